Source: an optimization exercise on an open RTL-to-GDS flow (aim: small area, a short achievable clock period and few clock cycles per item). Production flows keep margins and buffers that such runs may drop. Where RTL was checked, it was by simulation tests only, not by an equivalence proof against the original. The runs stand in the order in which they began. Some may have run side by side, so a run need not build on the results above it, and the first need not be the original design. Some runs may be left out. An edit can pass the tests and still lose a function that they never use. For runs 3, 4, 6 and 7, only the layout was checked, not whether the RTL still works.

==> flow/design.v <==
`timescale 1ns/10ps
parameter   IN          = 2;   
parameter   ICH         = 3;   
parameter   OCH         = 2;   
parameter   IX          = 8;   
parameter   IY          = 4;   
parameter	KX			= 4;   
parameter	KY			= 3;   
parameter   OX          = 5;   
parameter   OY          = 2;   
parameter	DATA_LEN	= 32;  
 `timescale 1ns/10ps
module cnn_kernel (
    clk             ,
    reset_n         ,
    i_soft_reset    ,
    i_cnn_weight    ,
    i_in_valid      ,
    i_in_fmap       ,
    o_ot_valid      ,
    o_ot_kernel_acc              
    );
 parameter   IN          = 2;   
parameter   ICH         = 3;   
parameter   OCH         = 2;   
parameter   IX          = 8;   
parameter   IY          = 4;   
parameter	KX			= 4;   
parameter	KY			= 3;   
parameter   OX          = 5;   
parameter   OY          = 2;   
parameter	DATA_LEN	= 32;  
localparam LATENCY = 2;
localparam ELEM_LEN = 8;             
localparam MUL_LEN  = 2*ELEM_LEN;    
input                               		clk         	;
input                               		reset_n     	;
input                               		i_soft_reset	;
input     [KX*KY*ELEM_LEN-1 : 0]  			i_cnn_weight 	;
input                               		i_in_valid  	;
input     [KX*KY*ELEM_LEN-1 : 0]  			i_in_fmap    	;
output                              		o_ot_valid  	;
output    [DATA_LEN-1 : 0]  				o_ot_kernel_acc ;
wire    [LATENCY-1 : 0] 	ce;
reg     [LATENCY-1 : 0] 	r_valid;
always @(posedge clk or negedge reset_n) begin
    if(!reset_n) begin
        r_valid   <= {LATENCY{1'b0}};
    end else if(i_soft_reset) begin
        r_valid   <= {LATENCY{1'b0}};
    end else begin
        r_valid[LATENCY-2]  <= i_in_valid;
        r_valid[LATENCY-1]  <= r_valid[LATENCY-2];
    end
end
assign	ce = r_valid;
wire      [KY*KX*MUL_LEN-1 : 0]    mul  ;
reg       [KY*KX*MUL_LEN-1 : 0]    r_mul;
genvar mul_idx;
generate
	for(mul_idx = 0; mul_idx < KY*KX; mul_idx = mul_idx + 1) begin : gen_mul
		assign  mul[mul_idx * MUL_LEN +: MUL_LEN]	= $signed(i_in_fmap[mul_idx * ELEM_LEN +: ELEM_LEN]) * $signed(i_cnn_weight[mul_idx * ELEM_LEN +: ELEM_LEN]);
		always @(posedge clk or negedge reset_n) begin
		    if(!reset_n) begin
		        r_mul[mul_idx * MUL_LEN +: MUL_LEN] <= {MUL_LEN{1'b0}};
		    end else if(i_soft_reset) begin
		        r_mul[mul_idx * MUL_LEN +: MUL_LEN] <= {MUL_LEN{1'b0}};
		    end else if(i_in_valid)begin
		        r_mul[mul_idx * MUL_LEN +: MUL_LEN] <= mul[mul_idx * MUL_LEN +: MUL_LEN];
		    end
		end
	end
endgenerate
reg       [DATA_LEN-1 : 0]    acc_kernel 	;
reg       [DATA_LEN-1 : 0]    r_acc_kernel  ;
integer acc_idx;
always @ (*) begin
	acc_kernel[0 +: DATA_LEN]= {DATA_LEN{1'b0}};
	for(acc_idx =0; acc_idx < KY*KX; acc_idx = acc_idx +1) begin
		acc_kernel[0 +: DATA_LEN] = acc_kernel[0 +: DATA_LEN] + {{(DATA_LEN-MUL_LEN){r_mul[acc_idx*MUL_LEN+MUL_LEN-1]}}, r_mul[acc_idx*MUL_LEN +: MUL_LEN]}; 
	end
end
always @(posedge clk or negedge reset_n) begin
	if(!reset_n) begin
		r_acc_kernel[0 +: DATA_LEN] <= {DATA_LEN{1'b0}};
	end else if(i_soft_reset) begin
		r_acc_kernel[0 +: DATA_LEN] <= {DATA_LEN{1'b0}};
	end else if(ce[LATENCY-2])begin
		r_acc_kernel[0 +: DATA_LEN] <= acc_kernel[0 +: DATA_LEN];
	end
end
assign o_ot_valid = r_valid[LATENCY-1];
assign o_ot_kernel_acc = r_acc_kernel;
endmodule
 `timescale 1ns/10ps
module cnn_topCore (
    clk             ,
    reset_n         ,
    i_soft_reset    ,
    i_in_valid      ,
    i_in_kind       ,
    i_in_data       ,
    o_in_ready      ,
    o_ot_valid      ,
    o_ot_data       ,
    i_ot_ready
    );
 parameter   IN          = 2;   
parameter   ICH         = 3;   
parameter   OCH         = 2;   
parameter   IX          = 8;   
parameter   IY          = 4;   
parameter	KX			= 4;   
parameter	KY			= 3;   
parameter   OX          = 5;   
parameter   OY          = 2;   
parameter	DATA_LEN	= 32;  
localparam ELEM_LEN  = 8;
localparam PACK      = DATA_LEN/ELEM_LEN;           
localparam W_ELEMS   = OCH*ICH*KY*KX;               
localparam F_ELEMS   = ICH*IY*IX;                   
localparam O_ELEMS   = OCH*OY*OX;                   
localparam W_WORDS   = W_ELEMS/PACK;                
localparam F_WORDS   = F_ELEMS/PACK;                
input                       clk         	;
input                       reset_n     	;
input                       i_soft_reset	;
input                       i_in_valid  	;
input                       i_in_kind   	;    
input     [DATA_LEN-1 : 0]  i_in_data   	;
output                      o_in_ready  	;
output                      o_ot_valid  	;
output    [DATA_LEN-1 : 0]  o_ot_data   	;
input                       i_ot_ready  	;
localparam ST_LOAD  = 2'd0;
localparam ST_ISSUE = 2'd1;
localparam ST_WAIT  = 2'd2;
localparam ST_OUT   = 2'd3;
reg [1:0] present_state;
reg [4:0] w_ptr;             
reg [4:0] f_ptr;             
reg [4:0] o_ptr;             
reg       och;
reg [1:0] ich;
reg       oy;
reg [2:0] ox;
reg [ELEM_LEN-1 : 0] wbuf [0 : W_ELEMS-1];
reg [ELEM_LEN-1 : 0] fbuf [0 : F_ELEMS-1];
reg [DATA_LEN-1 : 0] obuf [0 : O_ELEMS-1];
wire in_fire  = i_in_valid & o_in_ready & !i_soft_reset;
wire ot_fire  = o_ot_valid & i_ot_ready & !i_soft_reset;
wire w_fire   = in_fire &  i_in_kind;
wire f_fire   = in_fire & !i_in_kind;
wire                  w_ot_valid_temp;
wire [DATA_LEN-1 : 0] w_ot_kernel_acc_temp;
wire                  load = (present_state == ST_ISSUE);
wire last_ox  = (ox  == OX-1);
wire last_oy  = (oy  == OY-1);
wire last_ich = (ich == ICH-1);
wire last_och = (och == OCH-1);
always @(posedge clk or negedge reset_n) begin
    if(!reset_n) begin
        present_state <= ST_LOAD;
        w_ptr <= 0;
        f_ptr <= 0;
        o_ptr <= 0;
        och <= 0; ich <= 0; oy <= 0; ox <= 0;
    end else if(i_soft_reset) begin
        present_state <= ST_LOAD;
        w_ptr <= 0;
        f_ptr <= 0;
        o_ptr <= 0;
        och <= 0; ich <= 0; oy <= 0; ox <= 0;
    end else begin
        case (present_state)
            ST_LOAD: begin
                if(w_fire) w_ptr <= (w_ptr == W_WORDS-1) ? 5'd0 : w_ptr + 5'd1;
                if(f_fire) begin
                    if(f_ptr == F_WORDS-1) begin
                        f_ptr <= 0;
                        present_state <= ST_ISSUE;
                        och <= 0; ich <= 0; oy <= 0; ox <= 0;
                    end else begin
                        f_ptr <= f_ptr + 5'd1;
                    end
                end
            end
            ST_ISSUE: present_state <= ST_WAIT;
            ST_WAIT: begin
                if(w_ot_valid_temp) begin
                    present_state <= ST_ISSUE;
                    ox <= last_ox ? 3'd0 : ox + 3'd1;
                    if(last_ox) begin
                        oy <= last_oy ? 1'b0 : oy + 1'b1;
                        if(last_oy) begin
                            ich <= last_ich ? 2'd0 : ich + 2'd1;
                            if(last_ich) begin
                                och <= last_och ? 1'b0 : och + 1'b1;
                                if(last_och) begin
                                    present_state <= ST_OUT;
                                    o_ptr <= 0;
                                end
                            end
                        end
                    end
                end
            end
            ST_OUT: begin
                if(ot_fire) begin
                    if(o_ptr == O_ELEMS-1) begin
                        o_ptr <= 0;
                        present_state <= ST_LOAD;
                    end else begin
                        o_ptr <= o_ptr + 5'd1;
                    end
                end
            end
        endcase
    end
end
integer p;
always @(posedge clk) begin
    if(present_state == ST_LOAD && w_fire) begin
        for(p = 0; p < PACK; p = p+1)
            wbuf[w_ptr*PACK + p] <= i_in_data[p*ELEM_LEN +: ELEM_LEN];
    end
    if(present_state == ST_LOAD && f_fire) begin
        for(p = 0; p < PACK; p = p+1)
            fbuf[f_ptr*PACK + p] <= i_in_data[p*ELEM_LEN +: ELEM_LEN];
    end
end
always @(posedge clk) begin
    if(!i_soft_reset && present_state == ST_WAIT && w_ot_valid_temp) begin
        obuf[och*OY*OX + oy*OX + ox] <= (ich == 0) ? w_ot_kernel_acc_temp
                                      : obuf[och*OY*OX + oy*OX + ox] + w_ot_kernel_acc_temp;
    end
end
reg [KX*KY*ELEM_LEN-1 : 0] w_cnn_weight;
reg [KX*KY*ELEM_LEN-1 : 0] w_in_fmap_kernel;
integer kx, ky;
always @(*) begin
    for(ky = 0; ky < KY; ky = ky+1) begin
        for(kx = 0; kx < KX; kx = kx+1) begin
            w_cnn_weight[(ky*KX+kx)*ELEM_LEN +: ELEM_LEN]     = wbuf[((och*ICH + ich)*KY + ky)*KX + kx];
            w_in_fmap_kernel[(ky*KX+kx)*ELEM_LEN +: ELEM_LEN] = fbuf[(ich*IY + oy + ky)*IX + ox + kx];
        end
    end
end
cnn_kernel u_cnn_kernel(
.clk             (clk            ),
.reset_n         (reset_n        ),
.i_soft_reset    (i_soft_reset   ),
.i_cnn_weight    (w_cnn_weight   ),
.i_in_valid      (load           ),
.i_in_fmap       (w_in_fmap_kernel),
.o_ot_valid      (w_ot_valid_temp),
.o_ot_kernel_acc (w_ot_kernel_acc_temp)
);
assign o_in_ready = (present_state == ST_LOAD);
assign o_ot_valid = (present_state == ST_OUT);
assign o_ot_data  = obuf[o_ptr];
endmodule
==> flow/run.sh <==
#!/bin/bash
# synth_recipe.tcl (not shown) runs the flow's synth.tcl, then flattens the netlist and writes it again
# the make line also repeats each setting of config.mk as NAME=value (left out here)
make -C /OpenROAD-flow-scripts/flow DESIGN_CONFIG=/design/flow/config.mk WORK_HOME=/design/flow/orfs CLKGATE_MAP_FILE= SYNTH_SCRIPT=/design/flow/synth_recipe.tcl finish
==> flow/config.mk <==
export PLATFORM = sky130hd
export DESIGN_NAME = cnn_topCore
export DESIGN_NICKNAME = cnn_topCore
export VERILOG_FILES = /design/flow/design.v
export SDC_FILE = /design/flow/constraint.sdc
export NUM_CORES = 4
export LEC_CHECK = 0
export CAP_MARGIN = 20
export CORE_MARGIN = 2
export CORE_UTILIZATION = 40
export SLEW_MARGIN = 20
==> flow/constraint.sdc <==
create_clock -name core_clock -period 10.0 [get_ports {clk}]
set_input_delay 2.0000 -clock core_clock [delete_from_list [all_inputs] [get_ports {clk}]]
set_output_delay 2.0000 -clock core_clock [all_outputs]
set_load 0.01 [all_outputs]
==> results.json, run 1 <==
{
  "drive_gt1_frac": 0.243,
  "start_kind": "flip-flop",
  "critical-path-top-delay-family": "adder cells",
  "avgSynthCellArea_um2": 14.0,
  "clock_tree.root_cell": "clkbuf_16",
  "gp_congestion": 0.945,
  "reg2reg_slack_ns": 0.34,
  "crit_fanout": 31,
  "cts_tree": "yes",
  "async_flop_share": 0.112,
  "cp_common_cell": "inv_1",
  "regToRegEndpoint": "u_cnn_kernel.r_mul[63]$_DFFE_PN0P_",
  "die_area_mm2": 0.392,
  "ios": 72,
  "drtPass1Iterations": 6,
  "hold_viol": 0,
  "synth.top_cell.area_share": 0.385,
  "initial_core_util": 0.402,
  "grt_most_used_layer": "met2",
  "postLayoutSetupSlackWorst_ns": 0.340,
  "wl_per_cell_um": 30.9,
  "cp_data_required_time_ns": 10.75,
  "die_x_um": 626,
  "wirelength_mm": 510,
  "place_ws_ns": 0.191,
  "ys_ff_latch": 2234,
  "syn_area_mm2": 0.155,
  "ys_top_cells_by_area": "edfxtp_1 38%, mux4_2 21%, fa_1 11%",
  "crit_type": "flip-flop to flip-flop",
  "layout_commonest_cell": "edfxtp_1",
  "routed-via-count": 101000,
  "worst_ep_arrival_time_ns": 10.40,
  "fin_crit_sh": 0.966,
  "synthToLayoutAreaGrowth_pct": 10.9,
  "design_area_mm2": 0.172,
  "finalClockSkew_ns": 0.0975,
  "clk_path_buf_depth": 4,
  "holdCritPathClass": "flip-flop to flip-flop",
  "grt_setup_unrepaired": "false",
  "maxCapViolations": 0,
  "yosysSeqAreaShare": 0.425,
  "slew_headroom": 0.180,
  "drc_errors": 0,
  "fin_hold_ws_ns": 0.480,
  "status": "complete, no violations",
  "finalSetupViolations": 0,
  "clk_latency_ns": 1.00,
  "holdPathEnd": "u_cnn_kernel.r_mul[48]$_DFFE_PN0P_",
  "antenna_found_initial": 28,
  "finalMaxSlewViolations": 0,
  "fin_setup_tns_ns": 0,
  "cp-end-kind": "flip-flop",
  "routed_via_density": 6.10,
  "globalRouteTotalUtil": 0.257,
  "yosysTopAreaCell": "edfxtp_1",
  "path_clk_slew_ns": 0.06,
  "placed_area_mm2": 0.163,
  "layout_common_cells": "1984 x edfxtp_1, 1413 x mux4_2, 1097 x inv_1",
  "grtUsageMet2": 0.404,
  "numCtsBuffers": 244,
  "ys.flop_type": "edfxtp_1",
  "grt-ovfl-total": 0,
  "fmax_mhz": 104,
  "yosysUniqueCellTypes": 83,
  "critical_path_buf_inv_count": 11,
  "ff2ff_path_depth": 32,
  "synth-edff-count": 1984,
  "min_from": "u_cnn_kernel.r_mul[48]$_DFFE_PN0P_",
  "clock-sinks": 2234,
  "htreeDepth": 4,
  "holdPathStages": 2,
  "grt_pass1_wl_mm": 730,
  "grt_max_degree": 193,
  "grt_pass1_vias": 102000,
  "core_mm2": 0.385,
  "final.min_clock_period_ns": 9.66,
  "tightest_slew_ns": 1.22,
  "use_met1": 0.342,
  "fin_nets": 12400,
  "synth_cells": 11000,
  "fp-row-count": 228,
  "r2r_start": "och$_DFFE_PN0P_",
  "die_h_um": 626,
  "detail_route.iter0.violations": 12300,
  "io_buffer_count": 71,
  "dp_hpwl_mm": 356,
  "critPathMaxStageDelay_ns": 1.19,
  "grtUsageMet3": 0.0577,
  "cp_slowest_cell": "fa_4",
  "ys_warn_count": 2,
  "postRouteAntennaNets": 0,
  "postCtsHoldBufs": 0
}
[cell families (layout without fill, tap and decap cells)]
kind of cell    after synthesis  in the layout  share of synthesized area
compound gates             1253           1253                     0.0498
fa+ha+maj                  1264           1264                      0.143
mux                        2218           2218                      0.261
simple gates               2048           2048                     0.0584
xor+xnor                    286            286                     0.0164
flops                      2234           2234                      0.425
other cells                   0             18                          0
buf+inv                    1718           2025                     0.0471
[flip-flops by register name (all words and copies together), names as in the netlist]
name,flops
fbuf,768
obuf,640
wbuf,576
u_cnn_kernel.r_mul,192
u_cnn_kernel.r_acc_kernel,32
f_ptr,5
o_ptr,5
w_ptr,5
ox,3
ich,2
present_state,2
u_cnn_kernel.r_valid,2
och,1
oy,1
[through the flow]
step | instances | util
3_5_place_dp | 16100 | 0.424
4_1_cts | 16500 | 0.445
6_report | 16500 | 0.446
2_1_floorplan | 11000 | -
5_1_grt | 16500 | 0.446
3_3_place_gp | 16000 | 0.423
[what timing repair did]
| action | 4_1_cts | 5_1_grt |
|---|---|---|
| setup buffers | 0 | 0 |
| endpoints found under the setup margin | 0 | 6 |
| resized for setup | 0 | 8 |
[how the worst max path moves through the flow]
stage          slack (ns)                            endpoint                from  cells past startpoint
2_1_floorplan        1.20  u_cnn_kernel.r_mul[62]$_DFFE_PN0P_  ich[1]$_DFFE_PN0P_                     32
3_3_place_gp         0.30  u_cnn_kernel.r_mul[63]$_DFFE_PN0P_     och$_DFFE_PN0P_                     32
3_5_place_dp         0.19  u_cnn_kernel.r_mul[63]$_DFFE_PN0P_     och$_DFFE_PN0P_                     32
4_1_cts              0.06  u_cnn_kernel.r_mul[63]$_DFFE_PN0P_     och$_DFFE_PN0P_                     32
5_1_grt              0.02  u_cnn_kernel.r_mul[30]$_DFFE_PN0P_     och$_DFFE_PN0P_                     28
6_report             0.34  u_cnn_kernel.r_mul[63]$_DFFE_PN0P_     och$_DFFE_PN0P_                     32
[cell usage after synthesis (all sizes together) (27+ instances only)]
library cell,count
or2,135
o211ai,54
fa,833
xnor2,189
o21bai,36
xor2,97
ha,431
edfxtp,1984
a211oi,50
a21o,72
o22ai,55
a22o,51
a31oi,41
nor2b,109
mux2i,564
nor2,701
dfrtp,250
o21ai,427
a21oi,341
mux4,1413
buf,337
clkbuf,275
and2,27
inv,1104
nand2b,133
mux2,241
nand3,91
nand2,747
nor3,40
[area by class of cell]
class / count / area, µm²
inverters: 1106 / 4160
clock inverters: 159 / 1770
diodes: 18 / 45.0
clock buffers: 289 / 6420
repair buffers: 471 / 4350
flip-flops and latches: 2234 / 65900
well taps: 5175 / 6470
fillers: 33800 / 214000
multi-input cells: 7069 / 82700
[worst min-delay path: stages, from the launching register on]
cell	delay, ns
dfrtp_1	0.34
nand2_1	0.05
o31ai_1	0.05
[layer usage]
| layer | routed length (µm) | vias to the layer above |
|---|---|---|
| li1 | - | 41400 |
| met1 | 198000 | 52900 |
| met3 | 50400 | 1056 |
| met4 | 27800 | 12 |
| met2 | 233000 | 5360 |
| met5 | 87 | - |
Testbench counts, summed over its fixed seeds: cycles 28,816, images 128.
Power of run 1 is not shown: the default activity estimate is doubtful for this run.
==> run 2: too many edits to list; what changed since run 1 <==
flow/design.v: 262 -> 1397 lines; modules unchanged: 0
  cnn_kernel: edited, 82 -> 1236 lines, shown in part
  cnn_fa: new, 4 lines
  cnn_topCore: edited, 167 -> 144 lines
==> module cnn_kernel as of run 2, first 32 of 1236 lines <==
module cnn_kernel (
    input  wire        clk,
    input  wire [47:0] i_dig,      
    input  wire [31:0] i_w,        
    input  wire        i_act,      
    input  wire        i_clr,      
    output reg  [20:0] o_a0,
    output reg  [20:0] o_a1,
    output reg  [20:0] o_a2,
    output reg  [20:0] o_a3,
    output reg  [20:0] o_a4
);
wire pp_0_0_0_0 = (i_dig[0] & i_w[0]) ^ i_dig[2];
wire pp_0_0_0_1 = ((i_dig[0] & i_w[1]) | (i_dig[1] & i_w[0])) ^ i_dig[2];
wire pp_0_0_0_2 = ((i_dig[0] & i_w[2]) | (i_dig[1] & i_w[1])) ^ i_dig[2];
wire pp_0_0_0_3 = ((i_dig[0] & i_w[3]) | (i_dig[1] & i_w[2])) ^ i_dig[2];
wire pp_0_0_0_4 = ((i_dig[0] & i_w[4]) | (i_dig[1] & i_w[3])) ^ i_dig[2];
wire pp_0_0_0_5 = ((i_dig[0] & i_w[5]) | (i_dig[1] & i_w[4])) ^ i_dig[2];
wire pp_0_0_0_6 = ((i_dig[0] & i_w[6]) | (i_dig[1] & i_w[5])) ^ i_dig[2];
wire pp_0_0_0_7 = ((i_dig[0] & i_w[7]) | (i_dig[1] & i_w[6])) ^ i_dig[2];
wire pp_0_0_0_8 = ~(((i_dig[0] & i_w[7]) | (i_dig[1] & i_w[7])) ^ i_dig[2]);
wire pp_0_0_1_0 = (i_dig[3] & i_w[0]) ^ i_dig[5];
wire pp_0_0_1_1 = ((i_dig[3] & i_w[1]) | (i_dig[4] & i_w[0])) ^ i_dig[5];
wire pp_0_0_1_2 = ((i_dig[3] & i_w[2]) | (i_dig[4] & i_w[1])) ^ i_dig[5];
wire pp_0_0_1_3 = ((i_dig[3] & i_w[3]) | (i_dig[4] & i_w[2])) ^ i_dig[5];
wire pp_0_0_1_4 = ((i_dig[3] & i_w[4]) | (i_dig[4] & i_w[3])) ^ i_dig[5];
wire pp_0_0_1_5 = ((i_dig[3] & i_w[5]) | (i_dig[4] & i_w[4])) ^ i_dig[5];
wire pp_0_0_1_6 = ((i_dig[3] & i_w[6]) | (i_dig[4] & i_w[5])) ^ i_dig[5];
wire pp_0_0_1_7 = ((i_dig[3] & i_w[7]) | (i_dig[4] & i_w[6])) ^ i_dig[5];
wire pp_0_0_1_8 = ~(((i_dig[3] & i_w[7]) | (i_dig[4] & i_w[7])) ^ i_dig[5]);
wire pp_0_0_2_0 = (i_dig[6] & i_w[0]) ^ i_dig[8];
wire pp_0_0_2_1 = ((i_dig[6] & i_w[1]) | (i_dig[7] & i_w[0])) ^ i_dig[8];
==> module cnn_fa as of run 2 <==
module cnn_fa (input wire a, input wire b, input wire c, output wire s, output wire co);
assign s = a ^ b ^ c;
assign co = (a & b) | (c & (a ^ b));
endmodule
==> module cnn_topCore as of run 2 <==
module cnn_topCore (
    clk             ,
    reset_n         ,
    i_soft_reset    ,
    i_in_valid      ,
    i_in_kind       ,
    i_in_data       ,
    o_in_ready      ,
    o_ot_valid      ,
    o_ot_data       ,
    i_ot_ready
    );
input               clk         ;
input               reset_n     ;
input               i_soft_reset;
input               i_in_valid  ;
input               i_in_kind   ;    
input     [31 : 0]  i_in_data   ;
output              o_in_ready  ;
output              o_ot_valid  ;
output    [31 : 0]  o_ot_data   ;
input               i_ot_ready  ;
localparam ACC = 21;
reg        rdy;
reg  [4:0] fcnt;             
wire in_fire = i_in_valid & rdy & ~i_soft_reset;
wire w_fire  = in_fire &  i_in_kind;
wire f_fire  = in_fire & ~i_in_kind;
wire [4:0] fcnt_next = f_fire ? ((fcnt == 5'd23) ? 5'd0 : fcnt + 5'd1) : fcnt;
integer li, di;
reg  [47:0] dig_d;
reg  [7:0]  px;
reg  [2:0]  tri3;
always @(*) begin
    dig_d = 48'd0;
    for (li = 0; li < 4; li = li + 1) begin
        px = fcnt[0] ? i_in_data[(3-li)*8 +: 8] : i_in_data[li*8 +: 8];
        for (di = 0; di < 4; di = di + 1) begin
            tri3 = {px[2*di+1], px[2*di], (di == 0) ? 1'b0 : px[2*di-1]};
            dig_d[(li*4+di)*3 + 0] = f_fire & (tri3[1] ^ tri3[0]);
            dig_d[(li*4+di)*3 + 1] = f_fire & ((tri3 == 3'b100) | (tri3 == 3'b011));
            dig_d[(li*4+di)*3 + 2] = f_fire & tri3[2] & ~(tri3[1] & tri3[0]);
        end
    end
end
reg  [47:0] dig;             
reg         l_v;
reg  [4:0]  l_cnt;
always @(posedge clk) dig <= dig_d;
wire [1:0] l_ich = l_cnt[4:3];
wire [1:0] l_iy  = l_cnt[2:1];
wire       l_h   = l_cnt[0];
wire act0 = l_v & (l_iy != 2'd3);    
wire act1 = l_v & (l_iy != 2'd0);    
wire rotate = l_v & l_h & (l_iy != 2'd3);
reg [31:0] wr0 [0:8];
reg [31:0] wr1 [0:8];
integer q;
always @(posedge clk) begin
    if (w_fire | rotate) begin
        for (q = 0; q < 8; q = q + 1) begin
            wr0[q] <= wr0[q+1];
            wr1[q] <= wr1[q+1];
        end
        wr0[8] <= w_fire ? wr1[0] : wr0[0];
        wr1[8] <= w_fire ? i_in_data : wr1[0];
    end
end
function [31:0] wop;
    input [31:0] k;
    input        fwd;
    input        rev;
    begin
        wop = ({32{fwd}} & k) | ({32{rev}} & {k[7:0], k[15:8], k[23:16], k[31:24]});
    end
endfunction
wire [31:0] w00 = wop(wr0[0], act0 & ~l_h, act0 & l_h);
wire [31:0] w01 = wop(wr0[8], act1 & ~l_h, act1 & l_h);
wire [31:0] w10 = wop(wr1[0], act0 & ~l_h, act0 & l_h);
wire [31:0] w11 = wop(wr1[8], act1 & ~l_h, act1 & l_h);
reg act2_0, act2_1, clr2_0, clr2_1, last2;
wire [ACC-1:0] a00_0, a00_1, a00_2, a00_3, a00_4;
wire [ACC-1:0] a01_0, a01_1, a01_2, a01_3, a01_4;
wire [ACC-1:0] a10_0, a10_1, a10_2, a10_3, a10_4;
wire [ACC-1:0] a11_0, a11_1, a11_2, a11_3, a11_4;
cnn_kernel u00 (.clk(clk), .i_dig(dig), .i_w(w00), .i_act(act2_0), .i_clr(clr2_0),
    .o_a0(a00_0), .o_a1(a00_1), .o_a2(a00_2), .o_a3(a00_3), .o_a4(a00_4));
cnn_kernel u01 (.clk(clk), .i_dig(dig), .i_w(w01), .i_act(act2_1), .i_clr(clr2_1),
    .o_a0(a01_0), .o_a1(a01_1), .o_a2(a01_2), .o_a3(a01_3), .o_a4(a01_4));
cnn_kernel u10 (.clk(clk), .i_dig(dig), .i_w(w10), .i_act(act2_0), .i_clr(clr2_0),
    .o_a0(a10_0), .o_a1(a10_1), .o_a2(a10_2), .o_a3(a10_3), .o_a4(a10_4));
cnn_kernel u11 (.clk(clk), .i_dig(dig), .i_w(w11), .i_act(act2_1), .i_clr(clr2_1),
    .o_a0(a11_0), .o_a1(a11_1), .o_a2(a11_2), .o_a3(a11_3), .o_a4(a11_4));
reg [ACC-1:0] ring [0:19];
reg [ACC-1:0] obuf;
reg           ov;
reg           pending;       
reg  [4:0]    kcnt;          
reg  [4:0]    pos;           
wire ot_fire   = ov & i_ot_ready & ~i_soft_reset;
wire ring_free = (kcnt == 5'd20);
wire load      = pending & ring_free;
wire or_take   = (~ov | ot_fire) & ~ring_free & (pos == kcnt);
wire [4:0] kcnt_next = load ? 5'd0 : (or_take ? kcnt + 5'd1 : kcnt);
wire [ACC*20-1:0] res = {
    a11_0, a11_1, a11_2, a11_3, a11_4,
    a10_0, a10_1, a10_2, a10_3, a10_4,
    a01_0, a01_1, a01_2, a01_3, a01_4,
    a00_0, a00_1, a00_2, a00_3, a00_4 };
integer e;
always @(posedge clk) begin
    for (e = 0; e < 20; e = e + 1)
        ring[e] <= load ? res[e*ACC +: ACC] : ring[(e+1) % 20];
    if (or_take) obuf <= ring[0];
end
always @(posedge clk or negedge reset_n) begin
    if (!reset_n) begin
        rdy <= 1'b0; fcnt <= 5'd0; l_v <= 1'b0; l_cnt <= 5'd0;
        act2_0 <= 1'b0; act2_1 <= 1'b0; clr2_0 <= 1'b0; clr2_1 <= 1'b0; last2 <= 1'b0;
        pending <= 1'b0; kcnt <= 5'd20; pos <= 5'd0; ov <= 1'b0;
    end else if (i_soft_reset) begin
        rdy <= 1'b0; fcnt <= 5'd0; l_v <= 1'b0; l_cnt <= 5'd0;
        act2_0 <= 1'b0; act2_1 <= 1'b0; clr2_0 <= 1'b0; clr2_1 <= 1'b0; last2 <= 1'b0;
        pending <= 1'b0; kcnt <= 5'd20; pos <= 5'd0; ov <= 1'b0;
    end else begin
        fcnt   <= fcnt_next;
        rdy    <= (fcnt_next != 5'd0) | (kcnt_next == 5'd20);
        l_v    <= f_fire;
        l_cnt  <= fcnt;
        act2_0 <= act0;
        act2_1 <= act1;
        clr2_0 <= l_v & (l_ich == 2'd0) & (l_iy == 2'd0) & ~l_h;
        clr2_1 <= l_v & (l_ich == 2'd0) & (l_iy == 2'd1) & ~l_h;
        last2  <= l_v & (l_cnt == 5'd23);
        pending <= last2 | (pending & ~load);
        kcnt   <= kcnt_next;
        pos    <= load ? 5'd0 : ((pos == 5'd19) ? 5'd0 : pos + 5'd1);
        ov     <= or_take | (ov & ~ot_fire);
    end
end
assign o_in_ready = rdy;
assign o_ot_valid = ov;
assign o_ot_data  = {{(32-ACC){obuf[ACC-1]}}, obuf};
endmodule
--- a/flow/config.mk
+++ b/flow/config.mk
@@ -10,2 +10,4 @@
 export CORE_UTILIZATION = 40
 export SLEW_MARGIN = 20
+export SYNTH_HIERARCHICAL = 1
+export SYNTH_MINIMUM_KEEP_SIZE = 0
==> run 2 against run 1 <==
Design area down 16%. Worst hold slack worse by 0.091 ns. Clock skew down 0.038 ns. Flip-flop and latch count down 212. First-iteration DRC count down 14%. Synthesized cell count up 13%. Register-to-register slack better by 3.7 ns. Sequential share of layout area down 5.5 points. Worst setup slack better by 3.7 ns. Wire length down 15%. Highest routed layer unchanged. Still clean on timing, DRC and antenna. Die area down 14%. Largest cell class unchanged. Critical path depth down 21.
==> results.json, run 2 <==
{
  "crit_fanout": 108,
  "post-cts-setup-buffers": 0,
  "drtPass1Iterations": 7,
  "numCtsBuffers": 226,
  "cp-end-kind": "flip-flop",
  "yosysSeqAreaShare": 0.358,
  "holdPathStages": 2,
  "maxCapViolations": 0,
  "cts_tree": "yes",
  "worst_ep_arrival_time_ns": 6.71,
  "layout_commonest_cell": "nand2_1",
  "finalClockSkew_ns": 0.0595,
  "die_x_um": 580,
  "yosysMostFrequentCell": "nand2_1",
  "postRouteAntennaNets": 0,
  "ys.flop_type": "dfxtp_1",
  "ff2ff_path_depth": 11,
  "postCtsHoldBufs": 0,
  "gp_congestion": 0.902,
  "synth.top_cell.area_share": 0.207,
  "path_clk_slew_ns": 0.06,
  "clk_path_buf_depth": 4,
  "nFillCells": 31100,
  "fin_crit_sh": 0.592,
  "synthToLayoutAreaGrowth_pct": 9.28,
  "routed-via-count": 94500,
  "fin_setup_tns_ns": 0,
  "synth_top_family_by_area": "adder cells",
  "grt_pass1_vias": 96500,
  "avgSynthCellArea_um2": 10.6,
  "slew_headroom": 0.216,
  "ys_warn_count": 11,
  "globalRouteTotalUtil": 0.255,
  "layout_common_cells": "1827 x nand2_1, 1459 x xnor2_1, 1368 x fa_1",
  "largest_reg_flops": 420,
  "cp_data_required_time_ns": 10.79,
  "async_flop_share": 0.0143,
  "fmax_mhz": 169,
  "die_h_um": 580,
  "ys_ff_latch": 2022,
  "crit_type": "flip-flop to flip-flop",
  "yosys.area_share.adder": 0.260,
  "fin_nets": 14000,
  "wl_per_cell_um": 26.0,
  "synth_xor_area_frac": 0.113,
  "initial_core_util": 0.402,
  "synthMuxAreaShare": 0.0191,
  "synth_cells": 12500,
  "status": "complete, no violations",
  "final.min_clock_period_ns": 5.92,
  "detail_route.iter0.violations": 10500,
  "finalMaxSlewViolations": 0,
  "fp-row-count": 211,
  "synth_common_cells": "1830 x nand2_1, 1459 x xnor2_1, 1368 x fa_1, 1312 x dfxtp_1, 1120 x a22oi_1",
  "syn_area_mm2": 0.133,
  "antenna_found_initial": 26,
  "tightest_slew_ns": 1.18,
  "grt_pass1_wl_mm": 636,
  "ios": 72,
  "wirelength_mm": 432,
  "hold_viol": 0,
  "clock_tree.root_cell": "clkbuf_16",
  "holdCritPathClass": "flip-flop to flip-flop",
  "synth-compound-area-share": 0.122,
  "grt-ovfl-total": 0,
  "clock-sinks": 2022,
  "io_buffer_count": 71,
  "reg_top3": "ring: 420 flops, wr0: 288 flops, wr1: 288 flops",
  "core_mm2": 0.330,
  "die_area_mm2": 0.336,
  "drc_errors": 0,
  "clk_latency_ns": 0.94,
  "finalSetupViolations": 0,
  "synth-edff-count": 681,
  "yosys.area_share.simple": 0.0848,
  "start_kind": "flip-flop",
  "routed_via_density": 5.68,
  "cts_resized": 0,
  "yosysUniqueCellTypes": 78,
  "drive_gt1_frac": 0.0660,
  "ys_top_cells_by_area": "fa_1 21%, dfxtp_1 20%, edfxtp_1 15%",
  "yosysTopAreaCell": "fa_1",
  "dp_hpwl_mm": 291,
  "htreeDepth": 4,
  "top_register": "ring",
  "grt_setup_unrepaired": "false",
  "grt_max_degree": 194
}
## run 2: cells by family (layout without fill, tap and decap cells)
kind of cell	Yosys count	count (layout)
DFF	2022	2022
buffers and inverters	1470	1253
and+or+nand+nor	2707	2707
AOI/OAI and AO/OA	2388	2388
muxes	244	244
adders and majority gates	1932	1932
xor gates and xnor gates	1712	1712
other	4	13
## run 2: stage by stage
step | hold WS [ns] | setup slack (ns) | instances | utilization | instance area (µm²)
floorplan | 0.399 | 2.85 | 12500 | - | 133000
global placement | 0.400 | 4.14 | 16200 | 0.416 | 137000
detailed placement | 0.404 | 4.17 | 16200 | 0.416 | 137000
CTS | 0.393 | 4.11 | 16600 | 0.439 | 145000
global route | 0.401 | 3.78 | 16600 | 0.439 | 145000
finish | 0.389 | 4.08 | 16600 | 0.439 | 145000
## run 2: area by class of cell
type                    instances  area, µm²  share of cell area
diodes                          9       22.5            0.000156
clock buffers                 299       6220              0.0429
clock inverters               119       1290             0.00890
inverters                     534       2000              0.0138
repair buffers                301       2590              0.0179
multi-input cells            8987      79600               0.550
flip-flops and latches       2022      47600               0.329
well taps                    4366       5460              0.0377
## run 2: worst paths after layout
path                            slack, ns           startpoint                   to
worst min register to register       0.39  ring[5][14]$_DFF_P_  ring[4][14]$_DFF_P_
worst max register to register       4.08   l_cnt[0]$_DFF_PN0_  u10.r0_c[9]$_DFF_P_
worst max-delay path                 4.08   l_cnt[0]$_DFF_PN0_  u10.r0_c[9]$_DFF_P_
worst min-delay path                 0.39  ring[5][14]$_DFF_P_  ring[4][14]$_DFF_P_
max in group asynchronous            8.17              reset_n     act2_0$_DFF_PN0_
min in group asynchronous            1.18              reset_n    fcnt[3]$_DFF_PN0_
## run 2: layer usage
metal | part of all wire | track usage | wire length [µm] | up-vias
li1 | - | - | - | 41200
met1 | 0.42 | 0.347 | 182000 | 47300
met2 | 0.44 | 0.388 | 189000 | 4881
met3 | 0.10 | 0.0677 | 44700 | 1087
met4 | 0.039 | 0.0939 | 16700 | 14
met5 | 0.00026 | 0 | 112 | -
## run 2: worst max-delay path, cell delays in order, from the launching register on
cell and delay [ns]:
dfrtp_4 0.68, buf_12 0.51, mux2i_1 0.18, nor2_2 0.90, o21ai_0 0.28, xor2_1 0.26
fa_1 0.47, fa_1 0.55, fa_1 0.44, fa_1 0.40, fa_1 0.53, fa_1 0.40
## run 2: per-module statistics from Yosys (local to each module, per instance)
| module | copies in the design | cells | flops+latches |
|---|---|---|---|
| cnn_kernel | 4 | 2008 | 232 |
| cnn_fa | 1352 | 1 | 0 |
| cnn_topCore | 1 | 3095 | 1094 |
Testbench counts for the RTL of run 2, summed over its fixed seeds: cycles 3,408, images 128.
Power of run 2 is not shown: the default activity estimate is doubtful for this run.
==> run 3: changes to the inputs <==
--- a/flow/design.v
+++ b/flow/design.v
@@ -431,38 +431,10 @@
 wire t262 = 1'b1 ^ t229;
 wire t263 = 1'b1 & t229;
-wire t264 = pp_3_3_0_0 ^ t232;
-wire t265 = pp_3_3_0_0 & t232;
-wire t266, t267;
-cnn_fa ft266 (.a(t233), .b(t178), .c(t234), .s(t266), .co(t267));
-wire t268, t269;
-cnn_fa ft268 (.a(t235), .b(t236), .c(t182), .s(t268), .co(t269));
-wire t270, t271;
-cnn_fa ft270 (.a(t237), .b(t238), .c(t186), .s(t270), .co(t271));
-wire t272, t273;
-cnn_fa ft272 (.a(t239), .b(t190), .c(t240), .s(t272), .co(t273));
-wire t274, t275;
-cnn_fa ft274 (.a(t194), .b(t241), .c(t242), .s(t274), .co(t275));
-wire t276, t277;
-cnn_fa ft276 (.a(t243), .b(t244), .c(t198), .s(t276), .co(t277));
-wire t278, t279;
-cnn_fa ft278 (.a(t245), .b(t202), .c(t246), .s(t278), .co(t279));
-wire t280, t281;
-cnn_fa ft280 (.a(t206), .b(t247), .c(t248), .s(t280), .co(t281));
-wire t282, t283;
-cnn_fa ft282 (.a(t210), .b(t249), .c(t250), .s(t282), .co(t283));
-wire t284, t285;
-cnn_fa ft284 (.a(t214), .b(t251), .c(t252), .s(t284), .co(t285));
-wire t286, t287;
-cnn_fa ft286 (.a(t218), .b(t253), .c(t254), .s(t286), .co(t287));
-wire t288, t289;
-cnn_fa ft288 (.a(t222), .b(t255), .c(t256), .s(t288), .co(t289));
-wire t290, t291;
-cnn_fa ft290 (.a(t258), .b(t223), .c(t257), .s(t290), .co(t291));
-wire t292, t293;
-cnn_fa ft292 (.a(t260), .b(t227), .c(t259), .s(t292), .co(t293));
-wire t294, t295;
-cnn_fa ft294 (.a(t262), .b(t231), .c(t261), .s(t294), .co(t295));
-reg [17:0] r0_s, r0_c;
-always @(posedge clk) begin r0_s <= {1'b0, t295, t293, t291, t289, t287, t285, t283, t281, t279, t277, t275, t273, t271, t269, t267, t265, t264}; r0_c <= {1'b0, t263, t294, t292, t290, t288, t286, t284, t282, t280, t278, t276, t274, t272, t270, t268, t266, t176}; end
+reg [17:0] r0_0;
+always @(posedge clk) r0_0 <= {1'b0, t263, t261, t259, t257, t255, t253, t251, t249, t247, t245, t243, t241, t239, t237, t235, t233, t232};
+reg [17:0] r0_1;
+always @(posedge clk) r0_1 <= {1'b0, 1'b0, t262, t260, t258, t256, t254, t252, t250, t248, t246, t244, t242, t240, t238, t236, t234, pp_3_3_0_0};
+reg [17:0] r0_2;
+always @(posedge clk) r0_2 <= {1'b0, 1'b0, t231, t227, t223, t222, t218, t214, t210, t206, t202, t198, t194, t190, t186, t182, t178, t176};
 wire pp_1_0_0_0 = (i_dig[12] & i_w[0]) ^ i_dig[14];
 wire pp_1_0_0_1 = ((i_dig[12] & i_w[1]) | (i_dig[13] & i_w[0])) ^ i_dig[14];
@@ -573,200 +545,174 @@
 wire pp_3_2_3_7 = ((i_dig[45] & i_w[23]) | (i_dig[46] & i_w[22])) ^ i_dig[47];
 wire pp_3_2_3_8 = ~(((i_dig[45] & i_w[23]) | (i_dig[46] & i_w[23])) ^ i_dig[47]);
+wire t264, t265;
+cnn_fa ft264 (.a(i_dig[23]), .b(i_dig[35]), .c(i_dig[47]), .s(t264), .co(t265));
+wire t266, t267;
+cnn_fa ft266 (.a(i_dig[20]), .b(i_dig[32]), .c(i_dig[44]), .s(t266), .co(t267));
+wire t268 = pp_1_0_0_4 ^ pp_1_0_1_2;
+wire t269 = pp_1_0_0_4 & pp_1_0_1_2;
+wire t270, t271;
+cnn_fa ft270 (.a(pp_1_0_0_5), .b(pp_1_0_1_3), .c(pp_1_0_2_1), .s(t270), .co(t271));
+wire t272, t273;
+cnn_fa ft272 (.a(t264), .b(pp_1_0_0_6), .c(pp_1_0_1_4), .s(t272), .co(t273));
+wire t274, t275;
+cnn_fa ft274 (.a(pp_1_0_2_2), .b(pp_1_0_3_0), .c(pp_2_1_0_6), .s(t274), .co(t275));
+wire t276 = pp_2_1_1_4 ^ pp_2_1_2_2;
+wire t277 = pp_2_1_1_4 & pp_2_1_2_2;
+wire t278, t279;
+cnn_fa ft278 (.a(t265), .b(pp_1_0_0_7), .c(pp_1_0_1_5), .s(t278), .co(t279));
+wire t280, t281;
+cnn_fa ft280 (.a(pp_1_0_2_3), .b(pp_1_0_3_1), .c(pp_2_1_0_7), .s(t280), .co(t281));
+wire t282, t283;
+cnn_fa ft282 (.a(pp_2_1_1_5), .b(pp_2_1_2_3), .c(pp_2_1_3_1), .s(t282), .co(t283));
+wire t284 = pp_3_2_0_7 ^ pp_3_2_1_5;
+wire t285 = pp_3_2_0_7 & pp_3_2_1_5;
+wire t286 = 1'b1 ^ pp_1_0_0_8 ^ pp_1_0_1_6;
+wire t287 = (1'b1 & pp_1_0_0_8) | (pp_1_0_1_6 & (1'b1 ^ pp_1_0_0_8));
+wire t288, t289;
+cnn_fa ft288 (.a(pp_1_0_2_4), .b(pp_1_0_3_2), .c(pp_2_1_0_8), .s(t288), .co(t289));
+wire t290, t291;
+cnn_fa ft290 (.a(pp_2_1_1_6), .b(pp_2_1_2_4), .c(pp_2_1_3_2), .s(t290), .co(t291));
+wire t292, t293;
+cnn_fa ft292 (.a(pp_3_2_0_8), .b(pp_3_2_1_6), .c(pp_3_2_2_4), .s(t292), .co(t293));
+wire t294, t295;
+cnn_fa ft294 (.a(pp_1_0_1_7), .b(pp_1_0_2_5), .c(pp_1_0_3_3), .s(t294), .co(t295));
 wire t296, t297;
-cnn_fa ft296 (.a(i_dig[23]), .b(i_dig[35]), .c(i_dig[47]), .s(t296), .co(t297));
+cnn_fa ft296 (.a(pp_2_1_1_7), .b(pp_2_1_2_5), .c(pp_2_1_3_3), .s(t296), .co(t297));
 wire t298, t299;
-cnn_fa ft298 (.a(i_dig[20]), .b(i_dig[32]), .c(i_dig[44]), .s(t298), .co(t299));
-wire t300 = pp_1_0_0_4 ^ pp_1_0_1_2;
-wire t301 = pp_1_0_0_4 & pp_1_0_1_2;
-wire t302, t303;
-cnn_fa ft302 (.a(pp_1_0_0_5), .b(pp_1_0_1_3), .c(pp_1_0_2_1), .s(t302), .co(t303));
+cnn_fa ft298 (.a(pp_1_0_1_8), .b(pp_1_0_2_6), .c(pp_1_0_3_4), .s(t298), .co(t299));
+wire t300, t301;
+cnn_fa ft300 (.a(i_dig[17]), .b(i_dig[29]), .c(i_dig[41]), .s(t300), .co(t301));
+wire t302 = pp_1_0_0_2 ^ pp_1_0_1_0;
+wire t303 = pp_1_0_0_2 & pp_1_0_1_0;
 wire t304, t305;
-cnn_fa ft304 (.a(t296), .b(pp_1_0_0_6), .c(pp_1_0_1_4), .s(t304), .co(t305));
+cnn_fa ft304 (.a(pp_1_0_0_3), .b(pp_1_0_1_1), .c(pp_2_1_0_3), .s(t304), .co(t305));
 wire t306, t307;
-cnn_fa ft306 (.a(pp_1_0_2_2), .b(pp_1_0_3_0), .c(pp_2_1_0_6), .s(t306), .co(t307));
-wire t308 = pp_2_1_1_4 ^ pp_2_1_2_2;
-wire t309 = pp_2_1_1_4 & pp_2_1_2_2;
+cnn_fa ft306 (.a(t266), .b(pp_1_0_2_0), .c(pp_2_1_0_4), .s(t306), .co(t307));
+wire t308, t309;
+cnn_fa ft308 (.a(pp_2_1_1_2), .b(pp_2_1_2_0), .c(pp_3_2_0_4), .s(t308), .co(t309));
 wire t310, t311;
-cnn_fa ft310 (.a(t297), .b(pp_1_0_0_7), .c(pp_1_0_1_5), .s(t310), .co(t311));
+cnn_fa ft310 (.a(t267), .b(pp_2_1_0_5), .c(pp_2_1_1_3), .s(t310), .co(t311));
 wire t312, t313;
-cnn_fa ft312 (.a(pp_1_0_2_3), .b(pp_1_0_3_1), .c(pp_2_1_0_7), .s(t312), .co(t313));
-wire t314, t315;
-cnn_fa ft314 (.a(pp_2_1_1_5), .b(pp_2_1_2_3), .c(pp_2_1_3_1), .s(t314), .co(t315));
-wire t316 = pp_3_2_0_7 ^ pp_3_2_1_5;
-wire t317 = pp_3_2_0_7 & pp_3_2_1_5;
-wire t318 = 1'b1 ^ pp_1_0_0_8 ^ pp_1_0_1_6;
-wire t319 = (1'b1 & pp_1_0_0_8) | (pp_1_0_1_6 & (1'b1 ^ pp_1_0_0_8));
+cnn_fa ft312 (.a(pp_2_1_2_1), .b(pp_3_2_0_5), .c(pp_3_2_1_3), .s(t312), .co(t313));
+wire t314 = pp_3_2_2_1 ^ t269;
+wire t315 = pp_3_2_2_1 & t269;
+wire t316, t317;
+cnn_fa ft316 (.a(pp_2_1_3_0), .b(pp_3_2_0_6), .c(pp_3_2_1_4), .s(t316), .co(t317));
+wire t318, t319;
+cnn_fa ft318 (.a(pp_3_2_2_2), .b(pp_3_2_3_0), .c(t271), .s(t318), .co(t319));
 wire t320, t321;
-cnn_fa ft320 (.a(pp_1_0_2_4), .b(pp_1_0_3_2), .c(pp_2_1_0_8), .s(t320), .co(t321));
+cnn_fa ft320 (.a(t272), .b(t274), .c(t276), .s(t320), .co(t321));
 wire t322, t323;
-cnn_fa ft322 (.a(pp_2_1_1_6), .b(pp_2_1_2_4), .c(pp_2_1_3_2), .s(t322), .co(t323));
+cnn_fa ft322 (.a(pp_3_2_2_3), .b(pp_3_2_3_1), .c(t273), .s(t322), .co(t323));
 wire t324, t325;
-cnn_fa ft324 (.a(pp_3_2_0_8), .b(pp_3_2_1_6), .c(pp_3_2_2_4), .s(t324), .co(t325));
+cnn_fa ft324 (.a(t275), .b(t277), .c(t278), .s(t324), .co(t325));
 wire t326, t327;
-cnn_fa ft326 (.a(pp_1_0_1_7), .b(pp_1_0_2_5), .c(pp_1_0_3_3), .s(t326), .co(t327));
+cnn_fa ft326 (.a(t280), .b(t282), .c(t284), .s(t326), .co(t327));
 wire t328, t329;
-cnn_fa ft328 (.a(pp_2_1_1_7), .b(pp_2_1_2_5), .c(pp_2_1_3_3), .s(t328), .co(t329));
+cnn_fa ft328 (.a(pp_3_2_3_2), .b(t279), .c(t281), .s(t328), .co(t329));
 wire t330, t331;
-cnn_fa ft330 (.a(pp_1_0_1_8), .b(pp_1_0_2_6), .c(pp_1_0_3_4), .s(t330), .co(t331));
+cnn_fa ft330 (.a(t283), .b(t285), .c(t286), .s(t330), .co(t331));
 wire t332, t333;
-cnn_fa ft332 (.a(i_dig[17]), .b(i_dig[29]), .c(i_dig[41]), .s(t332), .co(t333));
-wire t334 = pp_1_0_0_2 ^ pp_1_0_1_0;
-wire t335 = pp_1_0_0_2 & pp_1_0_1_0;
+cnn_fa ft332 (.a(t288), .b(t290), .c(t292), .s(t332), .co(t333));
+wire t334, t335;
+cnn_fa ft334 (.a(pp_3_2_1_7), .b(pp_3_2_2_5), .c(pp_3_2_3_3), .s(t334), .co(t335));
 wire t336, t337;
-cnn_fa ft336 (.a(pp_1_0_0_3), .b(pp_1_0_1_1), .c(pp_2_1_0_3), .s(t336), .co(t337));
+cnn_fa ft336 (.a(t287), .b(t289), .c(t291), .s(t336), .co(t337));
 wire t338, t339;
-cnn_fa ft338 (.a(t298), .b(pp_1_0_2_0), .c(pp_2_1_0_4), .s(t338), .co(t339));
+cnn_fa ft338 (.a(t293), .b(t294), .c(t296), .s(t338), .co(t339));
 wire t340, t341;
-cnn_fa ft340 (.a(pp_2_1_1_2), .b(pp_2_1_2_0), .c(pp_3_2_0_4), .s(t340), .co(t341));
+cnn_fa ft340 (.a(pp_2_1_1_8), .b(pp_2_1_2_6), .c(pp_2_1_3_4), .s(t340), .co(t341));
 wire t342, t343;
-cnn_fa ft342 (.a(t299), .b(pp_2_1_0_5), .c(pp_2_1_1_3), .s(t342), .co(t343));
+cnn_fa ft342 (.a(pp_3_2_1_8), .b(pp_3_2_2_6), .c(pp_3_2_3_4), .s(t342), .co(t343));
 wire t344, t345;
-cnn_fa ft344 (.a(pp_2_1_2_1), .b(pp_3_2_0_5), .c(pp_3_2_1_3), .s(t344), .co(t345));
-wire t346 = pp_3_2_2_1 ^ t301;
-wire t347 = pp_3_2_2_1 & t301;
+cnn_fa ft344 (.a(t295), .b(t297), .c(t298), .s(t344), .co(t345));
+wire t346, t347;
+cnn_fa ft346 (.a(pp_1_0_2_7), .b(pp_1_0_3_5), .c(pp_2_1_2_7), .s(t346), .co(t347));
 wire t348, t349;
-cnn_fa ft348 (.a(pp_2_1_3_0), .b(pp_3_2_0_6), .c(pp_3_2_1_4), .s(t348), .co(t349));
+cnn_fa ft348 (.a(pp_2_1_3_5), .b(pp_3_2_2_7), .c(pp_3_2_3_5), .s(t348), .co(t349));
 wire t350, t351;
-cnn_fa ft350 (.a(pp_3_2_2_2), .b(pp_3_2_3_0), .c(t303), .s(t350), .co(t351));
+cnn_fa ft350 (.a(pp_1_0_2_8), .b(pp_1_0_3_6), .c(pp_2_1_2_8), .s(t350), .co(t351));
 wire t352, t353;
-cnn_fa ft352 (.a(t304), .b(t306), .c(t308), .s(t352), .co(t353));
+cnn_fa ft352 (.a(i_dig[14]), .b(i_dig[26]), .c(i_dig[38]), .s(t352), .co(t353));
 wire t354, t355;
-cnn_fa ft354 (.a(pp_3_2_2_3), .b(pp_3_2_3_1), .c(t305), .s(t354), .co(t355));
+cnn_fa ft354 (.a(t300), .b(pp_2_1_0_2), .c(pp_2_1_1_0), .s(t354), .co(t355));
 wire t356, t357;
-cnn_fa ft356 (.a(t307), .b(t309), .c(t310), .s(t356), .co(t357));
-wire t358, t359;
-cnn_fa ft358 (.a(t312), .b(t314), .c(t316), .s(t358), .co(t359));
+cnn_fa ft356 (.a(t301), .b(pp_2_1_1_1), .c(pp_3_2_0_3), .s(t356), .co(t357));
+wire t358 = pp_3_2_1_1 ^ t303;
+wire t359 = pp_3_2_1_1 & t303;
 wire t360, t361;
-cnn_fa ft360 (.a(pp_3_2_3_2), .b(t311), .c(t313), .s(t360), .co(t361));
+cnn_fa ft360 (.a(pp_3_2_1_2), .b(pp_3_2_2_0), .c(t305), .s(t360), .co(t361));
 wire t362, t363;
-cnn_fa ft362 (.a(t315), .b(t317), .c(t318), .s(t362), .co(t363));
+cnn_fa ft362 (.a(t306), .b(t308), .c(t268), .s(t362), .co(t363));
 wire t364, t365;
-cnn_fa ft364 (.a(t320), .b(t322), .c(t324), .s(t364), .co(t365));
+cnn_fa ft364 (.a(t307), .b(t309), .c(t310), .s(t364), .co(t365));
 wire t366, t367;
-cnn_fa ft366 (.a(pp_3_2_1_7), .b(pp_3_2_2_5), .c(pp_3_2_3_3), .s(t366), .co(t367));
+cnn_fa ft366 (.a(t312), .b(t270), .c(t314), .s(t366), .co(t367));
 wire t368, t369;
-cnn_fa ft368 (.a(t319), .b(t321), .c(t323), .s(t368), .co(t369));
+cnn_fa ft368 (.a(t311), .b(t313), .c(t316), .s(t368), .co(t369));
 wire t370, t371;
-cnn_fa ft370 (.a(t325), .b(t326), .c(t328), .s(t370), .co(t371));
+cnn_fa ft370 (.a(t315), .b(t318), .c(t320), .s(t370), .co(t371));
 wire t372, t373;
-cnn_fa ft372 (.a(pp_2_1_1_8), .b(pp_2_1_2_6), .c(pp_2_1_3_4), .s(t372), .co(t373));
+cnn_fa ft372 (.a(t317), .b(t319), .c(t321), .s(t372), .co(t373));
 wire t374, t375;
-cnn_fa ft374 (.a(pp_3_2_1_8), .b(pp_3_2_2_6), .c(pp_3_2_3_4), .s(t374), .co(t375));
+cnn_fa ft374 (.a(t322), .b(t324), .c(t326), .s(t374), .co(t375));
 wire t376, t377;
-cnn_fa ft376 (.a(t327), .b(t329), .c(t330), .s(t376), .co(t377));
+cnn_fa ft376 (.a(t323), .b(t325), .c(t327), .s(t376), .co(t377));
 wire t378, t379;
-cnn_fa ft378 (.a(pp_1_0_2_7), .b(pp_1_0_3_5), .c(pp_2_1_2_7), .s(t378), .co(t379));
+cnn_fa ft378 (.a(t328), .b(t330), .c(t332), .s(t378), .co(t379));
 wire t380, t381;
-cnn_fa ft380 (.a(pp_2_1_3_5), .b(pp_3_2_2_7), .c(pp_3_2_3_5), .s(t380), .co(t381));
+cnn_fa ft380 (.a(t334), .b(t329), .c(t331), .s(t380), .co(t381));
 wire t382, t383;
-cnn_fa ft382 (.a(pp_1_0_2_8), .b(pp_1_0_3_6), .c(pp_2_1_2_8), .s(t382), .co(t383));
+cnn_fa ft382 (.a(t333), .b(t336), .c(t338), .s(t382), .co(t383));
 wire t384, t385;
-cnn_fa ft384 (.a(i_dig[14]), .b(i_dig[26]), .c(i_dig[38]), .s(t384), .co(t385));
+cnn_fa ft384 (.a(t335), .b(t340), .c(t342), .s(t384), .co(t385));
 wire t386, t387;
-cnn_fa ft386 (.a(t332), .b(pp_2_1_0_2), .c(pp_2_1_1_0), .s(t386), .co(t387));
+cnn_fa ft386 (.a(t337), .b(t339), .c(t344), .s(t386), .co(t387));
 wire t388, t389;
-cnn_fa ft388 (.a(t333), .b(pp_2_1_1_1), .c(pp_3_2_0_3), .s(t388), .co(t389));
-wire t390 = pp_3_2_1_1 ^ t335;
-wire t391 = pp_3_2_1_1 & t335;
+cnn_fa ft388 (.a(t341), .b(t343), .c(t346), .s(t388), .co(t389));
+wire t390, t391;
+cnn_fa ft390 (.a(t348), .b(t299), .c(t345), .s(t390), .co(t391));
 wire t392, t393;
-cnn_fa ft392 (.a(pp_3_2_1_2), .b(pp_3_2_2_0), .c(t337), .s(t392), .co(t393));
+cnn_fa ft392 (.a(pp_2_1_3_6), .b(pp_3_2_2_8), .c(pp_3_2_3_6), .s(t392), .co(t393));
 wire t394, t395;
-cnn_fa ft394 (.a(t338), .b(t340), .c(t300), .s(t394), .co(t395));
+cnn_fa ft394 (.a(t347), .b(t349), .c(t350), .s(t394), .co(t395));
 wire t396, t397;
-cnn_fa ft396 (.a(t339), .b(t341), .c(t342), .s(t396), .co(t397));
-wire t398, t399;
-cnn_fa ft398 (.a(t344), .b(t302), .c(t346), .s(t398), .co(t399));
+cnn_fa ft396 (.a(pp_1_0_3_7), .b(pp_2_1_3_7), .c(pp_3_2_3_7), .s(t396), .co(t397));
+wire t398 = t352 ^ pp_1_0_0_0;
+wire t399 = t352 & pp_1_0_0_0;
 wire t400, t401;
-cnn_fa ft400 (.a(t343), .b(t345), .c(t348), .s(t400), .co(t401));
+cnn_fa ft400 (.a(t353), .b(pp_1_0_0_1), .c(pp_2_1_0_1), .s(t400), .co(t401));
 wire t402, t403;
-cnn_fa ft402 (.a(t347), .b(t350), .c(t352), .s(t402), .co(t403));
+cnn_fa ft402 (.a(pp_3_2_0_2), .b(pp_3_2_1_0), .c(t354), .s(t402), .co(t403));
 wire t404, t405;
-cnn_fa ft404 (.a(t349), .b(t351), .c(t353), .s(t404), .co(t405));
+cnn_fa ft404 (.a(t355), .b(t356), .c(t304), .s(t404), .co(t405));
 wire t406, t407;
-cnn_fa ft406 (.a(t354), .b(t356), .c(t358), .s(t406), .co(t407));
+cnn_fa ft406 (.a(t357), .b(t359), .c(t360), .s(t406), .co(t407));
 wire t408, t409;
-cnn_fa ft408 (.a(t355), .b(t357), .c(t359), .s(t408), .co(t409));
+cnn_fa ft408 (.a(t361), .b(t363), .c(t364), .s(t408), .co(t409));
 wire t410, t411;
-cnn_fa ft410 (.a(t360), .b(t362), .c(t364), .s(t410), .co(t411));
+cnn_fa ft410 (.a(t365), .b(t368), .c(t367), .s(t410), .co(t411));
 wire t412, t413;
-cnn_fa ft412 (.a(t366), .b(t361), .c(t363), .s(t412), .co(t413));
+cnn_fa ft412 (.a(t369), .b(t371), .c(t372), .s(t412), .co(t413));
 wire t414, t415;
-cnn_fa ft414 (.a(t365), .b(t368), .c(t370), .s(t414), .co(t415));
+cnn_fa ft414 (.a(t373), .b(t375), .c(t376), .s(t414), .co(t415));
 wire t416, t417;
-cnn_fa ft416 (.a(t367), .b(t372), .c(t374), .s(t416), .co(t417));
+cnn_fa ft416 (.a(t377), .b(t379), .c(t380), .s(t416), .co(t417));
 wire t418, t419;
-cnn_fa ft418 (.a(t369), .b(t371), .c(t376), .s(t418), .co(t419));
+cnn_fa ft418 (.a(t384), .b(t381), .c(t383), .s(t418), .co(t419));
 wire t420, t421;
-cnn_fa ft420 (.a(t373), .b(t375), .c(t378), .s(t420), .co(t421));
+cnn_fa ft420 (.a(t385), .b(t388), .c(t387), .s(t420), .co(t421));
 wire t422, t423;
-cnn_fa ft422 (.a(t380), .b(t331), .c(t377), .s(t422), .co(t423));
+cnn_fa ft422 (.a(t392), .b(t389), .c(t394), .s(t422), .co(t423));
 wire t424, t425;
-cnn_fa ft424 (.a(pp_2_1_3_6), .b(pp_3_2_2_8), .c(pp_3_2_3_6), .s(t424), .co(t425));
+cnn_fa ft424 (.a(t393), .b(t396), .c(t351), .s(t424), .co(t425));
 wire t426, t427;
-cnn_fa ft426 (.a(t379), .b(t381), .c(t382), .s(t426), .co(t427));
-wire t428, t429;
-cnn_fa ft428 (.a(pp_1_0_3_7), .b(pp_2_1_3_7), .c(pp_3_2_3_7), .s(t428), .co(t429));
-wire t430 = t384 ^ pp_1_0_0_0;
-wire t431 = t384 & pp_1_0_0_0;
-wire t432, t433;
-cnn_fa ft432 (.a(t385), .b(pp_1_0_0_1), .c(pp_2_1_0_1), .s(t432), .co(t433));
-wire t434, t435;
-cnn_fa ft434 (.a(pp_3_2_0_2), .b(pp_3_2_1_0), .c(t386), .s(t434), .co(t435));
-wire t436, t437;
-cnn_fa ft436 (.a(t387), .b(t388), .c(t336), .s(t436), .co(t437));
-wire t438, t439;
-cnn_fa ft438 (.a(t389), .b(t391), .c(t392), .s(t438), .co(t439));
-wire t440, t441;
-cnn_fa ft440 (.a(t393), .b(t395), .c(t396), .s(t440), .co(t441));
-wire t442, t443;
-cnn_fa ft442 (.a(t397), .b(t400), .c(t399), .s(t442), .co(t443));
-wire t444, t445;
-cnn_fa ft444 (.a(t401), .b(t403), .c(t404), .s(t444), .co(t445));
-wire t446, t447;
-cnn_fa ft446 (.a(t405), .b(t407), .c(t408), .s(t446), .co(t447));
-wire t448, t449;
-cnn_fa ft448 (.a(t409), .b(t411), .c(t412), .s(t448), .co(t449));
-wire t450, t451;
-cnn_fa ft450 (.a(t416), .b(t413), .c(t415), .s(t450), .co(t451));
-wire t452, t453;
-cnn_fa ft452 (.a(t417), .b(t420), .c(t419), .s(t452), .co(t453));
-wire t454, t455;
-cnn_fa ft454 (.a(t424), .b(t421), .c(t426), .s(t454), .co(t455));
-wire t456, t457;
-cnn_fa ft456 (.a(t425), .b(t428), .c(t383), .s(t456), .co(t457));
-wire t458, t459;
-cnn_fa ft458 (.a(pp_1_0_3_8), .b(pp_2_1_3_8), .c(pp_3_2_3_8), .s(t458), .co(t459));
-wire t460 = pp_2_1_0_0 ^ pp_3_2_0_0;
-wire t461 = pp_2_1_0_0 & pp_3_2_0_0;
-wire t462, t463;
-cnn_fa ft462 (.a(pp_3_2_0_1), .b(t431), .c(t432), .s(t462), .co(t463));
-wire t464, t465;
-cnn_fa ft464 (.a(t433), .b(t334), .c(t434), .s(t464), .co(t465));
-wire t466, t467;
-cnn_fa ft466 (.a(t435), .b(t436), .c(t390), .s(t466), .co(t467));
-wire t468, t469;
-cnn_fa ft468 (.a(t437), .b(t394), .c(t438), .s(t468), .co(t469));
-wire t470, t471;
-cnn_fa ft470 (.a(t439), .b(t440), .c(t398), .s(t470), .co(t471));
-wire t472, t473;
-cnn_fa ft472 (.a(t441), .b(t402), .c(t442), .s(t472), .co(t473));
-wire t474, t475;
-cnn_fa ft474 (.a(t406), .b(t443), .c(t444), .s(t474), .co(t475));
-wire t476, t477;
-cnn_fa ft476 (.a(t410), .b(t445), .c(t446), .s(t476), .co(t477));
-wire t478, t479;
-cnn_fa ft478 (.a(t414), .b(t447), .c(t448), .s(t478), .co(t479));
-wire t480, t481;
-cnn_fa ft480 (.a(t418), .b(t449), .c(t450), .s(t480), .co(t481));
-wire t482, t483;
-cnn_fa ft482 (.a(t422), .b(t451), .c(t452), .s(t482), .co(t483));
-wire t484, t485;
-cnn_fa ft484 (.a(t454), .b(t423), .c(t453), .s(t484), .co(t485));
-wire t486, t487;
-cnn_fa ft486 (.a(t456), .b(t427), .c(t455), .s(t486), .co(t487));
-wire t488, t489;
-cnn_fa ft488 (.a(t458), .b(t429), .c(t457), .s(t488), .co(t489));
-reg [16:0] r1_s, r1_c;
-always @(posedge clk) begin r1_s <= {1'b0, t489, t487, t485, t483, t481, t479, t477, t475, t473, t471, t469, t467, t465, t463, t461, t460}; r1_c <= {1'b0, t459, t488, t486, t484, t482, t480, t478, t476, t474, t472, t470, t468, t466, t464, t462, t430}; end
+cnn_fa ft426 (.a(pp_1_0_3_8), .b(pp_2_1_3_8), .c(pp_3_2_3_8), .s(t426), .co(t427));
+reg [16:0] r1_0;
+always @(posedge clk) r1_0 <= {1'b0, t427, t425, t423, t421, t419, t417, t415, t413, t411, t409, t407, t405, t403, t401, t399, t398};
+reg [16:0] r1_1;
+always @(posedge clk) r1_1 <= {1'b0, 1'b0, t426, t424, t422, t420, t418, t416, t414, t412, t410, t408, t406, t404, t402, t400, pp_2_1_0_0};
+reg [16:0] r1_2;
+always @(posedge clk) r1_2 <= {1'b0, 1'b0, t397, t395, t391, t390, t386, t382, t378, t374, t370, t366, t362, t358, t302, pp_3_2_0_1, pp_3_2_0_0};
 wire pp_2_0_0_0 = (i_dig[24] & i_w[0]) ^ i_dig[26];
 wire pp_2_0_0_1 = ((i_dig[24] & i_w[1]) | (i_dig[25] & i_w[0])) ^ i_dig[26];
@@ -841,134 +787,108 @@
 wire pp_3_1_3_7 = ((i_dig[45] & i_w[15]) | (i_dig[46] & i_w[14])) ^ i_dig[47];
 wire pp_3_1_3_8 = ~(((i_dig[45] & i_w[15]) | (i_dig[46] & i_w[15])) ^ i_dig[47]);
-wire t490 = i_dig[35] ^ i_dig[47];
-wire t491 = i_dig[35] & i_dig[47];
+wire t428 = i_dig[35] ^ i_dig[47];
+wire t429 = i_dig[35] & i_dig[47];
+wire t430, t431;
+cnn_fa ft430 (.a(i_dig[32]), .b(i_dig[44]), .c(pp_2_0_0_4), .s(t430), .co(t431));
+wire t432 = pp_2_0_0_5 ^ pp_2_0_1_3;
+wire t433 = pp_2_0_0_5 & pp_2_0_1_3;
+wire t434, t435;
+cnn_fa ft434 (.a(t428), .b(pp_2_0_0_6), .c(pp_2_0_1_4), .s(t434), .co(t435));
+wire t436, t437;
+cnn_fa ft436 (.a(pp_2_0_2_2), .b(pp_2_0_3_0), .c(pp_3_1_0_6), .s(t436), .co(t437));
+wire t438, t439;
+cnn_fa ft438 (.a(t429), .b(pp_2_0_0_7), .c(pp_2_0_1_5), .s(t438), .co(t439));
+wire t440, t441;
+cnn_fa ft440 (.a(pp_2_0_2_3), .b(pp_2_0_3_1), .c(pp_3_1_0_7), .s(t440), .co(t441));
+wire t442 = pp_3_1_1_5 ^ pp_3_1_2_3;
+wire t443 = pp_3_1_1_5 & pp_3_1_2_3;
+wire t444, t445;
+cnn_fa ft444 (.a(pp_2_0_0_8), .b(pp_2_0_1_6), .c(pp_2_0_2_4), .s(t444), .co(t445));
+wire t446, t447;
+cnn_fa ft446 (.a(pp_2_0_3_2), .b(pp_3_1_0_8), .c(pp_3_1_1_6), .s(t446), .co(t447));
+wire t448 = pp_3_1_2_4 ^ pp_3_1_3_2;
+wire t449 = pp_3_1_2_4 & pp_3_1_3_2;
+wire t450 = 1'b1 ^ pp_2_0_1_7 ^ pp_2_0_2_5;
+wire t451 = (1'b1 & pp_2_0_1_7) | (pp_2_0_2_5 & (1'b1 ^ pp_2_0_1_7));
+wire t452, t453;
+cnn_fa ft452 (.a(pp_2_0_3_3), .b(pp_3_1_1_7), .c(pp_3_1_2_5), .s(t452), .co(t453));
+wire t454 = 1'b1 ^ pp_2_0_1_8 ^ pp_2_0_2_6;
+wire t455 = (1'b1 & pp_2_0_1_8) | (pp_2_0_2_6 & (1'b1 ^ pp_2_0_1_8));
+wire t456 = pp_2_0_3_4 ^ pp_3_1_1_8;
+wire t457 = pp_2_0_3_4 & pp_3_1_1_8;
+wire t458, t459;
+cnn_fa ft458 (.a(i_dig[29]), .b(i_dig[41]), .c(pp_2_0_0_2), .s(t458), .co(t459));
+wire t460 = pp_2_0_0_3 ^ pp_2_0_1_1;
+wire t461 = pp_2_0_0_3 & pp_2_0_1_1;
+wire t462, t463;
+cnn_fa ft462 (.a(pp_2_0_1_2), .b(pp_2_0_2_0), .c(pp_3_1_0_4), .s(t462), .co(t463));
+wire t464 = pp_3_1_1_2 ^ pp_3_1_2_0;
+wire t465 = pp_3_1_1_2 & pp_3_1_2_0;
+wire t466, t467;
+cnn_fa ft466 (.a(pp_2_0_2_1), .b(pp_3_1_0_5), .c(pp_3_1_1_3), .s(t466), .co(t467));
+wire t468, t469;
+cnn_fa ft468 (.a(pp_3_1_2_1), .b(t431), .c(t432), .s(t468), .co(t469));
+wire t470, t471;
+cnn_fa ft470 (.a(pp_3_1_1_4), .b(pp_3_1_2_2), .c(pp_3_1_3_0), .s(t470), .co(t471));
+wire t472, t473;
+cnn_fa ft472 (.a(t433), .b(t434), .c(t436), .s(t472), .co(t473));
+wire t474, t475;
+cnn_fa ft474 (.a(pp_3_1_3_1), .b(t435), .c(t437), .s(t474), .co(t475));
+wire t476, t477;
+cnn_fa ft476 (.a(t438), .b(t440), .c(t442), .s(t476), .co(t477));
+wire t478, t479;
+cnn_fa ft478 (.a(t439), .b(t441), .c(t443), .s(t478), .co(t479));
+wire t480, t481;
+cnn_fa ft480 (.a(t444), .b(t446), .c(t448), .s(t480), .co(t481));
+wire t482, t483;
+cnn_fa ft482 (.a(pp_3_1_3_3), .b(t445), .c(t447), .s(t482), .co(t483));
+wire t484, t485;
+cnn_fa ft484 (.a(t449), .b(t450), .c(t452), .s(t484), .co(t485));
+wire t486, t487;
+cnn_fa ft486 (.a(pp_3_1_2_6), .b(pp_3_1_3_4), .c(t451), .s(t486), .co(t487));
+wire t488, t489;
+cnn_fa ft488 (.a(t453), .b(t454), .c(t456), .s(t488), .co(t489));
+wire t490, t491;
+cnn_fa ft490 (.a(pp_2_0_2_7), .b(pp_2_0_3_5), .c(pp_3_1_2_7), .s(t490), .co(t491));
 wire t492, t493;
-cnn_fa ft492 (.a(i_dig[32]), .b(i_dig[44]), .c(pp_2_0_0_4), .s(t492), .co(t493));
-wire t494 = pp_2_0_0_5 ^ pp_2_0_1_3;
-wire t495 = pp_2_0_0_5 & pp_2_0_1_3;
-wire t496, t497;
-cnn_fa ft496 (.a(t490), .b(pp_2_0_0_6), .c(pp_2_0_1_4), .s(t496), .co(t497));
-wire t498, t499;
-cnn_fa ft498 (.a(pp_2_0_2_2), .b(pp_2_0_3_0), .c(pp_3_1_0_6), .s(t498), .co(t499));
-wire t500, t501;
-cnn_fa ft500 (.a(t491), .b(pp_2_0_0_7), .c(pp_2_0_1_5), .s(t500), .co(t501));
+cnn_fa ft492 (.a(pp_3_1_3_5), .b(t455), .c(t457), .s(t492), .co(t493));
+wire t494 = 1'b1 ^ pp_2_0_2_8 ^ pp_2_0_3_6;
+wire t495 = (1'b1 & pp_2_0_2_8) | (pp_2_0_3_6 & (1'b1 ^ pp_2_0_2_8));
+wire t496 = pp_3_1_2_8 ^ pp_3_1_3_6;
+wire t497 = pp_3_1_2_8 & pp_3_1_3_6;
+wire t498 = i_dig[26] ^ i_dig[38];
+wire t499 = i_dig[26] & i_dig[38];
+wire t500 = pp_2_0_1_0 ^ pp_3_1_0_2;
+wire t501 = pp_2_0_1_0 & pp_3_1_0_2;
 wire t502, t503;
-cnn_fa ft502 (.a(pp_2_0_2_3), .b(pp_2_0_3_1), .c(pp_3_1_0_7), .s(t502), .co(t503));
-wire t504 = pp_3_1_1_5 ^ pp_3_1_2_3;
-wire t505 = pp_3_1_1_5 & pp_3_1_2_3;
+cnn_fa ft502 (.a(pp_3_1_0_3), .b(pp_3_1_1_1), .c(t459), .s(t502), .co(t503));
+wire t504, t505;
+cnn_fa ft504 (.a(t461), .b(t462), .c(t464), .s(t504), .co(t505));
 wire t506, t507;
-cnn_fa ft506 (.a(pp_2_0_0_8), .b(pp_2_0_1_6), .c(pp_2_0_2_4), .s(t506), .co(t507));
+cnn_fa ft506 (.a(t463), .b(t465), .c(t466), .s(t506), .co(t507));
 wire t508, t509;
-cnn_fa ft508 (.a(pp_2_0_3_2), .b(pp_3_1_0_8), .c(pp_3_1_1_6), .s(t508), .co(t509));
-wire t510 = pp_3_1_2_4 ^ pp_3_1_3_2;
-wire t511 = pp_3_1_2_4 & pp_3_1_3_2;
-wire t512 = 1'b1 ^ pp_2_0_1_7 ^ pp_2_0_2_5;
-wire t513 = (1'b1 & pp_2_0_1_7) | (pp_2_0_2_5 & (1'b1 ^ pp_2_0_1_7));
+cnn_fa ft508 (.a(t467), .b(t470), .c(t469), .s(t508), .co(t509));
+wire t510, t511;
+cnn_fa ft510 (.a(t471), .b(t473), .c(t474), .s(t510), .co(t511));
+wire t512, t513;
+cnn_fa ft512 (.a(t475), .b(t477), .c(t478), .s(t512), .co(t513));
 wire t514, t515;
-cnn_fa ft514 (.a(pp_2_0_3_3), .b(pp_3_1_1_7), .c(pp_3_1_2_5), .s(t514), .co(t515));
-wire t516 = 1'b1 ^ pp_2_0_1_8 ^ pp_2_0_2_6;
-wire t517 = (1'b1 & pp_2_0_1_8) | (pp_2_0_2_6 & (1'b1 ^ pp_2_0_1_8));
-wire t518 = pp_2_0_3_4 ^ pp_3_1_1_8;
-wire t519 = pp_2_0_3_4 & pp_3_1_1_8;
+cnn_fa ft514 (.a(t479), .b(t481), .c(t482), .s(t514), .co(t515));
+wire t516, t517;
+cnn_fa ft516 (.a(t483), .b(t485), .c(t486), .s(t516), .co(t517));
+wire t518, t519;
+cnn_fa ft518 (.a(t490), .b(t487), .c(t489), .s(t518), .co(t519));
 wire t520, t521;
-cnn_fa ft520 (.a(i_dig[29]), .b(i_dig[41]), .c(pp_2_0_0_2), .s(t520), .co(t521));
-wire t522 = pp_2_0_0_3 ^ pp_2_0_1_1;
-wire t523 = pp_2_0_0_3 & pp_2_0_1_1;
-wire t524, t525;
-cnn_fa ft524 (.a(pp_2_0_1_2), .b(pp_2_0_2_0), .c(pp_3_1_0_4), .s(t524), .co(t525));
-wire t526 = pp_3_1_1_2 ^ pp_3_1_2_0;
-wire t527 = pp_3_1_1_2 & pp_3_1_2_0;
-wire t528, t529;
-cnn_fa ft528 (.a(pp_2_0_2_1), .b(pp_3_1_0_5), .c(pp_3_1_1_3), .s(t528), .co(t529));
-wire t530, t531;
-cnn_fa ft530 (.a(pp_3_1_2_1), .b(t493), .c(t494), .s(t530), .co(t531));
-wire t532, t533;
-cnn_fa ft532 (.a(pp_3_1_1_4), .b(pp_3_1_2_2), .c(pp_3_1_3_0), .s(t532), .co(t533));
-wire t534, t535;
-cnn_fa ft534 (.a(t495), .b(t496), .c(t498), .s(t534), .co(t535));
-wire t536, t537;
-cnn_fa ft536 (.a(pp_3_1_3_1), .b(t497), .c(t499), .s(t536), .co(t537));
-wire t538, t539;
-cnn_fa ft538 (.a(t500), .b(t502), .c(t504), .s(t538), .co(t539));
-wire t540, t541;
-cnn_fa ft540 (.a(t501), .b(t503), .c(t505), .s(t540), .co(t541));
-wire t542, t543;
-cnn_fa ft542 (.a(t506), .b(t508), .c(t510), .s(t542), .co(t543));
-wire t544, t545;
-cnn_fa ft544 (.a(pp_3_1_3_3), .b(t507), .c(t509), .s(t544), .co(t545));
-wire t546, t547;
-cnn_fa ft546 (.a(t511), .b(t512), .c(t514), .s(t546), .co(t547));
-wire t548, t549;
-cnn_fa ft548 (.a(pp_3_1_2_6), .b(pp_3_1_3_4), .c(t513), .s(t548), .co(t549));
-wire t550, t551;
-cnn_fa ft550 (.a(t515), .b(t516), .c(t518), .s(t550), .co(t551));
-wire t552, t553;
-cnn_fa ft552 (.a(pp_2_0_2_7), .b(pp_2_0_3_5), .c(pp_3_1_2_7), .s(t552), .co(t553));
-wire t554, t555;
-cnn_fa ft554 (.a(pp_3_1_3_5), .b(t517), .c(t519), .s(t554), .co(t555));
-wire t556 = 1'b1 ^ pp_2_0_2_8 ^ pp_2_0_3_6;
-wire t557 = (1'b1 & pp_2_0_2_8) | (pp_2_0_3_6 & (1'b1 ^ pp_2_0_2_8));
-wire t558 = pp_3_1_2_8 ^ pp_3_1_3_6;
-wire t559 = pp_3_1_2_8 & pp_3_1_3_6;
-wire t560 = i_dig[26] ^ i_dig[38];
-wire t561 = i_dig[26] & i_dig[38];
-wire t562 = pp_2_0_1_0 ^ pp_3_1_0_2;
-wire t563 = pp_2_0_1_0 & pp_3_1_0_2;
-wire t564, t565;
-cnn_fa ft564 (.a(pp_3_1_0_3), .b(pp_3_1_1_1), .c(t521), .s(t564), .co(t565));
-wire t566, t567;
-cnn_fa ft566 (.a(t523), .b(t524), .c(t526), .s(t566), .co(t567));
-wire t568, t569;
-cnn_fa ft568 (.a(t525), .b(t527), .c(t528), .s(t568), .co(t569));
-wire t570, t571;
-cnn_fa ft570 (.a(t529), .b(t532), .c(t531), .s(t570), .co(t571));
-wire t572, t573;
-cnn_fa ft572 (.a(t533), .b(t535), .c(t536), .s(t572), .co(t573));
-wire t574, t575;
-cnn_fa ft574 (.a(t537), .b(t539), .c(t540), .s(t574), .co(t575));
-wire t576, t577;
-cnn_fa ft576 (.a(t541), .b(t543), .c(t544), .s(t576), .co(t577));
-wire t578, t579;
-cnn_fa ft578 (.a(t545), .b(t547), .c(t548), .s(t578), .co(t579));
-wire t580, t581;
-cnn_fa ft580 (.a(t552), .b(t549), .c(t551), .s(t580), .co(t581));
-wire t582, t583;
-cnn_fa ft582 (.a(t553), .b(t556), .c(t558), .s(t582), .co(t583));
-wire t584, t585;
-cnn_fa ft584 (.a(pp_2_0_3_7), .b(pp_3_1_3_7), .c(t557), .s(t584), .co(t585));
-wire t586 = 1'b1 ^ pp_2_0_3_8;
-wire t587 = 1'b1 & pp_2_0_3_8;
-wire t588 = t560 ^ pp_2_0_0_0;
-wire t589 = t560 & pp_2_0_0_0;
-wire t590, t591;
-cnn_fa ft590 (.a(t561), .b(pp_2_0_0_1), .c(pp_3_1_0_1), .s(t590), .co(t591));
-wire t592, t593;
-cnn_fa ft592 (.a(pp_3_1_1_0), .b(t562), .c(t520), .s(t592), .co(t593));
-wire t594, t595;
-cnn_fa ft594 (.a(t563), .b(t522), .c(t564), .s(t594), .co(t595));
-wire t596, t597;
-cnn_fa ft596 (.a(t492), .b(t565), .c(t566), .s(t596), .co(t597));
-wire t598, t599;
-cnn_fa ft598 (.a(t567), .b(t568), .c(t530), .s(t598), .co(t599));
-wire t600, t601;
-cnn_fa ft600 (.a(t569), .b(t534), .c(t570), .s(t600), .co(t601));
-wire t602, t603;
-cnn_fa ft602 (.a(t538), .b(t571), .c(t572), .s(t602), .co(t603));
-wire t604, t605;
-cnn_fa ft604 (.a(t542), .b(t573), .c(t574), .s(t604), .co(t605));
-wire t606, t607;
-cnn_fa ft606 (.a(t546), .b(t575), .c(t576), .s(t606), .co(t607));
-wire t608, t609;
-cnn_fa ft608 (.a(t550), .b(t577), .c(t578), .s(t608), .co(t609));
-wire t610, t611;
-cnn_fa ft610 (.a(t554), .b(t579), .c(t580), .s(t610), .co(t611));
-wire t612, t613;
-cnn_fa ft612 (.a(t582), .b(t555), .c(t581), .s(t612), .co(t613));
-wire t614, t615;
-cnn_fa ft614 (.a(t559), .b(t583), .c(t584), .s(t614), .co(t615));
-wire t616, t617;
-cnn_fa ft616 (.a(pp_3_1_3_8), .b(t586), .c(t585), .s(t616), .co(t617));
-reg [16:0] r2_s, r2_c;
-always @(posedge clk) begin r2_s <= {1'b0, t617, t615, t613, t611, t609, t607, t605, t603, t601, t599, t597, t595, t593, t591, t589, t588}; r2_c <= {1'b0, t587, t616, t614, t612, t610, t608, t606, t604, t602, t600, t598, t596, t594, t592, t590, pp_3_1_0_0}; end
+cnn_fa ft520 (.a(t491), .b(t494), .c(t496), .s(t520), .co(t521));
+wire t522, t523;
+cnn_fa ft522 (.a(pp_2_0_3_7), .b(pp_3_1_3_7), .c(t495), .s(t522), .co(t523));
+wire t524 = 1'b1 ^ pp_2_0_3_8;
+wire t525 = 1'b1 & pp_2_0_3_8;
+reg [16:0] r2_0;
+always @(posedge clk) r2_0 <= {1'b0, t525, t523, t521, t519, t517, t515, t513, t511, t509, t507, t505, t503, t501, t500, t499, t498};
+reg [16:0] r2_1;
+always @(posedge clk) r2_1 <= {1'b0, 1'b0, t524, t522, t520, t518, t516, t514, t512, t510, t508, t506, t504, t502, pp_3_1_1_0, pp_2_0_0_1, pp_2_0_0_0};
+reg [16:0] r2_2;
+always @(posedge clk) r2_2 <= {1'b0, 1'b0, pp_3_1_3_8, t497, t493, t492, t488, t484, t480, t476, t472, t468, t430, t460, t458, pp_3_1_0_1, pp_3_1_0_0};
 wire pp_3_0_0_0 = (i_dig[36] & i_w[0]) ^ i_dig[38];
 wire pp_3_0_0_1 = ((i_dig[36] & i_w[1]) | (i_dig[37] & i_w[0])) ^ i_dig[38];
@@ -1007,241 +927,365 @@
 wire pp_3_0_3_7 = ((i_dig[45] & i_w[7]) | (i_dig[46] & i_w[6])) ^ i_dig[47];
 wire pp_3_0_3_8 = ~(((i_dig[45] & i_w[7]) | (i_dig[46] & i_w[7])) ^ i_dig[47]);
-wire t618 = i_dig[47] ^ pp_3_0_0_6;
-wire t619 = i_dig[47] & pp_3_0_0_6;
-wire t620 = pp_3_0_0_7 ^ pp_3_0_1_5;
-wire t621 = pp_3_0_0_7 & pp_3_0_1_5;
-wire t622 = 1'b1 ^ pp_3_0_0_8 ^ pp_3_0_1_6;
-wire t623 = (1'b1 & pp_3_0_0_8) | (pp_3_0_1_6 & (1'b1 ^ pp_3_0_0_8));
-wire t624 = 1'b1 ^ pp_3_0_1_7;
-wire t625 = 1'b1 & pp_3_0_1_7;
-wire t626 = i_dig[44] ^ pp_3_0_0_4;
-wire t627 = i_dig[44] & pp_3_0_0_4;
-wire t628 = pp_3_0_0_5 ^ pp_3_0_1_3;
-wire t629 = pp_3_0_0_5 & pp_3_0_1_3;
-wire t630, t631;
-cnn_fa ft630 (.a(pp_3_0_1_4), .b(pp_3_0_2_2), .c(pp_3_0_3_0), .s(t630), .co(t631));
-wire t632, t633;
-cnn_fa ft632 (.a(pp_3_0_2_3), .b(pp_3_0_3_1), .c(t619), .s(t632), .co(t633));
-wire t634, t635;
-cnn_fa ft634 (.a(pp_3_0_2_4), .b(pp_3_0_3_2), .c(t621), .s(t634), .co(t635));
+wire t526 = i_dig[47] ^ pp_3_0_0_6;
+wire t527 = i_dig[47] & pp_3_0_0_6;
+wire t528 = pp_3_0_0_7 ^ pp_3_0_1_5;
+wire t529 = pp_3_0_0_7 & pp_3_0_1_5;
+wire t530 = 1'b1 ^ pp_3_0_0_8 ^ pp_3_0_1_6;
+wire t531 = (1'b1 & pp_3_0_0_8) | (pp_3_0_1_6 & (1'b1 ^ pp_3_0_0_8));
+wire t532 = 1'b1 ^ pp_3_0_1_7;
+wire t533 = 1'b1 & pp_3_0_1_7;
+wire t534 = i_dig[44] ^ pp_3_0_0_4;
+wire t535 = i_dig[44] & pp_3_0_0_4;
+wire t536 = pp_3_0_0_5 ^ pp_3_0_1_3;
+wire t537 = pp_3_0_0_5 & pp_3_0_1_3;
+wire t538, t539;
+cnn_fa ft538 (.a(pp_3_0_1_4), .b(pp_3_0_2_2), .c(pp_3_0_3_0), .s(t538), .co(t539));
+wire t540, t541;
+cnn_fa ft540 (.a(pp_3_0_2_3), .b(pp_3_0_3_1), .c(t527), .s(t540), .co(t541));
+wire t542, t543;
+cnn_fa ft542 (.a(pp_3_0_2_4), .b(pp_3_0_3_2), .c(t529), .s(t542), .co(t543));
+wire t544, t545;
+cnn_fa ft544 (.a(pp_3_0_2_5), .b(pp_3_0_3_3), .c(t531), .s(t544), .co(t545));
+wire t546, t547;
+cnn_fa ft546 (.a(pp_3_0_1_8), .b(pp_3_0_2_6), .c(pp_3_0_3_4), .s(t546), .co(t547));
+wire t548 = 1'b1 ^ pp_3_0_2_7;
+wire t549 = 1'b1 & pp_3_0_2_7;
+reg [15:0] r3_0;
+always @(posedge clk) r3_0 <= {1'b0, pp_3_0_3_8, 1'b1, t549, t547, t545, t543, t541, t539, t537, t535, t534, pp_3_0_0_3, i_dig[41], pp_3_0_0_1, i_dig[38]};
+reg [15:0] r3_1;
+always @(posedge clk) r3_1 <= {1'b0, 1'b0, pp_3_0_3_7, pp_3_0_2_8, t548, t546, t544, t542, t540, t538, t536, pp_3_0_1_2, pp_3_0_1_1, pp_3_0_0_2, 1'b0, pp_3_0_0_0};
+reg [15:0] r3_2;
+always @(posedge clk) r3_2 <= {1'b0, 1'b0, 1'b0, pp_3_0_3_6, pp_3_0_3_5, t533, t532, t530, t528, t526, pp_3_0_2_1, pp_3_0_2_0, 1'b0, pp_3_0_1_0, 1'b0, 1'b0};
+wire [20:0] accin0 = i_act ? (i_clr ? 21'd0 : o_a4) : o_a0;
+wire t550 = accin0[17] ^ r0_0[17];
+wire t551 = accin0[17] & r0_0[17];
+wire t552 = accin0[0] ^ r0_0[0];
+wire t553 = accin0[0] & r0_0[0];
+wire t554, t555;
+cnn_fa ft554 (.a(accin0[1]), .b(r0_0[1]), .c(r0_1[1]), .s(t554), .co(t555));
+wire t556, t557;
+cnn_fa ft556 (.a(accin0[2]), .b(r0_0[2]), .c(r0_1[2]), .s(t556), .co(t557));
+wire t558, t559;
+cnn_fa ft558 (.a(accin0[3]), .b(r0_0[3]), .c(r0_1[3]), .s(t558), .co(t559));
+wire t560, t561;
+cnn_fa ft560 (.a(accin0[4]), .b(r0_0[4]), .c(r0_1[4]), .s(t560), .co(t561));
+wire t562, t563;
+cnn_fa ft562 (.a(accin0[5]), .b(r0_0[5]), .c(r0_1[5]), .s(t562), .co(t563));
+wire t564, t565;
+cnn_fa ft564 (.a(accin0[6]), .b(r0_0[6]), .c(r0_1[6]), .s(t564), .co(t565));
+wire t566, t567;
+cnn_fa ft566 (.a(accin0[7]), .b(r0_0[7]), .c(r0_1[7]), .s(t566), .co(t567));
+wire t568, t569;
+cnn_fa ft568 (.a(accin0[8]), .b(r0_0[8]), .c(r0_1[8]), .s(t568), .co(t569));
+wire t570, t571;
+cnn_fa ft570 (.a(accin0[9]), .b(r0_0[9]), .c(r0_1[9]), .s(t570), .co(t571));
+wire t572, t573;
+cnn_fa ft572 (.a(accin0[10]), .b(r0_0[10]), .c(r0_1[10]), .s(t572), .co(t573));
+wire t574, t575;
+cnn_fa ft574 (.a(accin0[11]), .b(r0_0[11]), .c(r0_1[11]), .s(t574), .co(t575));
+wire t576, t577;
+cnn_fa ft576 (.a(accin0[12]), .b(r0_0[12]), .c(r0_1[12]), .s(t576), .co(t577));
+wire t578, t579;
+cnn_fa ft578 (.a(accin0[13]), .b(r0_0[13]), .c(r0_1[13]), .s(t578), .co(t579));
+wire t580, t581;
+cnn_fa ft580 (.a(accin0[14]), .b(r0_0[14]), .c(r0_1[14]), .s(t580), .co(t581));
+wire t582, t583;
+cnn_fa ft582 (.a(accin0[15]), .b(r0_0[15]), .c(r0_1[15]), .s(t582), .co(t583));
+wire t584, t585;
+cnn_fa ft584 (.a(accin0[16]), .b(r0_0[16]), .c(r0_1[16]), .s(t584), .co(t585));
+wire t586 = r0_1[17] ^ r0_2[17] ^ 1'b1;
+wire t587 = (r0_1[17] & r0_2[17]) | (1'b1 & (r0_1[17] ^ r0_2[17]));
+wire t588 = accin0[18] ^ 1'b1;
+wire t589 = accin0[18] & 1'b1;
+wire t590 = r0_1[0] ^ r0_2[0];
+wire t591 = r0_1[0] & r0_2[0];
+wire t592, t593;
+cnn_fa ft592 (.a(r0_2[1]), .b(t553), .c(t554), .s(t592), .co(t593));
+wire t594, t595;
+cnn_fa ft594 (.a(r0_2[2]), .b(t555), .c(t556), .s(t594), .co(t595));
+wire t596, t597;
+cnn_fa ft596 (.a(r0_2[3]), .b(t557), .c(t558), .s(t596), .co(t597));
+wire t598, t599;
+cnn_fa ft598 (.a(r0_2[4]), .b(t559), .c(t560), .s(t598), .co(t599));
+wire t600, t601;
+cnn_fa ft600 (.a(r0_2[5]), .b(t561), .c(t562), .s(t600), .co(t601));
+wire t602, t603;
+cnn_fa ft602 (.a(r0_2[6]), .b(t563), .c(t564), .s(t602), .co(t603));
+wire t604, t605;
+cnn_fa ft604 (.a(r0_2[7]), .b(t565), .c(t566), .s(t604), .co(t605));
+wire t606, t607;
+cnn_fa ft606 (.a(r0_2[8]), .b(t567), .c(t568), .s(t606), .co(t607));
+wire t608, t609;
+cnn_fa ft608 (.a(r0_2[9]), .b(t569), .c(t570), .s(t608), .co(t609));
+wire t610, t611;
+cnn_fa ft610 (.a(r0_2[10]), .b(t571), .c(t572), .s(t610), .co(t611));
+wire t612, t613;
+cnn_fa ft612 (.a(r0_2[11]), .b(t573), .c(t574), .s(t612), .co(t613));
+wire t614, t615;
+cnn_fa ft614 (.a(r0_2[12]), .b(t575), .c(t576), .s(t614), .co(t615));
+wire t616, t617;
+cnn_fa ft616 (.a(r0_2[13]), .b(t577), .c(t578), .s(t616), .co(t617));
+wire t618, t619;
+cnn_fa ft618 (.a(r0_2[14]), .b(t579), .c(t580), .s(t618), .co(t619));
+wire t620, t621;
+cnn_fa ft620 (.a(r0_2[15]), .b(t581), .c(t582), .s(t620), .co(t621));
+wire t622, t623;
+cnn_fa ft622 (.a(r0_2[16]), .b(t583), .c(t584), .s(t622), .co(t623));
+wire t624, t625;
+cnn_fa ft624 (.a(t585), .b(t586), .c(t550), .s(t624), .co(t625));
+wire t626, t627;
+cnn_fa ft626 (.a(t587), .b(t588), .c(t551), .s(t626), .co(t627));
+wire t628 = accin0[19] ^ 1'b1 ^ t589;
+wire t629 = (accin0[19] & 1'b1) | (t589 & (accin0[19] ^ 1'b1));
+wire t630 = accin0[20] ^ 1'b1;
+wire t631 = accin0[20] & 1'b1;
+wire [20:0] sum0 = {t629, t627, t625, t623, t621, t619, t617, t615, t613, t611, t609, t607, t605, t603, t601, t599, t597, t595, t593, t591, t590} + {t630, t628, t626, t624, t622, t620, t618, t616, t614, t612, t610, t608, t606, t604, t602, t600, t598, t596, t594, t592, t552};
+always @(posedge clk) o_a0 <= sum0;
+wire [20:0] accin1 = i_act ? (i_clr ? 21'd0 : o_a3) : o_a1;
+wire t632 = accin1[16] ^ r1_0[16];
+wire t633 = accin1[16] & r1_0[16];
+wire t634 = accin1[0] ^ r1_0[0];
+wire t635 = accin1[0] & r1_0[0];
 wire t636, t637;
-cnn_fa ft636 (.a(pp_3_0_2_5), .b(pp_3_0_3_3), .c(t623), .s(t636), .co(t637));
+cnn_fa ft636 (.a(accin1[1]), .b(r1_0[1]), .c(r1_1[1]), .s(t636), .co(t637));
 wire t638, t639;
-cnn_fa ft638 (.a(pp_3_0_1_8), .b(pp_3_0_2_6), .c(pp_3_0_3_4), .s(t638), .co(t639));
-wire t640 = 1'b1 ^ pp_3_0_2_7;
-wire t641 = 1'b1 & pp_3_0_2_7;
-wire t642 = i_dig[41] ^ pp_3_0_0_2;
-wire t643 = i_dig[41] & pp_3_0_0_2;
-wire t644 = pp_3_0_0_3 ^ pp_3_0_1_1;
-wire t645 = pp_3_0_0_3 & pp_3_0_1_1;
+cnn_fa ft638 (.a(accin1[2]), .b(r1_0[2]), .c(r1_1[2]), .s(t638), .co(t639));
+wire t640, t641;
+cnn_fa ft640 (.a(accin1[3]), .b(r1_0[3]), .c(r1_1[3]), .s(t640), .co(t641));
+wire t642, t643;
+cnn_fa ft642 (.a(accin1[4]), .b(r1_0[4]), .c(r1_1[4]), .s(t642), .co(t643));
+wire t644, t645;
+cnn_fa ft644 (.a(accin1[5]), .b(r1_0[5]), .c(r1_1[5]), .s(t644), .co(t645));
 wire t646, t647;
-cnn_fa ft646 (.a(pp_3_0_1_2), .b(pp_3_0_2_0), .c(t626), .s(t646), .co(t647));
+cnn_fa ft646 (.a(accin1[6]), .b(r1_0[6]), .c(r1_1[6]), .s(t646), .co(t647));
 wire t648, t649;
-cnn_fa ft648 (.a(pp_3_0_2_1), .b(t627), .c(t628), .s(t648), .co(t649));
+cnn_fa ft648 (.a(accin1[7]), .b(r1_0[7]), .c(r1_1[7]), .s(t648), .co(t649));
 wire t650, t651;
-cnn_fa ft650 (.a(t629), .b(t630), .c(t618), .s(t650), .co(t651));
+cnn_fa ft650 (.a(accin1[8]), .b(r1_0[8]), .c(r1_1[8]), .s(t650), .co(t651));
 wire t652, t653;
-cnn_fa ft652 (.a(t631), .b(t620), .c(t632), .s(t652), .co(t653));
+cnn_fa ft652 (.a(accin1[9]), .b(r1_0[9]), .c(r1_1[9]), .s(t652), .co(t653));
 wire t654, t655;
-cnn_fa ft654 (.a(t622), .b(t633), .c(t634), .s(t654), .co(t655));
+cnn_fa ft654 (.a(accin1[10]), .b(r1_0[10]), .c(r1_1[10]), .s(t654), .co(t655));
 wire t656, t657;
-cnn_fa ft656 (.a(t624), .b(t635), .c(t636), .s(t656), .co(t657));
+cnn_fa ft656 (.a(accin1[11]), .b(r1_0[11]), .c(r1_1[11]), .s(t656), .co(t657));
 wire t658, t659;
-cnn_fa ft658 (.a(t638), .b(t625), .c(t637), .s(t658), .co(t659));
+cnn_fa ft658 (.a(accin1[12]), .b(r1_0[12]), .c(r1_1[12]), .s(t658), .co(t659));
 wire t660, t661;
-cnn_fa ft660 (.a(pp_3_0_3_5), .b(t639), .c(t640), .s(t660), .co(t661));
+cnn_fa ft660 (.a(accin1[13]), .b(r1_0[13]), .c(r1_1[13]), .s(t660), .co(t661));
 wire t662, t663;
-cnn_fa ft662 (.a(pp_3_0_2_8), .b(pp_3_0_3_6), .c(t641), .s(t662), .co(t663));
-wire t664 = 1'b1 ^ pp_3_0_3_7;
-wire t665 = 1'b1 & pp_3_0_3_7;
-reg [15:0] r3_s, r3_c;
-always @(posedge clk) begin r3_s <= {1'b0, t665, t663, t661, t659, t657, t655, t653, t651, t649, t647, t645, t643, t642, pp_3_0_0_1, i_dig[38]}; r3_c <= {1'b0, pp_3_0_3_8, t664, t662, t660, t658, t656, t654, t652, t650, t648, t646, t644, pp_3_0_1_0, 1'b0, pp_3_0_0_0}; end
-wire [20:0] accin0 = i_act ? (i_clr ? 21'd0 : o_a4) : o_a0;
-wire t666 = accin0[17] ^ r0_s[17];
-wire t667 = accin0[17] & r0_s[17];
-wire t668 = accin0[0] ^ r0_s[0];
-wire t669 = accin0[0] & r0_s[0];
-wire t670, t671;
-cnn_fa ft670 (.a(accin0[1]), .b(r0_s[1]), .c(r0_c[1]), .s(t670), .co(t671));
+cnn_fa ft662 (.a(accin1[14]), .b(r1_0[14]), .c(r1_1[14]), .s(t662), .co(t663));
+wire t664, t665;
+cnn_fa ft664 (.a(accin1[15]), .b(r1_0[15]), .c(r1_1[15]), .s(t664), .co(t665));
+wire t666 = r1_1[16] ^ r1_2[16] ^ 1'b1;
+wire t667 = (r1_1[16] & r1_2[16]) | (1'b1 & (r1_1[16] ^ r1_2[16]));
+wire t668 = accin1[17] ^ 1'b1;
+wire t669 = accin1[17] & 1'b1;
+wire t670 = r1_1[0] ^ r1_2[0];
+wire t671 = r1_1[0] & r1_2[0];
 wire t672, t673;
-cnn_fa ft672 (.a(accin0[2]), .b(r0_s[2]), .c(r0_c[2]), .s(t672), .co(t673));
+cnn_fa ft672 (.a(r1_2[1]), .b(t635), .c(t636), .s(t672), .co(t673));
 wire t674, t675;
-cnn_fa ft674 (.a(accin0[3]), .b(r0_s[3]), .c(r0_c[3]), .s(t674), .co(t675));
+cnn_fa ft674 (.a(r1_2[2]), .b(t637), .c(t638), .s(t674), .co(t675));
 wire t676, t677;
-cnn_fa ft676 (.a(accin0[4]), .b(r0_s[4]), .c(r0_c[4]), .s(t676), .co(t677));
+cnn_fa ft676 (.a(r1_2[3]), .b(t639), .c(t640), .s(t676), .co(t677));
 wire t678, t679;
-cnn_fa ft678 (.a(accin0[5]), .b(r0_s[5]), .c(r0_c[5]), .s(t678), .co(t679));
+cnn_fa ft678 (.a(r1_2[4]), .b(t641), .c(t642), .s(t678), .co(t679));
 wire t680, t681;
-cnn_fa ft680 (.a(accin0[6]), .b(r0_s[6]), .c(r0_c[6]), .s(t680), .co(t681));
+cnn_fa ft680 (.a(r1_2[5]), .b(t643), .c(t644), .s(t680), .co(t681));
 wire t682, t683;
-cnn_fa ft682 (.a(accin0[7]), .b(r0_s[7]), .c(r0_c[7]), .s(t682), .co(t683));
+cnn_fa ft682 (.a(r1_2[6]), .b(t645), .c(t646), .s(t682), .co(t683));
 wire t684, t685;
-cnn_fa ft684 (.a(accin0[8]), .b(r0_s[8]), .c(r0_c[8]), .s(t684), .co(t685));
+cnn_fa ft684 (.a(r1_2[7]), .b(t647), .c(t648), .s(t684), .co(t685));
 wire t686, t687;
-cnn_fa ft686 (.a(accin0[9]), .b(r0_s[9]), .c(r0_c[9]), .s(t686), .co(t687));
+cnn_fa ft686 (.a(r1_2[8]), .b(t649), .c(t650), .s(t686), .co(t687));
 wire t688, t689;
-cnn_fa ft688 (.a(accin0[10]), .b(r0_s[10]), .c(r0_c[10]), .s(t688), .co(t689));
+cnn_fa ft688 (.a(r1_2[9]), .b(t651), .c(t652), .s(t688), .co(t689));
 wire t690, t691;
-cnn_fa ft690 (.a(accin0[11]), .b(r0_s[11]), .c(r0_c[11]), .s(t690), .co(t691));
+cnn_fa ft690 (.a(r1_2[10]), .b(t653), .c(t654), .s(t690), .co(t691));
 wire t692, t693;
-cnn_fa ft692 (.a(accin0[12]), .b(r0_s[12]), .c(r0_c[12]), .s(t692), .co(t693));
+cnn_fa ft692 (.a(r1_2[11]), .b(t655), .c(t656), .s(t692), .co(t693));
 wire t694, t695;
-cnn_fa ft694 (.a(accin0[13]), .b(r0_s[13]), .c(r0_c[13]), .s(t694), .co(t695));
+cnn_fa ft694 (.a(r1_2[12]), .b(t657), .c(t658), .s(t694), .co(t695));
 wire t696, t697;
-cnn_fa ft696 (.a(accin0[14]), .b(r0_s[14]), .c(r0_c[14]), .s(t696), .co(t697));
+cnn_fa ft696 (.a(r1_2[13]), .b(t659), .c(t660), .s(t696), .co(t697));
 wire t698, t699;
-cnn_fa ft698 (.a(accin0[15]), .b(r0_s[15]), .c(r0_c[15]), .s(t698), .co(t699));
+cnn_fa ft698 (.a(r1_2[14]), .b(t661), .c(t662), .s(t698), .co(t699));
 wire t700, t701;
-cnn_fa ft700 (.a(accin0[16]), .b(r0_s[16]), .c(r0_c[16]), .s(t700), .co(t701));
-wire t702 = r0_c[17] ^ 1'b1 ^ t666;
-wire t703 = (r0_c[17] & 1'b1) | (t666 & (r0_c[17] ^ 1'b1));
-wire t704 = accin0[18] ^ 1'b1 ^ t667;
-wire t705 = (accin0[18] & 1'b1) | (t667 & (accin0[18] ^ 1'b1));
-wire t706 = accin0[19] ^ 1'b1;
-wire t707 = accin0[19] & 1'b1;
-wire t708 = accin0[20] ^ 1'b1;
-wire t709 = accin0[20] & 1'b1;
-wire [20:0] sum0 = {t707, t705, t703, t701, t699, t697, t695, t693, t691, t689, t687, t685, t683, t681, t679, t677, t675, t673, t671, t669, t668} + {t708, t706, t704, t702, t700, t698, t696, t694, t692, t690, t688, t686, t684, t682, t680, t678, t676, t674, t672, t670, r0_c[0]};
-always @(posedge clk) o_a0 <= sum0;
-wire [20:0] accin1 = i_act ? (i_clr ? 21'd0 : o_a3) : o_a1;
-wire t710 = accin1[16] ^ r1_s[16];
-wire t711 = accin1[16] & r1_s[16];
-wire t712 = accin1[0] ^ r1_s[0];
-wire t713 = accin1[0] & r1_s[0];
-wire t714, t715;
-cnn_fa ft714 (.a(accin1[1]), .b(r1_s[1]), .c(r1_c[1]), .s(t714), .co(t715));
+cnn_fa ft700 (.a(r1_2[15]), .b(t663), .c(t664), .s(t700), .co(t701));
+wire t702, t703;
+cnn_fa ft702 (.a(t665), .b(t666), .c(t632), .s(t702), .co(t703));
+wire t704, t705;
+cnn_fa ft704 (.a(t667), .b(t668), .c(t633), .s(t704), .co(t705));
+wire t706 = accin1[18] ^ 1'b1 ^ t669;
+wire t707 = (accin1[18] & 1'b1) | (t669 & (accin1[18] ^ 1'b1));
+wire t708 = accin1[19] ^ 1'b1;
+wire t709 = accin1[19] & 1'b1;
+wire t710 = accin1[20] ^ 1'b1;
+wire t711 = accin1[20] & 1'b1;
+wire [20:0] sum1 = {t709, t707, t705, t703, t701, t699, t697, t695, t693, t691, t689, t687, t685, t683, t681, t679, t677, t675, t673, t671, t670} + {t710, t708, t706, t704, t702, t700, t698, t696, t694, t692, t690, t688, t686, t684, t682, t680, t678, t676, t674, t672, t634};
+always @(posedge clk) o_a1 <= sum1;
+wire [20:0] accin2 = i_act ? (i_clr ? 21'd0 : o_a2) : o_a2;
+wire t712 = accin2[16] ^ r2_0[16];
+wire t713 = accin2[16] & r2_0[16];
+wire t714 = accin2[0] ^ r2_0[0];
+wire t715 = accin2[0] & r2_0[0];
 wire t716, t717;
-cnn_fa ft716 (.a(accin1[2]), .b(r1_s[2]), .c(r1_c[2]), .s(t716), .co(t717));
+cnn_fa ft716 (.a(accin2[1]), .b(r2_0[1]), .c(r2_1[1]), .s(t716), .co(t717));
 wire t718, t719;
-cnn_fa ft718 (.a(accin1[3]), .b(r1_s[3]), .c(r1_c[3]), .s(t718), .co(t719));
+cnn_fa ft718 (.a(accin2[2]), .b(r2_0[2]), .c(r2_1[2]), .s(t718), .co(t719));
 wire t720, t721;
-cnn_fa ft720 (.a(accin1[4]), .b(r1_s[4]), .c(r1_c[4]), .s(t720), .co(t721));
+cnn_fa ft720 (.a(accin2[3]), .b(r2_0[3]), .c(r2_1[3]), .s(t720), .co(t721));
 wire t722, t723;
-cnn_fa ft722 (.a(accin1[5]), .b(r1_s[5]), .c(r1_c[5]), .s(t722), .co(t723));
+cnn_fa ft722 (.a(accin2[4]), .b(r2_0[4]), .c(r2_1[4]), .s(t722), .co(t723));
 wire t724, t725;
-cnn_fa ft724 (.a(accin1[6]), .b(r1_s[6]), .c(r1_c[6]), .s(t724), .co(t725));
+cnn_fa ft724 (.a(accin2[5]), .b(r2_0[5]), .c(r2_1[5]), .s(t724), .co(t725));
 wire t726, t727;
-cnn_fa ft726 (.a(accin1[7]), .b(r1_s[7]), .c(r1_c[7]), .s(t726), .co(t727));
+cnn_fa ft726 (.a(accin2[6]), .b(r2_0[6]), .c(r2_1[6]), .s(t726), .co(t727));
 wire t728, t729;
-cnn_fa ft728 (.a(accin1[8]), .b(r1_s[8]), .c(r1_c[8]), .s(t728), .co(t729));
+cnn_fa ft728 (.a(accin2[7]), .b(r2_0[7]), .c(r2_1[7]), .s(t728), .co(t729));
 wire t730, t731;
-cnn_fa ft730 (.a(accin1[9]), .b(r1_s[9]), .c(r1_c[9]), .s(t730), .co(t731));
+cnn_fa ft730 (.a(accin2[8]), .b(r2_0[8]), .c(r2_1[8]), .s(t730), .co(t731));
 wire t732, t733;
-cnn_fa ft732 (.a(accin1[10]), .b(r1_s[10]), .c(r1_c[10]), .s(t732), .co(t733));
+cnn_fa ft732 (.a(accin2[9]), .b(r2_0[9]), .c(r2_1[9]), .s(t732), .co(t733));
 wire t734, t735;
-cnn_fa ft734 (.a(accin1[11]), .b(r1_s[11]), .c(r1_c[11]), .s(t734), .co(t735));
+cnn_fa ft734 (.a(accin2[10]), .b(r2_0[10]), .c(r2_1[10]), .s(t734), .co(t735));
 wire t736, t737;
-cnn_fa ft736 (.a(accin1[12]), .b(r1_s[12]), .c(r1_c[12]), .s(t736), .co(t737));
+cnn_fa ft736 (.a(accin2[11]), .b(r2_0[11]), .c(r2_1[11]), .s(t736), .co(t737));
 wire t738, t739;
-cnn_fa ft738 (.a(accin1[13]), .b(r1_s[13]), .c(r1_c[13]), .s(t738), .co(t739));
+cnn_fa ft738 (.a(accin2[12]), .b(r2_0[12]), .c(r2_1[12]), .s(t738), .co(t739));
 wire t740, t741;
-cnn_fa ft740 (.a(accin1[14]), .b(r1_s[14]), .c(r1_c[14]), .s(t740), .co(t741));
+cnn_fa ft740 (.a(accin2[13]), .b(r2_0[13]), .c(r2_1[13]), .s(t740), .co(t741));
 wire t742, t743;
-cnn_fa ft742 (.a(accin1[15]), .b(r1_s[15]), .c(r1_c[15]), .s(t742), .co(t743));
-wire t744 = r1_c[16] ^ 1'b1 ^ t710;
-wire t745 = (r1_c[16] & 1'b1) | (t710 & (r1_c[16] ^ 1'b1));
-wire t746 = accin1[17] ^ 1'b1 ^ t711;
-wire t747 = (accin1[17] & 1'b1) | (t711 & (accin1[17] ^ 1'b1));
-wire t748 = accin1[18] ^ 1'b1;
-wire t749 = accin1[18] & 1'b1;
-wire t750 = accin1[19] ^ 1'b1;
-wire t751 = accin1[19] & 1'b1;
-wire t752 = accin1[20] ^ 1'b1;
-wire t753 = accin1[20] & 1'b1;
-wire [20:0] sum1 = {t751, t749, t747, t745, t743, t741, t739, t737, t735, t733, t731, t729, t727, t725, t723, t721, t719, t717, t715, t713, t712} + {t752, t750, t748, t746, t744, t742, t740, t738, t736, t734, t732, t730, t728, t726, t724, t722, t720, t718, t716, t714, r1_c[0]};
-always @(posedge clk) o_a1 <= sum1;
-wire [20:0] accin2 = i_act ? (i_clr ? 21'd0 : o_a2) : o_a2;
-wire t754 = accin2[16] ^ r2_s[16];
-wire t755 = accin2[16] & r2_s[16];
-wire t756 = accin2[0] ^ r2_s[0];
-wire t757 = accin2[0] & r2_s[0];
+cnn_fa ft742 (.a(accin2[14]), .b(r2_0[14]), .c(r2_1[14]), .s(t742), .co(t743));
+wire t744, t745;
+cnn_fa ft744 (.a(accin2[15]), .b(r2_0[15]), .c(r2_1[15]), .s(t744), .co(t745));
+wire t746 = r2_1[16] ^ r2_2[16] ^ 1'b1;
+wire t747 = (r2_1[16] & r2_2[16]) | (1'b1 & (r2_1[16] ^ r2_2[16]));
+wire t748 = accin2[17] ^ 1'b1;
+wire t749 = accin2[17] & 1'b1;
+wire t750 = r2_1[0] ^ r2_2[0];
+wire t751 = r2_1[0] & r2_2[0];
+wire t752, t753;
+cnn_fa ft752 (.a(r2_2[1]), .b(t715), .c(t716), .s(t752), .co(t753));
+wire t754, t755;
+cnn_fa ft754 (.a(r2_2[2]), .b(t717), .c(t718), .s(t754), .co(t755));
+wire t756, t757;
+cnn_fa ft756 (.a(r2_2[3]), .b(t719), .c(t720), .s(t756), .co(t757));
 wire t758, t759;
-cnn_fa ft758 (.a(accin2[1]), .b(r2_s[1]), .c(r2_c[1]), .s(t758), .co(t759));
+cnn_fa ft758 (.a(r2_2[4]), .b(t721), .c(t722), .s(t758), .co(t759));
 wire t760, t761;
-cnn_fa ft760 (.a(accin2[2]), .b(r2_s[2]), .c(r2_c[2]), .s(t760), .co(t761));
+cnn_fa ft760 (.a(r2_2[5]), .b(t723), .c(t724), .s(t760), .co(t761));
 wire t762, t763;
-cnn_fa ft762 (.a(accin2[3]), .b(r2_s[3]), .c(r2_c[3]), .s(t762), .co(t763));
+cnn_fa ft762 (.a(r2_2[6]), .b(t725), .c(t726), .s(t762), .co(t763));
 wire t764, t765;
-cnn_fa ft764 (.a(accin2[4]), .b(r2_s[4]), .c(r2_c[4]), .s(t764), .co(t765));
+cnn_fa ft764 (.a(r2_2[7]), .b(t727), .c(t728), .s(t764), .co(t765));
 wire t766, t767;
-cnn_fa ft766 (.a(accin2[5]), .b(r2_s[5]), .c(r2_c[5]), .s(t766), .co(t767));
+cnn_fa ft766 (.a(r2_2[8]), .b(t729), .c(t730), .s(t766), .co(t767));
 wire t768, t769;
-cnn_fa ft768 (.a(accin2[6]), .b(r2_s[6]), .c(r2_c[6]), .s(t768), .co(t769));
+cnn_fa ft768 (.a(r2_2[9]), .b(t731), .c(t732), .s(t768), .co(t769));
 wire t770, t771;
-cnn_fa ft770 (.a(accin2[7]), .b(r2_s[7]), .c(r2_c[7]), .s(t770), .co(t771));
+cnn_fa ft770 (.a(r2_2[10]), .b(t733), .c(t734), .s(t770), .co(t771));
 wire t772, t773;
-cnn_fa ft772 (.a(accin2[8]), .b(r2_s[8]), .c(r2_c[8]), .s(t772), .co(t773));
+cnn_fa ft772 (.a(r2_2[11]), .b(t735), .c(t736), .s(t772), .co(t773));
 wire t774, t775;
-cnn_fa ft774 (.a(accin2[9]), .b(r2_s[9]), .c(r2_c[9]), .s(t774), .co(t775));
+cnn_fa ft774 (.a(r2_2[12]), .b(t737), .c(t738), .s(t774), .co(t775));
 wire t776, t777;
-cnn_fa ft776 (.a(accin2[10]), .b(r2_s[10]), .c(r2_c[10]), .s(t776), .co(t777));
+cnn_fa ft776 (.a(r2_2[13]), .b(t739), .c(t740), .s(t776), .co(t777));
 wire t778, t779;
-cnn_fa ft778 (.a(accin2[11]), .b(r2_s[11]), .c(r2_c[11]), .s(t778), .co(t779));
+cnn_fa ft778 (.a(r2_2[14]), .b(t741), .c(t742), .s(t778), .co(t779));
 wire t780, t781;
-cnn_fa ft780 (.a(accin2[12]), .b(r2_s[12]), .c(r2_c[12]), .s(t780), .co(t781));
+cnn_fa ft780 (.a(r2_2[15]), .b(t743), .c(t744), .s(t780), .co(t781));
 wire t782, t783;
-cnn_fa ft782 (.a(accin2[13]), .b(r2_s[13]), .c(r2_c[13]), .s(t782), .co(t783));
+cnn_fa ft782 (.a(t745), .b(t746), .c(t712), .s(t782), .co(t783));
 wire t784, t785;
-cnn_fa ft784 (.a(accin2[14]), .b(r2_s[14]), .c(r2_c[14]), .s(t784), .co(t785));
-wire t786, t787;
-cnn_fa ft786 (.a(accin2[15]), .b(r2_s[15]), .c(r2_c[15]), .s(t786), .co(t787));
-wire t788 = r2_c[16] ^ 1'b1 ^ t754;
-wire t789 = (r2_c[16] & 1'b1) | (t754 & (r2_c[16] ^ 1'b1));
-wire t790 = accin2[17] ^ 1'b1 ^ t755;
-wire t791 = (accin2[17] & 1'b1) | (t755 & (accin2[17] ^ 1'b1));
-wire t792 = accin2[18] ^ 1'b1;
-wire t793 = accin2[18] & 1'b1;
-wire t794 = accin2[19] ^ 1'b1;
-wire t795 = accin2[19] & 1'b1;
-wire t796 = accin2[20] ^ 1'b1;
-wire t797 = accin2[20] & 1'b1;
-wire [20:0] sum2 = {t795, t793, t791, t789, t787, t785, t783, t781, t779, t777, t775, t773, t771, t769, t767, t765, t763, t761, t759, t757, t756} + {t796, t794, t792, t790, t788, t786, t784, t782, t780, t778, t776, t774, t772, t770, t768, t766, t764, t762, t760, t758, r2_c[0]};
+cnn_fa ft784 (.a(t747), .b(t748), .c(t713), .s(t784), .co(t785));
+wire t786 = accin2[18] ^ 1'b1 ^ t749;
+wire t787 = (accin2[18] & 1'b1) | (t749 & (accin2[18] ^ 1'b1));
+wire t788 = accin2[19] ^ 1'b1;
+wire t789 = accin2[19] & 1'b1;
+wire t790 = accin2[20] ^ 1'b1;
+wire t791 = accin2[20] & 1'b1;
+wire [20:0] sum2 = {t789, t787, t785, t783, t781, t779, t777, t775, t773, t771, t769, t767, t765, t763, t761, t759, t757, t755, t753, t751, t750} + {t790, t788, t786, t784, t782, t780, t778, t776, t774, t772, t770, t768, t766, t764, t762, t760, t758, t756, t754, t752, t714};
 always @(posedge clk) o_a2 <= sum2;
 wire [20:0] accin3 = i_act ? (i_clr ? 21'd0 : o_a1) : o_a3;
-wire t798 = accin3[15] ^ r3_s[15];
-wire t799 = accin3[15] & r3_s[15];
-wire t800 = accin3[0] ^ r3_s[0];
-wire t801 = accin3[0] & r3_s[0];
+wire t792 = accin3[15] ^ r3_0[15];
+wire t793 = accin3[15] & r3_0[15];
+wire t794 = accin3[0] ^ r3_0[0];
+wire t795 = accin3[0] & r3_0[0];
+wire t796, t797;
+cnn_fa ft796 (.a(accin3[1]), .b(r3_0[1]), .c(r3_1[1]), .s(t796), .co(t797));
+wire t798, t799;
+cnn_fa ft798 (.a(accin3[2]), .b(r3_0[2]), .c(r3_1[2]), .s(t798), .co(t799));
+wire t800, t801;
+cnn_fa ft800 (.a(accin3[3]), .b(r3_0[3]), .c(r3_1[3]), .s(t800), .co(t801));
 wire t802, t803;
-cnn_fa ft802 (.a(accin3[1]), .b(r3_s[1]), .c(r3_c[1]), .s(t802), .co(t803));
+cnn_fa ft802 (.a(accin3[4]), .b(r3_0[4]), .c(r3_1[4]), .s(t802), .co(t803));
 wire t804, t805;
-cnn_fa ft804 (.a(accin3[2]), .b(r3_s[2]), .c(r3_c[2]), .s(t804), .co(t805));
+cnn_fa ft804 (.a(accin3[5]), .b(r3_0[5]), .c(r3_1[5]), .s(t804), .co(t805));
 wire t806, t807;
-cnn_fa ft806 (.a(accin3[3]), .b(r3_s[3]), .c(r3_c[3]), .s(t806), .co(t807));
+cnn_fa ft806 (.a(accin3[6]), .b(r3_0[6]), .c(r3_1[6]), .s(t806), .co(t807));
 wire t808, t809;
-cnn_fa ft808 (.a(accin3[4]), .b(r3_s[4]), .c(r3_c[4]), .s(t808), .co(t809));
+cnn_fa ft808 (.a(accin3[7]), .b(r3_0[7]), .c(r3_1[7]), .s(t808), .co(t809));
 wire t810, t811;
-cnn_fa ft810 (.a(accin3[5]), .b(r3_s[5]), .c(r3_c[5]), .s(t810), .co(t811));
+cnn_fa ft810 (.a(accin3[8]), .b(r3_0[8]), .c(r3_1[8]), .s(t810), .co(t811));
 wire t812, t813;
-cnn_fa ft812 (.a(accin3[6]), .b(r3_s[6]), .c(r3_c[6]), .s(t812), .co(t813));
+cnn_fa ft812 (.a(accin3[9]), .b(r3_0[9]), .c(r3_1[9]), .s(t812), .co(t813));
 wire t814, t815;
-cnn_fa ft814 (.a(accin3[7]), .b(r3_s[7]), .c(r3_c[7]), .s(t814), .co(t815));
+cnn_fa ft814 (.a(accin3[10]), .b(r3_0[10]), .c(r3_1[10]), .s(t814), .co(t815));
 wire t816, t817;
-cnn_fa ft816 (.a(accin3[8]), .b(r3_s[8]), .c(r3_c[8]), .s(t816), .co(t817));
+cnn_fa ft816 (.a(accin3[11]), .b(r3_0[11]), .c(r3_1[11]), .s(t816), .co(t817));
 wire t818, t819;
-cnn_fa ft818 (.a(accin3[9]), .b(r3_s[9]), .c(r3_c[9]), .s(t818), .co(t819));
+cnn_fa ft818 (.a(accin3[12]), .b(r3_0[12]), .c(r3_1[12]), .s(t818), .co(t819));
 wire t820, t821;
-cnn_fa ft820 (.a(accin3[10]), .b(r3_s[10]), .c(r3_c[10]), .s(t820), .co(t821));
+cnn_fa ft820 (.a(accin3[13]), .b(r3_0[13]), .c(r3_1[13]), .s(t820), .co(t821));
 wire t822, t823;
-cnn_fa ft822 (.a(accin3[11]), .b(r3_s[11]), .c(r3_c[11]), .s(t822), .co(t823));
-wire t824, t825;
-cnn_fa ft824 (.a(accin3[12]), .b(r3_s[12]), .c(r3_c[12]), .s(t824), .co(t825));
-wire t826, t827;
-cnn_fa ft826 (.a(accin3[13]), .b(r3_s[13]), .c(r3_c[13]), .s(t826), .co(t827));
-wire t828, t829;
-cnn_fa ft828 (.a(accin3[14]), .b(r3_s[14]), .c(r3_c[14]), .s(t828), .co(t829));
-wire t830 = r3_c[15] ^ 1'b1 ^ t798;
-wire t831 = (r3_c[15] & 1'b1) | (t798 & (r3_c[15] ^ 1'b1));
-wire t832 = accin3[16] ^ 1'b1 ^ t799;
-wire t833 = (accin3[16] & 1'b1) | (t799 & (accin3[16] ^ 1'b1));
-wire t834 = accin3[17] ^ 1'b1;
-wire t835 = accin3[17] & 1'b1;
-wire t836 = accin3[18] ^ 1'b1;
-wire t837 = accin3[18] & 1'b1;
-wire t838 = accin3[19] ^ 1'b1;
-wire t839 = accin3[19] & 1'b1;
-wire t840 = accin3[20] ^ 1'b1;
-wire t841 = accin3[20] & 1'b1;
-wire [20:0] sum3 = {t839, t837, t835, t833, t831, t829, t827, t825, t823, t821, t819, t817, t815, t813, t811, t809, t807, t805, t803, t801, t800} + {t840, t838, t836, t834, t832, t830, t828, t826, t824, t822, t820, t818, t816, t814, t812, t810, t808, t806, t804, t802, r3_c[0]};
+cnn_fa ft822 (.a(accin3[14]), .b(r3_0[14]), .c(r3_1[14]), .s(t822), .co(t823));
+wire t824 = r3_1[15] ^ r3_2[15] ^ 1'b1;
+wire t825 = (r3_1[15] & r3_2[15]) | (1'b1 & (r3_1[15] ^ r3_2[15]));
+wire t826 = accin3[16] ^ 1'b1;
+wire t827 = accin3[16] & 1'b1;
+wire t828 = r3_1[0] ^ r3_2[0];
+wire t829 = r3_1[0] & r3_2[0];
+wire t830, t831;
+cnn_fa ft830 (.a(r3_2[1]), .b(t795), .c(t796), .s(t830), .co(t831));
+wire t832, t833;
+cnn_fa ft832 (.a(r3_2[2]), .b(t797), .c(t798), .s(t832), .co(t833));
+wire t834, t835;
+cnn_fa ft834 (.a(r3_2[3]), .b(t799), .c(t800), .s(t834), .co(t835));
+wire t836, t837;
+cnn_fa ft836 (.a(r3_2[4]), .b(t801), .c(t802), .s(t836), .co(t837));
+wire t838, t839;
+cnn_fa ft838 (.a(r3_2[5]), .b(t803), .c(t804), .s(t838), .co(t839));
+wire t840, t841;
+cnn_fa ft840 (.a(r3_2[6]), .b(t805), .c(t806), .s(t840), .co(t841));
+wire t842, t843;
+cnn_fa ft842 (.a(r3_2[7]), .b(t807), .c(t808), .s(t842), .co(t843));
+wire t844, t845;
+cnn_fa ft844 (.a(r3_2[8]), .b(t809), .c(t810), .s(t844), .co(t845));
+wire t846, t847;
+cnn_fa ft846 (.a(r3_2[9]), .b(t811), .c(t812), .s(t846), .co(t847));
+wire t848, t849;
+cnn_fa ft848 (.a(r3_2[10]), .b(t813), .c(t814), .s(t848), .co(t849));
+wire t850, t851;
+cnn_fa ft850 (.a(r3_2[11]), .b(t815), .c(t816), .s(t850), .co(t851));
+wire t852, t853;
+cnn_fa ft852 (.a(r3_2[12]), .b(t817), .c(t818), .s(t852), .co(t853));
+wire t854, t855;
+cnn_fa ft854 (.a(r3_2[13]), .b(t819), .c(t820), .s(t854), .co(t855));
+wire t856, t857;
+cnn_fa ft856 (.a(r3_2[14]), .b(t821), .c(t822), .s(t856), .co(t857));
+wire t858, t859;
+cnn_fa ft858 (.a(t823), .b(t824), .c(t792), .s(t858), .co(t859));
+wire t860, t861;
+cnn_fa ft860 (.a(t825), .b(t826), .c(t793), .s(t860), .co(t861));
+wire t862 = accin3[17] ^ 1'b1 ^ t827;
+wire t863 = (accin3[17] & 1'b1) | (t827 & (accin3[17] ^ 1'b1));
+wire t864 = accin3[18] ^ 1'b1;
+wire t865 = accin3[18] & 1'b1;
+wire t866 = accin3[19] ^ 1'b1;
+wire t867 = accin3[19] & 1'b1;
+wire t868 = accin3[20] ^ 1'b1;
+wire t869 = accin3[20] & 1'b1;
+wire [20:0] sum3 = {t867, t865, t863, t861, t859, t857, t855, t853, t851, t849, t847, t845, t843, t841, t839, t837, t835, t833, t831, t829, t828} + {t868, t866, t864, t862, t860, t858, t856, t854, t852, t850, t848, t846, t844, t842, t840, t838, t836, t834, t832, t830, t794};
 always @(posedge clk) o_a3 <= sum3;
 always @(posedge clk) o_a4 <= i_act ? (i_clr ? 21'd0 : o_a0) : o_a4;
@@ -1309,13 +1353,16 @@
 reg [31:0] wr0 [0:8];
 reg [31:0] wr1 [0:8];
+reg [31:0] win;              
+reg        win_v;
+always @(posedge clk) win <= i_in_data;
 integer q;
 always @(posedge clk) begin
-    if (w_fire | rotate) begin
+    if (win_v | rotate) begin
         for (q = 0; q < 8; q = q + 1) begin
             wr0[q] <= wr0[q+1];
             wr1[q] <= wr1[q+1];
         end
-        wr0[8] <= w_fire ? wr1[0] : wr0[0];
-        wr1[8] <= w_fire ? i_in_data : wr1[0];
+        wr0[8] <= win_v ? wr1[0] : wr0[0];
+        wr1[8] <= win_v ? win : wr1[0];
     end
 end
@@ -1328,8 +1375,16 @@
     end
 endfunction
-wire [31:0] w00 = wop(wr0[0], act0 & ~l_h, act0 & l_h);
-wire [31:0] w01 = wop(wr0[8], act1 & ~l_h, act1 & l_h);
-wire [31:0] w10 = wop(wr1[0], act0 & ~l_h, act0 & l_h);
-wire [31:0] w11 = wop(wr1[8], act1 & ~l_h, act1 & l_h);
+reg en_f0, en_r0, en_f1, en_r1;
+wire [1:0] a_iy = fcnt[2:1];
+always @(posedge clk) begin
+    en_f0 <= f_fire & (a_iy != 2'd3) & ~fcnt[0];
+    en_r0 <= f_fire & (a_iy != 2'd3) &  fcnt[0];
+    en_f1 <= f_fire & (a_iy != 2'd0) & ~fcnt[0];
+    en_r1 <= f_fire & (a_iy != 2'd0) &  fcnt[0];
+end
+wire [31:0] w00 = wop(wr0[0], en_f0, en_r0);
+wire [31:0] w01 = wop(wr0[8], en_f1, en_r1);
+wire [31:0] w10 = wop(wr1[0], en_f0, en_r0);
+wire [31:0] w11 = wop(wr1[8], en_f1, en_r1);
 reg act2_0, act2_1, clr2_0, clr2_1, last2;
 wire [ACC-1:0] a00_0, a00_1, a00_2, a00_3, a00_4;
@@ -1369,9 +1424,9 @@
 always @(posedge clk or negedge reset_n) begin
     if (!reset_n) begin
-        rdy <= 1'b0; fcnt <= 5'd0; l_v <= 1'b0; l_cnt <= 5'd0;
+        rdy <= 1'b0; fcnt <= 5'd0; l_v <= 1'b0; win_v <= 1'b0; l_cnt <= 5'd0;
         act2_0 <= 1'b0; act2_1 <= 1'b0; clr2_0 <= 1'b0; clr2_1 <= 1'b0; last2 <= 1'b0;
         pending <= 1'b0; kcnt <= 5'd20; pos <= 5'd0; ov <= 1'b0;
     end else if (i_soft_reset) begin
-        rdy <= 1'b0; fcnt <= 5'd0; l_v <= 1'b0; l_cnt <= 5'd0;
+        rdy <= 1'b0; fcnt <= 5'd0; l_v <= 1'b0; win_v <= 1'b0; l_cnt <= 5'd0;
         act2_0 <= 1'b0; act2_1 <= 1'b0; clr2_0 <= 1'b0; clr2_1 <= 1'b0; last2 <= 1'b0;
         pending <= 1'b0; kcnt <= 5'd20; pos <= 5'd0; ov <= 1'b0;
@@ -1380,4 +1435,5 @@
         rdy    <= (fcnt_next != 5'd0) | (kcnt_next == 5'd20);
         l_v    <= f_fire;
+        win_v  <= w_fire;
         l_cnt  <= fcnt;
         act2_0 <= act0;
==> run 3 against run 2 <==
Still clean. Area after synthesis rose by 4.1%. Via count increased by 3.0%. Non-clock buffer count shrank 24. First-iteration DRC count rose by 6.9%. Final cell count increased by 2.4%. Register-to-register slack improved by 0.27 ns. Count of clock-buffer cells in the layout increased by 51. Worst setup slack gained 0.27 ns. Critical path depth grew 5. Design area up 4.9%. Synthesized cell count rose by 0.70%. Critical path type unchanged.
==> results.json, run 3 <==
{
  "status": "complete, no violations",
  "cp-end-kind": "flip-flop",
  "reg_top3": "ring: 420 flops, wr0: 288 flops, wr1: 288 flops",
  "detail_route.iter0.violations": 11200,
  "maxCapViolations": 0,
  "initial_core_util": 0.402,
  "path_clk_slew_ns": 0.06,
  "antenna_found_initial": 20,
  "cp_cell_sequence": "buf_4 -> nor2b_4 -> buf_4 -> nand2_1 -> o21ai_0 -> fa_1 -> fa_1 -> inv_1 -> fa_1 -> nor2b_1 -> o21ai_0 -> a2111oi_2 -> o311ai_0 -> a21oi_1 -> o21ai_0 -> xnor2_1",
  "drive_gt1_frac": 0.0671,
  "postCtsHoldBufs": 0,
  "synth_common_cells": "1783 x nand2_1, 1552 x dfxtp_1, 1499 x xnor2_1, 1428 x fa_1, 1120 x a22oi_1",
  "crit_type": "flip-flop to flip-flop",
  "final_cells": 17000,
  "critical-path-top-delay-family": "compound AO/OA/AOI/OAI gates",
  "post-cts-setup-buffers": 0,
  "dp_hpwl_mm": 303,
  "yosysMostFrequentCell": "nand2_1",
  "htreeDepth": 5,
  "finalSetupViolations": 0,
  "syn_area_mm2": 0.138,
  "synth-edff-count": 681,
  "largest_reg_flops": 420,
  "nFillCells": 32200,
  "start_kind": "flip-flop",
  "clock_tree.root_cell": "clkbuf_16",
  "wirelength_mm": 459,
  "die_area_mm2": 0.350,
  "grt_pass1_wl_mm": 667,
  "grt_pass1_vias": 97800,
  "cts_resized": 0,
  "cp_slowest_cell": "dfrtp_4",
  "yosysTopAreaCell": "dfxtp_1",
  "ys_top_cells_by_area": "dfxtp_1 23%, fa_1 21%, edfxtp_1 15%",
  "worst_ep_arrival_time_ns": 6.39,
  "crit_fanout": 62,
  "slew_headroom": 0.148,
  "yosysUniqueCellTypes": 82,
  "grt_max_degree": 185,
  "die_x_um": 591,
  "grt_setup_unrepaired": "false",
  "final.min_clock_period_ns": 5.65,
  "hold_viol": 0,
  "dp_cells": 16500,
  "routed-via-count": 97300,
  "postRouteAntennaNets": 0,
  "async_flop_share": 0.0133,
  "wl_per_cell_um": 27.0,
  "fin_setup_tns_ns": 0,
  "holdCritPathClass": "flip-flop to flip-flop",
  "clk_path_buf_depth": 4,
  "routed_via_density": 5.71,
  "drc_errors": 0,
  "globalRouteTotalUtil": 0.258,
  "clk_latency_ns": 0.94,
  "top_register": "ring",
  "yosysSeqAreaShare": 0.379,
  "grt-ovfl-total": 0,
  "synth_cells": 12600,
  "ios": 72,
  "avgSynthCellArea_um2": 11.0,
  "drtPass1Iterations": 6,
  "critPathMaxStageDelay_ns": 0.67,
  "layout_common_cells": "1783 x nand2_1, 1503 x dfxtp_1, 1499 x xnor2_1",
  "core_mm2": 0.343,
  "tightest_slew_ns": 1.28,
  "fin_nets": 14300,
  "clock-sinks": 2263,
  "numCtsBuffers": 267,
  "cp_data_required_time_ns": 10.75,
  "die_h_um": 591,
  "gp_congestion": 0.904,
  "cts_tree": "yes",
  "fmax_mhz": 177,
  "fp-row-count": 215,
  "synthToLayoutAreaGrowth_pct": 10.1,
  "ys.flop_type": "dfxtp_1",
  "fin_crit_sh": 0.565,
  "layout_commonest_cell": "nand2_1",
  "io_buffer_count": 71,
  "critical_path_buf_inv_count": 3,
  "ys_ff_latch": 2263,
  "finalClockSkew_ns": 0.0949,
  "finalMaxSlewViolations": 0,
  "synth.top_cell.area_share": 0.225,
  "ys_warn_count": 11
}
==> run 3: cell count changes in the layout (fill, tap and decap cells not counted), sizes merged, moves of 47 or more <==
cell and delta:
nor2 -165, nand2 -47, fa +60, dfxtp +240, clkbuf +51, mux2i -116
conb +96, a22o +124
==> run 3: worst paths after layout <==
kind / startpoint / end / slack (ns) / cells after the start
worst max-delay path: act2_0$_DFF_PN0_ / u00.o_a1[20]$_DFF_P_ / 4.35 / 16
worst min-delay path: wr0[1][23]$_DFFE_PP_ / wr0[0][23]$_DFFE_PP_ / 0.41 / 0
worst max register to register: act2_0$_DFF_PN0_ / u00.o_a1[20]$_DFF_P_ / 4.35 / 16
worst min register to register: wr0[1][23]$_DFFE_PP_ / wr0[0][23]$_DFFE_PP_ / 0.41 / 0
max in group asynchronous: reset_n / act2_0$_DFF_PN0_ / 8.06 / 1
min in group asynchronous: reset_n / win_v$_DFF_PN0_ / 1.20 / 1
==> run 3: per-module statistics from Yosys (local to each module, per instance) <==
| module | area (µm²) | flip-flops and latches | copies in the design | cells inside |
|---|---|---|---|---|
| cnn_topCore | 37900 | 1131 | 1 | 3010 |
| cnn_kernel | 17900 | 283 | 4 | 2035 |
| cnn_fa | 20.0 | 0 | 1416 | 1 |
==> run 3: cells by family (layout without fill, tap and decap cells) <==
| group | Yosys count | count (layout) | synth area share |
|---|---|---|---|
| AOI/OAI and AO/OA | 2501 | 2501 | 0.126 |
| xor gates and xnor gates | 1737 | 1737 | 0.110 |
| adders and majority gates | 2000 | 2000 | 0.259 |
| buffers and inverters | 1441 | 1250 | 0.0405 |
| DFF | 2263 | 2263 | 0.379 |
| muxes | 123 | 123 | 0.00950 |
| other | 8 | 109 | 0.000218 |
| and+or+nand+nor | 2493 | 2493 | 0.0757 |
==> run 3: area by class of cell <==
cell class	instances	area, µm²	share of cell area
multi-input combinational	8954	80500	0.530
sequential	2263	52400	0.345
clock buffer	350	7480	0.0492
tap	4557	5700	0.0375
timing repair buffer	277	2450	0.0161
inverter	491	1840	0.0121
clock inverter	132	1490	0.00977
antenna	9	22.5	0.000148
==> run 3: routing by layer <==
metal	wire, µm	global-route usage	vias to the layer above
met5	42	0	-
met2	196000	0.384	5737
li1	-	-	41800
met3	50400	0.0660	1296
met1	192000	0.356	48500
met4	21300	0.110	6
==> run 3: through the flow <==
step,hold WS [ns],utilization,cell area [µm²],setup slack [ns]
2_1_floorplan,0.399,-,138000,0.845
3_3_place_gp,0.400,0.416,143000,4.34
3_5_place_dp,0.405,0.416,143000,4.41
4_1_cts,0.409,0.443,152000,4.35
5_1_grt,0.404,0.443,152000,3.96
6_report,0.408,0.443,152000,4.35
Power of run 3 is not shown: the default activity estimate is doubtful for this run.
==> run 4: changes to the inputs <==
--- a/flow/design.v
+++ b/flow/design.v
@@ -957,5 +957,7 @@
 reg [15:0] r3_2;
 always @(posedge clk) r3_2 <= {1'b0, 1'b0, 1'b0, pp_3_0_3_6, pp_3_0_3_5, t533, t532, t530, t528, t526, pp_3_0_2_1, pp_3_0_2_0, 1'b0, pp_3_0_1_0, 1'b0, 1'b0};
-wire [20:0] accin0 = i_act ? (i_clr ? 21'd0 : o_a4) : o_a0;
+reg hold, flip;    
+always @(posedge clk) begin hold <= ~i_act; flip <= i_act & ~i_clr; end
+wire [20:0] accin0 = ({21{hold}} & o_a0) | ({21{flip}} & o_a4);
 wire t550 = accin0[17] ^ r0_0[17];
 wire t551 = accin0[17] & r0_0[17];
@@ -1042,5 +1044,5 @@
 wire [20:0] sum0 = {t629, t627, t625, t623, t621, t619, t617, t615, t613, t611, t609, t607, t605, t603, t601, t599, t597, t595, t593, t591, t590} + {t630, t628, t626, t624, t622, t620, t618, t616, t614, t612, t610, t608, t606, t604, t602, t600, t598, t596, t594, t592, t552};
 always @(posedge clk) o_a0 <= sum0;
-wire [20:0] accin1 = i_act ? (i_clr ? 21'd0 : o_a3) : o_a1;
+wire [20:0] accin1 = ({21{hold}} & o_a1) | ({21{flip}} & o_a3);
 wire t632 = accin1[16] ^ r1_0[16];
 wire t633 = accin1[16] & r1_0[16];
@@ -1125,5 +1127,5 @@
 wire [20:0] sum1 = {t709, t707, t705, t703, t701, t699, t697, t695, t693, t691, t689, t687, t685, t683, t681, t679, t677, t675, t673, t671, t670} + {t710, t708, t706, t704, t702, t700, t698, t696, t694, t692, t690, t688, t686, t684, t682, t680, t678, t676, t674, t672, t634};
 always @(posedge clk) o_a1 <= sum1;
-wire [20:0] accin2 = i_act ? (i_clr ? 21'd0 : o_a2) : o_a2;
+wire [20:0] accin2 = ({21{hold}} & o_a2) | ({21{flip}} & o_a2);
 wire t712 = accin2[16] ^ r2_0[16];
 wire t713 = accin2[16] & r2_0[16];
@@ -1208,5 +1210,5 @@
 wire [20:0] sum2 = {t789, t787, t785, t783, t781, t779, t777, t775, t773, t771, t769, t767, t765, t763, t761, t759, t757, t755, t753, t751, t750} + {t790, t788, t786, t784, t782, t780, t778, t776, t774, t772, t770, t768, t766, t764, t762, t760, t758, t756, t754, t752, t714};
 always @(posedge clk) o_a2 <= sum2;
-wire [20:0] accin3 = i_act ? (i_clr ? 21'd0 : o_a1) : o_a3;
+wire [20:0] accin3 = ({21{hold}} & o_a3) | ({21{flip}} & o_a1);
 wire t792 = accin3[15] ^ r3_0[15];
 wire t793 = accin3[15] & r3_0[15];
@@ -1289,5 +1291,5 @@
 wire [20:0] sum3 = {t867, t865, t863, t861, t859, t857, t855, t853, t851, t849, t847, t845, t843, t841, t839, t837, t835, t833, t831, t829, t828} + {t868, t866, t864, t862, t860, t858, t856, t854, t852, t850, t848, t846, t844, t842, t840, t838, t836, t834, t832, t830, t794};
 always @(posedge clk) o_a3 <= sum3;
-always @(posedge clk) o_a4 <= i_act ? (i_clr ? 21'd0 : o_a0) : o_a4;
+always @(posedge clk) o_a4 <= ({21{hold}} & o_a4) | ({21{flip}} & o_a0);
 endmodule
 module cnn_fa (input wire a, input wire b, input wire c, output wire s, output wire co);
@@ -1325,4 +1327,12 @@
 wire f_fire  = in_fire & ~i_in_kind;
 wire [4:0] fcnt_next = f_fire ? ((fcnt == 5'd23) ? 5'd0 : fcnt + 5'd1) : fcnt;
+reg  [31:0] din;             
+reg         l_v;             
+reg  [4:0]  l_cnt;           
+always @(posedge clk) din <= i_in_data;
+wire [1:0] l_ich = l_cnt[4:3];
+wire [1:0] l_iy  = l_cnt[2:1];
+wire       l_h   = l_cnt[0];
+wire rotate = l_v & l_h & (l_iy != 2'd3);
 integer li, di;
 reg  [47:0] dig_d;
@@ -1332,23 +1342,22 @@
     dig_d = 48'd0;
     for (li = 0; li < 4; li = li + 1) begin
-        px = fcnt[0] ? i_in_data[(3-li)*8 +: 8] : i_in_data[li*8 +: 8];
+        px = l_h ? din[(3-li)*8 +: 8] : din[li*8 +: 8];
         for (di = 0; di < 4; di = di + 1) begin
             tri3 = {px[2*di+1], px[2*di], (di == 0) ? 1'b0 : px[2*di-1]};
-            dig_d[(li*4+di)*3 + 0] = f_fire & (tri3[1] ^ tri3[0]);
-            dig_d[(li*4+di)*3 + 1] = f_fire & ((tri3 == 3'b100) | (tri3 == 3'b011));
-            dig_d[(li*4+di)*3 + 2] = f_fire & tri3[2] & ~(tri3[1] & tri3[0]);
+            dig_d[(li*4+di)*3 + 0] = l_v & (tri3[1] ^ tri3[0]);
+            dig_d[(li*4+di)*3 + 1] = l_v & ((tri3 == 3'b100) | (tri3 == 3'b011));
+            dig_d[(li*4+di)*3 + 2] = l_v & tri3[2] & ~(tri3[1] & tri3[0]);
         end
     end
 end
 reg  [47:0] dig;             
-reg         l_v;
-reg  [4:0]  l_cnt;
+reg         m_v;
+reg  [4:0]  m_cnt;
 always @(posedge clk) dig <= dig_d;
-wire [1:0] l_ich = l_cnt[4:3];
-wire [1:0] l_iy  = l_cnt[2:1];
-wire       l_h   = l_cnt[0];
-wire act0 = l_v & (l_iy != 2'd3);    
-wire act1 = l_v & (l_iy != 2'd0);    
-wire rotate = l_v & l_h & (l_iy != 2'd3);
+wire [1:0] m_ich = m_cnt[4:3];
+wire [1:0] m_iy  = m_cnt[2:1];
+wire       m_h   = m_cnt[0];
+wire act0 = m_v & (m_iy != 2'd3);    
+wire act1 = m_v & (m_iy != 2'd0);    
 reg [31:0] wr0 [0:8];
 reg [31:0] wr1 [0:8];
@@ -1375,28 +1384,29 @@
     end
 endfunction
-reg en_f0, en_r0, en_f1, en_r1;
-wire [1:0] a_iy = fcnt[2:1];
+wire en_f0 = l_v & (l_iy != 2'd3) & ~l_h;
+wire en_r0 = l_v & (l_iy != 2'd3) &  l_h;
+wire en_f1 = l_v & (l_iy != 2'd0) & ~l_h;
+wire en_r1 = l_v & (l_iy != 2'd0) &  l_h;
+reg [31:0] w00, w01, w10, w11;
 always @(posedge clk) begin
-    en_f0 <= f_fire & (a_iy != 2'd3) & ~fcnt[0];
-    en_r0 <= f_fire & (a_iy != 2'd3) &  fcnt[0];
-    en_f1 <= f_fire & (a_iy != 2'd0) & ~fcnt[0];
-    en_r1 <= f_fire & (a_iy != 2'd0) &  fcnt[0];
+    w00 <= wop(wr0[0], en_f0, en_r0);
+    w01 <= wop(wr0[8], en_f1, en_r1);
+    w10 <= wop(wr1[0], en_f0, en_r0);
+    w11 <= wop(wr1[8], en_f1, en_r1);
 end
-wire [31:0] w00 = wop(wr0[0], en_f0, en_r0);
-wire [31:0] w01 = wop(wr0[8], en_f1, en_r1);
-wire [31:0] w10 = wop(wr1[0], en_f0, en_r0);
-wire [31:0] w11 = wop(wr1[8], en_f1, en_r1);
-reg act2_0, act2_1, clr2_0, clr2_1, last2;
+wire clr0 = (m_ich == 2'd0) & (m_iy == 2'd0) & ~m_h;
+wire clr1 = (m_ich == 2'd0) & (m_iy == 2'd1) & ~m_h;
+reg last2;
 wire [ACC-1:0] a00_0, a00_1, a00_2, a00_3, a00_4;
 wire [ACC-1:0] a01_0, a01_1, a01_2, a01_3, a01_4;
 wire [ACC-1:0] a10_0, a10_1, a10_2, a10_3, a10_4;
 wire [ACC-1:0] a11_0, a11_1, a11_2, a11_3, a11_4;
-cnn_kernel u00 (.clk(clk), .i_dig(dig), .i_w(w00), .i_act(act2_0), .i_clr(clr2_0),
+cnn_kernel u00 (.clk(clk), .i_dig(dig), .i_w(w00), .i_act(act0), .i_clr(clr0),
     .o_a0(a00_0), .o_a1(a00_1), .o_a2(a00_2), .o_a3(a00_3), .o_a4(a00_4));
-cnn_kernel u01 (.clk(clk), .i_dig(dig), .i_w(w01), .i_act(act2_1), .i_clr(clr2_1),
+cnn_kernel u01 (.clk(clk), .i_dig(dig), .i_w(w01), .i_act(act1), .i_clr(clr1),
     .o_a0(a01_0), .o_a1(a01_1), .o_a2(a01_2), .o_a3(a01_3), .o_a4(a01_4));
-cnn_kernel u10 (.clk(clk), .i_dig(dig), .i_w(w10), .i_act(act2_0), .i_clr(clr2_0),
+cnn_kernel u10 (.clk(clk), .i_dig(dig), .i_w(w10), .i_act(act0), .i_clr(clr0),
     .o_a0(a10_0), .o_a1(a10_1), .o_a2(a10_2), .o_a3(a10_3), .o_a4(a10_4));
-cnn_kernel u11 (.clk(clk), .i_dig(dig), .i_w(w11), .i_act(act2_1), .i_clr(clr2_1),
+cnn_kernel u11 (.clk(clk), .i_dig(dig), .i_w(w11), .i_act(act1), .i_clr(clr1),
     .o_a0(a11_0), .o_a1(a11_1), .o_a2(a11_2), .o_a3(a11_3), .o_a4(a11_4));
 reg [ACC-1:0] ring [0:19];
@@ -1424,10 +1434,10 @@
 always @(posedge clk or negedge reset_n) begin
     if (!reset_n) begin
-        rdy <= 1'b0; fcnt <= 5'd0; l_v <= 1'b0; win_v <= 1'b0; l_cnt <= 5'd0;
-        act2_0 <= 1'b0; act2_1 <= 1'b0; clr2_0 <= 1'b0; clr2_1 <= 1'b0; last2 <= 1'b0;
+        rdy <= 1'b0; fcnt <= 5'd0; l_v <= 1'b0; win_v <= 1'b0; l_cnt <= 5'd0; m_v <= 1'b0; m_cnt <= 5'd0;
+        last2 <= 1'b0;
         pending <= 1'b0; kcnt <= 5'd20; pos <= 5'd0; ov <= 1'b0;
     end else if (i_soft_reset) begin
-        rdy <= 1'b0; fcnt <= 5'd0; l_v <= 1'b0; win_v <= 1'b0; l_cnt <= 5'd0;
-        act2_0 <= 1'b0; act2_1 <= 1'b0; clr2_0 <= 1'b0; clr2_1 <= 1'b0; last2 <= 1'b0;
+        rdy <= 1'b0; fcnt <= 5'd0; l_v <= 1'b0; win_v <= 1'b0; l_cnt <= 5'd0; m_v <= 1'b0; m_cnt <= 5'd0;
+        last2 <= 1'b0;
         pending <= 1'b0; kcnt <= 5'd20; pos <= 5'd0; ov <= 1'b0;
     end else begin
@@ -1437,9 +1447,7 @@
         win_v  <= w_fire;
         l_cnt  <= fcnt;
-        act2_0 <= act0;
-        act2_1 <= act1;
-        clr2_0 <= l_v & (l_ich == 2'd0) & (l_iy == 2'd0) & ~l_h;
-        clr2_1 <= l_v & (l_ich == 2'd0) & (l_iy == 2'd1) & ~l_h;
-        last2  <= l_v & (l_cnt == 5'd23);
+        m_v    <= l_v;
+        m_cnt  <= l_cnt;
+        last2  <= m_v & (m_cnt == 5'd23);
         pending <= last2 | (pending & ~load);
         kcnt   <= kcnt_next;
--- a/flow/config.mk
+++ b/flow/config.mk
@@ -9,4 +9,5 @@
 export CORE_MARGIN = 2
 export CORE_UTILIZATION = 40
+export SETUP_SLACK_MARGIN = 5
 export SLEW_MARGIN = 20
 export SYNTH_HIERARCHICAL = 1
==> run 4 against run 3 <==
Still clean. Area after synthesis rose by 1.1%. Via count fell by 0.33%. Non-clock buffer count fell by 10.
==> results.json, run 4 <==
{
  "cp_common_cell": "fa_1",
  "dp_cells": 16200,
  "synth.top_cell.area_share": 0.254,
  "fin_crit_sh": 0.480,
  "crit_fanout": 25,
  "postLayoutSetupSlackWorst_ns": 5.20,
  "layout_common_cells": "1698 x dfxtp_1, 1566 x nand2_1, 1478 x xnor2_1",
  "crit_type": "flip-flop to flip-flop",
  "syn_area_mm2": 0.140,
  "top_register": "ring",
  "status": "complete, no violations",
  "ys_warn_count": 11,
  "grt_pass1_vias": 97800,
  "detail_route.iter0.violations": 11200,
  "yosysTopAreaCell": "dfxtp_1",
  "fin_setup_tns_ns": 0,
  "start_kind": "flip-flop",
  "avgSynthCellArea_um2": 11.4,
  "routed-via-count": 96900,
  "maxCapViolations": 0,
  "ios": 72,
  "fp-row-count": 216,
  "routed_via_density": 5.80,
  "drc_errors": 0,
  "slew_headroom": 0.133,
  "place_ws_ns": 5.14,
  "finalMaxSlewViolations": 0,
  "die_h_um": 595,
  "cp_data_required_time_ns": 10.76,
  "holdCritPathClass": "flip-flop to flip-flop",
  "io_buffer_count": 71,
  "drive_gt1_frac": 0.0658,
  "htreeDepth": 5,
  "die_area_mm2": 0.354,
  "ys.flop_type": "dfxtp_1",
  "cp_cell_sequence": "buf_4 -> buf_4 -> xnor2_1 -> fa_1 -> fa_1 -> fa_1 -> fa_1 -> fa_1",
  "postCtsHoldBufs": 0,
  "postRouteAntennaNets": 0,
  "holdPathStages": 0,
  "yosysSeqAreaShare": 0.388,
  "final_cells": 16700,
  "cts_tree": "yes",
  "wl_per_cell_um": 27.3,
  "ff2ff_path_depth": 8,
  "antenna_found_initial": 17,
  "dp_hpwl_mm": 299,
  "gp_congestion": 0.909,
  "hold_viol": 0,
  "fin_hold_ws_ns": 0.383,
  "cp-end-kind": "flip-flop",
  "clk_latency_ns": 0.90,
  "clock_tree.root_cell": "clkbuf_16",
  "fmax_mhz": 208,
  "critical-path-top-delay-family": "adder cells",
  "layout_commonest_cell": "dfxtp_1",
  "fin_nets": 14000,
  "final.min_clock_period_ns": 4.80,
  "cp.depth": 8,
  "path_clk_slew_ns": 0.06,
  "reg_top3": "ring: 420 flops, wr0: 288 flops, wr1: 288 flops",
  "synthToLayoutAreaGrowth_pct": 9.95,
  "initial_core_util": 0.403,
  "numCtsBuffers": 268,
  "ys_top_cells_by_area": "dfxtp_1 25%, fa_1 20%, edfxtp_1 13%",
  "core_mm2": 0.347,
  "die_x_um": 595,
  "cp_slowest_cell": "dfxtp_4",
  "synth-edff-count": 597,
  "worst_ep_arrival_time_ns": 5.55,
  "finalSetupViolations": 0,
  "synth_common_cells": "1768 x dfxtp_1, 1567 x nand2_1, 1478 x xnor2_1, 1428 x fa_1, 1164 x a22oi_1",
  "wirelength_mm": 457,
  "synth_cells": 12300,
  "critical_path_buf_inv_count": 2,
  "tightest_slew_ns": 1.30,
  "grt_pass1_wl_mm": 664,
  "largest_reg_flops": 420,
  "yosysUniqueCellTypes": 74,
  "clk_path_buf_depth": 4,
  "ys_ff_latch": 2397,
  "yosysMostFrequentCell": "dfxtp_1",
  "finalClockSkew_ns": 0.0768,
  "drtPass1Iterations": 6,
  "grt-ovfl-total": 0,
  "grt_max_degree": 160,
  "async_flop_share": 0.0134,
  "critPathMaxStageDelay_ns": 0.77,
  "grt_setup_unrepaired": "false",
  "clock-sinks": 2397,
  "globalRouteTotalUtil": 0.252
}
[run 4: changes by cell type after synthesis, sizes merged, moves of 60 or more]
cell,before,now
a22o,128,420
inv,491,241
dfxtp,1552,1768
nand2,1783,1567
o21ai,504,323
nor2,251,151
edfxtp,681,597
and2,92,25
a21o,104,164
[run 4: path summary, 6_finish.rpt]
kind	startpoint	to	slack, ns
max	dig[17]$_DFF_P_	u10.r0_1[8]$_DFF_P_	5.20
min	wr0[7][19]$_DFFE_PP_	wr0[6][19]$_DFFE_PP_	0.38
max reg2reg	dig[17]$_DFF_P_	u10.r0_1[8]$_DFF_P_	5.20
min reg2reg	wr0[7][19]$_DFFE_PP_	wr0[6][19]$_DFFE_PP_	0.38
max in group asynchronous	reset_n	l_cnt[0]$_DFF_PN0_	8.29
min in group asynchronous	reset_n	fcnt[0]$_DFF_PN0_	1.19
[run 4: Yosys stat by module, one instance, submodules excluded]
module	copies in the design	cell area [µm²]
cnn_fa	1416	20.0
cnn_kernel	4	17700
cnn_topCore	1	40600
[run 4: cell families after synthesis]
group	Yosys count	share of synthesized area
fa+ha+maj	2000	0.256
simple gates	2132	0.0643
xor+xnor	1737	0.109
other cells	8	0.000215
mux	113	0.00868
buf+inv	1222	0.0345
flops	2397	0.388
compound gates	2671	0.139
[run 4: metrics by stage]
step / util / cell area, µm²
4_1_cts: 0.442 / 153000
5_1_grt: 0.443 / 153000
3_5_place_dp: 0.416 / 144000
6_report: 0.443 / 153000
2_1_floorplan: - / 140000
3_3_place_gp: 0.416 / 144000
[run 4: worst reg2reg max path, delay by kind of cell, from the launching register on]
| family | cells | cell delay (ns) |
|---|---|---|
| adder cells (fa/ha/maj) | 5 | 2.38 |
| buffers and inverters | 2 | 1.31 |
| flip-flops | 1 | 0.77 |
| XOR/XNOR | 1 | 0.23 |
[run 4: cell type report]
cell class / count / area, µm²
inverter: 241 / 905
multi-input combinational: 8753 / 81000
antenna: 9 / 22.5
tap: 4578 / 5730
fill: 32100 / 193000
sequential: 2397 / 54300
clock inverter: 102 / 1350
timing repair buffer: 267 / 2410
clock buffer: 376 / 7690
[run 4: repair_timing]
item / 4_1_cts / 5_1_grt
endpoints found under the setup margin: 0 / 11
setup buffers: 0 / 1
gates resized for setup: 0 / 10
endpoints found under the hold margin: 0 / 0
[run 4: per-layer routing]
layer | vias to the layer above | wire [µm] | global-route usage | share of wire
met5 | - | 26 | 0 | 0.000057
li1 | 41400 | - | - | -
met3 | 1225 | 48500 | 0.0660 | 0.11
met1 | 48900 | 190000 | 0.344 | 0.42
met4 | 4 | 23100 | 0.113 | 0.050
met2 | 5401 | 195000 | 0.376 | 0.43
Power of run 4 is not shown: the default activity estimate is doubtful for this run.
==> run 5: changes to the inputs <==
--- a/flow/design.v
+++ b/flow/design.v
@@ -1327,12 +1327,4 @@
 wire f_fire  = in_fire & ~i_in_kind;
 wire [4:0] fcnt_next = f_fire ? ((fcnt == 5'd23) ? 5'd0 : fcnt + 5'd1) : fcnt;
-reg  [31:0] din;             
-reg         l_v;             
-reg  [4:0]  l_cnt;           
-always @(posedge clk) din <= i_in_data;
-wire [1:0] l_ich = l_cnt[4:3];
-wire [1:0] l_iy  = l_cnt[2:1];
-wire       l_h   = l_cnt[0];
-wire rotate = l_v & l_h & (l_iy != 2'd3);
 integer li, di;
 reg  [47:0] dig_d;
@@ -1342,22 +1334,23 @@
     dig_d = 48'd0;
     for (li = 0; li < 4; li = li + 1) begin
-        px = l_h ? din[(3-li)*8 +: 8] : din[li*8 +: 8];
+        px = fcnt[0] ? i_in_data[(3-li)*8 +: 8] : i_in_data[li*8 +: 8];
         for (di = 0; di < 4; di = di + 1) begin
             tri3 = {px[2*di+1], px[2*di], (di == 0) ? 1'b0 : px[2*di-1]};
-            dig_d[(li*4+di)*3 + 0] = l_v & (tri3[1] ^ tri3[0]);
-            dig_d[(li*4+di)*3 + 1] = l_v & ((tri3 == 3'b100) | (tri3 == 3'b011));
-            dig_d[(li*4+di)*3 + 2] = l_v & tri3[2] & ~(tri3[1] & tri3[0]);
+            dig_d[(li*4+di)*3 + 0] = f_fire & (tri3[1] ^ tri3[0]);
+            dig_d[(li*4+di)*3 + 1] = f_fire & ((tri3 == 3'b100) | (tri3 == 3'b011));
+            dig_d[(li*4+di)*3 + 2] = f_fire & tri3[2] & ~(tri3[1] & tri3[0]);
         end
     end
 end
 reg  [47:0] dig;             
-reg         m_v;
-reg  [4:0]  m_cnt;
+reg         l_v;
+reg  [4:0]  l_cnt;
 always @(posedge clk) dig <= dig_d;
-wire [1:0] m_ich = m_cnt[4:3];
-wire [1:0] m_iy  = m_cnt[2:1];
-wire       m_h   = m_cnt[0];
-wire act0 = m_v & (m_iy != 2'd3);    
-wire act1 = m_v & (m_iy != 2'd0);    
+wire [1:0] l_ich = l_cnt[4:3];
+wire [1:0] l_iy  = l_cnt[2:1];
+wire       l_h   = l_cnt[0];
+wire act0 = l_v & (l_iy != 2'd3);    
+wire act1 = l_v & (l_iy != 2'd0);    
+wire rotate = l_v & l_h & (l_iy != 2'd3);
 reg [31:0] wr0 [0:8];
 reg [31:0] wr1 [0:8];
@@ -1384,17 +1377,18 @@
     end
 endfunction
-wire en_f0 = l_v & (l_iy != 2'd3) & ~l_h;
-wire en_r0 = l_v & (l_iy != 2'd3) &  l_h;
-wire en_f1 = l_v & (l_iy != 2'd0) & ~l_h;
-wire en_r1 = l_v & (l_iy != 2'd0) &  l_h;
-reg [31:0] w00, w01, w10, w11;
+reg en_f0, en_r0, en_f1, en_r1;
+wire [1:0] a_iy = fcnt[2:1];
 always @(posedge clk) begin
-    w00 <= wop(wr0[0], en_f0, en_r0);
-    w01 <= wop(wr0[8], en_f1, en_r1);
-    w10 <= wop(wr1[0], en_f0, en_r0);
-    w11 <= wop(wr1[8], en_f1, en_r1);
+    en_f0 <= f_fire & (a_iy != 2'd3) & ~fcnt[0];
+    en_r0 <= f_fire & (a_iy != 2'd3) &  fcnt[0];
+    en_f1 <= f_fire & (a_iy != 2'd0) & ~fcnt[0];
+    en_r1 <= f_fire & (a_iy != 2'd0) &  fcnt[0];
 end
-wire clr0 = (m_ich == 2'd0) & (m_iy == 2'd0) & ~m_h;
-wire clr1 = (m_ich == 2'd0) & (m_iy == 2'd1) & ~m_h;
+wire [31:0] w00 = wop(wr0[0], en_f0, en_r0);
+wire [31:0] w01 = wop(wr0[8], en_f1, en_r1);
+wire [31:0] w10 = wop(wr1[0], en_f0, en_r0);
+wire [31:0] w11 = wop(wr1[8], en_f1, en_r1);
+wire clr0 = (l_ich == 2'd0) & (l_iy == 2'd0) & ~l_h;
+wire clr1 = (l_ich == 2'd0) & (l_iy == 2'd1) & ~l_h;
 reg last2;
 wire [ACC-1:0] a00_0, a00_1, a00_2, a00_3, a00_4;
@@ -1434,9 +1428,9 @@
 always @(posedge clk or negedge reset_n) begin
     if (!reset_n) begin
-        rdy <= 1'b0; fcnt <= 5'd0; l_v <= 1'b0; win_v <= 1'b0; l_cnt <= 5'd0; m_v <= 1'b0; m_cnt <= 5'd0;
+        rdy <= 1'b0; fcnt <= 5'd0; l_v <= 1'b0; win_v <= 1'b0; l_cnt <= 5'd0;
         last2 <= 1'b0;
         pending <= 1'b0; kcnt <= 5'd20; pos <= 5'd0; ov <= 1'b0;
     end else if (i_soft_reset) begin
-        rdy <= 1'b0; fcnt <= 5'd0; l_v <= 1'b0; win_v <= 1'b0; l_cnt <= 5'd0; m_v <= 1'b0; m_cnt <= 5'd0;
+        rdy <= 1'b0; fcnt <= 5'd0; l_v <= 1'b0; win_v <= 1'b0; l_cnt <= 5'd0;
         last2 <= 1'b0;
         pending <= 1'b0; kcnt <= 5'd20; pos <= 5'd0; ov <= 1'b0;
@@ -1447,7 +1441,5 @@
         win_v  <= w_fire;
         l_cnt  <= fcnt;
-        m_v    <= l_v;
-        m_cnt  <= l_cnt;
-        last2  <= m_v & (m_cnt == 5'd23);
+        last2  <= l_v & (l_cnt == 5'd23);
         pending <= last2 | (pending & ~load);
         kcnt   <= kcnt_next;
==> run 5 against run 4 <==
Still clean. Utilization down 0.14 points. Die area decreased by 2.1%. Register-to-register slack worse by 0.15 ns. Flip-flop and latch count shrank 130. Sequential share of layout area decreased by 0.95 points. Worst hold slack gained 0.010 ns. Critical path depth unchanged. Area after synthesis decreased by 2.1%. Global-route usage up 0.31 points. Synthesized cell count is 1.3% lower. Critical path type unchanged. Critical endpoint is now u00.r0_1[8]$_DFF_P_.
==> results.json, run 5 <==
{
  "status": "complete, no violations",
  "yosysMostFrequentCell": "dfxtp_1",
  "ys.flop_type": "dfxtp_1",
  "crit_type": "flip-flop to flip-flop",
  "maxCapViolations": 0,
  "fin_nets": 13800,
  "fp-row-count": 214,
  "cp_data_required_time_ns": 10.78,
  "cp-end-kind": "flip-flop",
  "drtPass1Iterations": 9,
  "io_buffer_count": 71,
  "drc_errors": 0,
  "htreeDepth": 4,
  "grt-ovfl-total": 0,
  "hold_viol": 0,
  "initial_core_util": 0.402,
  "grt_max_degree": 206,
  "ys_ff_latch": 2267,
  "critical_path_buf_inv_count": 1,
  "die_area_mm2": 0.346,
  "nFillCells": 31700,
  "crit_fanout": 36,
  "avgSynthCellArea_um2": 11.3,
  "ys_top_cells_by_area": "dfxtp_1 24%, fa_1 21%, edfxtp_1 13%",
  "holdCritPathClass": "flip-flop to flip-flop",
  "synth_cells": 12100,
  "synth_common_cells": "1644 x dfxtp_1, 1552 x nand2_1, 1431 x xnor2_1, 1428 x fa_1, 1164 x a22oi_1",
  "cp_cell_sequence": "buf_4 -> a22oi_1 -> xnor2_1 -> fa_1 -> fa_1 -> fa_1 -> fa_1 -> fa_1",
  "syn_area_mm2": 0.137,
  "detail_route.iter0.violations": 11400,
  "critPathMaxStageDelay_ns": 1.01,
  "die_x_um": 589,
  "tightest_slew_ns": 1.26,
  "cp_common_cell": "fa_1",
  "synthToLayoutAreaGrowth_pct": 9.77,
  "finalClockSkew_ns": 0.0688,
  "die_h_um": 589,
  "ys_warn_count": 11,
  "antenna_found_initial": 28,
  "clk_latency_ns": 0.95,
  "fmax_mhz": 202,
  "reg_top3": "ring: 420 flops, wr0: 288 flops, wr1: 288 flops",
  "wirelength_mm": 452,
  "top_register": "ring",
  "routed_via_density": 5.78,
  "yosysSeqAreaShare": 0.377,
  "grt_setup_unrepaired": "true",
  "dp_hpwl_mm": 301,
  "start_kind": "flip-flop",
  "cts_tree": "yes",
  "layout_commonest_cell": "dfxtp_1",
  "core_mm2": 0.340,
  "postCtsHoldBufs": 0,
  "clk_path_buf_depth": 4,
  "fin_crit_sh": 0.495,
  "finalMaxSlewViolations": 0,
  "async_flop_share": 0.0115,
  "wl_met3_mm": 49.0,
  "ios": 72,
  "grt_pass1_wl_mm": 657,
  "path_clk_slew_ns": 0.07,
  "worst_ep_arrival_time_ns": 5.73,
  "fin_setup_tns_ns": 0,
  "critical-path-top-delay-family": "adder cells",
  "clock_tree.root_cell": "clkbuf_16",
  "largest_reg_flops": 420,
  "synth.top_cell.area_share": 0.241,
  "clock-sinks": 2267,
  "wl_per_cell_um": 27.3,
  "highest_layer": "met5",
  "drive_gt1_frac": 0.0651,
  "grt_pass1_vias": 96100,
  "final.min_clock_period_ns": 4.95,
  "yosysTopAreaCell": "dfxtp_1",
  "layout_common_cells": "1586 x dfxtp_1, 1551 x nand2_1, 1431 x xnor2_1",
  "numCtsBuffers": 242,
  "postRouteAntennaNets": 0,
  "slew_headroom": 0.158,
  "wl_met1_mm": 190,
  "wl_met2_mm": 193,
  "gp_congestion": 0.889,
  "finalSetupViolations": 0,
  "globalRouteTotalUtil": 0.256,
  "yosysUniqueCellTypes": 75,
  "routed-via-count": 95500,
  "cp_slowest_cell": "dfxtp_2",
  "synth-edff-count": 597
}
## run 5: worst paths after layout
| kind | end | slack (ns) | cells after the start | start |
|---|---|---|---|---|
| max in group asynchronous | fcnt[0]$_DFF_PN0_ | 8.27 | 1 | reset_n |
| worst max-delay path | u00.r0_1[8]$_DFF_P_ | 5.05 | 8 | dig[19]$_DFF_P_ |
| worst min register to register | wr1[5][5]$_DFFE_PP_ | 0.39 | 0 | wr1[6][5]$_DFFE_PP_ |
| worst max register to register | u00.r0_1[8]$_DFF_P_ | 5.05 | 8 | dig[19]$_DFF_P_ |
| worst min-delay path | wr1[5][5]$_DFFE_PP_ | 0.39 | 0 | wr1[6][5]$_DFFE_PP_ |
| min in group asynchronous | win_v$_DFF_PN0_ | 1.14 | 1 | reset_n |
## run 5: stage by stage
step / instances / setup WS, ns / cell area (µm²) / hold WS (ns) / util
after floorplan: 12200 / 4.65 / 137000 / 0.399 / -
after global placement: 16100 / 4.98 / 142000 / 0.400 / 0.416
after detailed placement: 16100 / 4.94 / 142000 / 0.405 / 0.416
after CTS: 16500 / 5.09 / 150000 / 0.385 / 0.441
after global routing: 16500 / 4.96 / 150000 / 0.399 / 0.441
final: 16500 / 5.05 / 150000 / 0.393 / 0.441
## run 5: area by class of cell
class	instances	area [µm²]	area share
well taps	4536	5680	0.0378
repair buffers	269	2440	0.0163
flip-flops and latches	2267	51700	0.344
multi-input cells	8724	80900	0.539
diodes	13	32.5	0.000217
clock inverters	134	1610	0.0107
inverters	270	1010	0.00676
clock buffers	319	6710	0.0447
## run 5: kinds of logic (layout without fill, tap and decap cells)
kind of cell,count (synthesis),in the layout,share of synthesized area
and+or+nand+nor,2151,2151,0.0662
xor gates and xnor gates,1713,1713,0.110
adders and majority gates,2001,2001,0.262
AOI/OAI and AO/OA,2641,2641,0.142
buffers and inverters,1219,992,0.0345
muxes,118,118,0.00923
DFF,2267,2267,0.377
other,8,113,0.000220
## run 5: per-layer routing
| layer | GRT usage | vias up |
|---|---|---|
| met2 | 0.380 | 5310 |
| met5 | 0.000547 | - |
| met4 | 0.104 | 12 |
| met3 | 0.0700 | 1132 |
| met1 | 0.351 | 48000 |
| li1 | - | 41000 |
## run 5: repair_timing
item,CTS,global route
gates resized for setup,4,17
buffers inserted,0,1
endpoints found under the setup margin,10,40
endpoints found under the hold margin,0,0
## run 5: worst register-to-register path, stage by stage (launching register included)
cell     delay, ns
dfxtp_2       1.01
buf_4         0.92
a22oi_1       0.32
xnor2_1       0.25
fa_1          0.49
fa_1          0.52
fa_1          0.46
fa_1          0.41
fa_1          0.46
## run 5: per-module statistics from Yosys, one instance, submodules excluded
| module | cells | times used |
|---|---|---|
| cnn_fa | 1 | 1416 |
| cnn_topCore | 2998 | 1 |
| cnn_kernel | 1926 | 4 |
Testbench counts for the RTL of run 5, summed over its fixed seeds: cycles 3,408, images 128.
Power of run 5 is not shown: the default activity estimate is doubtful for this run.
==> run 6: changes to the inputs <==
==> flow/design.v: back to that of run 4 <==
==> flow/flow/run.sh (new file) <==
#!/bin/bash
set -o pipefail
cp standard.sh standard_sh.txt
export SETUP_SLACK_MARGIN=${MARGIN:-6.5}
bash standard.sh > standard.log 2>&1
==> flow/standard.sh (new file) <==
#!/bin/bash
# synth_recipe.tcl (not shown) runs the flow's synth.tcl, then flattens the netlist and writes it again
# the make line also repeats each setting of config.mk as NAME=value (left out here)
make -C /OpenROAD-flow-scripts/flow DESIGN_CONFIG=/design/flow/config.mk WORK_HOME=/design/flow/orfs CLKGATE_MAP_FILE= SYNTH_SCRIPT=/design/flow/synth_recipe.tcl "${@:-finish}"
--- a/flow/config.mk
+++ b/flow/config.mk
@@ -9,5 +9,4 @@
 export CORE_MARGIN = 2
 export CORE_UTILIZATION = 40
-export SETUP_SLACK_MARGIN = 5
 export SLEW_MARGIN = 20
 export SYNTH_HIERARCHICAL = 1
removed: flow/run.sh
==> run 6 against run 5 <==
Still clean on timing, DRC and antenna. Worst hold slack got worse by 0.052 ns. First-iteration DRC count up 18%. Final cell count grew 5.9%. Maximum frequency up 26%. Critical path depth is 4 lower. Wire length increased by 20%. Design area grew 14%. Sequential share of layout area down 2.7 points. Critical path type is now flip-flop to primary output. Critical endpoint is now o_ot_data[29]. Largest cell class unchanged.
==> results.json, run 6 <==
{
  "grt_pass1_wl_mm": 748,
  "top_register": "ring",
  "routed-via-count": 105000,
  "globalRouteTotalUtil": 0.292,
  "min_from": "wr0[1][11]$_DFFE_PP_",
  "die_x_um": 595,
  "reg_top3": "ring: 420 flops, wr0: 288 flops, wr1: 288 flops",
  "ys_warn_count": 11,
  "nFillCells": 30000,
  "clock-sinks": 2397,
  "crit_fanout": 5,
  "multi_input_area_mm2": 0.0868,
  "critical-path-top-delay-family": "buffers and inverters",
  "clk_latency_ns": 0.96,
  "grt_max_degree": 144,
  "crit_start": "obuf[20]$_DFFE_PN_",
  "maxCapViolations": 0,
  "cts_tree": "yes",
  "synth-compound-area-share": 0.139,
  "synthToLayoutAreaGrowth_pct": 22.7,
  "wl_per_cell_um": 31.0,
  "drive_gt1_frac": 0.190,
  "die_h_um": 595,
  "final.min_clock_period_ns": 3.91,
  "cp-end-kind": "primary output",
  "numCtsBuffers": 277,
  "grt_pass1_vias": 104000,
  "r2r_start": "u00.flip$_DFF_P_",
  "start_kind": "flip-flop",
  "synth_top_family_by_area": "adder cells",
  "ys.flop_type": "dfxtp_1",
  "cp_common_cell": "buf_6",
  "cp_data_required_time_ns": 8.00,
  "clk_path_buf_depth": 4,
  "io_buffer_count": 71,
  "fin_nets": 14700,
  "fin_setup_tns_ns": 0,
  "finalClockSkew_ns": 0.107,
  "layout_common_cells": "1679 x dfxtp_1, 1545 x nand2_1, 1448 x xnor2_1",
  "async_flop_share": 0.0134,
  "slew_headroom": 0.134,
  "cp_slowest_cell": "edfxtp_1",
  "routed_via_density": 6.02,
  "crit_type": "flip-flop to primary output",
  "antenna_found_initial": 49,
  "final-seq-area_mm2": 0.0544,
  "tightest_slew_ns": 1.29,
  "synth-edff-count": 597,
  "initial_core_util": 0.403,
  "ios": 72,
  "avgSynthCellArea_um2": 11.4,
  "yosysUniqueCellTypes": 74,
  "core_mm2": 0.347,
  "synthMuxAreaShare": 0.00868,
  "synth_cells": 12300,
  "synth_common_cells": "1768 x dfxtp_1, 1567 x nand2_1, 1478 x xnor2_1, 1428 x fa_1, 1164 x a22oi_1",
  "drtPass1Iterations": 13,
  "gp_congestion": 0.918,
  "path_clk_slew_ns": 0.06,
  "finalSetupViolations": 0,
  "ys_ff_latch": 2397,
  "clock_tree.root_cell": "clkbuf_16",
  "wirelength_mm": 543,
  "critPathMaxStageDelay_ns": 0.42,
  "yosysMostFrequentCell": "dfxtp_1",
  "postCtsHoldBufs": 0,
  "layout_commonest_cell": "dfxtp_1",
  "drc_errors": 0,
  "holdCritPathClass": "flip-flop to flip-flop",
  "htreeDepth": 5,
  "finalMaxSlewViolations": 0,
  "syn_area_mm2": 0.140,
  "yosys.area_share.adder": 0.256,
  "status": "complete, no violations",
  "largest_reg_flops": 420,
  "fin_crit_sh": 0.391,
  "die_area_mm2": 0.354,
  "ys_top_cells_by_area": "dfxtp_1 25%, fa_1 20%, edfxtp_1 13%",
  "critical_path_buf_inv_count": 4,
  "synth.top_cell.area_share": 0.254,
  "synth_xor_area_frac": 0.109,
  "yosysSeqAreaShare": 0.388,
  "yosys.area_share.simple": 0.0643,
  "grt_setup_unrepaired": "true",
  "fmax_mhz": 256,
  "fp-row-count": 216,
  "worst_ep_arrival_time_ns": 1.91,
  "grt-ovfl-total": 0,
  "hold_viol": 0,
  "yosysTopAreaCell": "dfxtp_1",
  "dp_hpwl_mm": 300,
  "detail_route.iter0.violations": 13500,
  "postRouteAntennaNets": 0,
  "cp_cell_sequence": "buf_6 -> buf_16 -> buf_8 -> buf_6"
}
[run 6: path summary, 6_finish.rpt]
kind                       cells after the start                   end  slack (ns)
setup / recovery                               4         o_ot_data[29]        6.09
hold / removal                                 0  wr0[0][11]$_DFFE_PP_        0.34
setup reg to reg                              14  u00.o_a1[18]$_DFF_P_        6.09
hold reg to reg                                0  wr0[0][11]$_DFFE_PP_        0.34
max in group asynchronous                      1    l_cnt[0]$_DFF_PN0_        8.32
min in group asynchronous                      1     fcnt[1]$_DFF_PN0_        1.16
[run 6: cell families after synthesis]
family                   count (synthesis)
AO/OA/AOI/OAI                         2671
flip-flops                            2397
AND/OR/NAND/NOR                       2132
adder cells (fa/ha/maj)               2000
XOR/XNOR                              1737
buffers and inverters                 1222
multiplexers                           113
other                                    8
[run 6: area by class of cell]
| class | count | area share |
|---|---|---|
| Clock inverter | 124 | 0.00912 |
| Sequential cell | 2397 | 0.318 |
| Timing Repair inverter | 1 | 0.0000438 |
| Antenna cell | 27 | 0.000394 |
| Inverter | 241 | 0.00530 |
| Multi-Input combinational cell | 8754 | 0.507 |
| Timing Repair Buffer | 1016 | 0.0808 |
| Tap cell | 4578 | 0.0334 |
| Clock buffer | 374 | 0.0460 |
[run 6: timing repair]
item / in CTS / in global routing
resized for setup: 1316 / 484
hold endpoints to repair: 0 / 0
pin swaps: 524 / 423
buffers inserted: 485 / 168
gates cloned: 70 / 23
endpoints found under the setup margin: 970 / 627
[run 6: per-module statistics from Yosys, one instance, submodules excluded]
| module | area (µm²) | flip-flops and latches | cells inside |
|---|---|---|---|
| cnn_fa | 20.0 | 0 | 1 |
| cnn_kernel | 17700 | 285 | 1934 |
| cnn_topCore | 40600 | 1257 | 3128 |
[run 6: metal layers]
layer,global-route usage,up-vias,share of wire
li1,-,43100,-
met1,0.377,52800,0.38
met2,0.421,7457,0.41
met3,0.0988,1994,0.13
met4,0.173,58,0.074
met5,0.0131,-,0.0020
[run 6: stage by stage]
stage / setup slack (ns) / instance area (µm²) / cells / hold WS (ns) / util
global placement: 5.17 / 145000 / 16200 / 0.400 / 0.418
floorplan: 4.47 / 141000 / 12400 / 0.399 / -
global route: 6.03 / 171000 / 17500 / 0.381 / 0.494
detailed placement: 5.17 / 145000 / 16200 / 0.405 / 0.418
CTS: 6.07 / 167000 / 17300 / 0.365 / 0.481
finish: 6.09 / 171000 / 17500 / 0.341 / 0.494
Power of run 6 is not shown: the default activity estimate is doubtful for this run.
==> run 7: too many edits to list; what changed since run 6 <==
flow/design.v: 1461 -> 1427 lines; modules unchanged: 1
  cnn_kernel: edited, 1282 -> 1235 lines, shown in part
  cnn_topCore: edited, 162 -> 175 lines
==> module cnn_kernel, changes in run 7, first 40 of 1522 lines <==
@@ -3,4 +3,5 @@
     input  wire [47:0] i_dig,      
     input  wire [31:0] i_w,        
+    input  wire [31:0] i_negc,     
     input  wire        i_act,      
     input  wire        i_clr,      
@@ -155,274 +156,264 @@
 wire pp_3_3_3_7 = ((i_dig[45] & i_w[31]) | (i_dig[46] & i_w[30])) ^ i_dig[47];
 wire pp_3_3_3_8 = ~(((i_dig[45] & i_w[31]) | (i_dig[46] & i_w[31])) ^ i_dig[47]);
-wire t0 = i_dig[11] ^ i_dig[23];
-wire t1 = i_dig[11] & i_dig[23];
-wire t2, t3;
-cnn_fa ft2 (.a(i_dig[8]), .b(i_dig[20]), .c(i_dig[32]), .s(t2), .co(t3));
-wire t4 = i_dig[44] ^ pp_0_0_0_4;
-wire t5 = i_dig[44] & pp_0_0_0_4;
-wire t6 = pp_0_0_0_5 ^ pp_0_0_1_3;
-wire t7 = pp_0_0_0_5 & pp_0_0_1_3;
+wire t0 = i_negc[5] ^ i_negc[6];
+wire t1 = i_negc[5] & i_negc[6];
+wire t2 = i_negc[7] ^ pp_0_0_0_5;
+wire t3 = i_negc[7] & pp_0_0_0_5;
+wire t4, t5;
+cnn_fa ft4 (.a(i_negc[8]), .b(i_negc[9]), .c(pp_0_0_0_6), .s(t4), .co(t5));
+wire t6, t7;
+cnn_fa ft6 (.a(pp_0_0_1_4), .b(pp_0_0_2_2), .c(pp_0_0_3_0), .s(t6), .co(t7));
 wire t8, t9;
-cnn_fa ft8 (.a(i_dig[35]), .b(i_dig[47]), .c(t0), .s(t8), .co(t9));
+cnn_fa ft8 (.a(pp_1_1_0_6), .b(pp_1_1_1_4), .c(pp_1_1_2_2), .s(t8), .co(t9));
 wire t10, t11;
-cnn_fa ft10 (.a(pp_0_0_0_6), .b(pp_0_0_1_4), .c(pp_0_0_2_2), .s(t10), .co(t11));
+cnn_fa ft10 (.a(i_negc[10]), .b(pp_0_0_0_7), .c(pp_0_0_1_5), .s(t10), .co(t11));
 wire t12, t13;
-cnn_fa ft12 (.a(pp_0_0_3_0), .b(pp_1_1_0_6), .c(pp_1_1_1_4), .s(t12), .co(t13));
-wire t14 = pp_1_1_2_2 ^ pp_1_1_3_0;
-wire t15 = pp_1_1_2_2 & pp_1_1_3_0;
-wire t16, t17;
-cnn_fa ft16 (.a(t1), .b(pp_0_0_0_7), .c(pp_0_0_1_5), .s(t16), .co(t17));
+cnn_fa ft12 (.a(pp_0_0_2_3), .b(pp_0_0_3_1), .c(pp_1_1_0_7), .s(t12), .co(t13));
+wire t14, t15;
+cnn_fa ft14 (.a(pp_1_1_1_5), .b(pp_1_1_2_3), .c(pp_1_1_3_1), .s(t14), .co(t15));
==> module cnn_topCore, changes in run 7 <==
@@ -52,4 +52,17 @@
     end
 end
+reg  [31:0] negc_d;
+integer nd;
+always @(*) begin
+    negc_d = 32'd0;
+    for (nd = 0; nd < 4; nd = nd + 1) begin
+        negc_d[nd*3 +: 3]      = dig_d[(0*4+nd)*3+2] + dig_d[(1*4+nd)*3+2] + dig_d[(2*4+nd)*3+2] + dig_d[(3*4+nd)*3+2];
+        negc_d[12 + nd*2 +: 2] = dig_d[(1*4+nd)*3+2] + dig_d[(2*4+nd)*3+2] + dig_d[(3*4+nd)*3+2];
+        negc_d[20 + nd*2 +: 2] = dig_d[(2*4+nd)*3+2] + dig_d[(3*4+nd)*3+2];
+        negc_d[28 + nd]        = dig_d[(3*4+nd)*3+2];
+    end
+end
+reg  [31:0] negc;
+always @(posedge clk) negc <= negc_d;
 reg  [47:0] dig;             
 reg         m_v;
@@ -103,11 +116,11 @@
 wire [ACC-1:0] a10_0, a10_1, a10_2, a10_3, a10_4;
 wire [ACC-1:0] a11_0, a11_1, a11_2, a11_3, a11_4;
-cnn_kernel u00 (.clk(clk), .i_dig(dig), .i_w(w00), .i_act(act0), .i_clr(clr0),
+cnn_kernel u00 (.clk(clk), .i_dig(dig), .i_w(w00), .i_negc(negc), .i_act(act0), .i_clr(clr0),
     .o_a0(a00_0), .o_a1(a00_1), .o_a2(a00_2), .o_a3(a00_3), .o_a4(a00_4));
-cnn_kernel u01 (.clk(clk), .i_dig(dig), .i_w(w01), .i_act(act1), .i_clr(clr1),
+cnn_kernel u01 (.clk(clk), .i_dig(dig), .i_w(w01), .i_negc(negc), .i_act(act1), .i_clr(clr1),
     .o_a0(a01_0), .o_a1(a01_1), .o_a2(a01_2), .o_a3(a01_3), .o_a4(a01_4));
-cnn_kernel u10 (.clk(clk), .i_dig(dig), .i_w(w10), .i_act(act0), .i_clr(clr0),
+cnn_kernel u10 (.clk(clk), .i_dig(dig), .i_w(w10), .i_negc(negc), .i_act(act0), .i_clr(clr0),
     .o_a0(a10_0), .o_a1(a10_1), .o_a2(a10_2), .o_a3(a10_3), .o_a4(a10_4));
-cnn_kernel u11 (.clk(clk), .i_dig(dig), .i_w(w11), .i_act(act1), .i_clr(clr1),
+cnn_kernel u11 (.clk(clk), .i_dig(dig), .i_w(w11), .i_negc(negc), .i_act(act1), .i_clr(clr1),
     .o_a0(a11_0), .o_a1(a11_1), .o_a2(a11_2), .o_a3(a11_3), .o_a4(a11_4));
 reg [ACC-1:0] ring [0:19];
==> run 7 against run 6 <==
Die area fell by 2.5%. Count of clock-buffer cells in the layout decreased by 52. Critical path type unchanged. Non-clock buffer count shrank 101. Final cell count shrank 5.9%. Highest routed layer unchanged. Worst setup slack gained 0.18 ns. Clock skew down 0.019 ns. Sequential share of layout area down 0.43 points. Utilization decreased by 0.37 points. Critical endpoint is now o_ot_data[24].
==> results.json, run 7 <==
{
  "synth.top_cell.area_share": 0.243,
  "die_area_mm2": 0.345,
  "ys_ff_latch": 2281,
  "start_kind": "flip-flop",
  "maxCapViolations": 0,
  "fmax_mhz": 268,
  "htreeDepth": 4,
  "fin_crit_sh": 0.373,
  "yosys.area_share.adder": 0.255,
  "detail_route.iter0.violations": 14900,
  "core_mm2": 0.339,
  "top_register": "ring",
  "finalClockSkew_ns": 0.0883,
  "ys_top_cells_by_area": "dfxtp_1 24%, fa_1 20%, edfxtp_1 13%",
  "final-seq-area_mm2": 0.0521,
  "nFillCells": 29100,
  "die_h_um": 587,
  "slew_headroom": 0.137,
  "min_from": "wr0[2][11]$_DFFE_PP_",
  "r2r_start": "dig[26]$_DFF_P_",
  "ys_warn_count": 11,
  "cp-end-kind": "primary output",
  "die_x_um": 587,
  "yosysTopAreaCell": "dfxtp_1",
  "clock-sinks": 2281,
  "async_flop_share": 0.0140,
  "numCtsBuffers": 245,
  "fp-row-count": 214,
  "final.min_clock_period_ns": 3.73,
  "ys.flop_type": "dfxtp_1",
  "drtPass1Iterations": 13,
  "layout_common_cells": "1551 x dfxtp_1, 1385 x xnor2_1, 1189 x fa_1",
  "final_cells": 16500,
  "routed-via-count": 104000,
  "synth_common_cells": "1652 x dfxtp_1, 1450 x xnor2_1, 1380 x fa_1, 1137 x a22oi_1, 731 x clkbuf_1",
  "wl_per_cell_um": 34.6,
  "antenna_found_initial": 96,
  "largest_reg_flops": 420,
  "gp_congestion": 0.952,
  "crit_type": "flip-flop to primary output",
  "yosysUniqueCellTypes": 78,
  "synthToLayoutAreaGrowth_pct": 22.3,
  "clk_latency_ns": 1.00,
  "synth_top_family_by_area": "adder cells",
  "finalMaxSlewViolations": 0,
  "status": "complete, no violations",
  "yosys.area_share.simple": 0.0373,
  "synth_cells": 11300,
  "grt_pass1_wl_mm": 751,
  "syn_area_mm2": 0.136,
  "fin_setup_tns_ns": 0,
  "clk_path_buf_depth": 4,
  "crit_fanout": 6,
  "synthMuxAreaShare": 0.0445,
  "grt_max_degree": 113,
  "synth-compound-area-share": 0.138,
  "io_buffer_count": 71,
  "fin_nets": 13600,
  "dp_cells": 15300,
  "synth-edff-count": 597,
  "cp_slowest_cell": "edfxtp_1",
  "drc_errors": 0,
  "dp_hpwl_mm": 321,
  "drive_gt1_frac": 0.231,
  "routed_via_density": 6.30,
  "multi_input_area_mm2": 0.0846,
  "cp_cell_sequence": "clkbuf_16 -> buf_6",
  "yosysMostFrequentCell": "dfxtp_1",
  "cp_data_required_time_ns": 8.00,
  "critPathMaxStageDelay_ns": 0.46,
  "crit_start": "obuf[20]$_DFFE_PN_",
  "synth_xor_area_frac": 0.111,
  "grt-ovfl-total": 0,
  "cts_tree": "yes",
  "finalSetupViolations": 0,
  "layout_commonest_cell": "dfxtp_1",
  "wirelength_mm": 570,
  "globalRouteTotalUtil": 0.303,
  "hold_viol": 0,
  "avgSynthCellArea_um2": 12.1,
  "clock_tree.root_cell": "clkbuf_16",
  "postRouteAntennaNets": 0,
  "postCtsHoldBufs": 0,
  "grt_pass1_vias": 100000,
  "initial_core_util": 0.401,
  "ios": 72,
  "path_clk_slew_ns": 0.07,
  "reg_top3": "ring: 420 flops, wr0: 288 flops, wr1: 288 flops",
  "tightest_slew_ns": 1.29,
  "yosysSeqAreaShare": 0.381,
  "holdCritPathClass": "flip-flop to flip-flop",
  "grt_setup_unrepaired": "true",
  "worst_ep_arrival_time_ns": 1.73
}
## run 7: per-module statistics from Yosys, one instance, submodules excluded
module | copies in the design | area (µm²) | flip-flops and latches | cells
cnn_kernel | 4 | 16900 | 249 | 1902
cnn_fa | 1356 | 20.0 | 0 | 1
cnn_topCore | 1 | 41200 | 1285 | 2300
## run 7: layout make-up
cell class | instances | share of cell area
multi-input cells | 7859 | 0.509
inverters | 291 | 0.00666
repair buffers | 915 | 0.0832
clock inverters | 131 | 0.00959
clock buffers | 322 | 0.0420
diodes | 137 | 0.00206
well taps | 4536 | 0.0341
flip-flops and latches | 2281 | 0.314
## run 7: cell families (layout without fill, tap and decap cells)
kind of cell / count (synthesis) / in the layout
adders and majority gates: 1944 / 1944
DFF: 2281 / 2281
and+or+nand+nor: 1012 / 1013
AOI/OAI and AO/OA: 2581 / 2581
xor gates and xnor gates: 1717 / 1717
muxes: 544 / 544
other: 8 / 197
buffers and inverters: 1177 / 1659
## run 7: per-layer routing
metal | up-vias | routed length, µm | global-route usage
met1 | 52200 | 205000 | 0.381
li1 | 40500 | - | -
met2 | 8364 | 226000 | 0.426
met5 | - | 1270 | 0
met4 | 58 | 55000 | 0.219
met3 | 2638 | 83100 | 0.113
## run 7: through the flow
| step | cell area [µm²] | hold WS [ns] | worst slack [ns] | utilization |
|---|---|---|---|---|
| finish | 166000 | 0.369 | 6.27 | 0.490 |
| global route | 166000 | 0.378 | 6.21 | 0.490 |
| CTS | 160000 | 0.390 | 6.19 | 0.470 |
| detailed placement | 141000 | 0.405 | 5.07 | 0.416 |
| global placement | 141000 | 0.400 | 5.20 | 0.416 |
| floorplan | 137000 | 0.398 | 4.45 | - |
## run 7: critical path, delay by kind of cell (launching register included)
family / cells / cell delay [ns]
buffers and inverters: 2 / 0.32
DFF: 1 / 0.46
## run 7: worst paths after layout
check                                             to  slack, ns  cells after the start
worst max-delay path                   o_ot_data[24]       6.27                      2
worst min-delay path            wr0[1][11]$_DFFE_PP_       0.37                      0
worst max register to register   u10.r1_1[9]$_DFF_P_       6.29                      7
worst min register to register  wr0[1][11]$_DFFE_PP_       0.37                      0
max in group asynchronous            win_v$_DFF_PN0_       8.36                      1
min in group asynchronous           pos[0]$_DFF_PN0_       1.11                      1
## run 7: timing repair
item / 4_1_cts / 5_1_grt
cloned: 88 / 59
buffers inserted: 304 / 179
gates resized for setup: 1071 / 783
setup endpoints to repair: 1163 / 461
pin swaps: 283 / 507
Power of run 7 is not shown: the default activity estimate is doubtful for this run.
==> run 8: changes to the inputs <==
--- a/flow/design.v
+++ b/flow/design.v
@@ -13,5 +13,5 @@
 module cnn_kernel (
     input  wire        clk,
-    input  wire [47:0] i_dig,      
+    input  wire [47:0] i_dig_d,    
     input  wire [31:0] i_w,        
     input  wire [31:0] i_negc,     
@@ -24,148 +24,150 @@
     output reg  [20:0] o_a4
 );
-wire pp_0_0_0_0 = (i_dig[0] & i_w[0]) ^ i_dig[2];
-wire pp_0_0_0_1 = ((i_dig[0] & i_w[1]) | (i_dig[1] & i_w[0])) ^ i_dig[2];
-wire pp_0_0_0_2 = ((i_dig[0] & i_w[2]) | (i_dig[1] & i_w[1])) ^ i_dig[2];
-wire pp_0_0_0_3 = ((i_dig[0] & i_w[3]) | (i_dig[1] & i_w[2])) ^ i_dig[2];
-wire pp_0_0_0_4 = ((i_dig[0] & i_w[4]) | (i_dig[1] & i_w[3])) ^ i_dig[2];
-wire pp_0_0_0_5 = ((i_dig[0] & i_w[5]) | (i_dig[1] & i_w[4])) ^ i_dig[2];
-wire pp_0_0_0_6 = ((i_dig[0] & i_w[6]) | (i_dig[1] & i_w[5])) ^ i_dig[2];
-wire pp_0_0_0_7 = ((i_dig[0] & i_w[7]) | (i_dig[1] & i_w[6])) ^ i_dig[2];
-wire pp_0_0_0_8 = ~(((i_dig[0] & i_w[7]) | (i_dig[1] & i_w[7])) ^ i_dig[2]);
-wire pp_0_0_1_0 = (i_dig[3] & i_w[0]) ^ i_dig[5];
-wire pp_0_0_1_1 = ((i_dig[3] & i_w[1]) | (i_dig[4] & i_w[0])) ^ i_dig[5];
-wire pp_0_0_1_2 = ((i_dig[3] & i_w[2]) | (i_dig[4] & i_w[1])) ^ i_dig[5];
-wire pp_0_0_1_3 = ((i_dig[3] & i_w[3]) | (i_dig[4] & i_w[2])) ^ i_dig[5];
-wire pp_0_0_1_4 = ((i_dig[3] & i_w[4]) | (i_dig[4] & i_w[3])) ^ i_dig[5];
-wire pp_0_0_1_5 = ((i_dig[3] & i_w[5]) | (i_dig[4] & i_w[4])) ^ i_dig[5];
-wire pp_0_0_1_6 = ((i_dig[3] & i_w[6]) | (i_dig[4] & i_w[5])) ^ i_dig[5];
-wire pp_0_0_1_7 = ((i_dig[3] & i_w[7]) | (i_dig[4] & i_w[6])) ^ i_dig[5];
-wire pp_0_0_1_8 = ~(((i_dig[3] & i_w[7]) | (i_dig[4] & i_w[7])) ^ i_dig[5]);
-wire pp_0_0_2_0 = (i_dig[6] & i_w[0]) ^ i_dig[8];
-wire pp_0_0_2_1 = ((i_dig[6] & i_w[1]) | (i_dig[7] & i_w[0])) ^ i_dig[8];
-wire pp_0_0_2_2 = ((i_dig[6] & i_w[2]) | (i_dig[7] & i_w[1])) ^ i_dig[8];
-wire pp_0_0_2_3 = ((i_dig[6] & i_w[3]) | (i_dig[7] & i_w[2])) ^ i_dig[8];
-wire pp_0_0_2_4 = ((i_dig[6] & i_w[4]) | (i_dig[7] & i_w[3])) ^ i_dig[8];
-wire pp_0_0_2_5 = ((i_dig[6] & i_w[5]) | (i_dig[7] & i_w[4])) ^ i_dig[8];
-wire pp_0_0_2_6 = ((i_dig[6] & i_w[6]) | (i_dig[7] & i_w[5])) ^ i_dig[8];
-wire pp_0_0_2_7 = ((i_dig[6] & i_w[7]) | (i_dig[7] & i_w[6])) ^ i_dig[8];
-wire pp_0_0_2_8 = ~(((i_dig[6] & i_w[7]) | (i_dig[7] & i_w[7])) ^ i_dig[8]);
-wire pp_0_0_3_0 = (i_dig[9] & i_w[0]) ^ i_dig[11];
-wire pp_0_0_3_1 = ((i_dig[9] & i_w[1]) | (i_dig[10] & i_w[0])) ^ i_dig[11];
-wire pp_0_0_3_2 = ((i_dig[9] & i_w[2]) | (i_dig[10] & i_w[1])) ^ i_dig[11];
-wire pp_0_0_3_3 = ((i_dig[9] & i_w[3]) | (i_dig[10] & i_w[2])) ^ i_dig[11];
-wire pp_0_0_3_4 = ((i_dig[9] & i_w[4]) | (i_dig[10] & i_w[3])) ^ i_dig[11];
-wire pp_0_0_3_5 = ((i_dig[9] & i_w[5]) | (i_dig[10] & i_w[4])) ^ i_dig[11];
-wire pp_0_0_3_6 = ((i_dig[9] & i_w[6]) | (i_dig[10] & i_w[5])) ^ i_dig[11];
-wire pp_0_0_3_7 = ((i_dig[9] & i_w[7]) | (i_dig[10] & i_w[6])) ^ i_dig[11];
-wire pp_0_0_3_8 = ~(((i_dig[9] & i_w[7]) | (i_dig[10] & i_w[7])) ^ i_dig[11]);
-wire pp_1_1_0_0 = (i_dig[12] & i_w[8]) ^ i_dig[14];
-wire pp_1_1_0_1 = ((i_dig[12] & i_w[9]) | (i_dig[13] & i_w[8])) ^ i_dig[14];
-wire pp_1_1_0_2 = ((i_dig[12] & i_w[10]) | (i_dig[13] & i_w[9])) ^ i_dig[14];
-wire pp_1_1_0_3 = ((i_dig[12] & i_w[11]) | (i_dig[13] & i_w[10])) ^ i_dig[14];
-wire pp_1_1_0_4 = ((i_dig[12] & i_w[12]) | (i_dig[13] & i_w[11])) ^ i_dig[14];
-wire pp_1_1_0_5 = ((i_dig[12] & i_w[13]) | (i_dig[13] & i_w[12])) ^ i_dig[14];
-wire pp_1_1_0_6 = ((i_dig[12] & i_w[14]) | (i_dig[13] & i_w[13])) ^ i_dig[14];
-wire pp_1_1_0_7 = ((i_dig[12] & i_w[15]) | (i_dig[13] & i_w[14])) ^ i_dig[14];
-wire pp_1_1_0_8 = ~(((i_dig[12] & i_w[15]) | (i_dig[13] & i_w[15])) ^ i_dig[14]);
-wire pp_1_1_1_0 = (i_dig[15] & i_w[8]) ^ i_dig[17];
-wire pp_1_1_1_1 = ((i_dig[15] & i_w[9]) | (i_dig[16] & i_w[8])) ^ i_dig[17];
-wire pp_1_1_1_2 = ((i_dig[15] & i_w[10]) | (i_dig[16] & i_w[9])) ^ i_dig[17];
-wire pp_1_1_1_3 = ((i_dig[15] & i_w[11]) | (i_dig[16] & i_w[10])) ^ i_dig[17];
-wire pp_1_1_1_4 = ((i_dig[15] & i_w[12]) | (i_dig[16] & i_w[11])) ^ i_dig[17];
-wire pp_1_1_1_5 = ((i_dig[15] & i_w[13]) | (i_dig[16] & i_w[12])) ^ i_dig[17];
-wire pp_1_1_1_6 = ((i_dig[15] & i_w[14]) | (i_dig[16] & i_w[13])) ^ i_dig[17];
-wire pp_1_1_1_7 = ((i_dig[15] & i_w[15]) | (i_dig[16] & i_w[14])) ^ i_dig[17];
-wire pp_1_1_1_8 = ~(((i_dig[15] & i_w[15]) | (i_dig[16] & i_w[15])) ^ i_dig[17]);
-wire pp_1_1_2_0 = (i_dig[18] & i_w[8]) ^ i_dig[20];
-wire pp_1_1_2_1 = ((i_dig[18] & i_w[9]) | (i_dig[19] & i_w[8])) ^ i_dig[20];
-wire pp_1_1_2_2 = ((i_dig[18] & i_w[10]) | (i_dig[19] & i_w[9])) ^ i_dig[20];
-wire pp_1_1_2_3 = ((i_dig[18] & i_w[11]) | (i_dig[19] & i_w[10])) ^ i_dig[20];
-wire pp_1_1_2_4 = ((i_dig[18] & i_w[12]) | (i_dig[19] & i_w[11])) ^ i_dig[20];
-wire pp_1_1_2_5 = ((i_dig[18] & i_w[13]) | (i_dig[19] & i_w[12])) ^ i_dig[20];
-wire pp_1_1_2_6 = ((i_dig[18] & i_w[14]) | (i_dig[19] & i_w[13])) ^ i_dig[20];
-wire pp_1_1_2_7 = ((i_dig[18] & i_w[15]) | (i_dig[19] & i_w[14])) ^ i_dig[20];
-wire pp_1_1_2_8 = ~(((i_dig[18] & i_w[15]) | (i_dig[19] & i_w[15])) ^ i_dig[20]);
-wire pp_1_1_3_0 = (i_dig[21] & i_w[8]) ^ i_dig[23];
-wire pp_1_1_3_1 = ((i_dig[21] & i_w[9]) | (i_dig[22] & i_w[8])) ^ i_dig[23];
-wire pp_1_1_3_2 = ((i_dig[21] & i_w[10]) | (i_dig[22] & i_w[9])) ^ i_dig[23];
-wire pp_1_1_3_3 = ((i_dig[21] & i_w[11]) | (i_dig[22] & i_w[10])) ^ i_dig[23];
-wire pp_1_1_3_4 = ((i_dig[21] & i_w[12]) | (i_dig[22] & i_w[11])) ^ i_dig[23];
-wire pp_1_1_3_5 = ((i_dig[21] & i_w[13]) | (i_dig[22] & i_w[12])) ^ i_dig[23];
-wire pp_1_1_3_6 = ((i_dig[21] & i_w[14]) | (i_dig[22] & i_w[13])) ^ i_dig[23];
-wire pp_1_1_3_7 = ((i_dig[21] & i_w[15]) | (i_dig[22] & i_w[14])) ^ i_dig[23];
-wire pp_1_1_3_8 = ~(((i_dig[21] & i_w[15]) | (i_dig[22] & i_w[15])) ^ i_dig[23]);
-wire pp_2_2_0_0 = (i_dig[24] & i_w[16]) ^ i_dig[26];
-wire pp_2_2_0_1 = ((i_dig[24] & i_w[17]) | (i_dig[25] & i_w[16])) ^ i_dig[26];
-wire pp_2_2_0_2 = ((i_dig[24] & i_w[18]) | (i_dig[25] & i_w[17])) ^ i_dig[26];
-wire pp_2_2_0_3 = ((i_dig[24] & i_w[19]) | (i_dig[25] & i_w[18])) ^ i_dig[26];
-wire pp_2_2_0_4 = ((i_dig[24] & i_w[20]) | (i_dig[25] & i_w[19])) ^ i_dig[26];
-wire pp_2_2_0_5 = ((i_dig[24] & i_w[21]) | (i_dig[25] & i_w[20])) ^ i_dig[26];
-wire pp_2_2_0_6 = ((i_dig[24] & i_w[22]) | (i_dig[25] & i_w[21])) ^ i_dig[26];
-wire pp_2_2_0_7 = ((i_dig[24] & i_w[23]) | (i_dig[25] & i_w[22])) ^ i_dig[26];
-wire pp_2_2_0_8 = ~(((i_dig[24] & i_w[23]) | (i_dig[25] & i_w[23])) ^ i_dig[26]);
-wire pp_2_2_1_0 = (i_dig[27] & i_w[16]) ^ i_dig[29];
-wire pp_2_2_1_1 = ((i_dig[27] & i_w[17]) | (i_dig[28] & i_w[16])) ^ i_dig[29];
-wire pp_2_2_1_2 = ((i_dig[27] & i_w[18]) | (i_dig[28] & i_w[17])) ^ i_dig[29];
-wire pp_2_2_1_3 = ((i_dig[27] & i_w[19]) | (i_dig[28] & i_w[18])) ^ i_dig[29];
-wire pp_2_2_1_4 = ((i_dig[27] & i_w[20]) | (i_dig[28] & i_w[19])) ^ i_dig[29];
-wire pp_2_2_1_5 = ((i_dig[27] & i_w[21]) | (i_dig[28] & i_w[20])) ^ i_dig[29];
-wire pp_2_2_1_6 = ((i_dig[27] & i_w[22]) | (i_dig[28] & i_w[21])) ^ i_dig[29];
-wire pp_2_2_1_7 = ((i_dig[27] & i_w[23]) | (i_dig[28] & i_w[22])) ^ i_dig[29];
-wire pp_2_2_1_8 = ~(((i_dig[27] & i_w[23]) | (i_dig[28] & i_w[23])) ^ i_dig[29]);
-wire pp_2_2_2_0 = (i_dig[30] & i_w[16]) ^ i_dig[32];
-wire pp_2_2_2_1 = ((i_dig[30] & i_w[17]) | (i_dig[31] & i_w[16])) ^ i_dig[32];
-wire pp_2_2_2_2 = ((i_dig[30] & i_w[18]) | (i_dig[31] & i_w[17])) ^ i_dig[32];
-wire pp_2_2_2_3 = ((i_dig[30] & i_w[19]) | (i_dig[31] & i_w[18])) ^ i_dig[32];
-wire pp_2_2_2_4 = ((i_dig[30] & i_w[20]) | (i_dig[31] & i_w[19])) ^ i_dig[32];
-wire pp_2_2_2_5 = ((i_dig[30] & i_w[21]) | (i_dig[31] & i_w[20])) ^ i_dig[32];
-wire pp_2_2_2_6 = ((i_dig[30] & i_w[22]) | (i_dig[31] & i_w[21])) ^ i_dig[32];
-wire pp_2_2_2_7 = ((i_dig[30] & i_w[23]) | (i_dig[31] & i_w[22])) ^ i_dig[32];
-wire pp_2_2_2_8 = ~(((i_dig[30] & i_w[23]) | (i_dig[31] & i_w[23])) ^ i_dig[32]);
-wire pp_2_2_3_0 = (i_dig[33] & i_w[16]) ^ i_dig[35];
-wire pp_2_2_3_1 = ((i_dig[33] & i_w[17]) | (i_dig[34] & i_w[16])) ^ i_dig[35];
-wire pp_2_2_3_2 = ((i_dig[33] & i_w[18]) | (i_dig[34] & i_w[17])) ^ i_dig[35];
-wire pp_2_2_3_3 = ((i_dig[33] & i_w[19]) | (i_dig[34] & i_w[18])) ^ i_dig[35];
-wire pp_2_2_3_4 = ((i_dig[33] & i_w[20]) | (i_dig[34] & i_w[19])) ^ i_dig[35];
-wire pp_2_2_3_5 = ((i_dig[33] & i_w[21]) | (i_dig[34] & i_w[20])) ^ i_dig[35];
-wire pp_2_2_3_6 = ((i_dig[33] & i_w[22]) | (i_dig[34] & i_w[21])) ^ i_dig[35];
-wire pp_2_2_3_7 = ((i_dig[33] & i_w[23]) | (i_dig[34] & i_w[22])) ^ i_dig[35];
-wire pp_2_2_3_8 = ~(((i_dig[33] & i_w[23]) | (i_dig[34] & i_w[23])) ^ i_dig[35]);
-wire pp_3_3_0_0 = (i_dig[36] & i_w[24]) ^ i_dig[38];
-wire pp_3_3_0_1 = ((i_dig[36] & i_w[25]) | (i_dig[37] & i_w[24])) ^ i_dig[38];
-wire pp_3_3_0_2 = ((i_dig[36] & i_w[26]) | (i_dig[37] & i_w[25])) ^ i_dig[38];
-wire pp_3_3_0_3 = ((i_dig[36] & i_w[27]) | (i_dig[37] & i_w[26])) ^ i_dig[38];
-wire pp_3_3_0_4 = ((i_dig[36] & i_w[28]) | (i_dig[37] & i_w[27])) ^ i_dig[38];
-wire pp_3_3_0_5 = ((i_dig[36] & i_w[29]) | (i_dig[37] & i_w[28])) ^ i_dig[38];
-wire pp_3_3_0_6 = ((i_dig[36] & i_w[30]) | (i_dig[37] & i_w[29])) ^ i_dig[38];
-wire pp_3_3_0_7 = ((i_dig[36] & i_w[31]) | (i_dig[37] & i_w[30])) ^ i_dig[38];
-wire pp_3_3_0_8 = ~(((i_dig[36] & i_w[31]) | (i_dig[37] & i_w[31])) ^ i_dig[38]);
-wire pp_3_3_1_0 = (i_dig[39] & i_w[24]) ^ i_dig[41];
-wire pp_3_3_1_1 = ((i_dig[39] & i_w[25]) | (i_dig[40] & i_w[24])) ^ i_dig[41];
-wire pp_3_3_1_2 = ((i_dig[39] & i_w[26]) | (i_dig[40] & i_w[25])) ^ i_dig[41];
-wire pp_3_3_1_3 = ((i_dig[39] & i_w[27]) | (i_dig[40] & i_w[26])) ^ i_dig[41];
-wire pp_3_3_1_4 = ((i_dig[39] & i_w[28]) | (i_dig[40] & i_w[27])) ^ i_dig[41];
-wire pp_3_3_1_5 = ((i_dig[39] & i_w[29]) | (i_dig[40] & i_w[28])) ^ i_dig[41];
-wire pp_3_3_1_6 = ((i_dig[39] & i_w[30]) | (i_dig[40] & i_w[29])) ^ i_dig[41];
-wire pp_3_3_1_7 = ((i_dig[39] & i_w[31]) | (i_dig[40] & i_w[30])) ^ i_dig[41];
-wire pp_3_3_1_8 = ~(((i_dig[39] & i_w[31]) | (i_dig[40] & i_w[31])) ^ i_dig[41]);
-wire pp_3_3_2_0 = (i_dig[42] & i_w[24]) ^ i_dig[44];
-wire pp_3_3_2_1 = ((i_dig[42] & i_w[25]) | (i_dig[43] & i_w[24])) ^ i_dig[44];
-wire pp_3_3_2_2 = ((i_dig[42] & i_w[26]) | (i_dig[43] & i_w[25])) ^ i_dig[44];
-wire pp_3_3_2_3 = ((i_dig[42] & i_w[27]) | (i_dig[43] & i_w[26])) ^ i_dig[44];
-wire pp_3_3_2_4 = ((i_dig[42] & i_w[28]) | (i_dig[43] & i_w[27])) ^ i_dig[44];
-wire pp_3_3_2_5 = ((i_dig[42] & i_w[29]) | (i_dig[43] & i_w[28])) ^ i_dig[44];
-wire pp_3_3_2_6 = ((i_dig[42] & i_w[30]) | (i_dig[43] & i_w[29])) ^ i_dig[44];
-wire pp_3_3_2_7 = ((i_dig[42] & i_w[31]) | (i_dig[43] & i_w[30])) ^ i_dig[44];
-wire pp_3_3_2_8 = ~(((i_dig[42] & i_w[31]) | (i_dig[43] & i_w[31])) ^ i_dig[44]);
-wire pp_3_3_3_0 = (i_dig[45] & i_w[24]) ^ i_dig[47];
-wire pp_3_3_3_1 = ((i_dig[45] & i_w[25]) | (i_dig[46] & i_w[24])) ^ i_dig[47];
-wire pp_3_3_3_2 = ((i_dig[45] & i_w[26]) | (i_dig[46] & i_w[25])) ^ i_dig[47];
-wire pp_3_3_3_3 = ((i_dig[45] & i_w[27]) | (i_dig[46] & i_w[26])) ^ i_dig[47];
-wire pp_3_3_3_4 = ((i_dig[45] & i_w[28]) | (i_dig[46] & i_w[27])) ^ i_dig[47];
-wire pp_3_3_3_5 = ((i_dig[45] & i_w[29]) | (i_dig[46] & i_w[28])) ^ i_dig[47];
-wire pp_3_3_3_6 = ((i_dig[45] & i_w[30]) | (i_dig[46] & i_w[29])) ^ i_dig[47];
-wire pp_3_3_3_7 = ((i_dig[45] & i_w[31]) | (i_dig[46] & i_w[30])) ^ i_dig[47];
-wire pp_3_3_3_8 = ~(((i_dig[45] & i_w[31]) | (i_dig[46] & i_w[31])) ^ i_dig[47]);
+reg [47:0] dig;    
+always @(posedge clk) dig <= i_dig_d;
+wire pp_0_0_0_0 = (dig[0] & i_w[0]) ^ dig[2];
+wire pp_0_0_0_1 = ((dig[0] & i_w[1]) | (dig[1] & i_w[0])) ^ dig[2];
+wire pp_0_0_0_2 = ((dig[0] & i_w[2]) | (dig[1] & i_w[1])) ^ dig[2];
+wire pp_0_0_0_3 = ((dig[0] & i_w[3]) | (dig[1] & i_w[2])) ^ dig[2];
+wire pp_0_0_0_4 = ((dig[0] & i_w[4]) | (dig[1] & i_w[3])) ^ dig[2];
+wire pp_0_0_0_5 = ((dig[0] & i_w[5]) | (dig[1] & i_w[4])) ^ dig[2];
+wire pp_0_0_0_6 = ((dig[0] & i_w[6]) | (dig[1] & i_w[5])) ^ dig[2];
+wire pp_0_0_0_7 = ((dig[0] & i_w[7]) | (dig[1] & i_w[6])) ^ dig[2];
+wire pp_0_0_0_8 = ~(((dig[0] & i_w[7]) | (dig[1] & i_w[7])) ^ dig[2]);
+wire pp_0_0_1_0 = (dig[3] & i_w[0]) ^ dig[5];
+wire pp_0_0_1_1 = ((dig[3] & i_w[1]) | (dig[4] & i_w[0])) ^ dig[5];
+wire pp_0_0_1_2 = ((dig[3] & i_w[2]) | (dig[4] & i_w[1])) ^ dig[5];
+wire pp_0_0_1_3 = ((dig[3] & i_w[3]) | (dig[4] & i_w[2])) ^ dig[5];
+wire pp_0_0_1_4 = ((dig[3] & i_w[4]) | (dig[4] & i_w[3])) ^ dig[5];
+wire pp_0_0_1_5 = ((dig[3] & i_w[5]) | (dig[4] & i_w[4])) ^ dig[5];
+wire pp_0_0_1_6 = ((dig[3] & i_w[6]) | (dig[4] & i_w[5])) ^ dig[5];
+wire pp_0_0_1_7 = ((dig[3] & i_w[7]) | (dig[4] & i_w[6])) ^ dig[5];
+wire pp_0_0_1_8 = ~(((dig[3] & i_w[7]) | (dig[4] & i_w[7])) ^ dig[5]);
+wire pp_0_0_2_0 = (dig[6] & i_w[0]) ^ dig[8];
+wire pp_0_0_2_1 = ((dig[6] & i_w[1]) | (dig[7] & i_w[0])) ^ dig[8];
+wire pp_0_0_2_2 = ((dig[6] & i_w[2]) | (dig[7] & i_w[1])) ^ dig[8];
+wire pp_0_0_2_3 = ((dig[6] & i_w[3]) | (dig[7] & i_w[2])) ^ dig[8];
+wire pp_0_0_2_4 = ((dig[6] & i_w[4]) | (dig[7] & i_w[3])) ^ dig[8];
+wire pp_0_0_2_5 = ((dig[6] & i_w[5]) | (dig[7] & i_w[4])) ^ dig[8];
+wire pp_0_0_2_6 = ((dig[6] & i_w[6]) | (dig[7] & i_w[5])) ^ dig[8];
+wire pp_0_0_2_7 = ((dig[6] & i_w[7]) | (dig[7] & i_w[6])) ^ dig[8];
+wire pp_0_0_2_8 = ~(((dig[6] & i_w[7]) | (dig[7] & i_w[7])) ^ dig[8]);
+wire pp_0_0_3_0 = (dig[9] & i_w[0]) ^ dig[11];
+wire pp_0_0_3_1 = ((dig[9] & i_w[1]) | (dig[10] & i_w[0])) ^ dig[11];
+wire pp_0_0_3_2 = ((dig[9] & i_w[2]) | (dig[10] & i_w[1])) ^ dig[11];
+wire pp_0_0_3_3 = ((dig[9] & i_w[3]) | (dig[10] & i_w[2])) ^ dig[11];
+wire pp_0_0_3_4 = ((dig[9] & i_w[4]) | (dig[10] & i_w[3])) ^ dig[11];
+wire pp_0_0_3_5 = ((dig[9] & i_w[5]) | (dig[10] & i_w[4])) ^ dig[11];
+wire pp_0_0_3_6 = ((dig[9] & i_w[6]) | (dig[10] & i_w[5])) ^ dig[11];
+wire pp_0_0_3_7 = ((dig[9] & i_w[7]) | (dig[10] & i_w[6])) ^ dig[11];
+wire pp_0_0_3_8 = ~(((dig[9] & i_w[7]) | (dig[10] & i_w[7])) ^ dig[11]);
+wire pp_1_1_0_0 = (dig[12] & i_w[8]) ^ dig[14];
+wire pp_1_1_0_1 = ((dig[12] & i_w[9]) | (dig[13] & i_w[8])) ^ dig[14];
+wire pp_1_1_0_2 = ((dig[12] & i_w[10]) | (dig[13] & i_w[9])) ^ dig[14];
+wire pp_1_1_0_3 = ((dig[12] & i_w[11]) | (dig[13] & i_w[10])) ^ dig[14];
+wire pp_1_1_0_4 = ((dig[12] & i_w[12]) | (dig[13] & i_w[11])) ^ dig[14];
+wire pp_1_1_0_5 = ((dig[12] & i_w[13]) | (dig[13] & i_w[12])) ^ dig[14];
+wire pp_1_1_0_6 = ((dig[12] & i_w[14]) | (dig[13] & i_w[13])) ^ dig[14];
+wire pp_1_1_0_7 = ((dig[12] & i_w[15]) | (dig[13] & i_w[14])) ^ dig[14];
+wire pp_1_1_0_8 = ~(((dig[12] & i_w[15]) | (dig[13] & i_w[15])) ^ dig[14]);
+wire pp_1_1_1_0 = (dig[15] & i_w[8]) ^ dig[17];
+wire pp_1_1_1_1 = ((dig[15] & i_w[9]) | (dig[16] & i_w[8])) ^ dig[17];
+wire pp_1_1_1_2 = ((dig[15] & i_w[10]) | (dig[16] & i_w[9])) ^ dig[17];
+wire pp_1_1_1_3 = ((dig[15] & i_w[11]) | (dig[16] & i_w[10])) ^ dig[17];
+wire pp_1_1_1_4 = ((dig[15] & i_w[12]) | (dig[16] & i_w[11])) ^ dig[17];
+wire pp_1_1_1_5 = ((dig[15] & i_w[13]) | (dig[16] & i_w[12])) ^ dig[17];
+wire pp_1_1_1_6 = ((dig[15] & i_w[14]) | (dig[16] & i_w[13])) ^ dig[17];
+wire pp_1_1_1_7 = ((dig[15] & i_w[15]) | (dig[16] & i_w[14])) ^ dig[17];
+wire pp_1_1_1_8 = ~(((dig[15] & i_w[15]) | (dig[16] & i_w[15])) ^ dig[17]);
+wire pp_1_1_2_0 = (dig[18] & i_w[8]) ^ dig[20];
+wire pp_1_1_2_1 = ((dig[18] & i_w[9]) | (dig[19] & i_w[8])) ^ dig[20];
+wire pp_1_1_2_2 = ((dig[18] & i_w[10]) | (dig[19] & i_w[9])) ^ dig[20];
+wire pp_1_1_2_3 = ((dig[18] & i_w[11]) | (dig[19] & i_w[10])) ^ dig[20];
+wire pp_1_1_2_4 = ((dig[18] & i_w[12]) | (dig[19] & i_w[11])) ^ dig[20];
+wire pp_1_1_2_5 = ((dig[18] & i_w[13]) | (dig[19] & i_w[12])) ^ dig[20];
+wire pp_1_1_2_6 = ((dig[18] & i_w[14]) | (dig[19] & i_w[13])) ^ dig[20];
+wire pp_1_1_2_7 = ((dig[18] & i_w[15]) | (dig[19] & i_w[14])) ^ dig[20];
+wire pp_1_1_2_8 = ~(((dig[18] & i_w[15]) | (dig[19] & i_w[15])) ^ dig[20]);
+wire pp_1_1_3_0 = (dig[21] & i_w[8]) ^ dig[23];
+wire pp_1_1_3_1 = ((dig[21] & i_w[9]) | (dig[22] & i_w[8])) ^ dig[23];
+wire pp_1_1_3_2 = ((dig[21] & i_w[10]) | (dig[22] & i_w[9])) ^ dig[23];
+wire pp_1_1_3_3 = ((dig[21] & i_w[11]) | (dig[22] & i_w[10])) ^ dig[23];
+wire pp_1_1_3_4 = ((dig[21] & i_w[12]) | (dig[22] & i_w[11])) ^ dig[23];
+wire pp_1_1_3_5 = ((dig[21] & i_w[13]) | (dig[22] & i_w[12])) ^ dig[23];
+wire pp_1_1_3_6 = ((dig[21] & i_w[14]) | (dig[22] & i_w[13])) ^ dig[23];
+wire pp_1_1_3_7 = ((dig[21] & i_w[15]) | (dig[22] & i_w[14])) ^ dig[23];
+wire pp_1_1_3_8 = ~(((dig[21] & i_w[15]) | (dig[22] & i_w[15])) ^ dig[23]);
+wire pp_2_2_0_0 = (dig[24] & i_w[16]) ^ dig[26];
+wire pp_2_2_0_1 = ((dig[24] & i_w[17]) | (dig[25] & i_w[16])) ^ dig[26];
+wire pp_2_2_0_2 = ((dig[24] & i_w[18]) | (dig[25] & i_w[17])) ^ dig[26];
+wire pp_2_2_0_3 = ((dig[24] & i_w[19]) | (dig[25] & i_w[18])) ^ dig[26];
+wire pp_2_2_0_4 = ((dig[24] & i_w[20]) | (dig[25] & i_w[19])) ^ dig[26];
+wire pp_2_2_0_5 = ((dig[24] & i_w[21]) | (dig[25] & i_w[20])) ^ dig[26];
+wire pp_2_2_0_6 = ((dig[24] & i_w[22]) | (dig[25] & i_w[21])) ^ dig[26];
+wire pp_2_2_0_7 = ((dig[24] & i_w[23]) | (dig[25] & i_w[22])) ^ dig[26];
+wire pp_2_2_0_8 = ~(((dig[24] & i_w[23]) | (dig[25] & i_w[23])) ^ dig[26]);
+wire pp_2_2_1_0 = (dig[27] & i_w[16]) ^ dig[29];
+wire pp_2_2_1_1 = ((dig[27] & i_w[17]) | (dig[28] & i_w[16])) ^ dig[29];
+wire pp_2_2_1_2 = ((dig[27] & i_w[18]) | (dig[28] & i_w[17])) ^ dig[29];
+wire pp_2_2_1_3 = ((dig[27] & i_w[19]) | (dig[28] & i_w[18])) ^ dig[29];
+wire pp_2_2_1_4 = ((dig[27] & i_w[20]) | (dig[28] & i_w[19])) ^ dig[29];
+wire pp_2_2_1_5 = ((dig[27] & i_w[21]) | (dig[28] & i_w[20])) ^ dig[29];
+wire pp_2_2_1_6 = ((dig[27] & i_w[22]) | (dig[28] & i_w[21])) ^ dig[29];
+wire pp_2_2_1_7 = ((dig[27] & i_w[23]) | (dig[28] & i_w[22])) ^ dig[29];
+wire pp_2_2_1_8 = ~(((dig[27] & i_w[23]) | (dig[28] & i_w[23])) ^ dig[29]);
+wire pp_2_2_2_0 = (dig[30] & i_w[16]) ^ dig[32];
+wire pp_2_2_2_1 = ((dig[30] & i_w[17]) | (dig[31] & i_w[16])) ^ dig[32];
+wire pp_2_2_2_2 = ((dig[30] & i_w[18]) | (dig[31] & i_w[17])) ^ dig[32];
+wire pp_2_2_2_3 = ((dig[30] & i_w[19]) | (dig[31] & i_w[18])) ^ dig[32];
+wire pp_2_2_2_4 = ((dig[30] & i_w[20]) | (dig[31] & i_w[19])) ^ dig[32];
+wire pp_2_2_2_5 = ((dig[30] & i_w[21]) | (dig[31] & i_w[20])) ^ dig[32];
+wire pp_2_2_2_6 = ((dig[30] & i_w[22]) | (dig[31] & i_w[21])) ^ dig[32];
+wire pp_2_2_2_7 = ((dig[30] & i_w[23]) | (dig[31] & i_w[22])) ^ dig[32];
+wire pp_2_2_2_8 = ~(((dig[30] & i_w[23]) | (dig[31] & i_w[23])) ^ dig[32]);
+wire pp_2_2_3_0 = (dig[33] & i_w[16]) ^ dig[35];
+wire pp_2_2_3_1 = ((dig[33] & i_w[17]) | (dig[34] & i_w[16])) ^ dig[35];
+wire pp_2_2_3_2 = ((dig[33] & i_w[18]) | (dig[34] & i_w[17])) ^ dig[35];
+wire pp_2_2_3_3 = ((dig[33] & i_w[19]) | (dig[34] & i_w[18])) ^ dig[35];
+wire pp_2_2_3_4 = ((dig[33] & i_w[20]) | (dig[34] & i_w[19])) ^ dig[35];
+wire pp_2_2_3_5 = ((dig[33] & i_w[21]) | (dig[34] & i_w[20])) ^ dig[35];
+wire pp_2_2_3_6 = ((dig[33] & i_w[22]) | (dig[34] & i_w[21])) ^ dig[35];
+wire pp_2_2_3_7 = ((dig[33] & i_w[23]) | (dig[34] & i_w[22])) ^ dig[35];
+wire pp_2_2_3_8 = ~(((dig[33] & i_w[23]) | (dig[34] & i_w[23])) ^ dig[35]);
+wire pp_3_3_0_0 = (dig[36] & i_w[24]) ^ dig[38];
+wire pp_3_3_0_1 = ((dig[36] & i_w[25]) | (dig[37] & i_w[24])) ^ dig[38];
+wire pp_3_3_0_2 = ((dig[36] & i_w[26]) | (dig[37] & i_w[25])) ^ dig[38];
+wire pp_3_3_0_3 = ((dig[36] & i_w[27]) | (dig[37] & i_w[26])) ^ dig[38];
+wire pp_3_3_0_4 = ((dig[36] & i_w[28]) | (dig[37] & i_w[27])) ^ dig[38];
+wire pp_3_3_0_5 = ((dig[36] & i_w[29]) | (dig[37] & i_w[28])) ^ dig[38];
+wire pp_3_3_0_6 = ((dig[36] & i_w[30]) | (dig[37] & i_w[29])) ^ dig[38];
+wire pp_3_3_0_7 = ((dig[36] & i_w[31]) | (dig[37] & i_w[30])) ^ dig[38];
+wire pp_3_3_0_8 = ~(((dig[36] & i_w[31]) | (dig[37] & i_w[31])) ^ dig[38]);
+wire pp_3_3_1_0 = (dig[39] & i_w[24]) ^ dig[41];
+wire pp_3_3_1_1 = ((dig[39] & i_w[25]) | (dig[40] & i_w[24])) ^ dig[41];
+wire pp_3_3_1_2 = ((dig[39] & i_w[26]) | (dig[40] & i_w[25])) ^ dig[41];
+wire pp_3_3_1_3 = ((dig[39] & i_w[27]) | (dig[40] & i_w[26])) ^ dig[41];
+wire pp_3_3_1_4 = ((dig[39] & i_w[28]) | (dig[40] & i_w[27])) ^ dig[41];
+wire pp_3_3_1_5 = ((dig[39] & i_w[29]) | (dig[40] & i_w[28])) ^ dig[41];
+wire pp_3_3_1_6 = ((dig[39] & i_w[30]) | (dig[40] & i_w[29])) ^ dig[41];
+wire pp_3_3_1_7 = ((dig[39] & i_w[31]) | (dig[40] & i_w[30])) ^ dig[41];
+wire pp_3_3_1_8 = ~(((dig[39] & i_w[31]) | (dig[40] & i_w[31])) ^ dig[41]);
+wire pp_3_3_2_0 = (dig[42] & i_w[24]) ^ dig[44];
+wire pp_3_3_2_1 = ((dig[42] & i_w[25]) | (dig[43] & i_w[24])) ^ dig[44];
+wire pp_3_3_2_2 = ((dig[42] & i_w[26]) | (dig[43] & i_w[25])) ^ dig[44];
+wire pp_3_3_2_3 = ((dig[42] & i_w[27]) | (dig[43] & i_w[26])) ^ dig[44];
+wire pp_3_3_2_4 = ((dig[42] & i_w[28]) | (dig[43] & i_w[27])) ^ dig[44];
+wire pp_3_3_2_5 = ((dig[42] & i_w[29]) | (dig[43] & i_w[28])) ^ dig[44];
+wire pp_3_3_2_6 = ((dig[42] & i_w[30]) | (dig[43] & i_w[29])) ^ dig[44];
+wire pp_3_3_2_7 = ((dig[42] & i_w[31]) | (dig[43] & i_w[30])) ^ dig[44];
+wire pp_3_3_2_8 = ~(((dig[42] & i_w[31]) | (dig[43] & i_w[31])) ^ dig[44]);
+wire pp_3_3_3_0 = (dig[45] & i_w[24]) ^ dig[47];
+wire pp_3_3_3_1 = ((dig[45] & i_w[25]) | (dig[46] & i_w[24])) ^ dig[47];
+wire pp_3_3_3_2 = ((dig[45] & i_w[26]) | (dig[46] & i_w[25])) ^ dig[47];
+wire pp_3_3_3_3 = ((dig[45] & i_w[27]) | (dig[46] & i_w[26])) ^ dig[47];
+wire pp_3_3_3_4 = ((dig[45] & i_w[28]) | (dig[46] & i_w[27])) ^ dig[47];
+wire pp_3_3_3_5 = ((dig[45] & i_w[29]) | (dig[46] & i_w[28])) ^ dig[47];
+wire pp_3_3_3_6 = ((dig[45] & i_w[30]) | (dig[46] & i_w[29])) ^ dig[47];
+wire pp_3_3_3_7 = ((dig[45] & i_w[31]) | (dig[46] & i_w[30])) ^ dig[47];
+wire pp_3_3_3_8 = ~(((dig[45] & i_w[31]) | (dig[46] & i_w[31])) ^ dig[47]);
 wire t0 = i_negc[5] ^ i_negc[6];
 wire t1 = i_negc[5] & i_negc[6];
@@ -428,112 +430,112 @@
 reg [20:0] r0_2;
 always @(posedge clk) r0_2 <= {1'b0, 1'b0, 1'b0, 1'b0, 1'b0, t221, t217, t213, t212, t208, t204, t200, t196, t192, t188, t184, t180, t176, t172, t168, t166};
-wire pp_1_0_0_0 = (i_dig[12] & i_w[0]) ^ i_dig[14];
-wire pp_1_0_0_1 = ((i_dig[12] & i_w[1]) | (i_dig[13] & i_w[0])) ^ i_dig[14];
-wire pp_1_0_0_2 = ((i_dig[12] & i_w[2]) | (i_dig[13] & i_w[1])) ^ i_dig[14];
-wire pp_1_0_0_3 = ((i_dig[12] & i_w[3]) | (i_dig[13] & i_w[2])) ^ i_dig[14];
-wire pp_1_0_0_4 = ((i_dig[12] & i_w[4]) | (i_dig[13] & i_w[3])) ^ i_dig[14];
-wire pp_1_0_0_5 = ((i_dig[12] & i_w[5]) | (i_dig[13] & i_w[4])) ^ i_dig[14];
-wire pp_1_0_0_6 = ((i_dig[12] & i_w[6]) | (i_dig[13] & i_w[5])) ^ i_dig[14];
-wire pp_1_0_0_7 = ((i_dig[12] & i_w[7]) | (i_dig[13] & i_w[6])) ^ i_dig[14];
-wire pp_1_0_0_8 = ~(((i_dig[12] & i_w[7]) | (i_dig[13] & i_w[7])) ^ i_dig[14]);
-wire pp_1_0_1_0 = (i_dig[15] & i_w[0]) ^ i_dig[17];
-wire pp_1_0_1_1 = ((i_dig[15] & i_w[1]) | (i_dig[16] & i_w[0])) ^ i_dig[17];
-wire pp_1_0_1_2 = ((i_dig[15] & i_w[2]) | (i_dig[16] & i_w[1])) ^ i_dig[17];
-wire pp_1_0_1_3 = ((i_dig[15] & i_w[3]) | (i_dig[16] & i_w[2])) ^ i_dig[17];
-wire pp_1_0_1_4 = ((i_dig[15] & i_w[4]) | (i_dig[16] & i_w[3])) ^ i_dig[17];
-wire pp_1_0_1_5 = ((i_dig[15] & i_w[5]) | (i_dig[16] & i_w[4])) ^ i_dig[17];
-wire pp_1_0_1_6 = ((i_dig[15] & i_w[6]) | (i_dig[16] & i_w[5])) ^ i_dig[17];
-wire pp_1_0_1_7 = ((i_dig[15] & i_w[7]) | (i_dig[16] & i_w[6])) ^ i_dig[17];
-wire pp_1_0_1_8 = ~(((i_dig[15] & i_w[7]) | (i_dig[16] & i_w[7])) ^ i_dig[17]);
-wire pp_1_0_2_0 = (i_dig[18] & i_w[0]) ^ i_dig[20];
-wire pp_1_0_2_1 = ((i_dig[18] & i_w[1]) | (i_dig[19] & i_w[0])) ^ i_dig[20];
-wire pp_1_0_2_2 = ((i_dig[18] & i_w[2]) | (i_dig[19] & i_w[1])) ^ i_dig[20];
-wire pp_1_0_2_3 = ((i_dig[18] & i_w[3]) | (i_dig[19] & i_w[2])) ^ i_dig[20];
-wire pp_1_0_2_4 = ((i_dig[18] & i_w[4]) | (i_dig[19] & i_w[3])) ^ i_dig[20];
-wire pp_1_0_2_5 = ((i_dig[18] & i_w[5]) | (i_dig[19] & i_w[4])) ^ i_dig[20];
-wire pp_1_0_2_6 = ((i_dig[18] & i_w[6]) | (i_dig[19] & i_w[5])) ^ i_dig[20];
-wire pp_1_0_2_7 = ((i_dig[18] & i_w[7]) | (i_dig[19] & i_w[6])) ^ i_dig[20];
-wire pp_1_0_2_8 = ~(((i_dig[18] & i_w[7]) | (i_dig[19] & i_w[7])) ^ i_dig[20]);
-wire pp_1_0_3_0 = (i_dig[21] & i_w[0]) ^ i_dig[23];
-wire pp_1_0_3_1 = ((i_dig[21] & i_w[1]) | (i_dig[22] & i_w[0])) ^ i_dig[23];
-wire pp_1_0_3_2 = ((i_dig[21] & i_w[2]) | (i_dig[22] & i_w[1])) ^ i_dig[23];
-wire pp_1_0_3_3 = ((i_dig[21] & i_w[3]) | (i_dig[22] & i_w[2])) ^ i_dig[23];
-wire pp_1_0_3_4 = ((i_dig[21] & i_w[4]) | (i_dig[22] & i_w[3])) ^ i_dig[23];
-wire pp_1_0_3_5 = ((i_dig[21] & i_w[5]) | (i_dig[22] & i_w[4])) ^ i_dig[23];
-wire pp_1_0_3_6 = ((i_dig[21] & i_w[6]) | (i_dig[22] & i_w[5])) ^ i_dig[23];
-wire pp_1_0_3_7 = ((i_dig[21] & i_w[7]) | (i_dig[22] & i_w[6])) ^ i_dig[23];
-wire pp_1_0_3_8 = ~(((i_dig[21] & i_w[7]) | (i_dig[22] & i_w[7])) ^ i_dig[23]);
-wire pp_2_1_0_0 = (i_dig[24] & i_w[8]) ^ i_dig[26];
-wire pp_2_1_0_1 = ((i_dig[24] & i_w[9]) | (i_dig[25] & i_w[8])) ^ i_dig[26];
-wire pp_2_1_0_2 = ((i_dig[24] & i_w[10]) | (i_dig[25] & i_w[9])) ^ i_dig[26];
-wire pp_2_1_0_3 = ((i_dig[24] & i_w[11]) | (i_dig[25] & i_w[10])) ^ i_dig[26];
-wire pp_2_1_0_4 = ((i_dig[24] & i_w[12]) | (i_dig[25] & i_w[11])) ^ i_dig[26];
-wire pp_2_1_0_5 = ((i_dig[24] & i_w[13]) | (i_dig[25] & i_w[12])) ^ i_dig[26];
-wire pp_2_1_0_6 = ((i_dig[24] & i_w[14]) | (i_dig[25] & i_w[13])) ^ i_dig[26];
-wire pp_2_1_0_7 = ((i_dig[24] & i_w[15]) | (i_dig[25] & i_w[14])) ^ i_dig[26];
-wire pp_2_1_0_8 = ~(((i_dig[24] & i_w[15]) | (i_dig[25] & i_w[15])) ^ i_dig[26]);
-wire pp_2_1_1_0 = (i_dig[27] & i_w[8]) ^ i_dig[29];
-wire pp_2_1_1_1 = ((i_dig[27] & i_w[9]) | (i_dig[28] & i_w[8])) ^ i_dig[29];
-wire pp_2_1_1_2 = ((i_dig[27] & i_w[10]) | (i_dig[28] & i_w[9])) ^ i_dig[29];
-wire pp_2_1_1_3 = ((i_dig[27] & i_w[11]) | (i_dig[28] & i_w[10])) ^ i_dig[29];
-wire pp_2_1_1_4 = ((i_dig[27] & i_w[12]) | (i_dig[28] & i_w[11])) ^ i_dig[29];
-wire pp_2_1_1_5 = ((i_dig[27] & i_w[13]) | (i_dig[28] & i_w[12])) ^ i_dig[29];
-wire pp_2_1_1_6 = ((i_dig[27] & i_w[14]) | (i_dig[28] & i_w[13])) ^ i_dig[29];
-wire pp_2_1_1_7 = ((i_dig[27] & i_w[15]) | (i_dig[28] & i_w[14])) ^ i_dig[29];
-wire pp_2_1_1_8 = ~(((i_dig[27] & i_w[15]) | (i_dig[28] & i_w[15])) ^ i_dig[29]);
-wire pp_2_1_2_0 = (i_dig[30] & i_w[8]) ^ i_dig[32];
-wire pp_2_1_2_1 = ((i_dig[30] & i_w[9]) | (i_dig[31] & i_w[8])) ^ i_dig[32];
-wire pp_2_1_2_2 = ((i_dig[30] & i_w[10]) | (i_dig[31] & i_w[9])) ^ i_dig[32];
-wire pp_2_1_2_3 = ((i_dig[30] & i_w[11]) | (i_dig[31] & i_w[10])) ^ i_dig[32];
-wire pp_2_1_2_4 = ((i_dig[30] & i_w[12]) | (i_dig[31] & i_w[11])) ^ i_dig[32];
-wire pp_2_1_2_5 = ((i_dig[30] & i_w[13]) | (i_dig[31] & i_w[12])) ^ i_dig[32];
-wire pp_2_1_2_6 = ((i_dig[30] & i_w[14]) | (i_dig[31] & i_w[13])) ^ i_dig[32];
-wire pp_2_1_2_7 = ((i_dig[30] & i_w[15]) | (i_dig[31] & i_w[14])) ^ i_dig[32];
-wire pp_2_1_2_8 = ~(((i_dig[30] & i_w[15]) | (i_dig[31] & i_w[15])) ^ i_dig[32]);
-wire pp_2_1_3_0 = (i_dig[33] & i_w[8]) ^ i_dig[35];
-wire pp_2_1_3_1 = ((i_dig[33] & i_w[9]) | (i_dig[34] & i_w[8])) ^ i_dig[35];
-wire pp_2_1_3_2 = ((i_dig[33] & i_w[10]) | (i_dig[34] & i_w[9])) ^ i_dig[35];
-wire pp_2_1_3_3 = ((i_dig[33] & i_w[11]) | (i_dig[34] & i_w[10])) ^ i_dig[35];
-wire pp_2_1_3_4 = ((i_dig[33] & i_w[12]) | (i_dig[34] & i_w[11])) ^ i_dig[35];
-wire pp_2_1_3_5 = ((i_dig[33] & i_w[13]) | (i_dig[34] & i_w[12])) ^ i_dig[35];
-wire pp_2_1_3_6 = ((i_dig[33] & i_w[14]) | (i_dig[34] & i_w[13])) ^ i_dig[35];
-wire pp_2_1_3_7 = ((i_dig[33] & i_w[15]) | (i_dig[34] & i_w[14])) ^ i_dig[35];
-wire pp_2_1_3_8 = ~(((i_dig[33] & i_w[15]) | (i_dig[34] & i_w[15])) ^ i_dig[35]);
-wire pp_3_2_0_0 = (i_dig[36] & i_w[16]) ^ i_dig[38];
-wire pp_3_2_0_1 = ((i_dig[36] & i_w[17]) | (i_dig[37] & i_w[16])) ^ i_dig[38];
-wire pp_3_2_0_2 = ((i_dig[36] & i_w[18]) | (i_dig[37] & i_w[17])) ^ i_dig[38];
-wire pp_3_2_0_3 = ((i_dig[36] & i_w[19]) | (i_dig[37] & i_w[18])) ^ i_dig[38];
-wire pp_3_2_0_4 = ((i_dig[36] & i_w[20]) | (i_dig[37] & i_w[19])) ^ i_dig[38];
-wire pp_3_2_0_5 = ((i_dig[36] & i_w[21]) | (i_dig[37] & i_w[20])) ^ i_dig[38];
-wire pp_3_2_0_6 = ((i_dig[36] & i_w[22]) | (i_dig[37] & i_w[21])) ^ i_dig[38];
-wire pp_3_2_0_7 = ((i_dig[36] & i_w[23]) | (i_dig[37] & i_w[22])) ^ i_dig[38];
-wire pp_3_2_0_8 = ~(((i_dig[36] & i_w[23]) | (i_dig[37] & i_w[23])) ^ i_dig[38]);
-wire pp_3_2_1_0 = (i_dig[39] & i_w[16]) ^ i_dig[41];
-wire pp_3_2_1_1 = ((i_dig[39] & i_w[17]) | (i_dig[40] & i_w[16])) ^ i_dig[41];
-wire pp_3_2_1_2 = ((i_dig[39] & i_w[18]) | (i_dig[40] & i_w[17])) ^ i_dig[41];
-wire pp_3_2_1_3 = ((i_dig[39] & i_w[19]) | (i_dig[40] & i_w[18])) ^ i_dig[41];
-wire pp_3_2_1_4 = ((i_dig[39] & i_w[20]) | (i_dig[40] & i_w[19])) ^ i_dig[41];
-wire pp_3_2_1_5 = ((i_dig[39] & i_w[21]) | (i_dig[40] & i_w[20])) ^ i_dig[41];
-wire pp_3_2_1_6 = ((i_dig[39] & i_w[22]) | (i_dig[40] & i_w[21])) ^ i_dig[41];
-wire pp_3_2_1_7 = ((i_dig[39] & i_w[23]) | (i_dig[40] & i_w[22])) ^ i_dig[41];
-wire pp_3_2_1_8 = ~(((i_dig[39] & i_w[23]) | (i_dig[40] & i_w[23])) ^ i_dig[41]);
-wire pp_3_2_2_0 = (i_dig[42] & i_w[16]) ^ i_dig[44];
-wire pp_3_2_2_1 = ((i_dig[42] & i_w[17]) | (i_dig[43] & i_w[16])) ^ i_dig[44];
-wire pp_3_2_2_2 = ((i_dig[42] & i_w[18]) | (i_dig[43] & i_w[17])) ^ i_dig[44];
-wire pp_3_2_2_3 = ((i_dig[42] & i_w[19]) | (i_dig[43] & i_w[18])) ^ i_dig[44];
-wire pp_3_2_2_4 = ((i_dig[42] & i_w[20]) | (i_dig[43] & i_w[19])) ^ i_dig[44];
-wire pp_3_2_2_5 = ((i_dig[42] & i_w[21]) | (i_dig[43] & i_w[20])) ^ i_dig[44];
-wire pp_3_2_2_6 = ((i_dig[42] & i_w[22]) | (i_dig[43] & i_w[21])) ^ i_dig[44];
-wire pp_3_2_2_7 = ((i_dig[42] & i_w[23]) | (i_dig[43] & i_w[22])) ^ i_dig[44];
-wire pp_3_2_2_8 = ~(((i_dig[42] & i_w[23]) | (i_dig[43] & i_w[23])) ^ i_dig[44]);
-wire pp_3_2_3_0 = (i_dig[45] & i_w[16]) ^ i_dig[47];
-wire pp_3_2_3_1 = ((i_dig[45] & i_w[17]) | (i_dig[46] & i_w[16])) ^ i_dig[47];
-wire pp_3_2_3_2 = ((i_dig[45] & i_w[18]) | (i_dig[46] & i_w[17])) ^ i_dig[47];
-wire pp_3_2_3_3 = ((i_dig[45] & i_w[19]) | (i_dig[46] & i_w[18])) ^ i_dig[47];
-wire pp_3_2_3_4 = ((i_dig[45] & i_w[20]) | (i_dig[46] & i_w[19])) ^ i_dig[47];
-wire pp_3_2_3_5 = ((i_dig[45] & i_w[21]) | (i_dig[46] & i_w[20])) ^ i_dig[47];
-wire pp_3_2_3_6 = ((i_dig[45] & i_w[22]) | (i_dig[46] & i_w[21])) ^ i_dig[47];
-wire pp_3_2_3_7 = ((i_dig[45] & i_w[23]) | (i_dig[46] & i_w[22])) ^ i_dig[47];
-wire pp_3_2_3_8 = ~(((i_dig[45] & i_w[23]) | (i_dig[46] & i_w[23])) ^ i_dig[47]);
+wire pp_1_0_0_0 = (dig[12] & i_w[0]) ^ dig[14];
+wire pp_1_0_0_1 = ((dig[12] & i_w[1]) | (dig[13] & i_w[0])) ^ dig[14];
+wire pp_1_0_0_2 = ((dig[12] & i_w[2]) | (dig[13] & i_w[1])) ^ dig[14];
+wire pp_1_0_0_3 = ((dig[12] & i_w[3]) | (dig[13] & i_w[2])) ^ dig[14];
+wire pp_1_0_0_4 = ((dig[12] & i_w[4]) | (dig[13] & i_w[3])) ^ dig[14];
+wire pp_1_0_0_5 = ((dig[12] & i_w[5]) | (dig[13] & i_w[4])) ^ dig[14];
+wire pp_1_0_0_6 = ((dig[12] & i_w[6]) | (dig[13] & i_w[5])) ^ dig[14];
+wire pp_1_0_0_7 = ((dig[12] & i_w[7]) | (dig[13] & i_w[6])) ^ dig[14];
+wire pp_1_0_0_8 = ~(((dig[12] & i_w[7]) | (dig[13] & i_w[7])) ^ dig[14]);
+wire pp_1_0_1_0 = (dig[15] & i_w[0]) ^ dig[17];
+wire pp_1_0_1_1 = ((dig[15] & i_w[1]) | (dig[16] & i_w[0])) ^ dig[17];
+wire pp_1_0_1_2 = ((dig[15] & i_w[2]) | (dig[16] & i_w[1])) ^ dig[17];
+wire pp_1_0_1_3 = ((dig[15] & i_w[3]) | (dig[16] & i_w[2])) ^ dig[17];
+wire pp_1_0_1_4 = ((dig[15] & i_w[4]) | (dig[16] & i_w[3])) ^ dig[17];
+wire pp_1_0_1_5 = ((dig[15] & i_w[5]) | (dig[16] & i_w[4])) ^ dig[17];
+wire pp_1_0_1_6 = ((dig[15] & i_w[6]) | (dig[16] & i_w[5])) ^ dig[17];
+wire pp_1_0_1_7 = ((dig[15] & i_w[7]) | (dig[16] & i_w[6])) ^ dig[17];
+wire pp_1_0_1_8 = ~(((dig[15] & i_w[7]) | (dig[16] & i_w[7])) ^ dig[17]);
+wire pp_1_0_2_0 = (dig[18] & i_w[0]) ^ dig[20];
+wire pp_1_0_2_1 = ((dig[18] & i_w[1]) | (dig[19] & i_w[0])) ^ dig[20];
+wire pp_1_0_2_2 = ((dig[18] & i_w[2]) | (dig[19] & i_w[1])) ^ dig[20];
+wire pp_1_0_2_3 = ((dig[18] & i_w[3]) | (dig[19] & i_w[2])) ^ dig[20];
+wire pp_1_0_2_4 = ((dig[18] & i_w[4]) | (dig[19] & i_w[3])) ^ dig[20];
+wire pp_1_0_2_5 = ((dig[18] & i_w[5]) | (dig[19] & i_w[4])) ^ dig[20];
+wire pp_1_0_2_6 = ((dig[18] & i_w[6]) | (dig[19] & i_w[5])) ^ dig[20];
+wire pp_1_0_2_7 = ((dig[18] & i_w[7]) | (dig[19] & i_w[6])) ^ dig[20];
+wire pp_1_0_2_8 = ~(((dig[18] & i_w[7]) | (dig[19] & i_w[7])) ^ dig[20]);
+wire pp_1_0_3_0 = (dig[21] & i_w[0]) ^ dig[23];
+wire pp_1_0_3_1 = ((dig[21] & i_w[1]) | (dig[22] & i_w[0])) ^ dig[23];
+wire pp_1_0_3_2 = ((dig[21] & i_w[2]) | (dig[22] & i_w[1])) ^ dig[23];
+wire pp_1_0_3_3 = ((dig[21] & i_w[3]) | (dig[22] & i_w[2])) ^ dig[23];
+wire pp_1_0_3_4 = ((dig[21] & i_w[4]) | (dig[22] & i_w[3])) ^ dig[23];
+wire pp_1_0_3_5 = ((dig[21] & i_w[5]) | (dig[22] & i_w[4])) ^ dig[23];
+wire pp_1_0_3_6 = ((dig[21] & i_w[6]) | (dig[22] & i_w[5])) ^ dig[23];
+wire pp_1_0_3_7 = ((dig[21] & i_w[7]) | (dig[22] & i_w[6])) ^ dig[23];
+wire pp_1_0_3_8 = ~(((dig[21] & i_w[7]) | (dig[22] & i_w[7])) ^ dig[23]);
+wire pp_2_1_0_0 = (dig[24] & i_w[8]) ^ dig[26];
+wire pp_2_1_0_1 = ((dig[24] & i_w[9]) | (dig[25] & i_w[8])) ^ dig[26];
+wire pp_2_1_0_2 = ((dig[24] & i_w[10]) | (dig[25] & i_w[9])) ^ dig[26];
+wire pp_2_1_0_3 = ((dig[24] & i_w[11]) | (dig[25] & i_w[10])) ^ dig[26];
+wire pp_2_1_0_4 = ((dig[24] & i_w[12]) | (dig[25] & i_w[11])) ^ dig[26];
+wire pp_2_1_0_5 = ((dig[24] & i_w[13]) | (dig[25] & i_w[12])) ^ dig[26];
+wire pp_2_1_0_6 = ((dig[24] & i_w[14]) | (dig[25] & i_w[13])) ^ dig[26];
+wire pp_2_1_0_7 = ((dig[24] & i_w[15]) | (dig[25] & i_w[14])) ^ dig[26];
+wire pp_2_1_0_8 = ~(((dig[24] & i_w[15]) | (dig[25] & i_w[15])) ^ dig[26]);
+wire pp_2_1_1_0 = (dig[27] & i_w[8]) ^ dig[29];
+wire pp_2_1_1_1 = ((dig[27] & i_w[9]) | (dig[28] & i_w[8])) ^ dig[29];
+wire pp_2_1_1_2 = ((dig[27] & i_w[10]) | (dig[28] & i_w[9])) ^ dig[29];
+wire pp_2_1_1_3 = ((dig[27] & i_w[11]) | (dig[28] & i_w[10])) ^ dig[29];
+wire pp_2_1_1_4 = ((dig[27] & i_w[12]) | (dig[28] & i_w[11])) ^ dig[29];
+wire pp_2_1_1_5 = ((dig[27] & i_w[13]) | (dig[28] & i_w[12])) ^ dig[29];
+wire pp_2_1_1_6 = ((dig[27] & i_w[14]) | (dig[28] & i_w[13])) ^ dig[29];
+wire pp_2_1_1_7 = ((dig[27] & i_w[15]) | (dig[28] & i_w[14])) ^ dig[29];
+wire pp_2_1_1_8 = ~(((dig[27] & i_w[15]) | (dig[28] & i_w[15])) ^ dig[29]);
+wire pp_2_1_2_0 = (dig[30] & i_w[8]) ^ dig[32];
+wire pp_2_1_2_1 = ((dig[30] & i_w[9]) | (dig[31] & i_w[8])) ^ dig[32];
+wire pp_2_1_2_2 = ((dig[30] & i_w[10]) | (dig[31] & i_w[9])) ^ dig[32];
+wire pp_2_1_2_3 = ((dig[30] & i_w[11]) | (dig[31] & i_w[10])) ^ dig[32];
+wire pp_2_1_2_4 = ((dig[30] & i_w[12]) | (dig[31] & i_w[11])) ^ dig[32];
+wire pp_2_1_2_5 = ((dig[30] & i_w[13]) | (dig[31] & i_w[12])) ^ dig[32];
+wire pp_2_1_2_6 = ((dig[30] & i_w[14]) | (dig[31] & i_w[13])) ^ dig[32];
+wire pp_2_1_2_7 = ((dig[30] & i_w[15]) | (dig[31] & i_w[14])) ^ dig[32];
+wire pp_2_1_2_8 = ~(((dig[30] & i_w[15]) | (dig[31] & i_w[15])) ^ dig[32]);
+wire pp_2_1_3_0 = (dig[33] & i_w[8]) ^ dig[35];
+wire pp_2_1_3_1 = ((dig[33] & i_w[9]) | (dig[34] & i_w[8])) ^ dig[35];
+wire pp_2_1_3_2 = ((dig[33] & i_w[10]) | (dig[34] & i_w[9])) ^ dig[35];
+wire pp_2_1_3_3 = ((dig[33] & i_w[11]) | (dig[34] & i_w[10])) ^ dig[35];
+wire pp_2_1_3_4 = ((dig[33] & i_w[12]) | (dig[34] & i_w[11])) ^ dig[35];
+wire pp_2_1_3_5 = ((dig[33] & i_w[13]) | (dig[34] & i_w[12])) ^ dig[35];
+wire pp_2_1_3_6 = ((dig[33] & i_w[14]) | (dig[34] & i_w[13])) ^ dig[35];
+wire pp_2_1_3_7 = ((dig[33] & i_w[15]) | (dig[34] & i_w[14])) ^ dig[35];
+wire pp_2_1_3_8 = ~(((dig[33] & i_w[15]) | (dig[34] & i_w[15])) ^ dig[35]);
+wire pp_3_2_0_0 = (dig[36] & i_w[16]) ^ dig[38];
+wire pp_3_2_0_1 = ((dig[36] & i_w[17]) | (dig[37] & i_w[16])) ^ dig[38];
+wire pp_3_2_0_2 = ((dig[36] & i_w[18]) | (dig[37] & i_w[17])) ^ dig[38];
+wire pp_3_2_0_3 = ((dig[36] & i_w[19]) | (dig[37] & i_w[18])) ^ dig[38];
+wire pp_3_2_0_4 = ((dig[36] & i_w[20]) | (dig[37] & i_w[19])) ^ dig[38];
+wire pp_3_2_0_5 = ((dig[36] & i_w[21]) | (dig[37] & i_w[20])) ^ dig[38];
+wire pp_3_2_0_6 = ((dig[36] & i_w[22]) | (dig[37] & i_w[21])) ^ dig[38];
+wire pp_3_2_0_7 = ((dig[36] & i_w[23]) | (dig[37] & i_w[22])) ^ dig[38];
+wire pp_3_2_0_8 = ~(((dig[36] & i_w[23]) | (dig[37] & i_w[23])) ^ dig[38]);
+wire pp_3_2_1_0 = (dig[39] & i_w[16]) ^ dig[41];
+wire pp_3_2_1_1 = ((dig[39] & i_w[17]) | (dig[40] & i_w[16])) ^ dig[41];
+wire pp_3_2_1_2 = ((dig[39] & i_w[18]) | (dig[40] & i_w[17])) ^ dig[41];
+wire pp_3_2_1_3 = ((dig[39] & i_w[19]) | (dig[40] & i_w[18])) ^ dig[41];
+wire pp_3_2_1_4 = ((dig[39] & i_w[20]) | (dig[40] & i_w[19])) ^ dig[41];
+wire pp_3_2_1_5 = ((dig[39] & i_w[21]) | (dig[40] & i_w[20])) ^ dig[41];
+wire pp_3_2_1_6 = ((dig[39] & i_w[22]) | (dig[40] & i_w[21])) ^ dig[41];
+wire pp_3_2_1_7 = ((dig[39] & i_w[23]) | (dig[40] & i_w[22])) ^ dig[41];
+wire pp_3_2_1_8 = ~(((dig[39] & i_w[23]) | (dig[40] & i_w[23])) ^ dig[41]);
+wire pp_3_2_2_0 = (dig[42] & i_w[16]) ^ dig[44];
+wire pp_3_2_2_1 = ((dig[42] & i_w[17]) | (dig[43] & i_w[16])) ^ dig[44];
+wire pp_3_2_2_2 = ((dig[42] & i_w[18]) | (dig[43] & i_w[17])) ^ dig[44];
+wire pp_3_2_2_3 = ((dig[42] & i_w[19]) | (dig[43] & i_w[18])) ^ dig[44];
+wire pp_3_2_2_4 = ((dig[42] & i_w[20]) | (dig[43] & i_w[19])) ^ dig[44];
+wire pp_3_2_2_5 = ((dig[42] & i_w[21]) | (dig[43] & i_w[20])) ^ dig[44];
+wire pp_3_2_2_6 = ((dig[42] & i_w[22]) | (dig[43] & i_w[21])) ^ dig[44];
+wire pp_3_2_2_7 = ((dig[42] & i_w[23]) | (dig[43] & i_w[22])) ^ dig[44];
+wire pp_3_2_2_8 = ~(((dig[42] & i_w[23]) | (dig[43] & i_w[23])) ^ dig[44]);
+wire pp_3_2_3_0 = (dig[45] & i_w[16]) ^ dig[47];
+wire pp_3_2_3_1 = ((dig[45] & i_w[17]) | (dig[46] & i_w[16])) ^ dig[47];
+wire pp_3_2_3_2 = ((dig[45] & i_w[18]) | (dig[46] & i_w[17])) ^ dig[47];
+wire pp_3_2_3_3 = ((dig[45] & i_w[19]) | (dig[46] & i_w[18])) ^ dig[47];
+wire pp_3_2_3_4 = ((dig[45] & i_w[20]) | (dig[46] & i_w[19])) ^ dig[47];
+wire pp_3_2_3_5 = ((dig[45] & i_w[21]) | (dig[46] & i_w[20])) ^ dig[47];
+wire pp_3_2_3_6 = ((dig[45] & i_w[22]) | (dig[46] & i_w[21])) ^ dig[47];
+wire pp_3_2_3_7 = ((dig[45] & i_w[23]) | (dig[46] & i_w[22])) ^ dig[47];
+wire pp_3_2_3_8 = ~(((dig[45] & i_w[23]) | (dig[46] & i_w[23])) ^ dig[47]);
 wire t254 = i_negc[16] ^ pp_1_0_0_4;
 wire t255 = i_negc[16] & pp_1_0_0_4;
@@ -726,76 +728,76 @@
 reg [16:0] r1_1;
 always @(posedge clk) r1_1 <= {1'b0, t409, t438, t436, t434, t432, t430, t428, t426, t424, t422, t420, t418, t416, t414, t412, t380};
-wire pp_2_0_0_0 = (i_dig[24] & i_w[0]) ^ i_dig[26];
-wire pp_2_0_0_1 = ((i_dig[24] & i_w[1]) | (i_dig[25] & i_w[0])) ^ i_dig[26];
-wire pp_2_0_0_2 = ((i_dig[24] & i_w[2]) | (i_dig[25] & i_w[1])) ^ i_dig[26];
-wire pp_2_0_0_3 = ((i_dig[24] & i_w[3]) | (i_dig[25] & i_w[2])) ^ i_dig[26];
-wire pp_2_0_0_4 = ((i_dig[24] & i_w[4]) | (i_dig[25] & i_w[3])) ^ i_dig[26];
-wire pp_2_0_0_5 = ((i_dig[24] & i_w[5]) | (i_dig[25] & i_w[4])) ^ i_dig[26];
-wire pp_2_0_0_6 = ((i_dig[24] & i_w[6]) | (i_dig[25] & i_w[5])) ^ i_dig[26];
-wire pp_2_0_0_7 = ((i_dig[24] & i_w[7]) | (i_dig[25] & i_w[6])) ^ i_dig[26];
-wire pp_2_0_0_8 = ~(((i_dig[24] & i_w[7]) | (i_dig[25] & i_w[7])) ^ i_dig[26]);
-wire pp_2_0_1_0 = (i_dig[27] & i_w[0]) ^ i_dig[29];
-wire pp_2_0_1_1 = ((i_dig[27] & i_w[1]) | (i_dig[28] & i_w[0])) ^ i_dig[29];
-wire pp_2_0_1_2 = ((i_dig[27] & i_w[2]) | (i_dig[28] & i_w[1])) ^ i_dig[29];
-wire pp_2_0_1_3 = ((i_dig[27] & i_w[3]) | (i_dig[28] & i_w[2])) ^ i_dig[29];
-wire pp_2_0_1_4 = ((i_dig[27] & i_w[4]) | (i_dig[28] & i_w[3])) ^ i_dig[29];
-wire pp_2_0_1_5 = ((i_dig[27] & i_w[5]) | (i_dig[28] & i_w[4])) ^ i_dig[29];
-wire pp_2_0_1_6 = ((i_dig[27] & i_w[6]) | (i_dig[28] & i_w[5])) ^ i_dig[29];
-wire pp_2_0_1_7 = ((i_dig[27] & i_w[7]) | (i_dig[28] & i_w[6])) ^ i_dig[29];
-wire pp_2_0_1_8 = ~(((i_dig[27] & i_w[7]) | (i_dig[28] & i_w[7])) ^ i_dig[29]);
-wire pp_2_0_2_0 = (i_dig[30] & i_w[0]) ^ i_dig[32];
-wire pp_2_0_2_1 = ((i_dig[30] & i_w[1]) | (i_dig[31] & i_w[0])) ^ i_dig[32];
-wire pp_2_0_2_2 = ((i_dig[30] & i_w[2]) | (i_dig[31] & i_w[1])) ^ i_dig[32];
-wire pp_2_0_2_3 = ((i_dig[30] & i_w[3]) | (i_dig[31] & i_w[2])) ^ i_dig[32];
-wire pp_2_0_2_4 = ((i_dig[30] & i_w[4]) | (i_dig[31] & i_w[3])) ^ i_dig[32];
-wire pp_2_0_2_5 = ((i_dig[30] & i_w[5]) | (i_dig[31] & i_w[4])) ^ i_dig[32];
-wire pp_2_0_2_6 = ((i_dig[30] & i_w[6]) | (i_dig[31] & i_w[5])) ^ i_dig[32];
-wire pp_2_0_2_7 = ((i_dig[30] & i_w[7]) | (i_dig[31] & i_w[6])) ^ i_dig[32];
-wire pp_2_0_2_8 = ~(((i_dig[30] & i_w[7]) | (i_dig[31] & i_w[7])) ^ i_dig[32]);
-wire pp_2_0_3_0 = (i_dig[33] & i_w[0]) ^ i_dig[35];
-wire pp_2_0_3_1 = ((i_dig[33] & i_w[1]) | (i_dig[34] & i_w[0])) ^ i_dig[35];
-wire pp_2_0_3_2 = ((i_dig[33] & i_w[2]) | (i_dig[34] & i_w[1])) ^ i_dig[35];
-wire pp_2_0_3_3 = ((i_dig[33] & i_w[3]) | (i_dig[34] & i_w[2])) ^ i_dig[35];
-wire pp_2_0_3_4 = ((i_dig[33] & i_w[4]) | (i_dig[34] & i_w[3])) ^ i_dig[35];
-wire pp_2_0_3_5 = ((i_dig[33] & i_w[5]) | (i_dig[34] & i_w[4])) ^ i_dig[35];
-wire pp_2_0_3_6 = ((i_dig[33] & i_w[6]) | (i_dig[34] & i_w[5])) ^ i_dig[35];
-wire pp_2_0_3_7 = ((i_dig[33] & i_w[7]) | (i_dig[34] & i_w[6])) ^ i_dig[35];
-wire pp_2_0_3_8 = ~(((i_dig[33] & i_w[7]) | (i_dig[34] & i_w[7])) ^ i_dig[35]);
-wire pp_3_1_0_0 = (i_dig[36] & i_w[8]) ^ i_dig[38];
-wire pp_3_1_0_1 = ((i_dig[36] & i_w[9]) | (i_dig[37] & i_w[8])) ^ i_dig[38];
-wire pp_3_1_0_2 = ((i_dig[36] & i_w[10]) | (i_dig[37] & i_w[9])) ^ i_dig[38];
-wire pp_3_1_0_3 = ((i_dig[36] & i_w[11]) | (i_dig[37] & i_w[10])) ^ i_dig[38];
-wire pp_3_1_0_4 = ((i_dig[36] & i_w[12]) | (i_dig[37] & i_w[11])) ^ i_dig[38];
-wire pp_3_1_0_5 = ((i_dig[36] & i_w[13]) | (i_dig[37] & i_w[12])) ^ i_dig[38];
-wire pp_3_1_0_6 = ((i_dig[36] & i_w[14]) | (i_dig[37] & i_w[13])) ^ i_dig[38];
-wire pp_3_1_0_7 = ((i_dig[36] & i_w[15]) | (i_dig[37] & i_w[14])) ^ i_dig[38];
-wire pp_3_1_0_8 = ~(((i_dig[36] & i_w[15]) | (i_dig[37] & i_w[15])) ^ i_dig[38]);
-wire pp_3_1_1_0 = (i_dig[39] & i_w[8]) ^ i_dig[41];
-wire pp_3_1_1_1 = ((i_dig[39] & i_w[9]) | (i_dig[40] & i_w[8])) ^ i_dig[41];
-wire pp_3_1_1_2 = ((i_dig[39] & i_w[10]) | (i_dig[40] & i_w[9])) ^ i_dig[41];
-wire pp_3_1_1_3 = ((i_dig[39] & i_w[11]) | (i_dig[40] & i_w[10])) ^ i_dig[41];
-wire pp_3_1_1_4 = ((i_dig[39] & i_w[12]) | (i_dig[40] & i_w[11])) ^ i_dig[41];
-wire pp_3_1_1_5 = ((i_dig[39] & i_w[13]) | (i_dig[40] & i_w[12])) ^ i_dig[41];
-wire pp_3_1_1_6 = ((i_dig[39] & i_w[14]) | (i_dig[40] & i_w[13])) ^ i_dig[41];
-wire pp_3_1_1_7 = ((i_dig[39] & i_w[15]) | (i_dig[40] & i_w[14])) ^ i_dig[41];
-wire pp_3_1_1_8 = ~(((i_dig[39] & i_w[15]) | (i_dig[40] & i_w[15])) ^ i_dig[41]);
-wire pp_3_1_2_0 = (i_dig[42] & i_w[8]) ^ i_dig[44];
-wire pp_3_1_2_1 = ((i_dig[42] & i_w[9]) | (i_dig[43] & i_w[8])) ^ i_dig[44];
-wire pp_3_1_2_2 = ((i_dig[42] & i_w[10]) | (i_dig[43] & i_w[9])) ^ i_dig[44];
-wire pp_3_1_2_3 = ((i_dig[42] & i_w[11]) | (i_dig[43] & i_w[10])) ^ i_dig[44];
-wire pp_3_1_2_4 = ((i_dig[42] & i_w[12]) | (i_dig[43] & i_w[11])) ^ i_dig[44];
-wire pp_3_1_2_5 = ((i_dig[42] & i_w[13]) | (i_dig[43] & i_w[12])) ^ i_dig[44];
-wire pp_3_1_2_6 = ((i_dig[42] & i_w[14]) | (i_dig[43] & i_w[13])) ^ i_dig[44];
-wire pp_3_1_2_7 = ((i_dig[42] & i_w[15]) | (i_dig[43] & i_w[14])) ^ i_dig[44];
-wire pp_3_1_2_8 = ~(((i_dig[42] & i_w[15]) | (i_dig[43] & i_w[15])) ^ i_dig[44]);
-wire pp_3_1_3_0 = (i_dig[45] & i_w[8]) ^ i_dig[47];
-wire pp_3_1_3_1 = ((i_dig[45] & i_w[9]) | (i_dig[46] & i_w[8])) ^ i_dig[47];
-wire pp_3_1_3_2 = ((i_dig[45] & i_w[10]) | (i_dig[46] & i_w[9])) ^ i_dig[47];
-wire pp_3_1_3_3 = ((i_dig[45] & i_w[11]) | (i_dig[46] & i_w[10])) ^ i_dig[47];
-wire pp_3_1_3_4 = ((i_dig[45] & i_w[12]) | (i_dig[46] & i_w[11])) ^ i_dig[47];
-wire pp_3_1_3_5 = ((i_dig[45] & i_w[13]) | (i_dig[46] & i_w[12])) ^ i_dig[47];
-wire pp_3_1_3_6 = ((i_dig[45] & i_w[14]) | (i_dig[46] & i_w[13])) ^ i_dig[47];
-wire pp_3_1_3_7 = ((i_dig[45] & i_w[15]) | (i_dig[46] & i_w[14])) ^ i_dig[47];
-wire pp_3_1_3_8 = ~(((i_dig[45] & i_w[15]) | (i_dig[46] & i_w[15])) ^ i_dig[47]);
+wire pp_2_0_0_0 = (dig[24] & i_w[0]) ^ dig[26];
+wire pp_2_0_0_1 = ((dig[24] & i_w[1]) | (dig[25] & i_w[0])) ^ dig[26];
+wire pp_2_0_0_2 = ((dig[24] & i_w[2]) | (dig[25] & i_w[1])) ^ dig[26];
+wire pp_2_0_0_3 = ((dig[24] & i_w[3]) | (dig[25] & i_w[2])) ^ dig[26];
+wire pp_2_0_0_4 = ((dig[24] & i_w[4]) | (dig[25] & i_w[3])) ^ dig[26];
+wire pp_2_0_0_5 = ((dig[24] & i_w[5]) | (dig[25] & i_w[4])) ^ dig[26];
+wire pp_2_0_0_6 = ((dig[24] & i_w[6]) | (dig[25] & i_w[5])) ^ dig[26];
+wire pp_2_0_0_7 = ((dig[24] & i_w[7]) | (dig[25] & i_w[6])) ^ dig[26];
+wire pp_2_0_0_8 = ~(((dig[24] & i_w[7]) | (dig[25] & i_w[7])) ^ dig[26]);
+wire pp_2_0_1_0 = (dig[27] & i_w[0]) ^ dig[29];
+wire pp_2_0_1_1 = ((dig[27] & i_w[1]) | (dig[28] & i_w[0])) ^ dig[29];
+wire pp_2_0_1_2 = ((dig[27] & i_w[2]) | (dig[28] & i_w[1])) ^ dig[29];
+wire pp_2_0_1_3 = ((dig[27] & i_w[3]) | (dig[28] & i_w[2])) ^ dig[29];
+wire pp_2_0_1_4 = ((dig[27] & i_w[4]) | (dig[28] & i_w[3])) ^ dig[29];
+wire pp_2_0_1_5 = ((dig[27] & i_w[5]) | (dig[28] & i_w[4])) ^ dig[29];
+wire pp_2_0_1_6 = ((dig[27] & i_w[6]) | (dig[28] & i_w[5])) ^ dig[29];
+wire pp_2_0_1_7 = ((dig[27] & i_w[7]) | (dig[28] & i_w[6])) ^ dig[29];
+wire pp_2_0_1_8 = ~(((dig[27] & i_w[7]) | (dig[28] & i_w[7])) ^ dig[29]);
+wire pp_2_0_2_0 = (dig[30] & i_w[0]) ^ dig[32];
+wire pp_2_0_2_1 = ((dig[30] & i_w[1]) | (dig[31] & i_w[0])) ^ dig[32];
+wire pp_2_0_2_2 = ((dig[30] & i_w[2]) | (dig[31] & i_w[1])) ^ dig[32];
+wire pp_2_0_2_3 = ((dig[30] & i_w[3]) | (dig[31] & i_w[2])) ^ dig[32];
+wire pp_2_0_2_4 = ((dig[30] & i_w[4]) | (dig[31] & i_w[3])) ^ dig[32];
+wire pp_2_0_2_5 = ((dig[30] & i_w[5]) | (dig[31] & i_w[4])) ^ dig[32];
+wire pp_2_0_2_6 = ((dig[30] & i_w[6]) | (dig[31] & i_w[5])) ^ dig[32];
+wire pp_2_0_2_7 = ((dig[30] & i_w[7]) | (dig[31] & i_w[6])) ^ dig[32];
+wire pp_2_0_2_8 = ~(((dig[30] & i_w[7]) | (dig[31] & i_w[7])) ^ dig[32]);
+wire pp_2_0_3_0 = (dig[33] & i_w[0]) ^ dig[35];
+wire pp_2_0_3_1 = ((dig[33] & i_w[1]) | (dig[34] & i_w[0])) ^ dig[35];
+wire pp_2_0_3_2 = ((dig[33] & i_w[2]) | (dig[34] & i_w[1])) ^ dig[35];
+wire pp_2_0_3_3 = ((dig[33] & i_w[3]) | (dig[34] & i_w[2])) ^ dig[35];
+wire pp_2_0_3_4 = ((dig[33] & i_w[4]) | (dig[34] & i_w[3])) ^ dig[35];
+wire pp_2_0_3_5 = ((dig[33] & i_w[5]) | (dig[34] & i_w[4])) ^ dig[35];
+wire pp_2_0_3_6 = ((dig[33] & i_w[6]) | (dig[34] & i_w[5])) ^ dig[35];
+wire pp_2_0_3_7 = ((dig[33] & i_w[7]) | (dig[34] & i_w[6])) ^ dig[35];
+wire pp_2_0_3_8 = ~(((dig[33] & i_w[7]) | (dig[34] & i_w[7])) ^ dig[35]);
+wire pp_3_1_0_0 = (dig[36] & i_w[8]) ^ dig[38];
+wire pp_3_1_0_1 = ((dig[36] & i_w[9]) | (dig[37] & i_w[8])) ^ dig[38];
+wire pp_3_1_0_2 = ((dig[36] & i_w[10]) | (dig[37] & i_w[9])) ^ dig[38];
+wire pp_3_1_0_3 = ((dig[36] & i_w[11]) | (dig[37] & i_w[10])) ^ dig[38];
+wire pp_3_1_0_4 = ((dig[36] & i_w[12]) | (dig[37] & i_w[11])) ^ dig[38];
+wire pp_3_1_0_5 = ((dig[36] & i_w[13]) | (dig[37] & i_w[12])) ^ dig[38];
+wire pp_3_1_0_6 = ((dig[36] & i_w[14]) | (dig[37] & i_w[13])) ^ dig[38];
+wire pp_3_1_0_7 = ((dig[36] & i_w[15]) | (dig[37] & i_w[14])) ^ dig[38];
+wire pp_3_1_0_8 = ~(((dig[36] & i_w[15]) | (dig[37] & i_w[15])) ^ dig[38]);
+wire pp_3_1_1_0 = (dig[39] & i_w[8]) ^ dig[41];
+wire pp_3_1_1_1 = ((dig[39] & i_w[9]) | (dig[40] & i_w[8])) ^ dig[41];
+wire pp_3_1_1_2 = ((dig[39] & i_w[10]) | (dig[40] & i_w[9])) ^ dig[41];
+wire pp_3_1_1_3 = ((dig[39] & i_w[11]) | (dig[40] & i_w[10])) ^ dig[41];
+wire pp_3_1_1_4 = ((dig[39] & i_w[12]) | (dig[40] & i_w[11])) ^ dig[41];
+wire pp_3_1_1_5 = ((dig[39] & i_w[13]) | (dig[40] & i_w[12])) ^ dig[41];
+wire pp_3_1_1_6 = ((dig[39] & i_w[14]) | (dig[40] & i_w[13])) ^ dig[41];
+wire pp_3_1_1_7 = ((dig[39] & i_w[15]) | (dig[40] & i_w[14])) ^ dig[41];
+wire pp_3_1_1_8 = ~(((dig[39] & i_w[15]) | (dig[40] & i_w[15])) ^ dig[41]);
+wire pp_3_1_2_0 = (dig[42] & i_w[8]) ^ dig[44];
+wire pp_3_1_2_1 = ((dig[42] & i_w[9]) | (dig[43] & i_w[8])) ^ dig[44];
+wire pp_3_1_2_2 = ((dig[42] & i_w[10]) | (dig[43] & i_w[9])) ^ dig[44];
+wire pp_3_1_2_3 = ((dig[42] & i_w[11]) | (dig[43] & i_w[10])) ^ dig[44];
+wire pp_3_1_2_4 = ((dig[42] & i_w[12]) | (dig[43] & i_w[11])) ^ dig[44];
+wire pp_3_1_2_5 = ((dig[42] & i_w[13]) | (dig[43] & i_w[12])) ^ dig[44];
+wire pp_3_1_2_6 = ((dig[42] & i_w[14]) | (dig[43] & i_w[13])) ^ dig[44];
+wire pp_3_1_2_7 = ((dig[42] & i_w[15]) | (dig[43] & i_w[14])) ^ dig[44];
+wire pp_3_1_2_8 = ~(((dig[42] & i_w[15]) | (dig[43] & i_w[15])) ^ dig[44]);
+wire pp_3_1_3_0 = (dig[45] & i_w[8]) ^ dig[47];
+wire pp_3_1_3_1 = ((dig[45] & i_w[9]) | (dig[46] & i_w[8])) ^ dig[47];
+wire pp_3_1_3_2 = ((dig[45] & i_w[10]) | (dig[46] & i_w[9])) ^ dig[47];
+wire pp_3_1_3_3 = ((dig[45] & i_w[11]) | (dig[46] & i_w[10])) ^ dig[47];
+wire pp_3_1_3_4 = ((dig[45] & i_w[12]) | (dig[46] & i_w[11])) ^ dig[47];
+wire pp_3_1_3_5 = ((dig[45] & i_w[13]) | (dig[46] & i_w[12])) ^ dig[47];
+wire pp_3_1_3_6 = ((dig[45] & i_w[14]) | (dig[46] & i_w[13])) ^ dig[47];
+wire pp_3_1_3_7 = ((dig[45] & i_w[15]) | (dig[46] & i_w[14])) ^ dig[47];
+wire pp_3_1_3_8 = ~(((dig[45] & i_w[15]) | (dig[46] & i_w[15])) ^ dig[47]);
 wire t440 = i_negc[24] ^ pp_2_0_0_4;
 wire t441 = i_negc[24] & pp_2_0_0_4;
@@ -926,40 +928,40 @@
 reg [16:0] r2_1;
 always @(posedge clk) r2_1 <= {1'b0, t533, t562, t560, t558, t556, t554, t552, t550, t548, t546, t544, t542, t540, t538, t536, pp_3_1_0_0};
-wire pp_3_0_0_0 = (i_dig[36] & i_w[0]) ^ i_dig[38];
-wire pp_3_0_0_1 = ((i_dig[36] & i_w[1]) | (i_dig[37] & i_w[0])) ^ i_dig[38];
-wire pp_3_0_0_2 = ((i_dig[36] & i_w[2]) | (i_dig[37] & i_w[1])) ^ i_dig[38];
-wire pp_3_0_0_3 = ((i_dig[36] & i_w[3]) | (i_dig[37] & i_w[2])) ^ i_dig[38];
-wire pp_3_0_0_4 = ((i_dig[36] & i_w[4]) | (i_dig[37] & i_w[3])) ^ i_dig[38];
-wire pp_3_0_0_5 = ((i_dig[36] & i_w[5]) | (i_dig[37] & i_w[4])) ^ i_dig[38];
-wire pp_3_0_0_6 = ((i_dig[36] & i_w[6]) | (i_dig[37] & i_w[5])) ^ i_dig[38];
-wire pp_3_0_0_7 = ((i_dig[36] & i_w[7]) | (i_dig[37] & i_w[6])) ^ i_dig[38];
-wire pp_3_0_0_8 = ~(((i_dig[36] & i_w[7]) | (i_dig[37] & i_w[7])) ^ i_dig[38]);
-wire pp_3_0_1_0 = (i_dig[39] & i_w[0]) ^ i_dig[41];
-wire pp_3_0_1_1 = ((i_dig[39] & i_w[1]) | (i_dig[40] & i_w[0])) ^ i_dig[41];
-wire pp_3_0_1_2 = ((i_dig[39] & i_w[2]) | (i_dig[40] & i_w[1])) ^ i_dig[41];
-wire pp_3_0_1_3 = ((i_dig[39] & i_w[3]) | (i_dig[40] & i_w[2])) ^ i_dig[41];
-wire pp_3_0_1_4 = ((i_dig[39] & i_w[4]) | (i_dig[40] & i_w[3])) ^ i_dig[41];
-wire pp_3_0_1_5 = ((i_dig[39] & i_w[5]) | (i_dig[40] & i_w[4])) ^ i_dig[41];
-wire pp_3_0_1_6 = ((i_dig[39] & i_w[6]) | (i_dig[40] & i_w[5])) ^ i_dig[41];
-wire pp_3_0_1_7 = ((i_dig[39] & i_w[7]) | (i_dig[40] & i_w[6])) ^ i_dig[41];
-wire pp_3_0_1_8 = ~(((i_dig[39] & i_w[7]) | (i_dig[40] & i_w[7])) ^ i_dig[41]);
-wire pp_3_0_2_0 = (i_dig[42] & i_w[0]) ^ i_dig[44];
-wire pp_3_0_2_1 = ((i_dig[42] & i_w[1]) | (i_dig[43] & i_w[0])) ^ i_dig[44];
-wire pp_3_0_2_2 = ((i_dig[42] & i_w[2]) | (i_dig[43] & i_w[1])) ^ i_dig[44];
-wire pp_3_0_2_3 = ((i_dig[42] & i_w[3]) | (i_dig[43] & i_w[2])) ^ i_dig[44];
-wire pp_3_0_2_4 = ((i_dig[42] & i_w[4]) | (i_dig[43] & i_w[3])) ^ i_dig[44];
-wire pp_3_0_2_5 = ((i_dig[42] & i_w[5]) | (i_dig[43] & i_w[4])) ^ i_dig[44];
-wire pp_3_0_2_6 = ((i_dig[42] & i_w[6]) | (i_dig[43] & i_w[5])) ^ i_dig[44];
-wire pp_3_0_2_7 = ((i_dig[42] & i_w[7]) | (i_dig[43] & i_w[6])) ^ i_dig[44];
-wire pp_3_0_2_8 = ~(((i_dig[42] & i_w[7]) | (i_dig[43] & i_w[7])) ^ i_dig[44]);
-wire pp_3_0_3_0 = (i_dig[45] & i_w[0]) ^ i_dig[47];
-wire pp_3_0_3_1 = ((i_dig[45] & i_w[1]) | (i_dig[46] & i_w[0])) ^ i_dig[47];
-wire pp_3_0_3_2 = ((i_dig[45] & i_w[2]) | (i_dig[46] & i_w[1])) ^ i_dig[47];
-wire pp_3_0_3_3 = ((i_dig[45] & i_w[3]) | (i_dig[46] & i_w[2])) ^ i_dig[47];
-wire pp_3_0_3_4 = ((i_dig[45] & i_w[4]) | (i_dig[46] & i_w[3])) ^ i_dig[47];
-wire pp_3_0_3_5 = ((i_dig[45] & i_w[5]) | (i_dig[46] & i_w[4])) ^ i_dig[47];
-wire pp_3_0_3_6 = ((i_dig[45] & i_w[6]) | (i_dig[46] & i_w[5])) ^ i_dig[47];
-wire pp_3_0_3_7 = ((i_dig[45] & i_w[7]) | (i_dig[46] & i_w[6])) ^ i_dig[47];
-wire pp_3_0_3_8 = ~(((i_dig[45] & i_w[7]) | (i_dig[46] & i_w[7])) ^ i_dig[47]);
+wire pp_3_0_0_0 = (dig[36] & i_w[0]) ^ dig[38];
+wire pp_3_0_0_1 = ((dig[36] & i_w[1]) | (dig[37] & i_w[0])) ^ dig[38];
+wire pp_3_0_0_2 = ((dig[36] & i_w[2]) | (dig[37] & i_w[1])) ^ dig[38];
+wire pp_3_0_0_3 = ((dig[36] & i_w[3]) | (dig[37] & i_w[2])) ^ dig[38];
+wire pp_3_0_0_4 = ((dig[36] & i_w[4]) | (dig[37] & i_w[3])) ^ dig[38];
+wire pp_3_0_0_5 = ((dig[36] & i_w[5]) | (dig[37] & i_w[4])) ^ dig[38];
+wire pp_3_0_0_6 = ((dig[36] & i_w[6]) | (dig[37] & i_w[5])) ^ dig[38];
+wire pp_3_0_0_7 = ((dig[36] & i_w[7]) | (dig[37] & i_w[6])) ^ dig[38];
+wire pp_3_0_0_8 = ~(((dig[36] & i_w[7]) | (dig[37] & i_w[7])) ^ dig[38]);
+wire pp_3_0_1_0 = (dig[39] & i_w[0]) ^ dig[41];
+wire pp_3_0_1_1 = ((dig[39] & i_w[1]) | (dig[40] & i_w[0])) ^ dig[41];
+wire pp_3_0_1_2 = ((dig[39] & i_w[2]) | (dig[40] & i_w[1])) ^ dig[41];
+wire pp_3_0_1_3 = ((dig[39] & i_w[3]) | (dig[40] & i_w[2])) ^ dig[41];
+wire pp_3_0_1_4 = ((dig[39] & i_w[4]) | (dig[40] & i_w[3])) ^ dig[41];
+wire pp_3_0_1_5 = ((dig[39] & i_w[5]) | (dig[40] & i_w[4])) ^ dig[41];
+wire pp_3_0_1_6 = ((dig[39] & i_w[6]) | (dig[40] & i_w[5])) ^ dig[41];
+wire pp_3_0_1_7 = ((dig[39] & i_w[7]) | (dig[40] & i_w[6])) ^ dig[41];
+wire pp_3_0_1_8 = ~(((dig[39] & i_w[7]) | (dig[40] & i_w[7])) ^ dig[41]);
+wire pp_3_0_2_0 = (dig[42] & i_w[0]) ^ dig[44];
+wire pp_3_0_2_1 = ((dig[42] & i_w[1]) | (dig[43] & i_w[0])) ^ dig[44];
+wire pp_3_0_2_2 = ((dig[42] & i_w[2]) | (dig[43] & i_w[1])) ^ dig[44];
+wire pp_3_0_2_3 = ((dig[42] & i_w[3]) | (dig[43] & i_w[2])) ^ dig[44];
+wire pp_3_0_2_4 = ((dig[42] & i_w[4]) | (dig[43] & i_w[3])) ^ dig[44];
+wire pp_3_0_2_5 = ((dig[42] & i_w[5]) | (dig[43] & i_w[4])) ^ dig[44];
+wire pp_3_0_2_6 = ((dig[42] & i_w[6]) | (dig[43] & i_w[5])) ^ dig[44];
+wire pp_3_0_2_7 = ((dig[42] & i_w[7]) | (dig[43] & i_w[6])) ^ dig[44];
+wire pp_3_0_2_8 = ~(((dig[42] & i_w[7]) | (dig[43] & i_w[7])) ^ dig[44]);
+wire pp_3_0_3_0 = (dig[45] & i_w[0]) ^ dig[47];
+wire pp_3_0_3_1 = ((dig[45] & i_w[1]) | (dig[46] & i_w[0])) ^ dig[47];
+wire pp_3_0_3_2 = ((dig[45] & i_w[2]) | (dig[46] & i_w[1])) ^ dig[47];
+wire pp_3_0_3_3 = ((dig[45] & i_w[3]) | (dig[46] & i_w[2])) ^ dig[47];
+wire pp_3_0_3_4 = ((dig[45] & i_w[4]) | (dig[46] & i_w[3])) ^ dig[47];
+wire pp_3_0_3_5 = ((dig[45] & i_w[5]) | (dig[46] & i_w[4])) ^ dig[47];
+wire pp_3_0_3_6 = ((dig[45] & i_w[6]) | (dig[46] & i_w[5])) ^ dig[47];
+wire pp_3_0_3_7 = ((dig[45] & i_w[7]) | (dig[46] & i_w[6])) ^ dig[47];
+wire pp_3_0_3_8 = ~(((dig[45] & i_w[7]) | (dig[46] & i_w[7])) ^ dig[47]);
 wire t564 = i_negc[31] ^ pp_3_0_0_6;
 wire t565 = i_negc[31] & pp_3_0_0_6;
@@ -1317,8 +1319,6 @@
 reg  [31:0] negc;
 always @(posedge clk) negc <= negc_d;
-reg  [47:0] dig;             
-reg         m_v;
+reg         m_v;             
 reg  [4:0]  m_cnt;
-always @(posedge clk) dig <= dig_d;
 wire [1:0] m_ich = m_cnt[4:3];
 wire [1:0] m_iy  = m_cnt[2:1];
@@ -1368,11 +1368,11 @@
 wire [ACC-1:0] a10_0, a10_1, a10_2, a10_3, a10_4;
 wire [ACC-1:0] a11_0, a11_1, a11_2, a11_3, a11_4;
-cnn_kernel u00 (.clk(clk), .i_dig(dig), .i_w(w00), .i_negc(negc), .i_act(act0), .i_clr(clr0),
+cnn_kernel u00 (.clk(clk), .i_dig_d(dig_d), .i_w(w00), .i_negc(negc), .i_act(act0), .i_clr(clr0),
     .o_a0(a00_0), .o_a1(a00_1), .o_a2(a00_2), .o_a3(a00_3), .o_a4(a00_4));
-cnn_kernel u01 (.clk(clk), .i_dig(dig), .i_w(w01), .i_negc(negc), .i_act(act1), .i_clr(clr1),
+cnn_kernel u01 (.clk(clk), .i_dig_d(dig_d), .i_w(w01), .i_negc(negc), .i_act(act1), .i_clr(clr1),
     .o_a0(a01_0), .o_a1(a01_1), .o_a2(a01_2), .o_a3(a01_3), .o_a4(a01_4));
-cnn_kernel u10 (.clk(clk), .i_dig(dig), .i_w(w10), .i_negc(negc), .i_act(act0), .i_clr(clr0),
+cnn_kernel u10 (.clk(clk), .i_dig_d(dig_d), .i_w(w10), .i_negc(negc), .i_act(act0), .i_clr(clr0),
     .o_a0(a10_0), .o_a1(a10_1), .o_a2(a10_2), .o_a3(a10_3), .o_a4(a10_4));
-cnn_kernel u11 (.clk(clk), .i_dig(dig), .i_w(w11), .i_negc(negc), .i_act(act1), .i_clr(clr1),
+cnn_kernel u11 (.clk(clk), .i_dig_d(dig_d), .i_w(w11), .i_negc(negc), .i_act(act1), .i_clr(clr1),
     .o_a0(a11_0), .o_a1(a11_1), .o_a2(a11_2), .o_a3(a11_3), .o_a4(a11_4));
 reg [ACC-1:0] ring [0:19];
==> run 8 against run 7 <==
Via count decreased by 5.3%. Still clean on timing, DRC and antenna. Maximum frequency decreased by 1.5%. Area after synthesis increased by 2.2%. Critical path depth increased by 1. Utilization decreased by 1.7 points. Sequential share of layout area increased by 2.5 points. Die area increased by 2.2%. Design area decreased by 1.6%. Global-route usage decreased by 2.6 points.
==> results.json, run 8 <==
{
  "status": "complete, no violations",
  "yosysMostFrequentCell": "dfxtp_1",
  "ys_ff_latch": 2429,
  "routed-via-count": 98200,
  "synthMuxAreaShare": 0.0435,
  "clk_path_buf_depth": 4,
  "synth_xor_area_frac": 0.108,
  "die_h_um": 593,
  "wirelength_mm": 526,
  "reg_top3": "ring: 420 flops, wr0: 288 flops, wr1: 288 flops",
  "detail_route.iter0.violations": 12500,
  "placed_area_mm2": 0.144,
  "io_buffer_count": 71,
  "initial_core_util": 0.402,
  "finalMaxSlewViolations": 0,
  "cp_data_required_time_ns": 8.00,
  "htreeDepth": 5,
  "critPathMaxStageDelay_ns": 0.41,
  "cp_cell_sequence": "buf_12 -> buf_12 -> buf_6",
  "critical_path_buf_inv_count": 3,
  "yosysSeqAreaShare": 0.394,
  "grt_pass1_vias": 97800,
  "fin_nets": 13500,
  "globalRouteTotalUtil": 0.277,
  "start_kind": "flip-flop",
  "avgSynthCellArea_um2": 12.2,
  "grt_setup_unrepaired": "true",
  "largest_reg_flops": 420,
  "routed_via_density": 5.99,
  "wl_per_cell_um": 32.1,
  "synth_common_cells": "1800 x dfxtp_1, 1450 x xnor2_1, 1380 x fa_1, 1137 x a22oi_1, 747 x clkbuf_1",
  "fin_crit_sh": 0.379,
  "tightest_slew_ns": 1.22,
  "grt_pass1_wl_mm": 710,
  "syn_area_mm2": 0.139,
  "design_area_mm2": 0.164,
  "finalSetupViolations": 0,
  "top_register": "ring",
  "cp_slowest_cell": "edfxtp_1",
  "dp_hpwl_mm": 336,
  "synth-compound-area-share": 0.135,
  "synthToLayoutAreaGrowth_pct": 17.8,
  "yosys.area_share.adder": 0.250,
  "gp_congestion": 0.936,
  "numCtsBuffers": 278,
  "antenna_found_initial": 96,
  "finalClockSkew_ns": 0.0603,
  "final_util": 0.473,
  "yosysUniqueCellTypes": 78,
  "layout_common_cells": "1593 x dfxtp_1, 1430 x xnor2_1, 1317 x fa_1",
  "final.min_clock_period_ns": 3.79,
  "drive_gt1_frac": 0.190,
  "critical-path-top-delay-family": "buffers and inverters",
  "layout_commonest_cell": "dfxtp_1",
  "crit_type": "flip-flop to primary output",
  "grt-ovfl-total": 0,
  "maxCapViolations": 0,
  "fin_hold_ws_ns": 0.385,
  "yosys.area_share.simple": 0.0365,
  "cp_common_cell": "buf_12",
  "clock_tree.root_cell": "clkbuf_16",
  "fp-row-count": 216,
  "ys_warn_count": 11,
  "crit_fanout": 6,
  "core_mm2": 0.346,
  "synth_cells": 11400,
  "postRouteAntennaNets": 0,
  "die_x_um": 593,
  "crit_start": "obuf[20]$_DFFE_PN_",
  "clk_latency_ns": 0.96,
  "holdCritPathClass": "flip-flop to flip-flop",
  "ys_top_cells_by_area": "dfxtp_1 26%, fa_1 20%, edfxtp_1 13%",
  "hold_viol": 0,
  "grt_max_degree": 133,
  "clock-sinks": 2429,
  "worst_ep_arrival_time_ns": 1.79,
  "min_from": "wr0[2][10]$_DFFE_PP_",
  "synth-edff-count": 597,
  "drtPass1Iterations": 6,
  "cp-end-kind": "primary output",
  "cts_tree": "yes",
  "synth_top_family_by_area": "adder cells",
  "fmax_mhz": 264,
  "ios": 72,
  "die_area_mm2": 0.352,
  "async_flop_share": 0.0132,
  "synth.top_cell.area_share": 0.259,
  "slew_headroom": 0.188,
  "fin_setup_tns_ns": 0,
  "yosysTopAreaCell": "dfxtp_1",
  "drc_errors": 0,
  "ys.flop_type": "dfxtp_1",
  "path_clk_slew_ns": 0.07,
  "r2r_start": "u11.flip$_DFF_P_"
}
==> run 8: changes by cell type after synthesis <==
cell / previous run / this run
dfxtp_1: 1652 / 1800
buf_1: 76 / 60
clkbuf_1: 731 / 747
==> run 8: worst paths after layout <==
kind | endpoint | slack [ns] | cells after the start
setup reg to reg | u11.o_a0[20]$_DFF_P_ | 6.41 | 14
setup / recovery | o_ot_data[25] | 6.21 | 3
hold / removal | wr0[1][10]$_DFFE_PP_ | 0.38 | 0
max in group asynchronous | l_cnt[0]$_DFF_PN0_ | 8.21 | 1
hold reg to reg | wr0[1][10]$_DFFE_PP_ | 0.38 | 0
min in group asynchronous | kcnt[1]$_DFF_PN0_ | 1.17 | 1
==> run 8: repair_timing <==
item / CTS / global route
hold buffers: 0 / 0
pin swaps: 85 / 247
hold endpoints to repair: 0 / 0
setup endpoints to repair: 1102 / 601
resized for setup: 791 / 662
setup buffers: 127 / 155
gates cloned: 43 / 58
==> run 8: cells by family (layout without fill, tap and decap cells) <==
group | after synthesis | in the layout
other | 8 | 101
AOI/OAI and AO/OA | 2581 | 2581
xor gates and xnor gates | 1717 | 1717
adders and majority gates | 1944 | 1944
and+or+nand+nor | 1012 | 1015
muxes | 544 | 544
buffers and inverters | 1177 | 1484
DFF | 2429 | 2429
==> run 8: area by class of cell <==
cell class / count / area, µm²
Timing Repair Buffer: 693 / 9680
Antenna cell: 41 / 103
Sequential cell: 2429 / 55300
Clock inverter: 142 / 1890
Multi-Input combinational cell: 7861 / 82200
Fill cell: 30300 / 182000
Inverter: 291 / 1120
Tap cell: 4578 / 5730
Clock buffer: 358 / 7640
==> run 8: worst reg2reg max path: stages, from the launching register on <==
cell and delay, ns:
dfxtp_4 0.37, buf_12 0.14, buf_16 0.15, buf_4 0.14, a22o_4 0.24, fa_1 0.45
fa_1 0.57, ha_4 0.23, o21a_1 0.18, o2111ai_1 0.22, a21o_4 0.19, buf_6 0.12
a21boi_4 0.05, o311a_1 0.29, nor3_1 0.13
==> run 8: metrics by stage <==
step                setup slack, ns  std cells
CTS                            6.16      16100
floorplan                      4.45      11500
detailed placement             5.39      15500
finish                         6.21      16400
global route                   6.16      16400
global placement               5.48      15500
==> run 8: per-module statistics from Yosys (local to each module, per instance) <==
module / area, µm² / flip-flops and latches / cells inside / times used
cnn_topCore: 40300 / 1241 / 2256 / 1
cnn_kernel: 17900 / 297 / 1950 / 4
cnn_fa: 20.0 / 0 / 1 / 1356
==> run 8: metal layers <==
metal,vias to the layer above,routed length [µm],GRT usage
li1,40400,-,-
met1,49900,203000,0.363
met2,6320,222000,0.406
met3,1542,65300,0.0892
met4,46,35200,0.150
met5,-,463,0
Testbench counts for the RTL of run 8, summed over its fixed seeds: cycles 3,416, images 128.
Power of run 8 is not shown: the default activity estimate is doubtful for this run.
==> run 9: changes to the inputs <==
==> flow/flow/run.sh (replaced) <==
#!/bin/bash
set -o pipefail
cp standard.sh standard_sh.txt
export SETUP_SLACK_MARGIN=${MARGIN:-6.2}
bash standard.sh > standard.log 2>&1
==> run 9 against run 8 <==
Still clean. Critical path depth up 10. Non-clock buffer count decreased by 325. Register-to-register slack got worse by 0.23 ns. Sequential share of layout area grew 1.5 points. First-iteration DRC count is 13% lower. Count of clock-buffer cells in the layout unchanged. Area after synthesis did not move. Clock skew shrank 0.0025 ns. Via count down 3.4%. Largest cell class unchanged. Highest routed layer unchanged.
==> results.json, run 9 <==
{
  "finalMaxSlewViolations": 0,
  "routed_via_density": 5.88,
  "ys_ff_latch": 2429,
  "crit_fanout": 8,
  "slew_headroom": 0.0941,
  "core_mm2": 0.346,
  "worst_ep_arrival_time_ns": 4.67,
  "ys_warn_count": 11,
  "wl_per_cell_um": 30.8,
  "hold_viol": 0,
  "grt_max_degree": 181,
  "clock_tree.root_cell": "clkbuf_16",
  "fin_setup_tns_ns": 0,
  "postCtsHoldBufs": 0,
  "synth-edff-count": 597,
  "clock-sinks": 2429,
  "ys_top_cells_by_area": "dfxtp_1 26%, fa_1 20%, edfxtp_1 13%",
  "clk_latency_ns": 0.96,
  "yosysTopAreaCell": "dfxtp_1",
  "critical-path-top-delay-family": "adder cells",
  "finalSetupViolations": 0,
  "fin_crit_sh": 0.382,
  "drive_gt1_frac": 0.128,
  "status": "complete, no violations",
  "grt_pass1_vias": 96100,
  "yosysSeqAreaShare": 0.394,
  "async_flop_share": 0.0132,
  "layout_common_cells": "1720 x dfxtp_1, 1450 x xnor2_1, 1380 x fa_1",
  "fmax_mhz": 262,
  "antenna_found_initial": 102,
  "initial_core_util": 0.402,
  "io_buffer_count": 71,
  "layout_commonest_cell": "dfxtp_1",
  "detail_route.iter0.violations": 10900,
  "cp-end-kind": "flip-flop",
  "grt-ovfl-total": 0,
  "cp_data_required_time_ns": 10.84,
  "holdCritPathClass": "flip-flop to flip-flop",
  "syn_area_mm2": 0.139,
  "reg2reg_slack_ns": 6.18,
  "numCtsBuffers": 278,
  "grt_setup_unrepaired": "true",
  "regToRegEndpoint": "u11.o_a0[20]$_DFF_P_",
  "reg_top3": "ring: 420 flops, wr0: 288 flops, wr1: 288 flops",
  "ys.flop_type": "dfxtp_1",
  "drc_errors": 0,
  "finalClockSkew_ns": 0.0578,
  "holdPathEnd": "wr0[3][20]$_DFFE_PP_",
  "drtPass1Iterations": 6,
  "path_clk_slew_ns": 0.06,
  "holdPathStages": 0,
  "die_x_um": 593,
  "fin_nets": 13200,
  "gp_congestion": 0.946,
  "globalRouteTotalUtil": 0.274,
  "dp_hpwl_mm": 346,
  "htreeDepth": 5,
  "die_area_mm2": 0.352,
  "critical_path_buf_inv_count": 2,
  "routed-via-count": 94900,
  "largest_reg_flops": 420,
  "wirelength_mm": 498,
  "final.min_clock_period_ns": 3.82,
  "start_kind": "flip-flop",
  "synth_common_cells": "1800 x dfxtp_1, 1450 x xnor2_1, 1380 x fa_1, 1137 x a22oi_1, 747 x clkbuf_1",
  "maxCapViolations": 0,
  "top_register": "ring",
  "cp_cell_sequence": "buf_4 -> a22o_1 -> fa_1 -> fa_1 -> ha_1 -> a21o_1 -> a21oi_1 -> nor2b_1 -> a311oi_4 -> buf_4 -> a21boi_1 -> o311a_1 -> nor3_1",
  "die_h_um": 593,
  "crit_type": "flip-flop to flip-flop",
  "synth_cells": 11400,
  "ff2ff_path_depth": 13,
  "nFillCells": 31100,
  "cts_tree": "yes",
  "critPathMaxStageDelay_ns": 0.57,
  "synth.top_cell.area_share": 0.259,
  "min_from": "wr0[4][20]$_DFFE_PP_",
  "tightest_slew_ns": 1.36,
  "yosysUniqueCellTypes": 78,
  "fp-row-count": 216,
  "ios": 72,
  "cp_slowest_cell": "fa_1",
  "grt_pass1_wl_mm": 701,
  "synthToLayoutAreaGrowth_pct": 12.0,
  "r2r_start": "u11.hold$_DFF_P_",
  "yosysMostFrequentCell": "dfxtp_1",
  "postRouteAntennaNets": 0,
  "clk_path_buf_depth": 4,
  "avgSynthCellArea_um2": 12.2
}
[run 9: per-module statistics from Yosys, one instance, submodules excluded]
module	times used	cells	cell area (µm²)	flops+latches
cnn_kernel	4	1950	17900	297
cnn_topCore	1	2256	40300	1241
cnn_fa	1356	1	20.0	0
[run 9: area by class of cell]
| type | count | area (µm²) | share of cell area |
|---|---|---|---|
| antenna | 114 | 285 | 0.00183 |
| inverter | 291 | 1100 | 0.00707 |
| clock buffer | 358 | 7710 | 0.0496 |
| multi-input combinational | 7862 | 80400 | 0.517 |
| tap | 4578 | 5730 | 0.0368 |
| sequential | 2429 | 54900 | 0.353 |
| timing repair buffer | 368 | 3640 | 0.0234 |
| clock inverter | 146 | 1860 | 0.0119 |
[run 9: worst max path at each step]
stage / from / to / slack, ns / cells past startpoint
floorplan: l_cnt[0]$_DFF_PN0_ / wr0[0][0]$_DFFE_PP_ / 4.45 / 6
global placement: i_soft_reset / rdy$_DFF_PN0_ / 4.63 / 9
detailed placement: i_soft_reset / rdy$_DFF_PN0_ / 4.69 / 9
CTS: obuf[20]$_DFFE_PN_ / o_ot_data[28] / 6.09 / 3
global route: u11.hold$_DFF_P_ / u11.o_a0[18]$_DFF_P_ / 6.09 / 13
finish: u11.hold$_DFF_P_ / u11.o_a0[20]$_DFF_P_ / 6.18 / 13
[run 9: logic make-up (layout without fill, tap and decap cells)]
kind of cell | Yosys count | after routing | synth area share
buffers and inverters | 1177 | 1163 | 0.0327
AND/OR/NAND/NOR | 1012 | 1016 | 0.0365
AO/OA/AOI/OAI | 2581 | 2581 | 0.135
flip-flops | 2429 | 2429 | 0.394
adder cells (fa/ha/maj) | 1944 | 1944 | 0.250
XOR/XNOR | 1717 | 1717 | 0.108
multiplexers | 544 | 544 | 0.0435
other | 8 | 174 | 0.000216
[run 9: metrics by stage]
stage / hold WS (ns) / setup WS (ns) / cell area [µm²] / utilization / instances
6_report: 0.392 / 6.18 / 156000 / 0.450 / 16100
5_1_grt: 0.391 / 6.09 / 155000 / 0.449 / 16100
4_1_cts: 0.402 / 6.09 / 155000 / 0.447 / 16000
3_5_place_dp: 0.405 / 4.69 / 144000 / 0.417 / 15500
3_3_place_gp: 0.401 / 4.63 / 144000 / 0.417 / 15500
2_1_floorplan: 0.353 / 4.45 / 139000 / - / 11500
[run 9: repair_timing]
action                     4_1_cts  5_1_grt
gates cloned                     5        4
pin swaps                       10       21
setup buffers                   19       21
resized for setup              153      152
setup endpoints to repair      267      145
[run 9: layer usage]
metal  vias to the layer above  share of wire  global-route usage
li1                      39800              -                   -
met1                     48400           0.41               0.363
met2                      5487           0.42               0.391
met3                      1174           0.11              0.0911
met4                        58          0.061               0.156
met5                         -         0.0011             0.00365
[run 9: worst register-to-register path, cell delays in order, from the launching register on]
cell	delay [ns]
dfxtp_4	0.40
buf_4	0.18
a22o_1	0.25
fa_1	0.57
fa_1	0.43
ha_1	0.36
a21o_1	0.21
a21oi_1	0.16
nor2b_1	0.09
a311oi_4	0.25
buf_4	0.20
a21boi_1	0.11
o311a_1	0.34
nor3_1	0.18
Power of run 9 is not shown: the default activity estimate is doubtful for this run.
==> run 10: changes to the inputs <==
--- a/flow/design.v
+++ b/flow/design.v
@@ -1424,4 +1424,19 @@
 assign o_in_ready = rdy;
 assign o_ot_valid = ov;
-assign o_ot_data  = {{(32-ACC){obuf[ACC-1]}}, obuf};
+wire [31:ACC] osign;
+genvar gs;
+generate
+    for (gs = ACC; gs < 32; gs = gs + 1) begin : g_sign
+        cnn_obit u_obit (.clk(clk), .i_en(or_take), .i_d(ring[0][ACC-1]), .o_q(osign[gs]));
+    end
+endgenerate
+assign o_ot_data  = {osign, obuf};
+endmodule
+module cnn_obit (
+    input  wire clk,
+    input  wire i_en,
+    input  wire i_d,
+    output reg  o_q
+);
+always @(posedge clk) if (i_en) o_q <= i_d;
 endmodule
==> flow/flow/run.sh (replaced) <==
#!/bin/bash
set -o pipefail
cp standard.sh standard_sh.txt
export SETUP_SLACK_MARGIN=${MARGIN:-6.5}
bash standard.sh > standard.log 2>&1
==> run 10 against run 9 <==
Utilization increased by 1.8 points. Die area increased by 0.38%. Non-clock buffer count increased by 246. Clock skew increased by 0.013 ns. Worst setup slack improved by 0.26 ns. Count of clock-buffer cells in the layout decreased by 12. Synthesized cell count increased by 7.9%. Highest routed layer unchanged. Via count increased by 4.6%. Critical path type unchanged. Sequential share of layout area decreased by 0.96 points. Wire length decreased by 1.6%. Maximum frequency increased by 7.2%.
==> results.json, run 10 <==
{
  "critPathMaxStageDelay_ns": 0.96,
  "hold_viol": 0,
  "yosysSeqAreaShare": 0.395,
  "ys.flop_type": "dfxtp_1",
  "dp_hpwl_mm": 314,
  "ys_top_cells_by_area": "dfxtp_1 26%, fa_1 20%, edfxtp_1 13%",
  "grt-ovfl-total": 0,
  "io_buffer_count": 71,
  "start_kind": "flip-flop",
  "synth_top_family_by_area": "adder cells",
  "fin_hold_ws_ns": 0.378,
  "gp_congestion": 0.923,
  "clock_tree.root_cell": "clkbuf_16",
  "initial_core_util": 0.402,
  "postCtsHoldBufs": 0,
  "yosysUniqueCellTypes": 80,
  "grt_pass1_wl_mm": 671,
  "fin_setup_tns_ns": 0,
  "reg2reg_slack_ns": 6.43,
  "yosys.area_share.adder": 0.249,
  "cp_cell_sequence": "a22oi_1 -> xnor2_1 -> fa_1 -> fa_1 -> fa_1 -> fa_1",
  "synthToLayoutAreaGrowth_pct": 16.2,
  "worst_ep_arrival_time_ns": 4.36,
  "synth_common_cells": "1800 x dfxtp_1, 1523 x nand2_1, 1450 x xnor2_1, 1380 x fa_1, 1136 x a22oi_1",
  "globalRouteTotalUtil": 0.258,
  "antenna_found_initial": 62,
  "cp_common_cell": "fa_1",
  "synth-compound-area-share": 0.135,
  "htreeDepth": 5,
  "numCtsBuffers": 276,
  "grt_setup_unrepaired": "true",
  "detail_route.iter0.violations": 11800,
  "fp-row-count": 216,
  "die_x_um": 595,
  "final.min_clock_period_ns": 3.57,
  "clk_path_buf_depth": 4,
  "core_mm2": 0.347,
  "top_register": "ring",
  "yosysTopAreaCell": "dfxtp_1",
  "ys_ff_latch": 2440,
  "grt_max_degree": 131,
  "ios": 72,
  "slew_headroom": 0.196,
  "holdCritPathClass": "flip-flop to flip-flop",
  "path_clk_slew_ns": 0.06,
  "postRouteAntennaNets": 0,
  "ff2ff_path_depth": 6,
  "die_h_um": 595,
  "wl_per_cell_um": 28.5,
  "clock-sinks": 2440,
  "syn_area_mm2": 0.140,
  "wirelength_mm": 490,
  "largest_reg_flops": 420,
  "synth_xor_area_frac": 0.108,
  "finalClockSkew_ns": 0.0705,
  "crit_fanout": 16,
  "drive_gt1_frac": 0.131,
  "cp_data_required_time_ns": 10.79,
  "crit_type": "flip-flop to flip-flop",
  "grt_pass1_vias": 95700,
  "fmax_mhz": 280,
  "async_flop_share": 0.0131,
  "routed-via-count": 99300,
  "yosys.area_share.simple": 0.0707,
  "synth-edff-count": 608,
  "clk_latency_ns": 0.97,
  "die_area_mm2": 0.354,
  "reg_top3": "ring: 420 flops, wr0: 288 flops, wr1: 288 flops",
  "status": "complete, no violations",
  "finalSetupViolations": 0,
  "avgSynthCellArea_um2": 11.3,
  "drc_errors": 0,
  "regToRegEndpoint": "u11.r1_1[9]$_DFF_P_",
  "fin_nets": 14300,
  "routed_via_density": 5.78,
  "synth_cells": 12300,
  "crit_start": "w11[18]$_DFF_P_",
  "yosysMostFrequentCell": "dfxtp_1",
  "synth.top_cell.area_share": 0.258,
  "cp_slowest_cell": "dfxtp_1",
  "synthMuxAreaShare": 0.00933,
  "layout_commonest_cell": "dfxtp_1",
  "ys_warn_count": 15,
  "maxCapViolations": 0,
  "r2r_start": "w11[18]$_DFF_P_",
  "cts_tree": "yes",
  "finalMaxSlewViolations": 0,
  "fin_crit_sh": 0.357,
  "tightest_slew_ns": 1.20,
  "critPathCapture": "u11.r1_1[9]$_DFF_P_",
  "drtPass1Iterations": 8,
  "cp-end-kind": "flip-flop",
  "layout_common_cells": "1616 x dfxtp_1, 1521 x nand2_1, 1436 x xnor2_1"
}
==> run 10: cell count changes after synthesis, moves of 10 or more <==
cell	before	now
edfxtp_1	597	608
mux2_2	485	64
buf_2	43	57
clkbuf_1	747	773
nand2_1	266	1523
buf_4	12	2
==> run 10: timing repair <==
item | CTS | global route
pin swaps | 40 | 206
endpoints found under the setup margin | 863 | 296
buffers inserted | 64 | 164
gates resized for setup | 614 | 624
gates cloned | 31 | 54
==> run 10: per-module statistics from Yosys, one instance, submodules excluded <==
module       area (µm²)  cells
cnn_fa             20.0      1
cnn_obit           30.0      1
cnn_kernel        17900   1950
cnn_topCore       40500   3147
==> run 10: area by class of cell <==
type | count | area [µm²]
fill | 31200 | 185000
multi-input combinational | 8710 | 81800
sequential | 2440 | 55600
timing repair buffer | 614 | 8270
clock buffer | 346 | 7650
tap | 4578 | 5730
clock inverter | 151 | 1760
inverter | 295 | 1120
antenna | 47 | 118
==> run 10: logic make-up (layout without fill, tap and decap cells) <==
group	after synthesis	in the layout
AOI/OAI and AO/OA	2583	2583
buffers and inverters	1220	1406
other	8	107
DFF	2440	2440
and+or+nand+nor	2280	2284
xor gates and xnor gates	1717	1717
muxes	122	122
adders and majority gates	1944	1944
==> run 10: routing by layer <==
layer	vias up	wire length [µm]	global-route usage
li1	42400	-	-
met1	49500	195000	0.345
met2	6015	205000	0.371
met3	1329	63100	0.0945
met4	44	26100	0.118
met5	-	421	0.00297
==> run 10: worst max-delay path: cells and delay by family (launching register included) <==
family,cells,cell delay (ns)
flops,1,0.96
fa+ha+maj,4,1.98
xor+xnor,1,0.27
compound gates,1,0.20
==> run 10: worst min-delay path by stage <==
stage | startpoint | endpoint | slack, ns | cells past startpoint
floorplan | negc[28]$_DFF_P_ | u00.r3_0[0]$_DFF_P_ | 0.35 | 0
global placement | wr1[3][27]$_DFFE_PP_ | wr1[2][27]$_DFFE_PP_ | 0.40 | 0
detailed placement | ring[4][10]$_DFF_P_ | ring[3][10]$_DFF_P_ | 0.40 | 2
CTS | ring[9][8]$_DFF_P_ | ring[8][8]$_DFF_P_ | 0.38 | 2
global route | wr1[2][19]$_DFFE_PP_ | wr1[1][19]$_DFFE_PP_ | 0.38 | 0
finish | wr1[2][19]$_DFFE_PP_ | wr1[1][19]$_DFFE_PP_ | 0.38 | 0
==> run 10: per-stage QoR <==
step                cell area [µm²]  instances  worst slack [ns]  utilization
detailed placement           145000      16300              5.55        0.417
finish                       162000      17200              6.43        0.467
floorplan                    140000      12400              4.47            -
global placement             145000      16300              5.58        0.417
CTS                          157000      16900              6.44        0.453
global route                 162000      17100              6.37        0.467
Testbench counts for the RTL of run 10, summed over its fixed seeds: cycles 3,416, images 128.
Power of run 10 is not shown: the default activity estimate is doubtful for this run.
==> run 11: changes to the inputs <==
==> flow/flow/run.sh (replaced) <==
#!/bin/bash
set -o pipefail
cp standard.sh standard_sh.txt
export SETUP_SLACK_MARGIN=${MARGIN:-6.0}
bash standard.sh > standard.log 2>&1
==> run 11 against run 10 <==
Design area fell by 4.8%. Via count fell by 3.8%. Critical path type unchanged. Sequential share of layout area rose by 1.5 points. Wire length fell by 7.1%. Synthesized cell count did not move. Still clean on timing, DRC and antenna. Flip-flop and latch count did not move. Count of clock-buffer cells in the layout rose by 9.
==> results.json, run 11 <==
{
  "yosysSeqAreaShare": 0.395,
  "fp-row-count": 216,
  "yosysUniqueCellTypes": 80,
  "layout_common_cells": "1726 x dfxtp_1, 1521 x nand2_1, 1450 x xnor2_1",
  "synth.top_cell.area_share": 0.258,
  "drc_errors": 0,
  "die_x_um": 595,
  "grt-ovfl-total": 0,
  "crit_start": "w10[8]$_DFF_P_",
  "holdPathEnd": "wr0[1][10]$_DFFE_PP_",
  "start_kind": "flip-flop",
  "ys.flop_type": "dfxtp_1",
  "crit_type": "flip-flop to flip-flop",
  "synth-edff-count": 608,
  "gp_congestion": 0.937,
  "maxCapViolations": 0,
  "ys_top_cells_by_area": "dfxtp_1 26%, fa_1 20%, edfxtp_1 13%",
  "holdPathStages": 0,
  "fmax_mhz": 251,
  "drive_gt1_frac": 0.0749,
  "finalClockSkew_ns": 0.0582,
  "min_from": "wr0[2][10]$_DFFE_PP_",
  "regToRegEndpoint": "u10.r1_1[8]$_DFF_P_",
  "initial_core_util": 0.402,
  "fin_setup_tns_ns": 0,
  "syn_area_mm2": 0.140,
  "drtPass1Iterations": 7,
  "cp-end-kind": "flip-flop",
  "clock-sinks": 2440,
  "r2r_start": "w10[8]$_DFF_P_",
  "final-seq-area_mm2": 0.0552,
  "routed_via_density": 5.66,
  "clock_tree.root_cell": "clkbuf_16",
  "die_h_um": 595,
  "postRouteAntennaNets": 0,
  "dp_hpwl_mm": 313,
  "multi_input_area_mm2": 0.0802,
  "async_flop_share": 0.0131,
  "wl_per_cell_um": 27.0,
  "path_clk_slew_ns": 0.06,
  "antenna_found_initial": 42,
  "slew_headroom": 0.174,
  "synthToLayoutAreaGrowth_pct": 10.6,
  "clk_path_buf_depth": 4,
  "wirelength_mm": 455,
  "synth_common_cells": "1800 x dfxtp_1, 1523 x nand2_1, 1450 x xnor2_1, 1380 x fa_1, 1136 x a22oi_1",
  "holdCritPathClass": "flip-flop to flip-flop",
  "grt_setup_unrepaired": "false",
  "cts_tree": "yes",
  "htreeDepth": 5,
  "reg2reg_slack_ns": 6.02,
  "finalMaxSlewViolations": 0,
  "detail_route.iter0.violations": 10700,
  "grt_max_degree": 192,
  "avgSynthCellArea_um2": 11.3,
  "status": "complete, no violations",
  "crit_fanout": 18,
  "globalRouteTotalUtil": 0.251,
  "numCtsBuffers": 279,
  "ys_warn_count": 15,
  "grt_pass1_wl_mm": 655,
  "grt_pass1_vias": 94200,
  "ios": 72,
  "fin_nets": 14000,
  "layout_commonest_cell": "dfxtp_1",
  "nFillCells": 32100,
  "yosysTopAreaCell": "dfxtp_1",
  "clk_latency_ns": 0.93,
  "finalSetupViolations": 0,
  "ff2ff_path_depth": 8,
  "largest_reg_flops": 420,
  "hold_viol": 0,
  "worst_ep_arrival_time_ns": 4.78,
  "synth_cells": 12300,
  "ys_ff_latch": 2440,
  "fin_crit_sh": 0.398,
  "routed-via-count": 95500,
  "cp_data_required_time_ns": 10.80,
  "tightest_slew_ns": 1.24,
  "core_mm2": 0.347,
  "reg_top3": "ring: 420 flops, wr0: 288 flops, wr1: 288 flops",
  "top_register": "ring",
  "die_area_mm2": 0.354,
  "io_buffer_count": 71,
  "yosysMostFrequentCell": "dfxtp_1",
  "final.min_clock_period_ns": 3.98
}
==> run 11: cell families after synthesis <==
kind of cell / Yosys count / share of synthesized area
other: 8 / 0.000215
multiplexers: 122 / 0.00933
AND/OR/NAND/NOR: 2280 / 0.0707
buffers and inverters: 1220 / 0.0337
AO/OA/AOI/OAI: 2583 / 0.135
flip-flops: 2440 / 0.395
adder cells (fa/ha/maj): 1944 / 0.249
XOR/XNOR: 1717 / 0.108
==> run 11: how the worst max path moves through the flow <==
| stage | end | slack [ns] | cells after the start |
|---|---|---|---|
| global route | u11.o_a2[17]$_DFF_P_ | 5.98 | 14 |
| floorplan | wr0[0][0]$_DFFE_PP_ | 4.47 | 6 |
| detailed placement | kcnt[4]$_DFF_PN1_ | 5.37 | 8 |
| CTS | u00.o_a2[17]$_DFF_P_ | 6.00 | 14 |
| finish | u10.r1_1[8]$_DFF_P_ | 6.02 | 8 |
| global placement | kcnt[4]$_DFF_PN1_ | 5.37 | 8 |
==> run 11: layer usage <==
metal	wire (µm)	up-vias	share of wire	track usage
met2	191000	5098	0.42	0.363
met3	53500	1057	0.12	0.0831
met5	248	-	0.00054	0.000811
li1	-	41700	-	-
met4	22100	28	0.049	0.113
met1	189000	47600	0.41	0.338
==> run 11: Yosys stat by module (local to each module, per instance) <==
module,area (µm²),flops+latches,copies in the design
cnn_kernel,17900,297,4
cnn_topCore,40500,1241,1
cnn_fa,20.0,0,1356
cnn_obit,30.0,1,11
==> run 11: worst max-delay path, stage by stage (launching register included) <==
cell and delay, ns:
dfxtp_1 0.61, buf_4 0.42, a22oi_1 0.17, xnor2_1 0.20, fa_1 0.58, fa_1 0.47, fa_1 0.41, fa_1 0.54
fa_1 0.43
==> run 11: per-stage QoR <==
step	hold slack, ns	instance area [µm²]	utilization	worst slack, ns	cells
after floorplan	0.353	140000	-	4.47	12400
after global routing	0.406	154000	0.445	5.98	16900
final	0.399	154000	0.445	6.02	16900
after CTS	0.401	154000	0.444	6.00	16800
after global placement	0.400	145000	0.417	5.37	16300
after detailed placement	0.405	145000	0.417	5.37	16300
==> run 11: final cells by class <==
cell class,instances,share of cell area
Antenna cell,38,0.000616
Clock buffer,355,0.0497
Clock inverter,149,0.00988
Inverter,295,0.00722
Multi-Input combinational cell,8706,0.519
Sequential cell,2440,0.358
Tap cell,4578,0.0371
Timing Repair Buffer,316,0.0182
==> run 11: repair_timing <==
action / in CTS / in global routing
endpoints found under the setup margin: 55 / 177
hold buffers: 0 / 0
buffers inserted: 0 / 6
cloned: 0 / 4
pin swaps: 0 / 8
gates resized for setup: 27 / 68
hold endpoints to repair: 0 / 0
Power of run 11 is not shown: the default activity estimate is doubtful for this run.
==> run 12: changes to the inputs <==
==> flow/flow/run.sh (replaced) <==
#!/bin/bash
set -o pipefail
cp standard.sh standard_sh.txt
export SETUP_SLACK_MARGIN=${MARGIN:-6.2}
bash standard.sh > standard.log 2>&1
==> run 12 against run 11 <==
Worst setup slack gained 0.23 ns. Wire length rose by 0.34%. Highest routed layer unchanged. Still clean on timing, DRC and antenna. Register-to-register slack better by 0.23 ns. First-iteration DRC count up 0.86%. Synthesized cell count stayed put.
==> results.json, run 12 <==
{
  "status": "complete, no violations",
  "syn_area_mm2": 0.140,
  "wl_per_cell_um": 27.0,
  "final.min_clock_period_ns": 3.75,
  "yosysTopAreaCell": "dfxtp_1",
  "holdCritPathClass": "flip-flop to flip-flop",
  "clk_latency_ns": 0.92,
  "yosys.area_share.simple": 0.0707,
  "synth-compound-area-share": 0.135,
  "initial_core_util": 0.402,
  "core_mm2": 0.347,
  "finalSetupViolations": 0,
  "cp-end-kind": "flip-flop",
  "ys_top_cells_by_area": "dfxtp_1 26%, fa_1 20%, edfxtp_1 13%",
  "fin_nets": 14000,
  "path_clk_slew_ns": 0.06,
  "async_flop_share": 0.0131,
  "grt_setup_unrepaired": "true",
  "drtPass1Iterations": 9,
  "synth_xor_area_frac": 0.108,
  "synth_top_family_by_area": "adder cells",
  "fin_setup_tns_ns": 0,
  "crit_fanout": 32,
  "fmax_mhz": 266,
  "io_buffer_count": 71,
  "ys.flop_type": "dfxtp_1",
  "grtUsageMet3": 0.0836,
  "cp_data_required_time_ns": 10.79,
  "synth_cells": 12300,
  "slew_headroom": 0.114,
  "antenna_found_initial": 43,
  "ys_warn_count": 15,
  "ys_ff_latch": 2440,
  "avgSynthCellArea_um2": 11.3,
  "postRouteAntennaNets": 0,
  "nFillCells": 32000,
  "grt_most_used_layer": "met2",
  "reg_top3": "ring: 420 flops, wr0: 288 flops, wr1: 288 flops",
  "synthMuxAreaShare": 0.00933,
  "detail_route.iter0.violations": 10800,
  "grtUsageMet2": 0.365,
  "grt_pass1_wl_mm": 657,
  "tightest_slew_ns": 1.33,
  "yosysSeqAreaShare": 0.395,
  "yosysUniqueCellTypes": 80,
  "layout_common_cells": "1702 x dfxtp_1, 1521 x nand2_1, 1450 x xnor2_1",
  "cts_tree": "yes",
  "die_area_mm2": 0.354,
  "finalClockSkew_ns": 0.0487,
  "fp-row-count": 216,
  "synth_common_cells": "1800 x dfxtp_1, 1523 x nand2_1, 1450 x xnor2_1, 1380 x fa_1, 1136 x a22oi_1",
  "drc_errors": 0,
  "numCtsBuffers": 279,
  "htreeDepth": 5,
  "finalMaxSlewViolations": 0,
  "largest_reg_flops": 420,
  "maxCapViolations": 0,
  "use_met1": 0.339,
  "start_kind": "flip-flop",
  "drive_gt1_frac": 0.0794,
  "worst_ep_arrival_time_ns": 4.55,
  "yosysMostFrequentCell": "dfxtp_1",
  "grt_max_degree": 192,
  "clk_path_buf_depth": 4,
  "dp_hpwl_mm": 313,
  "synth.top_cell.area_share": 0.258,
  "synth-edff-count": 608,
  "layout_commonest_cell": "dfxtp_1",
  "globalRouteTotalUtil": 0.251,
  "die_x_um": 595,
  "clock_tree.root_cell": "clkbuf_16",
  "postCtsHoldBufs": 0,
  "wirelength_mm": 457,
  "fin_crit_sh": 0.375,
  "grt_pass1_vias": 94300,
  "synthToLayoutAreaGrowth_pct": 10.9,
  "top_register": "ring",
  "clock-sinks": 2440,
  "die_h_um": 595,
  "routed-via-count": 95600,
  "grt-ovfl-total": 0,
  "gp_congestion": 0.937,
  "routed_via_density": 5.66,
  "crit_type": "flip-flop to flip-flop",
  "yosys.area_share.adder": 0.249,
  "ios": 72,
  "hold_viol": 0
}
-- run 12: cell types whose count changed in the layout (fill, tap and decap cells not counted), sizes merged --
| cell | change |
|---|---|
| clkdlybuf4s50 | -30 |
| dlygate4sd2 | +30 |
| buf | +13 |
| diode | +6 |
| bufbuf | +1 |
| clkinv | -1 |
| inv | +1 |
-- run 12: final cells by class --
| type | count | area [µm²] | area share |
|---|---|---|---|
| Antenna cell | 44 | 110 | 0.000711 |
| Clock buffer | 355 | 7680 | 0.0496 |
| Clock inverter | 149 | 1520 | 0.00985 |
| Inverter | 295 | 1110 | 0.00720 |
| Multi-Input combinational cell | 8706 | 80300 | 0.519 |
| Sequential cell | 2440 | 55300 | 0.357 |
| Tap cell | 4578 | 5730 | 0.0370 |
| Timing Repair Buffer | 330 | 3080 | 0.0199 |
-- run 12: path summary, 6_finish.rpt --
check	depth (start not counted)	from	slack, ns	endpoint
worst max-delay path	8	u11.dig[40]$_DFF_P_	6.25	u11.r1_1[9]$_DFF_P_
worst min-delay path	0	wr1[1][3]$_DFFE_PP_	0.40	wr1[0][3]$_DFFE_PP_
worst max register to register	8	u11.dig[40]$_DFF_P_	6.25	u11.r1_1[9]$_DFF_P_
worst min register to register	0	wr1[1][3]$_DFFE_PP_	0.40	wr1[0][3]$_DFFE_PP_
max in group asynchronous	1	reset_n	8.29	win_v$_DFF_PN0_
min in group asynchronous	1	reset_n	1.20	l_cnt[1]$_DFF_PN0_
-- run 12: through the flow --
stage	hold slack (ns)	instance area (µm²)	worst slack [ns]	util	cells
2_1_floorplan	0.353	140000	4.47	-	12400
3_3_place_gp	0.400	145000	5.37	0.417	16300
3_5_place_dp	0.405	145000	5.37	0.417	16300
4_1_cts	0.401	154000	6.13	0.444	16800
5_1_grt	0.406	155000	6.11	0.446	16900
6_report	0.398	155000	6.25	0.446	16900
-- run 12: modules after synthesis, one instance, submodules excluded --
module / cell area, µm² / copies in the design
cnn_fa: 20.0 / 1356
cnn_topCore: 40500 / 1
cnn_kernel: 17900 / 4
cnn_obit: 30.0 / 11
-- run 12: per-layer routing --
| layer | vias up | routed length (µm) | part of all wire |
|---|---|---|---|
| met3 | 1095 | 52900 | 0.12 |
| met2 | 5056 | 191000 | 0.42 |
| li1 | 41800 | - | - |
| met4 | 24 | 22700 | 0.050 |
| met5 | - | 209 | 0.00046 |
| met1 | 47700 | 190000 | 0.42 |
-- run 12: logic make-up after synthesis --
kind of cell,Yosys count
buffers and inverters,1220
flip-flops,2440
AND/OR/NAND/NOR,2280
XOR/XNOR,1717
other,8
adder cells (fa/ha/maj),1944
multiplexers,122
AO/OA/AOI/OAI,2583
-- run 12: what timing repair did --
item,in CTS,in global routing
buffers inserted,5,12
gates cloned,3,4
pin swaps,1,19
hold endpoints to repair,0,0
endpoints found under the setup margin,295,130
gates resized for setup,115,117
-- run 12: critical path, stage by stage, from the launching register on --
cell	delay (ns)
dfxtp_1	0.32
buf_6	0.36
a22oi_1	0.15
xnor2_1	0.43
fa_1	0.53
fa_1	0.48
fa_1	0.40
fa_1	0.54
fa_1	0.42
Power of run 12 is not shown: the default activity estimate is doubtful for this run.
==> run 13: changes to the inputs <==
==> flow/flow/run.sh (replaced) <==
#!/bin/bash
set -o pipefail
cp standard.sh standard_sh.txt
export SETUP_SLACK_MARGIN=${MARGIN:-6.7}
bash standard.sh > standard.log 2>&1
==> run 13 against run 12 <==
Still clean. First-iteration DRC count increased by 26%. Sequential share of layout area decreased by 3.3 points. Flip-flop and latch count unchanged. Utilization increased by 5.0 points. Worst setup slack improved by 0.17 ns. Via count increased by 9.1%. Worst hold slack got worse by 0.0098 ns. Area after synthesis unchanged. Critical endpoint is now u10.o_a0[20]$_DFF_P_. Highest routed layer unchanged.
==> results.json, run 13 <==
{
  "status": "complete, no violations",
  "ys.flop_type": "dfxtp_1",
  "cp_data_required_time_ns": 10.76,
  "layout_commonest_cell": "dfxtp_1",
  "ys_ff_latch": 2440,
  "detail_route.iter0.violations": 13600,
  "synth-compound-area-share": 0.135,
  "nFillCells": 30000,
  "grt_pass1_wl_mm": 758,
  "cp_slowest_cell": "fa_1",
  "drc_errors": 0,
  "critPathMaxStageDelay_ns": 0.56,
  "critical_path_buf_inv_count": 3,
  "final-seq-area_mm2": 0.0558,
  "crit_type": "flip-flop to flip-flop",
  "yosysUniqueCellTypes": 80,
  "clock_tree.root_cell": "clkbuf_16",
  "die_h_um": 595,
  "fp-row-count": 216,
  "layout_common_cells": "1547 x dfxtp_1, 1519 x nand2_1, 1361 x xnor2_1",
  "holdPathStages": 2,
  "wirelength_mm": 551,
  "yosysSeqAreaShare": 0.395,
  "cts_tree": "yes",
  "reg2reg_slack_ns": 6.41,
  "yosysMostFrequentCell": "dfxtp_1",
  "cp_common_cell": "fa_1",
  "synthMuxAreaShare": 0.00933,
  "finalMaxSlewViolations": 0,
  "initial_core_util": 0.402,
  "path_clk_slew_ns": 0.06,
  "cp_cell_sequence": "buf_12 -> buf_16 -> a22o_4 -> fa_1 -> fa_1 -> inv_1 -> fa_2 -> nor2b_1 -> o21a_1 -> o21ai_2 -> a21o_1 -> a21boi_2 -> o311a_1 -> nor3_2",
  "grt_max_degree": 176,
  "r2r_start": "u10.flip$_DFF_P_",
  "yosysTopAreaCell": "dfxtp_1",
  "regToRegEndpoint": "u10.o_a0[20]$_DFF_P_",
  "grt-ovfl-total": 0,
  "postRouteAntennaNets": 0,
  "drtPass1Iterations": 7,
  "synthToLayoutAreaGrowth_pct": 23.4,
  "design_area_mm2": 0.172,
  "cp-end-kind": "flip-flop",
  "synth-edff-count": 608,
  "io_buffer_count": 71,
  "yosys.area_share.simple": 0.0707,
  "multi_input_area_mm2": 0.0857,
  "grt_setup_unrepaired": "true",
  "finalClockSkew_ns": 0.0923,
  "synth_top_family_by_area": "adder cells",
  "slew_headroom": 0.131,
  "synth_cells": 12300,
  "top_register": "ring",
  "holdPathEnd": "ring[0][18]$_DFF_P_",
  "final_util": 0.496,
  "largest_reg_flops": 420,
  "fmax_mhz": 279,
  "fin_nets": 14800,
  "die_area_mm2": 0.354,
  "wl_per_cell_um": 31.2,
  "placed_area_mm2": 0.145,
  "ys_warn_count": 15,
  "min_from": "ring[1][18]$_DFF_P_",
  "routed-via-count": 104000,
  "clk_latency_ns": 0.95,
  "synth_common_cells": "1800 x dfxtp_1, 1523 x nand2_1, 1450 x xnor2_1, 1380 x fa_1, 1136 x a22oi_1",
  "numCtsBuffers": 279,
  "hold_viol": 0,
  "die_x_um": 595,
  "htreeDepth": 5,
  "grt_pass1_vias": 101000,
  "routed_via_density": 5.90,
  "yosys.area_share.adder": 0.249,
  "fin_setup_tns_ns": 0,
  "ff2ff_path_depth": 14,
  "dp_hpwl_mm": 341,
  "ys_top_cells_by_area": "dfxtp_1 26%, fa_1 20%, edfxtp_1 13%",
  "syn_area_mm2": 0.140,
  "avgSynthCellArea_um2": 11.3,
  "core_mm2": 0.347,
  "synth_xor_area_frac": 0.108,
  "cp.depth": 14,
  "globalRouteTotalUtil": 0.299,
  "tightest_slew_ns": 1.30,
  "postCtsHoldBufs": 0,
  "reg_top3": "ring: 420 flops, wr0: 288 flops, wr1: 288 flops",
  "fin_crit_sh": 0.359,
  "critical-path-top-delay-family": "adder cells",
  "worst_ep_arrival_time_ns": 4.34,
  "antenna_found_initial": 107,
  "holdCritPathClass": "flip-flop to flip-flop",
  "ios": 72,
  "final.min_clock_period_ns": 3.59,
  "async_flop_share": 0.0131,
  "synth.top_cell.area_share": 0.258,
  "start_kind": "flip-flop",
  "finalSetupViolations": 0,
  "clk_path_buf_depth": 4,
  "gp_congestion": 0.962,
  "clock-sinks": 2440,
  "drive_gt1_frac": 0.219,
  "maxCapViolations": 0,
  "crit_fanout": 5
}
==> run 13: kinds of logic (layout without fill, tap and decap cells) <==
kind of cell,count (synthesis),after routing
compound gates,2583,2583
flops,2440,2440
simple gates,2280,2284
fa+ha+maj,1944,1944
xor+xnor,1717,1717
buf+inv,1220,1859
mux,122,122
other cells,8,151
==> run 13: cell type report <==
cell class | count | area share
inverters | 295 | 0.00664
flip-flops and latches | 2440 | 0.324
clock buffers | 369 | 0.0452
well taps | 4578 | 0.0333
multi-input cells | 8710 | 0.498
repair buffers | 1064 | 0.0823
diodes | 91 | 0.00132
clock inverters | 131 | 0.00880
==> run 13: worst register-to-register path: cells and delay by family, from the launching register on <==
family,cells,cell delay [ns]
and+or+nand+nor,2,0.16
adders and majority gates,3,1.36
buffers and inverters,3,0.36
DFF,1,0.36
AOI/OAI and AO/OA,6,1.22
==> run 13: Yosys stat by module, one instance, submodules excluded <==
module | copies in the design | cells inside | flip-flops and latches | area [µm²]
cnn_topCore | 1 | 3147 | 1241 | 40500
cnn_fa | 1356 | 1 | 0 | 20.0
cnn_obit | 11 | 1 | 1 | 30.0
cnn_kernel | 4 | 1950 | 297 | 17900
==> run 13: per-layer routing <==
| metal | wire (µm) | GRT usage | vias to the layer above |
|---|---|---|---|
| met4 | 44500 | 0.191 | 84 |
| met3 | 73300 | 0.120 | 1927 |
| met2 | 223000 | 0.417 | 6945 |
| met1 | 209000 | 0.381 | 51900 |
| met5 | 850 | 0.00811 | - |
| li1 | - | - | 43500 |
==> run 13: metrics by stage <==
stage,cells,worst slack (ns),hold slack (ns)
2_1_floorplan,12400,4.47,0.353
3_3_place_gp,16300,5.63,0.400
3_5_place_dp,16300,5.63,0.405
4_1_cts,17400,6.43,0.380
5_1_grt,17600,6.35,0.415
6_report,17700,6.41,0.389
==> run 13: what timing repair did <==
item | in CTS | in global routing
pin swaps | 435 | 585
endpoints found under the hold margin | 0 | 0
endpoints found under the setup margin | 867 | 438
gates resized for setup | 1564 | 641
gates cloned | 128 | 12
setup buffers | 434 | 186
==> run 13: worst max path at each step <==
| stage | start | end |
|---|---|---|
| finish | u10.flip$_DFF_P_ | u10.o_a0[20]$_DFF_P_ |
| global route | u10.flip$_DFF_P_ | u10.o_a0[20]$_DFF_P_ |
| CTS | rdy$_DFF_PN0_ | o_in_ready |
| detailed placement | u11.flip$_DFF_P_ | u11.o_a0[20]$_DFF_P_ |
| global placement | u00.hold$_DFF_P_ | u00.o_a0[20]$_DFF_P_ |
| floorplan | l_cnt[0]$_DFF_PN0_ | wr0[0][0]$_DFFE_PP_ |
Power of run 13 is not shown: the default activity estimate is doubtful for this run.
==> run 14: changes to the inputs <==
==> flow/flow/run.sh (replaced) <==
#!/bin/bash
set -o pipefail
cp standard.sh standard_sh.txt
export SETUP_SLACK_MARGIN=${MARGIN:-6.4}
bash standard.sh > standard.log 2>&1
==> run 14 against run 13 <==
Utilization down 3.9 points. Worst hold slack better by 0.0064 ns. Register-to-register slack worse by 0.06 ns. Highest routed layer unchanged.
==> results.json, run 14 <==
{
  "status": "complete, no violations",
  "tightest_slew_ns": 1.28,
  "holdPathEnd": "wr0[3][25]$_DFFE_PP_",
  "grt_pass1_vias": 93900,
  "fp-row-count": 216,
  "maxCapViolations": 0,
  "fin_crit_sh": 0.364,
  "worst_ep_arrival_time_ns": 4.44,
  "avgSynthCellArea_um2": 11.3,
  "finalMaxSlewViolations": 0,
  "grt_pass1_wl_mm": 654,
  "cp_data_required_time_ns": 10.79,
  "min_from": "wr0[4][25]$_DFFE_PP_",
  "ys_warn_count": 15,
  "largest_reg_flops": 420,
  "cp_common_cell": "fa_1",
  "top_register": "ring",
  "holdPathStages": 0,
  "critPathMaxStageDelay_ns": 0.55,
  "synth_cells": 12300,
  "hold_viol": 0,
  "cp-end-kind": "flip-flop",
  "cp_cell_sequence": "buf_8 -> a22oi_1 -> xnor2_1 -> fa_1 -> fa_1 -> fa_1 -> fa_1 -> fa_1",
  "initial_core_util": 0.402,
  "slew_headroom": 0.140,
  "r2r_start": "u11.dig[39]$_DFF_P_",
  "ys_ff_latch": 2440,
  "synthToLayoutAreaGrowth_pct": 13.6,
  "fin_nets": 14200,
  "fin_setup_tns_ns": 0,
  "cp_slowest_cell": "fa_1",
  "wl_per_cell_um": 27.4,
  "die_area_mm2": 0.354,
  "clock-sinks": 2440,
  "yosysSeqAreaShare": 0.395,
  "syn_area_mm2": 0.140,
  "wirelength_mm": 466,
  "ios": 72,
  "drive_gt1_frac": 0.0990,
  "clock_tree.root_cell": "clkbuf_16",
  "synth.top_cell.area_share": 0.258,
  "dp_hpwl_mm": 309,
  "die_h_um": 595,
  "numCtsBuffers": 275,
  "ys.flop_type": "dfxtp_1",
  "drtPass1Iterations": 7,
  "routed-via-count": 96700,
  "ys_top_cells_by_area": "dfxtp_1 26%, fa_1 20%, edfxtp_1 13%",
  "grt_setup_unrepaired": "true",
  "grt-ovfl-total": 0,
  "core_mm2": 0.347,
  "reg2reg_slack_ns": 6.36,
  "die_x_um": 595,
  "io_buffer_count": 71,
  "layout_commonest_cell": "dfxtp_1",
  "crit_type": "flip-flop to flip-flop",
  "drc_errors": 0,
  "antenna_found_initial": 44,
  "finalClockSkew_ns": 0.0632,
  "synth-edff-count": 608,
  "htreeDepth": 5,
  "clk_latency_ns": 0.95,
  "reg_top3": "ring: 420 flops, wr0: 288 flops, wr1: 288 flops",
  "gp_congestion": 0.928,
  "critical-path-top-delay-family": "adder cells",
  "placed_area_mm2": 0.145,
  "routed_via_density": 5.68,
  "yosysTopAreaCell": "dfxtp_1",
  "path_clk_slew_ns": 0.06,
  "detail_route.iter0.violations": 11100,
  "clk_path_buf_depth": 4,
  "yosysUniqueCellTypes": 80,
  "cp.depth": 8,
  "synth_common_cells": "1800 x dfxtp_1, 1523 x nand2_1, 1450 x xnor2_1, 1380 x fa_1, 1136 x a22oi_1",
  "design_area_mm2": 0.159,
  "final.min_clock_period_ns": 3.64,
  "fmax_mhz": 274,
  "globalRouteTotalUtil": 0.251,
  "start_kind": "flip-flop",
  "async_flop_share": 0.0131,
  "layout_common_cells": "1678 x dfxtp_1, 1521 x nand2_1, 1450 x xnor2_1",
  "nFillCells": 31600,
  "holdCritPathClass": "flip-flop to flip-flop",
  "grt_max_degree": 185,
  "yosysMostFrequentCell": "dfxtp_1",
  "regToRegEndpoint": "u11.r1_1[9]$_DFF_P_",
  "finalSetupViolations": 0,
  "cts_tree": "yes",
  "ff2ff_path_depth": 8,
  "critical_path_buf_inv_count": 1,
  "postRouteAntennaNets": 0,
  "crit_fanout": 36
}
==> run 14: cell counts after synthesis <==
No cell type changed its count.
==> run 14: Yosys stat by module (local to each module, per instance) <==
module,cell area [µm²],cells,flip-flops and latches
cnn_topCore,40500,3147,1241
cnn_obit,30.0,1,1
cnn_kernel,17900,1950,297
cnn_fa,20.0,1,0
==> run 14: what timing repair did <==
item / CTS / global route
cloned: 11 / 31
hold buffers: 0 / 0
pin swaps: 11 / 93
endpoints found under the setup margin: 324 / 165
buffers inserted: 24 / 90
resized for setup: 277 / 458
==> run 14: metal layers <==
metal | part of all wire | global-route usage | wire length, µm | up-vias
met5 | 0.00031 | 0 | 146 | -
met4 | 0.050 | 0.103 | 23200 | 22
met3 | 0.12 | 0.0836 | 55300 | 1119
met2 | 0.42 | 0.367 | 197000 | 5233
met1 | 0.41 | 0.339 | 190000 | 48300
li1 | - | - | - | 42100
==> run 14: layout make-up <==
| cell class | count | area, µm² | area share |
|---|---|---|---|
| well taps | 4578 | 5730 | 0.0361 |
| inverters | 295 | 1120 | 0.00705 |
| clock inverters | 133 | 1700 | 0.0107 |
| clock buffers | 361 | 7760 | 0.0489 |
| flip-flops and latches | 2440 | 55400 | 0.350 |
| repair buffers | 463 | 5850 | 0.0369 |
| multi-input cells | 8707 | 80800 | 0.510 |
| diodes | 46 | 115 | 0.000726 |
==> run 14: how the worst max path moves through the flow <==
stage | to | slack (ns) | startpoint
after global routing | u11.o_a3[17]$_DFF_P_ | 6.31 | u11.hold$_DFF_P_
after global placement | kcnt[4]$_DFF_PN1_ | 5.39 | i_soft_reset
final | u11.r1_1[9]$_DFF_P_ | 6.36 | u11.dig[39]$_DFF_P_
after CTS | u00.o_a2[20]$_DFF_P_ | 6.30 | u00.flip$_DFF_P_
after floorplan | wr0[0][0]$_DFFE_PP_ | 4.47 | l_cnt[0]$_DFF_PN0_
after detailed placement | kcnt[4]$_DFF_PN1_ | 5.39 | i_soft_reset
==> run 14: stage by stage <==
stage / instances / hold slack (ns) / util / setup slack, ns
floorplan: 12400 / 0.353 / - / 4.47
global placement: 16300 / 0.400 / 0.417 / 5.39
detailed placement: 16300 / 0.405 / 0.417 / 5.39
CTS: 16900 / 0.390 / 0.448 / 6.30
global route: 17000 / 0.389 / 0.457 / 6.31
finish: 17000 / 0.395 / 0.457 / 6.36
==> run 14: logic make-up (layout without fill, tap and decap cells) <==
kind of cell               after synthesis  in the layout  share of synthesized area
other                                    8            106                   0.000215
and+or+nand+nor                       2280           2281                     0.0707
muxes                                  122            122                    0.00933
adders and majority gates             1944           1944                      0.249
xor gates and xnor gates              1717           1717                      0.108
buffers and inverters                 1220           1252                     0.0337
AOI/OAI and AO/OA                     2583           2583                      0.135
DFF                                   2440           2440                      0.395
Power of run 14 is not shown: the default activity estimate is doubtful for this run.
==> run 15: changes to the inputs <==
==> flow/flow/run.sh (replaced) <==
#!/bin/bash
set -o pipefail
cp standard.sh standard_sh.txt
export SETUP_SLACK_MARGIN=${MARGIN:-6.3}
bash standard.sh > standard.log 2>&1
==> run 15 against run 14 <==
Utilization shrank 0.90 points. Die area unchanged. Highest routed layer unchanged. Final cell count decreased by 0.62%. Flip-flop and latch count stayed put. Register-to-register slack got worse by 0.04 ns. Worst setup slack got worse by 0.036 ns.
==> results.json, run 15 <==
{
  "die_h_um": 595,
  "finalSetupViolations": 0,
  "grt_pass1_vias": 93500,
  "regToRegEndpoint": "u11.r0_1[9]$_DFF_P_",
  "nFillCells": 31900,
  "worst_ep_arrival_time_ns": 4.44,
  "clock_tree.root_cell": "clkbuf_16",
  "slew_headroom": 0.168,
  "postRouteAntennaNets": 0,
  "gp_congestion": 0.928,
  "highest_layer": "met5",
  "holdCritPathClass": "flip-flop to flip-flop",
  "fin_crit_sh": 0.368,
  "fin_setup_tns_ns": 0,
  "initial_core_util": 0.402,
  "finalClockSkew_ns": 0.0835,
  "reg2reg_slack_ns": 6.32,
  "start_kind": "flip-flop",
  "grt_pass1_wl_mm": 654,
  "grt-ovfl-total": 0,
  "top_register": "ring",
  "reg_top3": "ring: 420 flops, wr0: 288 flops, wr1: 288 flops",
  "path_clk_slew_ns": 0.06,
  "synth_cells": 12300,
  "avgSynthCellArea_um2": 11.3,
  "syn_area_mm2": 0.140,
  "holdPathEnd": "ring[11][10]$_DFF_P_",
  "cp_slowest_cell": "dfxtp_1",
  "cp_common_cell": "fa_1",
  "wl_met2_mm": 192,
  "yosysSeqAreaShare": 0.395,
  "fp-row-count": 216,
  "synth.top_cell.area_share": 0.258,
  "grt_max_degree": 201,
  "synth-edff-count": 608,
  "wl_met3_mm": 50.7,
  "holdPathStages": 2,
  "die_x_um": 595,
  "yosysMostFrequentCell": "dfxtp_1",
  "die_area_mm2": 0.354,
  "yosysUniqueCellTypes": 80,
  "cp_data_required_time_ns": 10.76,
  "drtPass1Iterations": 7,
  "core_mm2": 0.347,
  "critPathMaxStageDelay_ns": 1.02,
  "fin_nets": 14100,
  "antenna_found_initial": 42,
  "cp_cell_sequence": "a22oi_1 -> xnor2_1 -> fa_1 -> fa_1 -> fa_1 -> fa_1",
  "async_flop_share": 0.0131,
  "cts_tree": "yes",
  "drive_gt1_frac": 0.0811,
  "cp-end-kind": "flip-flop",
  "wl_met1_mm": 191,
  "clk_latency_ns": 0.95,
  "ys_ff_latch": 2440,
  "layout_commonest_cell": "dfxtp_1",
  "ys_top_cells_by_area": "dfxtp_1 26%, fa_1 20%, edfxtp_1 13%",
  "maxCapViolations": 0,
  "wl_per_cell_um": 26.9,
  "r2r_start": "w11[18]$_DFF_P_",
  "globalRouteTotalUtil": 0.250,
  "layout_common_cells": "1715 x dfxtp_1, 1521 x nand2_1, 1449 x xnor2_1",
  "routed_via_density": 5.67,
  "min_from": "ring[12][10]$_DFF_P_",
  "ys.flop_type": "dfxtp_1",
  "crit_type": "flip-flop to flip-flop",
  "dp_hpwl_mm": 311,
  "fmax_mhz": 272,
  "hold_viol": 0,
  "synth_common_cells": "1800 x dfxtp_1, 1523 x nand2_1, 1450 x xnor2_1, 1380 x fa_1, 1136 x a22oi_1",
  "wirelength_mm": 455,
  "status": "complete, no violations",
  "ff2ff_path_depth": 6,
  "clock-sinks": 2440,
  "ios": 72,
  "tightest_slew_ns": 1.25,
  "detail_route.iter0.violations": 10200,
  "yosysTopAreaCell": "dfxtp_1",
  "clk_path_buf_depth": 4,
  "routed-via-count": 96000,
  "ys_warn_count": 15,
  "numCtsBuffers": 277,
  "grt_setup_unrepaired": "true",
  "crit_fanout": 16,
  "drc_errors": 0,
  "io_buffer_count": 71,
  "finalMaxSlewViolations": 0,
  "largest_reg_flops": 420,
  "synthToLayoutAreaGrowth_pct": 11.4,
  "final.min_clock_period_ns": 3.68,
  "htreeDepth": 5
}
-- run 15: cell types whose count changed in the layout (fill, tap and decap cells not counted), sizes merged, moves of 2 or more --
| cell | change |
|---|---|
| clkdlybuf4s15 | -20 |
| diode | -7 |
| bufbuf | -4 |
| clkinvlp | +2 |
| buf | -82 |
| inv | +5 |
| bufinv | -15 |
| dlygate4sd2 | +23 |
| clkbuf | -6 |
-- run 15: area by class of cell --
| cell class | instances | area (µm²) | area share |
|---|---|---|---|
| clock inverter | 124 | 1280 | 0.00821 |
| sequential | 2440 | 55300 | 0.356 |
| tap | 4578 | 5730 | 0.0369 |
| timing repair buffer | 357 | 3700 | 0.0238 |
| multi-input combinational | 8707 | 80400 | 0.518 |
| inverter | 295 | 1120 | 0.00719 |
| antenna | 39 | 97.6 | 0.000628 |
| clock buffer | 378 | 7790 | 0.0501 |
-- run 15: routing by layer --
layer | global-route usage | up-vias
li1 | - | 41800
met1 | 0.339 | 48100
met2 | 0.363 | 5032
met3 | 0.0815 | 1034
met4 | 0.107 | 12
met5 | 0 | -
-- run 15: worst max-delay path by stage --
stage / from / end
after floorplan: l_cnt[0]$_DFF_PN0_ / wr0[0][0]$_DFFE_PP_
after global placement: i_soft_reset / kcnt[4]$_DFF_PN1_
after detailed placement: i_soft_reset / kcnt[4]$_DFF_PN1_
after CTS: u01.flip$_DFF_P_ / u01.o_a0[20]$_DFF_P_
after global routing: u01.hold$_DFF_P_ / u01.o_a2[20]$_DFF_P_
final: w11[18]$_DFF_P_ / u11.r0_1[9]$_DFF_P_
-- run 15: modules after synthesis (local to each module, per instance) --
module       cells  times used  cell area, µm²  flops+latches
cnn_fa           1        1356            20.0              0
cnn_kernel    1950           4           17900            297
cnn_obit         1          11            30.0              1
cnn_topCore   3147           1           40500           1241
-- run 15: stage by stage --
step / instance area, µm² / cells / util / worst slack [ns] / hold WS [ns]
CTS: 154000 / 16800 / 0.445 / 6.30 / 0.400
finish: 155000 / 16900 / 0.448 / 6.32 / 0.397
detailed placement: 145000 / 16300 / 0.417 / 5.33 / 0.404
global route: 155000 / 16900 / 0.448 / 6.23 / 0.408
floorplan: 140000 / 12400 / - / 4.47 / 0.353
global placement: 145000 / 16300 / 0.417 / 5.34 / 0.400
-- run 15: critical path: cells and delay by family (launching register included) --
kind,cells,cell delay (ns)
xor gates and xnor gates,1,0.21
AOI/OAI and AO/OA,1,0.19
DFF,1,1.02
adders and majority gates,4,2.08
-- run 15: kinds of logic (layout without fill, tap and decap cells) --
logic type      after synthesis  after routing  synth area share
other cells                   8             99          0.000215
buf+inv                    1220           1154            0.0337
fa+ha+maj                  1944           1944             0.249
flops                      2440           2440             0.395
mux                         122            122           0.00933
xor+xnor                   1717           1717             0.108
compound gates             2583           2583             0.135
simple gates               2280           2281            0.0707
-- run 15: what timing repair did --
action / CTS / global route
pin swaps: 3 / 20
buffers inserted: 8 / 23
gates cloned: 5 / 9
hold buffers: 0 / 0
endpoints found under the hold margin: 0 / 0
endpoints found under the setup margin: 416 / 184
gates resized for setup: 146 / 198
Power of run 15 is not shown: the default activity estimate is doubtful for this run.

-- separate check: timing with driven ports --
In the flow no input, the clock included, has a driving cell. The finished layouts below were timed again as built, in two steps. Step 1 assumes that a clkbuf_16 drives the clock port and a buf_2 every other input. Step 2 adds t to the input delays and takes it off the output delays; t is the mean of the earliest and latest rising clock arrival at the registers after step 1. Input paths then give back, and output paths get back, about the clock's delay inside the block. Three values: ideal, step 1, step 2; two values: the first two.
run | t (ns) | setup WS [ns] | worst hold slack (ns) | worst slew at a driven data input, ns
run 1 | 1.050 | 0.340 / 0.340 / 0.340 | 0.480 / 0.480 / 0.480 | 0.21
run 2 | 1.008 | 4.080 / 4.080 / 4.080 | 0.389 / 0.389 / 0.389 | 0.05
run 3 | 0.996 | 4.355 / 4.355 / 4.355 | 0.408 / 0.408 / 0.408 | 0.08
run 4 | 0.954 | 5.204 / 5.204 / 5.204 | 0.383 / 0.383 / 0.383 | 0.04
run 5 | 1.021 | 5.053 / 5.053 / 5.025 | 0.393 / 0.393 / 0.393 | 0.20
run 6 | 1.002 | 6.087 / 5.994 / 5.661 | 0.341 / 0.341 / 0.341 | 0.05
run 7 | 1.067 | 6.270 / 6.159 / 5.712 | 0.369 / 0.369 / 0.369 | 0.07
run 8 | 1.038 | 6.213 / 6.101 / 5.616 | 0.385 / 0.385 / 0.385 | 0.19
run 9 | 1.033 | 6.178 / 6.178 / 5.544 | 0.392 / 0.392 / 0.392 | 0.12
run 10 | 1.044 | 6.435 / 6.378 / 5.730 | 0.378 / 0.378 / 0.378 | 0.23
run 11 | 1.003 | 6.020 / 6.020 / 5.426 | 0.399 / 0.399 / 0.399 | 0.56
run 12 | 1.008 | 6.245 / 6.160 / 5.515 | 0.398 / 0.398 / 0.398 | 0.54
run 13 | 1.024 | 6.415 / 6.371 / 5.859 | 0.389 / 0.389 / 0.389 | 0.50
run 14 | 1.018 | 6.356 / 6.354 / 5.729 | 0.395 / 0.395 / 0.395 | 0.54
run 15 | 1.008 | 6.320 / 6.255 / 5.687 | 0.397 / 0.397 / 0.397 | 0.54
After both steps setup and hold are still met in every run listed. The setup slack of run 12, which loses most, moves by -0.085 ns with the drivers and by -0.730 ns with both steps.
